Background: an optimization exercise with open tools, aiming at small area and a short achievable clock period. Do not read the settings as production practice.
At most, simulation tests tie the RTL to the original design; equivalence was not proved.
Runs are listed by start time; runs that overlapped did not see each other's results, and the first one shown may already differ from the original design.
The series may have gaps, and a smaller design here may also do less where the tests do not look.
For runs 3 to 10, 13 and 14, only the layout was checked, not whether the RTL still works.
Power is estimated from default activity; no workload was simulated.

==> flow/design.v <==
module ip_stride #(parameter IP_TRACKER_COUNT = 8)
(
	input   logic 			clk,
	input   logic 			rst,
	input   logic   [63:0]  addr_i,
	input 	logic 	[63:0]	ip_i,
	output 	logic 	[63:0]	pref_addr1_o,
	output 	logic 	        pref_valid1_o,
	output 	logic 	[63:0]	pref_addr2_o,
	output 	logic 	        pref_valid2_o,
	output 	logic 	[63:0]	pref_addr3_o,
	output 	logic 	        pref_valid3_o
);
parameter ADDR_SIZE = 64;
parameter LOG2_BLOCK_SIZE = 6;
parameter LOG2_PAGE_SIZE = 12;
parameter CLA_SIZE = ADDR_SIZE - LOG2_BLOCK_SIZE;
typedef logic[ADDR_SIZE-1:0]              addr_t;
typedef logic[CLA_SIZE-1:0]               cla_t;
typedef logic signed[CLA_SIZE-1:0]        stride_t;
addr_t ip[IP_TRACKER_COUNT];
cla_t last_cla[IP_TRACKER_COUNT];
stride_t last_stride[IP_TRACKER_COUNT];
logic [IP_TRACKER_COUNT-1:0] lru;
cla_t cla;
int ip_match_idx, lru_idx;
stride_t stride;
logic pref_valid1, pref_valid2, pref_valid3;
addr_t pref_addr1, pref_addr2, pref_addr3;
logic stride_match, addr1_page_match, addr2_page_match, addr3_page_match;
assign pref_valid1_o = pref_valid1;
assign pref_valid2_o = pref_valid2;
assign pref_valid3_o = pref_valid3;
assign pref_addr1_o = pref_addr1;
assign pref_addr2_o = pref_addr2;
assign pref_addr3_o = pref_addr3;
assign pref_addr1 = (cla + stride) << LOG2_BLOCK_SIZE;
assign pref_addr2 = (cla + (stride*2)) << LOG2_BLOCK_SIZE;
assign pref_addr3 = (cla + (stride*3)) << LOG2_BLOCK_SIZE;
assign cla = addr_i >> LOG2_BLOCK_SIZE;
assign stride_match = stride == last_stride[ip_match_idx] ? 1'b1 : 1'b0;
assign addr1_page_match = (pref_addr1 >> LOG2_PAGE_SIZE) == (addr_i >> LOG2_PAGE_SIZE) ? 1'b1 : 1'b0;
assign addr2_page_match = (pref_addr2 >> LOG2_PAGE_SIZE) == (addr_i >> LOG2_PAGE_SIZE) ? 1'b1 : 1'b0;
assign addr3_page_match = (pref_addr3 >> LOG2_PAGE_SIZE) == (addr_i >> LOG2_PAGE_SIZE) ? 1'b1 : 1'b0;
always_comb begin
	ip_match_idx = -1;
	for (int i = 0; i < IP_TRACKER_COUNT; i++) begin
		if (ip[i] == ip_i)
			ip_match_idx = i;
	end
end
always_comb begin
	lru_idx = -1;
	for (int i = IP_TRACKER_COUNT - 1; i >= 0; i--) begin
		if (lru[i] == 1'b0)
			lru_idx = i;
	end
end
always_comb begin
	stride = '0;
	if (ip_match_idx != -1) begin
		if (cla > last_cla[ip_match_idx])
			stride = signed'(cla - last_cla[ip_match_idx]);
		else
			stride = -1 * signed'(last_cla[ip_match_idx] - cla);
	end
end
function void reset();
	for (int i = 0; i < IP_TRACKER_COUNT; i++) begin
		ip[i] <= '0;
		last_cla[i] <= '0;
		last_stride[i] <= '0;
	end
	lru <= '0;
	pref_valid1 <= 1'b0;
	pref_valid2 <= 1'b0;
	pref_valid3 <= 1'b0;
endfunction
function automatic logic [IP_TRACKER_COUNT-1:0] set_mru(logic [IP_TRACKER_COUNT-1:0] cur, int idx);
	logic [IP_TRACKER_COUNT-1:0] nxt;
	logic found_zero;
	nxt = cur;
	found_zero = 1'b0;
	nxt[idx] = 1'b1;
	for (int i = 0; i < IP_TRACKER_COUNT; i++) begin
		if (nxt[i] == 1'b0)
			found_zero = 1'b1;
	end
	if (~found_zero)
		nxt = '0;
	nxt[idx] = 1'b1;
	set_mru = nxt;
endfunction
function void allocate_new_tracker();
	ip[lru_idx] <= ip_i;
	last_cla[lru_idx] <= cla;
	last_stride[lru_idx] <= '0;
	lru <= set_mru(lru, lru_idx);
endfunction
function void update_tracker();
	pref_valid1 <= stride_match & addr1_page_match;
	pref_valid2 <= stride_match & addr2_page_match;
	pref_valid3 <= stride_match & addr3_page_match;
    last_cla[ip_match_idx] <= cla;
    last_stride[ip_match_idx] <= stride;
	lru <= set_mru(lru, ip_match_idx);
endfunction
always_ff @(posedge clk) begin
	if (rst) begin
		reset();
	end 
	else if (ip_match_idx == -1) begin  
		allocate_new_tracker();
	end 
	else if (stride != '0) begin
		update_tracker();
	end
end
endmodule  
==> flow/run.sh <==
#!/bin/bash
# synth_recipe.tcl (not shown) runs the flow's synth.tcl, then flattens the netlist and writes it again
# the make line also repeats each setting of config.mk as NAME=value (left out here)
make -C /OpenROAD-flow-scripts/flow DESIGN_CONFIG=/design/flow/config.mk WORK_HOME=/design/flow/orfs CLKGATE_MAP_FILE= SYNTH_SCRIPT=/design/flow/synth_recipe.tcl finish
==> flow/config.mk <==
export PLATFORM = sky130hd
export DESIGN_NAME = ip_stride
export DESIGN_NICKNAME = ip_stride
export VERILOG_FILES = /design/flow/design.v
export SDC_FILE = /design/flow/constraint.sdc
export NUM_CORES = 4
export LEC_CHECK = 0
export CAP_MARGIN = 20
export CORE_MARGIN = 2
export CORE_UTILIZATION = 40
export SLEW_MARGIN = 20
==> flow/constraint.sdc <==
create_clock -name core_clock -period 20.0 [get_ports {clk}]
set_input_delay 4.0000 -clock core_clock [delete_from_list [all_inputs] [get_ports {clk}]]
set_output_delay 4.0000 -clock core_clock [all_outputs]
set_load 0.01 [all_outputs]
==> metrics.md, run 1 <==
| Metric | Value |
|---|---|
| Max-slew violations | 0 |
| Internal power | 0.00535 W |
| Clock sinks | 1451 |
| Worst Path Buf+Inv | 10 |
| Post-synth cell types | between 100 and 150 |
| Routed WL | 291 mm |
| Post-synth ARST share | 0 |
| CTS tree | done |
| Slowest cell on crit path | clkdlybuf4s50_1 |
| GR Overflow Total | 0 |
| DR iter-0 viols | 6465 |
| Minimum clock period | 19.47 ns |
| Critical Path Max Stage Delay | 0.88 ns |
| Mux contribution to synthesized area | 0.0251 |
| Switching Power | roughly 0.0018 W |
| Final worst-path cycle share | 0.974 |
| Final setup TNS | 0 ns |
| Data required, critical path | 16.00 ns |
| Max frequency | 51.3 MHz |
| Worst Clk Skew | 0.0636 ns |
| Detail Route Antenna Nets | 0 |
| Synthesis-to-finish area growth | 16.8% |
| Clock tree buffer depth | 3 |
| Flop2flop setup slack | 5.71 ns |
| Seq/Total Area, Yosys | 0.503 |
| Via Count | 66400 |
| Max-cap violations | 0 |
| Floorplan Core Area | ~0.21 mm^2 |
| Critical Path AT | approximately 15 ns |
| PortBufs | 300 |
| Adder-cell share of the synthesized area | 0.0524 |
| Endpoint class of the critical path | output port |
| Switching share of power | 0.252 |
| Worst Max-Slew Pin Slew | 1.19 ns |
| WHS | 0.454 ns |
| IO Count | 325 |
| Crit path kind | in2out |
| Sequential share of power | 0.492 |
| H-tree Lvls | 4 |
| Most frequent cell on the critical path | buf_4 |
| RSZ-0062 raised after global routing | no |
| Synth Area in Compound Gates | 0.0799 |
| Wire length of the first global-routing pass | 427 mm |
| DRC Markers | 0 |
| Crit-path max FO | 13 |
| Die width | 469 um |
| Total CTS buffers | 159 |
| Clock share of power | 0.397 |
| GP Congestion | 0.959 |
| Drt via density | between 5 and 6 |
| Row Count | 170 |
| Clk pin slew, worst setup/hold paths | 0.06 ns |
| Type of the worst min-delay path | reg2reg |
| Number of synthesized flops with an enable pin | 1440 |
| Relative slew slack | 0.188 |
| Share of layout cells above drive strength 1 | 0.117 |
| Number of global-route vias before repair | 64400 |
| Crit path launch type | primary input |
| Yosys reg bits | 1451 |
| Setup slack after layout | 0.526 ns |
| Nets | 9203 |
| Synth Area in XOR/XNOR | 0.0959 |
| Cell area after synthesis | approximately 0.086 mm^2 |
| LEAKAGE | 40.5 nW |
| Chip height | about 470 um |
| Main synth FF type | edfxtp_1 |
| Finish-stage setup viols | 0 |
| Maximum VDD drop | 0.0888 mV |
| Die area | around 0.22 mm^2 |
| Power share of the combinational group | 0.112 |
| Post-Syn Instances | 8242 |
| Setup repair bufs after CTS | 0 |
| 1st-pass router iterations | 6 |
| Hold buffers post-CTS | 0 |
| Status | complete, no violations |
| WL/cell | 24.8 um |
| Gr usage total | 0.259 |
| Warnings, synthesis | 1 |
| Post-synthesis simple-gate area fraction | 0.204 |
| Initial core utilization | 0.402 |
| Hold Vio Cnt, Final | 0 |
| Initial antenna violation count | 12 |
| Main combinational cell family by area after synthesis | simple AND/OR/NAND/NOR gates |
| Root Driver | clkbuf_16 |
| Hpwl dp | between 150 and 200 mm |
| Power density cells | 70.9 mW/mm^2 |
| Mean area per synthesized cell | about 10 um^2 |
| Pin count of the biggest net entering global routing | approximately 120 |
| Setup slack at placement | 0.690 ns |
| Worst-Skew Late Latency | 0.82 ns |
| Crit-path leading delay family | compound AO/OA/AOI/OAI gates |
-- layout make-up --
type / count / area, um^2
Fill cell: 19700 / 114000
Multi-Input combinational cell: 5998 / 39900
Clock buffer: 193 / 4130
Inverter: 155 / 597
Clock inverter: 96 / 833
Timing Repair Buffer: 982 / 8460
Sequential cell: 1451 / 43500
Antenna cell: 8 / 20.0
Tap cell: 2838 / 3550
-- path summary, 6_finish.rpt --
path / endpoint / cells after the start / from
setup / recovery: pref_addr3_o[60] / 46 / ip_i[2]
hold / removal: pref_valid2 / 2 / pref_valid2
setup reg to reg: pref_valid3 / 48 / ip[1][4]
hold reg to reg: pref_valid2 / 2 / pref_valid2
-- placed cells by master, fill, tap and decap left out, types with 128 or more instances in the layout --
cell type	synthesis	routed
a21oi_1	233	231
xor2_1	258	258
buf_4	34	655
nor2_1	722	715
nand4_1	181	181
edfxtp_1	1440	1440
and3_1	520	520
and2_1	546	546
a31oi_1	129	128
o21ai_0	174	174
clkdlybuf4s50_1	0	299
xnor2_1	662	662
nand3_1	204	204
ha_1	266	266
mux2i_1	183	183
nand2_1	911	903
clkbuf_16	0	160
inv_1	146	146
-- cells by family (layout without fill, tap and decap cells) --
| family | after synthesis | after routing |
|---|---|---|
| AO/OA/AOI/OAI | 1031 | 1031 |
| XOR/XNOR | 930 | 930 |
| adder cells (fa/ha/maj) | 326 | 326 |
| buffers and inverters | 811 | 1426 |
| flip-flops | 1451 | 1451 |
| multiplexers | 201 | 201 |
| other | 1 | 26 |
| AND/OR/NAND/NOR | 3491 | 3492 |
-- cell usage after synthesis (all sizes together) (45+ instances only) --
| master | number | area [um^2] |
|---|---|---|
| inv | 149 | 559 |
| nor4 | 102 | 672 |
| fa | 60 | 1200 |
| mux2i | 184 | 1850 |
| edfxtp | 1440 | 43200 |
| a21o | 110 | 826 |
| clkbuf | 467 | 1750 |
| nand2 | 911 | 3420 |
| xor2 | 258 | 2260 |
| buf | 189 | 1100 |
| and2 | 547 | 3420 |
| ha | 266 | 3330 |
| a31oi | 129 | 807 |
| nand3 | 204 | 1020 |
| nand2b | 45 | 282 |
| a311oi | 72 | 637 |
| and3 | 520 | 3250 |
| o21ai | 178 | 891 |
| xnor2 | 662 | 5800 |
| nand4 | 181 | 1130 |
| nor3 | 86 | 430 |
| nor2 | 722 | 2710 |
| a21oi | 234 | 1170 |
-- state kept, by name, summed over array words and instances, names as in the netlist --
name and flops:
pref_valid2 1, ip 512, last_cla 464, pref_valid3 1, pref_valid1 1, last_stride 464, lru 8
-- tightest hold or removal path, delay by kind of cell, from the launching register on --
kind             cells  cell delay [ns]
flip-flops           1             0.31
AO/OA/AOI/OAI        1             0.05
AND/OR/NAND/NOR      1             0.05
-- timing repair --
action,CTS,global route
gates resized for setup,0,3
endpoints found under the hold margin,0,0
setup endpoints to repair,0,1
-- power groups by stage --
stage,Clock [W],Combinational [W],Sequential (W)
final,0.00284,0.000801,0.00352
after global placement,0,0.000788,0.00357
after floorplan,0,0.000453,0.00358
after global routing,0.00298,0.000856,0.00353
after CTS,0.00287,0.000799,0.00352
after detailed placement,0,0.000794,0.00358
-- per-layer routing --
metal,share of wire,vias up,global-route usage
li1,-,30400,-
met1,0.41,32800,0.345
met2,0.47,2765,0.428
met3,0.076,463,0.0394
met4,0.036,10,0.0880
met5,0.00021,-,0
-- metrics by stage --
stage | util | instances | area (um^2) | total power [W]
6_report | 0.470 | 11700 | 101000 | 0.00715
4_1_cts | 0.470 | 11700 | 101000 | 0.00718
3_3_place_gp | 0.447 | 11400 | 95900 | 0.00436
3_5_place_dp | 0.447 | 11400 | 95900 | 0.00437
5_1_grt | 0.470 | 11700 | 101000 | 0.00737
2_1_floorplan | - | 8259 | 86400 | 0.00403
==> run 2: changes to the inputs <==
==> flow/design.v (replaced) <==
module ip_stride #(parameter IP_TRACKER_COUNT = 8)
(
	input   logic 			clk,
	input   logic 			rst,
	input   logic   [63:0]  addr_i,
	input 	logic 	[63:0]	ip_i,
	output 	logic 	[63:0]	pref_addr1_o,
	output 	logic 	        pref_valid1_o,
	output 	logic 	[63:0]	pref_addr2_o,
	output 	logic 	        pref_valid2_o,
	output 	logic 	[63:0]	pref_addr3_o,
	output 	logic 	        pref_valid3_o
);
localparam N = IP_TRACKER_COUNT;
localparam CW = 58;
logic [63:0]   ip       [N];
logic [CW-1:0] last_cla [N];
logic [CW-1:0] pred     [N];
logic [N-1:0]  vld;
logic [N-1:0]  lru;
logic          pref_valid1, pref_valid2, pref_valid3;
logic [CW-1:0] cla;
assign cla = addr_i[63:6];
logic          ip_zero;
logic [N-1:0]  vmatch, match, sel, victim, wsel;
logic          hit, vhit;
assign ip_zero = (ip_i == 64'd0);
always_comb begin
	for (int i = 0; i < N; i++) begin
		vmatch[i] = vld[i] & (ip[i] == ip_i);
		match[i]  = vmatch[i] | (~vld[i] & ip_zero);
	end
end
assign hit  = |match;
assign vhit = |vmatch;
always_comb begin
	sel = '0;
	for (int i = 0; i < N; i++) begin
		sel[i] = match[i];
		for (int j = i + 1; j < N; j++)
			if (match[j]) sel[i] = 1'b0;
	end
end
always_comb begin
	victim = '0;
	for (int i = 0; i < N; i++) begin
		victim[i] = ~lru[i];
		for (int j = 0; j < i; j++)
			if (~lru[j]) victim[i] = 1'b0;
	end
end
logic [CW-1:0] rd_cla, rd_pred, lsel;
always_comb begin
	rd_cla  = '0;
	rd_pred = '0;
	for (int i = 0; i < N; i++) begin
		rd_cla  = rd_cla  | ({CW{vmatch[i]}} & last_cla[i]);
		rd_pred = rd_pred | ({CW{vmatch[i]}} & pred[i]);
	end
end
assign lsel = hit ? rd_cla : cla;
logic [CW-1:0] p1, p2, p3;
assign p1 = (cla << 1) - lsel;
assign p2 = cla + (cla << 1) - (lsel << 1);
assign p3 = (cla << 2) - lsel - (lsel << 1);
assign pref_addr1_o = {p1, 6'b000000};
assign pref_addr2_o = {p2, 6'b000000};
assign pref_addr3_o = {p3, 6'b000000};
assign pref_valid1_o = pref_valid1;
assign pref_valid2_o = pref_valid2;
assign pref_valid3_o = pref_valid3;
logic stride_nz, we, stride_match;
assign stride_nz    = (cla != lsel);
assign we           = ~hit | stride_nz;
assign wsel         = hit ? sel : victim;
assign stride_match = (cla == rd_pred);
logic [N-1:0] lru_set, lru_nxt;
assign lru_set = lru | wsel;
assign lru_nxt = (&lru_set) ? wsel : lru_set;
always_ff @(posedge clk) begin
	for (int i = 0; i < N; i++) begin
		if (we & wsel[i]) begin
			ip[i]       <= ip_i;
			last_cla[i] <= cla;
			pred[i]     <= p1;
		end
	end
end
always_ff @(posedge clk) begin
	if (rst) begin
		vld         <= '0;
		lru         <= '0;
		pref_valid1 <= 1'b0;
		pref_valid2 <= 1'b0;
		pref_valid3 <= 1'b0;
	end else if (we) begin
		vld <= vld | wsel;
		lru <= lru_nxt;
		if (hit) begin
			pref_valid1 <= stride_match & (p1[CW-1:6] == cla[CW-1:6]);
			pref_valid2 <= stride_match & (p2[CW-1:6] == cla[CW-1:6]);
			pref_valid3 <= stride_match & (p3[CW-1:6] == cla[CW-1:6]);
		end
	end
end
endmodule  
==> run 2 against run 1 <==
  * Still clean
  * Die area down 11%
  * Final area is 12% lower
  * Core utilization is 0.33 points lower
  * Clock power up 1%
  * Critical path type unchanged
  * Critical endpoint is now pref_addr3_o[63]
==> metrics.md, run 2 <==
| Metric | Value |
|---|---|
| Commonest non-fill, non-tap cells in the layout | 1440 x edfxtp_1, 647 x xnor2_1, 331 x nand2_1 |
| Seq/Total Area, Yosys | 0.570 (+0.0672) |
| Crit path kind | in2out |
| Final worst-path cycle share | 0.949 (-0.0245) |
| Detail Route Antenna Nets | 0 (unchanged) |
| Max FFs per register | 512 (unchanged) |
| Non-filler instance count after layout | 9189 (-22%) |
| CTS tree | done |
| Die width | 441 um (-5.9%) |
| Total CTS buffers | 155 (-2.5%) |
| RSZ-0062 raised after global routing | no |
| Cell taking the most area after synthesis | edfxtp_1 |
| Adder-cell share of the synthesized area | 0.0532 (+0.000749) |
| Post-Syn Instances | 6105 (-26%) |
| GP Congestion | 1.01 (+5.5%) |
| Post-synth ARST share | 0 (unchanged) |
| Type of the worst min-delay path | reg2reg |
| Slowest cell on crit path | clkdlybuf4s50_1 |
| Drt via density | 6.13 (+8.3%) |
| Number of global-route vias before repair | 53700 (-17%) |
| DRC Markers | 0 (unchanged) |
| Mean area per synthesized cell | 12.5 um^2 (+20%) |
| Status | complete, no violations |
| Post-synth cell types | 119 (+18%) |
| Worst Max-Slew Pin Slew | 1.34 ns (+0.152 ns) |
| Synthesis-to-finish area growth | 16.0% |
| Worst Clk Skew | 0.0762 ns (+0.0126 ns) |
| Power density cells | 92.0 mW/mm^2 (+30%) |
| Max frequency | 52.7 MHz (+2.6%) |
| Floorplan Core Area | 0.190 mm^2 (-11%) |
| Number of synthesized flops with an enable pin | 1440 (unchanged) |
| Setup repair bufs after CTS | 0 (unchanged) |
| Pwr Total | 0.00816 W (+14%) |
| Commonest non-fill, non-tap cell in the layout | edfxtp_1 |
| Post-synthesis simple-gate area fraction | 0.120 (-0.0835) |
| Initial antenna violation count | 21 (+9) |
| Number of instances in the placed design | 8907 (-22%) |
| Main synth FF type | edfxtp_1 |
| Most frequent cell on the critical path | o21ai_0 |
| FF/Latch Area | 0.0436 mm^2 (+0.37%) |
| Setup slack after layout | 1.02 ns (+0.490 ns) |
| Largest cells by area after synthesis | edfxtp_1 57%, xnor2_1 7.5%, ha_1 3.7%, nand4_1 2.3%, xor2_1 2.2% |
| Root Driver | clkbuf_16 |
| Data required, critical path | 16.00 ns (about the same) |
| Gr usage total | 0.291 (+0.0320) |
| Clock tree buffer depth | 3 (unchanged) |
| Maximum VDD drop | 0.0815 mV (-8.2%) |
| Number of fillers in the final layout | 17100 (-13%) |
| Post-synth top area share | 0.565 (+0.0648) |
| LEAKAGE | 30.2 nW (-25%) |
| Finish-stage setup viols | 0 (unchanged) |
| Area of the multi-input gates | 0.0307 mm^2 (-23%) |
| Top-count cell post-synth | edfxtp_1 |
| Critical Path Max Stage Delay | 1.18 ns (+0.30 ns) |
| Hold Vio Cnt, Final | 0 (unchanged) |
| Main combinational cell family by area after synthesis | compound AO/OA/AOI/OAI gates |
| H-tree Lvls | 4 (unchanged) |
| Wire length of the first global-routing pass | 404 mm (-5.5%) |
| Final setup TNS | 0 ns (unchanged) |
| Minimum clock period | 18.98 ns (-0.490 ns) |
| Endpoint class of the critical path | output port |
| PortBufs | 300 (unchanged) |
| Die area | 0.195 mm^2 (-11%) |
| Yosys reg bits | 1459 (+0.55%) |
| Critical Path AT | 14.98 ns (-0.49 ns) |
| WL/cell | 31.5 um (+27%) |
| Max-cap violations | 0 (unchanged) |
| Setup slack at placement | 1.35 ns (+0.663 ns) |
| Cts repair resizes | 0 (unchanged) |
| Clk pin slew, worst setup/hold paths | 0.06 ns (about the same) |
| Mux contribution to synthesized area | 0.00414 (-0.0210) |
| Nets | 6962 (-24%) |
| Relative slew slack | 0.0978 (-0.0904) |
| 1st-pass router iterations | 9 (+3) |
| Share of layout cells above drive strength 1 | 0.0981 (-0.0185) |
| Synth Area in XOR/XNOR | 0.100 (+0.00435) |
| Max-slew violations | 0 (unchanged) |
| IO Count | 325 (unchanged) |
| Hold buffers post-CTS | 0 (unchanged) |
| Clock sinks | 1459 (+0.55%) |
| Crit path launch type | primary input |
| Routed WL | 289 mm (-0.55%) |
| Row Count | 160 (-5.9%) |
| Synth Area in Compound Gates | 0.121 (+0.0408) |
| Worst-Skew Late Latency | 0.86 ns (+0.04 ns) |
| Pin count of the biggest net entering global routing | 108 (-9.2%) |
| Initial core utilization | 0.403 (about the same) |
| WHS | 0.461 ns (+0.00749 ns) |
| Hpwl dp | 205 mm (+4.0%) |
| GR Overflow Total | 0 (unchanged) |
| Crit-path max FO | 16 (+3) |
| Post-synth top cells | 1440 x edfxtp_1, 654 x xnor2_1, 331 x nand2_1 |
| Via Count | 56400 (-15%) |
| Warnings, synthesis | 4 (+3) |
| Chip height | 441 um (-5.9%) |
| DR iter-0 viols | 7531 (+16%) |
| Cell area after synthesis | 0.0765 mm^2 (-11%) |
run 2: cell families after synthesis:
kind of cell	count (synthesis)
and+or+nand+nor	1690
DFF	1459
AOI/OAI and AO/OA	1231
xor gates and xnor gates	860
buffers and inverters	538
adders and majority gates	296
muxes	30
other	1
run 2: area by class of cell:
cell class	count	area share
Inverter	203	0.00910
Clock buffer	190	0.0454
Tap cell	2511	0.0354
Antenna cell	3	0.0000846
Clock inverter	89	0.0116
Sequential cell	1459	0.492
Timing Repair Buffer	609	0.0604
Multi-Input combinational cell	4125	0.346
run 2: final timing paths:
check,from,to,slack (ns),cells after the start
hold reg to reg,pref_valid3,pref_valid3,0.46,2
setup reg to reg,ip[6][40],pref_valid3,7.45,32
setup / recovery,ip_i[37],pref_addr3_o[63],1.02,39
hold / removal,pref_valid3,pref_valid3,0.46,2
run 2: critical path: cells and delay by family:
family	cells	cell delay (ns)
compound gates	19	4.53
fa+ha+maj	2	0.82
buf+inv	8	2.89
xor+xnor	1	0.17
simple gates	9	2.52
run 2: through the flow:
step | instance area, um^2 | util
3_5_place_dp | 83600 | 0.440
6_report | 88700 | 0.467
3_3_place_gp | 83600 | 0.440
5_1_grt | 88700 | 0.467
2_1_floorplan | 76500 | -
4_1_cts | 88700 | 0.467
run 2: routing by layer:
metal,share of wire,GRT usage,routed length [um],vias to the layer above
met2,0.46,0.465,134000,3080
met3,0.090,0.0503,26100,624
met5,0.00020,0,59,-
met4,0.053,0.140,15500,10
met1,0.39,0.383,114000,28300
li1,-,-,-,24400
run 2: power breakdown:
group          total, W  switching [W]  internal [W]
clock           0.00288        0.00128       0.00160
sequential      0.00354      0.0000304       0.00351
combinational   0.00174        0.00106      0.000674
==> run 3: changes to the inputs <==
--- a/flow/design.v
+++ b/flow/design.v
@@ -59,9 +59,19 @@
 	end
 end
-assign lsel = hit ? rd_cla : cla;
+assign lsel = rd_cla | ({CW{~hit}} & cla);
+logic [CW-1:0] nl, nl2, c2, c4;
+assign nl  = ~lsel;
+assign nl2 = {~lsel[CW-2:0], 1'b1};
+assign c2  = {cla[CW-2:0], 1'b0};
+assign c4  = {cla[CW-3:0], 2'b00};
+logic [CW-1:0] s2, k2, s3, k3;
+assign s2 = cla ^ c2 ^ nl2;
+assign k2 = {(cla[CW-2:0] & c2[CW-2:0]) | (cla[CW-2:0] & nl2[CW-2:0]) | (c2[CW-2:0] & nl2[CW-2:0]), 1'b0};
+assign s3 = c4 ^ nl ^ nl2;
+assign k3 = {(c4[CW-2:0] & nl[CW-2:0]) | (c4[CW-2:0] & nl2[CW-2:0]) | (nl[CW-2:0] & nl2[CW-2:0]), 1'b1};
 logic [CW-1:0] p1, p2, p3;
-assign p1 = (cla << 1) - lsel;
-assign p2 = cla + (cla << 1) - (lsel << 1);
-assign p3 = (cla << 2) - lsel - (lsel << 1);
+pfx_add #(.W(CW)) u_add1 (.a(c2), .b(nl), .cin(1'b1), .s(p1));
+pfx_add #(.W(CW)) u_add2 (.a(s2), .b(k2), .cin(1'b1), .s(p2));
+pfx_add #(.W(CW)) u_add3 (.a(s3), .b(k3), .cin(1'b1), .s(p3));
 assign pref_addr1_o = {p1, 6'b000000};
 assign pref_addr2_o = {p2, 6'b000000};
@@ -105,2 +115,34 @@
 end
 endmodule  
+module pfx_add #(parameter W = 58)
+(
+	input  logic [W-1:0] a,
+	input  logic [W-1:0] b,
+	input  logic         cin,
+	output logic [W-1:0] s
+);
+localparam LV = $clog2(W);
+logic [W-1:0] g [LV+1];
+logic [W-1:0] p [LV+1];
+logic [W-1:0] hp;
+always_comb begin
+	hp = a ^ b;
+	g[0] = a & b;
+	p[0] = hp;
+	g[0][0] = (a[0] & b[0]) | (hp[0] & cin);
+	for (int l = 0; l < LV; l++) begin
+		for (int i = 0; i < W; i++) begin
+			if ((i >> l) & 1) begin
+				g[l+1][i] = g[l][i] | (p[l][i] & g[l][((i >> l) << l) - 1]);
+				p[l+1][i] = p[l][i] & p[l][((i >> l) << l) - 1];
+			end else begin
+				g[l+1][i] = g[l][i];
+				p[l+1][i] = p[l][i];
+			end
+		end
+	end
+	s[0] = hp[0] ^ cin;
+	for (int i = 1; i < W; i++)
+		s[i] = hp[i] ^ g[LV][i-1];
+end
+endmodule
--- a/flow/config.mk
+++ b/flow/config.mk
@@ -9,3 +9,4 @@
 export CORE_MARGIN = 2
 export CORE_UTILIZATION = 40
+export SETUP_SLACK_MARGIN = 5
 export SLEW_MARGIN = 20
==> run 3 against run 2 <==
  * Core utilization is 2.7 points higher
  * Synthesized cell count down 2.7%
  * Synthesized area is 1.5% lower
  * Final area up 4.3%
  * Power is 2.8% higher
  * Critical path type unchanged
  * Flip-flop and latch count is the same
==> metrics.md, run 3 <==
| Metric | Value |
|---|---|
| Placed cell area | 0.0820 mm^2 (-1.9%) |
| 1st-pass router iterations | 9 (unchanged) |
| Commonest non-fill, non-tap cells in the layout | 1440 x edfxtp_1, 518 x xnor2_1, 378 x buf_4 |
| Clock sinks | 1459 (unchanged) |
| Max FFs per register | 512 (unchanged) |
| Mean area per synthesized cell | 12.7 um^2 (+1.2%) |
| Top-count cell post-synth | edfxtp_1 |
| Hpwl dp | 203 mm (-0.91%) |
| Largest cells by area after synthesis | edfxtp_1 57%, xnor2_1 6.4%, ha_1 3.7%, nand4_1 2.6%, fa_1 2.4% |
| Max frequency | 65.7 MHz (+25%) |
| Worst-Skew Late Latency | 0.85 ns (about the same) |
| Share of layout cells above drive strength 1 | 0.180 (+0.0823) |
| Post-Syn Instances | 5939 (-2.7%) |
| GP Congestion | 0.989 (-2.4%) |
| Via Count | 56500 (+0.34%) |
| Initial antenna violation count | 22 (+4.8%) |
| Power density cells | 90.7 mW/mm^2 (-1.4%) |
| Root Driver | clkbuf_16 |
| Drt via density | 6.13 (-0.13%) |
| Initial core utilization | 0.402 (-0.000687) |
| Routed WL | 305 mm (+5.5%) |
| WL/cell | 33.1 um (+5.0%) |
| Finished Cell Area | 0.0925 mm^2 (+4.3%) |
| Crit path launch type | primary input |
| Reg2reg path depth | 38 (+19%) |
| Gr usage total | 0.309 (+0.0187) |
| Cell taking the most area after synthesis | edfxtp_1 |
| Crit path kind | in2out |
| DRC Markers | 0 (unchanged) |
| Seq/Total Area, Yosys | 0.579 (+0.00884) |
| Max-cap violations | 0 (unchanged) |
| Worst Clk Skew | 0.0682 ns (-0.00802 ns) |
| Final setup TNS | 0 ns (unchanged) |
| Post-synth ARST share | 0 (unchanged) |
| CTS tree | done |
| Critical Path Max Stage Delay | 0.54 ns (-0.64 ns) |
| Warnings, synthesis | 7 (+3) |
| Main synth FF type | edfxtp_1 |
| Detail Route Antenna Nets | 0 (unchanged) |
| Pin count of the biggest net entering global routing | 95 (-12%) |
| Floorplan Core Area | 0.187 mm^2 (-1.4%) |
| Maximum VDD drop | 0.0845 mV (+3.7%) |
| H-tree Lvls | 4 (unchanged) |
| Chip height | 438 um (-0.76%) |
| Number of synthesized flops with an enable pin | 1440 (unchanged) |
| Minimum clock period | 15.21 ns (-3.77 ns) |
| Data required, critical path | 16.00 ns (about the same) |
| Wire length of the first global-routing pass | 419 mm (+3.7%) |
| Cell area after synthesis | 0.0753 mm^2 (-1.5%) |
| Crit-path max FO | 11 (-5) |
| Final worst-path cycle share | 0.761 (-0.189) |
| Finish-stage setup viols | 0 (unchanged) |
| Die width | 438 um (-0.76%) |
| Number of global-route vias before repair | 54200 (+0.81%) |
| Endpoint class of the critical path | output port |
| Die area | 0.192 mm^2 (-1.5%) |
| Slowest cell on crit path | or4_4 |
| Final design utilization | 0.494 (+0.0268) |
| Nets | 7047 (+1.2%) |
| Post-synth top area share | 0.574 (+0.00876) |
| LEAKAGE | 32.8 nW (+8.6%) |
| PortBufs | 300 (unchanged) |
| Clock tree buffer depth | 3 (unchanged) |
| Commonest non-fill, non-tap cell in the layout | edfxtp_1 |
| Row Count | 159 (-0.63%) |
| DR iter-0 viols | 7790 (+3.4%) |
| Critical Path AT | 11.21 ns (-3.77 ns) |
| Hold buffers post-CTS | 0 (unchanged) |
| Setup slack after layout | 4.79 ns (+3.77 ns) |
| RSZ-0062 raised after global routing | yes |
| Clk pin slew, worst setup/hold paths | 0.08 ns (+0.02 ns) |
| Relative slew slack | 0.166 (+0.0681) |
| Yosys reg bits | 1459 (unchanged) |
| Status | complete, no violations |
| GR Overflow Total | 0 (unchanged) |
| Type of the worst min-delay path | reg2reg |
| Setup slack at placement | 1.40 ns (+0.0440 ns) |
| Hold-critical path depth | 2 (unchanged) |
| Max-slew violations | 0 (unchanged) |
| Total CTS buffers | 156 (+0.65%) |
| Post-synth cell types | 117 (-1.7%) |
| Hold Vio Cnt, Final | 0 (unchanged) |
| IO Count | 325 (unchanged) |
| Worst Max-Slew Pin Slew | 1.24 ns (-0.0994 ns) |
| Post-synth top cells | 1440 x edfxtp_1, 553 x xnor2_1, 322 x nand3_1 |
| Synthesis-to-finish area growth | 22.8% |
## run 3: power by group
part | internal (W) | switching (W)
sequential | 0.00351 | 0.0000306
clock | 0.00157 | 0.00126
combinational | 0.000796 | 0.00122
## run 3: area by class of cell
| class | count | area, um^2 |
|---|---|---|
| fillers | 16400 | 94900 |
| flip-flops and latches | 1459 | 43600 |
| multi-input cells | 3892 | 31200 |
| repair buffers | 816 | 8510 |
| clock buffers | 191 | 4140 |
| well taps | 2495 | 3120 |
| inverters | 280 | 1130 |
| clock inverters | 92 | 808 |
| diodes | 7 | 17.5 |
## run 3: routing by layer
| layer | vias to the layer above | part of all wire | global-route usage |
|---|---|---|---|
| li1 | 23900 | - | - |
| met1 | 28600 | 0.39 | 0.403 |
| met2 | 3277 | 0.46 | 0.489 |
| met3 | 693 | 0.094 | 0.0593 |
| met4 | 16 | 0.062 | 0.164 |
| met5 | - | 0.00031 | 0 |
## run 3: path summary, 6_finish.rpt
| check | startpoint | endpoint | slack (ns) |
|---|---|---|---|
| worst max register to register | ip[7][39] | pref_valid2 | 8.40 |
| worst min register to register | lru[7] | lru[7] | 0.49 |
| worst min-delay path | lru[7] | lru[7] | 0.49 |
| worst max-delay path | ip_i[30] | pref_addr2_o[63] | 4.79 |
## run 3: cells by family after synthesis
group                    count (synthesis)  share of synthesized area
flip-flops                            1459                      0.579
other                                    1                  0.0000498
buffers and inverters                  606                     0.0352
AND/OR/NAND/NOR                       1876                      0.139
XOR/XNOR                               758                     0.0902
AO/OA/AOI/OAI                          904                     0.0928
multiplexers                            11                    0.00151
adder cells (fa/ha/maj)                324                     0.0624
## run 3: repair_timing
item / CTS / global route
setup endpoints to repair: 154 / 82
gates cloned: 21 / 5
pin swaps: 82 / 87
resized for setup: 832 / 251
setup buffers: 145 / 82
## run 3: per-stage QoR
stage          hold slack, ns  power (W)  instances
6_report                0.488    0.00839       9232
5_1_grt                 0.519    0.00862       9227
4_1_cts                 0.478    0.00831       9138
3_5_place_dp            0.465    0.00543       8689
3_3_place_gp            0.457    0.00542       8689
2_1_floorplan           0.441    0.00454       5956
## run 3: worst max-delay path: cells and delay by family
kind	cells	cell delay, ns
buf+inv	11	1.78
fa+ha+maj	2	0.75
compound gates	10	1.21
simple gates	12	2.81
xor+xnor	3	0.60
==> run 4: changes to the inputs <==
--- a/flow/design.v
+++ b/flow/design.v
@@ -23,15 +23,20 @@
 assign cla = addr_i[63:6];
 logic          ip_zero;
-logic [N-1:0]  vmatch, match, sel, victim, wsel;
-logic          hit, vhit;
+logic [N-1:0]  eq, vmatch, match, sel, victim, wsel;
+logic          hit;
 assign ip_zero = (ip_i == 64'd0);
+genvar gi;
+generate
+	for (gi = 0; gi < N; gi++) begin : g_cmp
+		ips_eq64 u_eq (.a(ip[gi]), .b(ip_i), .eq(eq[gi]));
+	end
+endgenerate
 always_comb begin
 	for (int i = 0; i < N; i++) begin
-		vmatch[i] = vld[i] & (ip[i] == ip_i);
+		vmatch[i] = vld[i] & eq[i];
 		match[i]  = vmatch[i] | (~vld[i] & ip_zero);
 	end
 end
-assign hit  = |match;
-assign vhit = |vmatch;
+assign hit = |match;
 always_comb begin
 	sel = '0;
@@ -50,28 +55,16 @@
 	end
 end
-logic [CW-1:0] rd_cla, rd_pred, lsel;
+logic [N*CW-1:0] lc_flat, pr_flat;
 always_comb begin
-	rd_cla  = '0;
-	rd_pred = '0;
 	for (int i = 0; i < N; i++) begin
-		rd_cla  = rd_cla  | ({CW{vmatch[i]}} & last_cla[i]);
-		rd_pred = rd_pred | ({CW{vmatch[i]}} & pred[i]);
+		lc_flat[i*CW +: CW] = last_cla[i];
+		pr_flat[i*CW +: CW] = pred[i];
 	end
 end
-assign lsel = rd_cla | ({CW{~hit}} & cla);
-logic [CW-1:0] nl, nl2, c2, c4;
-assign nl  = ~lsel;
-assign nl2 = {~lsel[CW-2:0], 1'b1};
-assign c2  = {cla[CW-2:0], 1'b0};
-assign c4  = {cla[CW-3:0], 2'b00};
-logic [CW-1:0] s2, k2, s3, k3;
-assign s2 = cla ^ c2 ^ nl2;
-assign k2 = {(cla[CW-2:0] & c2[CW-2:0]) | (cla[CW-2:0] & nl2[CW-2:0]) | (c2[CW-2:0] & nl2[CW-2:0]), 1'b0};
-assign s3 = c4 ^ nl ^ nl2;
-assign k3 = {(c4[CW-2:0] & nl[CW-2:0]) | (c4[CW-2:0] & nl2[CW-2:0]) | (nl[CW-2:0] & nl2[CW-2:0]), 1'b1};
+logic [CW-1:0] lsel, rd_pred;
+ips_sel9 #(.W(CW)) u_lsel (.sel({~hit, vmatch}), .d({cla, lc_flat}), .q(lsel));
+ips_sel8 #(.W(CW)) u_psel (.sel(vmatch), .d(pr_flat), .q(rd_pred));
 logic [CW-1:0] p1, p2, p3;
-pfx_add #(.W(CW)) u_add1 (.a(c2), .b(nl), .cin(1'b1), .s(p1));
-pfx_add #(.W(CW)) u_add2 (.a(s2), .b(k2), .cin(1'b1), .s(p2));
-pfx_add #(.W(CW)) u_add3 (.a(s3), .b(k3), .cin(1'b1), .s(p3));
+ips_pref #(.W(CW)) u_pref (.c(cla), .l(lsel), .p1(p1), .p2(p2), .p3(p3));
 assign pref_addr1_o = {p1, 6'b000000};
 assign pref_addr2_o = {p2, 6'b000000};
@@ -115,5 +108,59 @@
 end
 endmodule  
-module pfx_add #(parameter W = 58)
+module ips_eq64
+(
+	input  logic [63:0] a,
+	input  logic [63:0] b,
+	output logic        eq
+);
+assign eq = (a == b);
+endmodule
+module ips_sel9 #(parameter W = 58)
+(
+	input  logic [8:0]     sel,
+	input  logic [9*W-1:0] d,
+	output logic [W-1:0]   q
+);
+always_comb begin
+	q = '0;
+	for (int i = 0; i < 9; i++)
+		q = q | ({W{sel[i]}} & d[i*W +: W]);
+end
+endmodule
+module ips_sel8 #(parameter W = 58)
+(
+	input  logic [7:0]     sel,
+	input  logic [8*W-1:0] d,
+	output logic [W-1:0]   q
+);
+always_comb begin
+	q = '0;
+	for (int i = 0; i < 8; i++)
+		q = q | ({W{sel[i]}} & d[i*W +: W]);
+end
+endmodule
+module ips_pref #(parameter W = 58)
+(
+	input  logic [W-1:0] c,
+	input  logic [W-1:0] l,
+	output logic [W-1:0] p1,
+	output logic [W-1:0] p2,
+	output logic [W-1:0] p3
+);
+logic [W-1:0] nl, nl2, c2, c4;
+assign nl  = ~l;
+assign nl2 = {~l[W-2:0], 1'b1};
+assign c2  = {c[W-2:0], 1'b0};
+assign c4  = {c[W-3:0], 2'b00};
+logic [W-1:0] s2, k2, s3, k3;
+assign s2 = c ^ c2 ^ nl2;
+assign k2 = {(c[W-2:0] & c2[W-2:0]) | (c[W-2:0] & nl2[W-2:0]) | (c2[W-2:0] & nl2[W-2:0]), 1'b0};
+assign s3 = c4 ^ nl ^ nl2;
+assign k3 = {(c4[W-2:0] & nl[W-2:0]) | (c4[W-2:0] & nl2[W-2:0]) | (nl[W-2:0] & nl2[W-2:0]), 1'b1};
+ips_add #(.W(W)) u_add1 (.a(c2), .b(nl), .cin(1'b1), .s(p1));
+ips_add #(.W(W)) u_add2 (.a(s2), .b(k2), .cin(1'b1), .s(p2));
+ips_add #(.W(W)) u_add3 (.a(s3), .b(k3), .cin(1'b1), .s(p3));
+endmodule
+module ips_add #(parameter W = 58)
 (
 	input  logic [W-1:0] a,
--- a/flow/config.mk
+++ b/flow/config.mk
@@ -11,2 +11,3 @@
 export SETUP_SLACK_MARGIN = 5
 export SLEW_MARGIN = 20
+export SYNTH_HIERARCHICAL = 1
==> run 4 against run 3 <==
  * Power shrank 0.60%
  * Clock power grew 1%
  * Synthesized area shrank 7.9%
  * Die area shrank 7.8%
  * Final area shrank 7.4%
  * Global-route usage shrank 6.8 points
  * Combinational power shrank 4%
  * Critical path type unchanged
  * Largest cell class unchanged
==> metrics.md, run 4 <==
| Metric | Value |
|---|---|
| Status | complete, no violations |
| Seq/Total Area, Yosys | 0.629 (+0.0496) |
| Top-count cell post-synth | edfxtp_1 |
| PortBufs | 300 (unchanged) |
| Reg2reg path depth | 34 (-11%) |
| Mean area per synthesized cell | 14.6 um^2 (+15%) |
| DRC Markers | 0 (unchanged) |
| Root Driver | clkbuf_16 |
| Largest cells by area after synthesis | edfxtp_1 62%, xor2_1 9.3%, fa_1 3.8%, a22oi_1 3.1%, ha_1 3.0% |
| Critical R2R Launch | ip[0][28] |
| Commonest non-fill, non-tap cell in the layout | edfxtp_1 |
| Worst Clk Skew | 0.0525 ns (-0.0157 ns) |
| Final design utilization | 0.498 (+0.00473) |
| Adder-cell share of the synthesized area | 0.0680 (+0.00563) |
| Pwr Total | 0.00834 W (-0.60%) |
| Critical Path Max Stage Delay | 0.58 ns (+0.04 ns) |
| Post-synthesis simple-gate area fraction | 0.0626 (-0.0761) |
| Max-slew violations | 0 (unchanged) |
| Clock sinks | 1459 (unchanged) |
| Hold Vio Cnt, Final | 0 (unchanged) |
| Initial core utilization | 0.403 (+0.00161) |
| Final setup TNS | 0 ns (unchanged) |
| Minimum clock period | 15.03 ns (-0.180 ns) |
| Number of instances in the placed design | 7361 (-15%) |
| Setup slack after layout | 4.97 ns (+0.180 ns) |
| DR iter-0 viols | 4453 (-43%) |
| Final worst-path cycle share | 0.751 (-0.00902) |
| Row Count | 152 (-4.4%) |
| Number of global-route vias before repair | 42800 (-21%) |
| Hpwl dp | 137 mm (-33%) |
| Drt via density | 5.68 (-7.3%) |
| IO Count | 325 (unchanged) |
| Routed WL | 219 mm (-28%) |
| GP Congestion | 0.972 (-1.7%) |
| Maximum VDD drop | 0.0996 mV (+18%) |
| Worst Max-Slew Pin Slew | 1.37 ns (+0.125 ns) |
| Main synth FF type | edfxtp_1 |
| Non-filler instance count after layout | 7859 (-15%) |
| Critical Path AT | 11.03 ns (-0.18 ns) |
| Hold-critical path depth | 2 (unchanged) |
| GR Overflow Total | 0 (unchanged) |
| Crit-path leading delay family | compound AO/OA/AOI/OAI gates |
| Mux contribution to synthesized area | 0 (-0.00151) |
| Worst Path Buf+Inv | 8 (-3) |
| Type of the worst min-delay path | reg2reg |
| Gr usage total | 0.241 (-0.0685) |
| Crit path launch type | primary input |
| CTS tree | done |
| Max frequency | 66.5 MHz (+1.2%) |
| Cell taking the most area after synthesis | edfxtp_1 |
| 1st-pass router iterations | 6 (-3) |
| Floorplan Core Area | 0.172 mm^2 (-8.3%) |
| Clk pin slew, worst setup/hold paths | 0.06 ns (-0.02 ns) |
| RSZ-0062 raised after global routing | yes |
| H-tree Lvls | 4 (unchanged) |
| Synth Area in XOR/XNOR | 0.115 (+0.0246) |
| Relative slew slack | 0.0815 (-0.0844) |
| Power density cells | 97.3 mW/mm^2 (+7.3%) |
| Chip height | 420 um (-4.0%) |
| Main combinational cell family by area after synthesis | XOR/XNOR gates |
| Flop2flop setup slack | 10.77 ns (+2.37 ns) |
| Critical path depth in cells | 29 (-24%) |
| Post-synth cell types | 82 (-30%) |
| Max-cap violations | 0 (unchanged) |
| Synthesis-to-finish area growth | 23.5% |
| Initial antenna violation count | 16 (-27%) |
| LEAKAGE | 30.8 nW (-6.1%) |
| Die area | 0.177 mm^2 (-7.8%) |
| Post-synth top area share | 0.623 (+0.0492) |
| Number of fillers in the final layout | 14700 (-11%) |
| Endpoint class of the critical path | output port |
| Die width | 420 um (-4.0%) |
| Post-Syn Instances | 4741 (-20%) |
| Total CTS buffers | 157 (+0.64%) |
| Crit path kind | in2out |
| Wire length of the first global-routing pass | 306 mm (-27%) |
| Commonest non-fill, non-tap cells in the layout | 1440 x edfxtp_1, 707 x xor2_1, 309 x buf_4 |
| Cell area after synthesis | 0.0694 mm^2 (-7.9%) |
| CP startpoint | ip_i[60] |
| Synth Area in Compound Gates | 0.0947 (+0.00189) |
| Worst-Skew Late Latency | 0.81 ns (-0.04 ns) |
| Setup slack at placement | 1.82 ns (+0.427 ns) |
| Number of synthesized flops with an enable pin | 1440 (unchanged) |
| Nets | 5848 (-17%) |
| Clock tree buffer depth | 3 (unchanged) |
| Detail Route Antenna Nets | 0 (unchanged) |
| Max FFs per register | 512 (unchanged) |
| Crit-path max FO | 17 (+6) |
| Slowest cell on crit path | fa_1 |
| Hold buffers post-CTS | 0 (unchanged) |
| WL/cell | 27.8 um (-16%) |
| Pin count of the biggest net entering global routing | 135 (+42%) |
| Yosys reg bits | 1459 (unchanged) |
| Via Count | 44600 (-21%) |
| Share of layout cells above drive strength 1 | 0.202 (+0.0214) |
| Finish-stage setup viols | 0 (unchanged) |
| Warnings, synthesis | 18 (+11) |
| Post-synth ARST share | 0 (unchanged) |
| Post-synth top cells | 1440 x edfxtp_1, 740 x xor2_1, 311 x inv_1 |
| Data required, critical path | 16.00 ns (about the same) |
| Hold_sp | lru[4] |
## run 4: cell types whose count changed after synthesis, sizes merged, moves of 95 or more
cell and delta:
nand4 -175, xnor2 -392, xor2 +547, a22oi +257, nand2 -168, nand3 -238
nor4 +95, nand2b -198
## run 4: repair_timing
action,CTS,global route
gates cloned,7,4
resized for setup,543,316
setup endpoints to repair,164,137
pin swaps,103,99
setup buffers,105,94
hold endpoints to repair,0,0
## run 4: path summary, 6_finish.rpt
path | endpoint
max | pref_addr2_o[63]
min | lru[4]
max reg2reg | pref_valid2
min reg2reg | lru[4]
## run 4: layout make-up
type / instances / area (um^2) / area share
diodes: 3 / 7.51 / 0.0000876
clock buffers: 195 / 4070 / 0.0475
clock inverters: 90 / 1050 / 0.0123
inverters: 311 / 1290 / 0.0151
multi-input cells: 2813 / 26300 / 0.307
flip-flops and latches: 1459 / 43600 / 0.509
well taps: 2310 / 2890 / 0.0337
repair buffers: 674 / 6370 / 0.0744
repair inverters: 4 / 35.0 / 0.000409
## run 4: worst min-delay path, cell delays in order (launching register included)
cell      delay (ns)
dfxtp_1         0.33
nor2_1          0.10
a211oi_1        0.05
## run 4: per-layer routing
layer / share of wire / GRT usage / up-vias
li1: - / - / 19500
met1: 0.40 / 0.316 / 22900
met2: 0.48 / 0.392 / 1828
met3: 0.071 / 0.0395 / 395
met4: 0.049 / 0.111 / 4
met5: 0.000096 / 0 / -
## run 4: kinds of logic after synthesis
kind of cell	after synthesis
other	3
buffers and inverters	492
XOR/XNOR	906
flip-flops	1459
AND/OR/NAND/NOR	765
adder cells (fa/ha/maj)	298
AO/OA/AOI/OAI	818
## run 4: report_power, final
| part | leakage [nW] | internal [W] | switching [W] |
|---|---|---|---|
| Sequential | 13.4 | 0.00352 | 0.0000276 |
| Clock | 2.47 | 0.00164 | 0.00124 |
| Combinational | 14.9 | 0.000755 | 0.00117 |
| Total | 30.8 | 0.00591 | 0.00243 |
## run 4: per-module statistics from Yosys, one instance, submodules excluded, a selection
module / times used / cell area, um^2
ip_stride: 1 / 48000
ips_eq64: 8 / 698
## run 4: through the flow
stage / instance area [um^2] / hold WS [ns]
floorplan: 69500 / 0.480
global placement: 75800 / 0.503
detailed placement: 75800 / 0.514
CTS: 83800 / 0.522
global route: 85700 / 0.558
finish: 85700 / 0.527
==> run 5: changes to the inputs <==
--- a/flow/design.v
+++ b/flow/design.v
@@ -81,12 +81,19 @@
 assign lru_set = lru | wsel;
 assign lru_nxt = (&lru_set) ? wsel : lru_set;
+localparam TW = 64 + 2*CW;
+logic [N-1:0] wen, nwen;
+logic [TW-1:0] tr_q [N];
+logic [TW-1:0] tr_d [N];
+assign wen  = {N{we}} & wsel;
+assign nwen = ~wen;
+generate
+	for (gi = 0; gi < N; gi++) begin : g_hold
+		assign tr_q[gi] = {ip[gi], last_cla[gi], pred[gi]};
+		ips_hold #(.W(TW)) u_hold (.en(wen[gi]), .nen(nwen[gi]), .d({ip_i, cla, p1}), .q(tr_q[gi]), .y(tr_d[gi]));
+	end
+endgenerate
 always_ff @(posedge clk) begin
-	for (int i = 0; i < N; i++) begin
-		if (we & wsel[i]) begin
-			ip[i]       <= ip_i;
-			last_cla[i] <= cla;
-			pred[i]     <= p1;
-		end
-	end
+	for (int i = 0; i < N; i++)
+		{ip[i], last_cla[i], pred[i]} <= tr_d[i];
 end
 always_ff @(posedge clk) begin
@@ -194,2 +201,12 @@
 end
 endmodule
+module ips_hold #(parameter W = 180)
+(
+	input  logic         en,
+	input  logic         nen,
+	input  logic [W-1:0] d,
+	input  logic [W-1:0] q,
+	output logic [W-1:0] y
+);
+assign y = ({W{en}} & d) | ({W{nen}} & q);
+endmodule
==> flow/flow/run.sh (new file) <==
#!/bin/bash
# Layout flow: the standard flow (standard synthesis unchanged), with
#  - a larger setup margin for the resizer's timing repair, so that it keeps
#    shortening the input-to-output paths below the 20 ns clock, and
#  - plain buffers (instead of the default delay-cell buffers) on the ports.
# Each tool's full output goes to the ORFS logs under orfs/logs; make's own
# output goes to standard.log.
set -euo pipefail
MARGIN=${MARGIN:-8}
bash standard.sh \
  SETUP_SLACK_MARGIN=$MARGIN \
  "BUFFER_PORTS_ARGS=-buffer_cell sky130_fd_sc_hd__buf_2" \
  finish > standard.log 2>&1
==> flow/standard.sh (new file) <==
#!/bin/bash
# synth_recipe.tcl (not shown) runs the flow's synth.tcl, then flattens the netlist and writes it again
# the make line also repeats each setting of config.mk as NAME=value (left out here)
make -C /OpenROAD-flow-scripts/flow DESIGN_CONFIG=/design/flow/config.mk WORK_HOME=/design/flow/orfs CLKGATE_MAP_FILE= SYNTH_SCRIPT=/design/flow/synth_recipe.tcl "${@:-finish}"
removed: flow/run.sh
==> run 5 against run 4 <==
  * Non-clock buffer count up 287
  * Sequential power up 17%
  * Register-to-register slack better by 0.17 ns
  * Power up 27%
  * Count of clock-buffer cells in the layout up 36
  * Critical path type unchanged
  * Critical endpoint is now pref_addr3_o[52]
==> metrics.md, run 5 <==
| Metric | Value |
|---|---|
| Top-count cell post-synth | a22o_1 |
| GR Overflow Total | 0 (unchanged) |
| Number of fillers in the final layout | 15000 (+2.5%) |
| Mean area per synthesized cell | 10.7 um^2 (-27%) |
| Crit path launch type | primary input |
| Post-synth ARST share | 0 (unchanged) |
| Initial core utilization | 0.402 (-0.00104) |
| Relative slew slack | 0.161 (+0.0798) |
| Slowest cell on crit path | nor4_4 |
| Worst Clk Skew | 0.0489 ns (-0.00358 ns) |
| Final worst-path cycle share | 0.738 (-0.0138) |
| PortBufs | 300 (unchanged) |
| Endpoint class of the critical path | output port |
| Hpwl dp | 160 mm (+16%) |
| Crit path kind | in2out |
| Finish-stage setup viols | 0 (unchanged) |
| Maximum VDD drop | 0.0877 mV (-12%) |
| LEAKAGE | 37.9 nW (+23%) |
| Yosys reg bits | 1459 (unchanged) |
| H-tree Lvls | 4 (unchanged) |
| Finished Cell Area | 0.0899 mm^2 (+4.9%) |
| WHS | 0.472 ns (-0.0553 ns) |
| Total CTS buffers | 154 (-1.9%) |
| Clock sinks | 1459 (unchanged) |
| Most frequent cell on the critical path | buf_12 |
| Placed cell area | 0.0740 mm^2 (-2.4%) |
| Number of synthesized flops with an enable pin | 0 (-100%) |
| Main synth FF type | dfxtp_1 |
| CTS tree | done |
| Initial antenna violation count | 16 (unchanged) |
| Root Driver | clkbuf_16 |
| Chip height | 422 um (+0.36%) |
| Detail Route Antenna Nets | 0 (unchanged) |
| Commonest non-fill, non-tap cells in the layout | 1498 x a22o_1, 1459 x dfxtp_1, 691 x xor2_1 |
| Commonest non-fill, non-tap cell in the layout | a22o_1 |
| Die width | 422 um (+0.36%) |
| Gr usage total | 0.301 (+0.0606) |
| Crit-path max FO | 10 (-7) |
| DR iter-0 viols | 6842 (+54%) |
| Critical Path AT | 10.75 ns (-0.28 ns) |
| Share of layout cells above drive strength 1 | 0.271 (+0.0696) |
| Row Count | 153 (+0.66%) |
| Post-synth top cells | 1498 x a22o_1, 1459 x dfxtp_1, 740 x xor2_1 |
| Clk pin slew, worst setup/hold paths | 0.05 ns (about the same) |
| Worst Max-Slew Pin Slew | 1.25 ns (-0.111 ns) |
| Area of the multi-input gates | 0.0421 mm^2 (+60%) |
| Type of the worst min-delay path | reg2reg |
| Largest cells by area after synthesis | dfxtp_1 42%, a22o_1 19%, xor2_1 9.3%, fa_1 3.8%, a22oi_1 3.1% |
| Routed WL | 283 mm (+29%) |
| DRC Markers | 0 (unchanged) |
| Nets | 7577 (+30%) |
| 1st-pass router iterations | 8 (+2) |
| Clock tree buffer depth | 3 (unchanged) |
| Post-synth top area share | 0.418 (-0.205) |
| Critical Path Max Stage Delay | 0.61 ns (+0.03 ns) |
| Drt via density | 6.24 (+9.9%) |
| Status | complete, no violations |
| Synthesis-to-finish area growth | 28.6% |
| Number of global-route vias before repair | 57900 (+35%) |
| Data required, critical path | 16.00 ns (about the same) |
| Cell area after synthesis | 0.0699 mm^2 (+0.73%) |
| Hold buffers post-CTS | 0 (unchanged) |
| Final design utilization | 0.518 (+0.0192) |
| Max FFs per register | 512 (unchanged) |
| Flop2flop setup slack | 10.94 ns (+0.17 ns) |
| Seq/Total Area, Yosys | 0.418 (-0.211) |
| Power density cells | 118 mW/mm^2 (+21%) |
| Max-slew violations | 0 (unchanged) |
| Final setup TNS | 0 ns (unchanged) |
| Max frequency | 67.8 MHz (+1.9%) |
| Warnings, synthesis | 21 (+3) |
| IO Count | 325 (unchanged) |
| FF/Latch Area | 0.0292 mm^2 (-33%) |
| Post-synth cell types | 88 (+7.3%) |
| Minimum clock period | 14.75 ns (-0.275 ns) |
| Via Count | 59900 (+34%) |
| Wire length of the first global-routing pass | 403 mm (+32%) |
| Worst-Skew Late Latency | 0.83 ns (+0.02 ns) |
| Max-cap violations | 0 (unchanged) |
| WL/cell | 29.4 um (+5.8%) |
| Pin count of the biggest net entering global routing | 150 (+11%) |
| Cell taking the most area after synthesis | dfxtp_1 |
| RSZ-0062 raised after global routing | yes |
| GP Congestion | 0.977 (+0.55%) |
| Hold Vio Cnt, Final | 0 (unchanged) |
| Die area | 0.178 mm^2 (+0.72%) |
| Floorplan Core Area | 0.174 mm^2 (+0.99%) |
| Post-Syn Instances | 6503 (+37%) |
[run 5: cell types whose count changed in the layout (fill, tap and decap cells not counted), moves of 36 or more]
cell	delta
ha_1	-36
a22o_1	+1440
edfxtp_1	-1440
clkbuf_8	+38
clkdlybuf4s50_1	-167
buf_4	+204
dlygate4sd2_1	-37
xnor2_4	+37
a21oi_1	-38
buf_2	+106
dfxtp_1	+1440
nor2_1	-48
dlymetal6s2s_1	-40
buf_6	+229
[run 5: through the flow]
step,setup WS (ns),power (W),instances
finish,5.25,0.0106,9603
global route,5.20,0.0110,9600
CTS,5.55,0.0103,9424
detailed placement,3.02,0.00677,8738
global placement,3.01,0.00670,8738
floorplan,6.60,0.00586,6524
[run 5: worst paths after layout]
path                            depth (start not counted)          endpoint            start
worst max-delay path                                   31  pref_addr3_o[52]          ip_i[8]
worst max register to register                         40       pref_valid3        ip[6][30]
worst min-delay path                                    1   last_cla[0][48]  last_cla[0][48]
worst min register to register                          1   last_cla[0][48]  last_cla[0][48]
[run 5: final cells by class]
type                       count  share of cell area
multi-input combinational   4242               0.469
sequential                  1459               0.325
timing repair buffer         961              0.0985
clock buffer                 231              0.0508
tap                         2325              0.0324
inverter                     326              0.0165
clock inverter                49             0.00760
timing repair inverter         5            0.000487
antenna                        5            0.000139
[run 5: critical path, delay by kind of cell]
family                     cells  cell delay, ns
and+or+nand+nor                7            1.99
buffers and inverters         13            1.92
AOI/OAI and AO/OA              8            1.87
adders and majority gates      2            0.73
xor gates and xnor gates       1            0.19
[run 5: routing by layer]
layer / routed length (um) / vias up / global-route usage
met1: 112000 / 30100 / 0.388
met2: 123000 / 3178 / 0.450
met3: 26800 / 776 / 0.0693
met4: 20800 / 18 / 0.200
li1: - / 25900 / -
met5: 87 / - / 0
[run 5: per-module statistics from Yosys, one instance, submodules excluded, a selection]
module / cell area (um^2) / times used / cells / flip-flops and latches
ips_eq64: 698 / 8 / 85 / 0
ip_stride: 33600 / 1 / 2075 / 1459
[run 5: cell families (layout without fill, tap and decap cells)]
group / after synthesis / count (layout) / synth area share
mux: 2 / 2 / 0.000286
flops: 1459 / 1459 / 0.418
other cells: 3 / 29 / 0.000161
fa+ha+maj: 298 / 298 / 0.0675
simple gates: 753 / 756 / 0.0621
xor+xnor: 906 / 906 / 0.114
buf+inv: 826 / 1572 / 0.0638
compound gates: 2256 / 2256 / 0.274
[run 5: power breakdown]
part	switching (W)	leakage (nW)	internal, W	total [W]
registers	0.000460	12.1	0.00367	0.00413
logic	0.00182	23.2	0.00170	0.00352
clock network	0.00127	2.56	0.00170	0.00297
total	0.00355	37.9	0.00707	0.0106
[run 5: what timing repair did]
action | 4_1_cts | 5_1_grt
cloned | 16 | 1
resized for setup | 802 | 316
hold endpoints to repair | 0 | 0
setup endpoints to repair | 1167 | 197
pin swaps | 299 | 259
setup buffers | 390 | 173
==> run 6: changes to the inputs <==
--- a/flow/design.v
+++ b/flow/design.v
@@ -32,11 +32,7 @@
 	end
 endgenerate
-always_comb begin
-	for (int i = 0; i < N; i++) begin
-		vmatch[i] = vld[i] & eq[i];
-		match[i]  = vmatch[i] | (~vld[i] & ip_zero);
-	end
-end
-assign hit = |match;
+logic nohit;
+ips_match #(.N(N)) u_match (.eq(eq), .vld(vld), .ipz(ip_zero), .vmatch(vmatch), .match(match), .nohit(nohit));
+assign hit = ~nohit;
 always_comb begin
 	sel = '0;
@@ -63,5 +59,5 @@
 end
 logic [CW-1:0] lsel, rd_pred;
-ips_sel9 #(.W(CW)) u_lsel (.sel({~hit, vmatch}), .d({cla, lc_flat}), .q(lsel));
+ips_sel9 #(.W(CW)) u_lsel (.sel({nohit, vmatch}), .d({cla, lc_flat}), .q(lsel));
 ips_sel8 #(.W(CW)) u_psel (.sel(vmatch), .d(pr_flat), .q(rd_pred));
 logic [CW-1:0] p1, p2, p3;
@@ -211,2 +207,15 @@
 assign y = ({W{en}} & d) | ({W{nen}} & q);
 endmodule
+module ips_match #(parameter N = 8)
+(
+	input  logic [N-1:0] eq,
+	input  logic [N-1:0] vld,
+	input  logic         ipz,
+	output logic [N-1:0] vmatch,
+	output logic [N-1:0] match,
+	output logic         nohit
+);
+assign vmatch = vld & eq;
+assign match  = vmatch | (~vld & {N{ipz}});
+assign nohit  = ~(|vmatch) & ~(ipz & ~(&vld));
+endmodule
==> run 6 against run 5 <==
  * Register-to-register slack improved by 1.1 ns
  * Synthesized area fell by 0.19%
  * Worst hold slack got worse by 0.0022 ns
  * First-iteration DRC count rose by 9.1%
  * Core utilization fell by 0.055 points
  * Critical endpoint is now pref_addr3_o[63]
  * Highest routed layer unchanged
==> metrics.md, run 6 <==
| Metric | Value |
|---|---|
| Critical Path Max Stage Delay | 0.56 ns (-0.05 ns) |
| Power density cells | 106 mW/mm^2 (-10%) |
| Worst Path Buf+Inv | 6 (-7) |
| Top-count cell post-synth | a22o_1 |
| Crit path kind | in2out |
| Final setup TNS | 0 ns (unchanged) |
| Data required, critical path | 16.00 ns (about the same) |
| GR Overflow Total | 0 (unchanged) |
| Relative slew slack | 0.158 (-0.00291) |
| Endpoint class of the critical path | output port |
| Cell area after synthesis | 0.0697 mm^2 (-0.19%) |
| Detail Route Antenna Nets | 0 (unchanged) |
| Largest cells by area after synthesis | dfxtp_1 42%, a22o_1 19%, xor2_1 8.2%, fa_1 3.8%, xnor2_1 3.2% |
| WL/cell | 29.7 um (+0.76%) |
| Area of the multi-input gates | 0.0420 mm^2 (-0.25%) |
| Max-cap violations | 0 (unchanged) |
| Hold Vio Cnt, Final | 0 (unchanged) |
| RSZ-0062 raised after global routing | yes |
| Number of global-route vias before repair | 57900 (-0.055%) |
| Max-slew violations | 0 (unchanged) |
| Share of layout cells above drive strength 1 | 0.270 (-0.00148) |
| Clk pin slew, worst setup/hold paths | 0.06 ns (about the same) |
| Crit-path max FO | 45 (+35) |
| Clock sinks | 1459 (unchanged) |
| Post-synth ARST share | 0 (unchanged) |
| Warnings, synthesis | 21 (unchanged) |
| GP Congestion | 1.00 (+2.3%) |
| Slowest cell on crit path | fa_1 |
| LEAKAGE | 37.1 nW (-2.0%) |
| Post-synth top area share | 0.419 (+0.000795) |
| Hpwl dp | 162 mm (+1.3%) |
| Worst-Skew Late Latency | 0.82 ns (about the same) |
| Final worst-path cycle share | 0.714 (-0.0237) |
| Row Count | 153 (unchanged) |
| Drt via density | 6.29 (+0.78%) |
| Nets | 7558 (-0.25%) |
| Main synth FF type | dfxtp_1 |
| Wire length of the first global-routing pass | 403 mm (about the same) |
| Commonest non-fill, non-tap cells in the layout | 1497 x a22o_1, 1459 x dfxtp_1, 600 x xor2_1 |
| Routed WL | 284 mm (+0.54%) |
| DRC Markers | 0 (unchanged) |
| Gr usage total | 0.302 (about the same) |
| Initial antenna violation count | 25 (+9) |
| Crit path launch type | primary input |
| Worst Max-Slew Pin Slew | 1.25 ns (-0.00291 ns) |
| Initial core utilization | 0.402 (-0.000764) |
| Status | complete, no violations |
| Finish-stage setup viols | 0 (unchanged) |
| CTS tree | done |
| Root Driver | clkbuf_16 |
| Die area | 0.178 mm^2 (-0.19%) |
| Cell taking the most area after synthesis | dfxtp_1 |
| Worst Clk Skew | 0.0469 ns (-0.00204 ns) |
| Max FFs per register | 512 (unchanged) |
| Chip height | 422 um (about the same) |
| Synthesis-to-finish area growth | 28.7% (about the same) |
| Mean area per synthesized cell | 10.7 um^2 (about the same) |
| Clock tree buffer depth | 3 (unchanged) |
| Total CTS buffers | 153 (-0.65%) |
| Max frequency | 70.0 MHz (+3.3%) |
| Maximum VDD drop | 0.0797 mV (-9.1%) |
| Post-synth cell types | 80 (-9.1%) |
| Via Count | 60200 (+0.56%) |
| Floorplan Core Area | 0.174 mm^2 (unchanged) |
| Minimum clock period | 14.28 ns (-0.474 ns) |
| Commonest non-fill, non-tap cell in the layout | a22o_1 |
| Number of synthesized flops with an enable pin | 0 (unchanged) |
| Type of the worst min-delay path | reg2reg |
| Post-synth top cells | 1498 x a22o_1, 1459 x dfxtp_1, 651 x xor2_1 |
| Post-Syn Instances | 6497 (-0.092%) |
| FF/Latch Area | 0.0292 mm^2 (unchanged) |
| Die width | 422 um (about the same) |
| Pin count of the biggest net entering global routing | 134 (-11%) |
| Flop2flop setup slack | 12.00 ns (+1.06 ns) |
| IO Count | 325 (unchanged) |
| PortBufs | 300 (unchanged) |
| Crit-path leading delay family | simple AND/OR/NAND/NOR gates |
| Seq/Total Area, Yosys | 0.419 (+0.000795) |
| Pwr Total | 0.00952 W (-10%) |
| Yosys reg bits | 1459 (unchanged) |
| 1st-pass router iterations | 7 (-1) |
| Number of fillers in the final layout | 15000 (-0.093%) |
| Critical Path AT | 10.28 ns (-0.47 ns) |
| H-tree Lvls | 4 (unchanged) |
| DR iter-0 viols | 7467 (+9.1%) |
| Critical path cell sequence | buf_4, xor2_1, nor4_1, nand4_1, nor4_2, nand2_2, buf_12, inv_16, buf_12, a221oi_4, nand3_4, inv_4, fa_1, ha_4, a21o_1, a21o_1, a221oi_4, o221ai_2, or4_4, o311a_4, a311o_1, and3_1, a211oi_2, buf_6 |
run 6: changes by cell type in the layout (fill, tap and decap cells not counted), moves of 8 or more:
| cell | delta |
|---|---|
| nor4_1 | -11 |
| xnor2_1 | +93 |
| nand4_1 | +23 |
| nor2_1 | +13 |
| nand2_4 | +11 |
| buf_4 | -14 |
| xor2_1 | -91 |
| a21oi_1 | -8 |
| xnor2_4 | -9 |
run 6: what timing repair did:
action / 4_1_cts / 5_1_grt
gates resized for setup: 862 / 311
hold buffers: 0 / 0
endpoints found under the setup margin: 176 / 171
pin swaps: 297 / 247
setup buffers: 374 / 163
cloned: 21 / 4
run 6: path summary, 6_finish.rpt:
path	depth (start not counted)	startpoint	end
min	1	last_cla[7][52]	last_cla[7][52]
max	24	ip_i[40]	pref_addr3_o[63]
max reg2reg	34	ip[4][42]	pref_valid2
min reg2reg	1	last_cla[7][52]	last_cla[7][52]
run 6: cell families (layout without fill, tap and decap cells):
kind of cell    Yosys count  in the layout  share of synthesized area
compound gates         2253           2253                      0.274
xor+xnor                906            906                      0.114
fa+ha+maj               298            298                     0.0677
buf+inv                 826           1558                     0.0636
flops                  1459           1459                      0.419
other cells               3             31                   0.000161
simple gates            752            752                     0.0614
run 6: routing by layer:
layer / vias to the layer above / routed length, um / global-route usage / share of wire
li1: 25800 / - / - / -
met1: 30200 / 112000 / 0.386 / 0.39
met2: 3255 / 124000 / 0.456 / 0.43
met3: 910 / 26800 / 0.0690 / 0.094
met4: 26 / 21600 / 0.197 / 0.076
met5: - / 147 / 0 / 0.00052
run 6: final cells by class:
cell class / count / area share
Inverter: 324 / 0.0169
Timing Repair Buffer: 953 / 0.0981
Clock inverter: 49 / 0.00880
Antenna cell: 7 / 0.000195
Tap cell: 2325 / 0.0324
Clock buffer: 226 / 0.0497
Multi-Input combinational cell: 4233 / 0.468
Sequential cell: 1459 / 0.325
Timing Repair inverter: 6 / 0.000641
run 6: Yosys stat by module (local to each module, per instance), a selection:
module	cell area [um^2]	cells	copies in the design
ip_stride	33300	2038	1
ips_eq64	698	85	8
run 6: where the power goes:
group	internal (W)	switching, W	leakage (nW)
Clock	0.00173	0.00127	2.57
Combinational	0.00141	0.00158	22.6
Sequential	0.00330	0.000235	12.0
Total	0.00643	0.00309	37.1
run 6: through the flow:
step	std cells	hold WS [ns]	utilization	setup slack [ns]	area [um^2]
5_1_grt	9579	0.477	0.517	5.58	89800
2_1_floorplan	6518	0.438	-	6.94	71600
3_3_place_gp	8738	0.451	0.424	3.73	73600
6_report	9582	0.469	0.517	5.72	89800
3_5_place_dp	8738	0.453	0.424	3.68	73600
4_1_cts	9408	0.472	0.500	5.77	86800
==> run 7: changes to the inputs <==
--- a/flow/flow/run.sh
+++ b/flow/flow/run.sh
@@ -7,5 +7,5 @@
 # output goes to standard.log.
 set -euo pipefail
-MARGIN=${MARGIN:-8}
+MARGIN=${MARGIN:-5}
 bash standard.sh \
   SETUP_SLACK_MARGIN=$MARGIN \
==> run 7 against run 6 <==
  * Still clean
  * Global-route usage down 1.9 points
  * Via count down 5.2%
  * Combinational power down about 30%
  * Count of clock-buffer cells in the layout up 3
  * Clock power down 2%
  * Synthesized cell count unchanged
  * Final area down 12%
  * Routed wire length down 7.2%
  * Flip-flop and latch count unchanged
  * Sequential power about the same
  * Setup slack worse by 0.65 ns
  * Critical path type unchanged
  * Largest cell class unchanged
==> metrics.md, run 7 <==
| Metric | Value |
|---|---|
| Area of the multi-input gates | 0.0374 mm^2 (-11%) |
| DR iter-0 viols | 6081 (-19%) |
| Mux contribution to synthesized area | 0 (unchanged) |
| Hpwl dp | 162 mm (+0.19%) |
| Number of global-route vias before repair | 54900 (-5.1%) |
| IO Count | 325 (unchanged) |
| Synth Area in XOR/XNOR | 0.114 (unchanged) |
| Gr usage total | 0.283 (-0.0185) |
| Post-synth ARST share | 0 (unchanged) |
| Synthesis-to-finish area growth | 13.9% |
| Final setup TNS | 0 ns (unchanged) |
| Final worst-path cycle share | 0.747 (+0.0325) |
| Synth Area in Compound Gates | 0.274 (unchanged) |
| Initial core utilization | 0.402 (unchanged) |
| Drt via density | 6.27 (-0.31%) |
| Max FFs per register | 512 (unchanged) |
| Share of layout cells above drive strength 1 | 0.149 (-0.121) |
| Cell taking the most area after synthesis | dfxtp_1 |
| Largest cells by area after synthesis | dfxtp_1 42%, a22o_1 19%, xor2_1 8.2%, fa_1 3.8%, xnor2_1 3.2% |
| Finish-stage setup viols | 0 (unchanged) |
| FF/Latch Area | 0.0292 mm^2 (unchanged) |
| Worst Clk Skew | 0.0534 ns (+0.00656 ns) |
| Hold_sp | pred[1][47] |
| GR Overflow Total | 0 (unchanged) |
| Top-count cell post-synth | a22o_1 |
| LEAKAGE | 33.2 nW (-11%) |
| Mean area per synthesized cell | 10.7 um^2 (unchanged) |
| Root Driver | clkbuf_16 |
| Nets | 7089 (-6.2%) |
| Commonest non-fill, non-tap cells in the layout | 1498 x a22o_1, 1459 x dfxtp_1, 646 x xor2_1 |
| Endpoint class of the critical path | output port |
| Clk pin slew, worst setup/hold paths | 0.06 ns (about the same) |
| Post-synthesis simple-gate area fraction | 0.0614 (unchanged) |
| Die width | 422 um (unchanged) |
| Type of the worst min-delay path | reg2reg |
| Chip height | 422 um (unchanged) |
| PortBufs | 300 (unchanged) |
| Clock sinks | 1459 (unchanged) |
| Post-synth top cells | 1498 x a22o_1, 1459 x dfxtp_1, 651 x xor2_1 |
| Crit-path max FO | 17 (-62%) |
| Number of instances in the placed design | 8780 (+0.48%) |
| Max-cap violations | 0 (unchanged) |
| RSZ-0062 raised after global routing | yes |
| Hold buffers post-CTS | 0 (unchanged) |
| Main synth FF type | dfxtp_1 |
| Adder-cell share of the synthesized area | 0.0677 (unchanged) |
| Number of fillers in the final layout | 16100 (+7.4%) |
| H-tree Lvls | 4 (unchanged) |
| Die area | 0.178 mm^2 (unchanged) |
| Status | complete, no violations |
| Cell area after synthesis | 0.0697 mm^2 (unchanged) |
| Maximum VDD drop | 0.0633 mV (-21%) |
| Setup slack at placement | 3.04 ns (-0.638 ns) |
| Total CTS buffers | 151 (-1.3%) |
| DRC Markers | 0 (unchanged) |
| Max frequency | 67.0 MHz (-4.4%) |
| Floorplan Core Area | 0.174 mm^2 (unchanged) |
| Data required, critical path | 16.00 ns (about the same) |
| Hold Vio Cnt, Final | 0 (unchanged) |
| Setup slack after layout | 5.07 ns (-0.651 ns) |
| Worst Max-Slew Pin Slew | 1.17 ns (-0.0834 ns) |
| Via Count | 57100 (-5.2%) |
| Commonest non-fill, non-tap cell in the layout | a22o_1 |
| 1st-pass router iterations | 8 (+1) |
| Number of synthesized flops with an enable pin | 0 (unchanged) |
| Routed WL | 264 mm (-7.2%) |
| Wire length of the first global-routing pass | 380 mm (-5.7%) |
| GP Congestion | 0.986 (-1.4%) |
| Power density cells | 108 mW/mm^2 (+1.5%) |
| Crit path kind | in2out |
| Pin count of the biggest net entering global routing | 123 (-8.2%) |
| Worst-Skew Late Latency | 0.82 ns (about the same) |
| Post-synth top area share | 0.419 (unchanged) |
| Critical R2R Launch | ip[5][3] |
| Row Count | 153 (unchanged) |
| Initial antenna violation count | 19 (-24%) |
| Relative slew slack | 0.222 (+0.0633) |
| CP startpoint | ip_i[28] |
| Detail Route Antenna Nets | 0 (unchanged) |
| Post-synth cell types | 80 (unchanged) |
| Yosys reg bits | 1459 (unchanged) |
| Max-slew violations | 0 (unchanged) |
| Non-filler instance count after layout | 9115 (-4.9%) |
| Post-Syn Instances | 6497 (unchanged) |
| Main combinational cell family by area after synthesis | compound AO/OA/AOI/OAI gates |
| CTS tree | done |
| Clock tree buffer depth | 3 (unchanged) |
| Warnings, synthesis | 21 (unchanged) |
| Critical Path AT | 10.93 ns (+0.65 ns) |
| Minimum clock period | 14.93 ns (+0.651 ns) |
| Crit path launch type | primary input |
| WL/cell | 28.9 um (-2.4%) |
| Seq/Total Area, Yosys | 0.419 (unchanged) |
==> run 7: cell counts after synthesis <==
Identical to the previous run, type by type.
==> run 7: layout make-up <==
cell class,instances,share of cell area
Multi-Input combinational cell,4233,0.471
Sequential cell,1459,0.368
Clock buffer,229,0.0569
Timing Repair Buffer,490,0.0405
Tap cell,2325,0.0366
Inverter,324,0.0180
Clock inverter,48,0.00862
Timing Repair inverter,2,0.000221
Antenna cell,5,0.000158
==> run 7: critical path: stages <==
cell and delay [ns]:
buf_4 0.20, xor2_1 0.19, nor4_1 0.47, nand4_1 0.35, nor4_4 0.44, nand2_1 0.28, nand4_1 0.23, nor3_4 0.10
clkbuf_16 0.20, a221oi_1 0.30, nand3_1 0.42, inv_1 0.39, fa_1 0.52, ha_1 0.32, and4_1 0.28, nand2_1 0.11
a211o_2 0.42, a211oi_4 0.37, o21bai_1 0.24, a31oi_2 0.34, a41oi_1 0.22, xnor2_2 0.29, buf_2 0.19
==> run 7: final timing paths <==
check / end / depth (start not counted) / slack, ns
setup / recovery: pref_addr3_o[53] / 23 / 5.07
setup reg to reg: pref_valid3 / 27 / 11.60
hold reg to reg: pred[1][47] / 1 / 0.47
hold / removal: pred[1][47] / 1 / 0.47
==> run 7: per-layer routing <==
metal | track usage | wire length, um | vias up
li1 | - | - | 24900
met1 | 0.366 | 108000 | 28700
met2 | 0.434 | 116000 | 2816
met3 | 0.0573 | 22300 | 661
met4 | 0.172 | 17400 | 22
met5 | 0 | 132 | -
==> run 7: cell families (layout without fill, tap and decap cells) <==
logic type      after synthesis  after routing
compound gates             2253           2253
xor+xnor                    906            906
fa+ha+maj                   298            298
buf+inv                     826           1093
flops                      1459           1459
other cells                   3             29
simple gates                752            752
==> run 7: power breakdown <==
part           internal [W]  total (W)  leakage (nW)  switching (W)
Clock               0.00168    0.00294          2.55        0.00126
Sequential          0.00330    0.00353          12.0       0.000231
Combinational      0.000837    0.00208          18.7        0.00124
Total               0.00582    0.00855          33.2        0.00273
==> run 7: modules after synthesis, one instance, submodules excluded, a selection <==
module | cells inside | flip-flops and latches | times used
ip_stride | 2038 | 1459 | 1
ips_eq64 | 85 | 0 | 8
==> run 7: what timing repair did <==
item | 4_1_cts | 5_1_grt
cloned | 0 | 6
buffers inserted | 21 | 26
endpoints found under the setup margin | 152 | 62
resized for setup | 194 | 109
pin swaps | 28 | 22
==> run 7: metrics by stage <==
stage	hold slack [ns]	area, um^2	power, W	util
finish	0.470	79400	0.00855	0.457
CTS	0.472	78600	0.00850	0.452
detailed placement	0.452	72300	0.00552	0.416
global route	0.476	79400	0.00885	0.457
floorplan	0.438	69800	0.00473	-
global placement	0.452	72300	0.00548	0.416
==> run 8: changes to the inputs <==
==> flow/flow/run.sh (replaced) <==
#!/bin/bash
# Layout flow: the standard flow (standard synthesis unchanged), with
#  - a setup margin for the resizer's timing repair,
#  - plain buffers (instead of the default delay-cell buffers) on the ports,
#  - a clock tree of mid-size clock buffers over larger sink clusters,
#    without dummy loads.
# Each tool's full output goes to the ORFS logs under orfs/logs; make's own
# output goes to standard.log.
set -euo pipefail
MARGIN=${MARGIN:-6.5}
bash standard.sh \
  SETUP_SLACK_MARGIN=$MARGIN \
  "BUFFER_PORTS_ARGS=-buffer_cell sky130_fd_sc_hd__buf_2" \
  "CTS_ARGS=-sink_clustering_enable -repair_clock_nets -dont_use_dummy_load -buf_list sky130_fd_sc_hd__clkbuf_8 -sink_clustering_size 16 -sink_clustering_max_diameter 50" \
  finish > standard.log 2>&1
==> run 8 against run 7 <==
  * Final area is 5.8% higher
  * Clock skew rose by 0.081 ns
  * Largest cell class unchanged
  * Highest routed layer unchanged
  * Non-clock buffer count increased by 396
  * Setup slack gained 0.34 ns
==> metrics.md, run 8 <==
| Metric | Value |
|---|---|
| Hold Vio Cnt, Final | 0 (unchanged) |
| Floorplan Core Area | 0.174 mm^2 (unchanged) |
| CP endpoint | pref_addr2_o[63] |
| Top sig layer | met5 |
| Post-synth ARST share | 0 (unchanged) |
| Pin count of the biggest net entering global routing | 123 (unchanged) |
| 1st-pass router iterations | 6 (-2) |
| Number of synthesized flops with an enable pin | 0 (unchanged) |
| Maximum VDD drop | 0.0489 mV (-23%) |
| CTS tree | done |
| Warnings, synthesis | 21 (unchanged) |
| Wire length of the first global-routing pass | 395 mm (+3.9%) |
| Root Driver | clkbuf_8 |
| Chip height | 422 um (unchanged) |
| Largest cells by area after synthesis | dfxtp_1 42%, a22o_1 19%, xor2_1 8.2%, fa_1 3.8%, xnor2_1 3.2% |
| Data required, critical path | 16.00 ns (about the same) |
| Clock tree buffer depth | 3 (unchanged) |
| LEAKAGE | 34.7 nW (+4.7%) |
| PortBufs | 300 (unchanged) |
| Final worst-path cycle share | 0.729 (-0.0171) |
| Post-synth cell types | 80 (unchanged) |
| Commonest non-fill, non-tap cell in the layout | a22o_1 |
| Hpwl dp | 162 mm (unchanged) |
| Number of instances in the placed design | 8780 (unchanged) |
| Nets | 7474 (+5.4%) |
| Clock sinks | 1459 (unchanged) |
| Worst Clk Skew | 0.135 ns (+0.0813 ns) |
| Die area | 0.178 mm^2 (unchanged) |
| Cell area after synthesis | 0.0697 mm^2 (unchanged) |
| Endpoint class of the critical path | output port |
| IO Count | 325 (unchanged) |
| Worst Max-Slew Pin Slew | 1.17 ns (+0.00541 ns) |
| Post-synth top cells | 1498 x a22o_1, 1459 x dfxtp_1, 651 x xor2_1 |
| WL/cell | 29.4 um (+1.8%) |
| Met1 Wirelength | 110 mm (+1.6%) |
| Top-count cell post-synth | a22o_1 |
| Relative slew slack | 0.218 (-0.00361) |
| Final setup TNS | 0 ns (unchanged) |
| Status | complete, no violations |
| DR WL met3 | 25.0 mm (+12%) |
| Post-Syn Instances | 6497 (unchanged) |
| Share of layout cells above drive strength 1 | 0.239 (+0.0903) |
| GR Overflow Total | 0 (unchanged) |
| Mean area per synthesized cell | 10.7 um^2 (unchanged) |
| Worst-Skew Late Latency | 0.92 ns (+0.10 ns) |
| Initial antenna violation count | 16 (-3) |
| Clk pin slew, worst setup/hold paths | 0.05 ns (about the same) |
| GP Congestion | 0.986 (unchanged) |
| H-tree Lvls | 4 (unchanged) |
| Power density cells | 94.1 mW/mm^2 (-13%) |
| Crit path kind | in2out |
| WHS | 0.469 ns (-0.000717 ns) |
| Number of global-route vias before repair | 56700 (+3.2%) |
| CP startpoint | ip_i[42] |
| Main synth FF type | dfxtp_1 |
| RR Endpoint | pred[3][9] |
| Pwr Total | 0.00791 W (-7.5%) |
| Crit path launch type | primary input |
| Critical R2R Launch | ip[0][42] |
| WL met2 | 121 mm (+5.1%) |
| DRC Markers | 0 (unchanged) |
| Max-cap violations | 0 (unchanged) |
| Detail Route Antenna Nets | 0 (unchanged) |
| Max frequency | 68.5 MHz (+2.3%) |
| Drt via density | 6.32 (+0.85%) |
| Yosys reg bits | 1459 (unchanged) |
| Max FFs per register | 512 (unchanged) |
| DR iter-0 viols | 6528 (+7.4%) |
| Crit-path max FO | 8 (-9) |
| RSZ-0062 raised after global routing | yes |
| Die width | 422 um (unchanged) |
| Cell taking the most area after synthesis | dfxtp_1 |
| Number of fillers in the final layout | 15600 (-3.4%) |
| Row Count | 153 (unchanged) |
| Post-synth top area share | 0.419 (unchanged) |
| Flop2flop setup slack | 11.58 ns (-0.02 ns) |
| Finish-stage setup viols | 0 (unchanged) |
| Non-filler instance count after layout | 9375 (+2.9%) |
| Max-slew violations | 0 (unchanged) |
| Commonest non-fill, non-tap cells in the layout | 1497 x a22o_1, 1459 x dfxtp_1, 609 x xor2_1 |
| Seq/Total Area, Yosys | 0.419 (unchanged) |
| Total CTS buffers | 136 (-9.9%) |
| Reg2reg path depth | 24 (-11%) |
| Minimum clock period | 14.59 ns (-0.342 ns) |
| Gr usage total | 0.295 (+0.0115) |
| Via Count | 59300 (+3.7%) |
| Type of the worst min-delay path | reg2reg |
| Synthesis-to-finish area growth | 20.5% |
| Initial core utilization | 0.402 (unchanged) |
| Routed WL | 276 mm (+4.7%) |
| Critical Path AT | 10.59 ns (-0.34 ns) |
-- run 8: repair_timing --
item                                    in CTS  in global routing
buffers inserted                           298                140
endpoints found under the setup margin     172                153
cloned                                      12                  1
gates resized for setup                    903                280
endpoints found under the hold margin        0                  0
hold buffers                                 0                  0
pin swaps                                  271                247
-- run 8: cell type report --
type                       count  area (um^2)  share of cell area
multi-input combinational   4233        40900               0.486
sequential                  1459        29200               0.348
timing repair buffer         886         7610              0.0906
tap                         2325         2910              0.0346
clock buffer                 136         1870              0.0223
inverter                     324         1480              0.0176
timing repair inverter         6         55.1            0.000655
antenna                        6         15.0            0.000179
-- run 8: cells by family after synthesis --
| family | after synthesis | synth area share |
|---|---|---|
| XOR/XNOR | 906 | 0.114 |
| other | 3 | 0.000161 |
| buffers and inverters | 826 | 0.0636 |
| AO/OA/AOI/OAI | 2253 | 0.274 |
| AND/OR/NAND/NOR | 752 | 0.0614 |
| flip-flops | 1459 | 0.419 |
| adder cells (fa/ha/maj) | 298 | 0.0677 |
-- run 8: modules after synthesis, one instance, submodules excluded, a selection --
module	cells	flops+latches	area [um^2]
ip_stride	2038	1459	33300
ips_eq64	85	0	698
-- run 8: power by group --
group,total [W],switching [W],internal [W]
registers,0.00353,0.000234,0.00329
clock network,0.00159,0.000987,0.000606
logic,0.00279,0.00149,0.00130
-- run 8: layer usage --
| metal | track usage | vias up |
|---|---|---|
| met1 | 0.378 | 29900 |
| met4 | 0.184 | 16 |
| met5 | 0 | - |
| met2 | 0.451 | 3097 |
| li1 | - | 25500 |
| met3 | 0.0641 | 784 |
-- run 8: worst min path at each step --
stage	slack, ns	cells after the start	startpoint	to
floorplan	0.44	1	last_cla[0][56]	last_cla[0][56]
global placement	0.45	1	last_cla[6][41]	last_cla[6][41]
detailed placement	0.45	1	last_cla[3][56]	last_cla[3][56]
CTS	0.47	1	pred[6][43]	pred[6][43]
global route	0.47	1	pred[6][43]	pred[6][43]
finish	0.47	1	last_cla[7][49]	last_cla[7][49]
-- run 8: critical path, cell delays in order --
cell	delay (ns)
buf_16	0.13
buf_12	0.15
xor2_4	0.18
nor4_4	0.44
nand4_1	0.44
nor4_4	0.43
nand2_2	0.11
nand4_1	0.13
nor3_4	0.12
buf_12	0.18
buf_16	0.16
a221oi_2	0.32
nand3_4	0.20
fa_1	0.54
inv_1	0.04
ha_1	0.41
and3_2	0.29
nand3_2	0.13
o221ai_2	0.15
or4_4	0.57
o311a_4	0.36
a311o_1	0.38
and3_4	0.18
a211oi_4	0.30
buf_2	0.20
-- run 8: through the flow --
step,util,area (um^2),setup WS [ns]
floorplan,-,69800,6.73
global placement,0.416,72300,3.05
detailed placement,0.416,72300,3.04
CTS,0.469,81400,5.52
global route,0.484,84000,5.33
finish,0.484,84000,5.41
==> run 9: changes to the inputs <==
--- a/flow/design.v
+++ b/flow/design.v
@@ -25,9 +25,13 @@
 logic [N-1:0]  eq, vmatch, match, sel, victim, wsel;
 logic          hit;
-assign ip_zero = (ip_i == 64'd0);
+logic ip_nz;
+ips_nz64 u_zero (.a(ip_i), .nz(ip_nz));
+assign ip_zero = ~ip_nz;
 genvar gi;
 generate
 	for (gi = 0; gi < N; gi++) begin : g_cmp
-		ips_eq64 u_eq (.a(ip[gi]), .b(ip_i), .eq(eq[gi]));
+		logic ne;
+		ips_ne64 u_ne (.a(ip[gi]), .b(ip_i), .ne(ne));
+		assign eq[gi] = ~ne;
 	end
 endgenerate
@@ -58,9 +62,10 @@
 	end
 end
-logic [CW-1:0] lsel, rd_pred;
-ips_sel9 #(.W(CW)) u_lsel (.sel({nohit, vmatch}), .d({cla, lc_flat}), .q(lsel));
+logic [CW-1:0] lsel, nlsel, rd_pred;
+ips_sel9n #(.W(CW)) u_lsel (.sel({nohit, vmatch}), .d({cla, lc_flat}), .qn(nlsel));
+assign lsel = ~nlsel;
 ips_sel8 #(.W(CW)) u_psel (.sel(vmatch), .d(pr_flat), .q(rd_pred));
 logic [CW-1:0] p1, p2, p3;
-ips_pref #(.W(CW)) u_pref (.c(cla), .l(lsel), .p1(p1), .p2(p2), .p3(p3));
+ips_pref #(.W(CW)) u_pref (.c(cla), .nl(nlsel), .p1(p1), .p2(p2), .p3(p3));
 assign pref_addr1_o = {p1, 6'b000000};
 assign pref_addr2_o = {p2, 6'b000000};
@@ -111,18 +116,11 @@
 end
 endmodule  
-module ips_eq64
-(
-	input  logic [63:0] a,
-	input  logic [63:0] b,
-	output logic        eq
-);
-assign eq = (a == b);
-endmodule
-module ips_sel9 #(parameter W = 58)
+module ips_sel9n #(parameter W = 58)
 (
 	input  logic [8:0]     sel,
 	input  logic [9*W-1:0] d,
-	output logic [W-1:0]   q
-);
+	output logic [W-1:0]   qn
+);
+logic [W-1:0] q;
 always_comb begin
 	q = '0;
@@ -130,4 +128,5 @@
 		q = q | ({W{sel[i]}} & d[i*W +: W]);
 end
+assign qn = ~q;
 endmodule
 module ips_sel8 #(parameter W = 58)
@@ -141,58 +140,4 @@
 	for (int i = 0; i < 8; i++)
 		q = q | ({W{sel[i]}} & d[i*W +: W]);
-end
-endmodule
-module ips_pref #(parameter W = 58)
-(
-	input  logic [W-1:0] c,
-	input  logic [W-1:0] l,
-	output logic [W-1:0] p1,
-	output logic [W-1:0] p2,
-	output logic [W-1:0] p3
-);
-logic [W-1:0] nl, nl2, c2, c4;
-assign nl  = ~l;
-assign nl2 = {~l[W-2:0], 1'b1};
-assign c2  = {c[W-2:0], 1'b0};
-assign c4  = {c[W-3:0], 2'b00};
-logic [W-1:0] s2, k2, s3, k3;
-assign s2 = c ^ c2 ^ nl2;
-assign k2 = {(c[W-2:0] & c2[W-2:0]) | (c[W-2:0] & nl2[W-2:0]) | (c2[W-2:0] & nl2[W-2:0]), 1'b0};
-assign s3 = c4 ^ nl ^ nl2;
-assign k3 = {(c4[W-2:0] & nl[W-2:0]) | (c4[W-2:0] & nl2[W-2:0]) | (nl[W-2:0] & nl2[W-2:0]), 1'b1};
-ips_add #(.W(W)) u_add1 (.a(c2), .b(nl), .cin(1'b1), .s(p1));
-ips_add #(.W(W)) u_add2 (.a(s2), .b(k2), .cin(1'b1), .s(p2));
-ips_add #(.W(W)) u_add3 (.a(s3), .b(k3), .cin(1'b1), .s(p3));
-endmodule
-module ips_add #(parameter W = 58)
-(
-	input  logic [W-1:0] a,
-	input  logic [W-1:0] b,
-	input  logic         cin,
-	output logic [W-1:0] s
-);
-localparam LV = $clog2(W);
-logic [W-1:0] g [LV+1];
-logic [W-1:0] p [LV+1];
-logic [W-1:0] hp;
-always_comb begin
-	hp = a ^ b;
-	g[0] = a & b;
-	p[0] = hp;
-	g[0][0] = (a[0] & b[0]) | (hp[0] & cin);
-	for (int l = 0; l < LV; l++) begin
-		for (int i = 0; i < W; i++) begin
-			if ((i >> l) & 1) begin
-				g[l+1][i] = g[l][i] | (p[l][i] & g[l][((i >> l) << l) - 1]);
-				p[l+1][i] = p[l][i] & p[l][((i >> l) << l) - 1];
-			end else begin
-				g[l+1][i] = g[l][i];
-				p[l+1][i] = p[l][i];
-			end
-		end
-	end
-	s[0] = hp[0] ^ cin;
-	for (int i = 1; i < W; i++)
-		s[i] = hp[i] ^ g[LV][i-1];
 end
 endmodule
@@ -220,2 +165,177 @@
 assign nohit  = ~(|vmatch) & ~(ipz & ~(&vld));
 endmodule
+module ips_xor2 (input logic a, input logic b, output logic y);
+assign y = a ^ b;
+endmodule
+module ips_xnor2 (input logic a, input logic b, output logic y);
+assign y = ~(a ^ b);
+endmodule
+module ips_and2 (input logic a, input logic b, output logic y);
+assign y = a & b;
+endmodule
+module ips_nor2 (input logic a, input logic b, output logic y);
+assign y = ~(a | b);
+endmodule
+module ips_nand2 (input logic a, input logic b, output logic y);
+assign y = ~(a & b);
+endmodule
+module ips_ao21 (input logic g, input logic p, input logic x, output logic y);
+assign y = g | (p & x);
+endmodule
+module ips_gp (input logic gh, input logic ph, input logic gl, input logic pl,
+               output logic g, output logic p);
+assign g = gh | (ph & gl);
+assign p = ph & pl;
+endmodule
+module ips_pg (input logic a, input logic b, output logic p, output logic g);
+assign p = a ^ b;
+assign g = a & b;
+endmodule
+module ips_ne64
+(
+	input  logic [63:0] a,
+	input  logic [63:0] b,
+	output logic        ne
+);
+logic [63:0] d;
+logic [31:0] e1;
+logic [15:0] n2;
+logic [7:0]  e3;
+logic [3:0]  n4;
+logic [1:0]  e5;
+genvar i;
+generate
+	for (i = 0; i < 64; i++) begin : g_d
+		ips_xor2 u (.a(a[i]), .b(b[i]), .y(d[i]));
+	end
+	for (i = 0; i < 32; i++) begin : g_e1
+		ips_nor2 u (.a(d[2*i]), .b(d[2*i+1]), .y(e1[i]));
+	end
+	for (i = 0; i < 16; i++) begin : g_n2
+		ips_nand2 u (.a(e1[2*i]), .b(e1[2*i+1]), .y(n2[i]));
+	end
+	for (i = 0; i < 8; i++) begin : g_e3
+		ips_nor2 u (.a(n2[2*i]), .b(n2[2*i+1]), .y(e3[i]));
+	end
+	for (i = 0; i < 4; i++) begin : g_n4
+		ips_nand2 u (.a(e3[2*i]), .b(e3[2*i+1]), .y(n4[i]));
+	end
+	for (i = 0; i < 2; i++) begin : g_e5
+		ips_nor2 u (.a(n4[2*i]), .b(n4[2*i+1]), .y(e5[i]));
+	end
+endgenerate
+ips_nand2 u_top (.a(e5[0]), .b(e5[1]), .y(ne));
+endmodule
+module ips_nz64
+(
+	input  logic [63:0] a,
+	output logic        nz
+);
+logic [31:0] e1;
+logic [15:0] n2;
+logic [7:0]  e3;
+logic [3:0]  n4;
+logic [1:0]  e5;
+genvar i;
+generate
+	for (i = 0; i < 32; i++) begin : g_e1
+		ips_nor2 u (.a(a[2*i]), .b(a[2*i+1]), .y(e1[i]));
+	end
+	for (i = 0; i < 16; i++) begin : g_n2
+		ips_nand2 u (.a(e1[2*i]), .b(e1[2*i+1]), .y(n2[i]));
+	end
+	for (i = 0; i < 8; i++) begin : g_e3
+		ips_nor2 u (.a(n2[2*i]), .b(n2[2*i+1]), .y(e3[i]));
+	end
+	for (i = 0; i < 4; i++) begin : g_n4
+		ips_nand2 u (.a(e3[2*i]), .b(e3[2*i+1]), .y(n4[i]));
+	end
+	for (i = 0; i < 2; i++) begin : g_e5
+		ips_nor2 u (.a(n4[2*i]), .b(n4[2*i+1]), .y(e5[i]));
+	end
+endgenerate
+ips_nand2 u_top (.a(e5[0]), .b(e5[1]), .y(nz));
+endmodule
+module ips_pref #(parameter W = 58)
+(
+	input  logic [W-1:0] c,
+	input  logic [W-1:0] nl,
+	output logic [W-1:0] p1,
+	output logic [W-1:0] p2,
+	output logic [W-1:0] p3
+);
+logic [W-1:0] nl2, c2, c4;
+assign nl2 = {nl[W-2:0], 1'b1};
+assign c2  = {c[W-2:0], 1'b0};
+assign c4  = {c[W-3:0], 2'b00};
+logic [W-1:0] t2, g2, s2, k2v;
+logic [W-1:0] u3, h3, s3, k3v;
+genvar i;
+generate
+	for (i = 0; i < W; i++) begin : g_csa
+		ips_pg   u_t2 (.a(c[i]), .b(c2[i]), .p(t2[i]), .g(g2[i]));
+		ips_xor2 u_s2 (.a(t2[i]), .b(nl2[i]), .y(s2[i]));
+		ips_ao21 u_k2 (.g(g2[i]), .p(t2[i]), .x(nl2[i]), .y(k2v[i]));
+		ips_pg   u_u3 (.a(nl[i]), .b(nl2[i]), .p(u3[i]), .g(h3[i]));
+		ips_xor2 u_s3 (.a(u3[i]), .b(c4[i]), .y(s3[i]));
+		ips_ao21 u_k3 (.g(h3[i]), .p(u3[i]), .x(c4[i]), .y(k3v[i]));
+	end
+endgenerate
+logic [W-1:0] k2, k3;
+assign k2 = {k2v[W-2:0], 1'b0};
+assign k3 = {k3v[W-2:0], 1'b1};
+ips_add #(.W(W)) u_add1 (.a(c2), .b(nl), .cin(1'b1), .s(p1));
+ips_add #(.W(W)) u_add2 (.a(s2), .b(k2), .cin(1'b1), .s(p2));
+ips_add #(.W(W)) u_add3 (.a(s3), .b(k3), .cin(1'b1), .s(p3));
+endmodule
+module ips_add #(parameter W = 58)
+(
+	input  logic [W-1:0] a,
+	input  logic [W-1:0] b,
+	input  logic         cin,
+	output logic [W-1:0] s
+);
+localparam LV = $clog2(W);
+logic [W-1:0] g [LV+1];
+logic [W-1:0] p [LV+1];
+logic [W-1:0] hp, hg;
+logic         g0;
+genvar l, i;
+generate
+	for (i = 0; i < W; i++) begin : g_pg
+		ips_pg u (.a(a[i]), .b(b[i]), .p(hp[i]), .g(hg[i]));
+	end
+	ips_ao21 u_g0 (.g(hg[0]), .p(hp[0]), .x(cin), .y(g0));
+	for (i = 0; i < W; i++) begin : g_l0
+		if (i == 0) begin : g_b0
+			assign g[0][i] = g0;
+		end else begin : g_bi
+			assign g[0][i] = hg[i];
+		end
+		assign p[0][i] = hp[i];
+	end
+	for (l = 0; l < LV; l++) begin : g_lv
+		for (i = 0; i < W; i++) begin : g_bit
+			if ((i >> l) & 1) begin : g_node
+				if ((i >> (l + 1)) == 0) begin : g_gonly
+					ips_ao21 u (.g(g[l][i]), .p(p[l][i]), .x(g[l][((i >> l) << l) - 1]), .y(g[l+1][i]));
+					assign p[l+1][i] = 1'b0;
+				end else begin : g_full
+					ips_gp u (.gh(g[l][i]), .ph(p[l][i]), .gl(g[l][((i >> l) << l) - 1]),
+					          .pl(p[l][((i >> l) << l) - 1]), .g(g[l+1][i]), .p(p[l+1][i]));
+				end
+			end else begin : g_pass
+				assign g[l+1][i] = g[l][i];
+				assign p[l+1][i] = p[l][i];
+			end
+		end
+	end
+	for (i = 0; i < W; i++) begin : g_sum
+		if (i == 0) begin : g_s0
+			ips_xor2 u (.a(hp[0]), .b(cin), .y(s[0]));
+		end else begin : g_si
+			ips_xor2 u (.a(hp[i]), .b(g[LV][i-1]), .y(s[i]));
+		end
+	end
+endgenerate
+endmodule
--- a/flow/flow/run.sh
+++ b/flow/flow/run.sh
@@ -8,5 +8,5 @@
 # output goes to standard.log.
 set -euo pipefail
-MARGIN=${MARGIN:-6.5}
+MARGIN=${MARGIN:-7}
 bash standard.sh \
   SETUP_SLACK_MARGIN=$MARGIN \
==> run 9 against run 8 <==
  * Core utilization decreased by 1.8 points
  * Non-clock buffer count decreased by 143
  * Register-to-register slack better by 0.36 ns
  * Critical endpoint is now pref_addr3_o[55]
==> metrics.md, run 9 <==
| Metric | Value |
|---|---|
| Top-count cell post-synth | dfxtp_1 |
| Placed cell area | 0.0755 mm^2 (+4.4%) |
| Synthesis-to-finish area growth | 15.6% |
| Final setup TNS | 0 ns (unchanged) |
| WL/cell | 27.6 um (-6.1%) |
| Routed WL | 273 mm (-1.1%) |
| RSZ-0062 raised after global routing | yes |
| Critical path depth in cells | 32 (+28%) |
| Worst Hold Path EP | last_cla[4][48] |
| Crit path kind | in2out |
| Final worst-path cycle share | 0.665 (-0.0641) |
| Die width | 431 um (+2.1%) |
| Warnings, synthesis | 23 (+9.5%) |
| Gr usage total | 0.276 (-0.0184) |
| Hold_sp | last_cla[4][48] |
| Floorplan Core Area | 0.181 mm^2 (+4.1%) |
| Post-synth top cells | 1459 x dfxtp_1, 1440 x a22o_1, 966 x xor2_1 |
| Max FFs per register | 512 (unchanged) |
| Post-synth cell types | 48 (-40%) |
| Clock sinks | 1459 (unchanged) |
| Power density cells | 102 mW/mm^2 (+8.3%) |
| Relative slew slack | 0.198 (-0.0203) |
| Initial antenna violation count | 20 (+4) |
| Finished Cell Area | 0.0841 mm^2 (+0.16%) |
| Cell taking the most area after synthesis | dfxtp_1 |
| Non-filler instance count after layout | 9875 (+5.3%) |
| Slowest cell on crit path | ha_1 |
| LEAKAGE | 38.4 nW (+10%) |
| DR iter-0 viols | 6894 (+5.6%) |
| Via Count | 60700 (+2.5%) |
| Yosys reg bits | 1459 (unchanged) |
| Worst-Skew Late Latency | 0.97 ns (+0.05 ns) |
| Commonest non-fill, non-tap cell in the layout | dfxtp_1 |
| Drt via density | 6.15 (-2.7%) |
| CTS tree | done |
| Critical Path Max Stage Delay | 0.38 ns (-0.19 ns) |
| Number of global-route vias before repair | 57900 (+2.2%) |
| Type of the worst min-delay path | reg2reg |
| Max-slew violations | 0 (unchanged) |
| Worst Clk Skew | 0.114 ns (-0.0210 ns) |
| FF/Latch Area | 0.0292 mm^2 (unchanged) |
| Finish-stage setup viols | 0 (unchanged) |
| Crit path launch type | primary input |
| Share of layout cells above drive strength 1 | 0.169 (-0.0709) |
| Clock tree buffer depth | 3 (unchanged) |
| PortBufs | 300 (unchanged) |
| 1st-pass router iterations | 8 (+2) |
| CP startpoint | ip_i[62] |
| Crit-path leading delay family | simple AND/OR/NAND/NOR gates |
| Worst Max-Slew Pin Slew | 1.20 ns (+0.0264 ns) |
| Initial core utilization | 0.403 (+0.000937) |
| Commonest non-fill, non-tap cells in the layout | 1459 x dfxtp_1, 1440 x a22o_1, 859 x xor2_1 |
| Maximum VDD drop | 0.0785 mV (+61%) |
| Post-synth top area share | 0.401 (-0.0174) |
| Largest cells by area after synthesis | dfxtp_1 40%, a22o_1 17%, xor2_1 12%, a21o_1 6.1%, ha_1 5.0% |
| Flop2flop setup slack | 11.94 ns (+0.36 ns) |
| Total CTS buffers | 152 (+12%) |
| Hold Vio Cnt, Final | 0 (unchanged) |
| Chip height | 431 um (+2.1%) |
| Die area | 0.185 mm^2 (+4.3%) |
| Max-cap violations | 0 (unchanged) |
| Main synth FF type | dfxtp_1 |
| DRC Markers | 0 (unchanged) |
| Cell area after synthesis | 0.0728 mm^2 (+4.3%) |
| Reg2reg path depth | 28 (+17%) |
| Max frequency | 75.2 MHz (+9.6%) |
| Pin count of the biggest net entering global routing | 134 (+8.9%) |
| IO Count | 325 (unchanged) |
| Met1 capacity usage during global routing | 0.365 (-0.0128) |
| Status | complete, no violations |
| Detail Route Antenna Nets | 0 (unchanged) |
| GP Congestion | 0.975 (-1.1%) |
| Endpoint class of the critical path | output port |
| Met3 GRT Util | 0.0589 (-0.00518) |
| Critical R2R Launch | ip[6][56] |
| Minimum clock period | 13.31 ns (-1.28 ns) |
| Root Driver | clkbuf_8 |
| Critical Path AT | 9.31 ns (-1.28 ns) |
| Number of fillers in the final layout | 16800 (+8.0%) |
| Clk pin slew, worst setup/hold paths | 0.03 ns (-0.02 ns) |
| Hold-critical path depth | 1 (unchanged) |
| Post-Syn Instances | 7066 (+8.8%) |
| Post-synth ARST share | 0 (unchanged) |
| Wire length of the first global-routing pass | 389 mm (-1.5%) |
| RR Endpoint | last_cla[3][15] |
| Hpwl dp | 162 mm (-0.22%) |
| Area of the multi-input gates | 0.0427 mm^2 (+4.4%) |
| Final design utilization | 0.466 (-0.0183) |
| Seq/Total Area, Yosys | 0.401 (-0.0174) |
| GRT Max-Usage Layer | met2 |
| Worst Path Buf+Inv | 9 (+3) |
| Met2 usage | 0.421 (-0.0303) |
| Data required, critical path | 16.00 ns (about the same) |
| Mean area per synthesized cell | 10.3 um^2 (-4.1%) |
| Pwr Total | 0.00858 W (+8.5%) |
| Row Count | 156 (+2.0%) |
| Nets | 7919 (+6.0%) |
| Number of instances in the placed design | 9432 (+7.4%) |
| Crit-path max FO | 26 (+18) |
| Number of synthesized flops with an enable pin | 0 (unchanged) |
| H-tree Lvls | 4 (unchanged) |
| GR Overflow Total | 0 (unchanged) |
-- run 9: changes by cell type after synthesis, moves of 57 or more --
cell	delta
nor4_1	-148
inv_1	-287
a21oi_1	-94
xnor2_1	-152
xor2_1	+315
a22o_1	-58
a21o_1	+570
ha_1	+124
nor2_1	+294
nand2_1	+140
a22oi_1	+57
and2_1	+296
fa_1	-132
-- run 9: what timing repair did --
action,4_1_cts,5_1_grt
gates cloned,6,21
setup buffers,165,91
setup endpoints to repair,167,135
pin swaps,103,104
hold endpoints to repair,0,0
resized for setup,482,329
hold buffers,0,0
-- run 9: area by class of cell --
cell class | count | area share
antenna | 8 | 0.000238
clock buffer | 152 | 0.0249
inverter | 37 | 0.00366
multi-input combinational | 5105 | 0.507
sequential | 1459 | 0.347
tap | 2370 | 0.0352
timing repair buffer | 743 | 0.0815
timing repair inverter | 1 | 0.000104
-- run 9: metrics by stage --
stage	worst slack (ns)	hold slack (ns)
2_1_floorplan	7.24	0.438
6_report	6.69	0.470
3_3_place_gp	4.54	0.451
3_5_place_dp	4.61	0.453
5_1_grt	6.57	0.477
4_1_cts	6.75	0.467
-- run 9: worst max-delay path by stage --
stage	to
2_1_floorplan	pref_addr3_o[39]
3_3_place_gp	pref_addr2_o[39]
3_5_place_dp	pref_addr1_o[45]
4_1_cts	pref_addr3_o[55]
5_1_grt	pref_addr3_o[55]
6_report	pref_addr3_o[55]
-- run 9: worst reg2reg max path: cells and delay by family, from the launching register on --
family                 cells  cell delay, ns
buffers and inverters      9            2.74
AND/OR/NAND/NOR           14            3.48
XOR/XNOR                   2            0.67
flip-flops                 1            0.33
AO/OA/AOI/OAI              3            0.72
-- run 9: kinds of logic (layout without fill, tap and decap cells) --
group / count (synthesis) / in the layout / synth area share
DFF: 1459 / 1459 / 0.401
adders and majority gates: 290 / 290 / 0.0499
xor gates and xnor gates: 1073 / 1073 / 0.130
and+or+nand+nor: 1158 / 1158 / 0.0788
other: 3 / 43 / 0.000155
buffers and inverters: 534 / 933 / 0.0475
AOI/OAI and AO/OA: 2549 / 2549 / 0.293
-- run 9: Yosys stat by module, one instance, submodules excluded, excerpt --
module	flip-flops and latches	copies in the design
ip_stride	1459	1
ips_ao21	0	285
ips_gp	0	309
ips_nand2	0	189
ips_nor2	0	378
ips_pg	0	290
ips_xor2	0	802
-- run 9: where the power goes --
group | switching, W | internal, W | total, W
Combinational | 0.00169 | 0.00135 | 0.00304
Clock | 0.00101 | 0.000675 | 0.00169
Sequential | 0.000364 | 0.00349 | 0.00385
-- run 9: routing by layer --
| metal | vias up | part of all wire |
|---|---|---|
| met5 | - | 0.00016 |
| met4 | 8 | 0.059 |
| met3 | 625 | 0.087 |
| met2 | 2979 | 0.43 |
| met1 | 30100 | 0.42 |
| li1 | 27000 | - |
==> run 10: changes to the inputs <==
==> flow/design.v: back to that of run 6 <==
--- a/flow/flow/run.sh
+++ b/flow/flow/run.sh
@@ -8,5 +8,5 @@
 # output goes to standard.log.
 set -euo pipefail
-MARGIN=${MARGIN:-7}
+MARGIN=${MARGIN:-5}
 bash standard.sh \
   SETUP_SLACK_MARGIN=$MARGIN \
==> run 10 against run 9 <==
  * Fmax is 11% lower
  * Final area is 9.7% lower
  * Setup slack worse by 1.6 ns
  * Worst hold slack hardly changed
  * Core utilization is 2.8 points lower
  * Clock skew is 0.022 ns higher
  * Via count is 7.0% lower
  * Sequential share of layout area is 3.7 points higher
  * Critical path depth is 8 lower
  * Clock power is 6% lower
  * Largest cell class unchanged
==> metrics.md, run 10 <==
| Metric | Value |
|---|---|
| Critical Path Max Stage Delay | 0.57 ns (+0.19 ns) |
| Hpwl dp | 162 mm (+0.22%) |
| Data required, critical path | 16.00 ns (about the same) |
| Cell area after synthesis | 0.0697 mm^2 (-4.2%) |
| Post-Syn Instances | 6497 (-8.1%) |
| Main synth FF type | dfxtp_1 |
| Hold buffers post-CTS | 0 (unchanged) |
| Worst-Skew Late Latency | 0.92 ns (-0.05 ns) |
| Hold_sp | last_cla[2][0] |
| WHS | 0.469 ns (-0.000260 ns) |
| Crit path kind | in2out |
| Critical path cell sequence | buf_4, xor2_1, nor4_2, nand4_1, nor4_4, nand2_2, nand4_1, nor3_4, clkbuf_16, a221oi_2, nand3_2, inv_2, fa_1, ha_1, a21o_1, a221oi_2, buf_4, o221ai_2, or4_4, o311a_4, a311o_1, and3_1, a211oi_4, buf_6 |
| Chip height | 422 um (-2.1%) |
| Endpoint class of the critical path | output port |
| RSZ-0062 raised after global routing | yes |
| Relative slew slack | 0.213 (+0.0149) |
| IO Count | 325 (unchanged) |
| Worst Hold Path EP | last_cla[2][0] |
| DR iter-0 viols | 5997 (-13%) |
| Mean area per synthesized cell | 10.7 um^2 (+4.2%) |
| Hold-critical path depth | 1 (unchanged) |
| Max-slew violations | 0 (unchanged) |
| Post-synth top cells | 1498 x a22o_1, 1459 x dfxtp_1, 651 x xor2_1 |
| Largest cells by area after synthesis | dfxtp_1 42%, a22o_1 19%, xor2_1 8.2%, fa_1 3.8%, xnor2_1 3.2% |
| Nets | 7067 (-11%) |
| Share of layout cells above drive strength 1 | 0.134 (-0.0344) |
| Type of the worst min-delay path | reg2reg |
| Row Count | 153 (-1.9%) |
| Die width | 422 um (-2.1%) |
| WL/cell | 29.2 um (+5.5%) |
| Critical Path AT | 10.93 ns (+1.62 ns) |
| Hold Vio Cnt, Final | 0 (unchanged) |
| Reg2reg path depth | 28 (unchanged) |
| RR Endpoint | pref_valid3 |
| Root Driver | clkbuf_8 |
| FF/Latch Area | 0.0292 mm^2 (unchanged) |
| Initial core utilization | 0.402 (-0.000937) |
| Number of instances in the placed design | 8780 (-6.9%) |
| Worst Path Buf+Inv | 5 (-4) |
| Wire length of the first global-routing pass | 378 mm (-3.0%) |
| Flop2flop setup slack | 11.45 ns (-0.49 ns) |
| Minimum clock period | 14.93 ns (+1.63 ns) |
| Non-filler instance count after layout | 8967 (-9.2%) |
| Via Count | 56500 (-7.0%) |
| Initial antenna violation count | 20 (unchanged) |
| Worst Clk Skew | 0.136 ns (+0.0221 ns) |
| CTS tree | done |
| Power share of the combinational group | 0.288 (-0.066) |
| Power density cells | 94.6 mW/mm^2 (-7.3%) |
| Switching share of power | 0.341 (-0.0167) |
| Gr usage total | 0.281 (+0.00507) |
| Cell taking the most area after synthesis | dfxtp_1 |
| Final setup TNS | 0 ns (unchanged) |
| Die area | 0.178 mm^2 (-4.1%) |
| Clock sinks | 1459 (unchanged) |
| Internal power | 0.00473 W (-14%) |
| Finish-stage setup viols | 0 (unchanged) |
| Yosys reg bits | 1459 (unchanged) |
| GR Overflow Total | 0 (unchanged) |
| Crit path launch type | primary input |
| Max-cap violations | 0 (unchanged) |
| 1st-pass router iterations | 8 (unchanged) |
| Number of global-route vias before repair | 54300 (-6.3%) |
| Drt via density | 6.30 (+2.4%) |
| Critical R2R Launch | ip[0][42] |
| Sequential share of power | 0.490 (+0.041) |
| Number of fillers in the final layout | 16500 (-2.3%) |
| Area of the multi-input gates | 0.0374 mm^2 (-12%) |
| Total CTS buffers | 136 (-11%) |
| H-tree Lvls | 4 (unchanged) |
| Max frequency | 67.0 MHz (-11%) |
| Commonest non-fill, non-tap cells in the layout | 1498 x a22o_1, 1459 x dfxtp_1, 646 x xor2_1 |
| Switching Power | 0.00245 W (-20%) |
| Post-synth ARST share | 0 (unchanged) |
| Maximum VDD drop | 0.0499 mV (-37%) |
| Status | complete, no violations |
| DRC Markers | 0 (unchanged) |
| Pin count of the biggest net entering global routing | 123 (-8.2%) |
| Top-count cell post-synth | a22o_1 |
| Max FFs per register | 512 (unchanged) |
| Final worst-path cycle share | 0.747 (+0.0814) |
| Crit-path max FO | 17 (-35%) |
| Commonest non-fill, non-tap cell in the layout | a22o_1 |
| Routed WL | 262 mm (-4.2%) |
| Warnings, synthesis | 21 (-8.7%) |
| PortBufs | 300 (unchanged) |
| Floorplan Core Area | 0.174 mm^2 (-3.9%) |
| Seq/Total Area, Yosys | 0.419 (+0.0174) |
| Post-synth cell types | 80 (+67%) |
| Worst Max-Slew Pin Slew | 1.18 ns (-0.0183 ns) |
| Detail Route Antenna Nets | 0 (unchanged) |
| Synthesis-to-finish area growth | 8.90% |
| GP Congestion | 0.986 (+1.1%) |
| LEAKAGE | 31.6 nW (-18%) |
| Final design utilization | 0.437 (-0.0281) |
| Clk pin slew, worst setup/hold paths | 0.05 ns (+0.02 ns) |
| Clock tree buffer depth | 3 (unchanged) |
| Crit-path leading delay family | simple AND/OR/NAND/NOR gates |
| Slowest cell on crit path | nor4_4 |
| Number of synthesized flops with an enable pin | 0 (unchanged) |
| Post-synth top area share | 0.419 (+0.0174) |
| Clock share of power | 0.221 (+0.024) |
-- run 10: changes by cell type in the layout (fill, tap and decap cells not counted), moves of 118 or more --
cell,before,now
fa_1,0,132
xor2_1,859,646
inv_1,14,291
nor4_1,40,166
a21o_1,573,25
nor2_1,347,89
xnor2_1,101,238
buf_4,359,199
nand2_1,175,57
and2_1,285,15
-- run 10: per-module statistics from Yosys, one instance, submodules excluded, excerpt --
module     cells  flops+latches  times used
ips_eq64      85              0           8
ip_stride   2038           1459           1
-- run 10: cell type report --
type / count / area share
timing repair inverter: 2 / 0.000231
timing repair buffer: 483 / 0.0416
sequential: 1459 / 0.385
inverter: 324 / 0.0188
clock buffer: 136 / 0.0246
antenna: 5 / 0.000165
tap: 2325 / 0.0383
multi-input combinational: 4233 / 0.492
-- run 10: metal layers --
metal  up-vias  GRT usage  routed length [um]
met4        20      0.164               16700
met5         -          0                 115
met3       607     0.0534               21800
met2      2863      0.435              115000
li1      24700          -                   -
met1     28300      0.366              107000
-- run 10: cells by family (layout without fill, tap and decap cells) --
logic type               count (synthesis)  count (layout)  synth area share
buffers and inverters                  826             945            0.0636
AND/OR/NAND/NOR                        752             752            0.0614
flip-flops                            1459            1459             0.419
XOR/XNOR                               906             906             0.114
AO/OA/AOI/OAI                         2253            2253             0.274
adder cells (fa/ha/maj)                298             298            0.0677
other                                    3              29          0.000161
-- run 10: worst max path at each step --
stage	startpoint	to	cells after the start
CTS	ip_i[42]	pref_addr3_o[45]	25
floorplan	ip_i[10]	pref_addr1_o[44]	20
detailed placement	ip_i[13]	pref_addr2_o[45]	26
finish	ip_i[3]	pref_addr3_o[63]	24
global placement	ip_i[13]	pref_addr2_o[45]	26
global route	ip_i[3]	pref_addr3_o[62]	24
-- run 10: per-stage QoR --
step | power, W | setup WS (ns) | cell area (um^2)
6_report | 0.00718 | 5.07 | 76000
5_1_grt | 0.00747 | 4.92 | 76000
4_1_cts | 0.00714 | 4.93 | 75200
3_5_place_dp | 0.00552 | 3.04 | 72300
3_3_place_gp | 0.00548 | 3.05 | 72300
2_1_floorplan | 0.00473 | 6.73 | 69800
-- run 10: power groups by stage --
stage	Combinational, W	Sequential [W]	Clock [W]
floorplan	0.00121	0.00352	0
CTS	0.00201	0.00351	0.00161
global route	0.00219	0.00356	0.00172
detailed placement	0.00194	0.00357	0
finish	0.00207	0.00352	0.00159
global placement	0.00192	0.00356	0
-- run 10: what timing repair did --
item                                   CTS  global route
pin swaps                               29            28
endpoints found under the hold margin    0             0
gates cloned                             0             5
setup endpoints to repair              152            59
buffers inserted                        21            20
resized for setup                      193            95
==> run 11: changes to the inputs <==
--- a/flow/design.v
+++ b/flow/design.v
@@ -25,9 +25,13 @@
 logic [N-1:0]  eq, vmatch, match, sel, victim, wsel;
 logic          hit;
-assign ip_zero = (ip_i == 64'd0);
+logic ip_nz;
+ips_nz64 u_zero (.a(ip_i), .nz(ip_nz));
+assign ip_zero = ~ip_nz;
 genvar gi;
 generate
 	for (gi = 0; gi < N; gi++) begin : g_cmp
-		ips_eq64 u_eq (.a(ip[gi]), .b(ip_i), .eq(eq[gi]));
+		logic ne;
+		ips_ne64 u_ne (.a(ip[gi]), .b(ip_i), .ne(ne));
+		assign eq[gi] = ~ne;
 	end
 endgenerate
@@ -58,9 +62,10 @@
 	end
 end
-logic [CW-1:0] lsel, rd_pred;
-ips_sel9 #(.W(CW)) u_lsel (.sel({nohit, vmatch}), .d({cla, lc_flat}), .q(lsel));
+logic [CW-1:0] lsel, nlsel, rd_pred;
+ips_sel9n #(.W(CW)) u_lsel (.sel({nohit, vmatch}), .d({cla, lc_flat}), .qn(nlsel));
+assign lsel = ~nlsel;
 ips_sel8 #(.W(CW)) u_psel (.sel(vmatch), .d(pr_flat), .q(rd_pred));
 logic [CW-1:0] p1, p2, p3;
-ips_pref #(.W(CW)) u_pref (.c(cla), .l(lsel), .p1(p1), .p2(p2), .p3(p3));
+ips_pref #(.W(CW)) u_pref (.c(cla), .nl(nlsel), .p1(p1), .p2(p2), .p3(p3));
 assign pref_addr1_o = {p1, 6'b000000};
 assign pref_addr2_o = {p2, 6'b000000};
@@ -111,18 +116,11 @@
 end
 endmodule  
-module ips_eq64
-(
-	input  logic [63:0] a,
-	input  logic [63:0] b,
-	output logic        eq
-);
-assign eq = (a == b);
-endmodule
-module ips_sel9 #(parameter W = 58)
+module ips_sel9n #(parameter W = 58)
 (
 	input  logic [8:0]     sel,
 	input  logic [9*W-1:0] d,
-	output logic [W-1:0]   q
-);
+	output logic [W-1:0]   qn
+);
+logic [W-1:0] q;
 always_comb begin
 	q = '0;
@@ -130,4 +128,5 @@
 		q = q | ({W{sel[i]}} & d[i*W +: W]);
 end
+assign qn = ~q;
 endmodule
 module ips_sel8 #(parameter W = 58)
@@ -141,58 +140,4 @@
 	for (int i = 0; i < 8; i++)
 		q = q | ({W{sel[i]}} & d[i*W +: W]);
-end
-endmodule
-module ips_pref #(parameter W = 58)
-(
-	input  logic [W-1:0] c,
-	input  logic [W-1:0] l,
-	output logic [W-1:0] p1,
-	output logic [W-1:0] p2,
-	output logic [W-1:0] p3
-);
-logic [W-1:0] nl, nl2, c2, c4;
-assign nl  = ~l;
-assign nl2 = {~l[W-2:0], 1'b1};
-assign c2  = {c[W-2:0], 1'b0};
-assign c4  = {c[W-3:0], 2'b00};
-logic [W-1:0] s2, k2, s3, k3;
-assign s2 = c ^ c2 ^ nl2;
-assign k2 = {(c[W-2:0] & c2[W-2:0]) | (c[W-2:0] & nl2[W-2:0]) | (c2[W-2:0] & nl2[W-2:0]), 1'b0};
-assign s3 = c4 ^ nl ^ nl2;
-assign k3 = {(c4[W-2:0] & nl[W-2:0]) | (c4[W-2:0] & nl2[W-2:0]) | (nl[W-2:0] & nl2[W-2:0]), 1'b1};
-ips_add #(.W(W)) u_add1 (.a(c2), .b(nl), .cin(1'b1), .s(p1));
-ips_add #(.W(W)) u_add2 (.a(s2), .b(k2), .cin(1'b1), .s(p2));
-ips_add #(.W(W)) u_add3 (.a(s3), .b(k3), .cin(1'b1), .s(p3));
-endmodule
-module ips_add #(parameter W = 58)
-(
-	input  logic [W-1:0] a,
-	input  logic [W-1:0] b,
-	input  logic         cin,
-	output logic [W-1:0] s
-);
-localparam LV = $clog2(W);
-logic [W-1:0] g [LV+1];
-logic [W-1:0] p [LV+1];
-logic [W-1:0] hp;
-always_comb begin
-	hp = a ^ b;
-	g[0] = a & b;
-	p[0] = hp;
-	g[0][0] = (a[0] & b[0]) | (hp[0] & cin);
-	for (int l = 0; l < LV; l++) begin
-		for (int i = 0; i < W; i++) begin
-			if ((i >> l) & 1) begin
-				g[l+1][i] = g[l][i] | (p[l][i] & g[l][((i >> l) << l) - 1]);
-				p[l+1][i] = p[l][i] & p[l][((i >> l) << l) - 1];
-			end else begin
-				g[l+1][i] = g[l][i];
-				p[l+1][i] = p[l][i];
-			end
-		end
-	end
-	s[0] = hp[0] ^ cin;
-	for (int i = 1; i < W; i++)
-		s[i] = hp[i] ^ g[LV][i-1];
 end
 endmodule
@@ -220,2 +165,177 @@
 assign nohit  = ~(|vmatch) & ~(ipz & ~(&vld));
 endmodule
+module ips_xor2 (input logic a, input logic b, output logic y);
+assign y = a ^ b;
+endmodule
+module ips_xnor2 (input logic a, input logic b, output logic y);
+assign y = ~(a ^ b);
+endmodule
+module ips_and2 (input logic a, input logic b, output logic y);
+assign y = a & b;
+endmodule
+module ips_nor2 (input logic a, input logic b, output logic y);
+assign y = ~(a | b);
+endmodule
+module ips_nand2 (input logic a, input logic b, output logic y);
+assign y = ~(a & b);
+endmodule
+module ips_ao21 (input logic g, input logic p, input logic x, output logic y);
+assign y = g | (p & x);
+endmodule
+module ips_gp (input logic gh, input logic ph, input logic gl, input logic pl,
+               output logic g, output logic p);
+assign g = gh | (ph & gl);
+assign p = ph & pl;
+endmodule
+module ips_pg (input logic a, input logic b, output logic p, output logic g);
+assign p = a ^ b;
+assign g = a & b;
+endmodule
+module ips_ne64
+(
+	input  logic [63:0] a,
+	input  logic [63:0] b,
+	output logic        ne
+);
+logic [63:0] d;
+logic [31:0] e1;
+logic [15:0] n2;
+logic [7:0]  e3;
+logic [3:0]  n4;
+logic [1:0]  e5;
+genvar i;
+generate
+	for (i = 0; i < 64; i++) begin : g_d
+		ips_xor2 u (.a(a[i]), .b(b[i]), .y(d[i]));
+	end
+	for (i = 0; i < 32; i++) begin : g_e1
+		ips_nor2 u (.a(d[2*i]), .b(d[2*i+1]), .y(e1[i]));
+	end
+	for (i = 0; i < 16; i++) begin : g_n2
+		ips_nand2 u (.a(e1[2*i]), .b(e1[2*i+1]), .y(n2[i]));
+	end
+	for (i = 0; i < 8; i++) begin : g_e3
+		ips_nor2 u (.a(n2[2*i]), .b(n2[2*i+1]), .y(e3[i]));
+	end
+	for (i = 0; i < 4; i++) begin : g_n4
+		ips_nand2 u (.a(e3[2*i]), .b(e3[2*i+1]), .y(n4[i]));
+	end
+	for (i = 0; i < 2; i++) begin : g_e5
+		ips_nor2 u (.a(n4[2*i]), .b(n4[2*i+1]), .y(e5[i]));
+	end
+endgenerate
+ips_nand2 u_top (.a(e5[0]), .b(e5[1]), .y(ne));
+endmodule
+module ips_nz64
+(
+	input  logic [63:0] a,
+	output logic        nz
+);
+logic [31:0] e1;
+logic [15:0] n2;
+logic [7:0]  e3;
+logic [3:0]  n4;
+logic [1:0]  e5;
+genvar i;
+generate
+	for (i = 0; i < 32; i++) begin : g_e1
+		ips_nor2 u (.a(a[2*i]), .b(a[2*i+1]), .y(e1[i]));
+	end
+	for (i = 0; i < 16; i++) begin : g_n2
+		ips_nand2 u (.a(e1[2*i]), .b(e1[2*i+1]), .y(n2[i]));
+	end
+	for (i = 0; i < 8; i++) begin : g_e3
+		ips_nor2 u (.a(n2[2*i]), .b(n2[2*i+1]), .y(e3[i]));
+	end
+	for (i = 0; i < 4; i++) begin : g_n4
+		ips_nand2 u (.a(e3[2*i]), .b(e3[2*i+1]), .y(n4[i]));
+	end
+	for (i = 0; i < 2; i++) begin : g_e5
+		ips_nor2 u (.a(n4[2*i]), .b(n4[2*i+1]), .y(e5[i]));
+	end
+endgenerate
+ips_nand2 u_top (.a(e5[0]), .b(e5[1]), .y(nz));
+endmodule
+module ips_pref #(parameter W = 58)
+(
+	input  logic [W-1:0] c,
+	input  logic [W-1:0] nl,
+	output logic [W-1:0] p1,
+	output logic [W-1:0] p2,
+	output logic [W-1:0] p3
+);
+logic [W-1:0] nl2, c2, c4;
+assign nl2 = {nl[W-2:0], 1'b1};
+assign c2  = {c[W-2:0], 1'b0};
+assign c4  = {c[W-3:0], 2'b00};
+logic [W-1:0] t2, g2, s2, k2v;
+logic [W-1:0] u3, h3, s3, k3v;
+genvar i;
+generate
+	for (i = 0; i < W; i++) begin : g_csa
+		ips_pg   u_t2 (.a(c[i]), .b(c2[i]), .p(t2[i]), .g(g2[i]));
+		ips_xor2 u_s2 (.a(t2[i]), .b(nl2[i]), .y(s2[i]));
+		ips_ao21 u_k2 (.g(g2[i]), .p(t2[i]), .x(nl2[i]), .y(k2v[i]));
+		ips_pg   u_u3 (.a(nl[i]), .b(nl2[i]), .p(u3[i]), .g(h3[i]));
+		ips_xor2 u_s3 (.a(u3[i]), .b(c4[i]), .y(s3[i]));
+		ips_ao21 u_k3 (.g(h3[i]), .p(u3[i]), .x(c4[i]), .y(k3v[i]));
+	end
+endgenerate
+logic [W-1:0] k2, k3;
+assign k2 = {k2v[W-2:0], 1'b0};
+assign k3 = {k3v[W-2:0], 1'b1};
+ips_add #(.W(W)) u_add1 (.a(c2), .b(nl), .cin(1'b1), .s(p1));
+ips_add #(.W(W)) u_add2 (.a(s2), .b(k2), .cin(1'b1), .s(p2));
+ips_add #(.W(W)) u_add3 (.a(s3), .b(k3), .cin(1'b1), .s(p3));
+endmodule
+module ips_add #(parameter W = 58)
+(
+	input  logic [W-1:0] a,
+	input  logic [W-1:0] b,
+	input  logic         cin,
+	output logic [W-1:0] s
+);
+localparam LV = (W > 32) ? 6 : (W > 16) ? 5 : (W > 8) ? 4 : (W > 4) ? 3 : (W > 2) ? 2 : 1;
+logic [W-1:0] g [LV+1];
+logic [W-1:0] p [LV+1];
+logic [W-1:0] hp, hg;
+logic         g0;
+genvar l, i;
+generate
+	for (i = 0; i < W; i++) begin : g_pg
+		ips_pg u (.a(a[i]), .b(b[i]), .p(hp[i]), .g(hg[i]));
+	end
+	ips_ao21 u_g0 (.g(hg[0]), .p(hp[0]), .x(cin), .y(g0));
+	for (i = 0; i < W; i++) begin : g_l0
+		if (i == 0) begin : g_b0
+			assign g[0][i] = g0;
+		end else begin : g_bi
+			assign g[0][i] = hg[i];
+		end
+		assign p[0][i] = hp[i];
+	end
+	for (l = 0; l < LV; l++) begin : g_lv
+		for (i = 0; i < W; i++) begin : g_bit
+			if ((i >> l) & 1) begin : g_node
+				if ((i >> (l + 1)) == 0) begin : g_gonly
+					ips_ao21 u (.g(g[l][i]), .p(p[l][i]), .x(g[l][((i >> l) << l) - 1]), .y(g[l+1][i]));
+					assign p[l+1][i] = 1'b0;
+				end else begin : g_full
+					ips_gp u (.gh(g[l][i]), .ph(p[l][i]), .gl(g[l][((i >> l) << l) - 1]),
+					          .pl(p[l][((i >> l) << l) - 1]), .g(g[l+1][i]), .p(p[l+1][i]));
+				end
+			end else begin : g_pass
+				assign g[l+1][i] = g[l][i];
+				assign p[l+1][i] = p[l][i];
+			end
+		end
+	end
+	for (i = 0; i < W; i++) begin : g_sum
+		if (i == 0) begin : g_s0
+			ips_xor2 u (.a(hp[0]), .b(cin), .y(s[0]));
+		end else begin : g_si
+			ips_xor2 u (.a(hp[i]), .b(g[LV][i-1]), .y(s[i]));
+		end
+	end
+endgenerate
+endmodule
--- a/flow/flow/run.sh
+++ b/flow/flow/run.sh
@@ -8,5 +8,5 @@
 # output goes to standard.log.
 set -euo pipefail
-MARGIN=${MARGIN:-5}
+MARGIN=${MARGIN:-7}
 bash standard.sh \
   SETUP_SLACK_MARGIN=$MARGIN \
==> run 11 against run 10 <==
  * Still clean
  * Power grew 19%
  * Final area up 11%
  * Combinational power grew 47%
  * Die area rose by 4.3%
  * Routed wire length up 4.3%
  * Flip-flop and latch count is the same
  * Via count is 7.6% higher
  * Cell count rose by 10%
  * Core utilization is 2.8 points higher
  * Non-clock buffer count up 260
  * Critical path type unchanged
  * Critical endpoint is now pref_addr3_o[55]
==> metrics.md, run 11 <==
| Metric | Value |
|---|---|
| Status | complete, no violations |
| H-tree Lvls | 4 (unchanged) |
| Cell taking the most area after synthesis | dfxtp_1 |
| Total CTS buffers | 152 (+12%) |
| CTS tree | done |
| Routed WL | 273 mm (+4.3%) |
| Main combinational cell family by area after synthesis | compound AO/OA/AOI/OAI gates |
| Power density cells | 102 mW/mm^2 (+7.9%) |
| Final setup TNS | 0 ns (unchanged) |
| Main synth FF type | dfxtp_1 |
| Mux contribution to synthesized area | 0 (unchanged) |
| Root Driver | clkbuf_8 |
| Drt via density | 6.15 (-2.3%) |
| Max-slew violations | 0 (unchanged) |
| Worst Clk Skew | 0.114 ns (-0.0221 ns) |
| Crit-path max FO | 26 (+9) |
| Wire length of the first global-routing pass | 389 mm (+3.1%) |
| Final design utilization | 0.466 (+0.0281) |
| Die area | 0.185 mm^2 (+4.3%) |
| Critical Path AT | 9.31 ns (-1.62 ns) |
| PortBufs | 300 (unchanged) |
| Commonest non-fill, non-tap cell in the layout | dfxtp_1 |
| LEAKAGE | 38.4 nW (+22%) |
| RSZ-0062 raised after global routing | yes |
| WL met2 | 118 mm (+2.5%) |
| Seq/Total Area, Yosys | 0.401 (-0.0174) |
| Post-synth top area share | 0.401 (-0.0174) |
| Gr usage total | 0.276 (-0.00507) |
| Maximum VDD drop | 0.0785 mV (+58%) |
| Endpoint class of the critical path | output port |
| Data required, critical path | 16.00 ns (about the same) |
| Hold buffers post-CTS | 0 (unchanged) |
| Crit path kind | in2out |
| Top-count cell post-synth | dfxtp_1 |
| Clock tree buffer depth | 3 (unchanged) |
| WL/cell | 27.6 um (-5.3%) |
| Post-synthesis simple-gate area fraction | 0.0788 (+0.0174) |
| Worst Max-Slew Pin Slew | 1.20 ns (+0.0183 ns) |
| Max-cap violations | 0 (unchanged) |
| Hold Vio Cnt, Final | 0 (unchanged) |
| DR WL met3 | 23.7 mm (+8.7%) |
| Type of the worst min-delay path | reg2reg |
| Yosys reg bits | 1459 (unchanged) |
| Mean area per synthesized cell | 10.3 um^2 (-4.1%) |
| Row Count | 156 (+2.0%) |
| Post-Syn Instances | 7066 (+8.8%) |
| Adder-cell share of the synthesized area | 0.0499 (-0.0178) |
| Synthesis-to-finish area growth | 15.6% |
| Floorplan Core Area | 0.181 mm^2 (+4.1%) |
| Number of fillers in the final layout | 16800 (+2.3%) |
| Post-synth top cells | 1459 x dfxtp_1, 1440 x a22o_1, 966 x xor2_1 |
| Finish-stage setup viols | 0 (unchanged) |
| Commonest non-fill, non-tap cells in the layout | 1459 x dfxtp_1, 1440 x a22o_1, 859 x xor2_1 |
| Synth Area in Compound Gates | 0.293 (+0.0184) |
| GR Overflow Total | 0 (unchanged) |
| Synth Area in XOR/XNOR | 0.130 (+0.0156) |
| Number of synthesized flops with an enable pin | 0 (unchanged) |
| DRC Markers | 0 (unchanged) |
| Share of layout cells above drive strength 1 | 0.169 (+0.0344) |
| Minimum clock period | 13.31 ns (-1.63 ns) |
| 1st-pass router iterations | 8 (unchanged) |
| Clk pin slew, worst setup/hold paths | 0.03 ns (-0.02 ns) |
| Via Count | 60700 (+7.6%) |
| Slowest cell on crit path | ha_1 |
| Die width | 431 um (+2.1%) |
| Nets | 7919 (+12%) |
| IO Count | 325 (unchanged) |
| Chip height | 431 um (+2.1%) |
| Warnings, synthesis | 23 (+9.5%) |
| Relative slew slack | 0.198 (-0.0149) |
| Final worst-path cycle share | 0.665 (-0.0814) |
| Worst-Skew Late Latency | 0.97 ns (+0.05 ns) |
| Initial core utilization | 0.403 (+0.000937) |
| Critical Path Max Stage Delay | 0.38 ns (-0.19 ns) |
| Met1 Wirelength | 115 mm (+6.7%) |
| Pin count of the biggest net entering global routing | 134 (+8.9%) |
| Number of global-route vias before repair | 57900 (+6.7%) |
| Initial antenna violation count | 20 (unchanged) |
| DR iter-0 viols | 6894 (+15%) |
| Max FFs per register | 512 (unchanged) |
| Post-synth ARST share | 0 (unchanged) |
| Detail Route Antenna Nets | 0 (unchanged) |
| Top sig layer | met5 |
| Hpwl dp | 162 mm (-0.22%) |
| GP Congestion | 0.975 (-1.1%) |
| Max frequency | 75.2 MHz (+12%) |
| Post-synth cell types | 48 (-40%) |
| Largest cells by area after synthesis | dfxtp_1 40%, a22o_1 17%, xor2_1 12%, a21o_1 6.1%, ha_1 5.0% |
| Cell area after synthesis | 0.0728 mm^2 (+4.3%) |
| Clock sinks | 1459 (unchanged) |
| Crit path launch type | primary input |
## run 11: modules after synthesis (local to each module, per instance), a selection
module | times used | flip-flops and latches | cells
ip_stride | 1 | 1459 | 2029
ips_ao21 | 285 | 0 | 1
ips_gp | 309 | 0 | 2
ips_nand2 | 189 | 0 | 1
ips_nor2 | 378 | 0 | 1
ips_pg | 290 | 0 | 1
ips_xor2 | 802 | 0 | 1
## run 11: area by class of cell
cell class                      count  area (um^2)  share of cell area
Clock buffer                      152         2090              0.0249
Inverter                           37          308             0.00366
Timing Repair Buffer              743         6860              0.0815
Multi-Input combinational cell   5105        42700               0.507
Tap cell                         2370         2970              0.0352
Timing Repair inverter              1         8.76            0.000104
Antenna cell                        8         20.0            0.000238
Sequential cell                  1459        29200               0.347
## run 11: logic make-up (layout without fill, tap and decap cells)
logic type / after synthesis / after routing
XOR/XNOR: 1073 / 1073
buffers and inverters: 534 / 933
flip-flops: 1459 / 1459
other: 3 / 43
AND/OR/NAND/NOR: 1158 / 1158
AO/OA/AOI/OAI: 2549 / 2549
adder cells (fa/ha/maj): 290 / 290
## run 11: metrics by stage
stage | instance area, um^2 | cells | worst slack (ns) | hold WS, ns | power, W
finish | 84100 | 9875 | 6.69 | 0.470 | 0.00858
global route | 84100 | 9874 | 6.57 | 0.477 | 0.00892
CTS | 81300 | 9755 | 6.75 | 0.467 | 0.00837
detailed placement | 75500 | 9432 | 4.61 | 0.453 | 0.00644
global placement | 75500 | 9430 | 4.54 | 0.451 | 0.00637
floorplan | 72900 | 7098 | 7.24 | 0.438 | 0.00545
## run 11: path summary, 6_finish.rpt
path | from | endpoint | cells past startpoint | slack, ns
worst min-delay path | last_cla[4][48] | last_cla[4][48] | 1 | 0.47
worst max register to register | ip[6][56] | last_cla[3][15] | 28 | 11.94
worst max-delay path | ip_i[62] | pref_addr3_o[55] | 32 | 6.69
worst min register to register | last_cla[4][48] | last_cla[4][48] | 1 | 0.47
## run 11: routing by layer
metal / vias up / GRT usage
met3: 625 / 0.0589
met5: - / 0
met4: 8 / 0.149
met2: 2979 / 0.421
li1: 27000 / -
met1: 30100 / 0.365
## run 11: report_power, final
part	internal, W	total (W)	switching, W
sequential	0.00349	0.00385	0.000364
clock	0.000675	0.00169	0.00101
combinational	0.00135	0.00304	0.00169
total	0.00551	0.00858	0.00307
## run 11: critical path, delay by kind of cell
family                     cells  cell delay [ns]
AOI/OAI and AO/OA              6             1.22
xor gates and xnor gates       3             0.52
adders and majority gates      2             0.63
buffers and inverters          9             1.35
and+or+nand+nor               12             1.48
## run 11: repair_timing
action                                 4_1_cts  5_1_grt
setup buffers                              165       91
gates resized for setup                    482      329
pin swaps                                  103      104
endpoints found under the hold margin        0        0
setup endpoints to repair                  167      135
cloned                                       6       21
==> run 12: changes to the inputs <==
--- a/flow/design.v
+++ b/flow/design.v
@@ -23,5 +23,5 @@
 assign cla = addr_i[63:6];
 logic          ip_zero;
-logic [N-1:0]  eq, vmatch, match, sel, victim, wsel;
+logic [N-1:0]  ne, vmatch, match, sel, victim, wsel;
 logic          hit;
 logic ip_nz;
@@ -31,11 +31,9 @@
 generate
 	for (gi = 0; gi < N; gi++) begin : g_cmp
-		logic ne;
-		ips_ne64 u_ne (.a(ip[gi]), .b(ip_i), .ne(ne));
-		assign eq[gi] = ~ne;
+		ips_ne64 u_ne (.a(ip[gi]), .b(ip_i), .ne(ne[gi]));
 	end
 endgenerate
 logic nohit;
-ips_match #(.N(N)) u_match (.eq(eq), .vld(vld), .ipz(ip_zero), .vmatch(vmatch), .match(match), .nohit(nohit));
+ips_match #(.N(N)) u_match (.ne(ne), .nvld(~vld), .ipz(ip_zero), .vmatch(vmatch), .match(match), .nohit(nohit));
 assign hit = ~nohit;
 always_comb begin
@@ -63,5 +61,11 @@
 end
 logic [CW-1:0] lsel, nlsel, rd_pred;
-ips_sel9n #(.W(CW)) u_lsel (.sel({nohit, vmatch}), .d({cla, lc_flat}), .qn(nlsel));
+logic [CW-1:0] rd_cla;
+ips_sel8 #(.W(CW)) u_lsel (.sel(vmatch), .d(lc_flat), .q(rd_cla));
+generate
+	for (gi = 0; gi < CW; gi++) begin : g_nl
+		ips_aoi21 u (.a1(nohit), .a2(cla[gi]), .b1(rd_cla[gi]), .y(nlsel[gi]));
+	end
+endgenerate
 assign lsel = ~nlsel;
 ips_sel8 #(.W(CW)) u_psel (.sel(vmatch), .d(pr_flat), .q(rd_pred));
@@ -116,17 +120,6 @@
 end
 endmodule  
-module ips_sel9n #(parameter W = 58)
-(
-	input  logic [8:0]     sel,
-	input  logic [9*W-1:0] d,
-	output logic [W-1:0]   qn
-);
-logic [W-1:0] q;
-always_comb begin
-	q = '0;
-	for (int i = 0; i < 9; i++)
-		q = q | ({W{sel[i]}} & d[i*W +: W]);
-end
-assign qn = ~q;
+module ips_aoi21 (input logic a1, input logic a2, input logic b1, output logic y);
+assign y = ~((a1 & a2) | b1);
 endmodule
 module ips_sel8 #(parameter W = 58)
@@ -154,6 +147,6 @@
 module ips_match #(parameter N = 8)
 (
-	input  logic [N-1:0] eq,
-	input  logic [N-1:0] vld,
+	input  logic [N-1:0] ne,
+	input  logic [N-1:0] nvld,
 	input  logic         ipz,
 	output logic [N-1:0] vmatch,
@@ -161,7 +154,7 @@
 	output logic         nohit
 );
-assign vmatch = vld & eq;
-assign match  = vmatch | (~vld & {N{ipz}});
-assign nohit  = ~(|vmatch) & ~(ipz & ~(&vld));
+assign vmatch = ~(ne | nvld);
+assign match  = vmatch | (nvld & {N{ipz}});
+assign nohit  = ~(|vmatch) & ~(ipz & (|nvld));
 endmodule
 module ips_xor2 (input logic a, input logic b, output logic y);
@@ -285,57 +278,277 @@
 assign k2 = {k2v[W-2:0], 1'b0};
 assign k3 = {k3v[W-2:0], 1'b1};
-ips_add #(.W(W)) u_add1 (.a(c2), .b(nl), .cin(1'b1), .s(p1));
-ips_add #(.W(W)) u_add2 (.a(s2), .b(k2), .cin(1'b1), .s(p2));
-ips_add #(.W(W)) u_add3 (.a(s3), .b(k3), .cin(1'b1), .s(p3));
+ips_add u_add1 (.a(c2), .b(nl), .cin(1'b1), .s(p1));
+ips_add u_add2 (.a(s2), .b(k2), .cin(1'b1), .s(p2));
+ips_add u_add3 (.a(s3), .b(k3), .cin(1'b1), .s(p3));
 endmodule
-module ips_add #(parameter W = 58)
+module ips_add
 (
-	input  logic [W-1:0] a,
-	input  logic [W-1:0] b,
-	input  logic         cin,
-	output logic [W-1:0] s
+	input  logic [57:0] a,
+	input  logic [57:0] b,
+	input  logic        cin,
+	output logic [57:0] s
 );
-localparam LV = (W > 32) ? 6 : (W > 16) ? 5 : (W > 8) ? 4 : (W > 4) ? 3 : (W > 2) ? 2 : 1;
-logic [W-1:0] g [LV+1];
-logic [W-1:0] p [LV+1];
-logic [W-1:0] hp, hg;
-logic         g0;
-genvar l, i;
+logic [57:0] hp, hg;
+genvar i;
 generate
-	for (i = 0; i < W; i++) begin : g_pg
+	for (i = 0; i < 58; i++) begin : g_pg
 		ips_pg u (.a(a[i]), .b(b[i]), .p(hp[i]), .g(hg[i]));
 	end
-	ips_ao21 u_g0 (.g(hg[0]), .p(hp[0]), .x(cin), .y(g0));
-	for (i = 0; i < W; i++) begin : g_l0
-		if (i == 0) begin : g_b0
-			assign g[0][i] = g0;
-		end else begin : g_bi
-			assign g[0][i] = hg[i];
-		end
-		assign p[0][i] = hp[i];
-	end
-	for (l = 0; l < LV; l++) begin : g_lv
-		for (i = 0; i < W; i++) begin : g_bit
-			if ((i >> l) & 1) begin : g_node
-				if ((i >> (l + 1)) == 0) begin : g_gonly
-					ips_ao21 u (.g(g[l][i]), .p(p[l][i]), .x(g[l][((i >> l) << l) - 1]), .y(g[l+1][i]));
-					assign p[l+1][i] = 1'b0;
-				end else begin : g_full
-					ips_gp u (.gh(g[l][i]), .ph(p[l][i]), .gl(g[l][((i >> l) << l) - 1]),
-					          .pl(p[l][((i >> l) << l) - 1]), .g(g[l+1][i]), .p(p[l+1][i]));
-				end
-			end else begin : g_pass
-				assign g[l+1][i] = g[l][i];
-				assign p[l+1][i] = p[l][i];
-			end
-		end
-	end
-	for (i = 0; i < W; i++) begin : g_sum
-		if (i == 0) begin : g_s0
-			ips_xor2 u (.a(hp[0]), .b(cin), .y(s[0]));
-		end else begin : g_si
-			ips_xor2 u (.a(hp[i]), .b(g[LV][i-1]), .y(s[i]));
-		end
-	end
 endgenerate
+logic g0;
+ips_ao21 u_g0 (.g(hg[0]), .p(hp[0]), .x(cin), .y(g0));
+logic g1_1, g1_3, p1_3, g1_5, p1_5, g1_7, p1_7, g1_9, p1_9, g1_11, p1_11, g1_13, p1_13, g1_15, p1_15, g1_17, p1_17, g1_19, p1_19, g1_21, p1_21, g1_23, p1_23, g1_25, p1_25, g1_27, p1_27, g1_29, p1_29, g1_31, p1_31, g1_33, p1_33, g1_35, p1_35, g1_37, p1_37, g1_39, p1_39, g1_41, p1_41, g1_43, p1_43, g1_45, p1_45, g1_47, p1_47, g1_49, p1_49, g1_51, p1_51, g1_53, p1_53, g1_55, p1_55, g1_57, p1_57, g2_2, g2_3, g2_6, p2_6, g2_7, p2_7, g2_10, p2_10, g2_11, p2_11, g2_14, p2_14, g2_15, p2_15, g2_18, p2_18, g2_19, p2_19, g2_22, p2_22, g2_23, p2_23, g2_26, p2_26, g2_27, p2_27, g2_30, p2_30, g2_31, p2_31, g2_34, p2_34, g2_35, p2_35, g2_38, p2_38, g2_39, p2_39, g2_42, p2_42, g2_43, p2_43, g2_46, p2_46, g2_47, p2_47, g2_50, p2_50, g2_51, p2_51, g2_54, p2_54, g2_55, p2_55, g3_4, g3_5, g3_6, g3_7, g3_12, p3_12, g3_13, p3_13, g3_14, p3_14, g3_15, p3_15, g3_20, p3_20, g3_21, p3_21, g3_22, p3_22, g3_23, p3_23, g3_28, p3_28, g3_29, p3_29, g3_30, p3_30, g3_31, p3_31, g3_36, p3_36, g3_37, p3_37, g3_38, p3_38, g3_39, p3_39, g3_44, p3_44, g3_45, p3_45, g3_46, p3_46, g3_47, p3_47, g3_52, p3_52, g3_53, p3_53, g3_54, p3_54, g3_55, p3_55, g4_8, g4_9, g4_10, g4_11, g4_12, g4_13, g4_14, g4_15, g4_24, p4_24, g4_25, p4_25, g4_26, p4_26, g4_27, p4_27, g4_28, p4_28, g4_29, p4_29, g4_30, p4_30, g4_31, p4_31, g4_40, p4_40, g4_41, p4_41, g4_42, p4_42, g4_43, p4_43, g4_44, p4_44, g4_45, p4_45, g4_46, p4_46, g4_47, p4_47, g4_56, p4_56, g4_57, p4_57, g5_16, g5_17, g5_18, g5_19, g5_20, g5_21, g5_22, g5_23, g5_24, g5_25, g5_26, g5_27, g5_28, g5_29, g5_30, g5_31, g5_48, p5_48, g5_49, p5_49, g5_50, p5_50, g5_51, p5_51, g5_52, p5_52, g5_53, p5_53, g5_54, p5_54, g5_55, p5_55, g5_56, p5_56, g5_57, p5_57, g6_32, g6_33, g6_34, g6_35, g6_36, g6_37, g6_38, g6_39, g6_40, g6_41, g6_42, g6_43, g6_44, g6_45, g6_46, g6_47, g6_48, g6_49, g6_50, g6_51, g6_52, g6_53, g6_54, g6_55, g6_56, g6_57;
+ips_nd00g u_n1_1 (.gh(hg[1]), .ph(hp[1]), .gl(g0), .y(g1_1));
+ips_nd00f u_n1_3 (.gh(hg[3]), .ph(hp[3]), .gl(hg[2]), .pl(hp[2]), .yg(g1_3), .yp(p1_3));
+ips_nd00f u_n1_5 (.gh(hg[5]), .ph(hp[5]), .gl(hg[4]), .pl(hp[4]), .yg(g1_5), .yp(p1_5));
+ips_nd00f u_n1_7 (.gh(hg[7]), .ph(hp[7]), .gl(hg[6]), .pl(hp[6]), .yg(g1_7), .yp(p1_7));
+ips_nd00f u_n1_9 (.gh(hg[9]), .ph(hp[9]), .gl(hg[8]), .pl(hp[8]), .yg(g1_9), .yp(p1_9));
+ips_nd00f u_n1_11 (.gh(hg[11]), .ph(hp[11]), .gl(hg[10]), .pl(hp[10]), .yg(g1_11), .yp(p1_11));
+ips_nd00f u_n1_13 (.gh(hg[13]), .ph(hp[13]), .gl(hg[12]), .pl(hp[12]), .yg(g1_13), .yp(p1_13));
+ips_nd00f u_n1_15 (.gh(hg[15]), .ph(hp[15]), .gl(hg[14]), .pl(hp[14]), .yg(g1_15), .yp(p1_15));
+ips_nd00f u_n1_17 (.gh(hg[17]), .ph(hp[17]), .gl(hg[16]), .pl(hp[16]), .yg(g1_17), .yp(p1_17));
+ips_nd00f u_n1_19 (.gh(hg[19]), .ph(hp[19]), .gl(hg[18]), .pl(hp[18]), .yg(g1_19), .yp(p1_19));
+ips_nd00f u_n1_21 (.gh(hg[21]), .ph(hp[21]), .gl(hg[20]), .pl(hp[20]), .yg(g1_21), .yp(p1_21));
+ips_nd00f u_n1_23 (.gh(hg[23]), .ph(hp[23]), .gl(hg[22]), .pl(hp[22]), .yg(g1_23), .yp(p1_23));
+ips_nd00f u_n1_25 (.gh(hg[25]), .ph(hp[25]), .gl(hg[24]), .pl(hp[24]), .yg(g1_25), .yp(p1_25));
+ips_nd00f u_n1_27 (.gh(hg[27]), .ph(hp[27]), .gl(hg[26]), .pl(hp[26]), .yg(g1_27), .yp(p1_27));
+ips_nd00f u_n1_29 (.gh(hg[29]), .ph(hp[29]), .gl(hg[28]), .pl(hp[28]), .yg(g1_29), .yp(p1_29));
+ips_nd00f u_n1_31 (.gh(hg[31]), .ph(hp[31]), .gl(hg[30]), .pl(hp[30]), .yg(g1_31), .yp(p1_31));
+ips_nd00f u_n1_33 (.gh(hg[33]), .ph(hp[33]), .gl(hg[32]), .pl(hp[32]), .yg(g1_33), .yp(p1_33));
+ips_nd00f u_n1_35 (.gh(hg[35]), .ph(hp[35]), .gl(hg[34]), .pl(hp[34]), .yg(g1_35), .yp(p1_35));
+ips_nd00f u_n1_37 (.gh(hg[37]), .ph(hp[37]), .gl(hg[36]), .pl(hp[36]), .yg(g1_37), .yp(p1_37));
+ips_nd00f u_n1_39 (.gh(hg[39]), .ph(hp[39]), .gl(hg[38]), .pl(hp[38]), .yg(g1_39), .yp(p1_39));
+ips_nd00f u_n1_41 (.gh(hg[41]), .ph(hp[41]), .gl(hg[40]), .pl(hp[40]), .yg(g1_41), .yp(p1_41));
+ips_nd00f u_n1_43 (.gh(hg[43]), .ph(hp[43]), .gl(hg[42]), .pl(hp[42]), .yg(g1_43), .yp(p1_43));
+ips_nd00f u_n1_45 (.gh(hg[45]), .ph(hp[45]), .gl(hg[44]), .pl(hp[44]), .yg(g1_45), .yp(p1_45));
+ips_nd00f u_n1_47 (.gh(hg[47]), .ph(hp[47]), .gl(hg[46]), .pl(hp[46]), .yg(g1_47), .yp(p1_47));
+ips_nd00f u_n1_49 (.gh(hg[49]), .ph(hp[49]), .gl(hg[48]), .pl(hp[48]), .yg(g1_49), .yp(p1_49));
+ips_nd00f u_n1_51 (.gh(hg[51]), .ph(hp[51]), .gl(hg[50]), .pl(hp[50]), .yg(g1_51), .yp(p1_51));
+ips_nd00f u_n1_53 (.gh(hg[53]), .ph(hp[53]), .gl(hg[52]), .pl(hp[52]), .yg(g1_53), .yp(p1_53));
+ips_nd00f u_n1_55 (.gh(hg[55]), .ph(hp[55]), .gl(hg[54]), .pl(hp[54]), .yg(g1_55), .yp(p1_55));
+ips_nd00f u_n1_57 (.gh(hg[57]), .ph(hp[57]), .gl(hg[56]), .pl(hp[56]), .yg(g1_57), .yp(p1_57));
+ips_nd01g u_n2_2 (.gh(hg[2]), .ph(hp[2]), .gl(g1_1), .y(g2_2));
+ips_nd11g u_n2_3 (.gh(g1_3), .ph(p1_3), .gl(g1_1), .y(g2_3));
+ips_nd01f u_n2_6 (.gh(hg[6]), .ph(hp[6]), .gl(g1_5), .pl(p1_5), .yg(g2_6), .yp(p2_6));
+ips_nd11f u_n2_7 (.gh(g1_7), .ph(p1_7), .gl(g1_5), .pl(p1_5), .yg(g2_7), .yp(p2_7));
+ips_nd01f u_n2_10 (.gh(hg[10]), .ph(hp[10]), .gl(g1_9), .pl(p1_9), .yg(g2_10), .yp(p2_10));
+ips_nd11f u_n2_11 (.gh(g1_11), .ph(p1_11), .gl(g1_9), .pl(p1_9), .yg(g2_11), .yp(p2_11));
+ips_nd01f u_n2_14 (.gh(hg[14]), .ph(hp[14]), .gl(g1_13), .pl(p1_13), .yg(g2_14), .yp(p2_14));
+ips_nd11f u_n2_15 (.gh(g1_15), .ph(p1_15), .gl(g1_13), .pl(p1_13), .yg(g2_15), .yp(p2_15));
+ips_nd01f u_n2_18 (.gh(hg[18]), .ph(hp[18]), .gl(g1_17), .pl(p1_17), .yg(g2_18), .yp(p2_18));
+ips_nd11f u_n2_19 (.gh(g1_19), .ph(p1_19), .gl(g1_17), .pl(p1_17), .yg(g2_19), .yp(p2_19));
+ips_nd01f u_n2_22 (.gh(hg[22]), .ph(hp[22]), .gl(g1_21), .pl(p1_21), .yg(g2_22), .yp(p2_22));
+ips_nd11f u_n2_23 (.gh(g1_23), .ph(p1_23), .gl(g1_21), .pl(p1_21), .yg(g2_23), .yp(p2_23));
+ips_nd01f u_n2_26 (.gh(hg[26]), .ph(hp[26]), .gl(g1_25), .pl(p1_25), .yg(g2_26), .yp(p2_26));
+ips_nd11f u_n2_27 (.gh(g1_27), .ph(p1_27), .gl(g1_25), .pl(p1_25), .yg(g2_27), .yp(p2_27));
+ips_nd01f u_n2_30 (.gh(hg[30]), .ph(hp[30]), .gl(g1_29), .pl(p1_29), .yg(g2_30), .yp(p2_30));
+ips_nd11f u_n2_31 (.gh(g1_31), .ph(p1_31), .gl(g1_29), .pl(p1_29), .yg(g2_31), .yp(p2_31));
+ips_nd01f u_n2_34 (.gh(hg[34]), .ph(hp[34]), .gl(g1_33), .pl(p1_33), .yg(g2_34), .yp(p2_34));
+ips_nd11f u_n2_35 (.gh(g1_35), .ph(p1_35), .gl(g1_33), .pl(p1_33), .yg(g2_35), .yp(p2_35));
+ips_nd01f u_n2_38 (.gh(hg[38]), .ph(hp[38]), .gl(g1_37), .pl(p1_37), .yg(g2_38), .yp(p2_38));
+ips_nd11f u_n2_39 (.gh(g1_39), .ph(p1_39), .gl(g1_37), .pl(p1_37), .yg(g2_39), .yp(p2_39));
+ips_nd01f u_n2_42 (.gh(hg[42]), .ph(hp[42]), .gl(g1_41), .pl(p1_41), .yg(g2_42), .yp(p2_42));
+ips_nd11f u_n2_43 (.gh(g1_43), .ph(p1_43), .gl(g1_41), .pl(p1_41), .yg(g2_43), .yp(p2_43));
+ips_nd01f u_n2_46 (.gh(hg[46]), .ph(hp[46]), .gl(g1_45), .pl(p1_45), .yg(g2_46), .yp(p2_46));
+ips_nd11f u_n2_47 (.gh(g1_47), .ph(p1_47), .gl(g1_45), .pl(p1_45), .yg(g2_47), .yp(p2_47));
+ips_nd01f u_n2_50 (.gh(hg[50]), .ph(hp[50]), .gl(g1_49), .pl(p1_49), .yg(g2_50), .yp(p2_50));
+ips_nd11f u_n2_51 (.gh(g1_51), .ph(p1_51), .gl(g1_49), .pl(p1_49), .yg(g2_51), .yp(p2_51));
+ips_nd01f u_n2_54 (.gh(hg[54]), .ph(hp[54]), .gl(g1_53), .pl(p1_53), .yg(g2_54), .yp(p2_54));
+ips_nd11f u_n2_55 (.gh(g1_55), .ph(p1_55), .gl(g1_53), .pl(p1_53), .yg(g2_55), .yp(p2_55));
+ips_nd00g u_n3_4 (.gh(hg[4]), .ph(hp[4]), .gl(g2_3), .y(g3_4));
+ips_nd10g u_n3_5 (.gh(g1_5), .ph(p1_5), .gl(g2_3), .y(g3_5));
+ips_nd10g u_n3_6 (.gh(g2_6), .ph(p2_6), .gl(g2_3), .y(g3_6));
+ips_nd00g u_n3_7 (.gh(g2_7), .ph(p2_7), .gl(g2_3), .y(g3_7));
+ips_nd00f u_n3_12 (.gh(hg[12]), .ph(hp[12]), .gl(g2_11), .pl(p2_11), .yg(g3_12), .yp(p3_12));
+ips_nd10f u_n3_13 (.gh(g1_13), .ph(p1_13), .gl(g2_11), .pl(p2_11), .yg(g3_13), .yp(p3_13));
+ips_nd10f u_n3_14 (.gh(g2_14), .ph(p2_14), .gl(g2_11), .pl(p2_11), .yg(g3_14), .yp(p3_14));
+ips_nd00f u_n3_15 (.gh(g2_15), .ph(p2_15), .gl(g2_11), .pl(p2_11), .yg(g3_15), .yp(p3_15));
+ips_nd00f u_n3_20 (.gh(hg[20]), .ph(hp[20]), .gl(g2_19), .pl(p2_19), .yg(g3_20), .yp(p3_20));
+ips_nd10f u_n3_21 (.gh(g1_21), .ph(p1_21), .gl(g2_19), .pl(p2_19), .yg(g3_21), .yp(p3_21));
+ips_nd10f u_n3_22 (.gh(g2_22), .ph(p2_22), .gl(g2_19), .pl(p2_19), .yg(g3_22), .yp(p3_22));
+ips_nd00f u_n3_23 (.gh(g2_23), .ph(p2_23), .gl(g2_19), .pl(p2_19), .yg(g3_23), .yp(p3_23));
+ips_nd00f u_n3_28 (.gh(hg[28]), .ph(hp[28]), .gl(g2_27), .pl(p2_27), .yg(g3_28), .yp(p3_28));
+ips_nd10f u_n3_29 (.gh(g1_29), .ph(p1_29), .gl(g2_27), .pl(p2_27), .yg(g3_29), .yp(p3_29));
+ips_nd10f u_n3_30 (.gh(g2_30), .ph(p2_30), .gl(g2_27), .pl(p2_27), .yg(g3_30), .yp(p3_30));
+ips_nd00f u_n3_31 (.gh(g2_31), .ph(p2_31), .gl(g2_27), .pl(p2_27), .yg(g3_31), .yp(p3_31));
+ips_nd00f u_n3_36 (.gh(hg[36]), .ph(hp[36]), .gl(g2_35), .pl(p2_35), .yg(g3_36), .yp(p3_36));
+ips_nd10f u_n3_37 (.gh(g1_37), .ph(p1_37), .gl(g2_35), .pl(p2_35), .yg(g3_37), .yp(p3_37));
+ips_nd10f u_n3_38 (.gh(g2_38), .ph(p2_38), .gl(g2_35), .pl(p2_35), .yg(g3_38), .yp(p3_38));
+ips_nd00f u_n3_39 (.gh(g2_39), .ph(p2_39), .gl(g2_35), .pl(p2_35), .yg(g3_39), .yp(p3_39));
+ips_nd00f u_n3_44 (.gh(hg[44]), .ph(hp[44]), .gl(g2_43), .pl(p2_43), .yg(g3_44), .yp(p3_44));
+ips_nd10f u_n3_45 (.gh(g1_45), .ph(p1_45), .gl(g2_43), .pl(p2_43), .yg(g3_45), .yp(p3_45));
+ips_nd10f u_n3_46 (.gh(g2_46), .ph(p2_46), .gl(g2_43), .pl(p2_43), .yg(g3_46), .yp(p3_46));
+ips_nd00f u_n3_47 (.gh(g2_47), .ph(p2_47), .gl(g2_43), .pl(p2_43), .yg(g3_47), .yp(p3_47));
+ips_nd00f u_n3_52 (.gh(hg[52]), .ph(hp[52]), .gl(g2_51), .pl(p2_51), .yg(g3_52), .yp(p3_52));
+ips_nd10f u_n3_53 (.gh(g1_53), .ph(p1_53), .gl(g2_51), .pl(p2_51), .yg(g3_53), .yp(p3_53));
+ips_nd10f u_n3_54 (.gh(g2_54), .ph(p2_54), .gl(g2_51), .pl(p2_51), .yg(g3_54), .yp(p3_54));
+ips_nd00f u_n3_55 (.gh(g2_55), .ph(p2_55), .gl(g2_51), .pl(p2_51), .yg(g3_55), .yp(p3_55));
+ips_nd01g u_n4_8 (.gh(hg[8]), .ph(hp[8]), .gl(g3_7), .y(g4_8));
+ips_nd11g u_n4_9 (.gh(g1_9), .ph(p1_9), .gl(g3_7), .y(g4_9));
+ips_nd11g u_n4_10 (.gh(g2_10), .ph(p2_10), .gl(g3_7), .y(g4_10));
+ips_nd01g u_n4_11 (.gh(g2_11), .ph(p2_11), .gl(g3_7), .y(g4_11));
+ips_nd11g u_n4_12 (.gh(g3_12), .ph(p3_12), .gl(g3_7), .y(g4_12));
+ips_nd01g u_n4_13 (.gh(g3_13), .ph(p3_13), .gl(g3_7), .y(g4_13));
+ips_nd01g u_n4_14 (.gh(g3_14), .ph(p3_14), .gl(g3_7), .y(g4_14));
+ips_nd11g u_n4_15 (.gh(g3_15), .ph(p3_15), .gl(g3_7), .y(g4_15));
+ips_nd01f u_n4_24 (.gh(hg[24]), .ph(hp[24]), .gl(g3_23), .pl(p3_23), .yg(g4_24), .yp(p4_24));
+ips_nd11f u_n4_25 (.gh(g1_25), .ph(p1_25), .gl(g3_23), .pl(p3_23), .yg(g4_25), .yp(p4_25));
+ips_nd11f u_n4_26 (.gh(g2_26), .ph(p2_26), .gl(g3_23), .pl(p3_23), .yg(g4_26), .yp(p4_26));
+ips_nd01f u_n4_27 (.gh(g2_27), .ph(p2_27), .gl(g3_23), .pl(p3_23), .yg(g4_27), .yp(p4_27));
+ips_nd11f u_n4_28 (.gh(g3_28), .ph(p3_28), .gl(g3_23), .pl(p3_23), .yg(g4_28), .yp(p4_28));
+ips_nd01f u_n4_29 (.gh(g3_29), .ph(p3_29), .gl(g3_23), .pl(p3_23), .yg(g4_29), .yp(p4_29));
+ips_nd01f u_n4_30 (.gh(g3_30), .ph(p3_30), .gl(g3_23), .pl(p3_23), .yg(g4_30), .yp(p4_30));
+ips_nd11f u_n4_31 (.gh(g3_31), .ph(p3_31), .gl(g3_23), .pl(p3_23), .yg(g4_31), .yp(p4_31));
+ips_nd01f u_n4_40 (.gh(hg[40]), .ph(hp[40]), .gl(g3_39), .pl(p3_39), .yg(g4_40), .yp(p4_40));
+ips_nd11f u_n4_41 (.gh(g1_41), .ph(p1_41), .gl(g3_39), .pl(p3_39), .yg(g4_41), .yp(p4_41));
+ips_nd11f u_n4_42 (.gh(g2_42), .ph(p2_42), .gl(g3_39), .pl(p3_39), .yg(g4_42), .yp(p4_42));
+ips_nd01f u_n4_43 (.gh(g2_43), .ph(p2_43), .gl(g3_39), .pl(p3_39), .yg(g4_43), .yp(p4_43));
+ips_nd11f u_n4_44 (.gh(g3_44), .ph(p3_44), .gl(g3_39), .pl(p3_39), .yg(g4_44), .yp(p4_44));
+ips_nd01f u_n4_45 (.gh(g3_45), .ph(p3_45), .gl(g3_39), .pl(p3_39), .yg(g4_45), .yp(p4_45));
+ips_nd01f u_n4_46 (.gh(g3_46), .ph(p3_46), .gl(g3_39), .pl(p3_39), .yg(g4_46), .yp(p4_46));
+ips_nd11f u_n4_47 (.gh(g3_47), .ph(p3_47), .gl(g3_39), .pl(p3_39), .yg(g4_47), .yp(p4_47));
+ips_nd01f u_n4_56 (.gh(hg[56]), .ph(hp[56]), .gl(g3_55), .pl(p3_55), .yg(g4_56), .yp(p4_56));
+ips_nd11f u_n4_57 (.gh(g1_57), .ph(p1_57), .gl(g3_55), .pl(p3_55), .yg(g4_57), .yp(p4_57));
+ips_nd00g u_n5_16 (.gh(hg[16]), .ph(hp[16]), .gl(g4_15), .y(g5_16));
+ips_nd10g u_n5_17 (.gh(g1_17), .ph(p1_17), .gl(g4_15), .y(g5_17));
+ips_nd10g u_n5_18 (.gh(g2_18), .ph(p2_18), .gl(g4_15), .y(g5_18));
+ips_nd00g u_n5_19 (.gh(g2_19), .ph(p2_19), .gl(g4_15), .y(g5_19));
+ips_nd10g u_n5_20 (.gh(g3_20), .ph(p3_20), .gl(g4_15), .y(g5_20));
+ips_nd00g u_n5_21 (.gh(g3_21), .ph(p3_21), .gl(g4_15), .y(g5_21));
+ips_nd00g u_n5_22 (.gh(g3_22), .ph(p3_22), .gl(g4_15), .y(g5_22));
+ips_nd10g u_n5_23 (.gh(g3_23), .ph(p3_23), .gl(g4_15), .y(g5_23));
+ips_nd10g u_n5_24 (.gh(g4_24), .ph(p4_24), .gl(g4_15), .y(g5_24));
+ips_nd00g u_n5_25 (.gh(g4_25), .ph(p4_25), .gl(g4_15), .y(g5_25));
+ips_nd00g u_n5_26 (.gh(g4_26), .ph(p4_26), .gl(g4_15), .y(g5_26));
+ips_nd10g u_n5_27 (.gh(g4_27), .ph(p4_27), .gl(g4_15), .y(g5_27));
+ips_nd00g u_n5_28 (.gh(g4_28), .ph(p4_28), .gl(g4_15), .y(g5_28));
+ips_nd10g u_n5_29 (.gh(g4_29), .ph(p4_29), .gl(g4_15), .y(g5_29));
+ips_nd10g u_n5_30 (.gh(g4_30), .ph(p4_30), .gl(g4_15), .y(g5_30));
+ips_nd00g u_n5_31 (.gh(g4_31), .ph(p4_31), .gl(g4_15), .y(g5_31));
+ips_nd00f u_n5_48 (.gh(hg[48]), .ph(hp[48]), .gl(g4_47), .pl(p4_47), .yg(g5_48), .yp(p5_48));
+ips_nd10f u_n5_49 (.gh(g1_49), .ph(p1_49), .gl(g4_47), .pl(p4_47), .yg(g5_49), .yp(p5_49));
+ips_nd10f u_n5_50 (.gh(g2_50), .ph(p2_50), .gl(g4_47), .pl(p4_47), .yg(g5_50), .yp(p5_50));
+ips_nd00f u_n5_51 (.gh(g2_51), .ph(p2_51), .gl(g4_47), .pl(p4_47), .yg(g5_51), .yp(p5_51));
+ips_nd10f u_n5_52 (.gh(g3_52), .ph(p3_52), .gl(g4_47), .pl(p4_47), .yg(g5_52), .yp(p5_52));
+ips_nd00f u_n5_53 (.gh(g3_53), .ph(p3_53), .gl(g4_47), .pl(p4_47), .yg(g5_53), .yp(p5_53));
+ips_nd00f u_n5_54 (.gh(g3_54), .ph(p3_54), .gl(g4_47), .pl(p4_47), .yg(g5_54), .yp(p5_54));
+ips_nd10f u_n5_55 (.gh(g3_55), .ph(p3_55), .gl(g4_47), .pl(p4_47), .yg(g5_55), .yp(p5_55));
+ips_nd10f u_n5_56 (.gh(g4_56), .ph(p4_56), .gl(g4_47), .pl(p4_47), .yg(g5_56), .yp(p5_56));
+ips_nd00f u_n5_57 (.gh(g4_57), .ph(p4_57), .gl(g4_47), .pl(p4_47), .yg(g5_57), .yp(p5_57));
+ips_nd01g u_n6_32 (.gh(hg[32]), .ph(hp[32]), .gl(g5_31), .y(g6_32));
+ips_nd11g u_n6_33 (.gh(g1_33), .ph(p1_33), .gl(g5_31), .y(g6_33));
+ips_nd11g u_n6_34 (.gh(g2_34), .ph(p2_34), .gl(g5_31), .y(g6_34));
+ips_nd01g u_n6_35 (.gh(g2_35), .ph(p2_35), .gl(g5_31), .y(g6_35));
+ips_nd11g u_n6_36 (.gh(g3_36), .ph(p3_36), .gl(g5_31), .y(g6_36));
+ips_nd01g u_n6_37 (.gh(g3_37), .ph(p3_37), .gl(g5_31), .y(g6_37));
+ips_nd01g u_n6_38 (.gh(g3_38), .ph(p3_38), .gl(g5_31), .y(g6_38));
+ips_nd11g u_n6_39 (.gh(g3_39), .ph(p3_39), .gl(g5_31), .y(g6_39));
+ips_nd11g u_n6_40 (.gh(g4_40), .ph(p4_40), .gl(g5_31), .y(g6_40));
+ips_nd01g u_n6_41 (.gh(g4_41), .ph(p4_41), .gl(g5_31), .y(g6_41));
+ips_nd01g u_n6_42 (.gh(g4_42), .ph(p4_42), .gl(g5_31), .y(g6_42));
+ips_nd11g u_n6_43 (.gh(g4_43), .ph(p4_43), .gl(g5_31), .y(g6_43));
+ips_nd01g u_n6_44 (.gh(g4_44), .ph(p4_44), .gl(g5_31), .y(g6_44));
+ips_nd11g u_n6_45 (.gh(g4_45), .ph(p4_45), .gl(g5_31), .y(g6_45));
+ips_nd11g u_n6_46 (.gh(g4_46), .ph(p4_46), .gl(g5_31), .y(g6_46));
+ips_nd01g u_n6_47 (.gh(g4_47), .ph(p4_47), .gl(g5_31), .y(g6_47));
+ips_nd11g u_n6_48 (.gh(g5_48), .ph(p5_48), .gl(g5_31), .y(g6_48));
+ips_nd01g u_n6_49 (.gh(g5_49), .ph(p5_49), .gl(g5_31), .y(g6_49));
+ips_nd01g u_n6_50 (.gh(g5_50), .ph(p5_50), .gl(g5_31), .y(g6_50));
+ips_nd11g u_n6_51 (.gh(g5_51), .ph(p5_51), .gl(g5_31), .y(g6_51));
+ips_nd01g u_n6_52 (.gh(g5_52), .ph(p5_52), .gl(g5_31), .y(g6_52));
+ips_nd11g u_n6_53 (.gh(g5_53), .ph(p5_53), .gl(g5_31), .y(g6_53));
+ips_nd11g u_n6_54 (.gh(g5_54), .ph(p5_54), .gl(g5_31), .y(g6_54));
+ips_nd01g u_n6_55 (.gh(g5_55), .ph(p5_55), .gl(g5_31), .y(g6_55));
+ips_nd01g u_n6_56 (.gh(g5_56), .ph(p5_56), .gl(g5_31), .y(g6_56));
+ips_nd11g u_n6_57 (.gh(g5_57), .ph(p5_57), .gl(g5_31), .y(g6_57));
+ips_xor2 u_s0 (.a(hp[0]), .b(cin), .y(s[0]));
+ips_xor2 u_s1 (.a(hp[1]), .b(g0), .y(s[1]));
+ips_xnor2 u_s2 (.a(hp[2]), .b(g1_1), .y(s[2]));
+ips_xnor2 u_s3 (.a(hp[3]), .b(g2_2), .y(s[3]));
+ips_xor2 u_s4 (.a(hp[4]), .b(g2_3), .y(s[4]));
+ips_xnor2 u_s5 (.a(hp[5]), .b(g3_4), .y(s[5]));
+ips_xor2 u_s6 (.a(hp[6]), .b(g3_5), .y(s[6]));
+ips_xor2 u_s7 (.a(hp[7]), .b(g3_6), .y(s[7]));
+ips_xnor2 u_s8 (.a(hp[8]), .b(g3_7), .y(s[8]));
+ips_xnor2 u_s9 (.a(hp[9]), .b(g4_8), .y(s[9]));
+ips_xor2 u_s10 (.a(hp[10]), .b(g4_9), .y(s[10]));
+ips_xor2 u_s11 (.a(hp[11]), .b(g4_10), .y(s[11]));
+ips_xnor2 u_s12 (.a(hp[12]), .b(g4_11), .y(s[12]));
+ips_xor2 u_s13 (.a(hp[13]), .b(g4_12), .y(s[13]));
+ips_xnor2 u_s14 (.a(hp[14]), .b(g4_13), .y(s[14]));
+ips_xnor2 u_s15 (.a(hp[15]), .b(g4_14), .y(s[15]));
+ips_xor2 u_s16 (.a(hp[16]), .b(g4_15), .y(s[16]));
+ips_xnor2 u_s17 (.a(hp[17]), .b(g5_16), .y(s[17]));
+ips_xor2 u_s18 (.a(hp[18]), .b(g5_17), .y(s[18]));
+ips_xor2 u_s19 (.a(hp[19]), .b(g5_18), .y(s[19]));
+ips_xnor2 u_s20 (.a(hp[20]), .b(g5_19), .y(s[20]));
+ips_xor2 u_s21 (.a(hp[21]), .b(g5_20), .y(s[21]));
+ips_xnor2 u_s22 (.a(hp[22]), .b(g5_21), .y(s[22]));
+ips_xnor2 u_s23 (.a(hp[23]), .b(g5_22), .y(s[23]));
+ips_xor2 u_s24 (.a(hp[24]), .b(g5_23), .y(s[24]));
+ips_xor2 u_s25 (.a(hp[25]), .b(g5_24), .y(s[25]));
+ips_xnor2 u_s26 (.a(hp[26]), .b(g5_25), .y(s[26]));
+ips_xnor2 u_s27 (.a(hp[27]), .b(g5_26), .y(s[27]));
+ips_xor2 u_s28 (.a(hp[28]), .b(g5_27), .y(s[28]));
+ips_xnor2 u_s29 (.a(hp[29]), .b(g5_28), .y(s[29]));
+ips_xor2 u_s30 (.a(hp[30]), .b(g5_29), .y(s[30]));
+ips_xor2 u_s31 (.a(hp[31]), .b(g5_30), .y(s[31]));
+ips_xnor2 u_s32 (.a(hp[32]), .b(g5_31), .y(s[32]));
+ips_xnor2 u_s33 (.a(hp[33]), .b(g6_32), .y(s[33]));
+ips_xor2 u_s34 (.a(hp[34]), .b(g6_33), .y(s[34]));
+ips_xor2 u_s35 (.a(hp[35]), .b(g6_34), .y(s[35]));
+ips_xnor2 u_s36 (.a(hp[36]), .b(g6_35), .y(s[36]));
+ips_xor2 u_s37 (.a(hp[37]), .b(g6_36), .y(s[37]));
+ips_xnor2 u_s38 (.a(hp[38]), .b(g6_37), .y(s[38]));
+ips_xnor2 u_s39 (.a(hp[39]), .b(g6_38), .y(s[39]));
+ips_xor2 u_s40 (.a(hp[40]), .b(g6_39), .y(s[40]));
+ips_xor2 u_s41 (.a(hp[41]), .b(g6_40), .y(s[41]));
+ips_xnor2 u_s42 (.a(hp[42]), .b(g6_41), .y(s[42]));
+ips_xnor2 u_s43 (.a(hp[43]), .b(g6_42), .y(s[43]));
+ips_xor2 u_s44 (.a(hp[44]), .b(g6_43), .y(s[44]));
+ips_xnor2 u_s45 (.a(hp[45]), .b(g6_44), .y(s[45]));
+ips_xor2 u_s46 (.a(hp[46]), .b(g6_45), .y(s[46]));
+ips_xor2 u_s47 (.a(hp[47]), .b(g6_46), .y(s[47]));
+ips_xnor2 u_s48 (.a(hp[48]), .b(g6_47), .y(s[48]));
+ips_xor2 u_s49 (.a(hp[49]), .b(g6_48), .y(s[49]));
+ips_xnor2 u_s50 (.a(hp[50]), .b(g6_49), .y(s[50]));
+ips_xnor2 u_s51 (.a(hp[51]), .b(g6_50), .y(s[51]));
+ips_xor2 u_s52 (.a(hp[52]), .b(g6_51), .y(s[52]));
+ips_xnor2 u_s53 (.a(hp[53]), .b(g6_52), .y(s[53]));
+ips_xor2 u_s54 (.a(hp[54]), .b(g6_53), .y(s[54]));
+ips_xor2 u_s55 (.a(hp[55]), .b(g6_54), .y(s[55]));
+ips_xnor2 u_s56 (.a(hp[56]), .b(g6_55), .y(s[56]));
+ips_xnor2 u_s57 (.a(hp[57]), .b(g6_56), .y(s[57]));
+endmodule
+module ips_nd00f (input logic gh, input logic ph, input logic gl, input logic pl,
+                  output logic yg, output logic yp);
+assign yg = ~(gh | (ph & gl));
+assign yp = ~(ph & pl);
+endmodule
+module ips_nd00g (input logic gh, input logic ph, input logic gl, output logic y);
+assign y = ~(gh | (ph & gl));
+endmodule
+module ips_nd01f (input logic gh, input logic ph, input logic gl, input logic pl,
+                  output logic yg, output logic yp);
+assign yg = ~(gh | (ph & ~gl));
+assign yp = ~(ph & ~pl);
+endmodule
+module ips_nd01g (input logic gh, input logic ph, input logic gl, output logic y);
+assign y = ~(gh | (ph & ~gl));
+endmodule
+module ips_nd10f (input logic gh, input logic ph, input logic gl, input logic pl,
+                  output logic yg, output logic yp);
+assign yg = (~gh | (~ph & gl));
+assign yp = (~ph & pl);
+endmodule
+module ips_nd10g (input logic gh, input logic ph, input logic gl, output logic y);
+assign y = (~gh | (~ph & gl));
+endmodule
+module ips_nd11f (input logic gh, input logic ph, input logic gl, input logic pl,
+                  output logic yg, output logic yp);
+assign yg = (~gh | (~ph & ~gl));
+assign yp = (~ph & ~pl);
+endmodule
+module ips_nd11g (input logic gh, input logic ph, input logic gl, output logic y);
+assign y = (~gh | (~ph & ~gl));
 endmodule
==> run 12 against run 11 <==
  * Clock skew decreased by 0.0064 ns
  * Sequential share of layout area decreased by 0.58 points
  * Count of clock-buffer cells in the layout decreased by 8
  * Cell count increased by 1.7%
  * Power increased by 0.34%
  * Final area increased by 1.7%
  * Non-clock buffer count decreased by 63
  * Sequential power about the same
  * Die area increased by 0.31%
  * Largest cell class unchanged
==> metrics.md, run 12 <==
| Metric | Value |
|---|---|
| Status | complete, no violations |
| H-tree Lvls | 4 (unchanged) |
| Met1 capacity usage during global routing | 0.368 (+0.00332) |
| Post-synth top cells | 1459 x dfxtp_1, 1440 x a22o_1, 892 x xor2_1 |
| Commonest non-fill, non-tap cells in the layout | 1459 x dfxtp_1, 1440 x a22o_1, 805 x xor2_1 |
| Adder-cell share of the synthesized area | 0.0497 (-0.000156) |
| Row Count | 156 (unchanged) |
| LEAKAGE | 35.9 nW (-6.5%) |
| Max FFs per register | 512 (unchanged) |
| Minimum clock period | 13.02 ns (-0.285 ns) |
| GRT Max-Usage Layer | met2 |
| WL/cell | 28.1 um (+1.5%) |
| Hold_sp | last_cla[1][51] |
| Number of synthesized flops with an enable pin | 0 (unchanged) |
| Finished Cell Area | 0.0856 mm^2 (+1.7%) |
| Cell taking the most area after synthesis | dfxtp_1 |
| Clock sinks | 1459 (unchanged) |
| Power density cells | 101 mW/mm^2 (-1.3%) |
| Reg2reg path depth | 32 (+14%) |
| Hold-critical path depth | 1 (unchanged) |
| Share of layout cells above drive strength 1 | 0.210 (+0.0414) |
| Initial core utilization | 0.403 (about the same) |
| Clock share of power | 0.191 (-0.006) |
| Main synth FF type | dfxtp_1 |
| Synth Area in Compound Gates | 0.293 (+0.000608) |
| Power share of the combinational group | 0.364 (+0.010) |
| Mux contribution to synthesized area | 0.000137 (+0.000137) |
| CTS tree | done |
| Via Count | 61600 (+1.5%) |
| DR iter-0 viols | 7015 (+1.8%) |
| Nets | 8075 (+2.0%) |
| Max-slew violations | 0 (unchanged) |
| Crit-path max FO | 17 (-35%) |
| Die area | 0.186 mm^2 (+0.31%) |
| Endpoint class of the critical path | output port |
| PortBufs | 300 (unchanged) |
| Wire length of the first global-routing pass | 399 mm (+2.5%) |
| RSZ-0062 raised after global routing | yes |
| Crit path kind | in2out |
| Number of global-route vias before repair | 57900 (-0.16%) |
| Synth Area in XOR/XNOR | 0.129 (-0.000904) |
| Cell area after synthesis | 0.0730 mm^2 (+0.31%) |
| Floorplan Core Area | 0.181 mm^2 (+0.22%) |
| Met2 usage | 0.436 (+0.0155) |
| Maximum VDD drop | 0.0755 mV (-3.8%) |
| Commonest non-fill, non-tap cell in the layout | dfxtp_1 |
| Initial antenna violation count | 23 (+15%) |
| Die width | 431 um (+0.16%) |
| Sequential share of power | 0.446 (-0.003) |
| Hold Vio Cnt, Final | 0 (unchanged) |
| Internal power | 0.00543 W (-1.4%) |
| DRC Markers | 0 (unchanged) |
| Warnings, synthesis | 17 (-26%) |
| Met3 GRT Util | 0.0586 (-0.000263) |
| Worst Max-Slew Pin Slew | 1.23 ns (+0.0347 ns) |
| Max-cap violations | 0 (unchanged) |
| Clock tree buffer depth | 3 (unchanged) |
| IO Count | 325 (unchanged) |
| Routed WL | 282 mm (+3.2%) |
| Final design utilization | 0.472 (+0.00684) |
| Worst Clk Skew | 0.107 ns (-0.00642 ns) |
| Finish-stage setup viols | 0 (unchanged) |
| Worst-Skew Late Latency | 0.94 ns (-0.03 ns) |
| Data required, critical path | 16.00 ns (about the same) |
| Yosys reg bits | 1459 (unchanged) |
| Post-synth cell types | 50 (+4.2%) |
| Chip height | 431 um (+0.16%) |
| Crit path launch type | primary input |
| Post-Syn Instances | 7283 (+3.1%) |
| Placed cell area | 0.0766 mm^2 (+1.5%) |
| Relative slew slack | 0.171 (-0.0263) |
| Mean area per synthesized cell | 10.0 um^2 (-2.7%) |
| Final worst-path cycle share | 0.651 (-0.0142) |
| 1st-pass router iterations | 6 (-2) |
| Post-synth top area share | 0.400 (-0.00126) |
| Clk pin slew, worst setup/hold paths | 0.04 ns (about the same) |
| Max frequency | 76.8 MHz (+2.2%) |
| GP Congestion | 0.928 (-4.9%) |
| Type of the worst min-delay path | reg2reg |
| Largest cells by area after synthesis | dfxtp_1 40%, a22o_1 17%, xor2_1 11%, ha_1 5.0%, a22oi_1 4.8% |
| Hpwl dp | 164 mm (+1.3%) |
| Detail Route Antenna Nets | 0 (unchanged) |
| Post-synthesis simple-gate area fraction | 0.0706 (-0.00815) |
| Root Driver | clkbuf_8 |
| GR Overflow Total | 0 (unchanged) |
| Setup slack after layout | 6.98 ns (+0.285 ns) |
| CP startpoint | ip_i[31] |
| Post-synth ARST share | 0 (unchanged) |
| Switching share of power | 0.369 (+0.0109) |
| Hold buffers post-CTS | 0 (unchanged) |
| Drt via density | 6.14 (-0.19%) |
| Synthesis-to-finish area growth | 17.2% |
| Gr usage total | 0.286 (+0.00944) |
| Final setup TNS | 0 ns (unchanged) |
| Total CTS buffers | 144 (-5.3%) |
| Switching Power | 0.00318 W (+3.4%) |
| Pin count of the biggest net entering global routing | 151 (+13%) |
| Critical R2R Launch | ip[1][62] |
| Seq/Total Area, Yosys | 0.400 (-0.00126) |
| Main combinational cell family by area after synthesis | compound AO/OA/AOI/OAI gates |
| Setup slack at placement | 5.01 ns (+0.397 ns) |
| Critical Path AT | 9.02 ns (-0.29 ns) |
| Top-count cell post-synth | dfxtp_1 |
==> run 12: worst max-delay path: stages <==
cell and delay (ns):
buf_12 0.13, xor2_1 0.16, nor2_1 0.10, nand2_1 0.06, nor2_1 0.23, nand2_1 0.14
nor2_2 0.27, nand2_2 0.17, o22ai_2 0.23, nor4_4 0.08, buf_6 0.14, buf_16 0.17
buf_12 0.15, buf_12 0.11, a21oi_4 0.33, ha_4 0.27, xor2_1 0.15, ha_1 0.41
a21oi_4 0.24, o21ai_4 0.11, a21oi_4 0.24, o21ai_4 0.10, a21oi_4 0.19, buf_12 0.18
inv_1 0.06, a21oi_2 0.18, xnor2_2 0.18, buf_2 0.19
==> run 12: path summary, 6_finish.rpt <==
check	end	slack (ns)
max	pref_addr3_o[39]	6.98
max reg2reg	pref_valid2	12.27
min reg2reg	last_cla[1][51]	0.47
min	last_cla[1][51]	0.47
==> run 12: through the flow <==
| stage | power (W) | cells | hold slack (ns) |
|---|---|---|---|
| 2_1_floorplan | 0.00563 | 7315 | 0.440 |
| 3_3_place_gp | 0.00655 | 9571 | 0.452 |
| 3_5_place_dp | 0.00662 | 9571 | 0.453 |
| 4_1_cts | 0.00843 | 9886 | 0.469 |
| 5_1_grt | 0.00897 | 10000 | 0.474 |
| 6_report | 0.00861 | 10000 | 0.469 |
==> run 12: cell type report <==
cell class	instances	area [um^2]
timing repair buffer	680	6930
clock buffer	144	1980
multi-input combinational	5143	43500
sequential	1459	29200
fill	16700	95600
antenna	15	37.5
tap	2370	2970
inverter	227	920
==> run 12: cells by family (layout without fill, tap and decap cells) <==
family          count (synthesis)  count (layout)
compound gates               2606            2611
xor+xnor                     1074            1074
fa+ha+maj                     290             290
buf+inv                       719            1051
flops                        1459            1459
mux                             1               1
other cells                     3              50
simple gates                 1131            1132
==> run 12: power groups by stage <==
stage	registers, W	clock network (W)	logic (W)
floorplan	0.00380	0	0.00183
global placement	0.00386	0	0.00270
detailed placement	0.00388	0	0.00274
CTS	0.00382	0.00167	0.00293
global route	0.00389	0.00177	0.00330
finish	0.00384	0.00164	0.00313
==> run 12: per-layer routing <==
layer | part of all wire | vias to the layer above
li1 | - | 27300
met1 | 0.40 | 30300
met2 | 0.44 | 3287
met3 | 0.089 | 768
met4 | 0.073 | 6
met5 | 0.00015 | -
==> run 12: modules after synthesis (local to each module, per instance), a selection <==
module,cells inside,copies in the design,cell area (um^2)
ips_nor2,1,378,3.75
ips_xor2,1,715,8.76
ips_nd10g,2,30,12.5
ips_nd10f,3,51,15.0
ip_stride,1999,1,33200
ips_pg,1,290,12.5
==> run 12: timing repair <==
item / in CTS / in global routing
gates cloned: 30 / 7
buffers inserted: 141 / 128
gates resized for setup: 504 / 227
pin swaps: 118 / 116
setup endpoints to repair: 164 / 118
==> run 13: changes to the inputs <==
--- a/flow/design.v
+++ b/flow/design.v
@@ -62,12 +62,20 @@
 logic [CW-1:0] lsel, nlsel, rd_pred;
 logic [CW-1:0] rd_cla;
-ips_sel8 #(.W(CW)) u_lsel (.sel(vmatch), .d(lc_flat), .q(rd_cla));
+logic [N-1:0]  vm_l, vm_p;
+ips_vm #(.N(N)) u_vm_l (.ne(ne), .nvld(~vld), .vm(vm_l));
+ips_vm #(.N(N)) u_vm_p (.ne(ne), .nvld(~vld), .vm(vm_p));
+ips_sel8 #(.W(CW)) u_lsel (.sel(vm_l), .d(lc_flat), .q(rd_cla));
+localparam NG = 4;
+logic [NG-1:0] nohit_d;
 generate
+	for (gi = 0; gi < NG; gi++) begin : g_nh
+		ips_nohit #(.N(N)) u (.ne(ne), .nvld(~vld), .ipz(ip_zero), .nohit(nohit_d[gi]));
+	end
 	for (gi = 0; gi < CW; gi++) begin : g_nl
-		ips_aoi21 u (.a1(nohit), .a2(cla[gi]), .b1(rd_cla[gi]), .y(nlsel[gi]));
+		ips_aoi21 u (.a1(nohit_d[gi * NG / CW]), .a2(cla[gi]), .b1(rd_cla[gi]), .y(nlsel[gi]));
 	end
 endgenerate
 assign lsel = ~nlsel;
-ips_sel8 #(.W(CW)) u_psel (.sel(vmatch), .d(pr_flat), .q(rd_pred));
+ips_sel8 #(.W(CW)) u_psel (.sel(vm_p), .d(pr_flat), .q(rd_pred));
 logic [CW-1:0] p1, p2, p3;
 ips_pref #(.W(CW)) u_pref (.c(cla), .nl(nlsel), .p1(p1), .p2(p2), .p3(p3));
@@ -158,4 +166,21 @@
 assign nohit  = ~(|vmatch) & ~(ipz & (|nvld));
 endmodule
+module ips_vm #(parameter N = 8)
+(
+	input  logic [N-1:0] ne,
+	input  logic [N-1:0] nvld,
+	output logic [N-1:0] vm
+);
+assign vm = ~(ne | nvld);
+endmodule
+module ips_nohit #(parameter N = 8)
+(
+	input  logic [N-1:0] ne,
+	input  logic [N-1:0] nvld,
+	input  logic         ipz,
+	output logic         nohit
+);
+assign nohit = ~(|(~(ne | nvld))) & ~(ipz & (|nvld));
+endmodule
 module ips_xor2 (input logic a, input logic b, output logic y);
 assign y = a ^ b;
@@ -182,6 +207,6 @@
 endmodule
 module ips_pg (input logic a, input logic b, output logic p, output logic g);
-assign p = a ^ b;
-assign g = a & b;
+ips_xor2 u_p (.a(a), .b(b), .y(p));
+ips_and2 u_g (.a(a), .b(b), .y(g));
 endmodule
 module ips_ne64
==> run 13 against run 12 <==
  * Non-clock buffer count increased by 55
  * Via count grew 3.5%
  * Clock power about the same
  * Cell count increased by 5.1%
  * Routed wire length is 0.42% higher
  * Worst hold slack gained 0.0035 ns
  * Final area down 0.13%
==> metrics.md, run 13 <==
| Metric | Value |
|---|---|
| Crit path launch type | primary input |
| Initial core utilization | 0.404 (+0.000664) |
| Finish-stage setup viols | 0 (unchanged) |
| Critical Path Max Stage Delay | 0.55 ns (+0.14 ns) |
| WL/cell | 26.8 um (-4.4%) |
| Mean area per synthesized cell | 9.70 um^2 (-3.2%) |
| Number of global-route vias before repair | 60100 (+3.9%) |
| Floorplan Core Area | 0.183 mm^2 (+1.3%) |
| Crit path kind | in2out |
| Chip height | 434 um (+0.72%) |
| Endpoint class of the critical path | output port |
| Data required, critical path | 16.00 ns (about the same) |
| Crit-path max FO | 17 (unchanged) |
| Most frequent cell on the critical path | a21oi_4 |
| Max frequency | 77.2 MHz (+0.47%) |
| Nets | 8207 (+1.6%) |
| DR iter-0 viols | 6934 (-1.2%) |
| Pwr Total | 0.00849 W (-1.4%) |
| RSZ-0062 raised after global routing | yes |
| Max FFs per register | 512 (unchanged) |
| Worst-Skew Late Latency | 0.94 ns (about the same) |
| Setup slack after layout | 7.04 ns (+0.0604 ns) |
| Pin count of the biggest net entering global routing | 126 (-17%) |
| Commonest non-fill, non-tap cells in the layout | 1459 x dfxtp_1, 1440 x a22o_1, 1014 x xor2_1 |
| RR Endpoint | last_cla[0][47] |
| Setup slack at placement | 4.84 ns (-0.167 ns) |
| Max-cap violations | 0 (unchanged) |
| Critical Path AT | 8.96 ns (-0.06 ns) |
| Initial antenna violation count | 34 (+48%) |
| Wire length of the first global-routing pass | 403 mm (+1.1%) |
| Drt via density | 6.04 (-1.6%) |
| Hold_sp | pred[5][48] |
| LEAKAGE | 35.2 nW (-1.8%) |
| Status | complete, no violations |
| Clock tree buffer depth | 3 (unchanged) |
| Final setup TNS | 0 ns (unchanged) |
| Relative slew slack | 0.189 (+0.0177) |
| Final worst-path cycle share | 0.648 (-0.00302) |
| GP Congestion | 0.980 (+5.6%) |
| Worst Clk Skew | 0.0935 ns (-0.0137 ns) |
| Reg2reg path depth | 23 (-28%) |
| Number of fillers in the final layout | 17100 (+2.2%) |
| Max-slew violations | 0 (unchanged) |
| Type of the worst min-delay path | reg2reg |
| Cell area after synthesis | 0.0741 mm^2 (+1.5%) |
| Row Count | 157 (+0.64%) |
| Flop2flop setup slack | 12.82 ns (+0.55 ns) |
| Hold Vio Cnt, Final | 0 (unchanged) |
| Commonest non-fill, non-tap cell in the layout | dfxtp_1 |
| DRC Markers | 0 (unchanged) |
| Clk pin slew, worst setup/hold paths | 0.07 ns (+0.03 ns) |
| Final design utilization | 0.466 (-0.00663) |
| Hold-critical path depth | 1 (unchanged) |
| Hold buffers post-CTS | 0 (unchanged) |
| CTS tree | done |
| IO Count | 325 (unchanged) |
| Worst Max-Slew Pin Slew | 1.22 ns (-0.0177 ns) |
| Maximum VDD drop | 0.0599 mV (-21%) |
| Gr usage total | 0.283 (-0.00227) |
| Slowest cell on crit path | or4_4 |
| Synthesis-to-finish area growth | 15.4% |
| Die area | 0.189 mm^2 (+1.4%) |
| Warnings, synthesis | 17 (unchanged) |
| PortBufs | 300 (unchanged) |
| Minimum clock period | 12.96 ns (-0.0604 ns) |
| Critical R2R Launch | ip[2][63] |
| Root Driver | clkbuf_8 |
| Total CTS buffers | 149 (+3.5%) |
| Power density cells | 99.3 mW/mm^2 (-1.3%) |
| Post-Syn Instances | 7637 (+4.9%) |
| Detail Route Antenna Nets | 0 (unchanged) |
| Via Count | 63800 (+3.5%) |
| Share of layout cells above drive strength 1 | 0.202 (-0.00837) |
| Worst Hold Path EP | pred[5][48] |
| Routed WL | 283 mm (+0.42%) |
| Hpwl dp | 168 mm (+2.9%) |
| GR Overflow Total | 0 (unchanged) |
| WHS | 0.472 ns (+0.00354 ns) |
| Die width | 434 um (+0.72%) |
| Clock sinks | 1459 (unchanged) |
| 1st-pass router iterations | 6 (unchanged) |
| H-tree Lvls | 4 (unchanged) |
run 13: critical path, delay by kind of cell:
kind	cells	cell delay [ns]
compound gates	10	1.68
xor+xnor	3	0.57
buf+inv	9	1.38
simple gates	8	1.27
run 13: per-stage QoR:
stage          area, um^2  instances
2_1_floorplan       74200       7674
3_3_place_gp        76900      10100
3_5_place_dp        76900      10100
4_1_cts             83000      10400
5_1_grt             85400      10500
6_report            85500      10600
run 13: repair_timing:
action                     in CTS  in global routing
cloned                         14                  9
pin swaps                      97                 80
buffers inserted              169                 95
resized for setup             443                254
setup endpoints to repair     161                 97
run 13: cell type report:
cell class | instances | area, um^2 | area share
well taps | 2464 | 3080 | 0.0361
clock buffers | 149 | 2050 | 0.0240
flip-flops and latches | 1459 | 29200 | 0.342
inverters | 229 | 923 | 0.0108
diodes | 11 | 27.5 | 0.000322
multi-input cells | 5503 | 43900 | 0.513
repair buffers | 735 | 6310 | 0.0738
run 13: how the worst max path moves through the flow:
stage	depth (start not counted)	from	end
3_5_place_dp	25	ip_i[63]	pref_addr2_o[57]
3_3_place_gp	26	ip_i[63]	pref_addr3_o[56]
5_1_grt	30	ip_i[42]	pref_addr3_o[55]
6_report	30	ip_i[61]	pref_addr3_o[56]
4_1_cts	27	ip_i[30]	pref_addr3_o[46]
2_1_floorplan	20	ip_i[21]	pref_addr1_o[40]
run 13: routing by layer:
layer | track usage | routed length, um
met4 | 0.161 | 18800
met2 | 0.428 | 121000
met5 | 0 | 182
met1 | 0.371 | 115000
met3 | 0.0647 | 27300
run 13: where the power goes:
part	switching, W	internal (W)	total (W)	leakage, nW
logic	0.00177	0.00122	0.00299	22.2
registers	0.000341	0.00349	0.00383	12.0
clock network	0.00100	0.000662	0.00166	1.07
total	0.00311	0.00538	0.00849	35.2
==> run 14: changes to the inputs <==
--- a/flow/design.v
+++ b/flow/design.v
@@ -217,9 +217,4 @@
 );
 logic [63:0] d;
-logic [31:0] e1;
-logic [15:0] n2;
-logic [7:0]  e3;
-logic [3:0]  n4;
-logic [1:0]  e5;
 genvar i;
 generate
@@ -227,21 +222,6 @@
 		ips_xor2 u (.a(a[i]), .b(b[i]), .y(d[i]));
 	end
-	for (i = 0; i < 32; i++) begin : g_e1
-		ips_nor2 u (.a(d[2*i]), .b(d[2*i+1]), .y(e1[i]));
-	end
-	for (i = 0; i < 16; i++) begin : g_n2
-		ips_nand2 u (.a(e1[2*i]), .b(e1[2*i+1]), .y(n2[i]));
-	end
-	for (i = 0; i < 8; i++) begin : g_e3
-		ips_nor2 u (.a(n2[2*i]), .b(n2[2*i+1]), .y(e3[i]));
-	end
-	for (i = 0; i < 4; i++) begin : g_n4
-		ips_nand2 u (.a(e3[2*i]), .b(e3[2*i+1]), .y(n4[i]));
-	end
-	for (i = 0; i < 2; i++) begin : g_e5
-		ips_nor2 u (.a(n4[2*i]), .b(n4[2*i+1]), .y(e5[i]));
-	end
 endgenerate
-ips_nand2 u_top (.a(e5[0]), .b(e5[1]), .y(ne));
+ips_or64t u_t (.d(d), .y(ne));
 endmodule
 module ips_nz64
@@ -250,28 +230,38 @@
 	output logic        nz
 );
-logic [31:0] e1;
-logic [15:0] n2;
-logic [7:0]  e3;
-logic [3:0]  n4;
-logic [1:0]  e5;
+ips_or64t u_t (.d(a), .y(nz));
+endmodule
+module ips_or64t
+(
+	input  logic [63:0] d,
+	output logic        y
+);
+logic [21:0] e1;
+logic [7:0]  n2;
+logic [2:0]  e3;
 genvar i;
 generate
-	for (i = 0; i < 32; i++) begin : g_e1
-		ips_nor2 u (.a(a[2*i]), .b(a[2*i+1]), .y(e1[i]));
-	end
-	for (i = 0; i < 16; i++) begin : g_n2
-		ips_nand2 u (.a(e1[2*i]), .b(e1[2*i+1]), .y(n2[i]));
-	end
-	for (i = 0; i < 8; i++) begin : g_e3
-		ips_nor2 u (.a(n2[2*i]), .b(n2[2*i+1]), .y(e3[i]));
+	for (i = 0; i < 20; i++) begin : g_e1
+		ips_nor3 u (.a(d[3*i]), .b(d[3*i+1]), .c(d[3*i+2]), .y(e1[i]));
 	end
-	for (i = 0; i < 4; i++) begin : g_n4
-		ips_nand2 u (.a(e3[2*i]), .b(e3[2*i+1]), .y(n4[i]));
-	end
-	for (i = 0; i < 2; i++) begin : g_e5
-		ips_nor2 u (.a(n4[2*i]), .b(n4[2*i+1]), .y(e5[i]));
+	ips_nor2 u_e1_20 (.a(d[60]), .b(d[61]), .y(e1[20]));
+	ips_nor2 u_e1_21 (.a(d[62]), .b(d[63]), .y(e1[21]));
+	for (i = 0; i < 6; i++) begin : g_n2
+		ips_nand3 u (.a(e1[3*i]), .b(e1[3*i+1]), .c(e1[3*i+2]), .y(n2[i]));
+	end
+	ips_nand2 u_n2_6 (.a(e1[18]), .b(e1[19]), .y(n2[6]));
+	ips_nand2 u_n2_7 (.a(e1[20]), .b(e1[21]), .y(n2[7]));
+	for (i = 0; i < 2; i++) begin : g_e3
+		ips_nor3 u (.a(n2[3*i]), .b(n2[3*i+1]), .c(n2[3*i+2]), .y(e3[i]));
 	end
+	ips_nor2 u_e3_2 (.a(n2[6]), .b(n2[7]), .y(e3[2]));
 endgenerate
-ips_nand2 u_top (.a(e5[0]), .b(e5[1]), .y(nz));
+ips_nand3 u_top (.a(e3[0]), .b(e3[1]), .c(e3[2]), .y(y));
+endmodule
+module ips_nor3 (input logic a, input logic b, input logic c, output logic y);
+assign y = ~(a | b | c);
+endmodule
+module ips_nand3 (input logic a, input logic b, input logic c, output logic y);
+assign y = ~(a & b & c);
 endmodule
 module ips_pref #(parameter W = 58)
==> run 14 against run 13 <==
  * Clock power barely moved
  * Still clean
  * Global-route usage down 0.48 points
  * Power up 3.4%
  * Fmax shrank 1.9%
  * Synthesized cell count down 3.4%
==> metrics.md, run 14 <==
| Metric | Value |
|---|---|
| Status | complete, no violations |
| GRT Max-Usage Layer | met2 |
| Pin count of the biggest net entering global routing | 137 (+8.7%) |
| Data required, critical path | 16.00 ns (about the same) |
| Mean area per synthesized cell | 10.1 um^2 (+4.0%) |
| Initial core utilization | 0.402 (-0.00159) |
| Routed WL | 289 mm (+2.3%) |
| Switching share of power | 0.370 (+0.00323) |
| DR iter-0 viols | 6850 (-1.2%) |
| Commonest non-fill, non-tap cell in the layout | dfxtp_1 |
| Finished Cell Area | 0.0888 mm^2 (+3.9%) |
| Met3 GRT Util | 0.0586 (-0.00608) |
| Row Count | 158 (+0.64%) |
| Critical Path AT | 9.21 ns (+0.25 ns) |
| Worst-Skew Late Latency | 0.94 ns (about the same) |
| Worst Max-Slew Pin Slew | 1.32 ns (+0.107 ns) |
| Nets | 8111 (-1.2%) |
| Switching Power | 0.00325 W (+4.3%) |
| Met1 capacity usage during global routing | 0.359 (-0.0112) |
| Minimum clock period | 13.21 ns (+0.248 ns) |
| Clock tree buffer depth | 3 (unchanged) |
| Number of global-route vias before repair | 60400 (+0.55%) |
| Hold buffers post-CTS | 0 (unchanged) |
| GP Congestion | 0.948 (-3.2%) |
| Final worst-path cycle share | 0.660 (+0.0124) |
| WHS | 0.470 ns (-0.00195 ns) |
| Synthesis-to-finish area growth | 19.4% |
| Drt via density | 6.11 (+1.2%) |
| Power density cells | 98.9 mW/mm^2 (-0.46%) |
| Clk pin slew, worst setup/hold paths | 0.06 ns (about the same) |
| Hold Vio Cnt, Final | 0 (unchanged) |
| Worst Clk Skew | 0.140 ns (+0.0461 ns) |
| 1st-pass router iterations | 8 (+2) |
| Finish-stage setup viols | 0 (unchanged) |
| Chip height | 435 um (+0.23%) |
| Share of layout cells above drive strength 1 | 0.263 (+0.0611) |
| Maximum VDD drop | 0.0512 mV (-15%) |
| IO Count | 325 (unchanged) |
| Final setup TNS | 0 ns (unchanged) |
| Power share of the combinational group | 0.374 (+0.021) |
| RSZ-0062 raised after global routing | yes |
| Max frequency | 75.7 MHz (-1.9%) |
| Sequential share of power | 0.436 (-0.015) |
| Warnings, synthesis | 17 (unchanged) |
| Number of fillers in the final layout | 16900 (-0.89%) |
| Final design utilization | 0.480 (+0.0142) |
| Via Count | 64000 (+0.35%) |
| Die width | 435 um (+0.23%) |
| Placed cell area | 0.0772 mm^2 (+0.33%) |
| Wire length of the first global-routing pass | 402 mm (-0.25%) |
| Hpwl dp | 166 mm (-1.5%) |
| Met2 usage | 0.429 (+0.00118) |
| Total CTS buffers | 149 (unchanged) |
| Initial antenna violation count | 33 (-2.9%) |
| Max FFs per register | 512 (unchanged) |
| CTS tree | done |
| WL/cell | 27.7 um (+3.2%) |
| H-tree Lvls | 4 (unchanged) |
| Detail Route Antenna Nets | 0 (unchanged) |
| Cell area after synthesis | 0.0744 mm^2 (+0.46%) |
| Die area | 0.189 mm^2 (+0.45%) |
| Type of the worst min-delay path | reg2reg |
| LEAKAGE | 36.2 nW (+2.8%) |
| Crit-path max FO | 17 (unchanged) |
| Relative slew slack | 0.114 (-0.0746) |
| DRC Markers | 0 (unchanged) |
| Root Driver | clkbuf_8 |
| GR Overflow Total | 0 (unchanged) |
| Max-cap violations | 0 (unchanged) |
| Commonest non-fill, non-tap cells in the layout | 1459 x dfxtp_1, 1440 x a22o_1, 935 x xor2_1 |
| Post-Syn Instances | 7376 (-3.4%) |
| Internal power | 0.00553 W (+2.9%) |
| Endpoint class of the critical path | output port |
| Crit path kind | in2out |
| Clock share of power | 0.190 (-0.006) |
| Clock sinks | 1459 (unchanged) |
| PortBufs | 300 (unchanged) |
| Floorplan Core Area | 0.185 mm^2 (+0.85%) |
| Gr usage total | 0.279 (-0.00477) |
| Max-slew violations | 0 (unchanged) |
| Crit path launch type | primary input |
## run 14: metrics by stage
step	cells	total power, W	setup WS [ns]
after CTS	10200	0.00843	6.84
final	10500	0.00878	6.79
after global routing	10500	0.00912	6.74
after global placement	9834	0.00645	4.10
after detailed placement	9834	0.00652	4.11
after floorplan	7413	0.00554	7.11
## run 14: worst paths after layout
path | from | end | slack, ns | depth (start not counted)
worst max-delay path | ip_i[25] | pref_addr3_o[59] | 6.79 | 26
worst max register to register | ip[7][2] | pred[6][42] | 12.31 | 21
worst min register to register | last_cla[7][36] | last_cla[7][36] | 0.47 | 1
worst min-delay path | last_cla[7][36] | last_cla[7][36] | 0.47 | 1
## run 14: cell type report
cell class              count  area, um^2  share of cell area
flip-flops and latches   1459       29200               0.329
repair buffers            904        8170              0.0920
diodes                      4        10.0            0.000113
inverters                 229         920              0.0104
multi-input cells        5238       45300               0.511
clock buffers             149        2050              0.0231
well taps                2480        3100              0.0349
## run 14: layer usage
metal,wire length [um],vias up
met5,213,-
met4,20200,36
met3,26600,967
met2,126000,3422
met1,116000,31700
li1,-,27900
## run 14: power by group through the flow
stage,logic [W],registers (W),clock network [W]
floorplan,0.00174,0.00380,0
global placement,0.00260,0.00385,0
detailed placement,0.00265,0.00387,0
CTS,0.00291,0.00382,0.00170
global route,0.00342,0.00389,0.00180
finish,0.00328,0.00383,0.00167
## run 14: worst max-delay path, stage by stage
cell and delay, ns:
buf_8 0.14, xor2_1 0.17, nor3_2 0.26, nand3_2 0.17, nor3_4 0.44, nand3_4 0.23
nor2_4 0.22, buf_12 0.17, buf_12 0.11, clkbuf_16 0.18, a22oi_1 0.08, nand4_1 0.14
a21oi_4 0.08, buf_12 0.19, xor2_1 0.20, xor2_1 0.29, xor2_2 0.31, a21oi_2 0.16
o21ai_4 0.23, a21oi_4 0.14, o21ai_4 0.29, inv_1 0.08, o21ai_1 0.27, a21oi_4 0.08
xnor2_4 0.33, buf_2 0.20
## run 14: timing repair
| action | CTS | global route |
|---|---|---|
| buffers inserted | 207 | 230 |
| endpoints found under the setup margin | 167 | 111 |
| gates resized for setup | 435 | 435 |
| cloned | 6 | 33 |
| pin swaps | 114 | 186 |
==> run 15: changes to the inputs <==
==> flow/design.v: back to that of run 12 <==
--- a/flow/config.mk
+++ b/flow/config.mk
@@ -8,5 +8,6 @@
 export CAP_MARGIN = 20
 export CORE_MARGIN = 2
-export CORE_UTILIZATION = 40
+export CORE_UTILIZATION = 50
+export PLACE_DENSITY = 0.75
 export SETUP_SLACK_MARGIN = 5
 export SLEW_MARGIN = 20
==> run 15 against run 14 <==
  * Synthesized area is 1.9% lower
  * Power is 2.0% lower
  * Clock skew is 0.0083 ns lower
  * Global-route usage is 6.0 points higher
  * Critical endpoint is now pref_addr1_o[48]
  * Largest cell class unchanged
  * Highest routed layer unchanged
==> metrics.md, run 15 <==
| Metric | Value |
|---|---|
| Hold-critical path depth | 1 (unchanged) |
| IO Count | 325 (unchanged) |
| Relative slew slack | 0.148 (+0.0340) |
| Share of layout cells above drive strength 1 | 0.220 (-0.0425) |
| Non-filler instance count after layout | 9629 (-8.0%) |
| Type of the worst min-delay path | reg2reg |
| Root Driver | clkbuf_8 |
| Power density cells | 100 mW/mm^2 (+1.5%) |
| Crit-path max FO | 26 (+9) |
| Post-synthesis simple-gate area fraction | 0.0706 |
| Top-count cell post-synth | dfxtp_1 |
| Main synth FF type | dfxtp_1 |
| Critical R2R Launch | ip[7][30] |
| Cell taking the most area after synthesis | dfxtp_1 |
| Number of instances in the placed design | 9121 (-7.3%) |
| Pin count of the biggest net entering global routing | 183 (+34%) |
| Finish-stage setup viols | 0 (unchanged) |
| Synth Area in XOR/XNOR | 0.129 |
| Most frequent cell on the critical path | a21oi_4 |
| Synth Area in Compound Gates | 0.293 |
| Mean area per synthesized cell | 10.0 um^2 (-0.63%) |
| Number of synthesized flops with an enable pin | 0 |
| Maximum VDD drop | 0.0848 mV (+66%) |
| Clock tree buffer depth | 3 (unchanged) |
| Finished Cell Area | 0.0858 mm^2 (-3.4%) |
| Post-synth cell types | 50 |
| Via Count | 63900 (-0.094%) |
| Worst Max-Slew Pin Slew | 1.28 ns (-0.0466 ns) |
| Data required, critical path | 16.00 ns (about the same) |
| Critical Path Max Stage Delay | 0.53 ns (+0.09 ns) |
| Crit path launch type | primary input |
| Post-Syn Instances | 7283 (-1.3%) |
| Setup slack at placement | 4.52 ns (+0.415 ns) |
| WL/cell | 28.3 um (+2.4%) |
| Row Count | 140 (-11%) |
| Drt via density | 6.64 (+8.6%) |
| Worst-Skew Late Latency | 0.95 ns (about the same) |
| LEAKAGE | 36.2 nW (about the same) |
| GP Congestion | 0.956 (+0.92%) |
| Detail Route Antenna Nets | 0 (unchanged) |
| Mux contribution to synthesized area | 0.000137 |
| Minimum clock period | 13.08 ns (-0.128 ns) |
| Die width | 386 um (-11%) |
| Commonest non-fill, non-tap cells in the layout | 1459 x dfxtp_1, 1440 x a22o_1, 785 x xor2_1 |
| H-tree Lvls | 4 (unchanged) |
| Main combinational cell family by area after synthesis | compound AO/OA/AOI/OAI gates |
| PortBufs | 300 (unchanged) |
| Gr usage total | 0.339 (+0.0601) |
| Die area | 0.149 mm^2 (-21%) |
| Wire length of the first global-routing pass | 385 mm (-4.3%) |
| Yosys reg bits | between 1000 and 1500 |
| Max-cap violations | 0 (unchanged) |
| Hpwl dp | 152 mm (-8.7%) |
| Final setup TNS | 0 ns (unchanged) |
| Slowest cell on crit path | or4_4 |
| Endpoint class of the critical path | output port |
| Setup slack after layout | 6.92 ns (+0.128 ns) |
| GR Overflow Total | 0 (unchanged) |
| Max-slew violations | 0 (unchanged) |
| Worst Hold Path EP | last_cla[1][56] |
| Adder-cell share of the synthesized area | 0.0497 |
| RSZ-0062 raised after global routing | yes |
| Synthesis-to-finish area growth | 17.5% |
| DRC Markers | 0 (unchanged) |
| Chip height | 386 um (-11%) |
| Hold Vio Cnt, Final | 0 (unchanged) |
| Max frequency | 76.4 MHz (+0.98%) |
| Clock sinks | 1459 (unchanged) |
| Final worst-path cycle share | 0.654 (-0.00639) |
| Max FFs per register | 512 (unchanged) |
| Hold_sp | last_cla[1][56] |
| 1st-pass router iterations | 7 (-1) |
| Routed WL | 273 mm (-5.8%) |
| Status | complete, no violations |
| Flop2flop setup slack | 10.87 ns (-1.44 ns) |
| RR Endpoint | pred[2][20] |
| Warnings, synthesis | 17 (unchanged) |
| Reg2reg path depth | 25 (+19%) |
| Placed cell area | 0.0761 mm^2 (-1.5%) |
| Clk pin slew, worst setup/hold paths | 0.06 ns (about the same) |
| Seq/Total Area, Yosys | 0.400 |
| Initial antenna violation count | 17 (-48%) |
| Post-synth top cells | 1459 x dfxtp_1, 1440 x a22o_1, 892 x xor2_1 |
| Number of fillers in the final layout | 11800 (-30%) |
| Total CTS buffers | 138 (-7.4%) |
| Nets | 8125 (+0.17%) |
| Largest cells by area after synthesis | dfxtp_1 40%, a22o_1 17%, xor2_1 11%, ha_1 5.0%, a22oi_1 4.8% |
| Number of global-route vias before repair | 60400 (-0.030%) |
| Commonest non-fill, non-tap cell in the layout | dfxtp_1 |
| Critical Path AT | 9.08 ns (-0.13 ns) |
| DR iter-0 viols | 8556 (+25%) |
| Crit path kind | in2out |
| Worst Clk Skew | 0.131 ns (-0.00829 ns) |
| Floorplan Core Area | 0.145 mm^2 (-21%) |
| Post-synth top area share | 0.400 |
| Initial core utilization | 0.502 (+0.100) |
| CTS tree | done |
| Post-synth ARST share | 0 |
| Cell area after synthesis | 0.0730 mm^2 (-1.9%) |
## run 15: power breakdown
part           leakage, nW  switching, W  internal, W
logic                 23.2       0.00181      0.00135
clock network        0.992      0.000986     0.000615
registers             12.0      0.000358      0.00349
## run 15: worst max-delay path by stage
stage / cells past startpoint / slack [ns] / to / from
after detailed placement: 26 / 4.52 / pref_addr3_o[61] / ip_i[63]
after global routing: 28 / 6.82 / pref_addr3_o[63] / ip_i[61]
final: 29 / 6.92 / pref_addr1_o[48] / ip_i[30]
after floorplan: 22 / 5.34 / pref_addr3_o[39] / ip_i[52]
after global placement: 26 / 4.62 / pref_addr3_o[61] / ip_i[63]
after CTS: 31 / 6.92 / pref_addr3_o[59] / ip_i[19]
## run 15: layout make-up
type / instances / area, um^2 / area share
multi-input combinational: 5141 / 43800 / 0.510
sequential: 1459 / 29200 / 0.341
inverter: 227 / 915 / 0.0107
timing repair buffer: 738 / 7570 / 0.0883
antenna: 9 / 22.5 / 0.000263
tap: 1917 / 2400 / 0.0280
clock buffer: 138 / 1900 / 0.0221
## run 15: worst max-delay path, delay by kind of cell
kind	cells	cell delay (ns)
adders and majority gates	1	0.30
xor gates and xnor gates	2	0.32
AOI/OAI and AO/OA	8	1.51
and+or+nand+nor	9	1.29
buffers and inverters	9	1.59
## run 15: timing repair
action                                  4_1_cts  5_1_grt
setup buffers                               186      128
hold buffers                                  0        0
gates cloned                                 25       22
resized for setup                           522      235
endpoints found under the setup margin      165      131
hold endpoints to repair                      0        0
pin swaps                                   123      137
## run 15: kinds of logic after synthesis
kind of cell / after synthesis
compound gates: 2606
xor+xnor: 1074
fa+ha+maj: 290
buf+inv: 719
flops: 1459
mux: 1
other cells: 3
simple gates: 1131
## run 15: per-module statistics from Yosys, one instance, submodules excluded, excerpt
| module | flops+latches | cell area [um^2] | copies in the design |
|---|---|---|---|
| ip_stride | 1459 | 33200 | 1 |
| ips_nd10f | 0 | 15.0 | 51 |
| ips_nd00f | 0 | 12.5 | 129 |
| ips_nd01g | 0 | 12.5 | 54 |
| ips_pg | 0 | 12.5 | 290 |
| ips_nd10g | 0 | 12.5 | 30 |
| ips_nd11f | 0 | 8.76 | 63 |
| ips_aoi21 | 0 | 8.76 | 58 |
| ips_xnor2 | 0 | 8.76 | 87 |
| ips_xor2 | 0 | 8.76 | 715 |
| ips_nd00g | 0 | 8.76 | 33 |
| ips_ao21 | 0 | 7.51 | 117 |
| ips_nd11g | 0 | 5.00 | 51 |
| ips_nand2 | 0 | 3.75 | 189 |
| ips_nor2 | 0 | 3.75 | 378 |
## run 15: per-stage QoR
step,total power (W),utilization,hold WS (ns)
3_5_place_dp,0.00654,0.523,0.453
3_3_place_gp,0.00645,0.523,0.452
6_report,0.00860,0.590,0.473
2_1_floorplan,0.00563,-,0.440
4_1_cts,0.00836,0.571,0.470
5_1_grt,0.00891,0.590,0.483
## run 15: per-layer routing
metal  track usage  share of wire
met5             0        0.00048
met4         0.209          0.074
met3         0.108           0.13
met2         0.513           0.43
met1         0.418           0.37
==> run 16: changes to the inputs <==
--- a/flow/config.mk
+++ b/flow/config.mk
@@ -6,9 +6,8 @@
 export NUM_CORES = 4
 export LEC_CHECK = 0
-export CAP_MARGIN = 20
+export CAP_MARGIN = 5
 export CORE_MARGIN = 2
-export CORE_UTILIZATION = 50
-export PLACE_DENSITY = 0.75
+export CORE_UTILIZATION = 40
 export SETUP_SLACK_MARGIN = 5
-export SLEW_MARGIN = 20
+export SLEW_MARGIN = 5
 export SYNTH_HIERARCHICAL = 1
==> run 16 against run 15 <==
  * Non-clock buffer count fell by 65
  * Synthesized area did not move
  * Flip-flop and latch count did not move
  * Core utilization fell by 12 points
  * Largest power group unchanged
  * Critical path type unchanged
  * Die area rose by 25%
  * Synthesized cell count did not move
==> metrics.md, run 16 <==
| Metric | Value |
|---|---|
| Worst Clk Skew | 0.103 ns (-0.0284 ns) |
| Max-slew violations | 0 (unchanged) |
| Met1 capacity usage during global routing | 0.368 (-0.0493) |
| Crit path launch type | primary input |
| Total CTS buffers | 144 (+4.3%) |
| Chip height | 431 um (+12%) |
| Row Count | 156 (+11%) |
| Number of fillers in the final layout | 16700 (+41%) |
| Maximum VDD drop | 0.0759 mV (-10%) |
| Synthesis-to-finish area growth | 17.0% |
| Clock tree buffer depth | 3 (unchanged) |
| Mean area per synthesized cell | 10.0 um^2 (unchanged) |
| Number of synthesized flops with an enable pin | 0 (unchanged) |
| Warnings, synthesis | 17 (unchanged) |
| Initial core utilization | 0.403 (-0.0991) |
| Commonest non-fill, non-tap cell in the layout | dfxtp_1 |
| Number of instances in the placed design | 9571 (+4.9%) |
| Wire length of the first global-routing pass | 399 mm (+3.7%) |
| Max-cap violations | 0 (unchanged) |
| Flop2flop setup slack | 12.31 ns (+1.44 ns) |
| Root Driver | clkbuf_8 |
| Met3 GRT Util | 0.0586 (-0.0490) |
| Minimum clock period | 13.00 ns (-0.0788 ns) |
| Final worst-path cycle share | 0.650 (-0.00394) |
| Hold Vio Cnt, Final | 0 (unchanged) |
| IO Count | 325 (unchanged) |
| GRT Max-Usage Layer | met2 |
| Cell taking the most area after synthesis | dfxtp_1 |
| Clock sinks | 1459 (unchanged) |
| Pin count of the biggest net entering global routing | 151 (-17%) |
| Status | complete, no violations |
| Max FFs per register | 512 (unchanged) |
| Crit-path max FO | 17 (-35%) |
| Endpoint class of the critical path | output port |
| Largest cells by area after synthesis | dfxtp_1 40%, a22o_1 17%, xor2_1 11%, ha_1 5.0%, a22oi_1 4.8% |
| Final setup TNS | 0 ns (unchanged) |
| GR Overflow Total | 0 (unchanged) |
| Floorplan Core Area | 0.181 mm^2 (+25%) |
| Detail Route Antenna Nets | 0 (unchanged) |
| Initial antenna violation count | 23 (+6) |
| DRC Markers | 0 (unchanged) |
| Critical Path AT | 9.00 ns (-0.08 ns) |
| Post-synth cell types | 50 (unchanged) |
| Gr usage total | 0.286 (-0.0530) |
| Number of global-route vias before repair | 57900 (-4.3%) |
| Top-count cell post-synth | dfxtp_1 |
| Post-synth ARST share | 0 (unchanged) |
| CTS tree | done |
| Hold buffers post-CTS | 0 (unchanged) |
| Seq/Total Area, Yosys | 0.400 (unchanged) |
| Post-Syn Instances | 7283 (unchanged) |
| Non-filler instance count after layout | 10000 (+4.2%) |
| Via Count | 61500 (-3.8%) |
| RSZ-0062 raised after global routing | yes |
| Nets | 8069 (-0.69%) |
| Drt via density | 6.13 (-7.7%) |
| CP endpoint | pref_addr3_o[23] |
| Post-synth top area share | 0.400 (unchanged) |
| Max frequency | 76.9 MHz (+0.61%) |
| Clk pin slew, worst setup/hold paths | 0.04 ns (-0.02 ns) |
| Commonest non-fill, non-tap cells in the layout | 1459 x dfxtp_1, 1440 x a22o_1, 807 x xor2_1 |
| Data required, critical path | 16.00 ns (about the same) |
| DR iter-0 viols | 7168 (-16%) |
| Routed WL | 282 mm (+3.4%) |
| WL/cell | 28.1 um (-0.76%) |
| GP Congestion | 0.928 (-3.0%) |
| LEAKAGE | 35.8 nW (-1.0%) |
| Cell area after synthesis | 0.0730 mm^2 (unchanged) |
| RR Endpoint | pref_valid2 |
| Worst Max-Slew Pin Slew | 1.31 ns (+0.0376 ns) |
| H-tree Lvls | 4 (unchanged) |
| Met2 usage | 0.436 (-0.0775) |
| Critical R2R Launch | ip[7][43] |
| Post-synth top cells | 1459 x dfxtp_1, 1440 x a22o_1, 892 x xor2_1 |
| PortBufs | 300 (unchanged) |
| CP startpoint | ip_i[31] |
| Hpwl dp | 164 mm (+8.0%) |
| Reg2reg path depth | 33 (+32%) |
| Main synth FF type | dfxtp_1 |
| Finish-stage setup viols | 0 (unchanged) |
| Power density cells | 100 mW/mm^2 (about the same) |
| Die width | 431 um (+12%) |
| Die area | 0.186 mm^2 (+25%) |
| Share of layout cells above drive strength 1 | 0.208 (-0.0126) |
| Worst-Skew Late Latency | 0.95 ns (about the same) |
| Yosys reg bits | 1459 (unchanged) |
| Crit path kind | in2out |
| 1st-pass router iterations | 6 (-1) |
| Relative slew slack | 0.123 (-0.0250) |
| Type of the worst min-delay path | reg2reg |
## run 16: area by class of cell
class | count | area (um^2) | share of cell area
multi-input combinational | 5144 | 43400 | 0.508
sequential | 1459 | 29200 | 0.342
timing repair buffer | 673 | 6890 | 0.0807
tap | 2370 | 2970 | 0.0347
clock buffer | 144 | 1980 | 0.0232
inverter | 227 | 912 | 0.0107
antenna | 16 | 40.0 | 0.000469
## run 16: repair_timing
action / in CTS / in global routing
pin swaps: 118 / 113
gates cloned: 30 / 9
buffers inserted: 141 / 122
endpoints found under the setup margin: 164 / 118
hold endpoints to repair: 0 / 0
resized for setup: 504 / 191
## run 16: logic make-up (layout without fill, tap and decap cells)
| family | after synthesis | in the layout | synth area share |
|---|---|---|---|
| AO/OA/AOI/OAI | 2606 | 2611 | 0.293 |
| XOR/XNOR | 1074 | 1074 | 0.129 |
| adder cells (fa/ha/maj) | 290 | 290 | 0.0497 |
| buffers and inverters | 719 | 1044 | 0.0572 |
| flip-flops | 1459 | 1459 | 0.400 |
| multiplexers | 1 | 1 | 0.000137 |
| other | 3 | 51 | 0.000154 |
| AND/OR/NAND/NOR | 1131 | 1133 | 0.0706 |
## run 16: per-layer routing
layer	vias up	share of wire
met3	727	0.088
met2	3135	0.44
met4	6	0.071
li1	27300	-
met1	30300	0.40
met5	-	0.00015
## run 16: Yosys stat by module (local to each module, per instance), excerpt
module     flops+latches  cell area (um^2)  cells inside
ip_stride           1459             33200          1999
ips_ao21               0              7.51             1
ips_aoi21              0              8.76             1
ips_nand2              0              3.75             1
ips_nd00f              0              12.5             2
ips_nd00g              0              8.76             1
ips_nd10f              0              15.0             3
ips_nd11g              0              5.00             1
ips_nor2               0              3.75             1
ips_xor2               0              8.76             1
## run 16: where the power goes
group	internal [W]	leakage [nW]	switching [W]	total [W]
Combinational	0.00128	22.8	0.00181	0.00309
Sequential	0.00349	12.0	0.000345	0.00384
Clock	0.000641	1.04	0.00100	0.00165
Total	0.00541	35.8	0.00316	0.00857
## run 16: worst min-delay path by stage
stage / start / endpoint / depth (start not counted)
final: last_cla[3][53] / last_cla[3][53] / 1
after detailed placement: pred[3][4] / pred[3][4] / 1
after global routing: pred[6][37] / pred[6][37] / 1
after global placement: pred[7][6] / pred[7][6] / 1
after CTS: last_cla[3][53] / last_cla[3][53] / 1
after floorplan: last_cla[0][56] / last_cla[0][56] / 1
## run 16: per-stage QoR
stage          utilization  worst slack, ns  power (W)  hold WS, ns  cell area [um^2]
2_1_floorplan            -             5.34    0.00563        0.440             74600
3_3_place_gp         0.423             5.04    0.00655        0.452             76600
3_5_place_dp         0.423             5.01    0.00662        0.453             76600
4_1_cts              0.459             6.98    0.00843        0.469             83100
5_1_grt              0.471             6.91    0.00892        0.474             85400
6_report             0.471             7.00    0.00857        0.470             85400
## run 16: worst max-delay path, stage by stage
cell,delay (ns)
buf_12,0.13
xor2_1,0.16
nor2_1,0.10
nand2_1,0.06
nor2_1,0.22
nand2_1,0.13
nor2_2,0.27
nand2_2,0.16
o22ai_2,0.23
nor4_4,0.08
buf_6,0.18
buf_16,0.17
buf_12,0.14
a21oi_4,0.32
ha_4,0.27
xor2_2,0.16
ha_4,0.32
nand2_2,0.07
o21ai_4,0.24
a21oi_4,0.14
o21ai_4,0.19
buf_12,0.17
buf_4,0.12
a21oi_2,0.05
xnor2_1,0.59
buf_2,0.25
==> run 17: changes to the inputs <==
--- a/flow/config.mk
+++ b/flow/config.mk
@@ -6,8 +6,9 @@
 export NUM_CORES = 4
 export LEC_CHECK = 0
-export CAP_MARGIN = 5
+export CAP_MARGIN = 20
 export CORE_MARGIN = 2
 export CORE_UTILIZATION = 40
 export SETUP_SLACK_MARGIN = 5
-export SLEW_MARGIN = 5
+export SLEW_MARGIN = 20
 export SYNTH_HIERARCHICAL = 1
+export TNS_END_PERCENT = 5
==> run 17 against run 16 <==
  * Still clean on timing, DRC and antenna
  * Power is 0.10% higher
  * Flip-flop and latch count stayed put
  * Worst hold slack worse by 0.0029 ns
  * Clock skew rose by 0.030 ns
  * Die area is the same
  * Via count shrank 0.22%
  * Count of clock-buffer cells in the layout up 1
  * Sequential share of layout area rose by 0.46 points
==> metrics.md, run 17 <==
| Metric | Value |
|---|---|
| Status | complete, no violations |
| 1st-pass router iterations | 6 (unchanged) |
| Wire length of the first global-routing pass | 400 mm (+0.21%) |
| GP Congestion | 1.02 (+10%) |
| Post-synth top cells | 1459 x dfxtp_1, 1440 x a22o_1, 892 x xor2_1 |
| Seq/Total Area, Yosys | 0.400 (unchanged) |
| Critical Path AT | 9.20 ns (+0.20 ns) |
| Worst Max-Slew Pin Slew | 1.29 ns (-0.0295 ns) |
| Die width | 431 um (unchanged) |
| Post-synth ARST share | 0 (unchanged) |
| Number of fillers in the final layout | 16800 (+0.29%) |
| Critical Path Max Stage Delay | 0.54 ns (-0.05 ns) |
| Initial antenna violation count | 25 (+8.7%) |
| Number of instances in the placed design | 9593 (+0.23%) |
| Final setup TNS | 0 ns (unchanged) |
| DRC Markers | 0 (unchanged) |
| WHS | 0.467 ns (-0.00288 ns) |
| Flop2flop setup slack | 11.44 ns (-0.87 ns) |
| Post-synth cell types | 50 (unchanged) |
| Detail Route Antenna Nets | 0 (unchanged) |
| CTS tree | done |
| PortBufs | 300 (unchanged) |
| Type of the worst min-delay path | reg2reg |
| Largest cells by area after synthesis | dfxtp_1 40%, a22o_1 17%, xor2_1 11%, ha_1 5.0%, a22oi_1 4.8% |
| Yosys reg bits | 1459 (unchanged) |
| Data required, critical path | 16.00 ns (about the same) |
| Hpwl dp | 162 mm (-0.99%) |
| Non-filler instance count after layout | 10000 (-0.18%) |
| Share of layout cells above drive strength 1 | 0.194 (-0.0131) |
| Synthesis-to-finish area growth | 15.4% |
| Main synth FF type | dfxtp_1 |
| Commonest non-fill, non-tap cell in the layout | dfxtp_1 |
| FF/Latch Area | 0.0292 mm^2 (unchanged) |
| CP startpoint | ip_i[45] |
| Clock tree buffer depth | 3 (unchanged) |
| Cell taking the most area after synthesis | dfxtp_1 |
| WL/cell | 28.3 um (+0.73%) |
| Die area | 0.186 mm^2 (unchanged) |
| Crit path launch type | primary input |
| Pin count of the biggest net entering global routing | 132 (-13%) |
| Slowest cell on crit path | or4_4 |
| Top-count cell post-synth | dfxtp_1 |
| Final worst-path cycle share | 0.660 (+0.0101) |
| Root Driver | clkbuf_8 |
| Clock sinks | 1459 (unchanged) |
| LEAKAGE | 35.3 nW (-1.5%) |
| Post-Syn Instances | 7283 (unchanged) |
| Relative slew slack | 0.137 (+0.0135) |
| GR Overflow Total | 0 (unchanged) |
| Commonest non-fill, non-tap cells in the layout | 1459 x dfxtp_1, 1440 x a22o_1, 829 x xor2_1 |
| Endpoint class of the critical path | output port |
| Initial core utilization | 0.403 (unchanged) |
| Number of synthesized flops with an enable pin | 0 (unchanged) |
| Gr usage total | 0.286 (+0.000582) |
| Total CTS buffers | 145 (+0.69%) |
| IO Count | 325 (unchanged) |
| Drt via density | 6.12 (about the same) |
| H-tree Lvls | 4 (unchanged) |
| Max FFs per register | 512 (unchanged) |
| Max frequency | 75.7 MHz (-1.5%) |
| Worst Clk Skew | 0.133 ns (+0.0297 ns) |
| Max-slew violations | 0 (unchanged) |
| Cell area after synthesis | 0.0730 mm^2 (unchanged) |
| Clk pin slew, worst setup/hold paths | 0.04 ns (about the same) |
| Nets | 8050 (-0.24%) |
| Max-cap violations | 0 (unchanged) |
| Routed WL | 284 mm (+0.55%) |
| Number of global-route vias before repair | 59000 (+1.9%) |
| Floorplan Core Area | 0.181 mm^2 (unchanged) |
| Crit path kind | in2out |
| DR iter-0 viols | 5944 (-17%) |
| Hold_sp | last_cla[1][54] |
| Post-synth top area share | 0.400 (unchanged) |
| Hold Vio Cnt, Final | 0 (unchanged) |
| Mean area per synthesized cell | 10.0 um^2 (unchanged) |
| Finish-stage setup viols | 0 (unchanged) |
| Crit-path max FO | 17 (unchanged) |
| Via Count | 61300 (-0.22%) |
| Row Count | 156 (unchanged) |
| Area of the multi-input gates | 0.0428 mm^2 (-1.4%) |
| RSZ-0062 raised after global routing | yes |
| Maximum VDD drop | 0.0761 mV (+0.31%) |
| Power density cells | 102 mW/mm^2 (+1.4%) |
| Worst-Skew Late Latency | 1.01 ns (+0.06 ns) |
| Chip height | 431 um (unchanged) |
| Critical R2R Launch | ip[7][8] |
| Warnings, synthesis | 17 (unchanged) |
| Minimum clock period | 13.20 ns (+0.201 ns) |
| Most frequent cell on the critical path | a21oi_4 |
-- run 17: timing repair --
item | CTS | global route
hold buffers | 0 | 0
endpoints found under the setup margin | 170 | 132
pin swaps | 105 | 94
resized for setup | 493 | 184
buffers inserted | 126 | 97
cloned | 19 | 17
-- run 17: area by class of cell --
class                   count  area share
well taps                2370      0.0352
multi-input cells        5144       0.508
clock buffers             145      0.0237
repair buffers            653      0.0754
flip-flops and latches   1459       0.347
inverters                 227      0.0108
diodes                     17    0.000505
-- run 17: stage by stage --
stage | instance area, um^2 | setup slack (ns) | power, W | util
final | 84300 | 6.80 | 0.00858 | 0.465
after global routing | 84200 | 6.70 | 0.00893 | 0.465
after CTS | 82000 | 6.79 | 0.00842 | 0.453
after detailed placement | 75800 | 4.39 | 0.00651 | 0.418
after global placement | 75800 | 4.43 | 0.00645 | 0.418
after floorplan | 73700 | 5.32 | 0.00555 | -
-- run 17: power by group --
group          switching, W  total (W)  internal [W]  leakage [nW]
Clock               0.00101    0.00165      0.000644          1.04
Sequential         0.000343    0.00383       0.00349          12.0
Combinational       0.00182    0.00310       0.00128          22.3
-- run 17: worst max-delay path: cells and delay by family --
family                   cells  cell delay, ns
buffers and inverters       10            1.67
AO/OA/AOI/OAI                7            1.00
AND/OR/NAND/NOR              9            1.20
XOR/XNOR                     3            0.68
adder cells (fa/ha/maj)      2            0.59
-- run 17: modules after synthesis, one instance, submodules excluded, a selection --
| module | flip-flops and latches | times used | area, um^2 | cells inside |
|---|---|---|---|---|
| ips_nd11g | 0 | 51 | 5.00 | 1 |
| ips_nd01g | 0 | 54 | 12.5 | 2 |
| ips_nd00g | 0 | 33 | 8.76 | 1 |
| ips_nor2 | 0 | 378 | 3.75 | 1 |
| ips_pg | 0 | 290 | 12.5 | 1 |
| ips_nd10f | 0 | 51 | 15.0 | 3 |
| ips_nd01f | 0 | 66 | 18.8 | 3 |
| ips_xnor2 | 0 | 87 | 8.76 | 1 |
-- run 17: path summary, 6_finish.rpt --
check | cells after the start | end
worst max-delay path | 31 | pref_addr3_o[46]
worst max register to register | 26 | last_cla[1][9]
worst min register to register | 1 | last_cla[1][54]
worst min-delay path | 1 | last_cla[1][54]
-- run 17: kinds of logic after synthesis --
| group | share of synthesized area |
|---|---|
| other | 0.000154 |
| flip-flops | 0.400 |
| AO/OA/AOI/OAI | 0.293 |
| adder cells (fa/ha/maj) | 0.0497 |
| AND/OR/NAND/NOR | 0.0706 |
| XOR/XNOR | 0.129 |
| buffers and inverters | 0.0572 |
| multiplexers | 0.000137 |
-- run 17: layer usage --
metal	GRT usage	vias to the layer above	routed length, um
met2	0.434	3034	122000
met1	0.359	30300	114000
li1	-	27300	-
met4	0.209	14	23600
met3	0.0599	766	24300
met5	0	-	84
==> run 18: changes to the inputs <==
--- a/flow/flow/run.sh
+++ b/flow/flow/run.sh
@@ -8,8 +8,8 @@
 # output goes to standard.log.
 set -euo pipefail
-MARGIN=${MARGIN:-7}
+MARGIN=${MARGIN:-7.5}
 bash standard.sh \
   SETUP_SLACK_MARGIN=$MARGIN \
-  "BUFFER_PORTS_ARGS=-buffer_cell sky130_fd_sc_hd__buf_2" \
+  "BUFFER_PORTS_ARGS=-buffer_cell sky130_fd_sc_hd__buf_1" \
   "CTS_ARGS=-sink_clustering_enable -repair_clock_nets -dont_use_dummy_load -buf_list sky130_fd_sc_hd__clkbuf_8 -sink_clustering_size 16 -sink_clustering_max_diameter 50" \
   finish > standard.log 2>&1
==> run 18 against run 17 <==
  * Highest routed layer unchanged
  * Synthesized cell count did not move
  * Power down 0.68%
  * Critical endpoint is now pref_addr3_o[23]
  * Critical path type unchanged
  * Routed wire length decreased by 0.59%
  * Via count rose by 1.6%
  * Synthesized area did not move
  * Final area rose by 1.4%
==> metrics.md, run 18 <==
| Metric | Value |
|---|---|
| Row Count | 156 (unchanged) |
| Number of instances in the placed design | 9686 (+0.97%) |
| WHS | 0.465 ns (-0.00194 ns) |
| Commonest non-fill, non-tap cells in the layout | 1459 x dfxtp_1, 1440 x a22o_1, 844 x xor2_1 |
| Floorplan Core Area | 0.181 mm^2 (unchanged) |
| Max frequency | 75.9 MHz (+0.17%) |
| Hold Vio Cnt, Final | 0 (unchanged) |
| DRC Markers | 0 (unchanged) |
| Setup slack after layout | 6.82 ns (+0.0229 ns) |
| Worst-Skew Late Latency | 0.93 ns (-0.08 ns) |
| Warnings, synthesis | 17 (unchanged) |
| Crit-path max FO | 7 (-10) |
| Post-synth top cells | 1459 x dfxtp_1, 1440 x a22o_1, 892 x xor2_1 |
| Flop2flop setup slack | 12.07 ns (+0.63 ns) |
| Max-slew violations | 0 (unchanged) |
| Setup slack at placement | 4.25 ns (-0.141 ns) |
| GP Congestion | 0.924 (-9.7%) |
| Wire length of the first global-routing pass | 405 mm (+1.3%) |
| Synthesis-to-finish area growth | 17.0% |
| Clock sinks | 1459 (unchanged) |
| Type of the worst min-delay path | reg2reg |
| Endpoint class of the critical path | output port |
| Final setup TNS | 0 ns (unchanged) |
| Adder-cell share of the synthesized area | 0.0497 (unchanged) |
| Crit path launch type | primary input |
| Reg2reg path depth | 26 (unchanged) |
| Hold_sp | last_cla[7][16] |
| Max-cap violations | 0 (unchanged) |
| Detail Route Antenna Nets | 0 (unchanged) |
| Hold-critical path depth | 1 (unchanged) |
| Synth Area in Compound Gates | 0.293 (unchanged) |
| Post-Syn Instances | 7283 (unchanged) |
| Commonest non-fill, non-tap cell in the layout | dfxtp_1 |
| Crit path kind | in2out |
| Yosys reg bits | 1459 (unchanged) |
| LEAKAGE | 35.6 nW (+0.88%) |
| Cell taking the most area after synthesis | dfxtp_1 |
| Clock tree buffer depth | 3 (unchanged) |
| Nets | 8286 (+2.9%) |
| Critical Path AT | 9.18 ns (-0.02 ns) |
| WL/cell | 27.5 um (-2.8%) |
| Status | complete, no violations |
| Top-count cell post-synth | dfxtp_1 |
| Number of synthesized flops with an enable pin | 0 (unchanged) |
| Non-filler instance count after layout | 10200 (+2.3%) |
| Main combinational cell family by area after synthesis | compound AO/OA/AOI/OAI gates |
| RR Endpoint | last_cla[4][41] |
| Synth Area in XOR/XNOR | 0.129 (unchanged) |
| Hpwl dp | 163 mm (+0.58%) |
| Mux contribution to synthesized area | 0.000137 (unchanged) |
| Post-synth ARST share | 0 (unchanged) |
| Post-synthesis simple-gate area fraction | 0.0706 (unchanged) |
| Via Count | 62300 (+1.6%) |
| H-tree Lvls | 4 (unchanged) |
| Power density cells | 99.7 mW/mm^2 (-2.0%) |
| RSZ-0062 raised after global routing | yes |
| Drt via density | 6.08 (-0.69%) |
| Finish-stage setup viols | 0 (unchanged) |
| Root Driver | clkbuf_8 |
| Die area | 0.186 mm^2 (unchanged) |
| Chip height | 431 um (unchanged) |
| Maximum VDD drop | 0.0602 mV (-21%) |
| Largest cells by area after synthesis | dfxtp_1 40%, a22o_1 17%, xor2_1 11%, ha_1 5.0%, a22oi_1 4.8% |
| Pin count of the biggest net entering global routing | 144 (+9.1%) |
| Max FFs per register | 512 (unchanged) |
| Share of layout cells above drive strength 1 | 0.190 (-0.00444) |
| Post-synth cell types | 50 (unchanged) |
| Routed WL | 282 mm (-0.59%) |
| PortBufs | 300 (unchanged) |
| DR iter-0 viols | 6765 (+14%) |
| Initial antenna violation count | 19 (-24%) |
| Minimum clock period | 13.18 ns (-0.0229 ns) |
| Main synth FF type | dfxtp_1 |
| Die width | 431 um (unchanged) |
| Clk pin slew, worst setup/hold paths | 0.03 ns (about the same) |
| Hold buffers post-CTS | 0 (unchanged) |
| Number of global-route vias before repair | 59900 (+1.6%) |
| Relative slew slack | 0.170 (+0.0331) |
| Worst Max-Slew Pin Slew | 1.24 ns (-0.0446 ns) |
| Critical R2R Launch | ip[6][21] |
| Worst Clk Skew | 0.115 ns (-0.0177 ns) |
| Data required, critical path | 16.00 ns (about the same) |
| Mean area per synthesized cell | 10.0 um^2 (unchanged) |
| Seq/Total Area, Yosys | 0.400 (unchanged) |
| Gr usage total | 0.289 (+0.00271) |
| Post-synth top area share | 0.400 (unchanged) |
| Cell area after synthesis | 0.0730 mm^2 (unchanged) |
| Total CTS buffers | 139 (-4.1%) |
| Final worst-path cycle share | 0.659 (-0.00114) |
| IO Count | 325 (unchanged) |
| Number of fillers in the final layout | 16800 (+0.30%) |
| Worst Hold Path EP | last_cla[7][16] |
| 1st-pass router iterations | 6 (unchanged) |
| CTS tree | done |
| GR Overflow Total | 0 (unchanged) |
| Initial core utilization | 0.403 (unchanged) |
[run 18: cell counts after synthesis]
No cell type changed its count.
[run 18: repair_timing]
action                                  in CTS  in global routing
cloned                                      36                 10
endpoints found under the hold margin        0                  0
buffers inserted                           278                 81
pin swaps                                  113                 49
gates resized for setup                    514                114
endpoints found under the setup margin     173                156
[run 18: area by class of cell]
type                       instances  area (um^2)  share of cell area
inverter                         227          915              0.0107
tap                             2370         2970              0.0347
multi-input combinational       5147        42900               0.503
antenna                            9         22.5            0.000264
clock buffer                     139         1910              0.0224
sequential                      1459        29200               0.342
timing repair buffer             892         7480              0.0875
[run 18: power by group]
| part | total, W | switching, W | internal [W] |
|---|---|---|---|
| logic | 0.00306 | 0.00181 | 0.00125 |
| clock network | 0.00162 | 0.00100 | 0.000620 |
| registers | 0.00384 | 0.000348 | 0.00349 |
[run 18: cells by family after synthesis]
group,after synthesis
AOI/OAI and AO/OA,2606
DFF,1459
and+or+nand+nor,1131
xor gates and xnor gates,1074
buffers and inverters,719
adders and majority gates,290
other,3
muxes,1
[run 18: worst max-delay path: stages]
cell and delay (ns):
buf_2 0.13, buf_8 0.14, xor2_1 0.16, nor2_1 0.10
nand2_1 0.07, nor2_1 0.17, nand2_2 0.13, nor2_2 0.24
nand2_2 0.15, nor2_4 0.19, or4_4 0.18, nor4_4 0.04
buf_6 0.15, buf_12 0.14, clkbuf_16 0.20, a21oi_4 0.35
ha_4 0.27, a21o_1 0.18, ha_1 0.38, nand2_2 0.13
nor2_4 0.16, nand2_2 0.09, o21ai_4 0.22, buf_12 0.20
buf_4 0.13, a21oi_2 0.05, xnor2_2 0.57, buf_1 0.22
[run 18: per-module statistics from Yosys, one instance, submodules excluded, a selection]
module	cell area [um^2]	flops+latches	cells	times used
ips_nd11g	5.00	0	1	51
ips_nor2	3.75	0	1	378
ips_pg	12.5	0	1	290
ips_nand2	3.75	0	1	189
ips_nd00g	8.76	0	1	33
ips_aoi21	8.76	0	1	58
ips_nd01g	12.5	0	2	54
ips_ao21	7.51	0	1	117
ips_nd01f	18.8	0	3	66
ips_nd10g	12.5	0	2	30
ips_nd11f	8.76	0	2	63
ips_nd00f	12.5	0	2	129
ips_xnor2	8.76	0	1	87
ips_xor2	8.76	0	1	715
ips_nd10f	15.0	0	3	51
[run 18: worst max path at each step]
| stage | startpoint | end | slack (ns) |
|---|---|---|---|
| 3_3_place_gp | ip_i[29] | pref_addr1_o[61] | 4.27 |
| 3_5_place_dp | ip_i[29] | pref_addr1_o[61] | 4.25 |
| 2_1_floorplan | ip_i[52] | pref_addr3_o[39] | 5.33 |
| 5_1_grt | ip_i[28] | pref_addr3_o[57] | 6.66 |
| 6_report | ip_i[19] | pref_addr3_o[23] | 6.82 |
| 4_1_cts | ip_i[5] | pref_addr3_o[57] | 6.81 |
[run 18: layer usage]
| layer | track usage | up-vias | part of all wire |
|---|---|---|---|
| li1 | - | 27700 | - |
| met1 | 0.364 | 30800 | 0.40 |
| met2 | 0.441 | 3036 | 0.44 |
| met3 | 0.0649 | 735 | 0.085 |
| met4 | 0.194 | 6 | 0.074 |
| met5 | 0 | - | 0.00012 |
[run 18: through the flow]
stage                     instance area [um^2]  power, W  utilization
final                                    85400   0.00852        0.472
after detailed placement                 76300   0.00652        0.421
after global placement                   76300   0.00645        0.421
after CTS                                83900   0.00838        0.463
after global routing                     85400   0.00886        0.472
after floorplan                          73800   0.00556            -
==> run 19: changes to the inputs <==
--- a/flow/flow/run.sh
+++ b/flow/flow/run.sh
@@ -8,8 +8,8 @@
 # output goes to standard.log.
 set -euo pipefail
-MARGIN=${MARGIN:-7.5}
+MARGIN=${MARGIN:-7}
 bash standard.sh \
   SETUP_SLACK_MARGIN=$MARGIN \
-  "BUFFER_PORTS_ARGS=-buffer_cell sky130_fd_sc_hd__buf_1" \
-  "CTS_ARGS=-sink_clustering_enable -repair_clock_nets -dont_use_dummy_load -buf_list sky130_fd_sc_hd__clkbuf_8 -sink_clustering_size 16 -sink_clustering_max_diameter 50" \
+  "BUFFER_PORTS_ARGS=-buffer_cell sky130_fd_sc_hd__buf_2" \
+  "CTS_ARGS=-sink_clustering_enable -repair_clock_nets -dont_use_dummy_load -buf_list sky130_fd_sc_hd__clkbuf_4 -sink_clustering_size 10 -sink_clustering_max_diameter 40" \
   finish > standard.log 2>&1
==> run 19 against run 18 <==
  * Core utilization down 1.4 points
  * Via count down 1.6%
  * Critical path depth up 2
  * Register-to-register slack worse by 0.50 ns
  * Clock power down 9%
  * Non-clock buffer count down 288
  * Sequential share of layout area up 1.0 points
  * Clock skew up 0.042 ns
  * Die area unchanged
  * Synthesized cell count unchanged
  * Power down 2.0%
==> metrics.md, run 19 <==
| Metric | Value |
|---|---|
| Wire length of the first global-routing pass | 398 mm (-1.9%) |
| Post-synth ARST share | 0 (unchanged) |
| Hpwl dp | 162 mm (-0.57%) |
| Via Count | 61300 (-1.6%) |
| Number of instances in the placed design | 9593 (-0.96%) |
| Hold-critical path depth | 1 (unchanged) |
| Die area | 0.186 mm^2 (unchanged) |
| Mean area per synthesized cell | 10.0 um^2 (unchanged) |
| Worst Clk Skew | 0.157 ns (+0.0418 ns) |
| Warnings, synthesis | 17 (unchanged) |
| Drt via density | 6.11 (+0.54%) |
| Gr usage total | 0.284 (-0.00483) |
| Pin count of the biggest net entering global routing | 132 (-8.3%) |
| Final worst-path cycle share | 0.657 (-0.00207) |
| Data required, critical path | 16.00 ns (about the same) |
| CP startpoint | ip_i[2] |
| Clk pin slew, worst setup/hold paths | 0.06 ns (+0.03 ns) |
| Commonest non-fill, non-tap cell in the layout | dfxtp_1 |
| Initial core utilization | 0.403 (unchanged) |
| Seq/Total Area, Yosys | 0.400 (unchanged) |
| Minimum clock period | 13.14 ns (-0.0414 ns) |
| Slowest cell on crit path | or4_4 |
| Crit path kind | in2out |
| Final setup TNS | 0 ns (unchanged) |
| Cell taking the most area after synthesis | dfxtp_1 |
| Largest cells by area after synthesis | dfxtp_1 40%, a22o_1 17%, xor2_1 11%, ha_1 5.0%, a22oi_1 4.8% |
| Worst-Skew Late Latency | 1.34 ns (+0.41 ns) |
| Critical Path Max Stage Delay | 0.50 ns (-0.07 ns) |
| Row Count | 156 (unchanged) |
| Number of global-route vias before repair | 58900 (-1.7%) |
| Routed WL | 280 mm (-0.79%) |
| Max FFs per register | 512 (unchanged) |
| Post-Syn Instances | 7283 (unchanged) |
| Post-synth cell types | 50 (unchanged) |
| Clock sinks | 1459 (unchanged) |
| LEAKAGE | 34.8 nW (-2.4%) |
| Share of layout cells above drive strength 1 | 0.194 (+0.00449) |
| Synthesis-to-finish area growth | 13.6% |
| IO Count | 325 (unchanged) |
| Initial antenna violation count | 32 (+13) |
| Commonest non-fill, non-tap cells in the layout | 1459 x dfxtp_1, 1440 x a22o_1, 829 x xor2_1 |
| PortBufs | 300 (unchanged) |
| Hold Vio Cnt, Final | 0 (unchanged) |
| Worst Max-Slew Pin Slew | 1.32 ns (+0.0787 ns) |
| Yosys reg bits | 1459 (unchanged) |
| Critical Path AT | 9.14 ns (-0.04 ns) |
| Status | complete, no violations |
| Non-filler instance count after layout | 10000 (-2.1%) |
| Relative slew slack | 0.120 (-0.0497) |
| Root Driver | clkbuf_4 |
| Number of synthesized flops with an enable pin | 0 (unchanged) |
| Post-synth top cells | 1459 x dfxtp_1, 1440 x a22o_1, 892 x xor2_1 |
| Post-synth top area share | 0.400 (unchanged) |
| Power density cells | 101 mW/mm^2 (+0.94%) |
| CTS tree | done |
| 1st-pass router iterations | 6 (unchanged) |
| Hold buffers post-CTS | 0 (unchanged) |
| Hold_sp | pred[1][48] |
| DR iter-0 viols | 6010 (-11%) |
| Crit-path max FO | 17 (+10) |
| Critical R2R Launch | ip[1][2] |
| Main synth FF type | dfxtp_1 |
| Detail Route Antenna Nets | 0 (unchanged) |
| Type of the worst min-delay path | reg2reg |
| Final design utilization | 0.458 (-0.0137) |
| Floorplan Core Area | 0.181 mm^2 (unchanged) |
| Nets | 8058 (-2.8%) |
| Max frequency | 76.1 MHz (+0.32%) |
| Finish-stage setup viols | 0 (unchanged) |
| Total CTS buffers | 203 (+46%) |
| Top-count cell post-synth | dfxtp_1 |
| Max-cap violations | 0 (unchanged) |
| GP Congestion | 1.02 (+11%) |
| Reg2reg path depth | 25 (-3.8%) |
| RSZ-0062 raised after global routing | yes |
| Maximum VDD drop | 0.0558 mV (-7.3%) |
| Clock tree buffer depth | 3 (unchanged) |
| DRC Markers | 0 (unchanged) |
| Cell area after synthesis | 0.0730 mm^2 (unchanged) |
| GR Overflow Total | 0 (unchanged) |
| Chip height | 431 um (unchanged) |
| Crit path launch type | primary input |
| H-tree Lvls | 4 (unchanged) |
| WL/cell | 27.9 um (+1.4%) |
| Die width | 431 um (unchanged) |
| Endpoint class of the critical path | output port |
| Max-slew violations | 0 (unchanged) |
run 19: layer usage:
metal,global-route usage,share of wire
met2,0.426,0.43
met1,0.357,0.41
met5,0,0.00040
met4,0.213,0.081
met3,0.0609,0.084
run 19: power by group:
part / leakage (nW) / switching (W) / internal (W)
registers: 12.0 / 0.000342 / 0.00349
logic: 21.8 / 0.00180 / 0.00125
clock network: 0.934 / 0.00101 / 0.000461
total: 34.8 / 0.00315 / 0.00520
run 19: kinds of logic (layout without fill, tap and decap cells):
kind of cell	after synthesis	count (layout)	synth area share
multiplexers	1	1	0.000137
adder cells (fa/ha/maj)	290	290	0.0497
buffers and inverters	719	1034	0.0572
flip-flops	1459	1459	0.400
other	3	53	0.000154
AO/OA/AOI/OAI	2606	2611	0.293
AND/OR/NAND/NOR	1131	1132	0.0706
XOR/XNOR	1074	1074	0.129
run 19: area by class of cell:
cell class | instances | area [um^2]
fillers | 17000 | 98200
well taps | 2370 | 2970
inverters | 227 | 912
clock buffers | 203 | 1520
diodes | 18 | 45.0
repair buffers | 604 | 5570
flip-flops and latches | 1459 | 29200
multi-input cells | 5143 | 42700
run 19: repair_timing:
action                     in CTS  in global routing
pin swaps                      66                 65
cloned                         15                 12
gates resized for setup       387                244
setup buffers                  83                 98
setup endpoints to repair     170                138
run 19: Yosys stat by module, one instance, submodules excluded, excerpt:
module	copies in the design	flops+latches	area (um^2)
ips_nd01f	66	0	18.8
ips_xor2	715	0	8.76
ips_ao21	117	0	7.51
ips_nd10g	30	0	12.5
ips_nd00f	129	0	12.5
ips_nor2	378	0	3.75
ips_nd11g	51	0	5.00
ips_nand2	189	0	3.75
ips_pg	290	0	12.5
ip_stride	1	1459	33200
ips_nd10f	51	0	15.0
run 19: worst max-delay path, delay by kind of cell:
family | cells | cell delay, ns
XOR/XNOR | 3 | 0.66
AND/OR/NAND/NOR | 10 | 1.35
adder cells (fa/ha/maj) | 2 | 0.74
buffers and inverters | 9 | 1.52
AO/OA/AOI/OAI | 6 | 0.76
run 19: through the flow:
step,cell area (um^2),total power (W),setup WS (ns),hold WS [ns]
final,83000,0.00835,6.86,0.470
after global routing,82900,0.00871,6.72,0.483
after CTS,80500,0.00819,6.69,0.472
after detailed placement,75800,0.00651,4.39,0.453
after global placement,75800,0.00645,4.43,0.452
after floorplan,73700,0.00555,5.32,0.440
run 19: worst paths after layout:
| kind | end | slack [ns] |
|---|---|---|
| setup reg to reg | pred[1][18] | 11.57 |
| hold reg to reg | pred[1][48] | 0.47 |
| hold / removal | pred[1][48] | 0.47 |
| setup / recovery | pref_addr3_o[44] | 6.86 |
==> run 20: changes to the inputs <==
==> flow/flow/run.sh (replaced) <==
#!/bin/bash
# Layout flow: the standard flow (standard synthesis unchanged), with
#  - a setup margin for the resizer's timing repair,
#  - plain buffers (instead of the default delay-cell buffers) on the ports,
#  - a clock tree of small clock buffers over small sink clusters,
#    without dummy loads.
# Each tool's full output goes to the ORFS logs under orfs/logs; make's own
# output goes to standard.log.
set -euo pipefail
MARGIN=${MARGIN:-6.5}
bash standard.sh \
  SETUP_SLACK_MARGIN=$MARGIN \
  "BUFFER_PORTS_ARGS=-buffer_cell sky130_fd_sc_hd__buf_2" \
  "CTS_ARGS=-sink_clustering_enable -repair_clock_nets -dont_use_dummy_load -buf_list sky130_fd_sc_hd__clkbuf_4 -sink_clustering_size 8 -sink_clustering_max_diameter 35" \
  finish > standard.log 2>&1
==> run 20 against run 19 <==
  * Critical endpoint is now pref_addr3_o[48]
  * Combinational power fell by 4%
  * Critical path depth fell by 2
  * Still clean
  * Power rose by 1.7%
==> metrics.md, run 20 <==
| Metric | Value |
|---|---|
| Pwr Total | 0.00850 W (+1.7%) |
| Warnings, synthesis | 17 (unchanged) |
| Critical path depth in cells | 28 (-6.7%) |
| Clock sinks | 1459 (unchanged) |
| H-tree Lvls | 5 (+1) |
| Post-synth ARST share | 0 (unchanged) |
| Critical Path AT | 9.58 ns (+0.44 ns) |
| Worst Max-Slew Pin Slew | 1.31 ns (-0.00743 ns) |
| Hold-critical path depth | 1 (unchanged) |
| Max FFs per register | 512 (unchanged) |
| Initial core utilization | 0.403 (unchanged) |
| DR iter-0 viols | 5662 (-5.8%) |
| Power density cells | 104 mW/mm^2 (+3.8%) |
| Crit path launch type | primary input |
| Final worst-path cycle share | 0.679 (+0.0220) |
| Commonest non-fill, non-tap cell in the layout | dfxtp_1 |
| DR WL met3 | 22.2 mm (-5.1%) |
| LEAKAGE | 34.3 nW (-1.5%) |
| Finished Cell Area | 0.0813 mm^2 (-2.0%) |
| Largest cells by area after synthesis | dfxtp_1 40%, a22o_1 17%, xor2_1 11%, ha_1 5.0%, a22oi_1 4.8% |
| Root Driver | clkbuf_4 |
| Drt via density | 6.09 (-0.37%) |
| Met1 Wirelength | 112 mm (-0.95%) |
| Max-slew violations | 0 (unchanged) |
| Post-synth top area share | 0.400 (unchanged) |
| Clk pin slew, worst setup/hold paths | 0.05 ns (about the same) |
| Status | complete, no violations |
| Most frequent cell on the critical path | nand2_1 |
| Post-synth cell types | 50 (unchanged) |
| Post-Syn Instances | 7283 (unchanged) |
| Non-filler instance count after layout | 10000 (-0.18%) |
| Number of synthesized flops with an enable pin | 0 (unchanged) |
| Top-count cell post-synth | dfxtp_1 |
| Row Count | 156 (unchanged) |
| Max frequency | 73.6 MHz (-3.2%) |
| GR Overflow Total | 0 (unchanged) |
| Data required, critical path | 16.00 ns (about the same) |
| Crit-path leading delay family | simple AND/OR/NAND/NOR gates |
| Crit path kind | in2out |
| Finish-stage setup viols | 0 (unchanged) |
| Die width | 431 um (unchanged) |
| Crit-path max FO | 36 (+19) |
| Floorplan Core Area | 0.181 mm^2 (unchanged) |
| Synthesis-to-finish area growth | 11.4% |
| Slowest cell on crit path | ha_2 |
| RSZ-0062 raised after global routing | yes |
| Minimum clock period | 13.58 ns (+0.440 ns) |
| Maximum VDD drop | 0.0571 mV (+2.3%) |
| Wire length of the first global-routing pass | 395 mm (-0.55%) |
| Final setup TNS | 0 ns (unchanged) |
| Total CTS buffers | 285 (+40%) |
| Main synth FF type | dfxtp_1 |
| Hold Vio Cnt, Final | 0 (unchanged) |
| Worst Path Buf+Inv | 7 (-2) |
| Routed WL | 275 mm (-1.8%) |
| Commonest non-fill, non-tap cells in the layout | 1459 x dfxtp_1, 1440 x a22o_1, 845 x xor2_1 |
| 1st-pass router iterations | 8 (+2) |
| Number of instances in the placed design | 9593 (unchanged) |
| Hpwl dp | 162 mm (unchanged) |
| Seq/Total Area, Yosys | 0.400 (unchanged) |
| WHS | 0.466 ns (-0.00449 ns) |
| Pin count of the biggest net entering global routing | 132 (unchanged) |
| DRC Markers | 0 (unchanged) |
| Endpoint class of the critical path | output port |
| Share of layout cells above drive strength 1 | 0.180 (-0.0140) |
| WL met2 | 119 mm (-0.80%) |
| Clock tree buffer depth | 4 (+1) |
| CTS tree | done |
| Yosys reg bits | 1459 (unchanged) |
| Chip height | 431 um (unchanged) |
| Max-cap violations | 0 (unchanged) |
| Mean area per synthesized cell | 10.0 um^2 (unchanged) |
| Via Count | 61000 (-0.55%) |
| Reg2reg path depth | 25 (unchanged) |
| Gr usage total | 0.282 (-0.00188) |
| WL/cell | 27.5 um (-1.6%) |
| Hold buffers post-CTS | 0 (unchanged) |
| Worst Clk Skew | 0.125 ns (-0.0319 ns) |
| Detail Route Antenna Nets | 0 (unchanged) |
| Post-synth top cells | 1459 x dfxtp_1, 1440 x a22o_1, 892 x xor2_1 |
| Number of global-route vias before repair | 58900 (+0.0068%) |
| Die area | 0.186 mm^2 (unchanged) |
| IO Count | 325 (unchanged) |
| Worst-Skew Late Latency | 1.38 ns (+0.04 ns) |
| Initial antenna violation count | 26 (-19%) |
| Cell taking the most area after synthesis | dfxtp_1 |
| Top sig layer | met5 |
| Type of the worst min-delay path | reg2reg |
| Cell area after synthesis | 0.0730 mm^2 (unchanged) |
| Placed cell area | 0.0758 mm^2 (unchanged) |
| Nets | 8037 (-0.26%) |
| GP Congestion | 1.02 (unchanged) |
| Critical Path Max Stage Delay | 0.39 ns (-0.11 ns) |
| Relative slew slack | 0.122 (+0.00198) |
| PortBufs | 300 (unchanged) |
[run 20: Yosys stat by module (local to each module, per instance), a selection]
module     flops+latches  cells
ips_nd11g              0      1
ips_nd01f              0      3
ips_nand2              0      1
ips_ao21               0      1
ips_nd00f              0      2
ips_pg                 0      1
ips_aoi21              0      1
ips_xnor2              0      1
ip_stride           1459   1999
ips_nd01g              0      2
ips_xor2               0      1
ips_nd10f              0      3
[run 20: routing by layer]
metal  global-route usage  vias to the layer above
li1                     -                    27300
met4                0.204                       10
met2                0.426                     2898
met3               0.0615                      704
met1                0.355                    30000
met5                    0                        -
[run 20: kinds of logic after synthesis]
| kind of cell | share of synthesized area |
|---|---|
| AO/OA/AOI/OAI | 0.293 |
| XOR/XNOR | 0.129 |
| flip-flops | 0.400 |
| multiplexers | 0.000137 |
| adder cells (fa/ha/maj) | 0.0497 |
| buffers and inverters | 0.0572 |
| AND/OR/NAND/NOR | 0.0706 |
| other | 0.000154 |
[run 20: layout make-up]
cell class                      instances  area, um^2
Clock buffer                          285        2140
Tap cell                             2370        2970
Timing Repair Buffer                  502        4090
Antenna cell                           21        52.6
Inverter                              227         912
Fill cell                           17200       99800
Multi-Input combinational cell       5142       42000
Sequential cell                      1459       29200
[run 20: per-stage QoR]
step / utilization / worst slack, ns
after floorplan: - / 5.32
after global placement: 0.418 / 4.43
after detailed placement: 0.418 / 4.39
after CTS: 0.442 / 6.46
after global routing: 0.449 / 6.37
final: 0.449 / 6.42
[run 20: worst reg2reg max path, cell delays in order, from the launching register on]
cell,delay (ns)
dfxtp_1,0.33
xor2_1,0.14
nor2_1,0.10
nand2_1,0.07
nor2_1,0.22
nand2_2,0.14
nor2_2,0.20
nand2_2,0.15
nor2_4,0.15
buf_8,0.28
or4_4,0.21
nor4_4,0.04
buf_6,0.19
buf_4,0.17
clkbuf_16,0.20
a21oi_2,0.58
xor2_1,0.70
nand4_1,0.37
nor4_1,0.42
nand4_1,0.20
buf_4,0.32
nand2_4,0.82
buf_4,0.85
inv_8,0.59
buf_4,0.66
a22o_1,0.41
[run 20: final timing paths]
path          startpoint                to  slack [ns]
max reg2reg     ip[1][3]        pred[1][9]       11.36
min reg2reg  pred[1][48]       pred[1][48]        0.47
min          pred[1][48]       pred[1][48]        0.47
max              ip_i[5]  pref_addr3_o[48]        6.42
[run 20: power by group]
part | switching (W) | leakage [nW] | total (W) | internal (W)
logic | 0.00176 | 21.0 | 0.00294 | 0.00118
clock network | 0.00107 | 1.31 | 0.00172 | 0.000654
registers | 0.000341 | 12.0 | 0.00383 | 0.00349
[run 20: timing repair]
action | 4_1_cts | 5_1_grt
endpoints found under the setup margin | 161 | 116
buffers inserted | 43 | 48
pin swaps | 27 | 36
gates cloned | 10 | 5
resized for setup | 286 | 141
==> run 21: changes to the inputs <==
--- a/flow/flow/run.sh
+++ b/flow/flow/run.sh
@@ -8,5 +8,5 @@
 # output goes to standard.log.
 set -euo pipefail
-MARGIN=${MARGIN:-6.5}
+MARGIN=${MARGIN:-6}
 bash standard.sh \
   SETUP_SLACK_MARGIN=$MARGIN \
==> run 21 against run 20 <==
  * Cell count is 0.62% lower
  * Die area unchanged
  * Critical path type unchanged
  * Routed wire length is 1.4% lower
  * Sequential share of layout area up 0.84 points
==> metrics.md, run 21 <==
| Metric | Value |
|---|---|
| Crit-path leading delay family | buffers and inverters |
| Top-count cell post-synth | dfxtp_1 |
| Power density cells | 105 mW/mm^2 (+0.80%) |
| WL/cell | 27.2 um (-0.82%) |
| Relative slew slack | 0.137 (+0.0150) |
| Initial core utilization | 0.403 (unchanged) |
| Nets | 7972 (-0.81%) |
| Drt via density | 6.08 (-0.27%) |
| Total CTS buffers | 285 (unchanged) |
| CTS tree | done |
| Row Count | 156 (unchanged) |
| Post-synth top cells | 1459 x dfxtp_1, 1440 x a22o_1, 892 x xor2_1 |
| Seq/Total Area, Yosys | 0.400 (unchanged) |
| Worst Max-Slew Pin Slew | 1.29 ns (-0.0225 ns) |
| Chip height | 431 um (unchanged) |
| Status | complete, no violations |
| Type of the worst min-delay path | reg2reg |
| Clk pin slew, worst setup/hold paths | 0.05 ns (about the same) |
| H-tree Lvls | 5 (unchanged) |
| Endpoint class of the critical path | output port |
| Critical Path Max Stage Delay | 0.78 ns (+0.39 ns) |
| Mean area per synthesized cell | 10.0 um^2 (unchanged) |
| Root Driver | clkbuf_4 |
| Number of global-route vias before repair | 58700 (-0.32%) |
| Final worst-path cycle share | 0.699 (+0.0199) |
| IO Count | 325 (unchanged) |
| Finish-stage setup viols | 0 (unchanged) |
| Warnings, synthesis | 17 (unchanged) |
| Yosys reg bits | 1459 (unchanged) |
| Crit-path max FO | 23 (-36%) |
| 1st-pass router iterations | 8 (unchanged) |
| Detail Route Antenna Nets | 0 (unchanged) |
| Gr usage total | 0.280 (-0.00250) |
| Hpwl dp | 162 mm (unchanged) |
| Worst Clk Skew | 0.116 ns (-0.00841 ns) |
| Worst Path Buf+Inv | 7 (unchanged) |
| Max FFs per register | 512 (unchanged) |
| LEAKAGE | 33.6 nW (-2.0%) |
| GP Congestion | 1.02 (unchanged) |
| Clock sinks | 1459 (unchanged) |
| DR iter-0 viols | 5609 (-0.94%) |
| Routed WL | 271 mm (-1.4%) |
| Pin count of the biggest net entering global routing | 132 (unchanged) |
| Main synth FF type | dfxtp_1 |
| Commonest non-fill, non-tap cells in the layout | 1459 x dfxtp_1, 1440 x a22o_1, 862 x xor2_1 |
| Via Count | 60400 (-0.89%) |
| Max-cap violations | 0 (unchanged) |
| Crit path kind | in2out |
| Post-synth ARST share | 0 (unchanged) |
| Crit path launch type | primary input |
| Post-synth top area share | 0.400 (unchanged) |
| Minimum clock period | 13.98 ns (+0.397 ns) |
| Number of instances in the placed design | 9593 (unchanged) |
| Initial antenna violation count | 28 (+7.7%) |
| Clock tree buffer depth | 4 (unchanged) |
| Commonest non-fill, non-tap cell in the layout | dfxtp_1 |
| Number of synthesized flops with an enable pin | 0 (unchanged) |
| DRC Markers | 0 (unchanged) |
| Worst-Skew Late Latency | 1.40 ns (+0.02 ns) |
| Hold Vio Cnt, Final | 0 (unchanged) |
| Post-Syn Instances | 7283 (unchanged) |
| RSZ-0062 raised after global routing | yes |
| Floorplan Core Area | 0.181 mm^2 (unchanged) |
| GR Overflow Total | 0 (unchanged) |
| PortBufs | 300 (unchanged) |
| Die area | 0.186 mm^2 (unchanged) |
| Slowest cell on crit path | xnor2_1 |
| Largest cells by area after synthesis | dfxtp_1 40%, a22o_1 17%, xor2_1 11%, ha_1 5.0%, a22oi_1 4.8% |
| Post-synth cell types | 50 (unchanged) |
| Data required, critical path | 16.00 ns (about the same) |
| Synthesis-to-finish area growth | 8.87% |
| Critical Path AT | 9.98 ns (+0.40 ns) |
| Maximum VDD drop | 0.0572 mV (+0.19%) |
| Max-slew violations | 0 (unchanged) |
| Cell taking the most area after synthesis | dfxtp_1 |
| Share of layout cells above drive strength 1 | 0.164 (-0.0167) |
| Max frequency | 71.6 MHz (-2.8%) |
| Die width | 431 um (unchanged) |
| Non-filler instance count after layout | 9944 (-0.62%) |
| Wire length of the first global-routing pass | 393 mm (-0.75%) |
| Final setup TNS | 0 ns (unchanged) |
| Cell area after synthesis | 0.0730 mm^2 (unchanged) |
==> run 21: layer usage <==
layer | GRT usage | routed length, um | share of wire | up-vias
met4 | 0.200 | 21000 | 0.078 | 12
met2 | 0.425 | 117000 | 0.43 | 2841
li1 | - | - | - | 27200
met5 | 0 | 74 | 0.00027 | -
met3 | 0.0594 | 21700 | 0.080 | 706
met1 | 0.352 | 111000 | 0.41 | 29700
==> run 21: final cells by class <==
type	instances	area (um^2)
antenna	24	60.1
clock buffer	285	2140
fill	17400	102000
inverter	227	912
multi-input combinational	5143	41100
sequential	1459	29200
tap	2370	2970
timing repair buffer	436	3060
==> run 21: final timing paths <==
check	start	endpoint	slack, ns	depth (start not counted)
worst max-delay path	ip_i[1]	pref_addr3_o[35]	6.02	28
worst max register to register	ip[1][2]	pred[1][12]	11.23	24
worst min-delay path	pred[1][48]	pred[1][48]	0.47	1
worst min register to register	pred[1][48]	pred[1][48]	0.47	1
==> run 21: cell families after synthesis <==
kind of cell,count (synthesis),share of synthesized area
flops,1459,0.400
simple gates,1131,0.0706
xor+xnor,1074,0.129
fa+ha+maj,290,0.0497
compound gates,2606,0.293
mux,1,0.000137
other cells,3,0.000154
buf+inv,719,0.0572
==> run 21: per-module statistics from Yosys (local to each module, per instance), excerpt <==
module / times used / flops+latches
ips_nd00f: 129 / 0
ips_nd11g: 51 / 0
ips_nd10g: 30 / 0
ips_nd11f: 63 / 0
ips_nand2: 189 / 0
ips_nd10f: 51 / 0
ip_stride: 1 / 1459
ips_nd01f: 66 / 0
ips_pg: 290 / 0
ips_xor2: 715 / 0
ips_nor2: 378 / 0
ips_nd00g: 33 / 0
ips_nd01g: 54 / 0
ips_aoi21: 58 / 0
ips_ao21: 117 / 0
ips_xnor2: 87 / 0
==> run 21: where the power goes <==
group	switching (W)	internal (W)	total, W
sequential	0.000341	0.00349	0.00383
clock	0.00107	0.000654	0.00173
combinational	0.00171	0.00110	0.00281
==> run 21: timing repair <==
action | 4_1_cts | 5_1_grt
hold buffers | 0 | 0
setup endpoints to repair | 145 | 106
gates resized for setup | 134 | 57
pin swaps | 15 | 5
cloned | 7 | 3
buffers inserted | 25 | 7
==> run 21: metrics by stage <==
stage	hold slack, ns	instance area (um^2)	util	setup slack (ns)	total power [W]
after global placement	0.452	75800	0.418	4.43	0.00645
after global routing	0.482	79400	0.439	5.89	0.00874
after floorplan	0.440	73700	-	5.32	0.00555
final	0.465	79500	0.439	6.02	0.00837
after detailed placement	0.453	75800	0.418	4.39	0.00651
after CTS	0.469	79000	0.436	5.98	0.00831
==> run 22: changes to the inputs <==
--- a/flow/flow/run.sh
+++ b/flow/flow/run.sh
@@ -8,8 +8,8 @@
 # output goes to standard.log.
 set -euo pipefail
-MARGIN=${MARGIN:-6}
+MARGIN=${MARGIN:-7}
 bash standard.sh \
   SETUP_SLACK_MARGIN=$MARGIN \
   "BUFFER_PORTS_ARGS=-buffer_cell sky130_fd_sc_hd__buf_2" \
-  "CTS_ARGS=-sink_clustering_enable -repair_clock_nets -dont_use_dummy_load -buf_list sky130_fd_sc_hd__clkbuf_4 -sink_clustering_size 8 -sink_clustering_max_diameter 35" \
+  "CTS_ARGS=-sink_clustering_enable -repair_clock_nets -dont_use_dummy_load -buf_list sky130_fd_sc_hd__clkbuf_4 -sink_clustering_size 10 -sink_clustering_max_diameter 40" \
   finish > standard.log 2>&1
==> run 22 against run 21 <==
  * Still clean on timing, DRC and antenna
  * Clock skew rose by 0.040 ns
  * Final area rose by 4.4%
  * Via count rose by 1.5%
  * Fmax is 6.4% higher
  * Critical path depth rose by 2
  * First-iteration DRC count grew 7.1%
  * Sequential share of layout area is 1.5 points lower
  * Combinational power rose by 8.5%
  * Routed wire length up 3.3%
  * Critical path type unchanged
  * Critical endpoint is now pref_addr3_o[44]
==> metrics.md, run 22 <==
| Metric | Value |
|---|---|
| Status | complete, no violations |
| Relative slew slack | 0.120 (-0.0170) |
| Worst Clk Skew | 0.157 ns (+0.0403 ns) |
| DR iter-0 viols | 6010 (+7.1%) |
| Post-synth top cells | 1459 x dfxtp_1, 1440 x a22o_1, 892 x xor2_1 |
| Final setup TNS | 0 ns (unchanged) |
| Post-synth cell types | 50 (unchanged) |
| Power share of the combinational group | 0.365 (+0.029) |
| H-tree Lvls | 4 (-1) |
| Hold buffers post-CTS | 0 (unchanged) |
| Post-Syn Instances | 7283 (unchanged) |
| RSZ-0062 raised after global routing | yes |
| Post-synth ARST share | 0 (unchanged) |
| Maximum VDD drop | 0.0558 mV (-2.4%) |
| Number of instances in the placed design | 9593 (unchanged) |
| Finish-stage setup viols | 0 (unchanged) |
| Share of layout cells above drive strength 1 | 0.194 (+0.0308) |
| Mean area per synthesized cell | 10.0 um^2 (unchanged) |
| Clock sinks | 1459 (unchanged) |
| Critical Path Max Stage Delay | 0.50 ns (-0.28 ns) |
| Final design utilization | 0.458 (+0.0193) |
| Crit-path max FO | 17 (-26%) |
| Drt via density | 6.11 (+0.64%) |
| Chip height | 431 um (unchanged) |
| Switching share of power | 0.377 (+0.00404) |
| Row Count | 156 (unchanged) |
| Die width | 431 um (unchanged) |
| Worst Max-Slew Pin Slew | 1.32 ns (+0.0299 ns) |
| Top-count cell post-synth | dfxtp_1 |
| Seq/Total Area, Yosys | 0.400 (unchanged) |
| Pin count of the biggest net entering global routing | 132 (unchanged) |
| Max-cap violations | 0 (unchanged) |
| DRC Markers | 0 (unchanged) |
| Crit path kind | in2out |
| Minimum clock period | 13.14 ns (-0.837 ns) |
| Hpwl dp | 162 mm (unchanged) |
| LEAKAGE | 34.8 nW (+3.5%) |
| Slowest cell on crit path | or4_4 |
| Power density cells | 101 mW/mm^2 (-4.4%) |
| Final worst-path cycle share | 0.657 (-0.0419) |
| Initial core utilization | 0.403 (unchanged) |
| Commonest non-fill, non-tap cell in the layout | dfxtp_1 |
| Critical path depth in cells | 30 (+7.1%) |
| Internal power | 0.00520 W (-0.84%) |
| 1st-pass router iterations | 6 (-2) |
| GP Congestion | 1.02 (unchanged) |
| Worst-Skew Late Latency | 1.34 ns (-0.06 ns) |
| Worst Path Buf+Inv | 9 (+2) |
| Cell taking the most area after synthesis | dfxtp_1 |
| Sequential share of power | 0.459 (about the same) |
| Data required, critical path | 16.00 ns (about the same) |
| Cell area after synthesis | 0.0730 mm^2 (unchanged) |
| Detail Route Antenna Nets | 0 (unchanged) |
| Non-filler instance count after layout | 10000 (+0.80%) |
| Clock tree buffer depth | 3 (-1) |
| Via Count | 61300 (+1.5%) |
| IO Count | 325 (unchanged) |
| Nets | 8058 (+1.1%) |
| Number of synthesized flops with an enable pin | 0 (unchanged) |
| Warnings, synthesis | 17 (unchanged) |
| Crit path launch type | primary input |
| CTS tree | done |
| CP startpoint | ip_i[2] |
| Initial antenna violation count | 32 (+14%) |
| Critical R2R Launch | ip[1][2] |
| WL/cell | 27.9 um (+2.5%) |
| Type of the worst min-delay path | reg2reg |
| Setup slack at placement | 4.39 ns (unchanged) |
| Hold Vio Cnt, Final | 0 (unchanged) |
| Floorplan Core Area | 0.181 mm^2 (unchanged) |
| Endpoint class of the critical path | output port |
| RR Endpoint | pred[1][18] |
| Post-synth top area share | 0.400 (unchanged) |
| Clk pin slew, worst setup/hold paths | 0.06 ns (about the same) |
| Wire length of the first global-routing pass | 398 mm (+1.3%) |
| Number of global-route vias before repair | 58900 (+0.31%) |
| Max-slew violations | 0 (unchanged) |
| Reg2reg path depth | 25 (+4.2%) |
| Gr usage total | 0.284 (+0.00437) |
| Commonest non-fill, non-tap cells in the layout | 1459 x dfxtp_1, 1440 x a22o_1, 829 x xor2_1 |
| Clock share of power | 0.176 (-0.030) |
| PortBufs | 300 (unchanged) |
| Main synth FF type | dfxtp_1 |
| Routed WL | 280 mm (+3.3%) |
| Yosys reg bits | 1459 (unchanged) |
| Max FFs per register | 512 (unchanged) |
| Root Driver | clkbuf_4 |
| Synthesis-to-finish area growth | 13.6% |
| Hold_sp | pred[1][48] |
| Switching Power | 0.00315 W (+0.88%) |
| GR Overflow Total | 0 (unchanged) |
| Total CTS buffers | 203 (-29%) |
| Flop2flop setup slack | 11.57 ns (+0.34 ns) |
| Die area | 0.186 mm^2 (unchanged) |
| Critical Path AT | 9.14 ns (-0.84 ns) |
| Crit-path leading delay family | buffers and inverters |
| Setup slack after layout | 6.86 ns (+0.837 ns) |
| CP endpoint | pref_addr3_o[44] |
| Largest cells by area after synthesis | dfxtp_1 40%, a22o_1 17%, xor2_1 11%, ha_1 5.0%, a22oi_1 4.8% |
| Max frequency | 76.1 MHz (+6.4%) |
-- run 22: cell counts after synthesis --
No cell type changed its count.
-- run 22: logic make-up after synthesis --
family	Yosys count	synth area share
buf+inv	719	0.0572
compound gates	2606	0.293
other cells	3	0.000154
fa+ha+maj	290	0.0497
simple gates	1131	0.0706
mux	1	0.000137
xor+xnor	1074	0.129
flops	1459	0.400
-- run 22: Yosys stat by module, one instance, submodules excluded, a selection --
module | flip-flops and latches | cell area (um^2) | cells
ips_nd00f | 0 | 12.5 | 2
ips_nd10g | 0 | 12.5 | 2
ips_aoi21 | 0 | 8.76 | 1
ips_nor2 | 0 | 3.75 | 1
ips_nd00g | 0 | 8.76 | 1
ips_xnor2 | 0 | 8.76 | 1
ips_nd01g | 0 | 12.5 | 2
ip_stride | 1459 | 33200 | 1999
ips_nand2 | 0 | 3.75 | 1
ips_xor2 | 0 | 8.76 | 1
ips_nd10f | 0 | 15.0 | 3
-- run 22: stage by stage --
step,instance area (um^2),hold slack (ns),power [W]
global placement,75800,0.452,0.00645
global route,82900,0.483,0.00871
floorplan,73700,0.440,0.00555
detailed placement,75800,0.453,0.00651
CTS,80500,0.472,0.00819
finish,83000,0.470,0.00835
-- run 22: what timing repair did --
action,in CTS,in global routing
pin swaps,66,65
gates resized for setup,387,244
setup endpoints to repair,170,138
gates cloned,15,12
buffers inserted,83,98
-- run 22: final cells by class --
cell class | count | area, um^2
sequential | 1459 | 29200
clock buffer | 203 | 1520
timing repair buffer | 604 | 5570
tap | 2370 | 2970
inverter | 227 | 912
multi-input combinational | 5143 | 42700
antenna | 18 | 45.0
fill | 17000 | 98200
-- run 22: worst min-delay path by stage --
stage | end | slack [ns] | depth (start not counted)
after floorplan | last_cla[0][56] | 0.44 | 1
after global placement | last_cla[3][44] | 0.45 | 1
after detailed placement | pred[1][31] | 0.45 | 1
after CTS | last_cla[1][44] | 0.47 | 1
after global routing | pred[0][30] | 0.48 | 1
final | pred[1][48] | 0.47 | 1
-- run 22: power by group through the flow --
stage	Clock [W]	Combinational, W	Sequential [W]
2_1_floorplan	0	0.00174	0.00380
3_3_place_gp	0	0.00259	0.00386
3_5_place_dp	0	0.00264	0.00388
4_1_cts	0.00150	0.00287	0.00382
5_1_grt	0.00162	0.00319	0.00389
6_report	0.00147	0.00305	0.00383
-- run 22: worst reg2reg max path, cell delays in order, from the launching register on --
cell and delay (ns):
dfxtp_1 0.36, xor2_1 0.16, nor2_1 0.05, nand2_1 0.08, nor2_2 0.06, nand2_2 0.14
nor2_4 0.07, nand2_4 0.11, nor2_4 0.05, buf_12 0.16, or4_4 0.50, nor4_4 0.21
buf_12 0.23, buf_4 0.16, bufbuf_16 0.32, a21oi_4 0.16, xor2_1 0.75, nand4_1 0.39
nor4_1 0.42, nand4_1 0.19, buf_4 0.30, nand2_4 0.80, buf_4 0.84, inv_8 0.60
buf_4 0.65, a22o_1 0.44
-- run 22: per-layer routing --
metal | up-vias | global-route usage | routed length, um
met3 | 749 | 0.0609 | 23400
met4 | 16 | 0.213 | 22700
met2 | 2995 | 0.426 | 120000
li1 | 27300 | - | -
met1 | 30200 | 0.357 | 113000
met5 | - | 0 | 111
==> run 23: changes to the inputs <==
==> flow/flow/run.sh (replaced) <==
#!/bin/bash
# Layout flow: the standard flow (standard synthesis unchanged), with
#  - a setup margin for the resizer's timing repair,
#  - plain buffers (instead of the default delay-cell buffers) on the ports,
#  - a clock tree of mid-size clock buffers over larger sink clusters,
#    without dummy loads.
# Each tool's full output goes to the ORFS logs under orfs/logs; make's own
# output goes to standard.log.
set -euo pipefail
MARGIN=${MARGIN:-6.5}
bash standard.sh \
  SETUP_SLACK_MARGIN=$MARGIN \
  "BUFFER_PORTS_ARGS=-buffer_cell sky130_fd_sc_hd__buf_2" \
  "CTS_ARGS=-sink_clustering_enable -repair_clock_nets -dont_use_dummy_load -buf_list sky130_fd_sc_hd__clkbuf_8 -sink_clustering_size 16 -sink_clustering_max_diameter 50" \
  finish > standard.log 2>&1
==> run 23 against run 22 <==
  * Critical path type unchanged
  * Synthesized cell count unchanged
  * Still clean on timing, DRC and antenna
  * Fmax is 2.9% lower
  * Core utilization shrank 0.92 points
  * Flip-flop and latch count is the same
  * Global-route usage decreased by 0.45 points
  * Synthesized area is the same
  * Largest power group unchanged
==> metrics.md, run 23 <==
| Metric | Value |
|---|---|
| Status | complete, no violations |
| Synthesis-to-finish area growth | 11.4% |
| Share of layout cells above drive strength 1 | 0.165 (-0.0300) |
| Largest cells by area after synthesis | dfxtp_1 40%, a22o_1 17%, xor2_1 11%, ha_1 5.0%, a22oi_1 4.8% |
| Data required, critical path | 16.00 ns (about the same) |
| Post-synth top cells | 1459 x dfxtp_1, 1440 x a22o_1, 892 x xor2_1 |
| Worst Path Buf+Inv | 7 (-2) |
| Endpoint class of the critical path | output port |
| Routed WL | 273 mm (-2.3%) |
| Warnings, synthesis | 17 (unchanged) |
| Top-count cell post-synth | dfxtp_1 |
| Die area | 0.186 mm^2 (unchanged) |
| H-tree Lvls | 4 (unchanged) |
| Relative slew slack | 0.194 (+0.0737) |
| Crit-path leading delay family | simple AND/OR/NAND/NOR gates |
| FF/Latch Area | 0.0292 mm^2 (unchanged) |
| Minimum clock period | 13.53 ns (+0.392 ns) |
| Number of synthesized flops with an enable pin | 0 (unchanged) |
| Post-synth cell types | 50 (unchanged) |
| Max frequency | 73.9 MHz (-2.9%) |
| Maximum VDD drop | 0.0643 mV (+15%) |
| Clk pin slew, worst setup/hold paths | 0.03 ns (-0.03 ns) |
| Worst-Skew Late Latency | 0.95 ns (-0.39 ns) |
| Finish-stage setup viols | 0 (unchanged) |
| Critical Path Max Stage Delay | 0.42 ns (-0.08 ns) |
| Number of global-route vias before repair | 58100 (-1.3%) |
| DR iter-0 viols | 6031 (+0.35%) |
| Chip height | 431 um (unchanged) |
| Nets | 7905 (-1.9%) |
| WL/cell | 27.7 um (-0.78%) |
| Post-synth ARST share | 0 (unchanged) |
| Max FFs per register | 512 (unchanged) |
| Gr usage total | 0.280 (-0.00449) |
| Yosys reg bits | 1459 (unchanged) |
| Type of the worst min-delay path | reg2reg |
| IO Count | 325 (unchanged) |
| Most frequent cell on the critical path | nand2_1 |
| Hold buffers post-CTS | 0 (unchanged) |
| Final setup TNS | 0 ns (unchanged) |
| 1st-pass router iterations | 6 (unchanged) |
| Cell taking the most area after synthesis | dfxtp_1 |
| LEAKAGE | 34.1 nW (-1.9%) |
| CTS tree | done |
| DRC Markers | 0 (unchanged) |
| Mean area per synthesized cell | 10.0 um^2 (unchanged) |
| Max-cap violations | 0 (unchanged) |
| Die width | 431 um (unchanged) |
| Max-slew violations | 0 (unchanged) |
| Floorplan Core Area | 0.181 mm^2 (unchanged) |
| Pin count of the biggest net entering global routing | 132 (unchanged) |
| Crit path launch type | primary input |
| Post-Syn Instances | 7283 (unchanged) |
| Non-filler instance count after layout | 9870 (-1.5%) |
| Row Count | 156 (unchanged) |
| Cell area after synthesis | 0.0730 mm^2 (unchanged) |
| Clock sinks | 1459 (unchanged) |
| Worst Max-Slew Pin Slew | 1.20 ns (-0.119 ns) |
| Final worst-path cycle share | 0.677 (+0.0196) |
| Seq/Total Area, Yosys | 0.400 (unchanged) |
| Critical Path AT | 9.53 ns (+0.39 ns) |
| Hpwl dp | 162 mm (unchanged) |
| Initial core utilization | 0.403 (unchanged) |
| Main synth FF type | dfxtp_1 |
| Total CTS buffers | 145 (-29%) |
| Clock tree buffer depth | 3 (unchanged) |
| Number of instances in the placed design | 9593 (unchanged) |
| GR Overflow Total | 0 (unchanged) |
| Power density cells | 103 mW/mm^2 (+2.7%) |
| Crit-path max FO | 36 (+19) |
| Drt via density | 6.10 (-0.18%) |
| Initial antenna violation count | 26 (-19%) |
| Worst Clk Skew | 0.123 ns (-0.0336 ns) |
| Crit path kind | in2out |
| Via Count | 60200 (-1.7%) |
| PortBufs | 300 (unchanged) |
| Commonest non-fill, non-tap cells in the layout | 1459 x dfxtp_1, 1440 x a22o_1, 846 x xor2_1 |
| Slowest cell on crit path | ha_2 |
| Hold Vio Cnt, Final | 0 (unchanged) |
| RSZ-0062 raised after global routing | yes |
| GP Congestion | 1.02 (unchanged) |
| Number of fillers in the final layout | 17100 (+0.77%) |
| Post-synth top area share | 0.400 (unchanged) |
| Root Driver | clkbuf_8 |
| Wire length of the first global-routing pass | 392 mm (-1.4%) |
| Detail Route Antenna Nets | 0 (unchanged) |
| Commonest non-fill, non-tap cell in the layout | dfxtp_1 |
| Area of the multi-input gates | 0.0419 mm^2 (-2.0%) |
| Final design utilization | 0.449 (-0.00919) |
## run 23: cell type report
| class | count | area share |
|---|---|---|
| antenna | 17 | 0.000523 |
| clock buffer | 145 | 0.0245 |
| inverter | 227 | 0.0112 |
| multi-input combinational | 5141 | 0.515 |
| sequential | 1459 | 0.359 |
| tap | 2370 | 0.0365 |
| timing repair buffer | 511 | 0.0529 |
## run 23: cell families (layout without fill, tap and decap cells)
group	count (synthesis)	in the layout	share of synthesized area
buffers and inverters	719	883	0.0572
and+or+nand+nor	1131	1132	0.0706
other	3	52	0.000154
DFF	1459	1459	0.400
xor gates and xnor gates	1074	1074	0.129
adders and majority gates	290	290	0.0497
muxes	1	1	0.000137
AOI/OAI and AO/OA	2606	2609	0.293
## run 23: report_power, final
group | total, W | switching, W | internal (W) | leakage [nW]
clock | 0.00164 | 0.000997 | 0.000644 | 1.04
sequential | 0.00383 | 0.000342 | 0.00349 | 12.0
combinational | 0.00293 | 0.00175 | 0.00118 | 21.1
total | 0.00841 | 0.00309 | 0.00532 | 34.1
## run 23: worst register-to-register path, stage by stage (launching register included)
cell and delay (ns):
dfxtp_1 0.34, xor2_2 0.15, nor2_1 0.12, nand2_1 0.08, nor2_1 0.22, nand2_2 0.14, nor2_2 0.19, nand2_2 0.15
nor2_4 0.15, buf_12 0.24, or4_4 0.19, nor4_4 0.04, buf_6 0.18, buf_16 0.21, buf_4 0.20, a21oi_4 0.43
xor2_1 0.30, nand4_1 0.20, nor4_1 0.99, nand4_1 0.29, buf_4 0.33, nand2_4 0.81, buf_4 0.85, inv_8 0.61
buf_4 0.67, a22o_1 0.38
## run 23: metrics by stage
step / hold slack, ns / area (um^2) / power (W) / setup slack [ns]
floorplan: 0.440 / 73700 / 0.00555 / 5.32
global placement: 0.452 / 75800 / 0.00645 / 4.43
detailed placement: 0.453 / 75800 / 0.00651 / 4.39
CTS: 0.469 / 80000 / 0.00830 / 6.48
global route: 0.478 / 81300 / 0.00876 / 6.43
finish: 0.466 / 81300 / 0.00841 / 6.47
## run 23: per-module statistics from Yosys (local to each module, per instance), a selection
| module | copies in the design | flip-flops and latches | cells | area (um^2) |
|---|---|---|---|---|
| ips_nd00g | 33 | 0 | 1 | 8.76 |
| ips_xnor2 | 87 | 0 | 1 | 8.76 |
| ips_nd10g | 30 | 0 | 2 | 12.5 |
| ips_nd01f | 66 | 0 | 3 | 18.8 |
| ips_xor2 | 715 | 0 | 1 | 8.76 |
| ips_nd10f | 51 | 0 | 3 | 15.0 |
| ips_nor2 | 378 | 0 | 1 | 3.75 |
## run 23: what timing repair did
action	4_1_cts	5_1_grt
pin swaps	30	31
gates cloned	10	7
endpoints found under the setup margin	161	114
resized for setup	287	142
setup buffers	53	44
## run 23: path summary, 6_finish.rpt
kind,start,to,slack [ns],cells after the start
min,last_cla[1][12],last_cla[1][12],0.47,1
min reg2reg,last_cla[1][12],last_cla[1][12],0.47,1
max reg2reg,ip[1][3],last_cla[1][9],11.35,25
max,ip_i[5],pref_addr3_o[38],6.47,27
## run 23: layer usage
metal	track usage	share of wire	vias to the layer above
met5	0	0.00028	-
met4	0.192	0.077	12
met3	0.0535	0.078	664
met2	0.429	0.43	2985
met1	0.355	0.41	29600
li1	-	-	27000
==> run 24: changes to the inputs <==
==> flow/flow/run.sh (replaced) <==
#!/bin/bash
# Layout flow: the standard flow (standard synthesis unchanged), with
#  - a setup margin for the resizer's timing repair,
#  - plain buffers (instead of the default delay-cell buffers) on the ports,
#  - a clock tree of small clock buffers over small sink clusters,
#    without dummy loads.
# Each tool's full output goes to the ORFS logs under orfs/logs; make's own
# output goes to standard.log.
set -euo pipefail
MARGIN=${MARGIN:-6.5}
bash standard.sh \
  SETUP_SLACK_MARGIN=$MARGIN \
  "BUFFER_PORTS_ARGS=-buffer_cell sky130_fd_sc_hd__buf_2" \
  "CTS_ARGS=-sink_clustering_enable -repair_clock_nets -dont_use_dummy_load -buf_list sky130_fd_sc_hd__clkbuf_4 -sink_clustering_size 10 -sink_clustering_max_diameter 40" \
  finish > standard.log 2>&1
==> run 24 against run 23 <==
  * Critical path type unchanged
  * Fmax about the same
  * Power decreased by 1.9%
  * Highest routed layer unchanged
  * Die area unchanged
  * Combinational power about the same
  * Critical path depth unchanged
  * Flip-flop and latch count unchanged
  * Non-clock buffer count decreased by 4
  * First-iteration DRC count decreased by 5.2%
  * Synthesized cell count unchanged
  * Global-route usage increased by 0.16 points
==> metrics.md, run 24 <==
| Metric | Value |
|---|---|
| Status | complete, no violations |
| Hold buffers post-CTS | 0 (unchanged) |
| LEAKAGE | 33.9 nW (-0.43%) |
| Commonest non-fill, non-tap cells in the layout | 1459 x dfxtp_1, 1440 x a22o_1, 846 x xor2_1 |
| Clock tree buffer depth | 3 (unchanged) |
| RSZ-0062 raised after global routing | yes |
| Crit path kind | in2out |
| Power share of the combinational group | 0.357 (+0.008) |
| Via Count | 60500 (+0.46%) |
| Number of synthesized flops with an enable pin | 0 (unchanged) |
| Hpwl dp | 162 mm (unchanged) |
| Post-synth ARST share | 0 (unchanged) |
| DRC Markers | 0 (unchanged) |
| CTS tree | done |
| GR Overflow Total | 0 (unchanged) |
| Yosys reg bits | 1459 (unchanged) |
| IO Count | 325 (unchanged) |
| Row Count | 156 (unchanged) |
| Die width | 431 um (unchanged) |
| PortBufs | 300 (unchanged) |
| Final setup TNS | 0 ns (unchanged) |
| Post-Syn Instances | 7283 (unchanged) |
| Nets | 7961 (+0.71%) |
| Setup slack at placement | 4.39 ns (unchanged) |
| Die area | 0.186 mm^2 (unchanged) |
| Max FFs per register | 512 (unchanged) |
| Wire length of the first global-routing pass | 394 mm (+0.49%) |
| Mean area per synthesized cell | 10.0 um^2 (unchanged) |
| Maximum VDD drop | 0.0562 mV (-13%) |
| Switching Power | 0.00311 W (+0.68%) |
| Top-count cell post-synth | dfxtp_1 |
| Largest cells by area after synthesis | dfxtp_1 40%, a22o_1 17%, xor2_1 11%, ha_1 5.0%, a22oi_1 4.8% |
| Post-synth top cells | 1459 x dfxtp_1, 1440 x a22o_1, 892 x xor2_1 |
| Relative slew slack | 0.138 (-0.0558) |
| Number of global-route vias before repair | 58500 (+0.67%) |
| Initial core utilization | 0.403 (unchanged) |
| Sequential share of power | 0.465 (+0.009) |
| Root Driver | clkbuf_4 |
| Finish-stage setup viols | 0 (unchanged) |
| Max frequency | 74.0 MHz (about the same) |
| Clock sinks | 1459 (unchanged) |
| Warnings, synthesis | 17 (unchanged) |
| Crit path launch type | primary input |
| Cell area after synthesis | 0.0730 mm^2 (unchanged) |
| Worst Clk Skew | 0.160 ns (+0.0366 ns) |
| Power density cells | 102 mW/mm^2 (-1.3%) |
| Flop2flop setup slack | 11.25 ns (-0.10 ns) |
| Endpoint class of the critical path | output port |
| Cell taking the most area after synthesis | dfxtp_1 |
| Seq/Total Area, Yosys | 0.400 (unchanged) |
| Share of layout cells above drive strength 1 | 0.172 (+0.00740) |
| Commonest non-fill, non-tap cell in the layout | dfxtp_1 |
| Max-cap violations | 0 (unchanged) |
| Crit-path max FO | 36 (unchanged) |
| Drt via density | 6.09 (-0.15%) |
| Clk pin slew, worst setup/hold paths | 0.06 ns (+0.03 ns) |
| Area of the multi-input gates | 0.0419 mm^2 (+0.13%) |
| Floorplan Core Area | 0.181 mm^2 (unchanged) |
| Routed WL | 274 mm (+0.34%) |
| Initial antenna violation count | 29 (+12%) |
| Internal power | 0.00514 W (-3.4%) |
| Critical Path AT | 9.52 ns (about the same) |
| Clock share of power | 0.178 (-0.017) |
| Gr usage total | 0.281 (+0.00160) |
| Chip height | 431 um (unchanged) |
| FF/Latch Area | 0.0292 mm^2 (unchanged) |
| Setup slack after layout | 6.48 ns (+0.0125 ns) |
| Type of the worst min-delay path | reg2reg |
| WL/cell | 27.6 um (-0.27%) |
| Post-synth top area share | 0.400 (unchanged) |
| Number of fillers in the final layout | 17200 (+0.55%) |
| WHS | 0.469 ns (+0.00340 ns) |
| Worst Max-Slew Pin Slew | 1.29 ns (+0.0879 ns) |
| DR iter-0 viols | 5719 (-5.2%) |
| Pin count of the biggest net entering global routing | 132 (unchanged) |
| Post-synth cell types | 50 (unchanged) |
| Hold Vio Cnt, Final | 0 (unchanged) |
| Main synth FF type | dfxtp_1 |
| Synthesis-to-finish area growth | 10.7% |
| 1st-pass router iterations | 7 (+1) |
| Minimum clock period | 13.52 ns (-0.0125 ns) |
| Final worst-path cycle share | 0.676 (about the same) |
| GP Congestion | 1.02 (unchanged) |
| Data required, critical path | 16.00 ns (about the same) |
| Detail Route Antenna Nets | 0 (unchanged) |
| Worst-Skew Late Latency | 1.36 ns (+0.41 ns) |
| Total CTS buffers | 203 (+40%) |
| Max-slew violations | 0 (unchanged) |
| H-tree Lvls | 4 (unchanged) |
| Switching share of power | 0.377 (+0.00970) |
-- run 24: cell counts after synthesis --
No cell type changed its count.
-- run 24: kinds of logic after synthesis --
group,share of synthesized area
XOR/XNOR,0.129
AO/OA/AOI/OAI,0.293
flip-flops,0.400
AND/OR/NAND/NOR,0.0706
multiplexers,0.000137
other,0.000154
buffers and inverters,0.0572
adder cells (fa/ha/maj),0.0497
-- run 24: power by group through the flow --
stage | clock (W) | combinational, W | sequential [W]
after floorplan | 0 | 0.00174 | 0.00380
after global placement | 0 | 0.00259 | 0.00386
after detailed placement | 0 | 0.00264 | 0.00388
after CTS | 0.00150 | 0.00280 | 0.00382
after global routing | 0.00162 | 0.00309 | 0.00389
final | 0.00147 | 0.00294 | 0.00383
-- run 24: final timing paths --
path	endpoint	start	cells after the start
worst max-delay path	pref_addr3_o[38]	ip_i[5]	27
worst min-delay path	pred[1][48]	pred[1][48]	1
worst max register to register	pred[1][18]	ip[1][1]	25
worst min register to register	pred[1][48]	pred[1][48]	1
-- run 24: cell type report --
cell class / instances / share of cell area
timing repair buffer: 507 / 0.0520
tap: 2370 / 0.0367
multi-input combinational: 5143 / 0.519
antenna: 22 / 0.000681
sequential: 1459 / 0.362
clock buffer: 203 / 0.0189
inverter: 227 / 0.0113
-- run 24: Yosys stat by module, one instance, submodules excluded, excerpt --
module	flip-flops and latches	cell area, um^2	copies in the design	cells inside
ip_stride	1459	33200	1	1999
ips_nd01g	0	12.5	54	2
ips_nd00f	0	12.5	129	2
ips_pg	0	12.5	290	1
ips_nd00g	0	8.76	33	1
ips_xor2	0	8.76	715	1
ips_ao21	0	7.51	117	1
ips_aoi21	0	8.76	58	1
ips_nor2	0	3.75	378	1
ips_xnor2	0	8.76	87	1
ips_nd11g	0	5.00	51	1
ips_nd10g	0	12.5	30	2
ips_nd11f	0	8.76	63	2
ips_nd01f	0	18.8	66	3
ips_nand2	0	3.75	189	1
ips_nd10f	0	15.0	51	3
-- run 24: metrics by stage --
step / power [W] / util / area, um^2 / instances
2_1_floorplan: 0.00555 / - / 73700 / 7315
3_3_place_gp: 0.00645 / 0.418 / 75800 / 9593
3_5_place_dp: 0.00651 / 0.418 / 75800 / 9593
4_1_cts: 0.00812 / 0.439 / 79500 / 9849
5_1_grt: 0.00860 / 0.446 / 80800 / 9922
6_report: 0.00825 / 0.446 / 80800 / 9931
-- run 24: critical path, cell delays in order --
cell,delay (ns)
buf_6,0.15
xor2_1,0.16
nor2_1,0.15
nand2_1,0.08
nor2_1,0.25
nand2_1,0.16
nor2_1,0.25
nand2_1,0.24
nor2_4,0.18
buf_12,0.22
buf_8,0.34
a22oi_1,0.15
nand4_1,0.21
a21oi_4,0.12
ha_1,0.37
xor2_1,0.16
ha_2,0.42
nand2_1,0.13
nor2_4,0.19
nand2_1,0.17
o21ai_4,0.22
buf_4,0.21
a21oi_4,0.04
buf_4,0.15
buf_12,0.14
xnor2_4,0.32
buf_2,0.21
-- run 24: metal layers --
metal,part of all wire,vias up,GRT usage
li1,-,27200,-
met1,0.41,29800,0.354
met2,0.43,2870,0.427
met3,0.083,692,0.0614
met4,0.077,14,0.198
met5,0.00039,-,0
-- run 24: timing repair --
| item | CTS | global route |
|---|---|---|
| cloned | 10 | 7 |
| setup buffers | 43 | 51 |
| endpoints found under the setup margin | 161 | 116 |
| resized for setup | 286 | 145 |
| pin swaps | 27 | 39 |

==> re-timing with driven ports <==
How much do the figures lean on ideal ports? The routed layouts below were timed once more, with nothing changed but the port constraints.
Step 1: set_driving_cell puts a clkbuf_16 on clk and a buf_2 on each other input, an assumption about the parent block.
Step 2 moves the port delays by t, midway between the first and last clock arrival at a register: inputs arrive t later, outputs are due t later. That takes back most of the time a late clock gives input paths.
Three values: no drivers, after step 1, after step 2; two values: the first two.
run	t (ns)	setup slack, ns	clock arrival spread, ns	pins driven straight from the clock port
run 1	0.873	0.526 / 0.501 / 0.501	0.064 / 0.063	1
run 2	0.907	1.016 / 0.992 / 0.992	0.077 / 0.076	1
run 3	0.901	4.790 / 4.758 / 4.564	0.068 / 0.068	1
run 4	0.875	4.970 / 4.945 / 4.945	0.052 / 0.053	1
run 5	0.893	5.246 / 5.176 / 5.176	0.048 / 0.049	1
run 6	0.889	5.720 / 5.637 / 5.637	0.047 / 0.046	1
run 7	0.877	5.069 / 5.033 / 5.033	0.053 / 0.053	1
run 8	0.934	5.412 / 5.350 / 5.350	0.135 / 0.135	1
run 9	1.005	6.694 / 6.596 / 6.596	0.113 / 0.114	1
run 10	0.933	5.066 / 4.998 / 4.998	0.136 / 0.136	1
run 11	1.005	6.694 / 6.596 / 6.596	0.113 / 0.114	1
run 12	0.982	6.979 / 6.864 / 6.864	0.107 / 0.108	1
run 13	0.980	7.039 / 6.954 / 6.954	0.094 / 0.093	1
run 14	0.949	6.791 / 6.740 / 6.740	0.143 / 0.143	1
run 15	0.986	6.919 / 6.806 / 6.806	0.144 / 0.145	1
run 16	0.987	6.998 / 6.898 / 6.898	0.103 / 0.103	1
run 17	1.020	6.797 / 6.712 / 6.712	0.132 / 0.133	1
run 18	0.968	6.820 / 6.799 / 6.799	0.115 / 0.115	1
run 19	1.341	6.861 / 6.778 / 6.778	0.156 / 0.157	1
run 20	1.395	6.421 / 6.371 / 6.371	0.124 / 0.125	1
run 21	1.423	6.024 / 5.976 / 5.976	0.117 / 0.117	1
run 22	1.341	6.861 / 6.778 / 6.778	0.156 / 0.157	1
run 23	0.974	6.469 / 6.419 / 6.419	0.123 / 0.123	1
run 24	1.372	6.482 / 6.409 / 6.409	0.160 / 0.160	1
After both steps every run listed still meets setup and hold. The setup slack of run 3, which loses most, moves by -0.032 ns with the drivers and by -0.226 ns with both steps.
